Source: an optimization exercise on an open RTL-to-GDS flow (aim: small area, a short achievable clock period and few clock cycles). Production flows keep margins and buffers that such runs may drop.
At most, simulation tests tie the RTL to the original design; equivalence was not proved.
The runs stand in the order in which they began. Some may have run side by side, so a run need not build on the results above it, and the first need not be the original design.
Not every run is shown, and edits may drop behaviour that the tests do not exercise.
The RTL of runs 2 to 8, 12 to 17, 22, 23 and 31 was laid out without a check of its function.
Power and IR drop assume default switching activity.

[flow/run.sh]
#!/bin/bash
# synth_recipe.tcl (not shown) runs the flow's synth.tcl, then flattens the netlist and writes it again
# the make line also repeats each setting of config.mk as NAME=value (left out here)
make -C /OpenROAD-flow-scripts/flow DESIGN_CONFIG=/design/flow/config.mk WORK_HOME=/design/flow/orfs CLKGATE_MAP_FILE= SYNTH_SCRIPT=/design/flow/synth_recipe.tcl finish
[flow/config.mk]
export PLATFORM = sky130hd
export DESIGN_NAME = divider
export DESIGN_NICKNAME = divider
export VERILOG_FILES = /design/flow/design.v
export SDC_FILE = /design/flow/constraint.sdc
export NUM_CORES = 4
export LEC_CHECK = 0
export CAP_MARGIN = 20
export CORE_MARGIN = 2
export CORE_UTILIZATION = 45
export PLACE_DENSITY = 0.6
export SLEW_MARGIN = 20
[flow/constraint.sdc]
create_clock -name core_clock -period 5.5 [get_ports {clk_i}]
set_input_delay 1.1000 -clock core_clock [delete_from_list [all_inputs] [get_ports {clk_i}]]
set_output_delay 1.1000 -clock core_clock [all_outputs]
set_load 0.01 [all_outputs]
[flow/design.v]
`timescale 1ns/1ps
module divider #(
    parameter XLEN_WIDTH = 32
)(
    input                   clk_i,
    input                   rst_i,
    input                   stall_i,
    input  logic [XLEN_WIDTH-1:0]      a_i,
    input  logic [XLEN_WIDTH-1:0]      b_i,
    input  logic            req_i,
    input  logic            kill_i,
    input  logic [ 1 : 0]   operation_sel_i,
    output logic [XLEN_WIDTH-1:0]      div_result_o,
    output logic            ready_o,
    output logic            result_valid_o
);
function logic [XLEN_WIDTH-1:0] abs;
    input logic [XLEN_WIDTH-1:0] num;
    abs = num[XLEN_WIDTH-1] ? -num : num;
endfunction
wire operation_div, operation_divu, operation_rem, operation_remu;
assign operation_div  = (operation_sel_i == 2'b00);
assign operation_divu = (operation_sel_i == 2'b01);
assign operation_rem  = (operation_sel_i == 2'b10);
assign operation_remu = (operation_sel_i == 2'b11);
wire is_a_zero, is_b_zero,
     is_a_neg, is_b_neg, signed_adjust, mul_overflow;
assign is_a_zero = (a_i == 32'b0);
assign is_b_zero = (b_i == 32'b0);
assign is_a_neg  = a_i[31] & (operation_div | operation_rem);
assign is_b_neg  = b_i[31] & (operation_div | operation_rem);
assign signed_adjust = is_a_neg ^ is_b_neg;
wire [XLEN_WIDTH-1 : 0] op_a, op_b;
assign op_a = ( | is_a_neg)? abs(a_i) : a_i;
assign op_b = ( | is_b_neg)? abs(b_i) : b_i;
wire              is_calc_done;
reg  [XLEN_WIDTH-1 : 0] reg32;
reg  [XLEN_WIDTH*2 : 0] result;        
reg  [ 5 : 0]     cnt;
assign is_calc_done = ~|cnt;
wire [XLEN_WIDTH-1 : 0]  quotient, remainder;
assign quotient = result[31 : 0];
assign remainder = result[64 : 33];
localparam S_IDLE        = 3'b000,
           S_CALC        = 3'b001,
           S_SIGN_ADJUST = 3'b010,
           S_DONE        = 3'b011,
           S_STALL       = 3'b100,
           S_KILL        = 3'b101;
reg [2 : 0] S, S_nxt;
always @(posedge clk_i)
begin
    if (rst_i)
        S <= S_IDLE;
    else
        S <= S_nxt;
end
always_comb
begin
    case (S)
        S_IDLE:
            if (req_i) begin  
                if ((is_a_zero | is_b_zero))
                    S_nxt = S_DONE;
                else
                    S_nxt = S_CALC;
            end else begin
                S_nxt = S_IDLE;
            end
        S_CALC:
            if (kill_i)
                S_nxt = S_KILL;
            else
                S_nxt = (is_calc_done)? S_SIGN_ADJUST : S_CALC;
        S_SIGN_ADJUST:
            S_nxt = (kill_i) ? S_KILL : S_DONE;
        S_DONE:
            S_nxt = (stall_i)? S_STALL : S_IDLE;
        S_STALL:
            S_nxt = (stall_i)? S_STALL : S_IDLE;
        S_KILL:
            S_nxt = S_IDLE;
        default:
            S_nxt = S_IDLE;
    endcase
end
wire div_sub = (result[63: 32] >= reg32);
wire [32 : 0] adder_opa, adder_opb;
assign adder_opa = -reg32;
assign adder_opb = result[63: 32];
wire [32 : 0] adder_tmp = adder_opa + adder_opb;
wire [64 : 0] result_tmp = {adder_tmp, result[31: 0]};
always @(posedge clk_i) begin
    if ( (S == S_IDLE) & req_i) begin
        if (is_b_zero) begin   
            result[64: 33] <= a_i;
            result[32]  <= 1'b0;
            result[31: 0] <= {32{1'b1}};
        end else begin
            cnt <= 'd32;
            reg32 <= op_b;
            result <= {1'b0, 32'b0, op_a};   
        end
    end else if (S == S_CALC) begin
        cnt <= cnt - 'd1;
        result <= (div_sub)? {result_tmp[63 : 0], 1'b1} : {result[63 : 0], 1'b0};
    end else if (S == S_SIGN_ADJUST) begin
        result[64: 33] <= (is_a_neg)? -remainder : remainder;
        result[31: 0] <= (signed_adjust)? -quotient : quotient;
    end else begin
        result <= result;
    end
end
always_ff @(posedge clk_i) begin
    if (S == S_DONE || S == S_STALL || S == S_KILL || (S == S_IDLE && ~req_i))
        ready_o <= 1;
    else
        ready_o <= 0;
end
always_ff @(posedge clk_i) begin
    if ( S == S_DONE && ~kill_i)
        result_valid_o <= 1;
    else if ( (S == S_STALL || stall_i) && ~kill_i)
        result_valid_o <= result_valid_o;
    else
        result_valid_o <= 0;
end
always_ff @(posedge clk_i) begin
    if (S == S_DONE)
        div_result_o <= ( {32{operation_div | operation_divu}} & quotient)
                      | ( {32{operation_rem | operation_remu}} & remainder)
                      ;
    else
        div_result_o <= div_result_o;
end
endmodule
==> results of run 1 <==
-- kinds of logic after synthesis --
kind of cell | share of synthesized area
AO/OA/AOI/OAI | 0.201
XOR/XNOR | 0.104
adder cells (fa/ha/maj) | 0.0453
buffers and inverters | 0.0453
flip-flops | 0.389
multiplexers | 0.0391
AND/OR/NAND/NOR | 0.177
-- power breakdown --
part / switching [uW] / leakage, uW / internal (uW)
logic: 841 / 0.00297 / 669
registers: 282 / 0.00135 / 1400
clock network: 491 / 0.000320 / 814
-- per-stage QoR --
step,setup WS [ns],instances,hold slack [ns],power (uW)
2_1_floorplan,1.48,1144,0.436,2730
3_3_place_gp,1.17,1522,0.467,3170
3_5_place_dp,1.06,1522,0.471,3170
4_1_cts,1.52,1554,0.483,4480
5_1_grt,1.33,1555,0.524,4730
6_report,1.59,1555,0.483,4490
-- Yosys cell counts (all sizes together) (5+ instances only) --
| library cell | number | area (um2) |
|---|---|---|
| o21ai | 85 | 425 |
| edfxtp | 134 | 4020 |
| dfxtp | 6 | 120 |
| a22oi | 24 | 180 |
| o211ai | 12 | 90.1 |
| o31ai | 14 | 105 |
| ha | 37 | 463 |
| a31oi | 11 | 68.8 |
| o22ai | 6 | 37.5 |
| or4 | 11 | 93.8 |
| xnor2 | 73 | 639 |
| nor2 | 94 | 353 |
| nor4b | 5 | 65.1 |
| nand3b | 10 | 75.1 |
| buf | 10 | 62.6 |
| a21o | 18 | 135 |
| clkbuf | 51 | 191 |
| nand3 | 16 | 80.1 |
| nand2 | 71 | 267 |
| a221oi | 12 | 111 |
| nor2b | 9 | 56.3 |
| inv | 61 | 229 |
| xor2 | 53 | 464 |
| a221o | 12 | 120 |
| mux2i | 9 | 90.1 |
| o41ai | 9 | 78.8 |
| nor4 | 31 | 268 |
| a21oi | 95 | 475 |
| o21bai | 5 | 37.5 |
| or3 | 16 | 105 |
| nand2b | 17 | 106 |
| nor3 | 34 | 185 |
| mux2 | 29 | 327 |
| nand4 | 8 | 50.1 |
-- flip-flops by register name, indices dropped and copies added (netlist names) --
name,flops
S,3
cnt,6
div_result_o,32
ready_o,1
reg32,32
result,65
result_valid_o,1
-- layout make-up --
type                    count  area (um2)  area share
repair buffers            121        1170      0.0925
flip-flops and latches    140        4140       0.327
inverters                  61         229      0.0181
well taps                 319         399      0.0315
clock buffers              17         425      0.0336
clock inverters            15         235      0.0186
multi-input cells         882        6070       0.479
-- worst paths after layout --
kind / to / depth (start not counted) / slack (ns)
worst max-delay path: cnt[3] / 9 / 1.59
worst min register to register: result_valid_o / 2 / 0.48
worst min-delay path: result_valid_o / 2 / 0.48
worst max register to register: result[64] / 10 / 1.86
-- per-layer routing --
layer  global-route usage  vias to the layer above
met5                    0                        -
met4               0.0771                        0
met3               0.0285                       40
met2                0.371                      306
met1                0.343                     4216
li1                     -                     4456
-- worst max-delay path: stages --
cell,delay (ns)
sky130_fd_sc_hd__clkdlybuf4s50_1,0.44
sky130_fd_sc_hd__inv_1,0.07
sky130_fd_sc_hd__ha_1,0.16
sky130_fd_sc_hd__or3b_1,0.39
sky130_fd_sc_hd__nor4_1,0.56
sky130_fd_sc_hd__nand2_1,0.33
sky130_fd_sc_hd__nor4_2,0.30
sky130_fd_sc_hd__buf_4,0.28
sky130_fd_sc_hd__o21ai_0,0.34
==> results.yml, run 1 <==
synthesis:
  syn_area_um2: 10700
  synth.net_count: 1253
  synth.ff_latch_count: 140
  synth_warnings: 1
  postSynthAreaPerCell_um2: 9.32
  ys_dominant_reg_cell: "sky130_fd_sc_hd__edfxtp_1"
  synth_sequential_area_ratio: 0.389
  synth_edf_count: 134
  async_reset_ff_frac: 0
  post_synth_num_cell_types: 77
  synthCells: 1144
critical_path:
  worst_ep_arrival_time_ns: 3.97
  critPathCaptureType: "flip-flop"
  cp-start-kind: "primary input"
  r2r-start: "result[37]"
  timing.setup.critical_path_class: "in -> reg"
  worstSetupStartpoint: "b_i[0]"
  worst-endpoint-required_ns: 5.56
  worst-path-max-fanout: 12
drt:
  met1_wl_mm: 13.9
  dr_total_vias: 9018
  drt_first_pass_iters: 5
  postRouteWirelength_mm: 29.3
  detail_route.drc_violations: 0
  highest_layer: "met4"
  met3_length_mm: 1.72
  route.detailed.wl_per_inst_um: 18.8
  antenna_violating_nets_post_route: 0
  wl_met2_mm: 13.0
  drt-initial-drc-count: 715
  avgViaCountPerCell: 5.80
power:
  cellLeakagePower_uw: 0.00464
  worst_ir_drop_vdd_uv: 177
  power_density_nw_per_um2: 354
cells_and_area:
  layout-area-overhead-vs-synth_pct: 18.9
  post_route_cells_drive_above_1_share: 0.0914
  final_area_um2: 12700
  filler_cell_count: 2111
  design.final.nets: 1332
  layout.cells.most_common: "sky130_fd_sc_hd__edfxtp_1"
  antenna_cells_inserted: 0
  most-common-layout-cells: "sky130_fd_sc_hd__edfxtp_1 (134), sky130_fd_sc_hd__clkdlybuf4s50_1 (104), sky130_fd_sc_hd__a21oi_1 (95)"
  postLayoutCoreUtil: 0.543
timing:
  timing.final.crit_period_ns: 3.91
  finalClockSkew_ns: 0.0112
  hold_violations: 0
  report.final.slew_viol_count: 0
  maxClockFrequency_mhz: 256
  slew-limit-headroom: 0.250
  fin_setup_tns_ns: 0
  timing_worst_slew_pin_value_ns: 1.12
  setup_viol: 0
  setup_repair_after_global_routing_missed_its_margin: "no"
  period_share: 0.710
cts:
  postCtsSetupBuffers: 0
  cts_resized: 0
  cts-hold-fix-buffers: 0
  clkLatencyLatePin_ns: 0.43
  tritoncts_num_sinks: 140
  tritoncts.num_buffers: 17
  cts.htree.levels: 4
  cts_tree: "done"
  cts_root_buf: "sky130_fd_sc_hd__clkbuf_16"
  ctsLongestPathBuffers: 2
  worst_path_clk_slew_ns: 0.07
die:
  core_area_um2: 23300
  start_util: 0.457
  row_count: 56
  die_h_um: 158
  die_area_um2: 24900
  io_pins: 105
  die-width_um: 158
run_status:
  outcome: "timing/DRC/antenna clean"
grt:
  overflow: 0
  grtUsageTotal: 0.238
  first_pass_grt_wire_length_mm: 45.8
  first_global_vias: 8401
  number_of_antenna_violations_at_the_first_check_in_global_routing: 0
  grt_start_max_net_pins: 44
placement:
  placed_cell_area_um2: 12000
  gp_congestion: 0.902
  dp.final_hpwl_mm: 22.0
  port_buffers: 104
hold_path:
  hold_removal_path_class: "reg -> reg"
  min_delay_src: "result_valid_o"
run:
  timing.max_cap.violations: 0
Testbench counts, summed over its fixed seeds: cycles 374,676.
==> run 2, diff against run 1 <==
==> flow/design.v (replaced) <==
`timescale 1ns/1ps
module divider #(
    parameter XLEN_WIDTH = 32
)(
    input                   clk_i,
    input                   rst_i,
    input                   stall_i,
    input  logic [XLEN_WIDTH-1:0]      a_i,
    input  logic [XLEN_WIDTH-1:0]      b_i,
    input  logic            req_i,
    input  logic            kill_i,
    input  logic [ 1 : 0]   operation_sel_i,
    output logic [XLEN_WIDTH-1:0]      div_result_o,
    output logic            ready_o,
    output logic            result_valid_o
);
function automatic [4:0] clz32(input [31:0] x);
    integer i;
    reg found;
    begin
        clz32 = 5'd0;
        found = 1'b0;
        for (i = 31; i >= 0; i = i - 1)
            if (!found && x[i]) begin
                clz32 = 5'(31 - i);
                found = 1'b1;
            end
    end
endfunction
wire is_div    = ~operation_sel_i[1];
wire is_signed = ~operation_sel_i[0];
wire a_neg     = is_signed & a_i[31];
wire b_neg     = is_signed & b_i[31];
wire a_zero    = (a_i == 32'b0);
wire b_zero    = (b_i == 32'b0);
wire [31:0] abs_a = a_neg ? -a_i : a_i;
wire [31:0] abs_b = b_neg ? -b_i : b_i;
wire res_neg   = is_div ? (a_neg ^ b_neg) : a_neg;
localparam S_IDLE  = 2'd0,
           S_SETUP = 2'd1,
           S_CALC  = 2'd2,
           S_FIX   = 2'd3;
reg [1:0] S;
reg [31:0] R;        
reg [31:0] D;        
reg [4:0]  cnt;      
wire [4:0] clz_r = clz32(R);
wire [4:0] clz_d = clz32(D);
wire [5:0] shamt = {1'b0, clz_d} - {1'b0, clz_r};
wire r_zero      = (R == 32'b0);
wire trivial     = shamt[5] | r_zero;      
wire [32:0] diff = {1'b0, R} - {1'b0, D};
wire qb          = ~diff[32];
wire [31:0] R_nx = qb ? diff[31:0] : R;
wire last        = (cnt == 5'd0);
wire start   = (S == S_IDLE) & req_i;
wire quick   = a_zero | b_zero;
wire [31:0] direct = is_div ? {32{b_zero}} : a_i;
wire done_setup = (S == S_SETUP) & trivial;
wire done_calc  = (S == S_CALC) & last & ~res_neg;
wire done_fix   = (S == S_FIX);
wire finish     = (start & quick) | done_setup | done_calc | done_fix;
always_ff @(posedge clk_i) begin
    if (rst_i)
        S <= S_IDLE;
    else if (kill_i)
        S <= S_IDLE;
    else case (S)
        S_IDLE:  S <= (req_i & ~quick) ? S_SETUP : S_IDLE;
        S_SETUP: S <= trivial ? S_IDLE : S_CALC;
        S_CALC:  S <= last ? (res_neg ? S_FIX : S_IDLE) : S_CALC;
        default: S <= S_IDLE;
    endcase
end
always_ff @(posedge clk_i) begin
    case (S)
        S_IDLE:  begin R <= abs_a; D <= abs_b; end
        S_SETUP: begin R <= R;     D <= D << shamt[4:0]; end
        default: begin R <= R_nx;  D <= D >> 1; end
    endcase
    cnt <= (S == S_SETUP) ? shamt[4:0] : cnt - 5'd1;
end
always_ff @(posedge clk_i) begin
    if (start | (S == S_SETUP))
        div_result_o <= direct;
    else if (S == S_CALC)
        div_result_o <= (last & ~is_div) ? R_nx : {div_result_o[30:0], qb};
    else if (S == S_FIX)
        div_result_o <= -div_result_o;
end
always_ff @(posedge clk_i) begin
    if (rst_i) begin
        ready_o        <= 1'b1;
        result_valid_o <= 1'b0;
    end else begin
        ready_o        <= kill_i | ((S == S_IDLE) & ~req_i) | finish;
        result_valid_o <= ~kill_i & (finish | (stall_i & result_valid_o));
    end
end
endmodule
==> results.yml, run 2 <==
run_status:
  outcome: "timing/DRC/antenna clean"
hold_path:
  hold_removal_path_class: "reg -> reg"
  hold_crit_depth: 1
die:
  die_area_um2: 26200
  start_util: 0.459
  row_count: 57
  core_area_um2: 24400
  die_h_um: 162
  io_pins: 105
  die-width_um: 162
synthesis:
  post_synth_num_cell_types: 84
  muxShareOfSynthArea: 0.0905
  main_combinational_cell_family_by_area_after_synthesis: "compound AO/OA/AOI/OAI gates"
  ys_dominant_reg_cell: "sky130_fd_sc_hd__edfxtp_1"
  synth_fa_ha_area_frac: 0.0494
  synth.ff_latch_count: 105
  synth-xor-area-share: 0.0860
  synth_sequential_area_ratio: 0.245
  synth_common_cells: "sky130_fd_sc_hd__nand2_1 (168), sky130_fd_sc_hd__nor2_1 (166), sky130_fd_sc_hd__a21oi_1 (160)"
  postSynthAreaPerCell_um2: 7.66
  synth_edf_count: 64
  synth_largest_area_cell: "sky130_fd_sc_hd__edfxtp_1"
  synth.net_count: 1577
  biggest_area_contributors_in_the_synthesized_netlist: "sky130_fd_sc_hd__edfxtp_1 (17%), sky130_fd_sc_hd__dfxtp_1 (7.3%), sky130_fd_sc_hd__a21oi_1 (7.1%)"
  synth_top_cell_area_share: 0.172
  synth-compound-area-share: 0.262
  syn_area_um2: 11200
  synthCells: 1463
  synth_most_common_cell: "sky130_fd_sc_hd__nand2_1"
  async_reset_ff_frac: 0
  synth_warnings: 1
  post_synth_and_or_nand_nor_area_fraction: 0.218
grt:
  first_global_vias: 11100
  overflow: 0
  number_of_antenna_violations_at_the_first_check_in_global_routing: 0
  first_pass_grt_wire_length_mm: 61.7
  grt_start_max_net_pins: 57
  grtUsageTotal: 0.299
placement:
  gp_congestion: 0.949
  port_buffers: 104
  placed_cells_incl_taps: 1857
  placed_cell_area_um2: 12700
  dp.final_hpwl_mm: 30.7
drt:
  drt-initial-drc-count: 991
  postRouteWirelength_mm: 39.6
  detail_route.drc_violations: 0
  dr_total_vias: 11500
  avgViaCountPerCell: 6.15
  route.detailed.wl_per_inst_um: 21.1
  drt_first_pass_iters: 6
  antenna_violating_nets_post_route: 0
cells_and_area:
  postLayoutCoreUtil: 0.535
  filler_cell_count: 2432
  antenna_cells_inserted: 0
  post_route_cells_drive_above_1_share: 0.0820
  design.final.nets: 1658
  layout-area-overhead-vs-synth_pct: 16.4
  most-common-layout-cells: "sky130_fd_sc_hd__nand2_1 (167), sky130_fd_sc_hd__nor2_1 (165), sky130_fd_sc_hd__a21oi_1 (160)"
  largestRegisters: "D: 32 flops, R: 32 flops, div_result_o: 32 flops"
  register_area_um2: 2740
  layout.cells.most_common: "sky130_fd_sc_hd__nand2_1"
  final_area_um2: 13000
  multi_input_comb_area_um2: 7940
  finish.cell_count_without_fillers: 1873
timing:
  maxClockFrequency_mhz: 196
  hold_violations: 0
  report.final.slew_viol_count: 0
  setup_repair_after_global_routing_missed_its_margin: "no"
  setup_viol: 0
  holdWs_ns: 0.479
  slew-limit-headroom: 0.316
  timing_worst_slew_pin_value_ns: 1.01
  fin_setup_tns_ns: 0
  timing.final.crit_period_ns: 5.09
  finalClockSkew_ns: 0.0176
  period_share: 0.925
cts:
  cts.htree.levels: 3
  tritoncts_num_sinks: 105
  worst_path_clk_slew_ns: 0.08
  ctsLongestPathBuffers: 2
  cts_tree: "done"
  postCtsSetupBuffers: 0
  cts_root_buf: "sky130_fd_sc_hd__clkbuf_16"
  tritoncts.num_buffers: 9
  clkLatencyLatePin_ns: 0.37
critical_path:
  timing.setup.critical_path_class: "reg -> reg"
  cp-start-kind: "flip-flop"
  reg2reg_depth: 20
  slowest_delay_ns: 0.64
  worst-path-max-fanout: 21
  worstPathCellList: "nor4_1 -> nand2_1 -> nor3_1 -> nand3_1 -> nor3_1 -> nand2_1 -> o311ai_1 -> nor2_1 -> a21oi_1 -> o22ai_1 -> ha_2 -> fa_2 -> buf_4 -> mux4_2 -> mux2i_1 -> nand2_1 -> o21ai_0 -> o221ai_1 -> o211ai_1 -> o21ai_0"
  critPathCaptureType: "flip-flop"
  slowest_stage: "sky130_fd_sc_hd__fa_2"
  critical_path.most_common_cell: "sky130_fd_sc_hd__nand2_1"
  worst-endpoint-required_ns: 5.74
  worst_ep_arrival_time_ns: 5.33
power:
  power_density_nw_per_um2: 501
  cellLeakagePower_uw: 0.00496
  worst_ir_drop_vdd_uv: 252
run:
  timing.max_cap.violations: 0
==> run 2: critical path: cells and delay by family (launching register included) <==
kind,cells,cell delay (ns)
AOI/OAI and AO/OA,7,1.32
adders and majority gates,2,0.86
buffers and inverters,1,0.33
DFF,1,0.39
muxes,2,0.57
and+or+nand+nor,8,1.48
==> run 2: kinds of logic (layout without fill, tap and decap cells) <==
logic type                 after synthesis  count (layout)
xor gates and xnor gates               110             110
muxes                                   69              69
buffers and inverters                  143             229
DFF                                    105             105
AOI/OAI and AO/OA                      474             474
adders and majority gates               43              43
and+or+nand+nor                        519             519
==> run 2: stage by stage <==
step | power [uW] | setup slack (ns)
2_1_floorplan | 4370 | 0.442
3_3_place_gp | 5750 | 0.551
3_5_place_dp | 5770 | 0.354
4_1_cts | 6470 | 0.333
5_1_grt | 7010 | 0.0670
6_report | 6530 | 0.410
==> run 2: where the power goes <==
part | internal, uW | switching [uW]
Combinational | 1930 | 2640
Clock | 323 | 357
Sequential | 1030 | 253
==> run 2: final timing paths <==
path              startpoint  endpoint  slack (ns)
setup / recovery       D[23]     D[21]        0.41
hold / removal        cnt[0]    cnt[0]        0.48
setup reg to reg       D[23]     D[21]        0.41
hold reg to reg       cnt[0]    cnt[0]        0.48
==> run 2: layout make-up <==
cell class | instances | share of cell area
timing repair buffer | 152 | 0.109
sequential | 105 | 0.210
clock buffer | 9 | 0.0173
multi-input combinational | 1215 | 0.609
tap | 324 | 0.0311
inverter | 61 | 0.0176
clock inverter | 7 | 0.00537
==> run 2: what timing repair did <==
action	CTS	global route
hold buffers	0	0
resized for setup	0	2
endpoints found under the setup margin	0	13
==> run 2: routing by layer <==
layer,track usage,vias to the layer above,wire length (um)
li1,-,5561,-
met3,0.0220,61,2120
met5,0,-,0
met1,0.409,5462,17700
met2,0.501,442,18600
met4,0.105,0,1140
==> run 3, diff against run 2 <==
--- a/flow/design.v
+++ b/flow/design.v
@@ -14,15 +14,15 @@
     output logic            ready_o,
     output logic            result_valid_o
 );
-function automatic [4:0] clz32(input [31:0] x);
+function automatic [5:0] clz32(input [31:0] x);
     integer i;
     reg found;
     begin
-        clz32 = 5'd0;
+        clz32 = 6'd32;
         found = 1'b0;
         for (i = 31; i >= 0; i = i - 1)
             if (!found && x[i]) begin
-                clz32 = 5'(31 - i);
+                clz32 = 6'(31 - i);
                 found = 1'b1;
             end
     end
@@ -36,6 +36,11 @@
 wire [31:0] abs_a = a_neg ? -a_i : a_i;
 wire [31:0] abs_b = b_neg ? -b_i : b_i;
 wire res_neg   = is_div ? (a_neg ^ b_neg) : a_neg;
+wire a_pow2 = &(~a_i[30:0] | a_i[31:1]);
+wire b_pow2 = &(~b_i[30:0] | b_i[31:1]);
+wire [5:0] clz_a = clz32(a_neg ? ~a_i : a_i) - {5'b0, a_neg & a_pow2};
+wire [5:0] clz_b = clz32(b_neg ? ~b_i : b_i) - {5'b0, b_neg & b_pow2};
+wire [6:0] shamt = {1'b0, clz_b} - {1'b0, clz_a};
 localparam S_IDLE  = 2'd0,
            S_SETUP = 2'd1,
            S_CALC  = 2'd2,
@@ -44,11 +49,7 @@
 reg [31:0] R;        
 reg [31:0] D;        
 reg [4:0]  cnt;      
-wire [4:0] clz_r = clz32(R);
-wire [4:0] clz_d = clz32(D);
-wire [5:0] shamt = {1'b0, clz_d} - {1'b0, clz_r};
-wire r_zero      = (R == 32'b0);
-wire trivial     = shamt[5] | r_zero;      
+reg        trivial;  
 wire [32:0] diff = {1'b0, R} - {1'b0, D};
 wire qb          = ~diff[32];
 wire [31:0] R_nx = qb ? diff[31:0] : R;
@@ -74,11 +75,10 @@
 end
 always_ff @(posedge clk_i) begin
     case (S)
-        S_IDLE:  begin R <= abs_a; D <= abs_b; end
-        S_SETUP: begin R <= R;     D <= D << shamt[4:0]; end
-        default: begin R <= R_nx;  D <= D >> 1; end
+        S_IDLE:  begin R <= abs_a; D <= abs_b; cnt <= shamt[4:0]; trivial <= shamt[6]; end
+        S_SETUP: begin R <= R;     D <= D << cnt; cnt <= cnt; end
+        default: begin R <= R_nx;  D <= D >> 1; cnt <= cnt - 5'd1; end
     endcase
-    cnt <= (S == S_SETUP) ? shamt[4:0] : cnt - 5'd1;
 end
 always_ff @(posedge clk_i) begin
     if (start | (S == S_SETUP))
==> results.yml, run 3 <==
cts:
  tritoncts_num_sinks: 106
  tritoncts.num_buffers: 9
  clkLatencyLatePin_ns: 0.37
  cts_root_buf: "sky130_fd_sc_hd__clkbuf_16"
  worst_path_clk_slew_ns: 0.08
  cts_resized: 0
  cts.htree.levels: 3
  postCtsSetupBuffers: 0
  ctsLongestPathBuffers: 2
  cts-hold-fix-buffers: 0
  cts_tree: "done"
synthesis:
  synth.ff_latch_count: 106
  synth_most_common_cell: "sky130_fd_sc_hd__nand2_1"
  biggest_area_contributors_in_the_synthesized_netlist: "sky130_fd_sc_hd__edfxtp_1 (17%), sky130_fd_sc_hd__a21oi_1 (6.7%), sky130_fd_sc_hd__dfxtp_1 (5.7%)"
  post_synth_num_cell_types: 89
  async_reset_ff_frac: 0
  synth_warnings: 1
  synthCells: 1724
  synth_sequential_area_ratio: 0.223
  ys_dominant_reg_cell: "sky130_fd_sc_hd__edfxtp_1"
  postSynthAreaPerCell_um2: 7.35
  synth_largest_area_cell: "sky130_fd_sc_hd__edfxtp_1"
  synth.net_count: 1843
  synth_common_cells: "sky130_fd_sc_hd__nand2_1 (187), sky130_fd_sc_hd__nor2_1 (171), sky130_fd_sc_hd__a21oi_1 (169)"
  synth_top_cell_area_share: 0.166
  syn_area_um2: 12700
  synth_edf_count: 70
timing:
  maxClockFrequency_mhz: 197
  fin_setup_tns_ns: 0
  slew-limit-headroom: 0.321
  period_share: 0.923
  timing_worst_slew_pin_value_ns: 1.01
  report.final.slew_viol_count: 0
  postLayoutSetupSlackWorst_ns: 0.425
  setup_repair_after_global_routing_missed_its_margin: "no"
  setup_viol: 0
  finalClockSkew_ns: 0.0164
  timing.final.crit_period_ns: 5.08
  hold_violations: 0
placement:
  dp.final_hpwl_mm: 37.6
  place_ws_ns: 0.0848
  gp_congestion: 0.980
  placed_cells_incl_taps: 2165
  port_buffers: 104
grt:
  first_global_vias: 12500
  number_of_antenna_violations_at_the_first_check_in_global_routing: 0
  grt_start_max_net_pins: 72
  grtUsageTotal: 0.326
  overflow: 0
  first_pass_grt_wire_length_mm: 73.8
power:
  worst_ir_drop_vdd_uv: 178
  p_total_uw: 4150
  power_density_nw_per_um2: 283
  cellLeakagePower_uw: 0.00564
cells_and_area:
  most-common-layout-cells: "sky130_fd_sc_hd__nand2_1 (187), sky130_fd_sc_hd__nor2_1 (170), sky130_fd_sc_hd__a21oi_1 (169)"
  layout.cells.most_common: "sky130_fd_sc_hd__nand2_1"
  finish.cell_count_without_fillers: 2181
  antenna_cells_inserted: 0
  layout-area-overhead-vs-synth_pct: 15.9
  design.final.nets: 1917
  largestRegisters: "D: 32 flops, R: 32 flops, div_result_o: 32 flops"
  post_route_cells_drive_above_1_share: 0.101
critical_path:
  worst_ep_arrival_time_ns: 5.16
  critPathCaptureType: "flip-flop"
  cp-start-kind: "primary input"
  timing.setup.critical_path_class: "in -> reg"
  r2r_setup_slack_ns: 1.16
  worst-endpoint-required_ns: 5.58
  worst-path-max-fanout: 6
die:
  die-width_um: 172
  io_pins: 105
  die_h_um: 172
  row_count: 61
  die_area_um2: 29500
  core_area_um2: 27800
  start_util: 0.456
drt:
  antenna_violating_nets_post_route: 0
  postRouteWirelength_mm: 48.4
  drt-initial-drc-count: 1709
  drt_first_pass_iters: 6
  avgViaCountPerCell: 6.34
  detail_route.drc_violations: 0
  route.detailed.wl_per_inst_um: 22.2
  dr_total_vias: 13800
run_status:
  outcome: "timing/DRC/antenna clean"
run:
  timing.max_cap.violations: 0
hold_path:
  hold_removal_path_class: "reg -> reg"
[run 3: cell families (layout without fill, tap and decap cells)]
family                   count (synthesis)  count (layout)  synth area share
buffers and inverters                  223             302            0.0702
AO/OA/AOI/OAI                          546             546             0.272
multiplexers                            65              65            0.0709
flip-flops                             106             106             0.223
XOR/XNOR                               117             117            0.0809
AND/OR/NAND/NOR                        619             619             0.234
adder cells (fa/ha/maj)                 48              48            0.0486
[run 3: report_power, final]
part           leakage (uW)  switching [uW]  internal (uW)
clock network      0.000138             334            357
logic               0.00448            1420            916
registers           0.00102             136            994
[run 3: final cells by class]
type,count,area [um2]
Tap cell,378,473
Clock inverter,7,75.1
Sequential cell,106,2820
Multi-Input combinational cell,1395,8970
Clock buffer,9,225
Inverter,82,308
Timing Repair Buffer,204,1800
Fill cell,2832,13100
[run 3: worst paths after layout]
check / end / start / depth (start not counted)
worst max register to register: div_result_o[28] / D[2] / 11
worst min register to register: D[25] / D[26] / 2
worst min-delay path: D[25] / D[26] / 2
worst max-delay path: cnt[4] / operation_sel_i[0] / 18
[run 3: critical path: stages]
cell and delay, ns:
sky130_fd_sc_hd__clkdlybuf4s50_1 0.48, sky130_fd_sc_hd__buf_4 0.21, sky130_fd_sc_hd__nand2b_1 0.24, sky130_fd_sc_hd__nor3_1 0.29
sky130_fd_sc_hd__a32oi_1 0.13, sky130_fd_sc_hd__or3_1 0.47, sky130_fd_sc_hd__nor4b_1 0.31, sky130_fd_sc_hd__buf_4 0.17
sky130_fd_sc_hd__a211oi_1 0.07, sky130_fd_sc_hd__ha_1 0.23, sky130_fd_sc_hd__ha_1 0.27, sky130_fd_sc_hd__inv_1 0.06
sky130_fd_sc_hd__fa_1 0.46, sky130_fd_sc_hd__a21o_1 0.20, sky130_fd_sc_hd__a21o_1 0.20, sky130_fd_sc_hd__xor2_1 0.14
sky130_fd_sc_hd__nor2_1 0.09, sky130_fd_sc_hd__a31oi_1 0.05
[run 3: metrics by stage]
step                      hold WS [ns]   util  area, um2
after global routing             0.556  0.528      14700
after CTS                        0.520  0.528      14700
final                            0.533  0.528      14700
after floorplan                  0.464      -      12700
after global placement           0.507  0.518      14400
after detailed placement         0.502  0.518      14400
[run 3: per-layer routing]
layer,up-vias,part of all wire,GRT usage
met1,6554,0.44,0.477
li1,6464,-,-
met5,-,0,0
met2,747,0.44,0.499
met4,0,0.021,0.0742
met3,69,0.097,0.0566
==> run 4, diff against run 3 <==
--- a/flow/design.v
+++ b/flow/design.v
@@ -48,12 +48,23 @@
 reg [1:0] S;
 reg [31:0] R;        
 reg [31:0] D;        
-reg [4:0]  cnt;      
+reg [3:0]  cnt;      
 reg        trivial;  
-wire [32:0] diff = {1'b0, R} - {1'b0, D};
-wire qb          = ~diff[32];
-wire [31:0] R_nx = qb ? diff[31:0] : R;
-wire last        = (cnt == 5'd0);
+wire [33:0] t1 = {2'b0, R} - {2'b0, D};
+wire [33:0] t2 = {2'b0, R} - {1'b0, D, 1'b0};
+wire [34:0] cx = {3'b0, R};
+wire [34:0] cy = ~{3'b0, D};
+wire [34:0] cz = ~{2'b0, D, 1'b0};
+wire [34:0] cs = cx ^ cy ^ cz;
+wire [34:0] cc = (cx & cy) | (cx & cz) | (cy & cz);
+wire [35:0] t3w = {cs, 1'b1} + {cc[33:0], 1'b1, 1'b1};
+wire [34:0] t3 = t3w[35:1];
+wire ge1 = ~t1[33];
+wire ge2 = ~t2[33];
+wire ge3 = ~t3[34];
+wire [1:0] qd = {ge2, ge3 | (ge1 & ~ge2)};
+wire [31:0] R_nx = ge3 ? t3[31:0] : ge2 ? t2[31:0] : ge1 ? t1[31:0] : R;
+wire last        = (cnt == 4'd0);
 wire start   = (S == S_IDLE) & req_i;
 wire quick   = a_zero | b_zero;
 wire [31:0] direct = is_div ? {32{b_zero}} : a_i;
@@ -75,16 +86,16 @@
 end
 always_ff @(posedge clk_i) begin
     case (S)
-        S_IDLE:  begin R <= abs_a; D <= abs_b; cnt <= shamt[4:0]; trivial <= shamt[6]; end
-        S_SETUP: begin R <= R;     D <= D << cnt; cnt <= cnt; end
-        default: begin R <= R_nx;  D <= D >> 1; cnt <= cnt - 5'd1; end
+        S_IDLE:  begin R <= abs_a; D <= abs_b; cnt <= shamt[4:1]; trivial <= shamt[6]; end
+        S_SETUP: begin R <= R;     D <= D << {cnt, 1'b0}; cnt <= cnt; end
+        default: begin R <= R_nx;  D <= D >> 2; cnt <= cnt - 4'd1; end
     endcase
 end
 always_ff @(posedge clk_i) begin
     if (start | (S == S_SETUP))
         div_result_o <= direct;
     else if (S == S_CALC)
-        div_result_o <= (last & ~is_div) ? R_nx : {div_result_o[30:0], qb};
+        div_result_o <= (last & ~is_div) ? R_nx : {div_result_o[29:0], qd};
     else if (S == S_FIX)
         div_result_o <= -div_result_o;
 end
==> results.yml, run 4 <==
run_status:
  outcome: "timing/DRC/antenna clean"
grt:
  first_pass_grt_wire_length_mm: 104
  grtUsageTotal: 0.356
  grt_start_max_net_pins: 55
  first_global_vias: 17000
  number_of_antenna_violations_at_the_first_check_in_global_routing: 1
  overflow: 0
cells_and_area:
  layout-area-overhead-vs-synth_pct: 13.5
  post_route_cells_drive_above_1_share: 0.0808
  antenna_cells_inserted: 0
  layout.cells.most_common: "sky130_fd_sc_hd__a21oi_1"
  most-common-layout-cells: "sky130_fd_sc_hd__a21oi_1 (234), sky130_fd_sc_hd__nand2_1 (230), sky130_fd_sc_hd__nor2_1 (197)"
  largestRegisters: "D: 32 flops, R: 32 flops, div_result_o: 32 flops"
  register_area_um2: 2790
  postLayoutCoreUtil: 0.520
  filler_cell_count: 3601
  design.final.nets: 2512
  multi_input_comb_area_um2: 12700
drt:
  avgViaCountPerCell: 6.56
  dr_total_vias: 18100
  met1_wl_mm: 30.7
  drt_first_pass_iters: 6
  drt-initial-drc-count: 2216
  postRouteWirelength_mm: 68.2
  wl_met2_mm: 28.5
  met3_length_mm: 6.40
  detail_route.drc_violations: 0
  highest_layer: "met4"
  route.detailed.wl_per_inst_um: 24.7
  antenna_violating_nets_post_route: 0
placement:
  port_buffers: 104
  dp.final_hpwl_mm: 54.6
  gp_congestion: 0.983
cts:
  ctsLongestPathBuffers: 2
  cts_root_buf: "sky130_fd_sc_hd__clkbuf_16"
  tritoncts.num_buffers: 9
  worst_path_clk_slew_ns: 0.09
  cts.htree.levels: 3
  cts_tree: "done"
  clkLatencyLatePin_ns: 0.39
  cts_resized: 0
  cts-hold-fix-buffers: 0
  postCtsSetupBuffers: 0
  tritoncts_num_sinks: 105
critical_path:
  timing.setup.critical_path_class: "reg -> reg"
  cp-start-kind: "flip-flop"
  critPathCaptureType: "flip-flop"
  slowest_delay_ns: 0.81
  worst_ep_arrival_time_ns: 5.33
  worst-endpoint-required_ns: 5.72
  slowest_stage: "sky130_fd_sc_hd__or2_1"
  worst-path-max-fanout: 18
  worstPathCellList: "ha_1 -> fa_1 -> nand2b_1 -> a21oi_1 -> o221a_2 -> a311oi_4 -> a211oi_2 -> or2_1 -> buf_4 -> nand4_1 -> a32oi_1 -> a22oi_1 -> o22ai_1"
timing:
  period_share: 0.930
  maxClockFrequency_mhz: 196
  hold_violations: 0
  fin_setup_tns_ns: 0
  timing.final.crit_period_ns: 5.11
  slew-limit-headroom: 0.266
  report.final.slew_viol_count: 0
  timing_worst_slew_pin_value_ns: 1.09
  setup_viol: 0
  finalClockSkew_ns: 0.0199
  setup_repair_after_global_routing_missed_its_margin: "no"
synthesis:
  synth_fa_ha_area_frac: 0.126
  async_reset_ff_frac: 0
  synth_common_cells: "sky130_fd_sc_hd__a21oi_1 (234), sky130_fd_sc_hd__nand2_1 (230), sky130_fd_sc_hd__nor2_1 (197)"
  synth_sequential_area_ratio: 0.170
  synth-xor-area-share: 0.0882
  synthCells: 2215
  post_synth_and_or_nand_nor_area_fraction: 0.215
  postSynthAreaPerCell_um2: 7.40
  main_combinational_cell_family_by_area_after_synthesis: "compound AO/OA/AOI/OAI gates"
  synth_warnings: 1
  synth_most_common_cell: "sky130_fd_sc_hd__a21oi_1"
  ys_dominant_reg_cell: "sky130_fd_sc_hd__edfxtp_1"
  synth-compound-area-share: 0.309
  syn_area_um2: 16400
  biggest_area_contributors_in_the_synthesized_netlist: "sky130_fd_sc_hd__edfxtp_1 (13%), sky130_fd_sc_hd__ha_1 (8.3%), sky130_fd_sc_hd__a21oi_1 (7.1%)"
  synth_edf_count: 69
  synth.ff_latch_count: 105
  synth_largest_area_cell: "sky130_fd_sc_hd__edfxtp_1"
  synth_top_cell_area_share: 0.126
  muxShareOfSynthArea: 0.0354
  post_synth_num_cell_types: 96
  synth.net_count: 2430
hold_path:
  hold_removal_path_class: "reg -> reg"
die:
  die_h_um: 195
  die_area_um2: 38000
  io_pins: 105
  row_count: 69
  die-width_um: 195
  start_util: 0.458
  core_area_um2: 35700
power:
  cellLeakagePower_uw: 0.00731
  power_density_nw_per_um2: 422
  p_total_uw: 7850
  worst_ir_drop_vdd_uv: 220
run:
  timing.max_cap.violations: 0
==> run 4: through the flow <==
stage / area (um2) / hold WS [ns] / instances / worst slack [ns]
global route: 18600 / 0.554 / 2763 / 0.111
finish: 18600 / 0.508 / 2763 / 0.388
global placement: 18300 / 0.482 / 2747 / 0.216
detailed placement: 18300 / 0.495 / 2747 / 0.122
CTS: 18600 / 0.507 / 2763 / 0.455
floorplan: 16400 / 0.446 / 2215 / 0.733
==> run 4: kinds of logic (layout without fill, tap and decap cells) <==
group | count (synthesis) | in the layout
buffers and inverters | 230 | 317
multiplexers | 51 | 51
flip-flops | 105 | 105
adder cells (fa/ha/maj) | 144 | 144
AND/OR/NAND/NOR | 732 | 732
AO/OA/AOI/OAI | 788 | 788
XOR/XNOR | 165 | 165
==> run 4: critical path, delay by kind of cell, from the launching register on <==
family / cells / cell delay (ns)
buffers and inverters: 1 / 0.33
AND/OR/NAND/NOR: 3 / 1.14
AO/OA/AOI/OAI: 7 / 2.31
adder cells (fa/ha/maj): 2 / 0.73
flip-flops: 1 / 0.43
==> run 4: final cells by class <==
type,instances,share of cell area
Clock inverter,7,0.00511
Sequential cell,105,0.150
Clock buffer,9,0.0121
Multi-Input combinational cell,1880,0.683
Inverter,88,0.0178
Timing Repair Buffer,213,0.101
Tap cell,461,0.0310
==> run 4: final timing paths <==
path	from	end	slack (ns)	cells after the start
worst max register to register	D[0]	div_result_o[26]	0.39	13
worst max-delay path	D[0]	div_result_o[26]	0.39	13
worst min register to register	D[27]	D[25]	0.51	2
worst min-delay path	D[27]	D[25]	0.51	2
==> run 4: power by group <==
part           internal (uW)  total [uW]  leakage (uW)  switching, uW
Clock                    368         734      0.000157            367
Combinational           2240        5920       0.00614           3680
Sequential              1000        1200       0.00101            196
Total                   3610        7850       0.00731           4240
==> run 4: per-layer routing <==
metal | vias to the layer above | global-route usage
met5 | - | 0
met2 | 920 | 0.530
met3 | 109 | 0.0614
met4 | 0 | 0.130
met1 | 8731 | 0.513
li1 | 8378 | -
==> run 5, diff against run 4 <==
--- a/flow/config.mk
+++ b/flow/config.mk
@@ -5,6 +5,7 @@
 export SDC_FILE = /design/flow/constraint.sdc
 export NUM_CORES = 4
 export LEC_CHECK = 0
+export ABC_CLOCK_PERIOD_IN_PS = 2000
 export CAP_MARGIN = 20
 export CORE_MARGIN = 2
 export CORE_UTILIZATION = 45
==> results.yml, run 5 <==
synthesis:
  biggest_area_contributors_in_the_synthesized_netlist: "sky130_fd_sc_hd__edfxtp_1 (13%), sky130_fd_sc_hd__ha_1 (8.3%), sky130_fd_sc_hd__a21oi_1 (7.1%)"
  synthCells: 2215
  synth_sequential_area_ratio: 0.170
  synth_common_cells: "sky130_fd_sc_hd__a21oi_1 (234), sky130_fd_sc_hd__nand2_1 (230), sky130_fd_sc_hd__nor2_1 (197)"
  post_synth_num_cell_types: 96
  synth.net_count: 2430
  synth_edf_count: 69
  synth_warnings: 1
  synth_top_cell_area_share: 0.126
  synth_largest_area_cell: "sky130_fd_sc_hd__edfxtp_1"
  synth.ff_latch_count: 105
  synth_most_common_cell: "sky130_fd_sc_hd__a21oi_1"
  async_reset_ff_frac: 0
  syn_area_um2: 16400
  ys_dominant_reg_cell: "sky130_fd_sc_hd__edfxtp_1"
  postSynthAreaPerCell_um2: 7.40
placement:
  dp.final_hpwl_mm: 54.6
  port_buffers: 104
  place_ws_ns: 0.122
  placed_cell_area_um2: 18300
  gp_congestion: 0.983
  placed_cells_incl_taps: 2747
grt:
  overflow: 0
  first_pass_grt_wire_length_mm: 104
  grt_start_max_net_pins: 55
  grtUsageTotal: 0.356
  first_global_vias: 17000
  number_of_antenna_violations_at_the_first_check_in_global_routing: 1
cells_and_area:
  most-common-layout-cells: "sky130_fd_sc_hd__a21oi_1 (234), sky130_fd_sc_hd__nand2_1 (230), sky130_fd_sc_hd__nor2_1 (197)"
  layout.cells.most_common: "sky130_fd_sc_hd__a21oi_1"
  layout-area-overhead-vs-synth_pct: 13.5
  post_route_cells_drive_above_1_share: 0.0808
  finish.cell_count_without_fillers: 2763
  antenna_cells_inserted: 0
  largestRegisters: "D: 32 flops, R: 32 flops, div_result_o: 32 flops"
  design.final.nets: 2512
  final_area_um2: 18600
timing:
  slew-limit-headroom: 0.266
  timing.final.crit_period_ns: 5.11
  period_share: 0.930
  hold_violations: 0
  maxClockFrequency_mhz: 196
  fin_setup_tns_ns: 0
  finalClockSkew_ns: 0.0199
  postLayoutSetupSlackWorst_ns: 0.388
  report.final.slew_viol_count: 0
  setup_repair_after_global_routing_missed_its_margin: "no"
  timing_worst_slew_pin_value_ns: 1.09
  setup_viol: 0
die:
  die_area_um2: 38000
  row_count: 69
  die_h_um: 195
  io_pins: 105
  core_area_um2: 35700
  die-width_um: 195
  start_util: 0.458
cts:
  tritoncts_num_sinks: 105
  worst_path_clk_slew_ns: 0.09
  cts_root_buf: "sky130_fd_sc_hd__clkbuf_16"
  cts_resized: 0
  postCtsSetupBuffers: 0
  ctsLongestPathBuffers: 2
  cts_tree: "done"
  tritoncts.num_buffers: 9
  cts.htree.levels: 3
  cts-hold-fix-buffers: 0
  clkLatencyLatePin_ns: 0.39
drt:
  antenna_violating_nets_post_route: 0
  detail_route.drc_violations: 0
  route.detailed.wl_per_inst_um: 24.7
  drt_first_pass_iters: 6
  avgViaCountPerCell: 6.56
  drt-initial-drc-count: 2216
  dr_total_vias: 18100
  postRouteWirelength_mm: 68.2
critical_path:
  worst_ep_arrival_time_ns: 5.33
  worst-path-max-fanout: 18
  cp-start-kind: "flip-flop"
  timing.setup.critical_path_class: "reg -> reg"
  worst-endpoint-required_ns: 5.72
  critPathCaptureType: "flip-flop"
hold_path:
  hold_removal_path_class: "reg -> reg"
power:
  cellLeakagePower_uw: 0.00731
  worst_ir_drop_vdd_uv: 220
  power_density_nw_per_um2: 422
run:
  timing.max_cap.violations: 0
run_status:
  outcome: "timing/DRC/antenna clean"
-- run 5: cell counts after synthesis --
Identical to the previous run, type by type.
-- run 5: critical path: stages (launching register included) --
cell                       delay, ns
sky130_fd_sc_hd__dfxtp_1        0.43
sky130_fd_sc_hd__ha_1           0.32
sky130_fd_sc_hd__fa_1           0.41
sky130_fd_sc_hd__nand2b_1       0.22
sky130_fd_sc_hd__a21oi_1        0.34
sky130_fd_sc_hd__o221a_2        0.34
sky130_fd_sc_hd__a311oi_4       0.20
sky130_fd_sc_hd__a211oi_2       0.54
sky130_fd_sc_hd__or2_1          0.81
sky130_fd_sc_hd__buf_4          0.33
sky130_fd_sc_hd__nand4_1        0.11
sky130_fd_sc_hd__a32oi_1        0.44
sky130_fd_sc_hd__a22oi_1        0.22
sky130_fd_sc_hd__o22ai_1        0.23
-- run 5: layout make-up --
cell class	count	area, um2
Clock buffer	9	225
Clock inverter	7	95.1
Fill cell	3601	17100
Inverter	88	330
Multi-Input combinational cell	1880	12700
Sequential cell	105	2790
Tap cell	461	577
Timing Repair Buffer	213	1870
-- run 5: cell families after synthesis --
family,synth area share
buffers and inverters,0.0555
adders and majority gates,0.126
DFF,0.170
muxes,0.0354
xor gates and xnor gates,0.0882
and+or+nand+nor,0.215
AOI/OAI and AO/OA,0.309
-- run 5: report_power, final --
part / leakage, uW / internal [uW] / switching [uW]
registers: 0.00101 / 1000 / 196
clock network: 0.000157 / 368 / 367
logic: 0.00614 / 2240 / 3680
-- run 5: path summary, 6_finish.rpt --
kind / end / cells past startpoint / start / slack [ns]
hold reg to reg: D[25] / 2 / D[27] / 0.51
hold / removal: D[25] / 2 / D[27] / 0.51
setup reg to reg: div_result_o[26] / 13 / D[0] / 0.39
setup / recovery: div_result_o[26] / 13 / D[0] / 0.39
-- run 5: metal layers --
layer,track usage,vias up,part of all wire
met5,0,-,0
met4,0.130,0,0.039
met3,0.0614,109,0.094
met2,0.530,920,0.42
met1,0.513,8731,0.45
li1,-,8378,-
-- run 5: through the flow --
step	total power (uW)	util	hold WS (ns)
3_5_place_dp	6910	0.511	0.495
6_report	7850	0.520	0.508
4_1_cts	7670	0.520	0.507
2_1_floorplan	5010	-	0.446
3_3_place_gp	6870	0.511	0.482
5_1_grt	8360	0.520	0.554
==> run 6, diff against run 5 <==
--- a/flow/design.v
+++ b/flow/design.v
@@ -15,16 +15,31 @@
     output logic            result_valid_o
 );
 function automatic [5:0] clz32(input [31:0] x);
+    reg [15:0] z1, c1;
+    reg [7:0]  z2; reg [1:0] c2 [0:7];
+    reg [3:0]  z3; reg [2:0] c3 [0:3];
+    reg [1:0]  z4; reg [3:0] c4 [0:1];
+    reg [4:0]  c5;
     integer i;
-    reg found;
     begin
-        clz32 = 6'd32;
-        found = 1'b0;
-        for (i = 31; i >= 0; i = i - 1)
-            if (!found && x[i]) begin
-                clz32 = 6'(31 - i);
-                found = 1'b1;
-            end
+        for (i = 0; i < 16; i = i + 1) begin
+            z1[i] = ~(x[2*i+1] | x[2*i]);
+            c1[i] = ~x[2*i+1];
+        end
+        for (i = 0; i < 8; i = i + 1) begin
+            z2[i] = z1[2*i+1] & z1[2*i];
+            c2[i] = z1[2*i+1] ? {1'b1, c1[2*i]} : {1'b0, c1[2*i+1]};
+        end
+        for (i = 0; i < 4; i = i + 1) begin
+            z3[i] = z2[2*i+1] & z2[2*i];
+            c3[i] = z2[2*i+1] ? {1'b1, c2[2*i]} : {1'b0, c2[2*i+1]};
+        end
+        for (i = 0; i < 2; i = i + 1) begin
+            z4[i] = z3[2*i+1] & z3[2*i];
+            c4[i] = z3[2*i+1] ? {1'b1, c3[2*i]} : {1'b0, c3[2*i+1]};
+        end
+        c5 = z4[1] ? {1'b1, c4[0]} : {1'b0, c4[1]};
+        clz32 = (z4[1] & z4[0]) ? 6'd32 : {1'b0, c5};
     end
 endfunction
 wire is_div    = ~operation_sel_i[1];
@@ -38,8 +53,10 @@
 wire res_neg   = is_div ? (a_neg ^ b_neg) : a_neg;
 wire a_pow2 = &(~a_i[30:0] | a_i[31:1]);
 wire b_pow2 = &(~b_i[30:0] | b_i[31:1]);
-wire [5:0] clz_a = clz32(a_neg ? ~a_i : a_i) - {5'b0, a_neg & a_pow2};
-wire [5:0] clz_b = clz32(b_neg ? ~b_i : b_i) - {5'b0, b_neg & b_pow2};
+wire [5:0] lz_a = clz32(a_i ^ {32{a_i[31]}}) - {5'b0, a_i[31] & a_pow2};
+wire [5:0] lz_b = clz32(b_i ^ {32{b_i[31]}}) - {5'b0, b_i[31] & b_pow2};
+wire [5:0] clz_a = (a_i[31] & ~is_signed) ? 6'd0 : lz_a;
+wire [5:0] clz_b = (b_i[31] & ~is_signed) ? 6'd0 : lz_b;
 wire [6:0] shamt = {1'b0, clz_b} - {1'b0, clz_a};
 localparam S_IDLE  = 2'd0,
            S_SETUP = 2'd1,
--- a/flow/config.mk
+++ b/flow/config.mk
@@ -5,7 +5,6 @@
 export SDC_FILE = /design/flow/constraint.sdc
 export NUM_CORES = 4
 export LEC_CHECK = 0
-export ABC_CLOCK_PERIOD_IN_PS = 2000
 export CAP_MARGIN = 20
 export CORE_MARGIN = 2
 export CORE_UTILIZATION = 45
==> results.yml, run 6 <==
synthesis:
  main_combinational_cell_family_by_area_after_synthesis: "compound AO/OA/AOI/OAI gates"
  synth.ff_latch_count: 105
  synth-xor-area-share: 0.0913
  synth.net_count: 2495
  synth_most_common_cell: "sky130_fd_sc_hd__nor2_1"
  ys_dominant_reg_cell: "sky130_fd_sc_hd__edfxtp_1"
  synth_edf_count: 69
  post_synth_num_cell_types: 85
  async_reset_ff_frac: 0
  synth_common_cells: "sky130_fd_sc_hd__nor2_1 (234), sky130_fd_sc_hd__a21oi_1 (231), sky130_fd_sc_hd__nand2_1 (220)"
  muxShareOfSynthArea: 0.0411
  synth-compound-area-share: 0.306
  postSynthAreaPerCell_um2: 7.29
  synth_largest_area_cell: "sky130_fd_sc_hd__edfxtp_1"
  syn_area_um2: 16600
  synth_warnings: 7
  post_synth_and_or_nand_nor_area_fraction: 0.209
  synth_sequential_area_ratio: 0.168
  synth_top_cell_area_share: 0.125
  synth_fa_ha_area_frac: 0.127
  biggest_area_contributors_in_the_synthesized_netlist: "sky130_fd_sc_hd__edfxtp_1 (12%), sky130_fd_sc_hd__ha_1 (8.5%), sky130_fd_sc_hd__a21oi_1 (7.0%)"
  synthCells: 2276
cts:
  tritoncts_num_sinks: 105
  worst_path_clk_slew_ns: 0.09
  cts_tree: "done"
  clkLatencyLatePin_ns: 0.39
  cts_resized: 0
  cts-hold-fix-buffers: 0
  cts.htree.levels: 3
  ctsLongestPathBuffers: 2
  tritoncts.num_buffers: 9
  postCtsSetupBuffers: 0
  cts_root_buf: "sky130_fd_sc_hd__clkbuf_16"
cells_and_area:
  filler_cell_count: 3673
  design.final.nets: 2530
  antenna_cells_inserted: 0
  largestRegisters: "D: 32 flops, R: 32 flops, div_result_o: 32 flops"
  most-common-layout-cells: "sky130_fd_sc_hd__nor2_1 (234), sky130_fd_sc_hd__a21oi_1 (231), sky130_fd_sc_hd__nand2_1 (219)"
  post_route_cells_drive_above_1_share: 0.0561
  layout-area-overhead-vs-synth_pct: 11.6
  layout.cells.most_common: "sky130_fd_sc_hd__nor2_1"
timing:
  postLayoutSetupSlackWorst_ns: 0.483
  maxClockFrequency_mhz: 199
  hold_violations: 0
  timing.final.crit_period_ns: 5.02
  setup_viol: 0
  period_share: 0.912
  setup_repair_after_global_routing_missed_its_margin: "no"
  report.final.slew_viol_count: 0
  slew-limit-headroom: 0.314
  timing_worst_slew_pin_value_ns: 1.03
  finalClockSkew_ns: 0.0179
  fin_setup_tns_ns: 0
die:
  die-width_um: 196
  row_count: 70
  start_util: 0.455
  die_area_um2: 38400
  core_area_um2: 36400
  io_pins: 105
  die_h_um: 196
grt:
  number_of_antenna_violations_at_the_first_check_in_global_routing: 0
  fraction_of_met1_tracks_used_by_global_routing: 0.506
  met3_usage: 0.0492
  first_global_vias: 16900
  global_route.usage.met2: 0.515
  grt_start_max_net_pins: 56
  overflow: 0
  busiest_layer: "met2"
  grtUsageTotal: 0.347
  first_pass_grt_wire_length_mm: 102
hold_path:
  hold_removal_path_class: "reg -> reg"
drt:
  drt_first_pass_iters: 6
  antenna_violating_nets_post_route: 0
  postRouteWirelength_mm: 67.3
  detail_route.drc_violations: 0
  route.detailed.wl_per_inst_um: 24.2
  drt-initial-drc-count: 1884
  dr_total_vias: 18200
  avgViaCountPerCell: 6.52
critical_path:
  cp-start-kind: "primary input"
  timing.setup.critical_path_class: "in -> reg"
  critPathCaptureType: "flip-flop"
  worst-endpoint-required_ns: 5.62
  worst_ep_arrival_time_ns: 5.13
  worst-path-max-fanout: 12
power:
  worst_ir_drop_vdd_uv: 182
  power_density_nw_per_um2: 445
  cellLeakagePower_uw: 0.00726
run_status:
  outcome: "timing/DRC/antenna clean"
placement:
  place_ws_ns: 0.160
  port_buffers: 104
  dp.final_hpwl_mm: 54.2
  gp_congestion: 1.01
run:
  timing.max_cap.violations: 0
run 6: changes by cell type after synthesis, sizes merged, moves of 8 or more:
cell,before,now
nor2,199,235
nor3,48,70
o21ai,173,195
and3,33,14
a211oi,27,43
xor2,56,72
nand2,232,220
a22oi,8,19
inv,86,94
o22ai,34,26
xnor2,109,101
run 6: cells by family (layout without fill, tap and decap cells):
family | Yosys count | after routing
compound gates | 803 | 803
simple gates | 748 | 748
buf+inv | 244 | 284
xor+xnor | 173 | 173
fa+ha+maj | 148 | 148
flops | 105 | 105
mux | 55 | 55
run 6: routing by layer:
| layer | share of wire | routed length, um |
|---|---|---|
| met4 | 0.040 | 2710 |
| met1 | 0.46 | 30800 |
| met5 | 0 | 0 |
| met2 | 0.42 | 28100 |
| met3 | 0.084 | 5680 |
run 6: final timing paths:
check | slack, ns | from | to | cells past startpoint
max | 0.48 | a_i[31] | cnt[3] | 17
min | 0.52 | D[18] | D[16] | 2
max reg2reg | 0.69 | D[15] | div_result_o[12] | 14
min reg2reg | 0.52 | D[18] | D[16] | 2
run 6: per-stage QoR:
step           cells  total power (uW)   util  hold slack, ns  instance area [um2]
2_1_floorplan   2276              5440      -           0.464                16600
3_3_place_gp    2768              7280  0.499           0.496                18200
3_5_place_dp    2768              7290  0.499           0.507                18200
4_1_cts         2784              8070  0.508           0.517                18500
5_1_grt         2784              8820  0.508           0.540                18500
6_report        2784              8240  0.508           0.516                18500
run 6: worst max-delay path, cell delays in order:
cell	delay, ns
sky130_fd_sc_hd__clkdlybuf4s50_1	0.54
sky130_fd_sc_hd__inv_1	0.08
sky130_fd_sc_hd__buf_4	0.19
sky130_fd_sc_hd__nor3_1	0.25
sky130_fd_sc_hd__a31o_2	0.17
sky130_fd_sc_hd__nand2_1	0.10
sky130_fd_sc_hd__or2_2	0.36
sky130_fd_sc_hd__o21bai_1	0.20
sky130_fd_sc_hd__o32a_1	0.35
sky130_fd_sc_hd__ha_1	0.24
sky130_fd_sc_hd__ha_1	0.29
sky130_fd_sc_hd__nand2b_1	0.18
sky130_fd_sc_hd__fa_1	0.45
sky130_fd_sc_hd__a21o_1	0.18
sky130_fd_sc_hd__a21o_1	0.20
sky130_fd_sc_hd__xnor2_1	0.17
sky130_fd_sc_hd__o21ai_0	0.09
run 6: cell type report:
class                   count  area [um2]  area share
repair buffers            171        1570      0.0847
well taps                 468         586      0.0316
clock buffers               9         225      0.0122
multi-input cells        1927       12900       0.696
flip-flops and latches    105        2790       0.151
clock inverters             7        95.1     0.00514
inverters                  97         364      0.0197
run 6: power breakdown:
part / total, uW / leakage, uW / switching (uW) / internal [uW]
logic: 6260 / 0.00609 / 3930 / 2330
registers: 1250 / 0.00101 / 245 / 1000
clock network: 738 / 0.000157 / 369 / 369
==> run 7, diff against run 6 <==
--- a/flow/config.mk
+++ b/flow/config.mk
@@ -9,4 +9,5 @@
 export CORE_MARGIN = 2
 export CORE_UTILIZATION = 45
 export PLACE_DENSITY = 0.6
+export SETUP_SLACK_MARGIN = 2.5
 export SLEW_MARGIN = 20
==> results.yml, run 7 <==
run_status:
  outcome: "timing/DRC/antenna clean"
synthesis:
  synth_top_cell_area_share: 0.125
  muxShareOfSynthArea: 0.0411
  main_combinational_cell_family_by_area_after_synthesis: "compound AO/OA/AOI/OAI gates"
  synth.ff_latch_count: 105
  synth-xor-area-share: 0.0913
  async_reset_ff_frac: 0
  synth-compound-area-share: 0.306
  synth_warnings: 7
  post_synth_num_cell_types: 85
  synth_most_common_cell: "sky130_fd_sc_hd__nor2_1"
  synthCells: 2276
  synth_sequential_area_ratio: 0.168
  synth_fa_ha_area_frac: 0.127
  synth.net_count: 2495
  postSynthAreaPerCell_um2: 7.29
  synth_edf_count: 69
  synth_common_cells: "sky130_fd_sc_hd__nor2_1 (234), sky130_fd_sc_hd__a21oi_1 (231), sky130_fd_sc_hd__nand2_1 (220)"
  ys_dominant_reg_cell: "sky130_fd_sc_hd__edfxtp_1"
  syn_area_um2: 16600
  post_synth_and_or_nand_nor_area_fraction: 0.209
  biggest_area_contributors_in_the_synthesized_netlist: "sky130_fd_sc_hd__edfxtp_1 (12%), sky130_fd_sc_hd__ha_1 (8.5%), sky130_fd_sc_hd__a21oi_1 (7.0%)"
  synth_largest_area_cell: "sky130_fd_sc_hd__edfxtp_1"
grt:
  number_of_antenna_violations_at_the_first_check_in_global_routing: 0
  grt_start_max_net_pins: 56
  first_pass_grt_wire_length_mm: 108
  first_global_vias: 17900
  grtUsageTotal: 0.363
  overflow: 0
drt:
  avgViaCountPerCell: 6.57
  route.detailed.wl_per_inst_um: 24.4
  detail_route.drc_violations: 0
  postRouteWirelength_mm: 71.8
  drt-initial-drc-count: 2252
  drt_first_pass_iters: 6
  antenna_violating_nets_post_route: 0
  dr_total_vias: 19300
die:
  core_area_um2: 36400
  die_h_um: 196
  start_util: 0.455
  die_area_um2: 38400
  row_count: 70
  die-width_um: 196
  io_pins: 105
timing:
  fin_setup_tns_ns: 0
  report.final.slew_viol_count: 0
  timing_worst_slew_pin_value_ns: 1.07
  maxClockFrequency_mhz: 250
  hold_violations: 0
  setup_viol: 0
  period_share: 0.728
  finalClockSkew_ns: 0.0136
  setup_repair_after_global_routing_missed_its_margin: "yes"
  slew-limit-headroom: 0.284
  timing.final.crit_period_ns: 4.00
placement:
  placed_cells_incl_taps: 2750
  gp_congestion: 0.966
  dp.final_hpwl_mm: 52.6
  port_buffers: 104
power:
  intPower_uw: 5160
  power_switching_share: 0.523
  cellLeakagePower_uw: 0.00854
  worst_ir_drop_vdd_uv: 221
  clock_power_share: 0.062
  power_frac_seq: 0.115
  power_switching_uw: 5660
  power_frac_comb: 0.823
  power_density_nw_per_um2: 488
cells_and_area:
  antenna_cells_inserted: 0
  largestRegisters: "D: 32 flops, R: 32 flops, div_result_o: 32 flops"
  layout.cells.most_common: "sky130_fd_sc_hd__nor2_1"
  layout-area-overhead-vs-synth_pct: 33.7
  post_route_cells_drive_above_1_share: 0.271
  most-common-layout-cells: "sky130_fd_sc_hd__nor2_1 (203), sky130_fd_sc_hd__a21oi_1 (199), sky130_fd_sc_hd__nand2_1 (198)"
  finish.cell_count_without_fillers: 2940
  design.final.nets: 2686
critical_path:
  r2r_setup_slack_ns: 1.56
  worst-endpoint-required_ns: 5.61
  timing.setup.critical_path_class: "in -> reg"
  worst_ep_arrival_time_ns: 4.11
  worst-path-max-fanout: 4
  cp-start-kind: "primary input"
  critPathCaptureType: "flip-flop"
cts:
  ctsLongestPathBuffers: 2
  clkLatencyLatePin_ns: 0.38
  cts-hold-fix-buffers: 0
  cts_tree: "done"
  tritoncts.num_buffers: 9
  tritoncts_num_sinks: 105
  cts_root_buf: "sky130_fd_sc_hd__clkbuf_16"
  cts.htree.levels: 3
  worst_path_clk_slew_ns: 0.08
run:
  timing.max_cap.violations: 0
hold_path:
  hold_removal_path_class: "reg -> reg"
==> run 7: cell counts after synthesis <==
No cell type changed its count.
==> run 7: timing repair <==
| action | in CTS | in global routing |
|---|---|---|
| pin swaps | 119 | 81 |
| setup buffers | 108 | 50 |
| cloned | 14 | 1 |
| gates resized for setup | 502 | 187 |
| setup endpoints to repair | 87 | 87 |
==> run 7: layout make-up <==
class                           instances  area (um2)
Timing Repair Buffer                  324        3110
Fill cell                            3304       14200
Multi-Input combinational cell       1930       15000
Tap cell                              468         586
Clock buffer                           10         250
Inverter                               97         402
Sequential cell                       105        2840
Clock inverter                          6        47.5
==> run 7: path summary, 6_finish.rpt <==
kind           start  endpoint  depth (start not counted)
max          a_i[31]    cnt[3]                         15
min            D[18]     D[16]                          2
max reg2reg    D[20]      R[6]                         15
min reg2reg    D[18]     D[16]                          2
==> run 7: metrics by stage <==
stage	hold slack (ns)	cell area, um2	total power, uW	utilization	worst slack (ns)
2_1_floorplan	0.456	17200	5790	-	1.15
4_1_cts	0.511	21300	10100	0.583	1.49
5_1_grt	0.561	22200	11400	0.609	1.40
6_report	0.533	22200	10800	0.609	1.50
3_5_place_dp	0.522	18500	7580	0.507	0.342
3_3_place_gp	0.519	18500	7560	0.507	0.450
==> run 7: metal layers <==
metal | share of wire | GRT usage
met4 | 0.033 | 0.120
met5 | 0 | 0
met3 | 0.091 | 0.0356
met1 | 0.43 | 0.524
met2 | 0.45 | 0.569
==> run 7: logic make-up (layout without fill, tap and decap cells) <==
family / after synthesis / in the layout
fa+ha+maj: 148 / 148
xor+xnor: 173 / 173
simple gates: 748 / 749
compound gates: 803 / 805
buf+inv: 244 / 437
flops: 105 / 105
mux: 55 / 55
==> run 7: power by group through the flow <==
stage	clock network [uW]	logic, uW	registers [uW]
3_3_place_gp	0	6310	1240
2_1_floorplan	0	4630	1150
5_1_grt	706	9450	1260
6_report	675	8900	1240
3_5_place_dp	0	6340	1240
4_1_cts	677	8220	1230
==> run 7: critical path: stages <==
cell	delay, ns
sky130_fd_sc_hd__buf_8	0.11
sky130_fd_sc_hd__or3_4	0.39
sky130_fd_sc_hd__a21oi_4	0.17
sky130_fd_sc_hd__nand2_2	0.08
sky130_fd_sc_hd__or2_4	0.26
sky130_fd_sc_hd__o21bai_4	0.17
sky130_fd_sc_hd__o32a_1	0.30
sky130_fd_sc_hd__ha_2	0.22
sky130_fd_sc_hd__ha_4	0.21
sky130_fd_sc_hd__nand2b_4	0.15
sky130_fd_sc_hd__fa_2	0.40
sky130_fd_sc_hd__a21o_1	0.17
sky130_fd_sc_hd__a21o_1	0.18
sky130_fd_sc_hd__xnor2_1	0.15
sky130_fd_sc_hd__o21ai_1	0.06
==> run 8, diff against run 7 <==
--- a/flow/config.mk
+++ b/flow/config.mk
@@ -9,5 +9,5 @@
 export CORE_MARGIN = 2
 export CORE_UTILIZATION = 45
 export PLACE_DENSITY = 0.6
-export SETUP_SLACK_MARGIN = 2.5
+export SETUP_SLACK_MARGIN = 3.0
 export SLEW_MARGIN = 20
==> results.yml, run 8 <==
synthesis:
  async_reset_ff_frac: 0
  synth.net_count: 2495
  synth_sequential_area_ratio: 0.168
  biggest_area_contributors_in_the_synthesized_netlist: "sky130_fd_sc_hd__edfxtp_1 (12%), sky130_fd_sc_hd__ha_1 (8.5%), sky130_fd_sc_hd__a21oi_1 (7.0%)"
  synth_warnings: 7
  synth.ff_latch_count: 105
  synth_most_common_cell: "sky130_fd_sc_hd__nor2_1"
  synth_largest_area_cell: "sky130_fd_sc_hd__edfxtp_1"
  synth_top_cell_area_share: 0.125
  post_synth_num_cell_types: 85
  synthCells: 2276
  syn_area_um2: 16600
  synth_edf_count: 69
  ys_dominant_reg_cell: "sky130_fd_sc_hd__edfxtp_1"
  synth_common_cells: "sky130_fd_sc_hd__nor2_1 (234), sky130_fd_sc_hd__a21oi_1 (231), sky130_fd_sc_hd__nand2_1 (220)"
  postSynthAreaPerCell_um2: 7.29
critical_path:
  worstSetupStartpoint: "a_i[18]"
  worst_ep_arrival_time_ns: 4.16
  r2r-start: "R[16]"
  worst-path-max-fanout: 3
  timing.setup.critical_path_class: "in -> reg"
  critPathCaptureType: "flip-flop"
  worst-endpoint-required_ns: 5.61
  cp-start-kind: "primary input"
  r2r_setup_slack_ns: 1.52
timing:
  report.final.slew_viol_count: 0
  postLayoutSetupSlackWorst_ns: 1.45
  setup_repair_after_global_routing_missed_its_margin: "yes"
  holdWs_ns: 0.503
  period_share: 0.736
  setup_viol: 0
  timing_worst_slew_pin_value_ns: 0.901
  finalClockSkew_ns: 0.0151
  maxClockFrequency_mhz: 247
  fin_setup_tns_ns: 0
  hold_violations: 0
  slew-limit-headroom: 0.399
  timing.final.crit_period_ns: 4.05
cells_and_area:
  final_area_um2: 22400
  layout-area-overhead-vs-synth_pct: 34.9
  largestRegisters: "D: 32 flops, R: 32 flops, div_result_o: 32 flops"
  design.final.nets: 2706
  antenna_cells_inserted: 0
  most-common-layout-cells: "sky130_fd_sc_hd__nor2_1 (202), sky130_fd_sc_hd__nand2_1 (198), sky130_fd_sc_hd__a21oi_1 (197)"
  layout.cells.most_common: "sky130_fd_sc_hd__nor2_1"
  post_route_cells_drive_above_1_share: 0.282
grt:
  grt_start_max_net_pins: 56
  first_pass_grt_wire_length_mm: 108
  number_of_antenna_violations_at_the_first_check_in_global_routing: 0
  grtUsageTotal: 0.362
  overflow: 0
  first_global_vias: 18200
hold_path:
  min_delay_src: "D[18]"
  hold_removal_path_class: "reg -> reg"
die:
  start_util: 0.455
  die_h_um: 196
  die-width_um: 196
  row_count: 70
  die_area_um2: 38400
  core_area_um2: 36400
  io_pins: 105
drt:
  drt_first_pass_iters: 6
  postRouteWirelength_mm: 71.0
  route.detailed.wl_per_inst_um: 24.0
  antenna_violating_nets_post_route: 0
  dr_total_vias: 19200
  avgViaCountPerCell: 6.48
  detail_route.drc_violations: 0
  drt-initial-drc-count: 2025
placement:
  port_buffers: 104
  place_ws_ns: 0.341
  gp_congestion: 0.962
  placed_cell_area_um2: 18500
  dp.final_hpwl_mm: 53.0
run:
  timing.max_cap.violations: 0
power:
  power_frac_comb: 0.821
  power_switching_share: 0.528
  clock_power_share: 0.063
  power_density_nw_per_um2: 471
  power_frac_seq: 0.115
  intPower_uw: 4980
  power_switching_uw: 5560
  p_total_uw: 10500
  cellLeakagePower_uw: 0.00871
  worst_ir_drop_vdd_uv: 226
run_status:
  outcome: "timing/DRC/antenna clean"
cts:
  tritoncts_num_sinks: 105
  clkLatencyLatePin_ns: 0.37
  tritoncts.num_buffers: 9
  worst_path_clk_slew_ns: 0.09
  cts_tree: "done"
  cts.htree.levels: 3
  cts_root_buf: "sky130_fd_sc_hd__clkbuf_16"
  ctsLongestPathBuffers: 2
[run 8: cell counts after synthesis]
Identical to the previous run, type by type.
[run 8: what timing repair did]
item / CTS / global route
resized for setup: 553 / 193
gates cloned: 9 / 0
pin swaps: 132 / 101
endpoints found under the setup margin: 128 / 107
hold buffers: 0 / 0
setup buffers: 143 / 39
[run 8: kinds of logic (layout without fill, tap and decap cells)]
group,count (synthesis),count (layout),synth area share
simple gates,748,749,0.209
compound gates,803,805,0.306
flops,105,105,0.168
buf+inv,244,457,0.0568
mux,55,55,0.0411
xor+xnor,173,173,0.0913
fa+ha+maj,148,148,0.127
[run 8: final timing paths]
path	to	cells after the start
hold / removal	D[16]	2
setup / recovery	cnt[3]	15
hold reg to reg	D[16]	2
setup reg to reg	R[3]	14
[run 8: metrics by stage]
| stage | util | instances |
|---|---|---|
| after global routing | 0.614 | 2960 |
| after floorplan | - | 2276 |
| final | 0.614 | 2960 |
| after global placement | 0.509 | 2753 |
| after detailed placement | 0.509 | 2753 |
| after CTS | 0.590 | 2921 |
[run 8: power by group through the flow]
stage / clock network [uW] / registers, uW / logic (uW)
3_5_place_dp: 0 / 1250 / 6330
6_report: 669 / 1210 / 8660
5_1_grt: 697 / 1220 / 9220
4_1_cts: 672 / 1210 / 7880
3_3_place_gp: 0 / 1250 / 6290
2_1_floorplan: 0 / 1150 / 4640
[run 8: worst max-delay path, cell delays in order]
cell	delay [ns]
sky130_fd_sc_hd__buf_6	0.09
sky130_fd_sc_hd__or2_4	0.26
sky130_fd_sc_hd__nor4_4	0.32
sky130_fd_sc_hd__o21bai_4	0.11
sky130_fd_sc_hd__or2_4	0.26
sky130_fd_sc_hd__o21bai_4	0.17
sky130_fd_sc_hd__o32a_1	0.32
sky130_fd_sc_hd__ha_4	0.19
sky130_fd_sc_hd__ha_4	0.21
sky130_fd_sc_hd__nand2b_4	0.15
sky130_fd_sc_hd__fa_2	0.39
sky130_fd_sc_hd__a21o_1	0.18
sky130_fd_sc_hd__a21o_1	0.17
sky130_fd_sc_hd__xnor2_1	0.16
sky130_fd_sc_hd__o21ai_1	0.07
[run 8: per-layer routing]
metal | global-route usage | wire length, um | vias to the layer above
met4 | 0.115 | 2590 | 0
li1 | - | - | 8821
met1 | 0.512 | 31000 | 9275
met3 | 0.0529 | 6020 | 133
met2 | 0.569 | 31400 | 945
met5 | 0 | 0 | -
[run 8: final cells by class]
class                      count  area, um2
tap                          468        586
fill                        3305      14000
multi-input combinational   1930      15100
clock inverter                 7       71.3
timing repair buffer         344       3170
inverter                      97        404
clock buffer                   9        225
sequential                   105       2840
==> run 9, diff against run 8 <==
--- a/flow/design.v
+++ b/flow/design.v
@@ -46,7 +46,6 @@
 wire is_signed = ~operation_sel_i[0];
 wire a_neg     = is_signed & a_i[31];
 wire b_neg     = is_signed & b_i[31];
-wire a_zero    = (a_i == 32'b0);
 wire b_zero    = (b_i == 32'b0);
 wire [31:0] abs_a = a_neg ? -a_i : a_i;
 wire [31:0] abs_b = b_neg ? -b_i : b_i;
@@ -66,7 +65,6 @@
 reg [31:0] R;        
 reg [31:0] D;        
 reg [3:0]  cnt;      
-reg        trivial;  
 wire [33:0] t1 = {2'b0, R} - {2'b0, D};
 wire [33:0] t2 = {2'b0, R} - {1'b0, D, 1'b0};
 wire [34:0] cx = {3'b0, R};
@@ -83,12 +81,11 @@
 wire [31:0] R_nx = ge3 ? t3[31:0] : ge2 ? t2[31:0] : ge1 ? t1[31:0] : R;
 wire last        = (cnt == 4'd0);
 wire start   = (S == S_IDLE) & req_i;
-wire quick   = a_zero | b_zero;
+wire quick   = b_zero | shamt[6];
 wire [31:0] direct = is_div ? {32{b_zero}} : a_i;
-wire done_setup = (S == S_SETUP) & trivial;
 wire done_calc  = (S == S_CALC) & last & ~res_neg;
 wire done_fix   = (S == S_FIX);
-wire finish     = (start & quick) | done_setup | done_calc | done_fix;
+wire finish     = (start & quick) | done_calc | done_fix;
 always_ff @(posedge clk_i) begin
     if (rst_i)
         S <= S_IDLE;
@@ -96,20 +93,20 @@
         S <= S_IDLE;
     else case (S)
         S_IDLE:  S <= (req_i & ~quick) ? S_SETUP : S_IDLE;
-        S_SETUP: S <= trivial ? S_IDLE : S_CALC;
+        S_SETUP: S <= S_CALC;
         S_CALC:  S <= last ? (res_neg ? S_FIX : S_IDLE) : S_CALC;
         default: S <= S_IDLE;
     endcase
 end
 always_ff @(posedge clk_i) begin
     case (S)
-        S_IDLE:  begin R <= abs_a; D <= abs_b; cnt <= shamt[4:1]; trivial <= shamt[6]; end
-        S_SETUP: begin R <= R;     D <= D << {cnt, 1'b0}; cnt <= cnt; end
+        S_IDLE:  begin R <= abs_a; D <= abs_b; cnt <= shamt[4:1]; end
+        S_SETUP: begin R <= abs_a; D <= D << {cnt, 1'b0}; cnt <= shamt[4:1]; end
         default: begin R <= R_nx;  D <= D >> 2; cnt <= cnt - 4'd1; end
     endcase
 end
 always_ff @(posedge clk_i) begin
-    if (start | (S == S_SETUP))
+    if (start)
         div_result_o <= direct;
     else if (S == S_CALC)
         div_result_o <= (last & ~is_div) ? R_nx : {div_result_o[29:0], qd};
--- a/flow/config.mk
+++ b/flow/config.mk
@@ -9,5 +9,5 @@
 export CORE_MARGIN = 2
 export CORE_UTILIZATION = 45
 export PLACE_DENSITY = 0.6
-export SETUP_SLACK_MARGIN = 3.0
+export SETUP_SLACK_MARGIN = 1.5
 export SLEW_MARGIN = 20
==> results.yml, run 9 <==
run_status:
  outcome: "timing/DRC/antenna clean"
hold_path:
  timing.hold.worst_endpoint: "D[17]"
  hold_crit_depth: 2
  hold_removal_path_class: "reg -> reg"
  min_delay_src: "D[19]"
drt:
  drt-initial-drc-count: 1938
  postRouteWirelength_mm: 65.1
  detail_route.drc_violations: 0
  avgViaCountPerCell: 6.45
  dr_total_vias: 18200
  drt_first_pass_iters: 6
  route.detailed.wl_per_inst_um: 23.0
  antenna_violating_nets_post_route: 0
die:
  io_pins: 105
  start_util: 0.459
  core_area_um2: 34600
  die-width_um: 192
  die_h_um: 192
  row_count: 68
  die_area_um2: 36800
placement:
  place_ws_ns: 0.0643
  gp_congestion: 0.980
  port_buffers: 104
  dp.final_hpwl_mm: 50.1
  placed_cells_incl_taps: 2719
synthesis:
  synth.ff_latch_count: 104
  synth_sequential_area_ratio: 0.151
  post_synth_num_cell_types: 81
  synth_common_cells: "sky130_fd_sc_hd__a21oi_1 (250), sky130_fd_sc_hd__nand2_1 (223), sky130_fd_sc_hd__nor2_1 (222)"
  async_reset_ff_frac: 0
  synth.net_count: 2441
  synth_largest_area_cell: "sky130_fd_sc_hd__dfxtp_1"
  syn_area_um2: 15900
  biggest_area_contributors_in_the_synthesized_netlist: "sky130_fd_sc_hd__dfxtp_1 (9.1%), sky130_fd_sc_hd__ha_1 (8.8%), sky130_fd_sc_hd__a21oi_1 (7.9%)"
  synth_warnings: 7
  postSynthAreaPerCell_um2: 7.15
  ys_dominant_reg_cell: "sky130_fd_sc_hd__dfxtp_1"
  synthCells: 2223
  synth_top_cell_area_share: 0.0907
  synth_most_common_cell: "sky130_fd_sc_hd__a21oi_1"
  synth_edf_count: 32
critical_path:
  reg2reg_depth: 15
  critical_path.most_common_cell: "sky130_fd_sc_hd__buf_4"
  cp-start-kind: "primary input"
  worstPathCellList: "clkdlybuf4s15_1 -> buf_6 -> nand4_1 -> o22ai_2 -> buf_4 -> buf_4 -> buf_4 -> buf_4 -> o221ai_1 -> a31oi_1 -> a211o_1 -> nor2b_1 -> xnor2_1 -> nand2_1 -> ha_1 -> a21oi_2 -> nor2b_1 -> o21a_1 -> o21ai_2 -> nor3b_2 -> a41oi_1 -> nor4_1"
  worst-endpoint-required_ns: 5.77
  slowest_stage: "sky130_fd_sc_hd__ha_1"
  worst-path-max-fanout: 7
  r2r_setup_slack_ns: 1.43
  timing.setup.critical_path_class: "in -> reg"
  worst_r2r_endpoint: "div_result_o[13]"
  slowest_delay_ns: 0.32
  r2r-start: "D[17]"
  critPathCaptureType: "flip-flop"
  worst_ep_arrival_time_ns: 4.65
timing:
  period_share: 0.797
  fin_setup_tns_ns: 0
  postLayoutSetupSlackWorst_ns: 1.12
  setup_viol: 0
  finalClockSkew_ns: 0.0183
  timing_worst_slew_pin_value_ns: 1.01
  report.final.slew_viol_count: 0
  slew-limit-headroom: 0.323
  maxClockFrequency_mhz: 228
  setup_repair_after_global_routing_missed_its_margin: "yes"
  timing.final.crit_period_ns: 4.38
  hold_violations: 0
power:
  power_density_nw_per_um2: 380
  worst_ir_drop_vdd_uv: 184
  cellLeakagePower_uw: 0.00777
  p_total_uw: 7510
cells_and_area:
  register_area_um2: 2440
  multi_input_comb_area_um2: 13600
  finish.cell_count_without_fillers: 2829
  largestRegisters: "D: 32 flops, R: 32 flops, div_result_o: 32 flops"
  antenna_cells_inserted: 0
  most-common-layout-cells: "sky130_fd_sc_hd__a21oi_1 (238), sky130_fd_sc_hd__nand2_1 (215), sky130_fd_sc_hd__nor2_1 (209)"
  layout-area-overhead-vs-synth_pct: 24.4
  design.final.nets: 2587
  layout.cells.most_common: "sky130_fd_sc_hd__a21oi_1"
  post_route_cells_drive_above_1_share: 0.201
  filler_cell_count: 3320
cts:
  cts.htree.levels: 3
  ctsLongestPathBuffers: 2
  cts_root_buf: "sky130_fd_sc_hd__clkbuf_16"
  clkLatencyLatePin_ns: 0.38
  cts_tree: "done"
  tritoncts.num_buffers: 9
  worst_path_clk_slew_ns: 0.09
  tritoncts_num_sinks: 104
grt:
  first_pass_grt_wire_length_mm: 97.7
  number_of_antenna_violations_at_the_first_check_in_global_routing: 0
  grt_start_max_net_pins: 92
  first_global_vias: 16500
  grtUsageTotal: 0.346
  overflow: 0
run:
  timing.max_cap.violations: 0
run 9: cell count changes after synthesis, sizes merged, moves of 17 or more:
cell	previous run	this run
a21oi	231	250
o21ai	195	147
dfxtp	36	72
nor3	70	53
edfxtp	69	32
run 9: logic make-up (layout without fill, tap and decap cells):
logic type      count (synthesis)  count (layout)  synth area share
flops                         104             104             0.151
simple gates                  722             723             0.212
fa+ha+maj                     147             147             0.132
mux                            54              54            0.0403
compound gates                782             782             0.312
xor+xnor                      172             172            0.0948
buf+inv                       242             392            0.0573
run 9: where the power goes:
group / total, uW / internal (uW) / leakage [uW] / switching (uW)
Combinational: 5720 / 2280 / 0.00670 / 3440
Sequential: 1090 / 915 / 0.000924 / 177
Clock: 694 / 329 / 0.000151 / 365
run 9: worst max path at each step:
stage,startpoint,end
after CTS,b_i[5],S[0]
after global placement,b_i[12],S[0]
after detailed placement,b_i[12],S[0]
final,a_i[10],S[0]
after floorplan,b_i[7],S[0]
after global routing,b_i[5],S[0]
run 9: what timing repair did:
| item | CTS | global route |
|---|---|---|
| setup buffers | 54 | 37 |
| endpoints found under the setup margin | 74 | 59 |
| resized for setup | 346 | 112 |
| cloned | 2 | 1 |
| pin swaps | 75 | 48 |
| hold buffers | 0 | 0 |
run 9: critical path: cells and delay by family:
kind	cells	cell delay, ns
buffers and inverters	6	0.84
AOI/OAI and AO/OA	8	1.24
adders and majority gates	1	0.32
xor gates and xnor gates	1	0.13
and+or+nand+nor	6	1.02
run 9: cell type report:
cell class	count	area share
multi-input combinational	1878	0.688
timing repair buffer	283	0.124
sequential	104	0.123
tap	455	0.0288
inverter	93	0.0201
clock buffer	9	0.0114
clock inverter	7	0.00424
run 9: layer usage:
metal,part of all wire,vias up,wire (um),GRT usage
met5,0,-,0,0
met4,0.039,0,2530,0.126
met3,0.098,111,6390,0.0486
met2,0.41,949,26600,0.486
met1,0.46,8709,29700,0.527
li1,-,8473,-,-
run 9: through the flow:
stage                     hold slack, ns  cell area, um2  utilization
after floorplan                    0.461           16000            -
after global placement             0.486           17700        0.511
after detailed placement           0.500           17700        0.511
after CTS                          0.508           19100        0.551
after global routing               0.524           19800        0.571
final                              0.504           19800        0.571
Testbench counts for the RTL of run 9, summed over its fixed seeds: cycles 67,179.
==> run 10, diff against run 9 <==
--- a/flow/config.mk
+++ b/flow/config.mk
@@ -9,5 +9,5 @@
 export CORE_MARGIN = 2
 export CORE_UTILIZATION = 45
 export PLACE_DENSITY = 0.6
-export SETUP_SLACK_MARGIN = 1.5
+export SETUP_SLACK_MARGIN = 1.0
 export SLEW_MARGIN = 20
==> results.yml, run 10 <==
power:
  power_frac_seq: 0.158
  worst_ir_drop_vdd_uv: 203
  power_frac_comb: 0.745
  power_density_nw_per_um2: 365
  power_switching_share: 0.534
  power_switching_uw: 3660
  clock_power_share: 0.096
  cellLeakagePower_uw: 0.00749
  intPower_uw: 3190
synthesis:
  post_synth_num_cell_types: 81
  postSynthAreaPerCell_um2: 7.15
  async_reset_ff_frac: 0
  synth-compound-area-share: 0.312
  muxShareOfSynthArea: 0.0403
  synth_common_cells: "sky130_fd_sc_hd__a21oi_1 (250), sky130_fd_sc_hd__nand2_1 (223), sky130_fd_sc_hd__nor2_1 (222)"
  syn_area_um2: 15900
  synth_most_common_cell: "sky130_fd_sc_hd__a21oi_1"
  biggest_area_contributors_in_the_synthesized_netlist: "sky130_fd_sc_hd__dfxtp_1 (9.1%), sky130_fd_sc_hd__ha_1 (8.8%), sky130_fd_sc_hd__a21oi_1 (7.9%)"
  synth_largest_area_cell: "sky130_fd_sc_hd__dfxtp_1"
  post_synth_and_or_nand_nor_area_fraction: 0.212
  synth-xor-area-share: 0.0948
  synth_top_cell_area_share: 0.0907
  synth_fa_ha_area_frac: 0.132
  synth_sequential_area_ratio: 0.151
  main_combinational_cell_family_by_area_after_synthesis: "compound AO/OA/AOI/OAI gates"
  synthCells: 2223
  synth_warnings: 7
  synth.net_count: 2441
  ys_dominant_reg_cell: "sky130_fd_sc_hd__dfxtp_1"
  synth.ff_latch_count: 104
  synth_edf_count: 32
critical_path:
  worst-path-max-fanout: 4
  worstPathCellList: "dlygate4sd2_1 -> or4_4 -> o22ai_4 -> o21ai_2 -> a2111oi_4 -> o21ai_2 -> a21oi_2 -> ha_4 -> xor2_1 -> nor2_1 -> ha_1 -> a21o_1 -> a21oi_2 -> nor2b_1 -> o21a_1 -> o21ai_2 -> nor3b_2 -> a41oi_1 -> nor4_1"
  cp-start-kind: "primary input"
  critPathTopFamily: "compound AO/OA/AOI/OAI gates"
  slowest_stage: "sky130_fd_sc_hd__or4_4"
  crit_buf_inv: 1
  slowest_delay_ns: 0.56
  worst-endpoint-required_ns: 5.74
  critPathCaptureType: "flip-flop"
  timing.setup.critical_path_class: "in -> reg"
  critical_path.most_common_cell: "sky130_fd_sc_hd__o21ai_2"
  worst_ep_arrival_time_ns: 4.71
placement:
  port_buffers: 104
  gp_congestion: 0.965
  dp.final_hpwl_mm: 49.4
drt:
  antenna_violating_nets_post_route: 0
  drt_first_pass_iters: 6
  drt-initial-drc-count: 2012
  avgViaCountPerCell: 6.39
  detail_route.drc_violations: 0
  postRouteWirelength_mm: 62.2
  dr_total_vias: 17800
  route.detailed.wl_per_inst_um: 22.4
cells_and_area:
  layout.cells.most_common: "sky130_fd_sc_hd__a21oi_1"
  design.final.nets: 2539
  filler_cell_count: 3370
  layout-area-overhead-vs-synth_pct: 18.0
  post_route_cells_drive_above_1_share: 0.127
  postLayoutCoreUtil: 0.541
  most-common-layout-cells: "sky130_fd_sc_hd__a21oi_1 (242), sky130_fd_sc_hd__nand2_1 (217), sky130_fd_sc_hd__nor2_1 (216)"
  antenna_cells_inserted: 0
  largestRegisters: "D: 32 flops, R: 32 flops, div_result_o: 32 flops"
timing:
  setup_viol: 0
  fin_setup_tns_ns: 0
  slew-limit-headroom: 0.327
  timing.final.crit_period_ns: 4.47
  report.final.slew_viol_count: 0
  timing_worst_slew_pin_value_ns: 1.01
  hold_violations: 0
  setup_repair_after_global_routing_missed_its_margin: "yes"
  period_share: 0.813
  maxClockFrequency_mhz: 224
  finalClockSkew_ns: 0.0176
die:
  die_area_um2: 36800
  die_h_um: 192
  io_pins: 105
  core_area_um2: 34600
  start_util: 0.459
  die-width_um: 192
  row_count: 68
run:
  timing.max_cap.violations: 0
cts:
  cts_tree: "done"
  cts.htree.levels: 3
  clkLatencyLatePin_ns: 0.38
  ctsLongestPathBuffers: 2
  worst_path_clk_slew_ns: 0.08
  cts_root_buf: "sky130_fd_sc_hd__clkbuf_16"
  tritoncts_num_sinks: 104
  cts-hold-fix-buffers: 0
  tritoncts.num_buffers: 9
run_status:
  outcome: "timing/DRC/antenna clean"
grt:
  grt_start_max_net_pins: 92
  overflow: 0
  number_of_antenna_violations_at_the_first_check_in_global_routing: 2
  grtUsageTotal: 0.332
  first_pass_grt_wire_length_mm: 93.6
  first_global_vias: 15700
hold_path:
  hold_removal_path_class: "reg -> reg"
-- run 10: metrics by stage --
step | hold slack (ns) | power [uW] | setup slack [ns] | instance area, um2 | instances
after global routing | 0.534 | 7300 | 0.840 | 18700 | 2781
final | 0.502 | 6850 | 1.03 | 18700 | 2781
after detailed placement | 0.503 | 5880 | 0.212 | 17700 | 2719
after floorplan | 0.461 | 4450 | 0.950 | 16000 | 2223
after global placement | 0.495 | 5860 | 0.215 | 17700 | 2719
after CTS | 0.501 | 6600 | 0.990 | 18500 | 2771
-- run 10: per-layer routing --
layer / track usage / up-vias / part of all wire / routed length [um]
met5: 0 / - / 0.00039 / 24
met4: 0.105 / 4 / 0.032 / 1980
met3: 0.0566 / 86 / 0.095 / 5930
met2: 0.460 / 903 / 0.40 / 25000
met1: 0.511 / 8437 / 0.47 / 29300
li1: - / 8352 / - / -
-- run 10: final timing paths --
path / from / end / slack [ns] / cells past startpoint
worst max-delay path: b_i[7] / S[0] / 1.03 / 19
worst min-delay path: D[19] / D[17] / 0.50 / 2
worst max register to register: D[26] / div_result_o[10] / 1.08 / 13
worst min register to register: D[19] / D[17] / 0.50 / 2
-- run 10: worst register-to-register path, delay by kind of cell (launching register included) --
family / cells / cell delay (ns)
AO/OA/AOI/OAI: 6 / 1.54
adder cells (fa/ha/maj): 2 / 0.89
buffers and inverters: 1 / 0.31
flip-flops: 1 / 0.33
AND/OR/NAND/NOR: 4 / 1.09
-- run 10: logic make-up after synthesis --
kind of cell | count (synthesis)
muxes | 54
AOI/OAI and AO/OA | 782
DFF | 104
adders and majority gates | 147
xor gates and xnor gates | 172
buffers and inverters | 242
and+or+nand+nor | 722
-- run 10: layout make-up --
cell class                 instances  area [um2]  share of cell area
clock buffer                       9         225              0.0120
clock inverter                     7        61.3             0.00327
inverter                          93         353              0.0188
multi-input combinational       1877       13100               0.698
sequential                       104        2410               0.129
tap                              455         569              0.0304
timing repair buffer             236        2050               0.109
-- run 10: power groups by stage --
stage	Combinational (uW)	Sequential, uW	Clock, uW
detailed placement	4790	1090	0
CTS	4860	1080	665
floorplan	3420	1040	0
global route	5520	1090	692
global placement	4770	1090	0
finish	5100	1080	659
-- run 10: timing repair --
item                       4_1_cts  5_1_grt
pin swaps                       41       32
setup endpoints to repair       14       41
buffers inserted                36       10
resized for setup              124       61
==> run 11, diff against run 10 <==
--- a/flow/config.mk
+++ b/flow/config.mk
@@ -7,7 +7,7 @@
 export LEC_CHECK = 0
 export CAP_MARGIN = 20
 export CORE_MARGIN = 2
-export CORE_UTILIZATION = 45
-export PLACE_DENSITY = 0.6
+export CORE_UTILIZATION = 65
+export PLACE_DENSITY = 0.75
 export SETUP_SLACK_MARGIN = 1.0
 export SLEW_MARGIN = 20
==> results.yml, run 11 <==
drt:
  dr_total_vias: 18700
  postRouteWirelength_mm: 60.2
  drt_first_pass_iters: 9
  antenna_violating_nets_post_route: 0
  route.detailed.wl_per_inst_um: 23.0
  avgViaCountPerCell: 7.13
  drt-initial-drc-count: 2864
  detail_route.drc_violations: 0
cts:
  clkLatencyLatePin_ns: 0.36
  tritoncts_num_sinks: 104
  ctsLongestPathBuffers: 2
  cts_root_buf: "sky130_fd_sc_hd__clkbuf_16"
  cts-hold-fix-buffers: 0
  worst_path_clk_slew_ns: 0.08
  cts_tree: "done"
  cts.htree.levels: 3
  tritoncts.num_buffers: 9
grt:
  grt_start_max_net_pins: 79
  overflow: 0
  number_of_antenna_violations_at_the_first_check_in_global_routing: 2
  first_pass_grt_wire_length_mm: 90.5
  grtUsageTotal: 0.439
  first_global_vias: 16800
power:
  p_total_uw: 6940
  intPower_uw: 3210
  clock_power_share: 0.095
  power_density_nw_per_um2: 374
  cellLeakagePower_uw: 0.00763
  worst_ir_drop_vdd_uv: 261
  power_frac_seq: 0.157
  power_switching_share: 0.538
  power_switching_uw: 3730
  power_frac_comb: 0.748
cells_and_area:
  multi_input_comb_area_um2: 13200
  postLayoutCoreUtil: 0.769
  layout-area-overhead-vs-synth_pct: 17.0
  most-common-layout-cells: "sky130_fd_sc_hd__a21oi_1 (242), sky130_fd_sc_hd__nand2_1 (215), sky130_fd_sc_hd__nor2_1 (207)"
  design.final.nets: 2507
  filler_cell_count: 1847
  post_route_cells_drive_above_1_share: 0.129
  register_area_um2: 2410
  layout.cells.most_common: "sky130_fd_sc_hd__a21oi_1"
  largestRegisters: "D: 32 flops, R: 32 flops, div_result_o: 32 flops"
timing:
  timing_worst_slew_pin_value_ns: 0.947
  setup_viol: 0
  report.final.slew_viol_count: 0
  finalClockSkew_ns: 0.0122
  slew-limit-headroom: 0.368
  maxClockFrequency_mhz: 219
  postLayoutSetupSlackWorst_ns: 0.923
  fin_setup_tns_ns: 0
  holdWs_ns: 0.515
  timing.final.crit_period_ns: 4.58
  period_share: 0.832
  hold_violations: 0
  setup_repair_after_global_routing_missed_its_margin: "yes"
critical_path:
  slowest_stage: "sky130_fd_sc_hd__or4_4"
  worst_r2r_endpoint: "div_result_o[28]"
  r2r_setup_slack_ns: 1.04
  worstPathCellList: "clkdlybuf4s15_1 -> buf_6 -> or4_4 -> o22ai_4 -> nand2_2 -> o22ai_2 -> a21oi_2 -> o32ai_2 -> ha_2 -> ha_4 -> nand2_2 -> mux2i_1 -> o32ai_2 -> ha_1 -> nor2b_4 -> o21a_1 -> o21ai_2 -> nor3b_2 -> a41oi_1 -> nor4_1"
  critPathCaptureType: "flip-flop"
  worst_ep_arrival_time_ns: 4.80
  cp-start-kind: "primary input"
  timing.setup.critical_path_class: "in -> reg"
  r2r-start: "D[4]"
  slowest_delay_ns: 0.50
  worst-path-max-fanout: 6
  worst-endpoint-required_ns: 5.72
  reg2reg_depth: 13
synthesis:
  synth_sequential_area_ratio: 0.151
  synth_most_common_cell: "sky130_fd_sc_hd__a21oi_1"
  synthCells: 2223
  synth_common_cells: "sky130_fd_sc_hd__a21oi_1 (250), sky130_fd_sc_hd__nand2_1 (223), sky130_fd_sc_hd__nor2_1 (222)"
  synth.ff_latch_count: 104
  post_synth_num_cell_types: 81
  synth_largest_area_cell: "sky130_fd_sc_hd__dfxtp_1"
  synth_top_cell_area_share: 0.0907
  synth.net_count: 2441
  syn_area_um2: 15900
  biggest_area_contributors_in_the_synthesized_netlist: "sky130_fd_sc_hd__dfxtp_1 (9.1%), sky130_fd_sc_hd__ha_1 (8.8%), sky130_fd_sc_hd__a21oi_1 (7.9%)"
  synth_warnings: 7
  postSynthAreaPerCell_um2: 7.15
  async_reset_ff_frac: 0
  ys_dominant_reg_cell: "sky130_fd_sc_hd__dfxtp_1"
  synth_edf_count: 32
die:
  core_area_um2: 24200
  start_util: 0.657
  io_pins: 105
  row_count: 57
  die_area_um2: 25700
  die_h_um: 160
  die-width_um: 160
hold_path:
  hold_removal_path_class: "reg -> reg"
  min_delay_src: "D[19]"
  hold_crit_depth: 2
  timing.hold.worst_endpoint: "D[17]"
run:
  timing.max_cap.violations: 0
placement:
  gp_congestion: 1.08
  port_buffers: 104
  dp.final_hpwl_mm: 45.3
  place_ws_ns: 0.117
run_status:
  outcome: "timing/DRC/antenna clean"
run 11: changes by cell type in the layout (fill, tap and decap cells not counted), moves of 4 or more:
cell | previous run | this run
sky130_fd_sc_hd__nor2_1 | 216 | 207
sky130_fd_sc_hd__o21ai_1 | 7 | 13
sky130_fd_sc_hd__buf_6 | 7 | 15
sky130_fd_sc_hd__dlygate4sd2_1 | 51 | 3
sky130_fd_sc_hd__nor2_2 | 5 | 14
sky130_fd_sc_hd__buf_4 | 122 | 83
sky130_fd_sc_hd__clkbuf_2 | 0 | 14
sky130_fd_sc_hd__dlymetal6s2s_1 | 5 | 36
sky130_fd_sc_hd__o21ai_0 | 134 | 130
run 11: what timing repair did:
item                       in CTS  in global routing
setup buffers                  15                 18
setup endpoints to repair      11                 40
gates cloned                    1                  0
hold endpoints to repair        0                  0
pin swaps                      25                 64
gates resized for setup        71                176
run 11: worst max-delay path: cells and delay by family:
kind            cells  cell delay [ns]
compound gates      8             1.48
buf+inv             2             0.38
mux                 1             0.14
fa+ha+maj           3             0.75
simple gates        6             0.97
run 11: power by group through the flow:
| stage | Combinational (uW) | Sequential, uW | Clock (uW) |
|---|---|---|---|
| 2_1_floorplan | 3420 | 1040 | 0 |
| 3_3_place_gp | 4650 | 1090 | 0 |
| 3_5_place_dp | 4750 | 1090 | 0 |
| 4_1_cts | 4850 | 1080 | 650 |
| 5_1_grt | 5550 | 1100 | 673 |
| 6_report | 5190 | 1090 | 660 |
run 11: kinds of logic (layout without fill, tap and decap cells):
| kind of cell | Yosys count | count (layout) | share of synthesized area |
|---|---|---|---|
| AOI/OAI and AO/OA | 782 | 782 | 0.312 |
| xor gates and xnor gates | 172 | 172 | 0.0948 |
| adders and majority gates | 147 | 147 | 0.132 |
| buffers and inverters | 242 | 313 | 0.0573 |
| DFF | 104 | 104 | 0.151 |
| muxes | 54 | 54 | 0.0403 |
| other | 0 | 2 | 0 |
| and+or+nand+nor | 722 | 722 | 0.212 |
run 11: area by class of cell:
type | count | share of cell area
clock buffer | 10 | 0.0129
timing repair buffer | 204 | 0.102
sequential | 104 | 0.130
multi-input combinational | 1877 | 0.711
tap | 324 | 0.0218
inverter | 93 | 0.0190
clock inverter | 6 | 0.00296
antenna | 2 | 0.000269
run 11: routing by layer:
metal  routed length, um  track usage
met1               22900        0.585
met2               26200        0.698
met3                7720       0.0891
met4                3280        0.183
met5                   0            0
run 11: worst max path at each step:
stage                     depth (start not counted)  endpoint     from
after floorplan                                  19      S[0]   b_i[6]
after global placement                           19      S[0]   b_i[7]
after detailed placement                         18      S[0]   b_i[7]
after CTS                                        17      S[0]  a_i[23]
after global routing                             19      S[0]   b_i[8]
final                                            20      S[0]  b_i[13]
run 11: metrics by stage:
step	area [um2]	cells
floorplan	16000	2223
CTS	18000	2600
global route	18600	2618
detailed placement	17400	2568
finish	18600	2620
global placement	17400	2568
==> run 12, diff against run 11 <==
--- a/flow/design.v
+++ b/flow/design.v
@@ -52,11 +52,11 @@
 wire res_neg   = is_div ? (a_neg ^ b_neg) : a_neg;
 wire a_pow2 = &(~a_i[30:0] | a_i[31:1]);
 wire b_pow2 = &(~b_i[30:0] | b_i[31:1]);
-wire [5:0] lz_a = clz32(a_i ^ {32{a_i[31]}}) - {5'b0, a_i[31] & a_pow2};
-wire [5:0] lz_b = clz32(b_i ^ {32{b_i[31]}}) - {5'b0, b_i[31] & b_pow2};
-wire [5:0] clz_a = (a_i[31] & ~is_signed) ? 6'd0 : lz_a;
-wire [5:0] clz_b = (b_i[31] & ~is_signed) ? 6'd0 : lz_b;
-wire [6:0] shamt = {1'b0, clz_b} - {1'b0, clz_a};
+wire [5:0] lz_a = clz32(a_i ^ {32{a_i[31]}});
+wire [5:0] lz_b = clz32(b_i ^ {32{b_i[31]}});
+wire [5:0] clz_a = (a_i[31] & ~is_signed) ? 6'd0 : lz_a - {5'b0, a_neg & a_pow2};
+wire [5:0] clz_b = (b_i[31] & ~is_signed) ? 6'd0 : lz_b - {5'b0, b_neg & b_pow2};
+wire shorter = clz_a > clz_b;
 localparam S_IDLE  = 2'd0,
            S_SETUP = 2'd1,
            S_CALC  = 2'd2,
@@ -65,6 +65,8 @@
 reg [31:0] R;        
 reg [31:0] D;        
 reg [3:0]  cnt;      
+reg [5:0]  lzr_a, lzr_b;   
+wire [5:0] shamt = lzr_b - lzr_a;
 wire [33:0] t1 = {2'b0, R} - {2'b0, D};
 wire [33:0] t2 = {2'b0, R} - {1'b0, D, 1'b0};
 wire [34:0] cx = {3'b0, R};
@@ -81,7 +83,7 @@
 wire [31:0] R_nx = ge3 ? t3[31:0] : ge2 ? t2[31:0] : ge1 ? t1[31:0] : R;
 wire last        = (cnt == 4'd0);
 wire start   = (S == S_IDLE) & req_i;
-wire quick   = b_zero | shamt[6];
+wire quick   = b_zero | shorter;
 wire [31:0] direct = is_div ? {32{b_zero}} : a_i;
 wire done_calc  = (S == S_CALC) & last & ~res_neg;
 wire done_fix   = (S == S_FIX);
@@ -101,9 +103,13 @@
 always_ff @(posedge clk_i) begin
     case (S)
         S_IDLE:  begin R <= abs_a; D <= abs_b; cnt <= shamt[4:1]; end
-        S_SETUP: begin R <= abs_a; D <= D << {cnt, 1'b0}; cnt <= shamt[4:1]; end
+        S_SETUP: begin R <= abs_a; D <= D << {shamt[4:1], 1'b0}; cnt <= shamt[4:1]; end
         default: begin R <= R_nx;  D <= D >> 2; cnt <= cnt - 4'd1; end
     endcase
+end
+always_ff @(posedge clk_i) begin
+    lzr_a <= clz_a;
+    lzr_b <= clz_b;
 end
 always_ff @(posedge clk_i) begin
     if (start)
--- a/flow/config.mk
+++ b/flow/config.mk
@@ -7,7 +7,7 @@
 export LEC_CHECK = 0
 export CAP_MARGIN = 20
 export CORE_MARGIN = 2
-export CORE_UTILIZATION = 65
-export PLACE_DENSITY = 0.75
+export CORE_UTILIZATION = 45
+export PLACE_DENSITY = 0.6
 export SETUP_SLACK_MARGIN = 1.0
 export SLEW_MARGIN = 20
==> results.yml, run 12 <==
drt:
  detail_route.drc_violations: 0
  drt_first_pass_iters: 8
  postRouteWirelength_mm: 64.3
  route.detailed.wl_per_inst_um: 22.7
  antenna_violating_nets_post_route: 0
  drt-initial-drc-count: 1867
  avgViaCountPerCell: 6.35
  dr_total_vias: 18000
cts:
  tritoncts_num_sinks: 114
  tritoncts.num_buffers: 17
  cts_tree: "done"
  cts_root_buf: "sky130_fd_sc_hd__clkbuf_16"
  clkLatencyLatePin_ns: 0.44
  ctsLongestPathBuffers: 2
  cts.htree.levels: 4
  worst_path_clk_slew_ns: 0.06
timing:
  report.final.slew_viol_count: 0
  period_share: 0.811
  setup_viol: 0
  timing_worst_slew_pin_value_ns: 1.24
  postLayoutSetupSlackWorst_ns: 1.04
  hold_violations: 0
  finalClockSkew_ns: 0.0104
  maxClockFrequency_mhz: 224
  setup_repair_after_global_routing_missed_its_margin: "yes"
  timing.final.crit_period_ns: 4.46
  fin_setup_tns_ns: 0
  slew-limit-headroom: 0.172
die:
  core_area_um2: 35600
  die_area_um2: 37600
  die_h_um: 194
  io_pins: 105
  start_util: 0.457
  die-width_um: 194
  row_count: 69
grt:
  first_pass_grt_wire_length_mm: 98.3
  grt_start_max_net_pins: 60
  number_of_antenna_violations_at_the_first_check_in_global_routing: 0
  first_global_vias: 17200
  overflow: 0
  grtUsageTotal: 0.331
synthesis:
  postSynthAreaPerCell_um2: 7.18
  synth_most_common_cell: "sky130_fd_sc_hd__a21oi_1"
  async_reset_ff_frac: 0
  biggest_area_contributors_in_the_synthesized_netlist: "sky130_fd_sc_hd__dfxtp_1 (10%), sky130_fd_sc_hd__ha_1 (8.9%), sky130_fd_sc_hd__a21oi_1 (7.9%)"
  synth_largest_area_cell: "sky130_fd_sc_hd__dfxtp_1"
  synth_warnings: 7
  synth_top_cell_area_share: 0.101
  synth.net_count: 2485
  post_synth_num_cell_types: 93
  synth_edf_count: 32
  ys_dominant_reg_cell: "sky130_fd_sc_hd__dfxtp_1"
  synth.ff_latch_count: 114
  synthCells: 2263
  synth_common_cells: "sky130_fd_sc_hd__a21oi_1 (256), sky130_fd_sc_hd__nor2_1 (226), sky130_fd_sc_hd__nand2_1 (220)"
  synth_sequential_area_ratio: 0.160
  syn_area_um2: 16200
placement:
  port_buffers: 104
  place_ws_ns: 0.136
  dp.final_hpwl_mm: 51.2
  gp_congestion: 1.01
cells_and_area:
  antenna_cells_inserted: 0
  largestRegisters: "D: 32 flops, R: 32 flops, div_result_o: 32 flops"
  layout.cells.most_common: "sky130_fd_sc_hd__a21oi_1"
  most-common-layout-cells: "sky130_fd_sc_hd__a21oi_1 (250), sky130_fd_sc_hd__nand2_1 (215), sky130_fd_sc_hd__nor2_1 (209)"
  postLayoutCoreUtil: 0.549
  post_route_cells_drive_above_1_share: 0.130
  design.final.nets: 2584
  layout-area-overhead-vs-synth_pct: 20.3
critical_path:
  worst-path-max-fanout: 7
  critPathCaptureType: "flip-flop"
  timing.setup.critical_path_class: "in -> reg"
  worst_ep_arrival_time_ns: 4.79
  worst-endpoint-required_ns: 5.83
  cp-start-kind: "primary input"
  reg2reg_depth: 12
power:
  worst_ir_drop_vdd_uv: 313
  cellLeakagePower_uw: 0.00781
  power_density_nw_per_um2: 373
run_status:
  outcome: "timing/DRC/antenna clean"
run:
  timing.max_cap.violations: 0
hold_path:
  hold_removal_path_class: "reg -> reg"
  hold_crit_depth: 2
[run 12: changes by cell type after synthesis, sizes merged, moves of 10 or more]
cell,before,now
dfxtp,72,82
xor2,65,83
o21ai,147,168
nor2b,21,34
o211ai,36,26
xnor2,107,91
[run 12: kinds of logic after synthesis]
kind of cell,after synthesis,synth area share
AO/OA/AOI/OAI,801,0.311
AND/OR/NAND/NOR,752,0.224
buffers and inverters,236,0.0555
adder cells (fa/ha/maj),151,0.133
XOR/XNOR,174,0.0939
flip-flops,114,0.160
multiplexers,35,0.0233
[run 12: worst paths after layout]
kind	to	from	slack (ns)
min	D[25]	D[27]	0.47
min reg2reg	D[25]	D[27]	0.47
max reg2reg	div_result_o[31]	D[23]	1.17
max	S[0]	a_i[15]	1.04
[run 12: power by group]
| group | switching (uW) | internal [uW] | total (uW) |
|---|---|---|---|
| Sequential | 165 | 996 | 1160 |
| Clock | 446 | 665 | 1110 |
| Combinational | 3120 | 1890 | 5020 |
| Total | 3730 | 3550 | 7290 |
[run 12: area by class of cell]
class,count,area [um2]
inverters,92,352
flip-flops and latches,114,2600
clock buffers,19,433
well taps,461,577
clock inverters,13,138
fillers,3448,16000
repair buffers,224,2030
multi-input cells,1913,13400
[run 12: routing by layer]
metal / routed length [um] / vias to the layer above / track usage / share of wire
li1: - / 8503 / - / -
met1: 26700 / 8452 / 0.429 / 0.41
met2: 29600 / 867 / 0.538 / 0.46
met3: 5060 / 186 / 0.0597 / 0.079
met4: 3030 / 0 / 0.143 / 0.047
met5: 0 / - / 0 / 0
[run 12: repair_timing]
| item | in CTS | in global routing |
|---|---|---|
| resized for setup | 83 | 116 |
| cloned | 1 | 0 |
| setup endpoints to repair | 6 | 31 |
| pin swaps | 37 | 52 |
| endpoints found under the hold margin | 0 | 0 |
| hold buffers | 0 | 0 |
| setup buffers | 22 | 15 |
[run 12: critical path, cell delays in order]
cell                              delay, ns
sky130_fd_sc_hd__clkdlybuf4s50_1       0.52
sky130_fd_sc_hd__buf_4                 0.22
sky130_fd_sc_hd__nand3_2               0.14
sky130_fd_sc_hd__nor2_2                0.18
sky130_fd_sc_hd__o21ba_4               0.16
sky130_fd_sc_hd__nand2_1               0.06
sky130_fd_sc_hd__and3_4                0.15
sky130_fd_sc_hd__o21ai_2               0.12
sky130_fd_sc_hd__ha_2                  0.21
sky130_fd_sc_hd__ha_4                  0.21
sky130_fd_sc_hd__nor2_4                0.12
sky130_fd_sc_hd__ha_4                  0.22
sky130_fd_sc_hd__nor2b_4               0.12
sky130_fd_sc_hd__o21a_1                0.18
sky130_fd_sc_hd__o21ai_2               0.10
sky130_fd_sc_hd__nand2b_1              0.07
sky130_fd_sc_hd__a21oi_2               0.11
sky130_fd_sc_hd__nor2b_1               0.07
sky130_fd_sc_hd__o22ai_2               0.21
sky130_fd_sc_hd__nand4_1               0.13
sky130_fd_sc_hd__a2111oi_2             0.35
[run 12: per-stage QoR]
stage / power [uW] / hold slack (ns) / instance area [um2] / std cells
after floorplan: 4590 / 0.430 / 16400 / 2263
after global routing: 7800 / 0.498 / 19500 / 2836
final: 7290 / 0.468 / 19500 / 2836
after detailed placement: 5980 / 0.464 / 18100 / 2766
after global placement: 5950 / 0.454 / 18100 / 2766
after CTS: 7150 / 0.473 / 19100 / 2821
==> run 13, diff against run 12 <==
--- a/flow/design.v
+++ b/flow/design.v
@@ -64,24 +64,13 @@
 reg [1:0] S;
 reg [31:0] R;        
 reg [31:0] D;        
-reg [3:0]  cnt;      
+reg [4:0]  cnt;      
 reg [5:0]  lzr_a, lzr_b;   
 wire [5:0] shamt = lzr_b - lzr_a;
-wire [33:0] t1 = {2'b0, R} - {2'b0, D};
-wire [33:0] t2 = {2'b0, R} - {1'b0, D, 1'b0};
-wire [34:0] cx = {3'b0, R};
-wire [34:0] cy = ~{3'b0, D};
-wire [34:0] cz = ~{2'b0, D, 1'b0};
-wire [34:0] cs = cx ^ cy ^ cz;
-wire [34:0] cc = (cx & cy) | (cx & cz) | (cy & cz);
-wire [35:0] t3w = {cs, 1'b1} + {cc[33:0], 1'b1, 1'b1};
-wire [34:0] t3 = t3w[35:1];
-wire ge1 = ~t1[33];
-wire ge2 = ~t2[33];
-wire ge3 = ~t3[34];
-wire [1:0] qd = {ge2, ge3 | (ge1 & ~ge2)};
-wire [31:0] R_nx = ge3 ? t3[31:0] : ge2 ? t2[31:0] : ge1 ? t1[31:0] : R;
-wire last        = (cnt == 4'd0);
+wire [32:0] diff = {1'b0, R} - {1'b0, D};
+wire qb          = ~diff[32];
+wire [31:0] R_nx = qb ? diff[31:0] : R;
+wire last        = (cnt == 5'd0);
 wire start   = (S == S_IDLE) & req_i;
 wire quick   = b_zero | shorter;
 wire [31:0] direct = is_div ? {32{b_zero}} : a_i;
@@ -102,9 +91,9 @@
 end
 always_ff @(posedge clk_i) begin
     case (S)
-        S_IDLE:  begin R <= abs_a; D <= abs_b; cnt <= shamt[4:1]; end
-        S_SETUP: begin R <= abs_a; D <= D << {shamt[4:1], 1'b0}; cnt <= shamt[4:1]; end
-        default: begin R <= R_nx;  D <= D >> 2; cnt <= cnt - 4'd1; end
+        S_IDLE:  begin R <= abs_a; D <= abs_b; cnt <= shamt[4:0]; end
+        S_SETUP: begin R <= abs_a; D <= D << shamt[4:0]; cnt <= shamt[4:0]; end
+        default: begin R <= R_nx;  D <= D >> 1; cnt <= cnt - 5'd1; end
     endcase
 end
 always_ff @(posedge clk_i) begin
@@ -115,7 +104,7 @@
     if (start)
         div_result_o <= direct;
     else if (S == S_CALC)
-        div_result_o <= (last & ~is_div) ? R_nx : {div_result_o[29:0], qd};
+        div_result_o <= (last & ~is_div) ? R_nx : {div_result_o[30:0], qb};
     else if (S == S_FIX)
         div_result_o <= -div_result_o;
 end
==> results.yml, run 13 <==
synthesis:
  post_synth_num_cell_types: 81
  synth_sequential_area_ratio: 0.212
  synthCells: 1693
  ys_dominant_reg_cell: "sky130_fd_sc_hd__dfxtp_1"
  async_reset_ff_frac: 0
  synth.ff_latch_count: 115
  synth.net_count: 1819
  syn_area_um2: 12400
  biggest_area_contributors_in_the_synthesized_netlist: "sky130_fd_sc_hd__dfxtp_1 (13%), sky130_fd_sc_hd__edfxtp_1 (7.8%), sky130_fd_sc_hd__a21oi_1 (6.7%)"
  synth_warnings: 7
  synth_common_cells: "sky130_fd_sc_hd__nand2_1 (186), sky130_fd_sc_hd__a21oi_1 (166), sky130_fd_sc_hd__nor2_1 (147)"
  synth_top_cell_area_share: 0.134
  synth_largest_area_cell: "sky130_fd_sc_hd__dfxtp_1"
  synth_edf_count: 32
  postSynthAreaPerCell_um2: 7.30
  synth_most_common_cell: "sky130_fd_sc_hd__nand2_1"
cts:
  cts_root_buf: "sky130_fd_sc_hd__clkbuf_16"
  ctsLongestPathBuffers: 2
  cts.htree.levels: 4
  worst_path_clk_slew_ns: 0.06
  cts_tree: "done"
  tritoncts.num_buffers: 17
  clkLatencyLatePin_ns: 0.43
  tritoncts_num_sinks: 115
  cts-hold-fix-buffers: 0
timing:
  postLayoutSetupSlackWorst_ns: 1.09
  slew-limit-headroom: 0.297
  timing_worst_slew_pin_value_ns: 1.05
  period_share: 0.801
  fin_setup_tns_ns: 0
  hold_violations: 0
  finalClockSkew_ns: 0.0108
  maxClockFrequency_mhz: 227
  report.final.slew_viol_count: 0
  timing.final.crit_period_ns: 4.41
  setup_viol: 0
  setup_repair_after_global_routing_missed_its_margin: "no"
critical_path:
  worst-path-max-fanout: 4
  r2r_setup_slack_ns: 1.55
  critPathCaptureType: "flip-flop"
  worst_ep_arrival_time_ns: 4.71
  cp-start-kind: "primary input"
  worst-endpoint-required_ns: 5.80
  timing.setup.critical_path_class: "in -> reg"
power:
  p_total_uw: 4850
  power_density_nw_per_um2: 316
  cellLeakagePower_uw: 0.00635
  worst_ir_drop_vdd_uv: 231
die:
  row_count: 60
  io_pins: 105
  die-width_um: 170
  die_area_um2: 28800
  die_h_um: 170
  start_util: 0.459
  core_area_um2: 27000
cells_and_area:
  final_area_um2: 15400
  most-common-layout-cells: "sky130_fd_sc_hd__nand2_1 (182), sky130_fd_sc_hd__a21oi_1 (162), sky130_fd_sc_hd__o21ai_0 (135)"
  antenna_cells_inserted: 0
  filler_cell_count: 2564
  layout.cells.most_common: "sky130_fd_sc_hd__nand2_1"
  largestRegisters: "D: 32 flops, R: 32 flops, div_result_o: 32 flops"
  post_route_cells_drive_above_1_share: 0.157
  design.final.nets: 1926
  layout-area-overhead-vs-synth_pct: 24.2
grt:
  grtUsageTotal: 0.327
  first_pass_grt_wire_length_mm: 72.2
  number_of_antenna_violations_at_the_first_check_in_global_routing: 1
  first_global_vias: 12600
  overflow: 0
  grt_start_max_net_pins: 69
drt:
  drt_first_pass_iters: 6
  postRouteWirelength_mm: 48.1
  route.detailed.wl_per_inst_um: 22.3
  detail_route.drc_violations: 0
  avgViaCountPerCell: 6.36
  antenna_violating_nets_post_route: 0
  drt-initial-drc-count: 1479
  dr_total_vias: 13700
placement:
  placed_cell_area_um2: 14100
  gp_congestion: 0.961
  place_ws_ns: 0.190
  port_buffers: 104
  dp.final_hpwl_mm: 36.7
hold_path:
  hold_removal_path_class: "reg -> reg"
run_status:
  outcome: "timing/DRC/antenna clean"
run:
  timing.max_cap.violations: 0
[run 13: changes by cell type after synthesis, sizes merged, moves of 23 or more]
cell	delta
xor2	-28
fa	-33
ha	-63
xnor2	-27
nand2	-35
clkbuf	-24
nor2b	-23
nor2	-81
a21oi	-87
[run 13: logic make-up (layout without fill, tap and decap cells)]
logic type,Yosys count,count (layout),share of synthesized area
AO/OA/AOI/OAI,582,582,0.299
AND/OR/NAND/NOR,556,556,0.212
buffers and inverters,204,324,0.0654
XOR/XNOR,119,119,0.0843
flip-flops,115,115,0.212
multiplexers,62,62,0.0704
adder cells (fa/ha/maj),55,55,0.0569
[run 13: repair_timing]
action / in CTS / in global routing
setup buffers: 6 / 22
pin swaps: 15 / 48
gates cloned: 1 / 0
gates resized for setup: 55 / 123
setup endpoints to repair: 3 / 4
[run 13: path summary, 6_finish.rpt]
path / from / endpoint / depth (start not counted)
setup / recovery: a_i[9] / result_valid_o / 20
hold / removal: cnt[0] / cnt[0] / 1
setup reg to reg: D[25] / div_result_o[4] / 10
hold reg to reg: cnt[0] / cnt[0] / 1
[run 13: area by class of cell]
| type | count | area [um2] | area share |
|---|---|---|---|
| clock buffers | 17 | 425 | 0.0277 |
| clock inverters | 15 | 230 | 0.0150 |
| inverters | 77 | 290 | 0.0189 |
| multi-input cells | 1374 | 9390 | 0.611 |
| flip-flops and latches | 115 | 2620 | 0.171 |
| well taps | 341 | 427 | 0.0278 |
| repair buffers | 215 | 1970 | 0.128 |
[run 13: metal layers]
metal	vias to the layer above	GRT usage	wire length (um)
met5	-	0	13
met4	2	0.0944	1260
met3	78	0.0756	4530
met2	700	0.494	21100
met1	6500	0.463	21100
li1	6430	-	-
[run 13: per-stage QoR]
step | hold slack (ns) | util | instances
final | 0.483 | 0.570 | 2154
after global routing | 0.488 | 0.570 | 2154
after CTS | 0.485 | 0.552 | 2132
after detailed placement | 0.477 | 0.522 | 2093
after global placement | 0.455 | 0.521 | 2092
after floorplan | 0.439 | - | 1693
[run 13: report_power, final]
group / switching [uW] / total [uW] / internal, uW
clock: 454 / 1260 / 808
combinational: 1470 / 2440 / 976
sequential: 141 / 1150 / 1010
total: 2060 / 4850 / 2790
[run 13: critical path, stage by stage]
cell and delay (ns):
sky130_fd_sc_hd__clkdlybuf4s50_1 0.42, sky130_fd_sc_hd__or4_4 0.51, sky130_fd_sc_hd__o22ai_4 0.13, sky130_fd_sc_hd__nand2b_1 0.14
sky130_fd_sc_hd__nor2_2 0.18, sky130_fd_sc_hd__nor3_2 0.06, sky130_fd_sc_hd__o21ai_1 0.15, sky130_fd_sc_hd__ha_2 0.22
sky130_fd_sc_hd__ha_4 0.21, sky130_fd_sc_hd__nor2_4 0.13, sky130_fd_sc_hd__ha_4 0.21, sky130_fd_sc_hd__nor2b_1 0.13
sky130_fd_sc_hd__o21a_1 0.16, sky130_fd_sc_hd__o21a_1 0.16, sky130_fd_sc_hd__o21ai_1 0.12, sky130_fd_sc_hd__nand2b_1 0.08
sky130_fd_sc_hd__a21oi_2 0.15, sky130_fd_sc_hd__o21ai_2 0.10, sky130_fd_sc_hd__a31oi_1 0.21, sky130_fd_sc_hd__o22ai_1 0.11
==> run 14, diff against run 13 <==
--- a/flow/config.mk
+++ b/flow/config.mk
@@ -9,5 +9,5 @@
 export CORE_MARGIN = 2
 export CORE_UTILIZATION = 45
 export PLACE_DENSITY = 0.6
-export SETUP_SLACK_MARGIN = 1.0
+export SETUP_SLACK_MARGIN = 2.0
 export SLEW_MARGIN = 20
==> results.yml, run 14 <==
synthesis:
  synth_most_common_cell: "sky130_fd_sc_hd__nand2_1"
  syn_area_um2: 12400
  async_reset_ff_frac: 0
  synth_sequential_area_ratio: 0.212
  synth_common_cells: "sky130_fd_sc_hd__nand2_1 (186), sky130_fd_sc_hd__a21oi_1 (166), sky130_fd_sc_hd__nor2_1 (147)"
  synthCells: 1693
  synth.ff_latch_count: 115
  biggest_area_contributors_in_the_synthesized_netlist: "sky130_fd_sc_hd__dfxtp_1 (13%), sky130_fd_sc_hd__edfxtp_1 (7.8%), sky130_fd_sc_hd__a21oi_1 (6.7%)"
  synth_largest_area_cell: "sky130_fd_sc_hd__dfxtp_1"
  synth_edf_count: 32
  synth_warnings: 7
  ys_dominant_reg_cell: "sky130_fd_sc_hd__dfxtp_1"
  synth_top_cell_area_share: 0.134
  synth.net_count: 1819
  postSynthAreaPerCell_um2: 7.30
  post_synth_num_cell_types: 81
power:
  power_density_nw_per_um2: 305
  cellLeakagePower_uw: 0.00640
  p_total_uw: 4840
  worst_ir_drop_vdd_uv: 243
cts:
  cts-hold-fix-buffers: 0
  tritoncts.num_buffers: 17
  tritoncts_num_sinks: 115
  worst_path_clk_slew_ns: 0.07
  cts.htree.levels: 4
  cts_root_buf: "sky130_fd_sc_hd__clkbuf_16"
  clkLatencyLatePin_ns: 0.43
  ctsLongestPathBuffers: 2
  cts_tree: "done"
cells_and_area:
  antenna_cells_inserted: 0
  filler_cell_count: 2516
  layout-area-overhead-vs-synth_pct: 28.2
  most-common-layout-cells: "sky130_fd_sc_hd__nand2_1 (180), sky130_fd_sc_hd__a21oi_1 (159), sky130_fd_sc_hd__o21ai_0 (132)"
  largestRegisters: "D: 32 flops, R: 32 flops, div_result_o: 32 flops"
  design.final.nets: 1974
  register_area_um2: 2630
  layout.cells.most_common: "sky130_fd_sc_hd__nand2_1"
  multi_input_comb_area_um2: 9700
  post_route_cells_drive_above_1_share: 0.212
drt:
  dr_total_vias: 14000
  drt_first_pass_iters: 6
  postRouteWirelength_mm: 49.4
  avgViaCountPerCell: 6.38
  route.detailed.wl_per_inst_um: 22.4
  antenna_violating_nets_post_route: 0
  drt-initial-drc-count: 1688
  detail_route.drc_violations: 0
die:
  io_pins: 105
  die-width_um: 170
  start_util: 0.459
  die_h_um: 170
  die_area_um2: 28800
  row_count: 60
  core_area_um2: 27000
placement:
  gp_congestion: 1.01
  port_buffers: 104
  dp.final_hpwl_mm: 36.5
timing:
  report.final.slew_viol_count: 0
  slew-limit-headroom: 0.378
  fin_setup_tns_ns: 0
  timing.final.crit_period_ns: 4.35
  setup_repair_after_global_routing_missed_its_margin: "yes"
  setup_viol: 0
  period_share: 0.791
  finalClockSkew_ns: 0.0160
  timing_worst_slew_pin_value_ns: 0.930
  maxClockFrequency_mhz: 230
  hold_violations: 0
grt:
  overflow: 0
  first_global_vias: 12900
  grtUsageTotal: 0.335
  first_pass_grt_wire_length_mm: 74.3
  number_of_antenna_violations_at_the_first_check_in_global_routing: 1
  grt_start_max_net_pins: 57
hold_path:
  hold_removal_path_class: "reg -> reg"
critical_path:
  worst-path-max-fanout: 4
  worst_ep_arrival_time_ns: 4.68
  worst-endpoint-required_ns: 5.83
  slowest_delay_ns: 0.52
  critPathCaptureType: "flip-flop"
  timing.setup.critical_path_class: "in -> reg"
  critPathTopFamily: "compound AO/OA/AOI/OAI gates"
  worstPathCellList: "clkdlybuf4s15_1 -> or4_4 -> o22ai_4 -> nand2_2 -> o21a_1 -> buf_6 -> a21oi_4 -> ha_4 -> nand2b_4 -> ha_4 -> nor2b_4 -> o21a_1 -> o21a_1 -> o21ai_1 -> nand2b_1 -> a21oi_2 -> o21ai_2 -> nand3b_1 -> a211oi_2"
  slowest_stage: "sky130_fd_sc_hd__or4_4"
  crit_buf_inv: 2
  critical_path.most_common_cell: "sky130_fd_sc_hd__o21a_1"
  cp-start-kind: "primary input"
run_status:
  outcome: "timing/DRC/antenna clean"
run:
  timing.max_cap.violations: 0
-- run 14: stage by stage --
| step | util | hold WS (ns) | instance area [um2] | setup WS, ns | cells |
|---|---|---|---|---|---|
| floorplan | - | 0.439 | 12500 | 1.07 | 1693 |
| global placement | 0.523 | 0.462 | 14100 | 0.131 | 2094 |
| detailed placement | 0.523 | 0.469 | 14100 | 0.149 | 2094 |
| CTS | 0.575 | 0.489 | 15500 | 1.21 | 2179 |
| global route | 0.588 | 0.520 | 15800 | 0.953 | 2202 |
| finish | 0.588 | 0.485 | 15800 | 1.15 | 2202 |
-- run 14: power breakdown --
group | internal (uW) | switching (uW)
registers | 1010 | 142
logic | 1050 | 1530
clock network | 634 | 477
total | 2690 | 2150
-- run 14: path summary, 6_finish.rpt --
path / startpoint / to / slack [ns] / depth (start not counted)
setup reg to reg: D[1] / div_result_o[10] / 2.11 / 11
hold / removal: cnt[0] / cnt[0] / 0.48 / 1
hold reg to reg: cnt[0] / cnt[0] / 0.48 / 1
setup / recovery: b_i[4] / S[0] / 1.15 / 19
-- run 14: cell families (layout without fill, tap and decap cells) --
kind of cell | after synthesis | after routing | share of synthesized area
AOI/OAI and AO/OA | 582 | 583 | 0.299
and+or+nand+nor | 556 | 557 | 0.212
xor gates and xnor gates | 119 | 119 | 0.0843
adders and majority gates | 55 | 55 | 0.0569
muxes | 62 | 62 | 0.0704
DFF | 115 | 115 | 0.212
buffers and inverters | 204 | 370 | 0.0654
-- run 14: cell type report --
| cell class | count | share of cell area |
|---|---|---|
| inverter | 77 | 0.0183 |
| timing repair buffer | 261 | 0.141 |
| clock inverter | 15 | 0.00924 |
| sequential | 115 | 0.166 |
| clock buffer | 17 | 0.0268 |
| tap | 341 | 0.0269 |
| multi-input combinational | 1376 | 0.612 |
-- run 14: routing by layer --
metal | global-route usage | vias to the layer above | routed length [um]
li1 | - | 6546 | -
met1 | 0.465 | 6594 | 21100
met2 | 0.521 | 787 | 22000
met3 | 0.0690 | 116 | 4770
met4 | 0.106 | 2 | 1590
met5 | 0 | - | 12
-- run 14: timing repair --
action / 4_1_cts / 5_1_grt
gates resized for setup: 260 / 69
gates cloned: 2 / 2
setup endpoints to repair: 54 / 51
pin swaps: 63 / 48
setup buffers: 51 / 21
-- run 14: worst reg2reg max path: cells and delay by family (launching register included) --
| family | cells | cell delay (ns) |
|---|---|---|
| compound gates | 6 | 1.22 |
| simple gates | 2 | 0.69 |
| flops | 1 | 0.53 |
| fa+ha+maj | 1 | 0.28 |
| mux | 1 | 0.26 |
| buf+inv | 1 | 0.16 |
==> run 15, diff against run 14 <==
--- a/flow/config.mk
+++ b/flow/config.mk
@@ -9,5 +9,5 @@
 export CORE_MARGIN = 2
 export CORE_UTILIZATION = 45
 export PLACE_DENSITY = 0.6
-export SETUP_SLACK_MARGIN = 2.0
+export SETUP_SLACK_MARGIN = 2.5
 export SLEW_MARGIN = 20
==> results.yml, run 15 <==
critical_path:
  worstPathCellList: "buf_12 -> or4_4 -> o22ai_4 -> nand2_4 -> nor2_4 -> o21a_1 -> a31oi_1 -> ha_2 -> ha_4 -> nand2b_4 -> ha_4 -> nor2b_4 -> o21a_1 -> o21a_1 -> o21ai_1 -> nand2b_1 -> a21oi_2 -> o21ai_2 -> nand3b_1 -> a211oi_2"
  worst-endpoint-required_ns: 5.83
  timing.setup.critical_path_class: "in -> reg"
  r2r-start: "D[0]"
  worst_ep_arrival_time_ns: 4.66
  reg2reg_depth: 12
  slowest_stage: "sky130_fd_sc_hd__or4_4"
  slowest_delay_ns: 0.55
  cp-start-kind: "primary input"
  critPathCaptureType: "flip-flop"
  worst-path-max-fanout: 7
  r2r_setup_slack_ns: 2.25
  critical_path.most_common_cell: "sky130_fd_sc_hd__o21a_1"
  worst_r2r_endpoint: "div_result_o[4]"
cts:
  clkLatencyLatePin_ns: 0.43
  tritoncts.num_buffers: 17
  cts.htree.levels: 4
  tritoncts_num_sinks: 115
  cts_tree: "done"
  cts_root_buf: "sky130_fd_sc_hd__clkbuf_16"
  ctsLongestPathBuffers: 2
  worst_path_clk_slew_ns: 0.07
cells_and_area:
  design.final.nets: 2001
  antenna_cells_inserted: 0
  layout-area-overhead-vs-synth_pct: 36.9
  finish.cell_count_without_fillers: 2229
  layout.cells.most_common: "sky130_fd_sc_hd__nand2_1"
  filler_cell_count: 2473
  most-common-layout-cells: "sky130_fd_sc_hd__nand2_1 (176), sky130_fd_sc_hd__buf_4 (142), sky130_fd_sc_hd__nor2_1 (127)"
  largestRegisters: "D: 32 flops, R: 32 flops, div_result_o: 32 flops"
  post_route_cells_drive_above_1_share: 0.284
placement:
  dp.final_hpwl_mm: 36.8
  gp_congestion: 1.01
  placed_cells_incl_taps: 2090
  port_buffers: 104
synthesis:
  synth_sequential_area_ratio: 0.212
  syn_area_um2: 12400
  synth.ff_latch_count: 115
  synth_most_common_cell: "sky130_fd_sc_hd__nand2_1"
  synthCells: 1693
  synth.net_count: 1819
  post_synth_and_or_nand_nor_area_fraction: 0.212
  synth_edf_count: 32
  async_reset_ff_frac: 0
  main_combinational_cell_family_by_area_after_synthesis: "compound AO/OA/AOI/OAI gates"
  muxShareOfSynthArea: 0.0704
  synth_common_cells: "sky130_fd_sc_hd__nand2_1 (186), sky130_fd_sc_hd__a21oi_1 (166), sky130_fd_sc_hd__nor2_1 (147)"
  biggest_area_contributors_in_the_synthesized_netlist: "sky130_fd_sc_hd__dfxtp_1 (13%), sky130_fd_sc_hd__edfxtp_1 (7.8%), sky130_fd_sc_hd__a21oi_1 (6.7%)"
  synth_top_cell_area_share: 0.134
  synth_largest_area_cell: "sky130_fd_sc_hd__dfxtp_1"
  synth_fa_ha_area_frac: 0.0569
  synth_warnings: 7
  synth-compound-area-share: 0.299
  ys_dominant_reg_cell: "sky130_fd_sc_hd__dfxtp_1"
  postSynthAreaPerCell_um2: 7.30
  post_synth_num_cell_types: 81
  synth-xor-area-share: 0.0843
power:
  power_frac_comb: 0.558
  power_frac_seq: 0.225
  power_switching_share: 0.444
  intPower_uw: 2880
  power_switching_uw: 2300
  clock_power_share: 0.217
  power_density_nw_per_um2: 306
  worst_ir_drop_vdd_uv: 246
  cellLeakagePower_uw: 0.00681
die:
  die_area_um2: 28800
  io_pins: 105
  row_count: 60
  start_util: 0.459
  core_area_um2: 27000
  die_h_um: 170
  die-width_um: 170
grt:
  overflow: 0
  grt_start_max_net_pins: 57
  first_global_vias: 13100
  number_of_antenna_violations_at_the_first_check_in_global_routing: 2
  first_pass_grt_wire_length_mm: 75.0
  grtUsageTotal: 0.338
hold_path:
  hold_removal_path_class: "reg -> reg"
  timing.hold.worst_endpoint: "cnt[0]"
  hold_crit_depth: 1
  min_delay_src: "cnt[0]"
drt:
  detail_route.drc_violations: 0
  route.detailed.wl_per_inst_um: 22.7
  drt-initial-drc-count: 1563
  dr_total_vias: 14200
  postRouteWirelength_mm: 50.6
  antenna_violating_nets_post_route: 0
  drt_first_pass_iters: 6
  avgViaCountPerCell: 6.38
timing:
  setup_viol: 0
  timing_worst_slew_pin_value_ns: 0.977
  fin_setup_tns_ns: 0
  report.final.slew_viol_count: 0
  maxClockFrequency_mhz: 231
  timing.final.crit_period_ns: 4.33
  finalClockSkew_ns: 0.0158
  hold_violations: 0
  setup_repair_after_global_routing_missed_its_margin: "yes"
  period_share: 0.788
  slew-limit-headroom: 0.347
run_status:
  outcome: "timing/DRC/antenna clean"
run:
  timing.max_cap.violations: 0
[run 15: power by group through the flow]
| stage | sequential, uW | clock (uW) | combinational (uW) |
|---|---|---|---|
| finish | 1160 | 1120 | 2890 |
| global route | 1180 | 1170 | 3090 |
| floorplan | 1120 | 0 | 1660 |
| detailed placement | 1160 | 0 | 2350 |
| CTS | 1160 | 1120 | 2620 |
| global placement | 1160 | 0 | 2340 |
[run 15: final cells by class]
type | count | area [um2] | share of cell area
Tap cell | 341 | 427 | 0.0252
Clock buffer | 17 | 425 | 0.0251
Clock inverter | 15 | 149 | 0.00880
Sequential cell | 115 | 2640 | 0.156
Multi-Input combinational cell | 1375 | 10400 | 0.616
Inverter | 77 | 293 | 0.0173
Timing Repair Buffer | 289 | 2580 | 0.152
[run 15: how the worst max path moves through the flow]
| stage | end | from | depth (start not counted) | slack, ns |
|---|---|---|---|---|
| 2_1_floorplan | S[0] | b_i[14] | 19 | 1.07 |
| 3_3_place_gp | S[0] | a_i[31] | 20 | 0.08 |
| 3_5_place_dp | S[0] | a_i[31] | 20 | 0.08 |
| 4_1_cts | S[0] | a_i[31] | 19 | 1.16 |
| 5_1_grt | S[0] | b_i[1] | 22 | 1.08 |
| 6_report | S[0] | b_i[25] | 20 | 1.17 |
[run 15: cells by family (layout without fill, tap and decap cells)]
group / after synthesis / count (layout)
and+or+nand+nor: 556 / 556
muxes: 62 / 62
DFF: 115 / 115
adders and majority gates: 55 / 55
xor gates and xnor gates: 119 / 119
AOI/OAI and AO/OA: 582 / 583
buffers and inverters: 204 / 398
[run 15: what timing repair did]
action | CTS | global route
resized for setup | 322 | 204
hold buffers | 0 | 0
setup buffers | 66 | 37
endpoints found under the setup margin | 101 | 90
pin swaps | 71 | 76
gates cloned | 2 | 2
[run 15: layer usage]
layer,vias up,share of wire,GRT usage
met5,-,0.00045,0
met4,4,0.029,0.0929
met3,105,0.095,0.0723
met1,6745,0.43,0.467
met2,756,0.45,0.534
li1,6605,-,-
[run 15: through the flow]
step	util	hold WS, ns	setup WS (ns)	total power [uW]	cell area, um2
final	0.628	0.478	1.17	5170	16900
after global routing	0.628	0.503	1.08	5440	16900
after CTS	0.599	0.485	1.16	4900	16200
after detailed placement	0.528	0.473	0.0842	3510	14200
after global placement	0.528	0.460	0.0752	3500	14200
after floorplan	-	0.439	1.07	2790	12700
[run 15: critical path: cells and delay by family]
family                   cells  cell delay, ns
buffers and inverters        1            0.11
AO/OA/AOI/OAI                9            1.46
AND/OR/NAND/NOR              7            1.29
adder cells (fa/ha/maj)      3            0.68
==> run 16, diff against run 15 <==
--- a/flow/design.v
+++ b/flow/design.v
@@ -57,6 +57,7 @@
 wire [5:0] clz_a = (a_i[31] & ~is_signed) ? 6'd0 : lz_a - {5'b0, a_neg & a_pow2};
 wire [5:0] clz_b = (b_i[31] & ~is_signed) ? 6'd0 : lz_b - {5'b0, b_neg & b_pow2};
 wire shorter = clz_a > clz_b;
+wire near    = {1'b0, clz_b} <= {1'b0, clz_a} + 7'd1;
 localparam S_IDLE  = 2'd0,
            S_SETUP = 2'd1,
            S_CALC  = 2'd2,
@@ -64,13 +65,24 @@
 reg [1:0] S;
 reg [31:0] R;        
 reg [31:0] D;        
-reg [4:0]  cnt;      
+reg [3:0]  cnt;      
 reg [5:0]  lzr_a, lzr_b;   
 wire [5:0] shamt = lzr_b - lzr_a;
-wire [32:0] diff = {1'b0, R} - {1'b0, D};
-wire qb          = ~diff[32];
-wire [31:0] R_nx = qb ? diff[31:0] : R;
-wire last        = (cnt == 5'd0);
+wire [33:0] t1 = {2'b0, R} - {2'b0, D};
+wire [33:0] t2 = {2'b0, R} - {1'b0, D, 1'b0};
+wire [34:0] cx = {3'b0, R};
+wire [34:0] cy = ~{3'b0, D};
+wire [34:0] cz = ~{2'b0, D, 1'b0};
+wire [34:0] cs = cx ^ cy ^ cz;
+wire [34:0] cc = (cx & cy) | (cx & cz) | (cy & cz);
+wire [35:0] t3w = {cs, 1'b1} + {cc[33:0], 1'b1, 1'b1};
+wire [34:0] t3 = t3w[35:1];
+wire ge1 = ~t1[33];
+wire ge2 = ~t2[33];
+wire ge3 = ~t3[34];
+wire [1:0] qd = {ge2, ge3 | (ge1 & ~ge2)};
+wire [31:0] R_nx = ge3 ? t3[31:0] : ge2 ? t2[31:0] : ge1 ? t1[31:0] : R;
+wire last        = (cnt == 4'd0);
 wire start   = (S == S_IDLE) & req_i;
 wire quick   = b_zero | shorter;
 wire [31:0] direct = is_div ? {32{b_zero}} : a_i;
@@ -83,7 +95,7 @@
     else if (kill_i)
         S <= S_IDLE;
     else case (S)
-        S_IDLE:  S <= (req_i & ~quick) ? S_SETUP : S_IDLE;
+        S_IDLE:  S <= (req_i & ~quick) ? (near ? S_CALC : S_SETUP) : S_IDLE;
         S_SETUP: S <= S_CALC;
         S_CALC:  S <= last ? (res_neg ? S_FIX : S_IDLE) : S_CALC;
         default: S <= S_IDLE;
@@ -91,9 +103,9 @@
 end
 always_ff @(posedge clk_i) begin
     case (S)
-        S_IDLE:  begin R <= abs_a; D <= abs_b; cnt <= shamt[4:0]; end
-        S_SETUP: begin R <= abs_a; D <= D << shamt[4:0]; cnt <= shamt[4:0]; end
-        default: begin R <= R_nx;  D <= D >> 1; cnt <= cnt - 5'd1; end
+        S_IDLE:  begin R <= abs_a; D <= abs_b; cnt <= 4'd0; end
+        S_SETUP: begin R <= abs_a; D <= D << {shamt[4:1], 1'b0}; cnt <= shamt[4:1]; end
+        default: begin R <= R_nx;  D <= D >> 2; cnt <= cnt - 4'd1; end
     endcase
 end
 always_ff @(posedge clk_i) begin
@@ -104,7 +116,7 @@
     if (start)
         div_result_o <= direct;
     else if (S == S_CALC)
-        div_result_o <= (last & ~is_div) ? R_nx : {div_result_o[30:0], qb};
+        div_result_o <= (last & ~is_div) ? R_nx : {div_result_o[29:0], qd};
     else if (S == S_FIX)
         div_result_o <= -div_result_o;
 end
--- a/flow/config.mk
+++ b/flow/config.mk
@@ -9,5 +9,5 @@
 export CORE_MARGIN = 2
 export CORE_UTILIZATION = 45
 export PLACE_DENSITY = 0.6
-export SETUP_SLACK_MARGIN = 2.5
+export SETUP_SLACK_MARGIN = 1.0
 export SLEW_MARGIN = 20
==> results.yml, run 16 <==
placement:
  port_buffers: 104
  dp.final_hpwl_mm: 50.7
  gp_congestion: 0.989
  placed_cells_incl_taps: 2787
cts:
  worst_path_clk_slew_ns: 0.06
  clkLatencyLatePin_ns: 0.46
  cts-hold-fix-buffers: 0
  cts.htree.levels: 4
  tritoncts_num_sinks: 114
  ctsLongestPathBuffers: 2
  tritoncts.num_buffers: 17
  cts_tree: "done"
  cts_root_buf: "sky130_fd_sc_hd__clkbuf_16"
power:
  power_switching_uw: 4970
  power_frac_comb: 0.738
  clock_power_share: 0.123
  power_switching_share: 0.530
  p_total_uw: 9380
  cellLeakagePower_uw: 0.00796
  intPower_uw: 4410
  worst_ir_drop_vdd_uv: 309
  power_density_nw_per_um2: 469
  power_frac_seq: 0.139
timing:
  period_share: 0.829
  slew-limit-headroom: 0.317
  maxClockFrequency_mhz: 219
  timing_worst_slew_pin_value_ns: 1.02
  setup_viol: 0
  finalClockSkew_ns: 0.0119
  timing.final.crit_period_ns: 4.56
  holdWs_ns: 0.487
  fin_setup_tns_ns: 0
  setup_repair_after_global_routing_missed_its_margin: "yes"
  report.final.slew_viol_count: 0
  hold_violations: 0
grt:
  grt_start_max_net_pins: 60
  overflow: 0
  first_global_vias: 17000
  first_pass_grt_wire_length_mm: 98.6
  grtUsageTotal: 0.331
  number_of_antenna_violations_at_the_first_check_in_global_routing: 0
cells_and_area:
  filler_cell_count: 3423
  register_area_um2: 2610
  multi_input_comb_area_um2: 13400
  finish.cell_count_without_fillers: 2869
  most-common-layout-cells: "sky130_fd_sc_hd__a21oi_1 (251), sky130_fd_sc_hd__nand2_1 (200), sky130_fd_sc_hd__nor2_1 (178)"
  design.final.nets: 2624
  postLayoutCoreUtil: 0.561
  largestRegisters: "D: 32 flops, R: 32 flops, div_result_o: 32 flops"
  antenna_cells_inserted: 0
  post_route_cells_drive_above_1_share: 0.162
  layout-area-overhead-vs-synth_pct: 22.4
  layout.cells.most_common: "sky130_fd_sc_hd__a21oi_1"
critical_path:
  worstPathCellList: "clkdlybuf4s15_2 -> buf_12 -> and3_1 -> o21ai_4 -> and4bb_2 -> buf_4 -> a211o_1 -> o21a_1 -> ha_4 -> and2_4 -> mux2i_1 -> a22oi_2 -> nor2_2 -> ha_1 -> o21ai_1 -> nand2b_1 -> a21oi_2 -> o21ai_2 -> or4_4 -> o22ai_1"
  critPathCaptureType: "flip-flop"
  worst_ep_arrival_time_ns: 4.94
  cp-start-kind: "primary input"
  slowest_stage: "sky130_fd_sc_hd__or4_4"
  worst-path-max-fanout: 18
  slowest_delay_ns: 0.44
  worst-endpoint-required_ns: 5.88
  timing.setup.critical_path_class: "in -> reg"
synthesis:
  postSynthAreaPerCell_um2: 7.28
  biggest_area_contributors_in_the_synthesized_netlist: "sky130_fd_sc_hd__dfxtp_1 (10%), sky130_fd_sc_hd__ha_1 (9.4%), sky130_fd_sc_hd__a21oi_1 (7.9%)"
  syn_area_um2: 16300
  synth_largest_area_cell: "sky130_fd_sc_hd__dfxtp_1"
  synth_edf_count: 32
  synthCells: 2243
  synth_sequential_area_ratio: 0.159
  ys_dominant_reg_cell: "sky130_fd_sc_hd__dfxtp_1"
  synth.ff_latch_count: 114
  synth.net_count: 2472
  synth_most_common_cell: "sky130_fd_sc_hd__a21oi_1"
  synth_top_cell_area_share: 0.101
  async_reset_ff_frac: 0
  post_synth_num_cell_types: 98
  synth_common_cells: "sky130_fd_sc_hd__a21oi_1 (257), sky130_fd_sc_hd__nand2_1 (203), sky130_fd_sc_hd__nor2_1 (203)"
  synth_warnings: 7
run:
  timing.max_cap.violations: 0
run_status:
  outcome: "timing/DRC/antenna clean"
drt:
  detail_route.drc_violations: 0
  drt-initial-drc-count: 2013
  drt_first_pass_iters: 6
  route.detailed.wl_per_inst_um: 22.6
  antenna_violating_nets_post_route: 0
  postRouteWirelength_mm: 64.8
  dr_total_vias: 18300
  avgViaCountPerCell: 6.39
die:
  die-width_um: 195
  core_area_um2: 35700
  die_h_um: 195
  die_area_um2: 37800
  start_util: 0.458
  io_pins: 105
  row_count: 69
hold_path:
  hold_removal_path_class: "reg -> reg"
## run 16: changes by cell type after synthesis, sizes merged, moves of 33 or more
cell | previous run | this run
a21oi | 169 | 258
fa | 2 | 35
ha | 53 | 123
nor2 | 147 | 204
xnor2 | 64 | 126
## run 16: per-layer routing
| layer | track usage | share of wire | up-vias |
|---|---|---|---|
| li1 | - | - | 8595 |
| met1 | 0.438 | 0.42 | 8673 |
| met2 | 0.536 | 0.46 | 925 |
| met3 | 0.0649 | 0.089 | 148 |
| met4 | 0.119 | 0.035 | 0 |
| met5 | 0 | 0 | - |
## run 16: logic make-up after synthesis
kind of cell             share of synthesized area
adder cells (fa/ha/maj)                      0.137
multiplexers                                0.0291
AND/OR/NAND/NOR                              0.204
buffers and inverters                       0.0636
XOR/XNOR                                    0.0955
AO/OA/AOI/OAI                                0.311
flip-flops                                   0.159
## run 16: cell type report
cell class	count	area share
tap	461	0.0289
inverter	101	0.0194
multi-input combinational	1885	0.672
clock buffer	18	0.0225
timing repair buffer	276	0.120
clock inverter	14	0.00707
sequential	114	0.130
## run 16: worst max-delay path: cells and delay by family
kind                     cells  cell delay (ns)
AO/OA/AOI/OAI                8             1.37
AND/OR/NAND/NOR              6             1.23
buffers and inverters        3             0.60
adder cells (fa/ha/maj)      2             0.49
multiplexers                 1             0.13
## run 16: final timing paths
check / from / endpoint / slack [ns] / depth (start not counted)
worst max-delay path: a_i[31] / S[0] / 0.94 / 20
worst min-delay path: cnt[0] / cnt[0] / 0.49 / 1
worst max register to register: D[0] / div_result_o[31] / 1.19 / 16
worst min register to register: cnt[0] / cnt[0] / 0.49 / 1
## run 16: power by group through the flow
| stage | clock network, uW | logic (uW) | registers [uW] |
|---|---|---|---|
| after floorplan | 0 | 4800 | 1240 |
| after global placement | 0 | 6510 | 1320 |
| after detailed placement | 0 | 6560 | 1320 |
| after CTS | 1160 | 6680 | 1300 |
| after global routing | 1210 | 7480 | 1330 |
| final | 1150 | 6920 | 1300 |
## run 16: through the flow
step / cell area (um2) / worst slack (ns)
after CTS: 19600 / 0.990
after floorplan: 16600 / 0.819
after global routing: 20000 / 0.831
final: 20000 / 0.939
after global placement: 18400 / 0.0654
after detailed placement: 18400 / -0.0595
## run 16: what timing repair did
item	in CTS	in global routing
resized for setup	177	106
setup buffers	27	21
cloned	2	0
endpoints found under the setup margin	22	37
pin swaps	42	36
==> run 17, diff against run 16 <==
--- a/flow/design.v
+++ b/flow/design.v
@@ -48,7 +48,7 @@
 wire b_neg     = is_signed & b_i[31];
 wire b_zero    = (b_i == 32'b0);
 wire [31:0] abs_a = a_neg ? -a_i : a_i;
-wire [31:0] abs_b = b_neg ? -b_i : b_i;
+wire [31:0] ones_b = b_i ^ {32{b_neg}};
 wire res_neg   = is_div ? (a_neg ^ b_neg) : a_neg;
 wire a_pow2 = &(~a_i[30:0] | a_i[31:1]);
 wire b_pow2 = &(~b_i[30:0] | b_i[31:1]);
@@ -66,16 +66,20 @@
 reg [31:0] R;        
 reg [31:0] D;        
 reg [3:0]  cnt;      
+reg        dn;       
 reg [5:0]  lzr_a, lzr_b;   
 wire [5:0] shamt = lzr_b - lzr_a;
-wire [33:0] t1 = {2'b0, R} - {2'b0, D};
-wire [33:0] t2 = {2'b0, R} - {1'b0, D, 1'b0};
+wire cin = ~dn;
+wire [34:0] t1w = {2'b0, R, 1'b1} + {~{2'b0, D}, cin};
+wire [34:0] t2w = {2'b0, R, 1'b1} + {~{1'b0, D, dn}, cin};
+wire [33:0] t1 = t1w[34:1];
+wire [33:0] t2 = t2w[34:1];
 wire [34:0] cx = {3'b0, R};
 wire [34:0] cy = ~{3'b0, D};
-wire [34:0] cz = ~{2'b0, D, 1'b0};
+wire [34:0] cz = ~{2'b0, D, dn};
 wire [34:0] cs = cx ^ cy ^ cz;
 wire [34:0] cc = (cx & cy) | (cx & cz) | (cy & cz);
-wire [35:0] t3w = {cs, 1'b1} + {cc[33:0], 1'b1, 1'b1};
+wire [35:0] t3w = {cs, 1'b1} + {cc[33:0], cin, cin};
 wire [34:0] t3 = t3w[35:1];
 wire ge1 = ~t1[33];
 wire ge2 = ~t2[33];
@@ -103,12 +107,13 @@
 end
 always_ff @(posedge clk_i) begin
     case (S)
-        S_IDLE:  begin R <= abs_a; D <= abs_b; cnt <= 4'd0; end
-        S_SETUP: begin R <= abs_a; D <= D << {shamt[4:1], 1'b0}; cnt <= shamt[4:1]; end
+        S_IDLE:  begin R <= abs_a; D <= ones_b; cnt <= 4'd0; end
+        S_SETUP: begin R <= abs_a; D <= (D << {shamt[4:1], 1'b0}) | ({32{dn}} & ~(32'hffffffff << {shamt[4:1], 1'b0})); cnt <= shamt[4:1]; end
         default: begin R <= R_nx;  D <= D >> 2; cnt <= cnt - 4'd1; end
     endcase
 end
 always_ff @(posedge clk_i) begin
+    dn    <= b_neg;
     lzr_a <= clz_a;
     lzr_b <= clz_b;
 end
==> results.yml, run 17 <==
run_status:
  outcome: "timing/DRC/antenna clean"
synthesis:
  syn_area_um2: 17000
  synth_most_common_cell: "sky130_fd_sc_hd__a21oi_1"
  synth_common_cells: "sky130_fd_sc_hd__a21oi_1 (209), sky130_fd_sc_hd__nand2_1 (195), sky130_fd_sc_hd__o21ai_0 (190)"
  post_synth_num_cell_types: 86
  main_combinational_cell_family_by_area_after_synthesis: "compound AO/OA/AOI/OAI gates"
  ys_dominant_reg_cell: "sky130_fd_sc_hd__dfxtp_1"
  postSynthAreaPerCell_um2: 7.32
  synth.ff_latch_count: 115
  synth_warnings: 7
  synth_edf_count: 32
  synth.net_count: 2552
  synth-compound-area-share: 0.319
  synth_sequential_area_ratio: 0.154
  synth_largest_area_cell: "sky130_fd_sc_hd__dfxtp_1"
  synth-xor-area-share: 0.0850
  synth_fa_ha_area_frac: 0.132
  muxShareOfSynthArea: 0.0377
  biggest_area_contributors_in_the_synthesized_netlist: "sky130_fd_sc_hd__dfxtp_1 (9.8%), sky130_fd_sc_hd__ha_1 (9.2%), sky130_fd_sc_hd__a21oi_1 (6.2%)"
  async_reset_ff_frac: 0
  post_synth_and_or_nand_nor_area_fraction: 0.214
  synth_top_cell_area_share: 0.0977
  synthCells: 2322
timing:
  period_share: 0.824
  timing.final.crit_period_ns: 4.53
  maxClockFrequency_mhz: 221
  slew-limit-headroom: 0.283
  setup_viol: 0
  report.final.slew_viol_count: 0
  finalClockSkew_ns: 0.0184
  hold_violations: 0
  setup_repair_after_global_routing_missed_its_margin: "yes"
  timing_worst_slew_pin_value_ns: 1.07
run:
  timing.max_cap.violations: 0
drt:
  avgViaCountPerCell: 6.49
  drt-initial-drc-count: 2067
  dr_total_vias: 19300
  postRouteWirelength_mm: 69.9
  route.detailed.wl_per_inst_um: 23.5
  detail_route.drc_violations: 0
  antenna_violating_nets_post_route: 0
  drt_first_pass_iters: 6
grt:
  first_global_vias: 17600
  number_of_antenna_violations_at_the_first_check_in_global_routing: 0
  grtUsageTotal: 0.351
  overflow: 0
  grt_start_max_net_pins: 82
  first_pass_grt_wire_length_mm: 105
placement:
  placed_cells_incl_taps: 2903
  port_buffers: 104
  gp_congestion: 0.977
  dp.final_hpwl_mm: 54.4
cells_and_area:
  finish.cell_count_without_fillers: 2971
  design.final.nets: 2677
  post_route_cells_drive_above_1_share: 0.150
  most-common-layout-cells: "sky130_fd_sc_hd__a21oi_1 (204), sky130_fd_sc_hd__nand2_1 (192), sky130_fd_sc_hd__nor2_1 (182)"
  layout-area-overhead-vs-synth_pct: 20.9
  layout.cells.most_common: "sky130_fd_sc_hd__a21oi_1"
  largestRegisters: "D: 32 flops, R: 32 flops, div_result_o: 32 flops"
  antenna_cells_inserted: 0
die:
  row_count: 71
  die_h_um: 198
  die_area_um2: 39400
  core_area_um2: 37400
  start_util: 0.455
  die-width_um: 198
  io_pins: 105
cts:
  clkLatencyLatePin_ns: 0.43
  cts_root_buf: "sky130_fd_sc_hd__clkbuf_16"
  ctsLongestPathBuffers: 2
  tritoncts_num_sinks: 115
  tritoncts.num_buffers: 17
  cts_tree: "done"
  worst_path_clk_slew_ns: 0.06
  cts.htree.levels: 4
critical_path:
  worst_ep_arrival_time_ns: 4.81
  worst-path-max-fanout: 3
  cp-start-kind: "primary input"
  worst-endpoint-required_ns: 5.78
  timing.setup.critical_path_class: "in -> reg"
  slowest_delay_ns: 0.56
  slowest_stage: "sky130_fd_sc_hd__or4_4"
  critPathTopFamily: "compound AO/OA/AOI/OAI gates"
  crit_buf_inv: 2
  worstPathCellList: "clkdlybuf4s15_1 -> or4_4 -> o22a_4 -> buf_4 -> a21oi_1 -> o22a_1 -> o221a_4 -> ha_4 -> nor2_4 -> ha_4 -> nor2b_4 -> o21a_1 -> o21a_1 -> o21a_1 -> o21a_1 -> o22ai_2 -> nand2_1 -> a21boi_2 -> o311ai_1"
  critical_path.most_common_cell: "sky130_fd_sc_hd__o21a_1"
  critPathCaptureType: "flip-flop"
power:
  power_density_nw_per_um2: 523
  p_total_uw: 10800
  worst_ir_drop_vdd_uv: 298
  cellLeakagePower_uw: 0.00814
hold_path:
  hold_removal_path_class: "reg -> reg"
[run 17: worst paths after layout]
check | start | to | slack, ns | depth (start not counted)
max reg2reg | D[15] | div_result_o[16] | 1.14 | 12
min reg2reg | cnt[0] | cnt[0] | 0.47 | 1
max | a_i[22] | ready_o | 0.97 | 19
min | cnt[0] | cnt[0] | 0.47 | 1
[run 17: power breakdown]
group	total [uW]	leakage, uW	internal, uW	switching [uW]
Sequential	1400	0.00101	1090	314
Combinational	8170	0.00684	3080	5080
Clock	1190	0.000296	765	425
Total	10800	0.00814	4940	5820
[run 17: area by class of cell]
type | instances | area, um2
sequential | 115 | 2630
tap | 511 | 639
multi-input combinational | 1962 | 14100
clock inverter | 11 | 159
clock buffer | 21 | 450
fill | 3615 | 16800
timing repair buffer | 254 | 2200
inverter | 97 | 373
[run 17: metal layers]
| layer | GRT usage | part of all wire | vias up |
|---|---|---|---|
| met1 | 0.532 | 0.46 | 9191 |
| li1 | - | - | 8951 |
| met2 | 0.492 | 0.40 | 1050 |
| met3 | 0.0621 | 0.11 | 95 |
| met4 | 0.120 | 0.032 | 0 |
| met5 | 0 | 0 | - |
[run 17: cell families after synthesis]
group / after synthesis
fa+ha+maj: 159
flops: 115
compound gates: 835
xor+xnor: 165
buf+inv: 245
simple gates: 749
mux: 54
[run 17: what timing repair did]
item                       CTS  global route
buffers inserted            24            11
gates cloned                 1             0
gates resized for setup    174            99
setup endpoints to repair    6            31
hold buffers                 0             0
pin swaps                   47            56
[run 17: per-stage QoR]
step                TNS, ns   util  hold slack, ns  setup slack [ns]  area [um2]
floorplan                 0      -           0.428             0.715       17200
global placement     -0.163  0.511           0.458            -0.103       19100
detailed placement   -0.363  0.511           0.465            -0.162       19100
CTS                       0  0.541           0.478             0.963       20200
global route              0  0.550           0.516             0.827       20600
finish                    0  0.550           0.474             0.970       20600
==> run 18, diff against run 17 <==
--- a/flow/design.v
+++ b/flow/design.v
@@ -54,10 +54,13 @@
 wire b_pow2 = &(~b_i[30:0] | b_i[31:1]);
 wire [5:0] lz_a = clz32(a_i ^ {32{a_i[31]}});
 wire [5:0] lz_b = clz32(b_i ^ {32{b_i[31]}});
-wire [5:0] clz_a = (a_i[31] & ~is_signed) ? 6'd0 : lz_a - {5'b0, a_neg & a_pow2};
-wire [5:0] clz_b = (b_i[31] & ~is_signed) ? 6'd0 : lz_b - {5'b0, b_neg & b_pow2};
-wire shorter = clz_a > clz_b;
-wire near    = {1'b0, clz_b} <= {1'b0, clz_a} + 7'd1;
+wire [5:0] clz_a = (a_i[31] & ~is_signed) ? 6'd0 : lz_a;
+wire [5:0] clz_b = (b_i[31] & ~is_signed) ? 6'd0 : lz_b;
+wire pow2_a = a_neg & a_pow2;
+wire pow2_b = b_neg & b_pow2;
+wire signed [6:0] d = {1'b0, clz_b} - {1'b0, clz_a};
+wire shorter = (pow2_a == pow2_b) ? (d < 0) : pow2_b ? (d <= 0) : (d < -1);
+wire near    = (pow2_a == pow2_b) ? (d <= 1) : pow2_b ? (d <= 2) : (d <= 0);
 localparam S_IDLE  = 2'd0,
            S_SETUP = 2'd1,
            S_CALC  = 2'd2,
@@ -68,7 +71,8 @@
 reg [3:0]  cnt;      
 reg        dn;       
 reg [5:0]  lzr_a, lzr_b;   
-wire [5:0] shamt = lzr_b - lzr_a;
+reg        p2r_a, p2r_b;   
+wire [5:0] shamt = lzr_b - lzr_a + {5'b0, p2r_a} - {5'b0, p2r_b};
 wire cin = ~dn;
 wire [34:0] t1w = {2'b0, R, 1'b1} + {~{2'b0, D}, cin};
 wire [34:0] t2w = {2'b0, R, 1'b1} + {~{1'b0, D, dn}, cin};
@@ -116,6 +120,8 @@
     dn    <= b_neg;
     lzr_a <= clz_a;
     lzr_b <= clz_b;
+    p2r_a <= pow2_a;
+    p2r_b <= pow2_b;
 end
 always_ff @(posedge clk_i) begin
     if (start)
==> results.yml, run 18 <==
timing:
  setup_viol: 0
  slew-limit-headroom: 0.367
  timing.final.crit_period_ns: 4.65
  timing_worst_slew_pin_value_ns: 0.947
  postLayoutSetupSlackWorst_ns: 0.850
  finalClockSkew_ns: 0.0200
  fin_setup_tns_ns: 0
  hold_violations: 0
  report.final.slew_viol_count: 0
  setup_repair_after_global_routing_missed_its_margin: "yes"
  period_share: 0.845
  maxClockFrequency_mhz: 215
synthesis:
  synth_largest_area_cell: "sky130_fd_sc_hd__dfxtp_1"
  ys_dominant_reg_cell: "sky130_fd_sc_hd__dfxtp_1"
  biggest_area_contributors_in_the_synthesized_netlist: "sky130_fd_sc_hd__dfxtp_1 (10%), sky130_fd_sc_hd__ha_1 (8.7%), sky130_fd_sc_hd__a21oi_1 (6.0%)"
  synth_common_cells: "sky130_fd_sc_hd__nand2_1 (256), sky130_fd_sc_hd__a21oi_1 (202), sky130_fd_sc_hd__o21ai_0 (188)"
  synthCells: 2309
  postSynthAreaPerCell_um2: 7.31
  post_synth_num_cell_types: 94
  async_reset_ff_frac: 0
  synth_sequential_area_ratio: 0.158
  synth_warnings: 7
  syn_area_um2: 16900
  synth.net_count: 2534
  synth_edf_count: 32
  synth.ff_latch_count: 117
  synth_top_cell_area_share: 0.101
  synth_most_common_cell: "sky130_fd_sc_hd__nand2_1"
power:
  cellLeakagePower_uw: 0.00819
  worst_ir_drop_vdd_uv: 296
  power_density_nw_per_um2: 440
  power_switching_uw: 4680
  intPower_uw: 4220
  power_frac_seq: 0.146
  power_switching_share: 0.526
  clock_power_share: 0.127
  power_frac_comb: 0.727
critical_path:
  worst-endpoint-required_ns: 5.85
  worst_ep_arrival_time_ns: 5.00
  slowest_delay_ns: 0.51
  timing.setup.critical_path_class: "in -> reg"
  worst-path-max-fanout: 3
  crit_buf_inv: 3
  worstPathCellList: "clkdlybuf4s50_1 -> nor4_2 -> buf_4 -> buf_4 -> a2111oi_0 -> a21oi_1 -> a31oi_1 -> a32o_1 -> ha_1 -> nor2b_2 -> o21ai_2 -> a21boi_1 -> nor2_1 -> nand4_1 -> nor4_2 -> o22ai_1 -> or4_1 -> a21boi_1"
  critPathCaptureType: "flip-flop"
  critPathTopFamily: "compound AO/OA/AOI/OAI gates"
  r2r_setup_slack_ns: 1.13
  slowest_stage: "sky130_fd_sc_hd__clkdlybuf4s50_1"
  cp-start-kind: "primary input"
drt:
  dr_total_vias: 18700
  antenna_violating_nets_post_route: 0
  route.detailed.wl_per_inst_um: 23.0
  postRouteWirelength_mm: 66.9
  avgViaCountPerCell: 6.45
  drt_first_pass_iters: 7
  detail_route.drc_violations: 0
  drt-initial-drc-count: 2034
run:
  timing.max_cap.violations: 0
die:
  start_util: 0.459
  io_pins: 105
  core_area_um2: 36800
  die_area_um2: 39100
  die-width_um: 198
  die_h_um: 198
  row_count: 70
cells_and_area:
  design.final.nets: 2647
  antenna_cells_inserted: 0
  layout.cells.most_common: "sky130_fd_sc_hd__nand2_1"
  most-common-layout-cells: "sky130_fd_sc_hd__nand2_1 (252), sky130_fd_sc_hd__a21oi_1 (197), sky130_fd_sc_hd__o21ai_0 (173)"
  post_route_cells_drive_above_1_share: 0.140
  filler_cell_count: 3546
  postLayoutCoreUtil: 0.550
  finish.cell_count_without_fillers: 2903
  layout-area-overhead-vs-synth_pct: 19.9
  largestRegisters: "D: 32 flops, R: 32 flops, div_result_o: 32 flops"
cts:
  worst_path_clk_slew_ns: 0.07
  cts.htree.levels: 4
  tritoncts.num_buffers: 17
  tritoncts_num_sinks: 117
  clkLatencyLatePin_ns: 0.43
  cts_root_buf: "sky130_fd_sc_hd__clkbuf_16"
  cts_tree: "done"
  ctsLongestPathBuffers: 2
grt:
  overflow: 0
  first_global_vias: 17200
  grtUsageTotal: 0.338
  first_pass_grt_wire_length_mm: 102
  number_of_antenna_violations_at_the_first_check_in_global_routing: 0
  grt_start_max_net_pins: 88
run_status:
  outcome: "timing/DRC/antenna clean"
placement:
  place_ws_ns: 0.0509
  dp.final_hpwl_mm: 52.5
  port_buffers: 104
  gp_congestion: 0.997
  placed_cells_incl_taps: 2822
hold_path:
  hold_removal_path_class: "reg -> reg"
-- run 18: metrics by stage --
step / total power [uW] / cell area, um2 / hold WS, ns
finish: 8900 / 20200 / 0.484
global route: 9510 / 20200 / 0.538
global placement: 7330 / 18700 / 0.470
detailed placement: 7360 / 18700 / 0.471
CTS: 8630 / 19800 / 0.483
floorplan: 5520 / 17000 / 0.445
-- run 18: final cells by class --
type	count	area [um2]	area share
Clock buffer	18	450	0.0222
Multi-Input combinational cell	1933	13800	0.680
Sequential cell	117	2670	0.132
Timing Repair Buffer	241	2210	0.109
Clock inverter	14	139	0.00686
Inverter	112	432	0.0213
Tap cell	468	586	0.0289
-- run 18: cells by family (layout without fill, tap and decap cells) --
kind of cell,Yosys count,after routing,synth area share
XOR/XNOR,175,175,0.0908
AND/OR/NAND/NOR,759,759,0.217
buffers and inverters,259,385,0.0607
multiplexers,37,37,0.0335
adder cells (fa/ha/maj),154,154,0.131
flip-flops,117,117,0.158
AO/OA/AOI/OAI,808,808,0.309
-- run 18: final timing paths --
check / from / cells after the start / endpoint
setup / recovery: b_i[12] / 18 / S[0]
hold / removal: cnt[0] / 1 / cnt[0]
setup reg to reg: D[8] / 13 / div_result_o[15]
hold reg to reg: cnt[0] / 1 / cnt[0]
-- run 18: what timing repair did --
item                       in CTS  in global routing
pin swaps                      38                 53
setup endpoints to repair      38                 55
buffers inserted               26                 20
resized for setup             109                142
hold buffers                    0                  0
gates cloned                    2                  1
-- run 18: power groups by stage --
stage	Combinational, uW	Sequential [uW]	Clock, uW
2_1_floorplan	4310	1210	0
3_3_place_gp	6030	1300	0
3_5_place_dp	6060	1300	0
4_1_cts	6210	1280	1140
5_1_grt	7020	1310	1180
6_report	6470	1300	1130
-- run 18: routing by layer --
metal,up-vias,global-route usage,share of wire
met3,96,0.0536,0.094
met2,994,0.500,0.42
met1,8917,0.502,0.45
met4,0,0.101,0.028
met5,-,0,0
li1,8720,-,-
Testbench counts for the RTL of run 18, summed over its fixed seeds: cycles 64,645.
==> run 19, diff against run 18 <==
==> flow/flow/run.sh (new file) <==
#!/bin/bash
# Standard layout, with the port buffers made from plain buffers rather than
# the delay cells buffer_ports picks by default.
set -e
cp standard.sh standard_sh.log
export BUFFER_PORTS_ARGS="-buffer_cell sky130_fd_sc_hd__buf_2"
bash standard.sh > standard.log 2>&1
==> flow/standard.sh (new file) <==
#!/bin/bash
# synth_recipe.tcl (not shown) runs the flow's synth.tcl, then flattens the netlist and writes it again
# the make line also repeats each setting of config.mk as NAME=value (left out here)
make -C /OpenROAD-flow-scripts/flow DESIGN_CONFIG=/design/flow/config.mk WORK_HOME=/design/flow/orfs CLKGATE_MAP_FILE= SYNTH_SCRIPT=/design/flow/synth_recipe.tcl "${@:-finish}"
removed: flow/run.sh
==> results.yml, run 19 <==
die:
  die-width_um: 198
  die_h_um: 198
  io_pins: 105
  die_area_um2: 39100
  row_count: 70
  start_util: 0.459
  core_area_um2: 36800
synthesis:
  biggest_area_contributors_in_the_synthesized_netlist: "sky130_fd_sc_hd__dfxtp_1 (10%), sky130_fd_sc_hd__ha_1 (8.7%), sky130_fd_sc_hd__a21oi_1 (6.0%)"
  async_reset_ff_frac: 0
  synth_largest_area_cell: "sky130_fd_sc_hd__dfxtp_1"
  muxShareOfSynthArea: 0.0335
  post_synth_num_cell_types: 94
  synth_fa_ha_area_frac: 0.131
  synth-compound-area-share: 0.309
  main_combinational_cell_family_by_area_after_synthesis: "compound AO/OA/AOI/OAI gates"
  post_synth_and_or_nand_nor_area_fraction: 0.217
  ys_dominant_reg_cell: "sky130_fd_sc_hd__dfxtp_1"
  synth_edf_count: 32
  postSynthAreaPerCell_um2: 7.31
  synth_common_cells: "sky130_fd_sc_hd__nand2_1 (256), sky130_fd_sc_hd__a21oi_1 (202), sky130_fd_sc_hd__o21ai_0 (188)"
  synth.net_count: 2534
  synthCells: 2309
  synth_top_cell_area_share: 0.101
  synth_sequential_area_ratio: 0.158
  synth_most_common_cell: "sky130_fd_sc_hd__nand2_1"
  syn_area_um2: 16900
  synth_warnings: 7
  synth-xor-area-share: 0.0908
  synth.ff_latch_count: 117
cells_and_area:
  most-common-layout-cells: "sky130_fd_sc_hd__nand2_1 (256), sky130_fd_sc_hd__a21oi_1 (198), sky130_fd_sc_hd__o21ai_0 (178)"
  postLayoutCoreUtil: 0.515
  post_route_cells_drive_above_1_share: 0.143
  largestRegisters: "D: 32 flops, R: 32 flops, div_result_o: 32 flops"
  design.final.nets: 2572
  final_area_um2: 19000
  layout-area-overhead-vs-synth_pct: 12.3
  filler_cell_count: 3650
  antenna_cells_inserted: 0
  layout.cells.most_common: "sky130_fd_sc_hd__nand2_1"
drt:
  route.detailed.wl_per_inst_um: 23.1
  antenna_violating_nets_post_route: 0
  drt-initial-drc-count: 1945
  avgViaCountPerCell: 6.46
  dr_total_vias: 18300
  drt_first_pass_iters: 6
  detail_route.drc_violations: 0
  postRouteWirelength_mm: 65.3
cts:
  worst_path_clk_slew_ns: 0.07
  tritoncts_num_sinks: 117
  clkLatencyLatePin_ns: 0.44
  ctsLongestPathBuffers: 2
  cts.htree.levels: 4
  cts_root_buf: "sky130_fd_sc_hd__clkbuf_16"
  cts_tree: "done"
  cts-hold-fix-buffers: 0
  tritoncts.num_buffers: 17
critical_path:
  crit_buf_inv: 2
  worstPathCellList: "buf_12 -> or2_4 -> o31ai_4 -> o21a_1 -> and2_4 -> nand2b_4 -> a311oi_2 -> o21a_1 -> ha_2 -> inv_2 -> fa_2 -> a21o_1 -> a21oi_2 -> o21ai_1 -> a21o_1 -> nor4b_2 -> o21ai_1 -> o21ai_1 -> or4_4 -> a21boi_2"
  critPathCaptureType: "flip-flop"
  timing.setup.critical_path_class: "in -> reg"
  critical_path.most_common_cell: "sky130_fd_sc_hd__o21ai_1"
  slowest_delay_ns: 0.49
  cp-start-kind: "primary input"
  worst_ep_arrival_time_ns: 4.82
  worst-path-max-fanout: 9
  slowest_stage: "sky130_fd_sc_hd__or4_4"
  worst-endpoint-required_ns: 5.88
  critPathTopFamily: "compound AO/OA/AOI/OAI gates"
timing:
  finalClockSkew_ns: 0.0108
  setup_viol: 0
  setup_repair_after_global_routing_missed_its_margin: "yes"
  maxClockFrequency_mhz: 225
  hold_violations: 0
  timing.final.crit_period_ns: 4.44
  fin_setup_tns_ns: 0
  timing_worst_slew_pin_value_ns: 0.940
  report.final.slew_viol_count: 0
  period_share: 0.808
  slew-limit-headroom: 0.373
power:
  cellLeakagePower_uw: 0.00750
  worst_ir_drop_vdd_uv: 271
  power_density_nw_per_um2: 460
hold_path:
  hold_removal_path_class: "reg -> reg"
grt:
  grtUsageTotal: 0.328
  overflow: 0
  number_of_antenna_violations_at_the_first_check_in_global_routing: 0
  grt_start_max_net_pins: 71
  first_global_vias: 16900
  first_pass_grt_wire_length_mm: 99.9
placement:
  dp.final_hpwl_mm: 52.2
  port_buffers: 104
  placed_cell_area_um2: 17800
  gp_congestion: 1.00
run_status:
  outcome: "timing/DRC/antenna clean"
run:
  timing.max_cap.violations: 0
## run 19: cell types whose count changed in the layout (fill, tap and decap cells not counted), moves of 5 or more
cell / previous run / this run
sky130_fd_sc_hd__buf_4: 119 / 58
sky130_fd_sc_hd__dlymetal6s2s_1: 22 / 0
sky130_fd_sc_hd__buf_2: 3 / 96
sky130_fd_sc_hd__clkbuf_2: 12 / 0
sky130_fd_sc_hd__o21ai_0: 173 / 178
sky130_fd_sc_hd__dlygate4sd2_1: 12 / 0
sky130_fd_sc_hd__clkdlybuf4s50_1: 46 / 0
sky130_fd_sc_hd__buf_6: 13 / 3
## run 19: kinds of logic (layout without fill, tap and decap cells)
kind of cell	count (synthesis)	count (layout)
buffers and inverters	259	310
adders and majority gates	154	154
and+or+nand+nor	759	759
muxes	37	37
xor gates and xnor gates	175	175
AOI/OAI and AO/OA	808	808
DFF	117	117
## run 19: timing repair
action / 4_1_cts / 5_1_grt
pin swaps: 13 / 22
resized for setup: 28 / 78
cloned: 0 / 1
setup endpoints to repair: 34 / 65
setup buffers: 5 / 17
## run 19: worst paths after layout
| check | from | end | slack, ns | cells past startpoint |
|---|---|---|---|---|
| worst min-delay path | cnt[0] | cnt[0] | 0.51 | 1 |
| worst max-delay path | a_i[21] | S[0] | 1.06 | 20 |
| worst max register to register | D[10] | div_result_o[20] | 1.15 | 13 |
| worst min register to register | cnt[0] | cnt[0] | 0.51 | 1 |
## run 19: cell type report
class                           count  area [um2]  share of cell area
Timing Repair Buffer              166        1110              0.0587
Clock buffer                       17         425              0.0224
Clock inverter                     15         158             0.00832
Sequential cell                   117        2670               0.141
Multi-Input combinational cell   1933       13600               0.716
Inverter                          112         439              0.0232
Tap cell                          468         586              0.0309
## run 19: report_power, final
part | internal (uW) | leakage [uW] | switching [uW]
Combinational | 2410 | 0.00619 | 3910
Clock | 607 | 0.000285 | 510
Sequential | 1050 | 0.00103 | 238
## run 19: per-stage QoR
stage | hold slack [ns] | setup WS (ns) | std cells | total power [uW]
2_1_floorplan | 0.445 | 0.905 | 2309 | 5520
3_3_place_gp | 0.466 | 0.422 | 2773 | 7150
3_5_place_dp | 0.485 | 0.372 | 2773 | 7180
4_1_cts | 0.498 | 1.01 | 2810 | 8410
5_1_grt | 0.540 | 0.847 | 2828 | 9310
6_report | 0.507 | 1.06 | 2828 | 8720
## run 19: routing by layer
layer	global-route usage	up-vias	part of all wire
li1	-	8588	-
met1	0.487	8710	0.47
met2	0.482	885	0.42
met3	0.0572	85	0.089
met4	0.0983	0	0.028
met5	0	-	0
==> run 20, diff against run 19 <==
--- a/flow/config.mk
+++ b/flow/config.mk
@@ -9,5 +9,5 @@
 export CORE_MARGIN = 2
 export CORE_UTILIZATION = 45
 export PLACE_DENSITY = 0.6
-export SETUP_SLACK_MARGIN = 1.0
+export SETUP_SLACK_MARGIN = 1.4
 export SLEW_MARGIN = 20
==> results.yml, run 20 <==
run_status:
  outcome: "timing/DRC/antenna clean"
run:
  timing.max_cap.violations: 0
critical_path:
  worst_ep_arrival_time_ns: 4.83
  r2r-start: "D[1]"
  r2r_setup_slack_ns: 1.52
  timing.setup.critical_path_class: "in -> reg"
  worst_r2r_endpoint: "div_result_o[10]"
  cp-start-kind: "primary input"
  worstPathCellList: "buf_4 -> and3_4 -> and3_1 -> a31oi_1 -> a211oi_4 -> and2_4 -> o311ai_1 -> o311ai_1 -> o41ai_2 -> nand2_1 -> ha_2 -> inv_2 -> fa_2 -> a21o_1 -> a21oi_4 -> o21ai_1 -> a21o_1 -> nor4b_4 -> o21ai_2 -> o21ai_1 -> or4_1 -> a21boi_1"
  critPathCaptureType: "flip-flop"
  worst-path-max-fanout: 5
  worst-endpoint-required_ns: 5.86
  slowest_stage: "sky130_fd_sc_hd__or4_1"
  reg2reg_depth: 13
  slowest_delay_ns: 0.49
cells_and_area:
  filler_cell_count: 3613
  layout.cells.most_common: "sky130_fd_sc_hd__nand2_1"
  layout-area-overhead-vs-synth_pct: 16.0
  final_area_um2: 19600
  design.final.nets: 2599
  register_area_um2: 2690
  postLayoutCoreUtil: 0.532
  antenna_cells_inserted: 0
  post_route_cells_drive_above_1_share: 0.183
  largestRegisters: "D: 32 flops, R: 32 flops, div_result_o: 32 flops"
  multi_input_comb_area_um2: 14000
  most-common-layout-cells: "sky130_fd_sc_hd__nand2_1 (255), sky130_fd_sc_hd__a21oi_1 (193), sky130_fd_sc_hd__nor2_1 (171)"
cts:
  worst_path_clk_slew_ns: 0.07
  cts_tree: "done"
  cts-hold-fix-buffers: 0
  clkLatencyLatePin_ns: 0.44
  tritoncts_num_sinks: 117
  tritoncts.num_buffers: 17
  cts.htree.levels: 4
  ctsLongestPathBuffers: 2
  cts_root_buf: "sky130_fd_sc_hd__clkbuf_16"
grt:
  number_of_antenna_violations_at_the_first_check_in_global_routing: 0
  grt_start_max_net_pins: 89
  overflow: 0
  first_pass_grt_wire_length_mm: 102
  first_global_vias: 17100
  grtUsageTotal: 0.336
placement:
  port_buffers: 104
  dp.final_hpwl_mm: 52.3
  placed_cell_area_um2: 17900
  gp_congestion: 0.999
power:
  power_frac_seq: 0.142
  cellLeakagePower_uw: 0.00766
  power_density_nw_per_um2: 464
  clock_power_share: 0.117
  worst_ir_drop_vdd_uv: 250
  power_switching_share: 0.526
  intPower_uw: 4300
  power_switching_uw: 4780
  power_frac_comb: 0.741
drt:
  detail_route.drc_violations: 0
  dr_total_vias: 18500
  avgViaCountPerCell: 6.46
  antenna_violating_nets_post_route: 0
  postRouteWirelength_mm: 66.3
  route.detailed.wl_per_inst_um: 23.2
  drt_first_pass_iters: 8
  drt-initial-drc-count: 1986
synthesis:
  synth_largest_area_cell: "sky130_fd_sc_hd__dfxtp_1"
  synth_most_common_cell: "sky130_fd_sc_hd__nand2_1"
  synth_sequential_area_ratio: 0.158
  synthCells: 2309
  syn_area_um2: 16900
  async_reset_ff_frac: 0
  postSynthAreaPerCell_um2: 7.31
  synth.ff_latch_count: 117
  ys_dominant_reg_cell: "sky130_fd_sc_hd__dfxtp_1"
  synth_warnings: 7
  synth.net_count: 2534
  synth_common_cells: "sky130_fd_sc_hd__nand2_1 (256), sky130_fd_sc_hd__a21oi_1 (202), sky130_fd_sc_hd__o21ai_0 (188)"
  synth_edf_count: 32
  synth_top_cell_area_share: 0.101
  post_synth_num_cell_types: 94
  biggest_area_contributors_in_the_synthesized_netlist: "sky130_fd_sc_hd__dfxtp_1 (10%), sky130_fd_sc_hd__ha_1 (8.7%), sky130_fd_sc_hd__a21oi_1 (6.0%)"
timing:
  fin_setup_tns_ns: 0
  slew-limit-headroom: 0.281
  setup_viol: 0
  maxClockFrequency_mhz: 224
  setup_repair_after_global_routing_missed_its_margin: "yes"
  finalClockSkew_ns: 0.0116
  holdWs_ns: 0.499
  timing_worst_slew_pin_value_ns: 1.07
  hold_violations: 0
  period_share: 0.813
  report.final.slew_viol_count: 0
  timing.final.crit_period_ns: 4.47
die:
  die-width_um: 198
  die_h_um: 198
  io_pins: 105
  row_count: 70
  start_util: 0.459
  die_area_um2: 39100
  core_area_um2: 36800
hold_path:
  timing.hold.worst_endpoint: "cnt[0]"
  hold_crit_depth: 1
  hold_removal_path_class: "reg -> reg"
  min_delay_src: "cnt[0]"
## run 20: changes by cell type in the layout (fill, tap and decap cells not counted), moves of 12 or more
cell and delta:
sky130_fd_sc_hd__ha_1 -12, sky130_fd_sc_hd__dfxtp_2 +14, sky130_fd_sc_hd__dfxtp_1 -15, sky130_fd_sc_hd__o21ai_0 -12, sky130_fd_sc_hd__buf_4 +25, sky130_fd_sc_hd__inv_1 -12
## run 20: how the worst max path moves through the flow
stage | from | to | cells past startpoint
2_1_floorplan | a_i[21] | S[0] | 20
3_3_place_gp | b_i[31] | S[0] | 18
3_5_place_dp | b_i[31] | S[0] | 21
4_1_cts | b_i[2] | S[0] | 21
5_1_grt | b_i[2] | S[0] | 21
6_report | b_i[26] | S[0] | 22
## run 20: per-stage QoR
stage                     power (uW)  setup slack (ns)  std cells
after detailed placement        7250             0.324       2781
after global placement          7230             0.335       2781
final                           9080              1.03       2855
after global routing            9680             0.843       2855
after floorplan                 5520             0.909       2309
after CTS                       8580              1.13       2836
## run 20: timing repair
item                                    4_1_cts  5_1_grt
gates cloned                                  2        2
endpoints found under the setup margin       65       78
setup buffers                                21       17
resized for setup                           106      102
pin swaps                                    32       23
## run 20: critical path, delay by kind of cell
kind / cells / cell delay (ns)
AO/OA/AOI/OAI: 12 / 1.76
adder cells (fa/ha/maj): 2 / 0.52
buffers and inverters: 2 / 0.16
AND/OR/NAND/NOR: 6 / 1.28
## run 20: final cells by class
type	instances	area share
sequential	117	0.137
tap	468	0.0299
inverter	112	0.0224
clock buffer	18	0.0219
timing repair buffer	192	0.0701
multi-input combinational	1934	0.712
clock inverter	14	0.00607
## run 20: metal layers
layer | routed length [um] | vias to the layer above | GRT usage
met4 | 1620 | 0 | 0.0847
met1 | 30300 | 8830 | 0.494
met2 | 28400 | 895 | 0.508
met5 | 0 | - | 0
met3 | 6010 | 81 | 0.0563
li1 | - | 8649 | -
## run 20: logic make-up (layout without fill, tap and decap cells)
family,after synthesis,in the layout,synth area share
buf+inv,259,336,0.0607
compound gates,808,808,0.309
flops,117,117,0.158
fa+ha+maj,154,154,0.131
simple gates,759,759,0.217
mux,37,37,0.0335
xor+xnor,175,176,0.0908
## run 20: power groups by stage
stage               clock network [uW]  registers, uW  logic, uW
floorplan                            0           1210       4310
global placement                     0           1280       5950
detailed placement                   0           1280       5970
CTS                               1070           1270       6250
global route                      1110           1300       7270
finish                            1070           1290       6730
==> run 21, diff against run 20 <==
--- a/flow/config.mk
+++ b/flow/config.mk
@@ -9,5 +9,5 @@
 export CORE_MARGIN = 2
 export CORE_UTILIZATION = 45
 export PLACE_DENSITY = 0.6
-export SETUP_SLACK_MARGIN = 1.4
+export SETUP_SLACK_MARGIN = 0.7
 export SLEW_MARGIN = 20
==> results.yml, run 21 <==
synthesis:
  synth-compound-area-share: 0.309
  synth_common_cells: "sky130_fd_sc_hd__nand2_1 (256), sky130_fd_sc_hd__a21oi_1 (202), sky130_fd_sc_hd__o21ai_0 (188)"
  synth_warnings: 7
  synth_fa_ha_area_frac: 0.131
  synth_largest_area_cell: "sky130_fd_sc_hd__dfxtp_1"
  synth-xor-area-share: 0.0908
  post_synth_and_or_nand_nor_area_fraction: 0.217
  synth.ff_latch_count: 117
  ys_dominant_reg_cell: "sky130_fd_sc_hd__dfxtp_1"
  main_combinational_cell_family_by_area_after_synthesis: "compound AO/OA/AOI/OAI gates"
  muxShareOfSynthArea: 0.0335
  synth_sequential_area_ratio: 0.158
  postSynthAreaPerCell_um2: 7.31
  syn_area_um2: 16900
  biggest_area_contributors_in_the_synthesized_netlist: "sky130_fd_sc_hd__dfxtp_1 (10%), sky130_fd_sc_hd__ha_1 (8.7%), sky130_fd_sc_hd__a21oi_1 (6.0%)"
  post_synth_num_cell_types: 94
  synth.net_count: 2534
  synth_edf_count: 32
  async_reset_ff_frac: 0
  synth_most_common_cell: "sky130_fd_sc_hd__nand2_1"
  synthCells: 2309
  synth_top_cell_area_share: 0.101
cells_and_area:
  layout.cells.most_common: "sky130_fd_sc_hd__nand2_1"
  post_route_cells_drive_above_1_share: 0.120
  filler_cell_count: 3656
  design.final.nets: 2558
  most-common-layout-cells: "sky130_fd_sc_hd__nand2_1 (256), sky130_fd_sc_hd__a21oi_1 (198), sky130_fd_sc_hd__o21ai_0 (183)"
  postLayoutCoreUtil: 0.506
  layout-area-overhead-vs-synth_pct: 10.2
  largestRegisters: "D: 32 flops, R: 32 flops, div_result_o: 32 flops"
  antenna_cells_inserted: 0
grt:
  first_global_vias: 17000
  first_pass_grt_wire_length_mm: 99.9
  overflow: 0
  grt_start_max_net_pins: 86
  grtUsageTotal: 0.332
  number_of_antenna_violations_at_the_first_check_in_global_routing: 1
critical_path:
  worst_ep_arrival_time_ns: 4.74
  worst-path-max-fanout: 33
  worst-endpoint-required_ns: 5.64
  cp-start-kind: "flip-flop"
  timing.setup.critical_path_class: "reg -> reg"
  critPathCaptureType: "flip-flop"
drt:
  route.detailed.wl_per_inst_um: 23.0
  dr_total_vias: 18300
  drt_first_pass_iters: 8
  postRouteWirelength_mm: 64.8
  drt-initial-drc-count: 1814
  antenna_violating_nets_post_route: 0
  detail_route.drc_violations: 0
  avgViaCountPerCell: 6.49
run:
  timing.max_cap.violations: 0
timing:
  maxClockFrequency_mhz: 218
  slew-limit-headroom: 0.272
  finalClockSkew_ns: 0.0204
  setup_viol: 0
  timing_worst_slew_pin_value_ns: 1.09
  setup_repair_after_global_routing_missed_its_margin: "yes"
  report.final.slew_viol_count: 0
  timing.final.crit_period_ns: 4.59
  hold_violations: 0
  fin_setup_tns_ns: 0
  period_share: 0.835
die:
  start_util: 0.459
  die_area_um2: 39100
  die-width_um: 198
  die_h_um: 198
  core_area_um2: 36800
  io_pins: 105
  row_count: 70
cts:
  cts_tree: "done"
  cts-hold-fix-buffers: 0
  tritoncts.num_buffers: 17
  cts_root_buf: "sky130_fd_sc_hd__clkbuf_16"
  tritoncts_num_sinks: 117
  cts.htree.levels: 4
  clkLatencyLatePin_ns: 0.44
  worst_path_clk_slew_ns: 0.06
  ctsLongestPathBuffers: 2
hold_path:
  hold_removal_path_class: "reg -> reg"
power:
  p_total_uw: 8620
  cellLeakagePower_uw: 0.00739
  power_density_nw_per_um2: 463
  worst_ir_drop_vdd_uv: 213
run_status:
  outcome: "timing/DRC/antenna clean"
placement:
  gp_congestion: 1.00
  port_buffers: 104
  dp.final_hpwl_mm: 52.3
[run 21: power breakdown]
| group | total [uW] | switching, uW | internal [uW] | leakage, uW |
|---|---|---|---|---|
| clock | 1140 | 480 | 662 | 0.000291 |
| sequential | 1290 | 241 | 1040 | 0.00103 |
| combinational | 6190 | 3850 | 2340 | 0.00607 |
| total | 8620 | 4570 | 4040 | 0.00739 |
[run 21: metrics by stage]
step                      worst slack (ns)  hold slack (ns)  instances  instance area [um2]
after floorplan                      0.708            0.445       2309                16900
after global placement               0.361            0.474       2780                17800
after detailed placement             0.309            0.475       2780                17800
after CTS                            0.709            0.499       2812                18400
after global routing                 0.598            0.523       2814                18600
final                                0.908            0.501       2814                18600
[run 21: final timing paths]
check         start                to  slack [ns]  depth (start not counted)
max            D[9]  div_result_o[16]        0.91                         13
min reg2reg  cnt[0]            cnt[0]        0.50                          1
min          cnt[0]            cnt[0]        0.50                          1
max reg2reg    D[9]  div_result_o[16]        0.91                         13
[run 21: cell type report]
class | instances | area (um2) | share of cell area
Clock inverter | 14 | 140 | 0.00754
Clock buffer | 18 | 450 | 0.0242
Sequential cell | 117 | 2660 | 0.143
Timing Repair Buffer | 152 | 907 | 0.0488
Tap cell | 468 | 586 | 0.0315
Multi-Input combinational cell | 1933 | 13400 | 0.722
Inverter | 112 | 422 | 0.0227
[run 21: worst max-delay path, stage by stage, from the launching register on]
cell and delay, ns:
sky130_fd_sc_hd__dfxtp_1 0.49, sky130_fd_sc_hd__inv_1 0.24, sky130_fd_sc_hd__fa_1 0.52, sky130_fd_sc_hd__ha_1 0.43, sky130_fd_sc_hd__nand4_1 0.19, sky130_fd_sc_hd__nor2_1 0.18, sky130_fd_sc_hd__o211ai_1 0.31, sky130_fd_sc_hd__a2111oi_4 0.50
sky130_fd_sc_hd__o21ai_2 0.16, sky130_fd_sc_hd__o31ai_4 0.27, sky130_fd_sc_hd__buf_6 0.30, sky130_fd_sc_hd__a21oi_1 0.10, sky130_fd_sc_hd__a22oi_1 0.42, sky130_fd_sc_hd__o22ai_1 0.16
[run 21: logic make-up after synthesis]
group / Yosys count
AOI/OAI and AO/OA: 808
buffers and inverters: 259
and+or+nand+nor: 759
DFF: 117
adders and majority gates: 154
muxes: 37
xor gates and xnor gates: 175
[run 21: repair_timing]
item / CTS / global route
pin swaps: 0 / 14
gates resized for setup: 1 / 41
buffers inserted: 0 / 2
endpoints found under the setup margin: 2 / 36
[run 21: per-layer routing]
| layer | share of wire | GRT usage |
|---|---|---|
| met4 | 0.028 | 0.0930 |
| met1 | 0.46 | 0.498 |
| met5 | 0 | 0 |
| met2 | 0.42 | 0.490 |
| met3 | 0.091 | 0.0478 |
==> run 22, diff against run 21 <==
--- a/flow/design.v
+++ b/flow/design.v
@@ -48,19 +48,15 @@
 wire b_neg     = is_signed & b_i[31];
 wire b_zero    = (b_i == 32'b0);
 wire [31:0] abs_a = a_neg ? -a_i : a_i;
-wire [31:0] ones_b = b_i ^ {32{b_neg}};
+wire [31:0] abs_b = b_neg ? -b_i : b_i;
 wire res_neg   = is_div ? (a_neg ^ b_neg) : a_neg;
 wire a_pow2 = &(~a_i[30:0] | a_i[31:1]);
 wire b_pow2 = &(~b_i[30:0] | b_i[31:1]);
-wire [5:0] lz_a = clz32(a_i ^ {32{a_i[31]}});
-wire [5:0] lz_b = clz32(b_i ^ {32{b_i[31]}});
+wire [5:0] lz_a = clz32(a_i ^ {32{a_i[31]}}) - {5'b0, a_i[31] & a_pow2};
+wire [5:0] lz_b = clz32(b_i ^ {32{b_i[31]}}) - {5'b0, b_i[31] & b_pow2};
 wire [5:0] clz_a = (a_i[31] & ~is_signed) ? 6'd0 : lz_a;
 wire [5:0] clz_b = (b_i[31] & ~is_signed) ? 6'd0 : lz_b;
-wire pow2_a = a_neg & a_pow2;
-wire pow2_b = b_neg & b_pow2;
-wire signed [6:0] d = {1'b0, clz_b} - {1'b0, clz_a};
-wire shorter = (pow2_a == pow2_b) ? (d < 0) : pow2_b ? (d <= 0) : (d < -1);
-wire near    = (pow2_a == pow2_b) ? (d <= 1) : pow2_b ? (d <= 2) : (d <= 0);
+wire [6:0] shamt = {1'b0, clz_b} - {1'b0, clz_a};
 localparam S_IDLE  = 2'd0,
            S_SETUP = 2'd1,
            S_CALC  = 2'd2,
@@ -69,21 +65,14 @@
 reg [31:0] R;        
 reg [31:0] D;        
 reg [3:0]  cnt;      
-reg        dn;       
-reg [5:0]  lzr_a, lzr_b;   
-reg        p2r_a, p2r_b;   
-wire [5:0] shamt = lzr_b - lzr_a + {5'b0, p2r_a} - {5'b0, p2r_b};
-wire cin = ~dn;
-wire [34:0] t1w = {2'b0, R, 1'b1} + {~{2'b0, D}, cin};
-wire [34:0] t2w = {2'b0, R, 1'b1} + {~{1'b0, D, dn}, cin};
-wire [33:0] t1 = t1w[34:1];
-wire [33:0] t2 = t2w[34:1];
+wire [33:0] t1 = {2'b0, R} - {2'b0, D};
+wire [33:0] t2 = {2'b0, R} - {1'b0, D, 1'b0};
 wire [34:0] cx = {3'b0, R};
 wire [34:0] cy = ~{3'b0, D};
-wire [34:0] cz = ~{2'b0, D, dn};
+wire [34:0] cz = ~{2'b0, D, 1'b0};
 wire [34:0] cs = cx ^ cy ^ cz;
 wire [34:0] cc = (cx & cy) | (cx & cz) | (cy & cz);
-wire [35:0] t3w = {cs, 1'b1} + {cc[33:0], cin, cin};
+wire [35:0] t3w = {cs, 1'b1} + {cc[33:0], 1'b1, 1'b1};
 wire [34:0] t3 = t3w[35:1];
 wire ge1 = ~t1[33];
 wire ge2 = ~t2[33];
@@ -92,7 +81,8 @@
 wire [31:0] R_nx = ge3 ? t3[31:0] : ge2 ? t2[31:0] : ge1 ? t1[31:0] : R;
 wire last        = (cnt == 4'd0);
 wire start   = (S == S_IDLE) & req_i;
-wire quick   = b_zero | shorter;
+wire quick   = b_zero | shamt[6];
+wire near    = (shamt[5:1] == 5'd0);
 wire [31:0] direct = is_div ? {32{b_zero}} : a_i;
 wire done_calc  = (S == S_CALC) & last & ~res_neg;
 wire done_fix   = (S == S_FIX);
@@ -111,17 +101,10 @@
 end
 always_ff @(posedge clk_i) begin
     case (S)
-        S_IDLE:  begin R <= abs_a; D <= ones_b; cnt <= 4'd0; end
-        S_SETUP: begin R <= abs_a; D <= (D << {shamt[4:1], 1'b0}) | ({32{dn}} & ~(32'hffffffff << {shamt[4:1], 1'b0})); cnt <= shamt[4:1]; end
+        S_IDLE:  begin R <= abs_a; D <= abs_b; cnt <= shamt[4:1]; end
+        S_SETUP: begin R <= abs_a; D <= D << {cnt, 1'b0}; cnt <= shamt[4:1]; end
         default: begin R <= R_nx;  D <= D >> 2; cnt <= cnt - 4'd1; end
     endcase
-end
-always_ff @(posedge clk_i) begin
-    dn    <= b_neg;
-    lzr_a <= clz_a;
-    lzr_b <= clz_b;
-    p2r_a <= pow2_a;
-    p2r_b <= pow2_b;
 end
 always_ff @(posedge clk_i) begin
     if (start)
--- a/flow/config.mk
+++ b/flow/config.mk
@@ -9,5 +9,5 @@
 export CORE_MARGIN = 2
 export CORE_UTILIZATION = 45
 export PLACE_DENSITY = 0.6
-export SETUP_SLACK_MARGIN = 0.7
+export SETUP_SLACK_MARGIN = 1.0
 export SLEW_MARGIN = 20
==> results.yml, run 22 <==
synthesis:
  synth.net_count: 2419
  synth_most_common_cell: "sky130_fd_sc_hd__nand2_1"
  postSynthAreaPerCell_um2: 7.16
  async_reset_ff_frac: 0
  synth_warnings: 7
  synth_largest_area_cell: "sky130_fd_sc_hd__dfxtp_1"
  synth_top_cell_area_share: 0.0914
  synth_common_cells: "sky130_fd_sc_hd__nand2_1 (242), sky130_fd_sc_hd__a21oi_1 (222), sky130_fd_sc_hd__nor2_1 (209)"
  post_synth_num_cell_types: 90
  ys_dominant_reg_cell: "sky130_fd_sc_hd__dfxtp_1"
  syn_area_um2: 15800
  synth_sequential_area_ratio: 0.152
  biggest_area_contributors_in_the_synthesized_netlist: "sky130_fd_sc_hd__dfxtp_1 (9.1%), sky130_fd_sc_hd__ha_1 (8.9%), sky130_fd_sc_hd__a21oi_1 (7.0%)"
  synth_edf_count: 32
  synthCells: 2201
  synth.ff_latch_count: 104
critical_path:
  r2r_setup_slack_ns: 1.18
  worstSetupStartpoint: "b_i[31]"
  critPathCaptureType: "flip-flop"
  worst-endpoint-required_ns: 5.76
  cp-start-kind: "primary input"
  r2r-start: "D[11]"
  worst_ep_arrival_time_ns: 5.00
  worst-path-max-fanout: 6
  worst_r2r_endpoint: "div_result_o[21]"
  crit_end: "S[1]"
  timing.setup.critical_path_class: "in -> reg"
  reg2reg_depth: 13
timing:
  finalClockSkew_ns: 0.0112
  setup_repair_after_global_routing_missed_its_margin: "yes"
  slew-limit-headroom: 0.284
  maxClockFrequency_mhz: 211
  hold_violations: 0
  report.final.slew_viol_count: 0
  period_share: 0.861
  setup_viol: 0
  timing_worst_slew_pin_value_ns: 1.07
  timing.final.crit_period_ns: 4.74
cts:
  cts_root_buf: "sky130_fd_sc_hd__clkbuf_16"
  tritoncts.num_buffers: 9
  cts.htree.levels: 3
  clkLatencyLatePin_ns: 0.37
  ctsLongestPathBuffers: 2
  cts_tree: "done"
  tritoncts_num_sinks: 104
  cts-hold-fix-buffers: 0
  worst_path_clk_slew_ns: 0.08
run:
  timing.max_cap.violations: 0
placement:
  gp_congestion: 0.977
  placed_cell_area_um2: 16800
  dp.final_hpwl_mm: 48.1
  port_buffers: 104
  placed_cells_incl_taps: 2661
cells_and_area:
  register_area_um2: 2410
  multi_input_comb_area_um2: 12900
  largestRegisters: "D: 32 flops, R: 32 flops, div_result_o: 32 flops"
  filler_cell_count: 3547
  layout-area-overhead-vs-synth_pct: 13.0
  antenna_cells_inserted: 0
  final_area_um2: 17800
  most-common-layout-cells: "sky130_fd_sc_hd__nand2_1 (240), sky130_fd_sc_hd__a21oi_1 (214), sky130_fd_sc_hd__nor2_1 (199)"
  post_route_cells_drive_above_1_share: 0.143
  layout.cells.most_common: "sky130_fd_sc_hd__nand2_1"
  postLayoutCoreUtil: 0.516
  finish.cell_count_without_fillers: 2708
  design.final.nets: 2466
drt:
  drt_first_pass_iters: 6
  antenna_violating_nets_post_route: 0
  drt-initial-drc-count: 2046
  avgViaCountPerCell: 6.45
  postRouteWirelength_mm: 60.7
  route.detailed.wl_per_inst_um: 22.4
  detail_route.drc_violations: 0
  dr_total_vias: 17500
power:
  cellLeakagePower_uw: 0.00717
  p_total_uw: 7010
  worst_ir_drop_vdd_uv: 231
  power_density_nw_per_um2: 394
hold_path:
  hold_removal_path_class: "reg -> reg"
  hold_crit_depth: 2
grt:
  first_pass_grt_wire_length_mm: 93.4
  first_global_vias: 15900
  grt_start_max_net_pins: 56
  grtUsageTotal: 0.329
  overflow: 0
  number_of_antenna_violations_at_the_first_check_in_global_routing: 0
die:
  core_area_um2: 34500
  row_count: 68
  die_area_um2: 36600
  die_h_um: 191
  die-width_um: 191
  start_util: 0.456
  io_pins: 105
run_status:
  outcome: "timing/DRC/antenna clean"
-- run 22: area by class of cell --
type,instances,area share
multi-input combinational,1861,0.726
sequential,104,0.135
timing repair buffer,185,0.0714
tap,455,0.0320
inverter,87,0.0190
clock buffer,12,0.0138
clock inverter,4,0.00295
-- run 22: layer usage --
layer	share of wire	up-vias	track usage	routed length (um)
met5	0	-	0	0
met2	0.40	889	0.469	24600
met1	0.47	8281	0.506	28500
met4	0.034	0	0.104	2090
li1	-	8218	-	-
met3	0.092	80	0.0402	5570
-- run 22: worst max-delay path, cell delays in order --
cell and delay (ns):
sky130_fd_sc_hd__buf_4 0.14, sky130_fd_sc_hd__buf_12 0.14, sky130_fd_sc_hd__or3_4 0.40, sky130_fd_sc_hd__o22ai_4 0.15, sky130_fd_sc_hd__nand2_4 0.10, sky130_fd_sc_hd__a311o_1 0.31
sky130_fd_sc_hd__a32oi_2 0.22, sky130_fd_sc_hd__ha_2 0.25, sky130_fd_sc_hd__and3_1 0.21, sky130_fd_sc_hd__xor2_1 0.16, sky130_fd_sc_hd__nor2_1 0.07, sky130_fd_sc_hd__ha_1 0.34
sky130_fd_sc_hd__inv_1 0.10, sky130_fd_sc_hd__o21bai_1 0.07, sky130_fd_sc_hd__a21oi_1 0.16, sky130_fd_sc_hd__xnor2_1 0.08, sky130_fd_sc_hd__or4_1 0.50, sky130_fd_sc_hd__o32a_1 0.31
sky130_fd_sc_hd__a2111oi_2 0.18
-- run 22: timing repair --
action	CTS	global route
setup buffers	21	8
pin swaps	27	22
resized for setup	53	52
gates cloned	2	0
setup endpoints to repair	45	47
-- run 22: kinds of logic after synthesis --
family                     share of synthesized area
muxes                                         0.0355
buffers and inverters                         0.0574
AOI/OAI and AO/OA                              0.307
DFF                                            0.152
adders and majority gates                      0.133
xor gates and xnor gates                      0.0933
and+or+nand+nor                                0.221
-- run 22: metrics by stage --
| step | worst slack, ns | hold WS [ns] | TNS, ns |
|---|---|---|---|
| floorplan | 0.512 | 0.446 | 0 |
| global placement | 0.0824 | 0.462 | 0 |
| detailed placement | -0.0197 | 0.469 | -0.0197 |
| CTS | 0.743 | 0.479 | 0 |
| global route | 0.590 | 0.522 | 0 |
| finish | 0.762 | 0.469 | 0 |
-- run 22: how the worst min path moves through the flow --
stage                     end      startpoint  slack (ns)
2_1_floorplan           D[28]           D[30]        0.45
3_3_place_gp   result_valid_o  result_valid_o        0.46
3_5_place_dp   result_valid_o  result_valid_o        0.47
4_1_cts        result_valid_o  result_valid_o        0.48
5_1_grt        result_valid_o  result_valid_o        0.52
6_report       result_valid_o  result_valid_o        0.47
-- run 22: where the power goes --
part / switching, uW / internal (uW) / leakage, uW
Sequential: 206 / 924 / 0.000921
Combinational: 3220 / 1980 / 0.00610
Clock: 316 / 368 / 0.000143
Total: 3740 / 3270 / 0.00717
==> run 23, diff against run 22 <==
--- a/flow/design.v
+++ b/flow/design.v
@@ -48,7 +48,7 @@
 wire b_neg     = is_signed & b_i[31];
 wire b_zero    = (b_i == 32'b0);
 wire [31:0] abs_a = a_neg ? -a_i : a_i;
-wire [31:0] abs_b = b_neg ? -b_i : b_i;
+wire [31:0] ones_b = b_i ^ {32{b_neg}};
 wire res_neg   = is_div ? (a_neg ^ b_neg) : a_neg;
 wire a_pow2 = &(~a_i[30:0] | a_i[31:1]);
 wire b_pow2 = &(~b_i[30:0] | b_i[31:1]);
@@ -64,15 +64,19 @@
 reg [1:0] S;
 reg [31:0] R;        
 reg [31:0] D;        
+reg        dn;       
 reg [3:0]  cnt;      
-wire [33:0] t1 = {2'b0, R} - {2'b0, D};
-wire [33:0] t2 = {2'b0, R} - {1'b0, D, 1'b0};
+wire cin = ~dn;
+wire [34:0] t1w = {2'b0, R, 1'b1} + {~{2'b0, D}, cin};
+wire [34:0] t2w = {2'b0, R, 1'b1} + {~{1'b0, D, dn}, cin};
+wire [33:0] t1 = t1w[34:1];
+wire [33:0] t2 = t2w[34:1];
 wire [34:0] cx = {3'b0, R};
 wire [34:0] cy = ~{3'b0, D};
-wire [34:0] cz = ~{2'b0, D, 1'b0};
+wire [34:0] cz = ~{2'b0, D, dn};
 wire [34:0] cs = cx ^ cy ^ cz;
 wire [34:0] cc = (cx & cy) | (cx & cz) | (cy & cz);
-wire [35:0] t3w = {cs, 1'b1} + {cc[33:0], 1'b1, 1'b1};
+wire [35:0] t3w = {cs, 1'b1} + {cc[33:0], cin, cin};
 wire [34:0] t3 = t3w[35:1];
 wire ge1 = ~t1[33];
 wire ge2 = ~t2[33];
@@ -101,11 +105,13 @@
 end
 always_ff @(posedge clk_i) begin
     case (S)
-        S_IDLE:  begin R <= abs_a; D <= abs_b; cnt <= shamt[4:1]; end
-        S_SETUP: begin R <= abs_a; D <= D << {cnt, 1'b0}; cnt <= shamt[4:1]; end
+        S_IDLE:  begin R <= abs_a; D <= ones_b; cnt <= shamt[4:1]; end
+        S_SETUP: begin R <= abs_a; D <= (D << {cnt, 1'b0}) | ({32{dn}} & ~(32'hffffffff << {cnt, 1'b0})); cnt <= shamt[4:1]; end
         default: begin R <= R_nx;  D <= D >> 2; cnt <= cnt - 4'd1; end
     endcase
 end
+always_ff @(posedge clk_i)
+    dn <= b_neg;
 always_ff @(posedge clk_i) begin
     if (start)
         div_result_o <= direct;
==> results.yml, run 23 <==
drt:
  antenna_violating_nets_post_route: 0
  dr_total_vias: 18300
  drt_first_pass_iters: 5
  postRouteWirelength_mm: 65.4
  avgViaCountPerCell: 6.53
  met1_wl_mm: 30.4
  met3_length_mm: 5.86
  wl_met2_mm: 27.6
  detail_route.drc_violations: 0
  route.detailed.wl_per_inst_um: 23.4
  highest_layer: "met4"
  drt-initial-drc-count: 1937
hold_path:
  hold_removal_path_class: "reg -> reg"
placement:
  gp_congestion: 0.943
  port_buffers: 104
  dp.final_hpwl_mm: 52.7
cells_and_area:
  layout-area-overhead-vs-synth_pct: 8.73
  post_route_cells_drive_above_1_share: 0.117
  largestRegisters: "D: 32 flops, R: 32 flops, div_result_o: 32 flops"
  filler_cell_count: 3689
  layout.cells.most_common: "sky130_fd_sc_hd__a21oi_1"
  design.final.nets: 2544
  most-common-layout-cells: "sky130_fd_sc_hd__a21oi_1 (232), sky130_fd_sc_hd__nand2_1 (220), sky130_fd_sc_hd__nor2_1 (205)"
  postLayoutCoreUtil: 0.496
timing:
  maxClockFrequency_mhz: 213
  slew-limit-headroom: 0.320
  fin_setup_tns_ns: 0
  report.final.slew_viol_count: 0
  hold_violations: 0
  period_share: 0.852
  timing_worst_slew_pin_value_ns: 1.02
  setup_repair_after_global_routing_missed_its_margin: "yes"
  finalClockSkew_ns: 0.0158
  setup_viol: 0
  timing.final.crit_period_ns: 4.69
die:
  io_pins: 105
  die_area_um2: 38600
  core_area_um2: 36500
  row_count: 70
  start_util: 0.456
  die_h_um: 196
  die-width_um: 196
synthesis:
  syn_area_um2: 16700
  synthCells: 2314
  biggest_area_contributors_in_the_synthesized_netlist: "sky130_fd_sc_hd__dfxtp_1 (8.8%), sky130_fd_sc_hd__ha_1 (8.7%), sky130_fd_sc_hd__a21oi_1 (7.1%)"
  async_reset_ff_frac: 0
  post_synth_num_cell_types: 97
  synth.net_count: 2535
  synth_largest_area_cell: "sky130_fd_sc_hd__dfxtp_1"
  synth_common_cells: "sky130_fd_sc_hd__a21oi_1 (236), sky130_fd_sc_hd__nand2_1 (221), sky130_fd_sc_hd__nor2_1 (209)"
  synth_top_cell_area_share: 0.0877
  synth_warnings: 7
  postSynthAreaPerCell_um2: 7.20
  synth_sequential_area_ratio: 0.145
  synth_most_common_cell: "sky130_fd_sc_hd__a21oi_1"
  synth_edf_count: 32
  synth.ff_latch_count: 105
  ys_dominant_reg_cell: "sky130_fd_sc_hd__dfxtp_1"
critical_path:
  worst_ep_arrival_time_ns: 4.95
  critical_path.most_common_cell: "sky130_fd_sc_hd__o21a_1"
  critPathTopFamily: "simple AND/OR/NAND/NOR gates"
  slowest_stage: "sky130_fd_sc_hd__or4_4"
  worstPathCellList: "buf_8 -> or4_4 -> o22a_1 -> or2_4 -> or2_4 -> o21bai_4 -> a311oi_2 -> a21oi_1 -> ha_2 -> ha_4 -> nand2b_4 -> ha_4 -> o21a_1 -> o21a_1 -> o21a_1 -> or2_4 -> and4_1 -> o21ai_2 -> nor4_2 -> o21a_1"
  cp-start-kind: "primary input"
  worst-path-max-fanout: 2
  r2r_setup_slack_ns: 1.00
  timing.setup.critical_path_class: "in -> reg"
  slowest_delay_ns: 0.53
  crit_buf_inv: 1
  critPathCaptureType: "flip-flop"
  worst-endpoint-required_ns: 5.76
grt:
  first_global_vias: 16800
  grtUsageTotal: 0.333
  grt_start_max_net_pins: 87
  first_pass_grt_wire_length_mm: 100
  overflow: 0
  number_of_antenna_violations_at_the_first_check_in_global_routing: 1
run:
  timing.max_cap.violations: 0
power:
  worst_ir_drop_vdd_uv: 199
  cellLeakagePower_uw: 0.00716
  power_density_nw_per_um2: 419
run_status:
  outcome: "timing/DRC/antenna clean"
cts:
  ctsLongestPathBuffers: 2
  clkLatencyLatePin_ns: 0.36
  cts_root_buf: "sky130_fd_sc_hd__clkbuf_16"
  cts_tree: "done"
  tritoncts.num_buffers: 9
  cts.htree.levels: 3
  worst_path_clk_slew_ns: 0.08
  tritoncts_num_sinks: 105
## run 23: logic make-up after synthesis
kind of cell,count (synthesis),synth area share
adders and majority gates,150,0.128
DFF,105,0.145
xor gates and xnor gates,160,0.0841
AOI/OAI and AO/OA,828,0.326
buffers and inverters,250,0.0583
muxes,43,0.0339
and+or+nand+nor,778,0.225
## run 23: layout make-up
| type | count | area, um2 | share of cell area |
|---|---|---|---|
| clock buffers | 9 | 225 | 0.0124 |
| repair buffers | 157 | 955 | 0.0527 |
| well taps | 468 | 586 | 0.0323 |
| clock inverters | 7 | 52.6 | 0.00290 |
| flip-flops and latches | 105 | 2430 | 0.134 |
| inverters | 91 | 342 | 0.0189 |
| diodes | 1 | 2.50 | 0.000138 |
| multi-input cells | 1959 | 13500 | 0.747 |
## run 23: worst reg2reg max path, delay by kind of cell (launching register included)
family	cells	cell delay, ns
buf+inv	2	0.41
simple gates	1	0.31
flops	1	0.46
compound gates	8	2.13
fa+ha+maj	2	0.90
## run 23: routing by layer
layer | track usage | vias to the layer above
li1 | - | 8615
met1 | 0.489 | 8785
met2 | 0.496 | 783
met3 | 0.0659 | 69
met4 | 0.0856 | 0
met5 | 0 | -
## run 23: path summary, 6_finish.rpt
check        startpoint               end  cells after the start
max             a_i[25]              S[1]                     20
min                D[6]              D[4]                      2
max reg2reg        D[2]  div_result_o[28]                     13
min reg2reg        D[6]              D[4]                      2
## run 23: power breakdown
group | switching (uW) | leakage [uW] | internal [uW]
clock network | 331 | 0.000133 | 313
registers | 203 | 0.000930 | 932
logic | 3660 | 0.00609 | 2150
## run 23: stage by stage
step                      hold slack [ns]  cell area [um2]  total power [uW]  setup slack [ns]  cells
after CTS                           0.494            17900              7300             0.669   2790
after global placement              0.477            17500              6580             0.292   2765
after floorplan                     0.445            16700              5040             0.621   2314
after detailed placement            0.484            17500              6610            0.0711   2765
after global routing                0.518            18100              8120             0.656   2796
final                               0.494            18100              7580             0.814   2797
## run 23: what timing repair did
item | CTS | global route
pin swaps | 12 | 15
hold buffers | 0 | 0
setup endpoints to repair | 29 | 43
cloned | 0 | 0
setup buffers | 9 | 6
resized for setup | 23 | 31
==> run 24, diff against run 23 <==
--- a/flow/design.v
+++ b/flow/design.v
@@ -48,7 +48,7 @@
 wire b_neg     = is_signed & b_i[31];
 wire b_zero    = (b_i == 32'b0);
 wire [31:0] abs_a = a_neg ? -a_i : a_i;
-wire [31:0] ones_b = b_i ^ {32{b_neg}};
+wire [31:0] abs_b = b_neg ? -b_i : b_i;
 wire res_neg   = is_div ? (a_neg ^ b_neg) : a_neg;
 wire a_pow2 = &(~a_i[30:0] | a_i[31:1]);
 wire b_pow2 = &(~b_i[30:0] | b_i[31:1]);
@@ -64,19 +64,15 @@
 reg [1:0] S;
 reg [31:0] R;        
 reg [31:0] D;        
-reg        dn;       
 reg [3:0]  cnt;      
-wire cin = ~dn;
-wire [34:0] t1w = {2'b0, R, 1'b1} + {~{2'b0, D}, cin};
-wire [34:0] t2w = {2'b0, R, 1'b1} + {~{1'b0, D, dn}, cin};
-wire [33:0] t1 = t1w[34:1];
-wire [33:0] t2 = t2w[34:1];
+wire [33:0] t1 = {2'b0, R} - {2'b0, D};
+wire [33:0] t2 = {2'b0, R} - {1'b0, D, 1'b0};
 wire [34:0] cx = {3'b0, R};
 wire [34:0] cy = ~{3'b0, D};
-wire [34:0] cz = ~{2'b0, D, dn};
+wire [34:0] cz = ~{2'b0, D, 1'b0};
 wire [34:0] cs = cx ^ cy ^ cz;
 wire [34:0] cc = (cx & cy) | (cx & cz) | (cy & cz);
-wire [35:0] t3w = {cs, 1'b1} + {cc[33:0], cin, cin};
+wire [35:0] t3w = {cs, 1'b1} + {cc[33:0], 1'b1, 1'b1};
 wire [34:0] t3 = t3w[35:1];
 wire ge1 = ~t1[33];
 wire ge2 = ~t2[33];
@@ -86,7 +82,6 @@
 wire last        = (cnt == 4'd0);
 wire start   = (S == S_IDLE) & req_i;
 wire quick   = b_zero | shamt[6];
-wire near    = (shamt[5:1] == 5'd0);
 wire [31:0] direct = is_div ? {32{b_zero}} : a_i;
 wire done_calc  = (S == S_CALC) & last & ~res_neg;
 wire done_fix   = (S == S_FIX);
@@ -97,7 +92,7 @@
     else if (kill_i)
         S <= S_IDLE;
     else case (S)
-        S_IDLE:  S <= (req_i & ~quick) ? (near ? S_CALC : S_SETUP) : S_IDLE;
+        S_IDLE:  S <= (req_i & ~quick) ? S_SETUP : S_IDLE;
         S_SETUP: S <= S_CALC;
         S_CALC:  S <= last ? (res_neg ? S_FIX : S_IDLE) : S_CALC;
         default: S <= S_IDLE;
@@ -105,13 +100,11 @@
 end
 always_ff @(posedge clk_i) begin
     case (S)
-        S_IDLE:  begin R <= abs_a; D <= ones_b; cnt <= shamt[4:1]; end
-        S_SETUP: begin R <= abs_a; D <= (D << {cnt, 1'b0}) | ({32{dn}} & ~(32'hffffffff << {cnt, 1'b0})); cnt <= shamt[4:1]; end
+        S_IDLE:  begin R <= abs_a; D <= abs_b; cnt <= shamt[4:1]; end
+        S_SETUP: begin R <= abs_a; D <= D << {cnt, 1'b0}; cnt <= shamt[4:1]; end
         default: begin R <= R_nx;  D <= D >> 2; cnt <= cnt - 4'd1; end
     endcase
 end
-always_ff @(posedge clk_i)
-    dn <= b_neg;
 always_ff @(posedge clk_i) begin
     if (start)
         div_result_o <= direct;
==> results.yml, run 24 <==
die:
  core_area_um2: 34600
  die-width_um: 192
  row_count: 68
  start_util: 0.459
  die_area_um2: 36800
  die_h_um: 192
  io_pins: 105
grt:
  first_global_vias: 15700
  overflow: 0
  number_of_antenna_violations_at_the_first_check_in_global_routing: 1
  grt_start_max_net_pins: 58
  grtUsageTotal: 0.327
  first_pass_grt_wire_length_mm: 92.6
drt:
  postRouteWirelength_mm: 60.6
  drt-initial-drc-count: 2009
  route.detailed.wl_per_inst_um: 22.4
  detail_route.drc_violations: 0
  drt_first_pass_iters: 6
  antenna_violating_nets_post_route: 0
  dr_total_vias: 17300
  avgViaCountPerCell: 6.40
critical_path:
  worst_ep_arrival_time_ns: 4.69
  r2r_setup_slack_ns: 1.16
  worst-path-max-fanout: 9
  worst-endpoint-required_ns: 5.74
  reg2reg_depth: 14
  critPathCaptureType: "flip-flop"
  r2r-start: "D[0]"
  worst_r2r_endpoint: "div_result_o[30]"
  timing.setup.critical_path_class: "in -> reg"
  cp-start-kind: "primary input"
power:
  worst_ir_drop_vdd_uv: 204
  power_frac_seq: 0.160
  clock_power_share: 0.098
  power_switching_uw: 3610
  power_frac_comb: 0.742
  intPower_uw: 3120
  cellLeakagePower_uw: 0.00697
  power_density_nw_per_um2: 384
  power_switching_share: 0.536
timing:
  setup_repair_after_global_routing_missed_its_margin: "yes"
  setup_viol: 0
  period_share: 0.809
  maxClockFrequency_mhz: 225
  timing.final.crit_period_ns: 4.45
  timing_worst_slew_pin_value_ns: 1.07
  hold_violations: 0
  postLayoutSetupSlackWorst_ns: 1.05
  slew-limit-headroom: 0.285
  report.final.slew_viol_count: 0
  fin_setup_tns_ns: 0
  finalClockSkew_ns: 0.0145
hold_path:
  timing.hold.worst_endpoint: "D[17]"
  hold_crit_depth: 2
  min_delay_src: "D[19]"
  hold_removal_path_class: "reg -> reg"
synthesis:
  synth_most_common_cell: "sky130_fd_sc_hd__a21oi_1"
  ys_dominant_reg_cell: "sky130_fd_sc_hd__dfxtp_1"
  synth.net_count: 2441
  synth_warnings: 7
  synth_common_cells: "sky130_fd_sc_hd__a21oi_1 (250), sky130_fd_sc_hd__nand2_1 (223), sky130_fd_sc_hd__nor2_1 (222)"
  synthCells: 2223
  biggest_area_contributors_in_the_synthesized_netlist: "sky130_fd_sc_hd__dfxtp_1 (9.1%), sky130_fd_sc_hd__ha_1 (8.8%), sky130_fd_sc_hd__a21oi_1 (7.9%)"
  syn_area_um2: 15900
  synth.ff_latch_count: 104
  post_synth_num_cell_types: 81
  synth_top_cell_area_share: 0.0907
  postSynthAreaPerCell_um2: 7.15
  synth_largest_area_cell: "sky130_fd_sc_hd__dfxtp_1"
  synth_sequential_area_ratio: 0.151
  synth_edf_count: 32
  async_reset_ff_frac: 0
cells_and_area:
  postLayoutCoreUtil: 0.506
  register_area_um2: 2410
  post_route_cells_drive_above_1_share: 0.125
  largestRegisters: "D: 32 flops, R: 32 flops, div_result_o: 32 flops"
  layout-area-overhead-vs-synth_pct: 10.2
  layout.cells.most_common: "sky130_fd_sc_hd__a21oi_1"
  most-common-layout-cells: "sky130_fd_sc_hd__a21oi_1 (244), sky130_fd_sc_hd__nor2_1 (219), sky130_fd_sc_hd__nand2_1 (219)"
  design.final.nets: 2459
  multi_input_comb_area_um2: 12900
  filler_cell_count: 3507
cts:
  cts-hold-fix-buffers: 0
  cts_root_buf: "sky130_fd_sc_hd__clkbuf_16"
  tritoncts.num_buffers: 9
  worst_path_clk_slew_ns: 0.08
  tritoncts_num_sinks: 104
  cts.htree.levels: 3
  cts_tree: "done"
  ctsLongestPathBuffers: 2
  clkLatencyLatePin_ns: 0.37
placement:
  dp.final_hpwl_mm: 48.5
  place_ws_ns: 0.410
  gp_congestion: 0.970
  port_buffers: 104
run:
  timing.max_cap.violations: 0
run_status:
  outcome: "timing/DRC/antenna clean"
-- run 24: cells by family after synthesis --
logic type	count (synthesis)	synth area share
xor gates and xnor gates	172	0.0948
and+or+nand+nor	722	0.212
DFF	104	0.151
buffers and inverters	242	0.0573
adders and majority gates	147	0.132
muxes	54	0.0403
AOI/OAI and AO/OA	782	0.312
-- run 24: metal layers --
metal,up-vias,part of all wire,GRT usage
met3,56,0.087,0.0406
met5,-,0,0
met2,827,0.41,0.474
li1,8195,-,-
met4,0,0.020,0.0719
met1,8213,0.48,0.509
-- run 24: timing repair --
| action | 4_1_cts | 5_1_grt |
|---|---|---|
| hold endpoints to repair | 0 | 0 |
| endpoints found under the setup margin | 10 | 32 |
| pin swaps | 9 | 28 |
| gates resized for setup | 24 | 68 |
| buffers inserted | 6 | 11 |
-- run 24: critical path, stage by stage --
cell	delay, ns
sky130_fd_sc_hd__buf_2	0.18
sky130_fd_sc_hd__or4_4	0.55
sky130_fd_sc_hd__o22ai_2	0.17
sky130_fd_sc_hd__nand2_2	0.08
sky130_fd_sc_hd__a21boi_2	0.16
sky130_fd_sc_hd__o22ai_2	0.20
sky130_fd_sc_hd__a21oi_2	0.08
sky130_fd_sc_hd__o32ai_2	0.13
sky130_fd_sc_hd__ha_2	0.26
sky130_fd_sc_hd__ha_4	0.16
sky130_fd_sc_hd__xor2_2	0.13
sky130_fd_sc_hd__nor2_1	0.06
sky130_fd_sc_hd__ha_1	0.33
sky130_fd_sc_hd__a21o_1	0.20
sky130_fd_sc_hd__a21oi_2	0.15
sky130_fd_sc_hd__nor2b_1	0.06
sky130_fd_sc_hd__o21a_1	0.20
sky130_fd_sc_hd__o21ai_2	0.15
sky130_fd_sc_hd__nor3b_2	0.06
sky130_fd_sc_hd__a41oi_1	0.20
sky130_fd_sc_hd__nor4_1	0.07
-- run 24: worst max path at each step --
stage	end	cells past startpoint	from
floorplan	S[0]	19	b_i[6]
global placement	S[0]	22	a_i[31]
detailed placement	S[0]	22	a_i[31]
CTS	div_result_o[31]	18	D[1]
global route	S[0]	21	b_i[3]
finish	S[0]	21	b_i[3]
-- run 24: area by class of cell --
class	count	share of cell area
well taps	455	0.0325
inverters	93	0.0201
diodes	1	0.000143
multi-input cells	1877	0.739
repair buffers	156	0.0546
clock inverters	5	0.00200
clock buffers	11	0.0145
flip-flops and latches	104	0.138
-- run 24: metrics by stage --
| step | hold slack [ns] | total power, uW | instance area (um2) | cells |
|---|---|---|---|---|
| 6_report | 0.511 | 6730 | 17500 | 2702 |
| 5_1_grt | 0.539 | 7210 | 17500 | 2702 |
| 4_1_cts | 0.512 | 6510 | 17200 | 2690 |
| 3_5_place_dp | 0.502 | 5800 | 16800 | 2668 |
| 3_3_place_gp | 0.489 | 5750 | 16800 | 2668 |
| 2_1_floorplan | 0.461 | 4450 | 16000 | 2223 |
-- run 24: power by group through the flow --
stage / Sequential [uW] / Combinational (uW) / Clock, uW
2_1_floorplan: 1040 / 3420 / 0
3_3_place_gp: 1080 / 4670 / 0
3_5_place_dp: 1090 / 4710 / 0
4_1_cts: 1070 / 4780 / 659
5_1_grt: 1090 / 5430 / 686
6_report: 1080 / 4990 / 659
Testbench counts for the RTL of run 24, summed over its fixed seeds: cycles 67,179.
==> run 25, diff against run 24 <==
--- a/flow/config.mk
+++ b/flow/config.mk
@@ -9,5 +9,5 @@
 export CORE_MARGIN = 2
 export CORE_UTILIZATION = 45
 export PLACE_DENSITY = 0.6
-export SETUP_SLACK_MARGIN = 1.0
+export SETUP_SLACK_MARGIN = 1.25
 export SLEW_MARGIN = 20
==> results.yml, run 25 <==
run_status:
  outcome: "timing/DRC/antenna clean"
critical_path:
  worst_r2r_endpoint: "div_result_o[28]"
  slowest_delay_ns: 0.52
  slowest_stage: "sky130_fd_sc_hd__or4_1"
  crit_end: "S[0]"
  reg2reg_depth: 14
  timing.setup.critical_path_class: "in -> reg"
  worst-path-max-fanout: 7
  worstSetupStartpoint: "a_i[13]"
  critical_path.most_common_cell: "sky130_fd_sc_hd__nor2b_1"
  worstPathCellList: "buf_2 -> nor2b_1 -> a21oi_1 -> o221ai_1 -> or4_1 -> nor4_2 -> ha_2 -> ha_1 -> nand2b_4 -> fa_2 -> a21o_1 -> a21oi_2 -> nor2b_1 -> o21a_1 -> o21ai_2 -> nor3b_2 -> a41oi_2 -> nor4_1"
  r2r-start: "D[0]"
  critPathCaptureType: "flip-flop"
  cp-start-kind: "primary input"
  worst_ep_arrival_time_ns: 4.59
  r2r_setup_slack_ns: 1.32
  worst-endpoint-required_ns: 5.74
power:
  cellLeakagePower_uw: 0.00729
  worst_ir_drop_vdd_uv: 197
  power_density_nw_per_um2: 384
synthesis:
  synth_edf_count: 32
  async_reset_ff_frac: 0
  postSynthAreaPerCell_um2: 7.15
  synthCells: 2223
  post_synth_num_cell_types: 81
  synth_largest_area_cell: "sky130_fd_sc_hd__dfxtp_1"
  ys_dominant_reg_cell: "sky130_fd_sc_hd__dfxtp_1"
  biggest_area_contributors_in_the_synthesized_netlist: "sky130_fd_sc_hd__dfxtp_1 (9.1%), sky130_fd_sc_hd__ha_1 (8.8%), sky130_fd_sc_hd__a21oi_1 (7.9%)"
  synth_most_common_cell: "sky130_fd_sc_hd__a21oi_1"
  synth.net_count: 2441
  synth.ff_latch_count: 104
  synth_common_cells: "sky130_fd_sc_hd__a21oi_1 (250), sky130_fd_sc_hd__nand2_1 (223), sky130_fd_sc_hd__nor2_1 (222)"
  syn_area_um2: 15900
  synth_top_cell_area_share: 0.0907
  synth_sequential_area_ratio: 0.151
  synth_warnings: 7
placement:
  gp_congestion: 0.997
  dp.final_hpwl_mm: 48.0
  placed_cell_area_um2: 16800
  port_buffers: 104
cts:
  clkLatencyLatePin_ns: 0.36
  tritoncts.num_buffers: 9
  worst_path_clk_slew_ns: 0.08
  cts_tree: "done"
  cts.htree.levels: 3
  tritoncts_num_sinks: 104
  cts_root_buf: "sky130_fd_sc_hd__clkbuf_16"
  ctsLongestPathBuffers: 2
cells_and_area:
  post_route_cells_drive_above_1_share: 0.162
  largestRegisters: "D: 32 flops, R: 32 flops, div_result_o: 32 flops"
  design.final.nets: 2496
  postLayoutCoreUtil: 0.527
  layout-area-overhead-vs-synth_pct: 14.9
  layout.cells.most_common: "sky130_fd_sc_hd__a21oi_1"
  most-common-layout-cells: "sky130_fd_sc_hd__a21oi_1 (239), sky130_fd_sc_hd__nor2_1 (219), sky130_fd_sc_hd__nand2_1 (215)"
  final_area_um2: 18300
die:
  start_util: 0.459
  io_pins: 105
  die-width_um: 192
  row_count: 68
  die_h_um: 192
  core_area_um2: 34600
  die_area_um2: 36800
grt:
  busiest_layer: "met1"
  grt_start_max_net_pins: 56
  grtUsageTotal: 0.324
  first_global_vias: 15700
  global_route.usage.met2: 0.455
  overflow: 0
  first_pass_grt_wire_length_mm: 92.3
  number_of_antenna_violations_at_the_first_check_in_global_routing: 1
  met3_usage: 0.0468
  fraction_of_met1_tracks_used_by_global_routing: 0.498
drt:
  dr_total_vias: 17600
  avgViaCountPerCell: 6.44
  drt-initial-drc-count: 2127
  antenna_violating_nets_post_route: 0
  detail_route.drc_violations: 0
  drt_first_pass_iters: 5
  postRouteWirelength_mm: 61.0
  route.detailed.wl_per_inst_um: 22.3
timing:
  maxClockFrequency_mhz: 230
  fin_setup_tns_ns: 0
  report.final.slew_viol_count: 0
  hold_violations: 0
  finalClockSkew_ns: 0.0122
  timing_worst_slew_pin_value_ns: 0.918
  holdWs_ns: 0.498
  period_share: 0.790
  setup_viol: 0
  timing.final.crit_period_ns: 4.35
  slew-limit-headroom: 0.386
  setup_repair_after_global_routing_missed_its_margin: "yes"
hold_path:
  hold_removal_path_class: "reg -> reg"
run:
  timing.max_cap.violations: 0
## run 25: changes by cell type in the layout (fill, tap and decap cells not counted), moves of 5 or more
| cell | before | now |
|---|---|---|
| sky130_fd_sc_hd__buf_2 | 98 | 88 |
| sky130_fd_sc_hd__buf_4 | 51 | 80 |
| sky130_fd_sc_hd__a21oi_2 | 5 | 10 |
| sky130_fd_sc_hd__dfxtp_1 | 67 | 61 |
| sky130_fd_sc_hd__buf_6 | 2 | 17 |
| sky130_fd_sc_hd__a21oi_1 | 244 | 239 |
| sky130_fd_sc_hd__dfxtp_2 | 5 | 11 |
| sky130_fd_sc_hd__o21ai_0 | 132 | 124 |
| sky130_fd_sc_hd__o21ai_2 | 2 | 7 |
## run 25: repair_timing
action                     in CTS  in global routing
buffers inserted               31                 22
hold buffers                    0                  0
setup endpoints to repair      55                 47
pin swaps                      34                 55
gates resized for setup        91                106
cloned                          1                  1
## run 25: cell type report
| type | instances | area (um2) |
|---|---|---|
| fillers | 3399 | 16400 |
| multi-input cells | 1878 | 13200 |
| flip-flops and latches | 104 | 2420 |
| repair buffers | 192 | 1370 |
| well taps | 455 | 569 |
| inverters | 93 | 358 |
| clock buffers | 10 | 239 |
| clock inverters | 6 | 90.1 |
| diodes | 1 | 2.50 |
## run 25: layer usage
metal | up-vias | share of wire
met4 | 0 | 0.032
met5 | - | 0
met1 | 8371 | 0.46
met3 | 77 | 0.095
li1 | 8265 | -
met2 | 934 | 0.41
## run 25: how the worst min path moves through the flow
stage / slack, ns / end / cells after the start / start
floorplan: 0.46 / D[22] / 2 / D[24]
global placement: 0.49 / D[22] / 2 / D[24]
detailed placement: 0.50 / D[22] / 2 / D[24]
CTS: 0.50 / D[21] / 2 / D[23]
global route: 0.53 / D[21] / 2 / D[23]
finish: 0.50 / D[21] / 2 / D[23]
## run 25: logic make-up after synthesis
logic type | synth area share
compound gates | 0.312
simple gates | 0.212
buf+inv | 0.0573
xor+xnor | 0.0948
fa+ha+maj | 0.132
flops | 0.151
mux | 0.0403
## run 25: critical path: cells and delay by family
kind,cells,cell delay [ns]
AOI/OAI and AO/OA,7,1.16
and+or+nand+nor,7,1.33
buffers and inverters,1,0.14
adders and majority gates,3,0.86
## run 25: power by group
part           switching (uW)  internal [uW]  total [uW]
Sequential                186            913        1100
Clock                     323            414         737
Combinational            3180           1990        5170
## run 25: through the flow
stage	worst slack, ns	total power, uW	instances
finish	1.15	7010	2739
global route	1.03	7470	2739
CTS	1.16	6690	2715
detailed placement	0.469	5770	2667
global placement	0.464	5740	2667
floorplan	0.950	4460	2223
==> run 26, diff against run 25 <==
--- a/flow/design.v
+++ b/flow/design.v
@@ -83,7 +83,8 @@
 wire start   = (S == S_IDLE) & req_i;
 wire quick   = b_zero | shamt[6];
 wire [31:0] direct = is_div ? {32{b_zero}} : a_i;
-wire done_calc  = (S == S_CALC) & last & ~res_neg;
+wire iter       = (S == S_CALC) | ((S == S_SETUP) & last);
+wire done_calc  = iter & last & ~res_neg;
 wire done_fix   = (S == S_FIX);
 wire finish     = (start & quick) | done_calc | done_fix;
 always_ff @(posedge clk_i) begin
@@ -93,7 +94,7 @@
         S <= S_IDLE;
     else case (S)
         S_IDLE:  S <= (req_i & ~quick) ? S_SETUP : S_IDLE;
-        S_SETUP: S <= S_CALC;
+        S_SETUP,
         S_CALC:  S <= last ? (res_neg ? S_FIX : S_IDLE) : S_CALC;
         default: S <= S_IDLE;
     endcase
@@ -101,14 +102,14 @@
 always_ff @(posedge clk_i) begin
     case (S)
         S_IDLE:  begin R <= abs_a; D <= abs_b; cnt <= shamt[4:1]; end
-        S_SETUP: begin R <= abs_a; D <= D << {cnt, 1'b0}; cnt <= shamt[4:1]; end
+        S_SETUP: begin R <= last ? R_nx : abs_a; D <= D << {cnt, 1'b0}; cnt <= shamt[4:1]; end
         default: begin R <= R_nx;  D <= D >> 2; cnt <= cnt - 4'd1; end
     endcase
 end
 always_ff @(posedge clk_i) begin
     if (start)
         div_result_o <= direct;
-    else if (S == S_CALC)
+    else if (iter)
         div_result_o <= (last & ~is_div) ? R_nx : {div_result_o[29:0], qd};
     else if (S == S_FIX)
         div_result_o <= -div_result_o;
--- a/flow/config.mk
+++ b/flow/config.mk
@@ -9,5 +9,5 @@
 export CORE_MARGIN = 2
 export CORE_UTILIZATION = 45
 export PLACE_DENSITY = 0.6
-export SETUP_SLACK_MARGIN = 1.25
+export SETUP_SLACK_MARGIN = 1.0
 export SLEW_MARGIN = 20
==> results.yml, run 26 <==
synthesis:
  synthCells: 2209
  biggest_area_contributors_in_the_synthesized_netlist: "sky130_fd_sc_hd__dfxtp_1 (9.1%), sky130_fd_sc_hd__ha_1 (9.1%), sky130_fd_sc_hd__a21oi_1 (6.6%)"
  synth.ff_latch_count: 104
  post_synth_num_cell_types: 90
  synth_edf_count: 32
  syn_area_um2: 15800
  synth_warnings: 7
  synth_top_cell_area_share: 0.0911
  ys_dominant_reg_cell: "sky130_fd_sc_hd__dfxtp_1"
  async_reset_ff_frac: 0
  synth_largest_area_cell: "sky130_fd_sc_hd__dfxtp_1"
  synth.net_count: 2430
  synth_most_common_cell: "sky130_fd_sc_hd__nand2_1"
  synth_common_cells: "sky130_fd_sc_hd__nand2_1 (256), sky130_fd_sc_hd__a21oi_1 (210), sky130_fd_sc_hd__nor2_1 (194)"
  synth_sequential_area_ratio: 0.152
  postSynthAreaPerCell_um2: 7.17
die:
  die-width_um: 192
  io_pins: 105
  row_count: 68
  die_area_um2: 36700
  core_area_um2: 34600
  start_util: 0.457
  die_h_um: 192
cells_and_area:
  most-common-layout-cells: "sky130_fd_sc_hd__nand2_1 (252), sky130_fd_sc_hd__a21oi_1 (205), sky130_fd_sc_hd__nor2_1 (189)"
  layout-area-overhead-vs-synth_pct: 9.14
  layout.cells.most_common: "sky130_fd_sc_hd__nand2_1"
  final_area_um2: 17300
  design.final.nets: 2447
  antenna_cells_inserted: 0
  post_route_cells_drive_above_1_share: 0.114
  largestRegisters: "D: 32 flops, R: 32 flops, div_result_o: 32 flops"
timing:
  timing.final.crit_period_ns: 4.38
  finalClockSkew_ns: 0.0200
  hold_violations: 0
  postLayoutSetupSlackWorst_ns: 1.12
  maxClockFrequency_mhz: 228
  slew-limit-headroom: 0.342
  timing_worst_slew_pin_value_ns: 0.984
  period_share: 0.796
  setup_viol: 0
  report.final.slew_viol_count: 0
  fin_setup_tns_ns: 0
  holdWs_ns: 0.471
  setup_repair_after_global_routing_missed_its_margin: "yes"
drt:
  highest_layer: "met4"
  antenna_violating_nets_post_route: 0
  route.detailed.wl_per_inst_um: 23.1
  avgViaCountPerCell: 6.50
  drt_first_pass_iters: 6
  dr_total_vias: 17500
  met1_wl_mm: 25.0
  drt-initial-drc-count: 1881
  detail_route.drc_violations: 0
  met3_length_mm: 5.21
  postRouteWirelength_mm: 62.0
  wl_met2_mm: 28.8
critical_path:
  worst_r2r_endpoint: "div_result_o[29]"
  timing.setup.critical_path_class: "reg -> reg"
  worstPathCellList: "buf_4 -> inv_1 -> fa_1 -> inv_1 -> ha_1 -> inv_1 -> fa_1 -> a211oi_1 -> o21ai_1 -> o21bai_1 -> a21oi_1 -> or2_2 -> a211oi_2 -> o21ai_0 -> xor2_1 -> a2bb2oi_2 -> a21oi_1"
  cp-start-kind: "flip-flop"
  critPathCaptureType: "flip-flop"
  r2r_setup_slack_ns: 1.12
  worst_ep_arrival_time_ns: 4.51
  worst-endpoint-required_ns: 5.64
  r2r-start: "D[0]"
  slowest_stage: "sky130_fd_sc_hd__fa_1"
  critical_path.most_common_cell: "sky130_fd_sc_hd__inv_1"
  worst-path-max-fanout: 6
  slowest_delay_ns: 0.47
  reg2reg_depth: 17
  worstSetupStartpoint: "D[0]"
hold_path:
  hold_removal_path_class: "reg -> reg"
  hold_crit_depth: 2
  min_delay_src: "result_valid_o"
  timing.hold.worst_endpoint: "result_valid_o"
grt:
  first_pass_grt_wire_length_mm: 93.7
  grtUsageTotal: 0.333
  overflow: 0
  grt_start_max_net_pins: 49
  number_of_antenna_violations_at_the_first_check_in_global_routing: 0
  first_global_vias: 16300
cts:
  clkLatencyLatePin_ns: 0.39
  cts_root_buf: "sky130_fd_sc_hd__clkbuf_16"
  ctsLongestPathBuffers: 2
  worst_path_clk_slew_ns: 0.09
  tritoncts.num_buffers: 9
  cts.htree.levels: 3
  cts_tree: "done"
  tritoncts_num_sinks: 104
placement:
  gp_congestion: 0.999
  port_buffers: 104
  placed_cell_area_um2: 16700
  dp.final_hpwl_mm: 50.0
  place_ws_ns: 0.605
run_status:
  outcome: "timing/DRC/antenna clean"
power:
  power_density_nw_per_um2: 468
  worst_ir_drop_vdd_uv: 309
  cellLeakagePower_uw: 0.00699
run:
  timing.max_cap.violations: 0
[run 26: kinds of logic (layout without fill, tap and decap cells)]
family | Yosys count | in the layout | share of synthesized area
buffers and inverters | 238 | 260 | 0.0602
XOR/XNOR | 167 | 167 | 0.0924
flip-flops | 104 | 104 | 0.152
multiplexers | 37 | 37 | 0.0251
AND/OR/NAND/NOR | 744 | 744 | 0.221
AO/OA/AOI/OAI | 769 | 769 | 0.314
adder cells (fa/ha/maj) | 150 | 150 | 0.135
[run 26: metrics by stage]
step | cells | power [uW] | utilization
floorplan | 2209 | 5460 | -
global placement | 2658 | 7160 | 0.483
finish | 2686 | 8090 | 0.499
CTS | 2674 | 7930 | 0.493
detailed placement | 2658 | 7180 | 0.483
global route | 2686 | 8680 | 0.499
[run 26: how the worst max path moves through the flow]
stage | endpoint | slack, ns | cells past startpoint
final | div_result_o[29] | 1.12 | 17
after floorplan | result_valid_o | 0.96 | 19
after detailed placement | result_valid_o | 0.61 | 18
after CTS | result_valid_o | 1.01 | 18
after global routing | div_result_o[31] | 0.93 | 17
after global placement | result_valid_o | 0.69 | 19
[run 26: power by group]
group	switching (uW)	total (uW)	internal (uW)	leakage [uW]
sequential	240	1180	945	0.000921
combinational	3860	6210	2350	0.00593
clock	373	701	328	0.000146
[run 26: final cells by class]
class,count,area (um2)
Clock buffer,9,225
Clock inverter,7,80.1
Fill cell,3524,17400
Inverter,85,323
Multi-Input combinational cell,1867,12700
Sequential cell,104,2400
Tap cell,455,569
Timing Repair Buffer,159,948
[run 26: metal layers]
layer  global-route usage  up-vias
met2                0.545      832
met1                0.417     8266
met4                0.163        0
met3               0.0637      164
li1                     -     8188
met5                    0        -
[run 26: critical path: cells and delay by family (launching register included)]
| family | cells | cell delay (ns) |
|---|---|---|
| AOI/OAI and AO/OA | 8 | 1.67 |
| adders and majority gates | 3 | 1.06 |
| DFF | 1 | 0.43 |
| buffers and inverters | 4 | 0.42 |
| and+or+nand+nor | 1 | 0.36 |
| xor gates and xnor gates | 1 | 0.19 |
[run 26: what timing repair did]
action / 4_1_cts / 5_1_grt
setup buffers: 0 / 12
hold buffers: 0 / 0
resized for setup: 3 / 38
cloned: 0 / 0
pin swaps: 0 / 16
setup endpoints to repair: 3 / 35
Testbench counts for the RTL of run 26, summed over its fixed seeds: cycles 64,645.
==> run 27, diff against run 26 <==
--- a/flow/config.mk
+++ b/flow/config.mk
@@ -9,5 +9,5 @@
 export CORE_MARGIN = 2
 export CORE_UTILIZATION = 45
 export PLACE_DENSITY = 0.6
-export SETUP_SLACK_MARGIN = 1.0
+export SETUP_SLACK_MARGIN = 0.85
 export SLEW_MARGIN = 20
==> results.yml, run 27 <==
run_status:
  outcome: "timing/DRC/antenna clean"
cts:
  cts_tree: "done"
  ctsLongestPathBuffers: 2
  cts.htree.levels: 3
  clkLatencyLatePin_ns: 0.39
  tritoncts.num_buffers: 9
  tritoncts_num_sinks: 104
  worst_path_clk_slew_ns: 0.09
  cts_root_buf: "sky130_fd_sc_hd__clkbuf_16"
synthesis:
  synth.ff_latch_count: 104
  synth_sequential_area_ratio: 0.152
  synthCells: 2209
  biggest_area_contributors_in_the_synthesized_netlist: "sky130_fd_sc_hd__dfxtp_1 (9.1%), sky130_fd_sc_hd__ha_1 (9.1%), sky130_fd_sc_hd__a21oi_1 (6.6%)"
  synth_largest_area_cell: "sky130_fd_sc_hd__dfxtp_1"
  ys_dominant_reg_cell: "sky130_fd_sc_hd__dfxtp_1"
  synth_warnings: 7
  async_reset_ff_frac: 0
  postSynthAreaPerCell_um2: 7.17
  syn_area_um2: 15800
  post_synth_num_cell_types: 90
  synth_edf_count: 32
  synth_top_cell_area_share: 0.0911
  synth_common_cells: "sky130_fd_sc_hd__nand2_1 (256), sky130_fd_sc_hd__a21oi_1 (210), sky130_fd_sc_hd__nor2_1 (194)"
  synth_most_common_cell: "sky130_fd_sc_hd__nand2_1"
  synth.net_count: 2430
grt:
  busiest_layer: "met2"
  first_pass_grt_wire_length_mm: 94.0
  met3_usage: 0.0430
  fraction_of_met1_tracks_used_by_global_routing: 0.415
  overflow: 0
  grtUsageTotal: 0.335
  first_global_vias: 16200
  global_route.usage.met2: 0.566
  number_of_antenna_violations_at_the_first_check_in_global_routing: 0
  grt_start_max_net_pins: 49
critical_path:
  cp-start-kind: "primary input"
  timing.setup.critical_path_class: "in -> reg"
  worst-endpoint-required_ns: 5.82
  reg2reg_depth: 13
  r2r-start: "D[2]"
  worst_ep_arrival_time_ns: 4.82
  worst-path-max-fanout: 8
  r2r_setup_slack_ns: 1.04
  worstSetupStartpoint: "b_i[27]"
  worst_r2r_endpoint: "div_result_o[9]"
  critPathCaptureType: "flip-flop"
  crit_end: "result_valid_o"
die:
  die_h_um: 192
  core_area_um2: 34600
  start_util: 0.457
  row_count: 68
  io_pins: 105
  die_area_um2: 36700
  die-width_um: 192
cells_and_area:
  largestRegisters: "D: 32 flops, R: 32 flops, div_result_o: 32 flops"
  post_route_cells_drive_above_1_share: 0.0992
  design.final.nets: 2433
  most-common-layout-cells: "sky130_fd_sc_hd__nand2_1 (256), sky130_fd_sc_hd__a21oi_1 (206), sky130_fd_sc_hd__nor2_1 (191)"
  layout.cells.most_common: "sky130_fd_sc_hd__nand2_1"
  antenna_cells_inserted: 0
  postLayoutCoreUtil: 0.493
  layout-area-overhead-vs-synth_pct: 7.81
timing:
  maxClockFrequency_mhz: 222
  period_share: 0.818
  report.final.slew_viol_count: 0
  timing_worst_slew_pin_value_ns: 1.07
  setup_viol: 0
  setup_repair_after_global_routing_missed_its_margin: "yes"
  fin_setup_tns_ns: 0
  finalClockSkew_ns: 0.0180
  slew-limit-headroom: 0.285
  timing.final.crit_period_ns: 4.50
  hold_violations: 0
power:
  power_switching_share: 0.554
  cellLeakagePower_uw: 0.00691
  power_density_nw_per_um2: 473
  power_switching_uw: 4460
  worst_ir_drop_vdd_uv: 297
  power_frac_seq: 0.147
  intPower_uw: 3600
  clock_power_share: 0.084
  power_frac_comb: 0.768
  p_total_uw: 8070
drt:
  detail_route.drc_violations: 0
  dr_total_vias: 17100
  postRouteWirelength_mm: 62.3
  drt_first_pass_iters: 8
  avgViaCountPerCell: 6.41
  route.detailed.wl_per_inst_um: 23.3
  drt-initial-drc-count: 1633
  antenna_violating_nets_post_route: 0
placement:
  port_buffers: 104
  dp.final_hpwl_mm: 50.0
  gp_congestion: 1.02
hold_path:
  hold_removal_path_class: "reg -> reg"
run:
  timing.max_cap.violations: 0
[run 27: cell counts after synthesis]
No cell type changed its count.
[run 27: per-layer routing]
| metal | wire length, um | part of all wire | vias up |
|---|---|---|---|
| li1 | - | - | 8161 |
| met1 | 25400 | 0.41 | 8142 |
| met2 | 29700 | 0.48 | 684 |
| met3 | 3960 | 0.064 | 151 |
| met4 | 3250 | 0.052 | 0 |
| met5 | 0 | 0 | - |
[run 27: worst min-delay path by stage]
| stage | slack [ns] | from | endpoint | cells after the start |
|---|---|---|---|---|
| floorplan | 0.45 | D[29] | D[27] | 2 |
| global placement | 0.48 | D[29] | D[27] | 2 |
| detailed placement | 0.48 | D[29] | D[27] | 2 |
| CTS | 0.49 | D[29] | D[27] | 2 |
| global route | 0.52 | D[29] | D[27] | 2 |
| finish | 0.49 | D[29] | D[27] | 2 |
[run 27: worst max-delay path, stage by stage]
cell and delay [ns]:
sky130_fd_sc_hd__buf_2 0.15, sky130_fd_sc_hd__or4_4 0.58, sky130_fd_sc_hd__o22ai_2 0.18, sky130_fd_sc_hd__nand2_1 0.13
sky130_fd_sc_hd__nor2_2 0.18, sky130_fd_sc_hd__nand2_1 0.12, sky130_fd_sc_hd__o32a_1 0.37, sky130_fd_sc_hd__ha_1 0.22
sky130_fd_sc_hd__ha_1 0.21, sky130_fd_sc_hd__xnor2_1 0.14, sky130_fd_sc_hd__nor2_1 0.21, sky130_fd_sc_hd__ha_4 0.25
sky130_fd_sc_hd__a21o_1 0.16, sky130_fd_sc_hd__a21oi_2 0.16, sky130_fd_sc_hd__nor2b_1 0.07, sky130_fd_sc_hd__o21a_1 0.17
sky130_fd_sc_hd__o21ai_2 0.15, sky130_fd_sc_hd__a221oi_2 0.10, sky130_fd_sc_hd__a21boi_1 0.15
[run 27: power by group through the flow]
stage / Clock, uW / Sequential (uW) / Combinational [uW]
floorplan: 0 / 1100 / 4350
global placement: 0 / 1200 / 6010
detailed placement: 0 / 1200 / 6030
CTS: 689 / 1180 / 6100
global route: 717 / 1210 / 6740
finish: 680 / 1190 / 6200
[run 27: area by class of cell]
class                      count  area (um2)
fill                        3532       17600
clock inverter                 7        65.1
inverter                      85         327
tap                          455         569
clock buffer                   9         225
timing repair buffer         145         872
sequential                   104        2410
multi-input combinational   1867       12600
[run 27: timing repair]
| action | 4_1_cts | 5_1_grt |
|---|---|---|
| resized for setup | 5 | 22 |
| setup buffers | 0 | 3 |
| setup endpoints to repair | 5 | 34 |
| pin swaps | 0 | 5 |
| cloned | 0 | 0 |
| hold buffers | 0 | 0 |
[run 27: metrics by stage]
stage	instance area (um2)	hold slack, ns	worst slack (ns)	std cells
4_1_cts	17000	0.485	0.854	2669
2_1_floorplan	15900	0.454	0.861	2209
3_3_place_gp	16600	0.475	0.567	2653
3_5_place_dp	16600	0.482	0.389	2653
5_1_grt	17100	0.523	0.807	2672
6_report	17100	0.485	1.00	2672
[run 27: logic make-up after synthesis]
kind of cell	Yosys count	share of synthesized area
flops	104	0.152
xor+xnor	167	0.0924
compound gates	769	0.314
mux	37	0.0251
simple gates	744	0.221
fa+ha+maj	150	0.135
buf+inv	238	0.0602
==> run 28, diff against run 27 <==
--- a/flow/config.mk
+++ b/flow/config.mk
@@ -9,5 +9,5 @@
 export CORE_MARGIN = 2
 export CORE_UTILIZATION = 45
 export PLACE_DENSITY = 0.6
-export SETUP_SLACK_MARGIN = 0.85
+export SETUP_SLACK_MARGIN = 1.15
 export SLEW_MARGIN = 20
==> results.yml, run 28 <==
run_status:
  outcome: "timing/DRC/antenna clean"
critical_path:
  worst-path-max-fanout: 11
  r2r-start: "D[2]"
  slowest_delay_ns: 0.55
  worst_r2r_endpoint: "div_result_o[28]"
  critPathTopFamily: "compound AO/OA/AOI/OAI gates"
  r2r_setup_slack_ns: 1.34
  timing.setup.critical_path_class: "in -> reg"
  worst-endpoint-required_ns: 5.83
  critPathCaptureType: "flip-flop"
  worstPathCellList: "buf_2 -> or4_4 -> o22ai_4 -> nand2_4 -> nor2_4 -> nand2_2 -> o32a_1 -> ha_2 -> ha_2 -> nor2_4 -> fa_2 -> a21o_1 -> a21oi_2 -> nor2b_1 -> o21a_1 -> o21ai_2 -> a221oi_2 -> a21boi_1"
  reg2reg_depth: 14
  crit_buf_inv: 1
  slowest_stage: "sky130_fd_sc_hd__or4_4"
  cp-start-kind: "primary input"
  worst_ep_arrival_time_ns: 4.66
timing:
  setup_repair_after_global_routing_missed_its_margin: "yes"
  maxClockFrequency_mhz: 231
  finalClockSkew_ns: 0.0202
  timing_worst_slew_pin_value_ns: 0.996
  period_share: 0.788
  hold_violations: 0
  report.final.slew_viol_count: 0
  slew-limit-headroom: 0.334
  setup_viol: 0
  timing.final.crit_period_ns: 4.33
  fin_setup_tns_ns: 0
drt:
  antenna_violating_nets_post_route: 0
  detail_route.drc_violations: 0
  dr_total_vias: 17500
  route.detailed.wl_per_inst_um: 23.0
  drt-initial-drc-count: 1571
  postRouteWirelength_mm: 61.8
  drt_first_pass_iters: 6
  avgViaCountPerCell: 6.50
cells_and_area:
  finish.cell_count_without_fillers: 2688
  largestRegisters: "D: 32 flops, R: 32 flops, div_result_o: 32 flops"
  post_route_cells_drive_above_1_share: 0.121
  layout.cells.most_common: "sky130_fd_sc_hd__nand2_1"
  layout-area-overhead-vs-synth_pct: 10.5
  design.final.nets: 2448
  most-common-layout-cells: "sky130_fd_sc_hd__nand2_1 (252), sky130_fd_sc_hd__a21oi_1 (203), sky130_fd_sc_hd__nor2_1 (190)"
grt:
  first_pass_grt_wire_length_mm: 93.3
  grtUsageTotal: 0.330
  met3_usage: 0.0595
  first_global_vias: 16400
  global_route.usage.met2: 0.534
  grt_start_max_net_pins: 49
  number_of_antenna_violations_at_the_first_check_in_global_routing: 0
  busiest_layer: "met2"
  overflow: 0
  fraction_of_met1_tracks_used_by_global_routing: 0.419
synthesis:
  main_combinational_cell_family_by_area_after_synthesis: "compound AO/OA/AOI/OAI gates"
  post_synth_and_or_nand_nor_area_fraction: 0.221
  synthCells: 2209
  synth-compound-area-share: 0.314
  post_synth_num_cell_types: 90
  synth_warnings: 7
  synth.ff_latch_count: 104
  synth_top_cell_area_share: 0.0911
  async_reset_ff_frac: 0
  syn_area_um2: 15800
  biggest_area_contributors_in_the_synthesized_netlist: "sky130_fd_sc_hd__dfxtp_1 (9.1%), sky130_fd_sc_hd__ha_1 (9.1%), sky130_fd_sc_hd__a21oi_1 (6.6%)"
  synth_edf_count: 32
  ys_dominant_reg_cell: "sky130_fd_sc_hd__dfxtp_1"
  synth_common_cells: "sky130_fd_sc_hd__nand2_1 (256), sky130_fd_sc_hd__a21oi_1 (210), sky130_fd_sc_hd__nor2_1 (194)"
  synth_fa_ha_area_frac: 0.135
  synth_largest_area_cell: "sky130_fd_sc_hd__dfxtp_1"
  postSynthAreaPerCell_um2: 7.17
  synth-xor-area-share: 0.0924
  synth_most_common_cell: "sky130_fd_sc_hd__nand2_1"
  synth_sequential_area_ratio: 0.152
  synth.net_count: 2430
  muxShareOfSynthArea: 0.0251
cts:
  tritoncts.num_buffers: 9
  tritoncts_num_sinks: 104
  ctsLongestPathBuffers: 2
  clkLatencyLatePin_ns: 0.39
  cts.htree.levels: 3
  cts_tree: "done"
  worst_path_clk_slew_ns: 0.09
  cts_root_buf: "sky130_fd_sc_hd__clkbuf_16"
die:
  die_area_um2: 36700
  start_util: 0.457
  core_area_um2: 34600
  row_count: 68
  die-width_um: 192
  io_pins: 105
  die_h_um: 192
power:
  cellLeakagePower_uw: 0.00706
  clock_power_share: 0.086
  p_total_uw: 8200
  power_switching_uw: 4510
  worst_ir_drop_vdd_uv: 307
  intPower_uw: 3690
  power_frac_comb: 0.769
  power_switching_share: 0.550
  power_frac_seq: 0.145
  power_density_nw_per_um2: 469
placement:
  dp.final_hpwl_mm: 49.6
  placed_cells_incl_taps: 2651
  gp_congestion: 1.01
  port_buffers: 104
hold_path:
  timing.hold.worst_endpoint: "result_valid_o"
  hold_removal_path_class: "reg -> reg"
  min_delay_src: "result_valid_o"
  hold_crit_depth: 2
run:
  timing.max_cap.violations: 0
run 28: worst max path at each step:
stage | cells after the start | endpoint | from
after floorplan | 19 | result_valid_o | a_i[5]
after global placement | 19 | result_valid_o | a_i[0]
after detailed placement | 19 | result_valid_o | b_i[31]
after CTS | 19 | result_valid_o | a_i[6]
after global routing | 18 | result_valid_o | b_i[21]
final | 18 | result_valid_o | b_i[21]
run 28: area by class of cell:
| cell class | count | area, um2 |
|---|---|---|
| Clock inverter | 7 | 75.1 |
| Antenna cell | 1 | 2.50 |
| Timing Repair Buffer | 160 | 1030 |
| Sequential cell | 104 | 2410 |
| Fill cell | 3499 | 17100 |
| Inverter | 85 | 323 |
| Multi-Input combinational cell | 1867 | 12900 |
| Clock buffer | 9 | 225 |
| Tap cell | 455 | 569 |
run 28: worst register-to-register path, stage by stage (launching register included):
cell and delay, ns:
sky130_fd_sc_hd__dfxtp_1 0.51, sky130_fd_sc_hd__inv_1 0.21, sky130_fd_sc_hd__fa_1 0.55, sky130_fd_sc_hd__ha_1 0.31, sky130_fd_sc_hd__nor2b_1 0.14, sky130_fd_sc_hd__o31a_1 0.26
sky130_fd_sc_hd__o21ai_1 0.20, sky130_fd_sc_hd__o211ai_1 0.16, sky130_fd_sc_hd__o211ai_1 0.19, sky130_fd_sc_hd__buf_4 0.17, sky130_fd_sc_hd__o21ba_4 0.30, sky130_fd_sc_hd__buf_4 0.27
sky130_fd_sc_hd__nor2_1 0.07, sky130_fd_sc_hd__a31oi_1 0.41, sky130_fd_sc_hd__a211oi_1 0.14
run 28: cells by family after synthesis:
family                     after synthesis
buffers and inverters                  238
muxes                                   37
and+or+nand+nor                        744
adders and majority gates              150
xor gates and xnor gates               167
AOI/OAI and AO/OA                      769
DFF                                    104
run 28: timing repair:
action | CTS | global route
gates resized for setup | 27 | 62
setup buffers | 5 | 15
endpoints found under the setup margin | 58 | 37
hold buffers | 0 | 0
pin swaps | 6 | 30
run 28: metal layers:
layer	up-vias	routed length, um
met4	0	3200
met1	8298	25300
met2	825	28300
met5	-	0
li1	8175	-
met3	169	5110
run 28: power by group through the flow:
stage | combinational, uW | clock (uW) | sequential (uW)
final | 6300 | 706 | 1190
after global routing | 6880 | 728 | 1200
after CTS | 6070 | 708 | 1190
after detailed placement | 5950 | 0 | 1200
after global placement | 5930 | 0 | 1200
after floorplan | 4360 | 0 | 1100
run 28: per-stage QoR:
step,hold WS (ns),instance area (um2),worst slack (ns),utilization
6_report,0.469,17500,1.17,0.505
5_1_grt,0.507,17500,1.02,0.505
4_1_cts,0.464,17100,1.16,0.495
3_5_place_dp,0.463,16700,0.603,0.482
3_3_place_gp,0.451,16700,0.688,0.482
2_1_floorplan,0.454,16000,0.966,-
==> run 29, diff against run 28 <==
--- a/flow/config.mk
+++ b/flow/config.mk
@@ -7,7 +7,7 @@
 export LEC_CHECK = 0
 export CAP_MARGIN = 20
 export CORE_MARGIN = 2
-export CORE_UTILIZATION = 45
-export PLACE_DENSITY = 0.6
-export SETUP_SLACK_MARGIN = 1.15
+export CORE_UTILIZATION = 55
+export PLACE_DENSITY = 0.7
+export SETUP_SLACK_MARGIN = 1.0
 export SLEW_MARGIN = 20
==> results.yml, run 29 <==
placement:
  gp_congestion: 1.05
  placed_cell_area_um2: 16600
  port_buffers: 104
  dp.final_hpwl_mm: 48.1
synthesis:
  synth.ff_latch_count: 104
  ys_dominant_reg_cell: "sky130_fd_sc_hd__dfxtp_1"
  syn_area_um2: 15800
  synthCells: 2209
  synth_most_common_cell: "sky130_fd_sc_hd__nand2_1"
  synth_warnings: 7
  synth_common_cells: "sky130_fd_sc_hd__nand2_1 (256), sky130_fd_sc_hd__a21oi_1 (210), sky130_fd_sc_hd__nor2_1 (194)"
  synth_top_cell_area_share: 0.0911
  postSynthAreaPerCell_um2: 7.17
  synth.net_count: 2430
  post_synth_num_cell_types: 90
  biggest_area_contributors_in_the_synthesized_netlist: "sky130_fd_sc_hd__dfxtp_1 (9.1%), sky130_fd_sc_hd__ha_1 (9.1%), sky130_fd_sc_hd__a21oi_1 (6.6%)"
  synth_sequential_area_ratio: 0.152
  synth_largest_area_cell: "sky130_fd_sc_hd__dfxtp_1"
  async_reset_ff_frac: 0
  synth_edf_count: 32
die:
  die-width_um: 174
  core_area_um2: 28500
  start_util: 0.554
  die_area_um2: 30200
  io_pins: 105
  die_h_um: 174
  row_count: 62
critical_path:
  critPathCaptureType: "flip-flop"
  cp-start-kind: "primary input"
  worst_ep_arrival_time_ns: 4.71
  worst-endpoint-required_ns: 5.80
  worst-path-max-fanout: 10
  timing.setup.critical_path_class: "in -> reg"
cells_and_area:
  filler_cell_count: 2828
  postLayoutCoreUtil: 0.601
  post_route_cells_drive_above_1_share: 0.110
  final_area_um2: 17200
  antenna_cells_inserted: 0
  design.final.nets: 2432
  layout.cells.most_common: "sky130_fd_sc_hd__nand2_1"
  layout-area-overhead-vs-synth_pct: 8.38
  largestRegisters: "D: 32 flops, R: 32 flops, div_result_o: 32 flops"
  most-common-layout-cells: "sky130_fd_sc_hd__nand2_1 (252), sky130_fd_sc_hd__a21oi_1 (204), sky130_fd_sc_hd__nor2_1 (189)"
grt:
  busiest_layer: "met2"
  grt_start_max_net_pins: 50
  first_global_vias: 16500
  overflow: 0
  first_pass_grt_wire_length_mm: 92.7
  fraction_of_met1_tracks_used_by_global_routing: 0.478
  global_route.usage.met2: 0.635
  met3_usage: 0.0796
  number_of_antenna_violations_at_the_first_check_in_global_routing: 0
  grtUsageTotal: 0.389
timing:
  fin_setup_tns_ns: 0
  timing.final.crit_period_ns: 4.41
  slew-limit-headroom: 0.307
  timing_worst_slew_pin_value_ns: 1.04
  period_share: 0.801
  setup_repair_after_global_routing_missed_its_margin: "no"
  report.final.slew_viol_count: 0
  finalClockSkew_ns: 0.0256
  maxClockFrequency_mhz: 227
  setup_viol: 0
  hold_violations: 0
power:
  power_density_nw_per_um2: 474
  clock_power_share: 0.085
  power_switching_uw: 4500
  power_frac_seq: 0.151
  worst_ir_drop_vdd_uv: 264
  intPower_uw: 3630
  cellLeakagePower_uw: 0.00693
  power_frac_comb: 0.764
  power_switching_share: 0.554
cts:
  cts-hold-fix-buffers: 0
  cts.htree.levels: 3
  worst_path_clk_slew_ns: 0.08
  tritoncts_num_sinks: 104
  ctsLongestPathBuffers: 2
  clkLatencyLatePin_ns: 0.38
  tritoncts.num_buffers: 9
  cts_root_buf: "sky130_fd_sc_hd__clkbuf_16"
  cts_tree: "done"
drt:
  dr_total_vias: 17700
  antenna_violating_nets_post_route: 0
  route.detailed.wl_per_inst_um: 23.3
  drt_first_pass_iters: 9
  postRouteWirelength_mm: 60.6
  drt-initial-drc-count: 2013
  detail_route.drc_violations: 0
  avgViaCountPerCell: 6.81
hold_path:
  hold_removal_path_class: "reg -> reg"
run:
  timing.max_cap.violations: 0
run_status:
  outcome: "timing/DRC/antenna clean"
[run 29: cell counts after synthesis]
Identical to the previous run, type by type.
[run 29: critical path, cell delays in order]
cell and delay, ns:
sky130_fd_sc_hd__buf_2 0.21, sky130_fd_sc_hd__or4_1 0.64, sky130_fd_sc_hd__o22ai_1 0.26, sky130_fd_sc_hd__nand2b_1 0.18
sky130_fd_sc_hd__o221ai_1 0.19, sky130_fd_sc_hd__and3_1 0.18, sky130_fd_sc_hd__ha_2 0.21, sky130_fd_sc_hd__ha_4 0.20
sky130_fd_sc_hd__nand2b_4 0.15, sky130_fd_sc_hd__fa_2 0.41, sky130_fd_sc_hd__a21o_1 0.21, sky130_fd_sc_hd__a21oi_2 0.15
sky130_fd_sc_hd__nor2b_1 0.06, sky130_fd_sc_hd__o21a_1 0.17, sky130_fd_sc_hd__o21ai_2 0.15, sky130_fd_sc_hd__a221oi_2 0.11
sky130_fd_sc_hd__a21boi_1 0.14
[run 29: final cells by class]
class | instances | area [um2] | area share
flip-flops and latches | 104 | 2410 | 0.140
well taps | 384 | 480 | 0.0280
multi-input cells | 1867 | 12800 | 0.744
inverters | 85 | 325 | 0.0190
clock inverters | 7 | 83.8 | 0.00489
repair buffers | 144 | 870 | 0.0507
clock buffers | 9 | 225 | 0.0131
[run 29: power groups by stage]
stage,Clock (uW),Combinational (uW),Sequential (uW)
floorplan,0,4360,1100
global placement,0,5860,1230
detailed placement,0,5920,1240
CTS,685,5990,1220
global route,713,6720,1240
finish,687,6210,1230
[run 29: per-stage QoR]
stage	hold slack, ns	std cells	total power (uW)	setup WS (ns)
floorplan	0.454	2209	5460	0.964
global placement	0.457	2578	7100	0.615
detailed placement	0.468	2578	7160	0.449
CTS	0.487	2594	7890	0.962
global route	0.496	2600	8680	0.948
finish	0.482	2600	8130	1.09
[run 29: timing repair]
item | in CTS | in global routing
gates resized for setup | 5 | 49
setup endpoints to repair | 6 | 38
pin swaps | 0 | 22
buffers inserted | 0 | 6
[run 29: layer usage]
| metal | share of wire | wire length [um] | vias up |
|---|---|---|---|
| met5 | 0 | 0 | - |
| met4 | 0.063 | 3810 | 0 |
| met3 | 0.090 | 5430 | 220 |
| met2 | 0.46 | 27900 | 982 |
| met1 | 0.39 | 23500 | 8353 |
| li1 | - | - | 8162 |
[run 29: worst paths after layout]
path,start,end,slack [ns],cells past startpoint
setup reg to reg,D[2],div_result_o[22],1.19,16
hold reg to reg,result_valid_o,result_valid_o,0.48,2
hold / removal,result_valid_o,result_valid_o,0.48,2
setup / recovery,a_i[19],result_valid_o,1.09,17
[run 29: cell families after synthesis]
| family | after synthesis | synth area share |
|---|---|---|
| flip-flops | 104 | 0.152 |
| AO/OA/AOI/OAI | 769 | 0.314 |
| XOR/XNOR | 167 | 0.0924 |
| AND/OR/NAND/NOR | 744 | 0.221 |
| multiplexers | 37 | 0.0251 |
| adder cells (fa/ha/maj) | 150 | 0.135 |
| buffers and inverters | 238 | 0.0602 |
==> run 30, diff against run 29 <==
--- a/flow/config.mk
+++ b/flow/config.mk
@@ -7,7 +7,7 @@
 export LEC_CHECK = 0
 export CAP_MARGIN = 20
 export CORE_MARGIN = 2
-export CORE_UTILIZATION = 55
-export PLACE_DENSITY = 0.7
+export CORE_UTILIZATION = 38
+export PLACE_DENSITY = 0.5
 export SETUP_SLACK_MARGIN = 1.0
 export SLEW_MARGIN = 20
==> results.yml, run 30 <==
timing:
  period_share: 0.798
  slew-limit-headroom: 0.270
  timing.final.crit_period_ns: 4.39
  fin_setup_tns_ns: 0
  finalClockSkew_ns: 0.0177
  hold_violations: 0
  setup_viol: 0
  setup_repair_after_global_routing_missed_its_margin: "yes"
  maxClockFrequency_mhz: 228
  timing_worst_slew_pin_value_ns: 1.09
  report.final.slew_viol_count: 0
drt:
  drt-initial-drc-count: 1388
  postRouteWirelength_mm: 65.5
  detail_route.drc_violations: 0
  route.detailed.wl_per_inst_um: 23.7
  antenna_violating_nets_post_route: 0
  dr_total_vias: 17300
  avgViaCountPerCell: 6.24
  drt_first_pass_iters: 6
cells_and_area:
  layout-area-overhead-vs-synth_pct: 10.8
  filler_cell_count: 4342
  most-common-layout-cells: "sky130_fd_sc_hd__nand2_1 (251), sky130_fd_sc_hd__a21oi_1 (204), sky130_fd_sc_hd__nor2_1 (189)"
  finish.cell_count_without_fillers: 2768
  largestRegisters: "D: 32 flops, R: 32 flops, div_result_o: 32 flops"
  multi_input_comb_area_um2: 12800
  layout.cells.most_common: "sky130_fd_sc_hd__nand2_1"
  register_area_um2: 2400
  post_route_cells_drive_above_1_share: 0.120
  design.final.nets: 2450
synthesis:
  post_synth_num_cell_types: 90
  synth_sequential_area_ratio: 0.152
  synth_edf_count: 32
  synth.net_count: 2430
  postSynthAreaPerCell_um2: 7.17
  synth.ff_latch_count: 104
  ys_dominant_reg_cell: "sky130_fd_sc_hd__dfxtp_1"
  synthCells: 2209
  synth_common_cells: "sky130_fd_sc_hd__nand2_1 (256), sky130_fd_sc_hd__a21oi_1 (210), sky130_fd_sc_hd__nor2_1 (194)"
  biggest_area_contributors_in_the_synthesized_netlist: "sky130_fd_sc_hd__dfxtp_1 (9.1%), sky130_fd_sc_hd__ha_1 (9.1%), sky130_fd_sc_hd__a21oi_1 (6.6%)"
  synth_top_cell_area_share: 0.0911
  synth_largest_area_cell: "sky130_fd_sc_hd__dfxtp_1"
  synth_warnings: 7
  synth_most_common_cell: "sky130_fd_sc_hd__nand2_1"
  syn_area_um2: 15800
  async_reset_ff_frac: 0
critical_path:
  worst-path-max-fanout: 8
  worst-endpoint-required_ns: 5.82
  worst_r2r_endpoint: "div_result_o[31]"
  slowest_stage: "sky130_fd_sc_hd__or4_4"
  slowest_delay_ns: 0.56
  timing.setup.critical_path_class: "in -> reg"
  critPathTopFamily: "compound AO/OA/AOI/OAI gates"
  crit_buf_inv: 1
  worst_ep_arrival_time_ns: 4.70
  worstPathCellList: "buf_2 -> or4_4 -> o22ai_2 -> nand2_2 -> nor2_4 -> nand2_2 -> o32a_1 -> ha_2 -> ha_2 -> nor2_4 -> fa_2 -> a21o_1 -> a21oi_2 -> nor2b_1 -> o21a_1 -> o21ai_2 -> a221oi_2 -> a21boi_1"
  reg2reg_depth: 14
  r2r-start: "D[1]"
  critPathCaptureType: "flip-flop"
  r2r_setup_slack_ns: 1.20
  cp-start-kind: "primary input"
die:
  row_count: 74
  core_area_um2: 41000
  die_h_um: 208
  die_area_um2: 43300
  start_util: 0.386
  io_pins: 105
  die-width_um: 208
grt:
  first_global_vias: 16500
  grtUsageTotal: 0.293
  first_pass_grt_wire_length_mm: 98.8
  number_of_antenna_violations_at_the_first_check_in_global_routing: 0
  grt_start_max_net_pins: 49
  overflow: 0
cts:
  cts_tree: "done"
  cts.htree.levels: 3
  cts_root_buf: "sky130_fd_sc_hd__clkbuf_16"
  tritoncts_num_sinks: 104
  ctsLongestPathBuffers: 2
  tritoncts.num_buffers: 9
  worst_path_clk_slew_ns: 0.08
  clkLatencyLatePin_ns: 0.38
hold_path:
  hold_crit_depth: 2
  hold_removal_path_class: "reg -> reg"
  timing.hold.worst_endpoint: "D[27]"
  min_delay_src: "D[29]"
placement:
  gp_congestion: 0.954
  port_buffers: 104
  dp.final_hpwl_mm: 52.8
  placed_cells_incl_taps: 2735
run_status:
  outcome: "timing/DRC/antenna clean"
power:
  worst_ir_drop_vdd_uv: 239
  cellLeakagePower_uw: 0.00704
  power_density_nw_per_um2: 469
run:
  timing.max_cap.violations: 0
run 30: cell counts after synthesis:
Identical to the previous run, type by type.
run 30: worst max-delay path by stage:
| stage | depth (start not counted) | to | startpoint | slack (ns) |
|---|---|---|---|---|
| finish | 18 | result_valid_o | b_i[24] | 1.11 |
| detailed placement | 19 | result_valid_o | a_i[2] | 0.55 |
| floorplan | 19 | result_valid_o | a_i[5] | 0.96 |
| CTS | 15 | div_result_o[9] | D[0] | 1.00 |
| global route | 19 | result_valid_o | a_i[0] | 0.93 |
| global placement | 19 | result_valid_o | a_i[2] | 0.58 |
run 30: where the power goes:
part | switching [uW] | internal, uW | total [uW]
logic | 3960 | 2400 | 6360
registers | 246 | 945 | 1190
clock network | 354 | 327 | 681
total | 4560 | 3680 | 8240
run 30: worst register-to-register path, stage by stage (launching register included):
cell                         delay (ns)
sky130_fd_sc_hd__dfxtp_2           0.44
sky130_fd_sc_hd__clkinvlp_4        0.22
sky130_fd_sc_hd__buf_4             0.18
sky130_fd_sc_hd__ha_1              0.27
sky130_fd_sc_hd__nor2b_1           0.14
sky130_fd_sc_hd__o2111a_1          0.26
sky130_fd_sc_hd__o21ai_1           0.37
sky130_fd_sc_hd__o31ai_2           0.20
sky130_fd_sc_hd__a311oi_1          0.72
sky130_fd_sc_hd__o41ai_1           0.16
sky130_fd_sc_hd__nor4_1            0.54
sky130_fd_sc_hd__o211ai_1          0.16
sky130_fd_sc_hd__o211ai_1          0.12
sky130_fd_sc_hd__buf_4             0.17
sky130_fd_sc_hd__o31ai_1           0.08
run 30: repair_timing:
| item | 4_1_cts | 5_1_grt |
|---|---|---|
| endpoints found under the setup margin | 9 | 46 |
| setup buffers | 2 | 12 |
| resized for setup | 11 | 70 |
| cloned | 0 | 1 |
| hold buffers | 0 | 0 |
| pin swaps | 2 | 28 |
run 30: routing by layer:
| metal | global-route usage | vias up | part of all wire |
|---|---|---|---|
| met5 | 0 | - | 0 |
| met4 | 0.102 | 0 | 0.034 |
| met3 | 0.0445 | 108 | 0.067 |
| met2 | 0.508 | 689 | 0.48 |
| met1 | 0.371 | 8279 | 0.42 |
| li1 | - | 8209 | - |
run 30: through the flow:
step	worst slack, ns	area [um2]	power (uW)	hold slack [ns]	util
6_report	1.11	17500	8240	0.497	0.428
4_1_cts	1.00	17200	8070	0.499	0.419
3_3_place_gp	0.580	16800	7310	0.467	0.410
3_5_place_dp	0.547	16800	7300	0.479	0.410
2_1_floorplan	0.964	16000	5460	0.454	-
5_1_grt	0.932	17500	8900	0.536	0.428
run 30: cell families after synthesis:
logic type | Yosys count | share of synthesized area
AOI/OAI and AO/OA | 769 | 0.314
adders and majority gates | 150 | 0.135
DFF | 104 | 0.152
muxes | 37 | 0.0251
buffers and inverters | 238 | 0.0602
and+or+nand+nor | 744 | 0.221
xor gates and xnor gates | 167 | 0.0924
run 30: area by class of cell:
type / instances / share of cell area
diodes: 2 / 0.000285
clock buffers: 10 / 0.0136
clock inverters: 6 / 0.00300
inverters: 85 / 0.0184
multi-input cells: 1868 / 0.732
flip-flops and latches: 104 / 0.137
well taps: 532 / 0.0379
repair buffers: 161 / 0.0577
==> run 31, diff against run 30 <==
--- a/flow/design.v
+++ b/flow/design.v
@@ -48,7 +48,7 @@
 wire b_neg     = is_signed & b_i[31];
 wire b_zero    = (b_i == 32'b0);
 wire [31:0] abs_a = a_neg ? -a_i : a_i;
-wire [31:0] abs_b = b_neg ? -b_i : b_i;
+wire [31:0] ones_b = b_i ^ {32{b_neg}};
 wire res_neg   = is_div ? (a_neg ^ b_neg) : a_neg;
 wire a_pow2 = &(~a_i[30:0] | a_i[31:1]);
 wire b_pow2 = &(~b_i[30:0] | b_i[31:1]);
@@ -64,15 +64,19 @@
 reg [1:0] S;
 reg [31:0] R;        
 reg [31:0] D;        
+reg        dn;       
 reg [3:0]  cnt;      
-wire [33:0] t1 = {2'b0, R} - {2'b0, D};
-wire [33:0] t2 = {2'b0, R} - {1'b0, D, 1'b0};
+wire cin = ~dn;
+wire [34:0] t1w = {2'b0, R, 1'b1} + {~{2'b0, D}, cin};
+wire [34:0] t2w = {2'b0, R, 1'b1} + {~{1'b0, D, dn}, cin};
+wire [33:0] t1 = t1w[34:1];
+wire [33:0] t2 = t2w[34:1];
 wire [34:0] cx = {3'b0, R};
 wire [34:0] cy = ~{3'b0, D};
-wire [34:0] cz = ~{2'b0, D, 1'b0};
+wire [34:0] cz = ~{2'b0, D, dn};
 wire [34:0] cs = cx ^ cy ^ cz;
 wire [34:0] cc = (cx & cy) | (cx & cz) | (cy & cz);
-wire [35:0] t3w = {cs, 1'b1} + {cc[33:0], 1'b1, 1'b1};
+wire [35:0] t3w = {cs, 1'b1} + {cc[33:0], cin, cin};
 wire [34:0] t3 = t3w[35:1];
 wire ge1 = ~t1[33];
 wire ge2 = ~t2[33];
@@ -101,11 +105,13 @@
 end
 always_ff @(posedge clk_i) begin
     case (S)
-        S_IDLE:  begin R <= abs_a; D <= abs_b; cnt <= shamt[4:1]; end
-        S_SETUP: begin R <= last ? R_nx : abs_a; D <= D << {cnt, 1'b0}; cnt <= shamt[4:1]; end
+        S_IDLE:  begin R <= abs_a; D <= ones_b; cnt <= shamt[4:1]; end
+        S_SETUP: begin R <= last ? R_nx : abs_a; D <= (D << {cnt, 1'b0}) | ({32{dn}} & ~(32'hffffffff << {cnt, 1'b0})); cnt <= shamt[4:1]; end
         default: begin R <= R_nx;  D <= D >> 2; cnt <= cnt - 4'd1; end
     endcase
 end
+always_ff @(posedge clk_i)
+    dn <= b_neg;
 always_ff @(posedge clk_i) begin
     if (start)
         div_result_o <= direct;
--- a/flow/config.mk
+++ b/flow/config.mk
@@ -7,7 +7,7 @@
 export LEC_CHECK = 0
 export CAP_MARGIN = 20
 export CORE_MARGIN = 2
-export CORE_UTILIZATION = 38
-export PLACE_DENSITY = 0.5
+export CORE_UTILIZATION = 45
+export PLACE_DENSITY = 0.6
 export SETUP_SLACK_MARGIN = 1.0
 export SLEW_MARGIN = 20
==> results.yml, run 31 <==
power:
  power_switching_share: 0.555
  power_frac_seq: 0.151
  power_frac_comb: 0.762
  clock_power_share: 0.087
  worst_ir_drop_vdd_uv: 410
  cellLeakagePower_uw: 0.00736
  power_switching_uw: 4600
  power_density_nw_per_um2: 461
  intPower_uw: 3680
synthesis:
  main_combinational_cell_family_by_area_after_synthesis: "compound AO/OA/AOI/OAI gates"
  synth_sequential_area_ratio: 0.148
  synth_warnings: 7
  post_synth_num_cell_types: 84
  synth_fa_ha_area_frac: 0.134
  async_reset_ff_frac: 0
  synth.net_count: 2465
  postSynthAreaPerCell_um2: 7.29
  synth_largest_area_cell: "sky130_fd_sc_hd__ha_1"
  synth_edf_count: 32
  muxShareOfSynthArea: 0.0448
  post_synth_and_or_nand_nor_area_fraction: 0.201
  synthCells: 2240
  synth.ff_latch_count: 105
  synth-xor-area-share: 0.0965
  synth_common_cells: "sky130_fd_sc_hd__a21oi_1 (226), sky130_fd_sc_hd__nand2_1 (219), sky130_fd_sc_hd__nor2_1 (193)"
  biggest_area_contributors_in_the_synthesized_netlist: "sky130_fd_sc_hd__ha_1 (9.2%), sky130_fd_sc_hd__dfxtp_1 (8.9%), sky130_fd_sc_hd__a21oi_1 (6.9%)"
  synth-compound-area-share: 0.317
  ys_dominant_reg_cell: "sky130_fd_sc_hd__dfxtp_1"
  syn_area_um2: 16300
  synth_top_cell_area_share: 0.0919
  synth_most_common_cell: "sky130_fd_sc_hd__a21oi_1"
drt:
  route.detailed.wl_per_inst_um: 25.1
  antenna_violating_nets_post_route: 0
  drt_first_pass_iters: 6
  postRouteWirelength_mm: 68.7
  detail_route.drc_violations: 0
  avgViaCountPerCell: 6.62
  drt-initial-drc-count: 1743
  dr_total_vias: 18100
die:
  core_area_um2: 35700
  row_count: 69
  die_h_um: 195
  die-width_um: 195
  io_pins: 105
  start_util: 0.458
  die_area_um2: 37800
critical_path:
  cp-start-kind: "primary input"
  worst_r2r_endpoint: "div_result_o[18]"
  timing.setup.critical_path_class: "in -> reg"
  worst-endpoint-required_ns: 5.79
  worst-path-max-fanout: 7
  critPathCaptureType: "flip-flop"
  r2r_setup_slack_ns: 1.14
  worst_ep_arrival_time_ns: 4.65
  r2r-start: "D[1]"
  reg2reg_depth: 13
timing:
  finalClockSkew_ns: 0.0218
  period_share: 0.792
  maxClockFrequency_mhz: 230
  setup_viol: 0
  setup_repair_after_global_routing_missed_its_margin: "yes"
  timing_worst_slew_pin_value_ns: 1.17
  fin_setup_tns_ns: 0
  timing.final.crit_period_ns: 4.36
  report.final.slew_viol_count: 0
  slew-limit-headroom: 0.219
  hold_violations: 0
  holdWs_ns: 0.491
grt:
  overflow: 0
  number_of_antenna_violations_at_the_first_check_in_global_routing: 2
  first_global_vias: 17200
  grtUsageTotal: 0.354
  grt_start_max_net_pins: 51
  first_pass_grt_wire_length_mm: 103
cts:
  cts-hold-fix-buffers: 0
  clkLatencyLatePin_ns: 0.40
  cts.htree.levels: 3
  cts_root_buf: "sky130_fd_sc_hd__clkbuf_16"
  tritoncts.num_buffers: 9
  ctsLongestPathBuffers: 2
  tritoncts_num_sinks: 105
  cts_tree: "done"
  worst_path_clk_slew_ns: 0.09
placement:
  gp_congestion: 1.02
  port_buffers: 104
  dp.final_hpwl_mm: 54.8
hold_path:
  timing.hold.worst_endpoint: "result_valid_o"
  hold_crit_depth: 2
  min_delay_src: "result_valid_o"
  hold_removal_path_class: "reg -> reg"
cells_and_area:
  design.final.nets: 2494
  most-common-layout-cells: "sky130_fd_sc_hd__a21oi_1 (220), sky130_fd_sc_hd__nand2_1 (218), sky130_fd_sc_hd__nor2_1 (181)"
  post_route_cells_drive_above_1_share: 0.130
  largestRegisters: "D: 32 flops, R: 32 flops, div_result_o: 32 flops"
  antenna_cells_inserted: 0
  layout.cells.most_common: "sky130_fd_sc_hd__a21oi_1"
  layout-area-overhead-vs-synth_pct: 9.90
run:
  timing.max_cap.violations: 0
run_status:
  outcome: "timing/DRC/antenna clean"
-- run 31: logic make-up after synthesis --
logic type	after synthesis
AO/OA/AOI/OAI	807
AND/OR/NAND/NOR	700
buffers and inverters	236
XOR/XNOR	180
adder cells (fa/ha/maj)	154
flip-flops	105
multiplexers	58
-- run 31: per-stage QoR --
stage | setup WS [ns] | power (uW) | util | instances | instance area (um2)
global route | 0.959 | 8840 | 0.503 | 2735 | 18000
CTS | 0.949 | 8050 | 0.493 | 2723 | 17600
global placement | 0.555 | 7270 | 0.483 | 2707 | 17200
finish | 1.14 | 8280 | 0.503 | 2735 | 18000
detailed placement | 0.506 | 7280 | 0.483 | 2707 | 17200
floorplan | 1.00 | 5560 | - | 2240 | 16400
-- run 31: repair_timing --
item / CTS / global route
gates cloned: 0 / 0
gates resized for setup: 5 / 67
buffers inserted: 0 / 12
setup endpoints to repair: 6 / 57
pin swaps: 0 / 15
-- run 31: worst max-delay path by stage --
stage	start	to	slack, ns
after floorplan	a_i[31]	S[0]	1.00
after global placement	a_i[27]	S[0]	0.55
after detailed placement	a_i[27]	S[0]	0.51
after CTS	D[0]	div_result_o[0]	0.95
after global routing	a_i[27]	ready_o	0.96
final	a_i[25]	S[0]	1.14
-- run 31: metal layers --
metal,wire (um),track usage
met1,27400,0.446
met2,31700,0.578
met3,5680,0.0585
met4,3860,0.194
met5,13,0
-- run 31: cell type report --
type	instances	area, um2
inverters	97	368
repair buffers	157	960
flip-flops and latches	105	2420
fillers	3644	17700
well taps	461	577
clock inverters	7	78.8
multi-input cells	1899	13300
clock buffers	9	225
-- run 31: worst max-delay path, cell delays in order --
cell                        delay, ns
sky130_fd_sc_hd__buf_2           0.15
sky130_fd_sc_hd__inv_1           0.14
sky130_fd_sc_hd__nor2_1          0.07
sky130_fd_sc_hd__a21oi_1         0.23
sky130_fd_sc_hd__o221ai_1        0.22
sky130_fd_sc_hd__a2111oi_2       0.29
sky130_fd_sc_hd__nand4_1         0.19
sky130_fd_sc_hd__nor3_2          0.25
sky130_fd_sc_hd__ha_2            0.22
sky130_fd_sc_hd__ha_2            0.26
sky130_fd_sc_hd__nand2b_4        0.15
sky130_fd_sc_hd__fa_2            0.37
sky130_fd_sc_hd__a21o_1          0.19
sky130_fd_sc_hd__a21oi_2         0.16
sky130_fd_sc_hd__nor2b_1         0.06
sky130_fd_sc_hd__o21a_1          0.18
sky130_fd_sc_hd__o21bai_2        0.17
sky130_fd_sc_hd__o21ai_1         0.07
sky130_fd_sc_hd__and2_1          0.16
-- run 31: power groups by stage --
stage / Combinational [uW] / Clock (uW) / Sequential [uW]
finish: 6310 / 719 / 1250
global route: 6830 / 754 / 1260
CTS: 6080 / 730 / 1240
detailed placement: 6020 / 0 / 1260
global placement: 6010 / 0 / 1260
floorplan: 4440 / 0 / 1120
==> run 32, diff against run 31 <==
--- a/flow/design.v
+++ b/flow/design.v
@@ -48,7 +48,7 @@
 wire b_neg     = is_signed & b_i[31];
 wire b_zero    = (b_i == 32'b0);
 wire [31:0] abs_a = a_neg ? -a_i : a_i;
-wire [31:0] ones_b = b_i ^ {32{b_neg}};
+wire [31:0] abs_b = b_neg ? -b_i : b_i;
 wire res_neg   = is_div ? (a_neg ^ b_neg) : a_neg;
 wire a_pow2 = &(~a_i[30:0] | a_i[31:1]);
 wire b_pow2 = &(~b_i[30:0] | b_i[31:1]);
@@ -64,19 +64,15 @@
 reg [1:0] S;
 reg [31:0] R;        
 reg [31:0] D;        
-reg        dn;       
 reg [3:0]  cnt;      
-wire cin = ~dn;
-wire [34:0] t1w = {2'b0, R, 1'b1} + {~{2'b0, D}, cin};
-wire [34:0] t2w = {2'b0, R, 1'b1} + {~{1'b0, D, dn}, cin};
-wire [33:0] t1 = t1w[34:1];
-wire [33:0] t2 = t2w[34:1];
+wire [33:0] t1 = {2'b0, R} - {2'b0, D};
+wire [33:0] t2 = {2'b0, R} - {1'b0, D, 1'b0};
 wire [34:0] cx = {3'b0, R};
 wire [34:0] cy = ~{3'b0, D};
-wire [34:0] cz = ~{2'b0, D, dn};
+wire [34:0] cz = ~{2'b0, D, 1'b0};
 wire [34:0] cs = cx ^ cy ^ cz;
 wire [34:0] cc = (cx & cy) | (cx & cz) | (cy & cz);
-wire [35:0] t3w = {cs, 1'b1} + {cc[33:0], cin, cin};
+wire [35:0] t3w = {cs, 1'b1} + {cc[33:0], 1'b1, 1'b1};
 wire [34:0] t3 = t3w[35:1];
 wire ge1 = ~t1[33];
 wire ge2 = ~t2[33];
@@ -105,13 +101,11 @@
 end
 always_ff @(posedge clk_i) begin
     case (S)
-        S_IDLE:  begin R <= abs_a; D <= ones_b; cnt <= shamt[4:1]; end
-        S_SETUP: begin R <= last ? R_nx : abs_a; D <= (D << {cnt, 1'b0}) | ({32{dn}} & ~(32'hffffffff << {cnt, 1'b0})); cnt <= shamt[4:1]; end
+        S_IDLE:  begin R <= abs_a; D <= abs_b; cnt <= shamt[4:1]; end
+        S_SETUP: begin R <= last ? R_nx : abs_a; D <= D << {cnt, 1'b0}; cnt <= shamt[4:1]; end
         default: begin R <= R_nx;  D <= D >> 2; cnt <= cnt - 4'd1; end
     endcase
 end
-always_ff @(posedge clk_i)
-    dn <= b_neg;
 always_ff @(posedge clk_i) begin
     if (start)
         div_result_o <= direct;
==> flow/flow/run.sh (replaced) <==
#!/bin/bash
# Standard layout, with the port buffers made from the smallest plain buffers rather than
# the delay cells buffer_ports picks by default.
set -e
cp standard.sh standard_sh.log
export BUFFER_PORTS_ARGS="-buffer_cell sky130_fd_sc_hd__buf_1"
bash standard.sh > standard.log 2>&1
==> results.yml, run 32 <==
synthesis:
  synth_sequential_area_ratio: 0.152
  synth_warnings: 7
  postSynthAreaPerCell_um2: 7.17
  synth_top_cell_area_share: 0.0911
  synth_edf_count: 32
  ys_dominant_reg_cell: "sky130_fd_sc_hd__dfxtp_1"
  syn_area_um2: 15800
  synthCells: 2209
  synth.ff_latch_count: 104
  synth_common_cells: "sky130_fd_sc_hd__nand2_1 (256), sky130_fd_sc_hd__a21oi_1 (210), sky130_fd_sc_hd__nor2_1 (194)"
  async_reset_ff_frac: 0
  post_synth_num_cell_types: 90
  synth.net_count: 2430
  biggest_area_contributors_in_the_synthesized_netlist: "sky130_fd_sc_hd__dfxtp_1 (9.1%), sky130_fd_sc_hd__ha_1 (9.1%), sky130_fd_sc_hd__a21oi_1 (6.6%)"
  synth_largest_area_cell: "sky130_fd_sc_hd__dfxtp_1"
  synth_most_common_cell: "sky130_fd_sc_hd__nand2_1"
drt:
  postRouteWirelength_mm: 63.0
  drt_first_pass_iters: 8
  antenna_violating_nets_post_route: 0
  avgViaCountPerCell: 6.49
  dr_total_vias: 17400
  drt-initial-drc-count: 1605
  detail_route.drc_violations: 0
  route.detailed.wl_per_inst_um: 23.5
cells_and_area:
  final_area_um2: 17200
  layout-area-overhead-vs-synth_pct: 8.63
  most-common-layout-cells: "sky130_fd_sc_hd__nand2_1 (252), sky130_fd_sc_hd__a21oi_1 (206), sky130_fd_sc_hd__nor2_1 (187)"
  antenna_cells_inserted: 0
  design.final.nets: 2444
  filler_cell_count: 3525
  largestRegisters: "D: 32 flops, R: 32 flops, div_result_o: 32 flops"
  post_route_cells_drive_above_1_share: 0.0790
  layout.cells.most_common: "sky130_fd_sc_hd__nand2_1"
cts:
  cts.htree.levels: 3
  cts_tree: "done"
  worst_path_clk_slew_ns: 0.09
  tritoncts_num_sinks: 104
  cts-hold-fix-buffers: 0
  cts_root_buf: "sky130_fd_sc_hd__clkbuf_16"
  clkLatencyLatePin_ns: 0.40
  tritoncts.num_buffers: 9
  ctsLongestPathBuffers: 2
placement:
  placed_cell_area_um2: 16600
  port_buffers: 104
  dp.final_hpwl_mm: 50.5
  gp_congestion: 1.01
power:
  cellLeakagePower_uw: 0.00676
  worst_ir_drop_vdd_uv: 313
  power_density_nw_per_um2: 475
grt:
  grtUsageTotal: 0.342
  first_global_vias: 16300
  first_pass_grt_wire_length_mm: 95.9
  number_of_antenna_violations_at_the_first_check_in_global_routing: 2
  overflow: 0
  grt_start_max_net_pins: 49
timing:
  timing.final.crit_period_ns: 4.33
  period_share: 0.788
  timing_worst_slew_pin_value_ns: 1.09
  fin_setup_tns_ns: 0
  report.final.slew_viol_count: 0
  setup_viol: 0
  slew-limit-headroom: 0.275
  setup_repair_after_global_routing_missed_its_margin: "yes"
  hold_violations: 0
  finalClockSkew_ns: 0.0187
  maxClockFrequency_mhz: 231
die:
  core_area_um2: 34600
  die-width_um: 192
  row_count: 68
  die_h_um: 192
  io_pins: 105
  die_area_um2: 36700
  start_util: 0.457
critical_path:
  reg2reg_depth: 16
  crit_end: "result_valid_o"
  worst_r2r_endpoint: "div_result_o[21]"
  worstSetupStartpoint: "a_i[15]"
  critPathCaptureType: "flip-flop"
  r2r_setup_slack_ns: 1.19
  worst_ep_arrival_time_ns: 4.67
  worst-endpoint-required_ns: 5.84
  r2r-start: "D[1]"
  timing.setup.critical_path_class: "in -> reg"
  worst-path-max-fanout: 9
  cp-start-kind: "primary input"
hold_path:
  hold_removal_path_class: "reg -> reg"
run_status:
  outcome: "timing/DRC/antenna clean"
run:
  timing.max_cap.violations: 0
## run 32: cell count changes in the layout (fill, tap and decap cells not counted), moves of 14 or more
| cell | previous run | this run |
|---|---|---|
| sky130_fd_sc_hd__a211oi_1 | 20 | 42 |
| sky130_fd_sc_hd__a21oi_1 | 220 | 206 |
| sky130_fd_sc_hd__a22oi_1 | 33 | 17 |
| sky130_fd_sc_hd__buf_1 | 0 | 80 |
| sky130_fd_sc_hd__buf_2 | 102 | 5 |
| sky130_fd_sc_hd__clkbuf_2 | 0 | 17 |
| sky130_fd_sc_hd__nand2_1 | 218 | 252 |
| sky130_fd_sc_hd__o21ai_0 | 177 | 133 |
| sky130_fd_sc_hd__o221ai_1 | 21 | 7 |
| sky130_fd_sc_hd__o22ai_1 | 21 | 54 |
| sky130_fd_sc_hd__xor2_1 | 84 | 67 |
## run 32: layout make-up
cell class | count | area (um2) | area share
Multi-Input combinational cell | 1867 | 12800 | 0.742
Sequential cell | 104 | 2410 | 0.140
Timing Repair Buffer | 156 | 836 | 0.0486
Tap cell | 455 | 569 | 0.0331
Inverter | 85 | 323 | 0.0188
Clock buffer | 9 | 225 | 0.0131
Clock inverter | 7 | 82.6 | 0.00480
## run 32: critical path: stages
cell                       delay [ns]
sky130_fd_sc_hd__buf_1           0.27
sky130_fd_sc_hd__nor2_2          0.31
sky130_fd_sc_hd__a21oi_1         0.06
sky130_fd_sc_hd__or4_1           0.51
sky130_fd_sc_hd__nor4_1          0.42
sky130_fd_sc_hd__ha_2            0.30
sky130_fd_sc_hd__ha_4            0.20
sky130_fd_sc_hd__nand2b_4        0.14
sky130_fd_sc_hd__fa_2            0.40
sky130_fd_sc_hd__a21o_1          0.18
sky130_fd_sc_hd__a21oi_2         0.15
sky130_fd_sc_hd__nor2b_1         0.07
sky130_fd_sc_hd__o21a_1          0.19
sky130_fd_sc_hd__o21ai_2         0.15
sky130_fd_sc_hd__a221oi_2        0.10
sky130_fd_sc_hd__a21boi_1        0.12
## run 32: through the flow
step | setup WS [ns] | total power (uW) | util | hold slack [ns] | instances
3_3_place_gp | 0.469 | 7170 | 0.480 | 0.454 | 2658
2_1_floorplan | 0.964 | 5460 | - | 0.454 | 2209
5_1_grt | 0.944 | 8780 | 0.497 | 0.504 | 2683
6_report | 1.17 | 8160 | 0.497 | 0.474 | 2683
3_5_place_dp | 0.451 | 7190 | 0.480 | 0.468 | 2658
4_1_cts | 1.02 | 7980 | 0.490 | 0.482 | 2676
## run 32: logic make-up after synthesis
family	Yosys count	share of synthesized area
buffers and inverters	238	0.0602
AND/OR/NAND/NOR	744	0.221
multiplexers	37	0.0251
XOR/XNOR	167	0.0924
AO/OA/AOI/OAI	769	0.314
adder cells (fa/ha/maj)	150	0.135
flip-flops	104	0.152
## run 32: repair_timing
item	in CTS	in global routing
setup buffers	2	7
hold endpoints to repair	0	0
resized for setup	11	61
pin swaps	1	10
cloned	0	0
endpoints found under the setup margin	16	38
## run 32: metal layers
metal / part of all wire / vias to the layer above / GRT usage
met3: 0.081 / 184 / 0.0639
met4: 0.051 / 2 / 0.168
met5: 0.00019 / - / 0
li1: - / 8184 / -
met1: 0.41 / 8226 / 0.436
met2: 0.46 / 809 / 0.550
## run 32: how the worst min path moves through the flow
stage / cells after the start / start / slack [ns] / end
2_1_floorplan: 2 / D[29] / 0.45 / D[27]
3_3_place_gp: 2 / result_valid_o / 0.45 / result_valid_o
3_5_place_dp: 2 / result_valid_o / 0.47 / result_valid_o
4_1_cts: 2 / result_valid_o / 0.48 / result_valid_o
5_1_grt: 2 / D[29] / 0.50 / D[27]
6_report: 2 / result_valid_o / 0.47 / result_valid_o
## run 32: power breakdown
part           internal, uW  switching (uW)  leakage, uW  total (uW)
combinational          2360            3910      0.00570        6270
sequential              945             236     0.000921        1180
clock                   325             382     0.000147         707
total                  3630            4530      0.00676        8160
Testbench counts for the RTL of run 32, summed over its fixed seeds: cycles 64,645.

[port drivers added, routing unchanged]
The results above use ideal ports. As a check the final layouts listed here were re-extracted and re-timed, cells and wires unchanged. Step 1 (the two cells are an assumption about what drives the block):
set clk [get_ports {clk_i}]
set_driving_cell -lib_cell sky130_fd_sc_hd__clkbuf_16 $clk
set_driving_cell -lib_cell sky130_fd_sc_hd__buf_2 [delete_from_list [all_inputs] $clk]
Step 2, shift: input delay + t, output delay - t, t = (earliest + latest rising clock arrival at the registers) / 2. This alone moves slack from input paths to output paths. Slacks: ideal / step 1 / step 2; pairs: ideal / step 1.
run | shift t [ns] | setup WS [ns] | latest minus earliest clock arrival (ns)
run 1 | 0.470 | 1.594 / 1.620 / 1.150 | 0.012 / 0.011
run 2 | 0.413 | 0.410 / 0.410 / 0.410 | 0.018 / 0.018
run 3 | 0.411 | 0.425 / 0.452 / 0.041 | 0.016 / 0.017
run 4 | 0.441 | 0.388 / 0.388 / 0.063 | 0.020 / 0.019
run 5 | 0.441 | 0.388 / 0.388 / 0.063 | 0.020 / 0.019
run 6 | 0.426 | 0.483 / 0.507 / 0.081 | 0.018 / 0.018
run 7 | 0.418 | 1.499 / 1.510 / 1.092 | 0.013 / 0.013
run 8 | 0.412 | 1.454 / 1.467 / 1.054 | 0.015 / 0.015
run 9 | 0.415 | 1.115 / 1.141 / 0.726 | 0.018 / 0.018
run 10 | 0.417 | 1.029 / 1.058 / 0.641 | 0.017 / 0.018
run 11 | 0.400 | 0.923 / 0.947 / 0.547 | 0.012 / 0.012
run 12 | 0.485 | 1.041 / 1.065 / 0.579 | 0.011 / 0.011
run 13 | 0.470 | 1.092 / 1.119 / 0.650 | 0.011 / 0.011
run 14 | 0.474 | 1.148 / 1.166 / 0.692 | 0.016 / 0.016
run 15 | 0.468 | 1.165 / 1.166 / 0.698 | 0.016 / 0.016
run 16 | 0.500 | 0.939 / 0.961 / 0.461 | 0.012 / 0.012
run 17 | 0.471 | 0.970 / 0.995 / 0.525 | 0.018 / 0.019
run 18 | 0.480 | 0.850 / 0.863 / 0.383 | 0.020 / 0.020
run 19 | 0.492 | 1.058 / 1.069 / 0.576 | 0.011 / 0.011
run 20 | 0.485 | 1.029 / 1.039 / 0.554 | 0.012 / 0.012
run 21 | 0.486 | 0.908 / 0.908 / 0.475 | 0.020 / 0.021
run 22 | 0.414 | 0.762 / 0.773 / 0.359 | 0.011 / 0.012
run 23 | 0.405 | 0.814 / 0.819 / 0.414 | 0.015 / 0.016
run 24 | 0.412 | 1.051 / 1.067 / 0.654 | 0.014 / 0.015
run 25 | 0.404 | 1.153 / 1.182 / 0.778 | 0.012 / 0.012
run 26 | 0.428 | 1.123 / 1.123 / 0.773 | 0.020 / 0.020
run 27 | 0.430 | 1.002 / 1.035 / 0.606 | 0.018 / 0.018
run 28 | 0.427 | 1.166 / 1.198 / 0.771 | 0.020 / 0.021
run 29 | 0.416 | 1.094 / 1.120 / 0.704 | 0.025 / 0.026
run 30 | 0.428 | 1.112 / 1.135 / 0.706 | 0.017 / 0.017
run 31 | 0.438 | 1.144 / 1.145 / 0.727 | 0.022 / 0.022
run 32 | 0.441 | 1.166 / 1.190 / 0.749 | 0.019 / 0.018
After both steps every run listed still meets setup and hold. For run 19, which loses most, drivers alone change the setup slack by +0.011 ns; drivers and shift together by -0.482 ns.
